What follows belongs to an exercise in optimizing a design on an open flow for small area; a production flow would make more cautious choices. RTL that was checked went through simulation tests only; none was proved equivalent to the original. Order is by start time. A run may have started before the one above it ended, and the first run may already hold edits. The series may have gaps, and a smaller design here may also do less where the tests do not look. For runs 3, 4, 7, 8, 11, 13 to 17, 19 to 21, 27 to 29, 33, 36 and 37, only the layout was checked, not whether the RTL still works. Power is estimated from default activity; no workload was simulated.

==> run.sh <==
#!/bin/bash
# synth_recipe.tcl (not shown) runs the flow's synth.tcl, then flattens the netlist and writes it again
# the make line also repeats each setting of config.mk as NAME=value (left out here)
make -C /OpenROAD-flow-scripts/flow DESIGN_CONFIG=/design/flow/config.mk WORK_HOME=/design/flow/orfs CLKGATE_MAP_FILE= SYNTH_SCRIPT=/design/flow/synth_recipe.tcl finish
==> config.mk <==
export PLATFORM = sky130hd
export DESIGN_NAME = ALU
export DESIGN_NICKNAME = ALU
export VERILOG_FILES = /design/flow/design.v
export SDC_FILE = /design/flow/constraint.sdc
export NUM_CORES = 4
export LEC_CHECK = 0
export CAP_MARGIN = 20
export CORE_MARGIN = 2
export CORE_UTILIZATION = 40
export SLEW_MARGIN = 20
==> constraint.sdc <==
create_clock -name core_clock -period 5.0 [get_ports {clk}]
set_input_delay 1.0000 -clock core_clock [delete_from_list [all_inputs] [get_ports {clk}]]
set_output_delay 1.0000 -clock core_clock [all_outputs]
set_load 0.01 [all_outputs]
==> design.v <==
module ALU (
input             clk               ,   
input             rst_n             ,   
input             dcd_req           ,   
input      [3:0]  dcd_opcode        ,   
input      [11:0] dcd_mem_addr      ,   
input      [2:0]  dcd_src_reg_1_addr,   
input      [2:0]  dcd_src_reg_2_addr,   
input      [2:0]  dcd_dst_reg_addr  ,   
input      [15:0] dcd_const         ,   
output reg        dcd_ack           ,   
input      [31:0] data_mem_rd_data  ,   
output reg        data_mem_cen      ,   
output reg        data_mem_rw       ,   
output reg [11:0] data_mem_addr     ,   
output reg [31:0] data_mem_rw_data  ,   
input      [15:0] reg_0_rd_data     ,   
input             reg_0_ack         ,   
output reg        reg_0_req         ,   
output            reg_0_rw          ,   
output reg [2:0]  reg_0_addr        ,   
input      [15:0] reg_1_rd_data     ,   
input             reg_1_ack         ,   
output reg        reg_1_req         ,   
output reg        reg_1_rw          ,   
output reg [2:0]  reg_1_addr        ,   
output reg [15:0] reg_1_wr_data     ,   
output reg        pc_jump_req       ,   
output reg [11:0] pc_jump_addr          
);
localparam LOAD = 4'b0000;
localparam LOAD_const = 4'b0001;
localparam STORE = 4'b0010;
localparam STORE_const = 4'b0011;
localparam ADD = 4'b0100;
localparam SUBSTRACT = 4'b0101;
localparam AND = 4'b0110;
localparam OR = 4'b0111;
localparam JUMP = 4'b1000;
localparam JUMP_IF_EQ = 4'b1001;
reg dcd_req_delay;  
reg cen_delay;  
wire alu_start;  
always@(posedge clk or negedge rst_n)
if(~rst_n) dcd_req_delay <= 0; else
           dcd_req_delay <= dcd_req;
assign alu_start = dcd_req & ~dcd_req_delay;
always@(posedge clk or negedge rst_n)
if(~rst_n) cen_delay <= 0; else
           cen_delay <= data_mem_cen;
always @(posedge clk or negedge rst_n)
if(~rst_n) data_mem_cen <= 0; else
if(data_mem_cen) data_mem_cen <= 0; else
if (((dcd_opcode == LOAD) & alu_start) | ((dcd_opcode == STORE_const) & alu_start) | ((dcd_opcode == STORE) & (reg_0_req & reg_0_ack))) data_mem_cen <= 1;
always @(posedge clk or negedge rst_n)
if(~rst_n) data_mem_rw <= 0; else
if(alu_start) data_mem_rw <= (dcd_opcode == LOAD);
always @(posedge clk or negedge rst_n)
if(~rst_n) data_mem_addr <= 0; else
if(alu_start) data_mem_addr <= (dcd_mem_addr);
always @(posedge clk or negedge rst_n)
if(~rst_n) data_mem_rw_data <= 0; else
if((alu_start) & (dcd_opcode == STORE_const))       data_mem_rw_data <= dcd_const; else
if((reg_0_req & reg_0_ack) & (dcd_opcode == STORE)) data_mem_rw_data <= reg_0_rd_data;
always @(posedge clk or negedge rst_n)
if(~rst_n) reg_0_req <= 0; else
if(reg_0_ack) reg_0_req <= 0; else
if((dcd_opcode != STORE_const) & (dcd_opcode != JUMP) & (dcd_opcode != LOAD) & (dcd_opcode != LOAD_const) & alu_start) reg_0_req <= 1;
assign reg_0_rw = 1;
always @(posedge clk or negedge rst_n)
if(~rst_n) reg_0_addr <= 0; else
if(alu_start) reg_0_addr <= (dcd_src_reg_1_addr);
always @(posedge clk or negedge rst_n)
if(~rst_n) reg_1_req <= 0; else
if(((dcd_opcode == ADD) | (dcd_opcode == SUBSTRACT) | (dcd_opcode == AND) | (dcd_opcode == OR)) & (reg_1_req & reg_1_ack & reg_1_rw)) reg_1_req <= 1; else
if(reg_1_ack) reg_1_req <= 0; else
if(((dcd_opcode == LOAD_const) | (dcd_opcode == ADD) | (dcd_opcode == SUBSTRACT) | (dcd_opcode == AND) | (dcd_opcode == OR)) & (alu_start | (reg_1_req & reg_1_ack))) reg_1_req <= 1; else
if((dcd_opcode == LOAD) & cen_delay) reg_1_req <= 1; 
always @(posedge clk or negedge rst_n)
if(~rst_n) reg_1_rw <= 0; else
if ( ((dcd_opcode == ADD) | (dcd_opcode == SUBSTRACT) | (dcd_opcode == AND) | (dcd_opcode == OR)) & alu_start) reg_1_rw <= 1; else
if (alu_start & (dcd_opcode == LOAD_const)) reg_1_rw <= 0; else
if(((dcd_opcode == ADD) | (dcd_opcode == SUBSTRACT) | (dcd_opcode == AND) | (dcd_opcode == OR)) & reg_1_req & reg_1_ack) reg_1_rw <= 0; else
if((cen_delay) & (dcd_opcode == LOAD)) reg_1_rw <= 0;  
always @(posedge clk or negedge rst_n)
if(~rst_n)                                         reg_1_wr_data <= 0; else
if(reg_1_req & reg_1_ack & reg_1_rw) begin
if(dcd_opcode == ADD)                              reg_1_wr_data <= reg_0_rd_data + reg_1_rd_data; else
if(dcd_opcode == SUBSTRACT)                        reg_1_wr_data <= reg_0_rd_data - reg_1_rd_data; else 
if(dcd_opcode == AND)                              reg_1_wr_data <= reg_0_rd_data & reg_1_rd_data; else 
if(dcd_opcode == OR)                               reg_1_wr_data <= reg_0_rd_data | reg_1_rd_data; 
end
else if(alu_start & (dcd_opcode == LOAD_const))                       reg_1_wr_data <= dcd_const; else 
if((cen_delay) & (dcd_opcode == LOAD))             reg_1_wr_data <= data_mem_rd_data; 
always @(posedge clk or negedge rst_n)
if(~rst_n) reg_1_addr <= 0; else
if(((dcd_opcode == ADD) | (dcd_opcode == SUBSTRACT) | (dcd_opcode == AND) | (dcd_opcode == OR)) & (reg_1_req & reg_1_ack & reg_1_rw)) reg_1_addr <= dcd_dst_reg_addr; else
if(alu_start & ((dcd_opcode == LOAD_const) | (dcd_opcode == LOAD))) reg_1_addr <= dcd_dst_reg_addr; else
if(alu_start) reg_1_addr <= (dcd_src_reg_2_addr);
always @(posedge clk or negedge rst_n)
if(~rst_n) pc_jump_req <= 0; else
if(pc_jump_req) pc_jump_req <= 0; else  
if((alu_start) & (dcd_opcode == JUMP))        pc_jump_req <= 1; else 
if((reg_0_req & reg_0_ack) & (dcd_opcode == JUMP_IF_EQ)) pc_jump_req <= (dcd_const == reg_0_rd_data) ? 1 : 0;
always @(posedge clk or negedge rst_n)
if(~rst_n)    pc_jump_addr <= 0; else
if(alu_start) pc_jump_addr <= (dcd_mem_addr);
always @(posedge clk or negedge rst_n)
if(~rst_n)                                                                                                                       dcd_ack <= 0; else
if(dcd_ack)                                                                                                                      dcd_ack <= 0; else
if(((dcd_opcode == LOAD) | (dcd_opcode == LOAD_const)) & (reg_1_rw == 0) & (reg_1_ack))                                          dcd_ack <= 1; else
if(((dcd_opcode == STORE) | (dcd_opcode == STORE_const)) & (data_mem_cen))                                                       dcd_ack <= 1; else
if(((dcd_opcode == ADD) | (dcd_opcode == SUBSTRACT) | (dcd_opcode == AND) | (dcd_opcode == OR)) & (reg_1_rw == 0) & (reg_1_ack)) dcd_ack <= 1; else
if((dcd_opcode == JUMP) & (alu_start))                                                                                           dcd_ack <= 1; else  
if((dcd_opcode == JUMP_IF_EQ) & (reg_0_req & reg_0_ack))                                                                         dcd_ack <= 1; 
endmodule  
==> run summary, run 1 <==
* Status: finished clean
* Slew HR at roughly a third
* Worst-Margin Slew at 0.995 ns
* Max Cap Violations at 0
* Total global routing overflow at 0
* DRT Pass-1 Iters at 5
* Area leader, netlist: dfrtp_1
* Most frequent cell after synthesis: nand2_1
* Postcts setup bufs at 0
* Routed len/inst at around 20 microns
* CP required at about 5.2 ns
* Total Nets Final at 1034
* Crit-path cells: clkdlybuf4s50_1 > inv_1 > ha_1 > o21bai_1 > o211ai_1 > buf_4 > a2111oi_0 > mux2_2 > a21oi_1 > a21oi_1
* Post-CTS Hold Fix Bufs at 0
* Largest net degree at the start of global routing at 40
* Hold WC Path Type: reg2reg
* Switching share of power at 35.0%
* Top cells by area, synth: dfrtp_1 (26%), ha_1 (10%), nand2_1 (7.3%)
* Total GRT Usage at 27.2%
* Die X at 124 microns
* Worst Setup End Kind: register
* Post-synthesis cell count at 739
* Routed WL at 20900 microns
* Syn-to-layout area delta at 33.0%
* Initial Util at 41.1%
* Die ar. at around 0.015 sq mm
* Combinational power share at 40.2%
* Vias after detailed routing at 5928
* TritonCTS clock tree: yes
* Area of the core at 0.0139 sq mm
* Setup violators final at 0
* Number of buffers created by CTS at 9
* Commonest cells post-synth: nand2_1 (112), a21oi_1 (62), dfrtp_1 (59)
* Final Non-Filler Cells at 1060
* Gp weighted congestion at 0.982
* CTS clk-pin slew, worst paths at 0.06 ns
* Tmin final at 3.78 ns
* Ys flop type: dfrtp_1
* Hold_sp: dcd_ack
* Die Ht at 124 microns
* Clk root buf: clkbuf_16
* Clock buffer depth at 2
* Detail Placement HPWL at 15900 microns
* Vias in the first global route at 5672
* Clock Latency Late Sink at 0.34 ns
* Hold EP: dcd_ack
* Cells after DPL at 1044
* H-tree levels at 3
* Post-CTS sizing at 0
* Reg-to-Reg End: reg_1_wr_data[12]
* DRT iter0 DRCs at approximately 450
* Count of cell types in the netlist at approximately 70
* Power per cell area at 270 mW/mm^2
* N_diodes at 0
* Worst vdd ir at 0.000142 V
* EDFF count, synth at 0
* Critical path class: in2reg
* Most frequent CP cell: a21oi_1
* Power share of the clock group at 28.4%
* Mapped cell area at 0.00573 sq mm
* RSZ-0062 raised after global routing: false
* Final Max Tran Viols at 0
* Flop pwr share at 31.3%
* Reg2Reg Depth at 7
* Final critical-path share of the clock period at 75.6%
* CP Max Fanout at 7
* DR vias/cell at 5.59
* # rows at 43
* FF+latch count, synth at 59
* Top-level port count at 196
* Max frequency at 265 MHz
* Clock skew at 0.00920 ns
* CP peak stage delay at 0.73 ns
* R2r setup slk at 2.35 ns
* Setup TNS at 0 ns
* Mapped Avg Cell Area at 7.76 sq um
* R2r startpoint: reg_1_rw
* Async set or reset register ratio after synthesis at 100%
* DRC at 0
* Synth top area share at 25.8%
* IO Port Bufs at 162
* Startpoint Class: input port
* Critical Path Source: reg_0_rd_data[1]
* Sw power at 721 uW
* Min Hold Slack at around 0.43 ns
* DRT antenna net count at 0
* Final Hold Vio Count at 0
* First-pass GRT wire length at 31300 microns
* CTS Sinks at 59
* Layout cells sized above 1 at 5.34%
* Syn. warnings at 1
* Initial antenna violation count at 0
* LEAKAGE at 0.00340 uW
* P_int at approximately 1300 uW
* Slowest cell on the critical path: a2111oi_0
* Sequential share of the synthesized area at between 20% and 30%
* Crit path DAT at 4.01 ns
* Hold Path Cell Cnt at 1
## cell type report
class                   count  area (sq um)
multi-input cells         579          3740
clock buffers              10           229
flip-flops and latches     59          1480
clock inverters             6          41.3
fillers                  1348          6310
inverters                  49           184
well taps                 180           225
repair buffers            177          1730
## kinds of logic after synthesis
family / after synthesis / share of synthesized area, %
xor+xnor: 23 / 3.51
mux: 27 / 4.85
other cells: 2 / 0.131
fa+ha+maj: 49 / 11.0
buf+inv: 116 / 10.0
simple gates: 253 / 20.7
compound gates: 210 / 24.1
flops: 59 / 25.8
## placed cells by master, fill, tap and decap left out, types with 9 or more instances in the layout
cell / n
o21ai_0: 45
nand3_1: 13
nor3_1: 15
nand2b_1: 16
nand2_1: 112
mux2i_1: 24
conb_1: 17
clkdlybuf4s50_1: 161
nor2b_1: 11
ha_1: 47
a31oi_1: 9
clkbuf_16: 9
nor2_1: 48
buf_4: 15
inv_1: 49
a21oi_1: 62
dfrtp_1: 59
xnor2_1: 9
xor2_1: 14
## through the flow
step                      power [uW]  cell area [sq um]  utilization (%)  setup WS, ns
after floorplan                 1060               5790                -          2.06
after global placement          1460               7350             52.8         0.895
after detailed placement        1480               7350             52.8         0.820
after CTS                       2070               7620             54.7          1.18
after global routing            2170               7620             54.7          1.11
final                           2060               7620             54.7          1.22
## state kept, by name, summed over array words and instances, names as in the netlist
name              count
cen_delay             1
data_mem_cen          1
data_mem_rw           1
data_mem_rw_data     16
dcd_ack               1
dcd_req_delay         1
pc_jump_addr         12
pc_jump_req           1
reg_0_addr            3
reg_0_req             1
reg_1_addr            3
reg_1_req             1
reg_1_rw              1
reg_1_wr_data        16
## power by group through the flow
stage / combinational [uW] / clock (uW) / sequential, uW
after global routing: 899 / 615 / 658
after global placement: 815 / 0 / 649
after detailed placement: 823 / 0 / 654
after floorplan: 366 / 0 / 690
after CTS: 829 / 594 / 646
final: 829 / 586 / 645
## routing by layer
| metal | global-route usage (%) | up-vias | wire (microns) |
|---|---|---|---|
| met4 | 9.23 | 0 | 501 |
| met3 | 4.72 | 31 | 1450 |
| met1 | 35.4 | 2838 | 9000 |
| li1 | - | 2836 | - |
| met2 | 45.6 | 223 | 9900 |
| met5 | 0 | - | 0 |
## worst max path at each step
| stage | to |
|---|---|
| after floorplan | reg_1_wr_data[11] |
| after global placement | reg_1_wr_data[11] |
| after detailed placement | reg_1_wr_data[11] |
| after CTS | reg_1_wr_data[11] |
| after global routing | reg_1_wr_data[11] |
| final | reg_1_wr_data[11] |
## worst max-delay path, delay by kind of cell
family | cells | cell delay, ns
AOI/OAI and AO/OA | 5 | 1.29
buffers and inverters | 3 | 0.95
adders and majority gates | 1 | 0.35
muxes | 1 | 0.41
==> run 2, diff against run 1 <==
==> design.v (replaced) <==
module ALU (
input             clk               ,   
input             rst_n             ,   
input             dcd_req           ,   
input      [3:0]  dcd_opcode        ,   
input      [11:0] dcd_mem_addr      ,   
input      [2:0]  dcd_src_reg_1_addr,   
input      [2:0]  dcd_src_reg_2_addr,   
input      [2:0]  dcd_dst_reg_addr  ,   
input      [15:0] dcd_const         ,   
output reg        dcd_ack           ,   
input      [31:0] data_mem_rd_data  ,   
output reg        data_mem_cen      ,   
output            data_mem_rw       ,   
output     [11:0] data_mem_addr     ,   
output     [31:0] data_mem_rw_data  ,   
input      [15:0] reg_0_rd_data     ,   
input             reg_0_ack         ,   
output reg        reg_0_req         ,   
output            reg_0_rw          ,   
output reg [2:0]  reg_0_addr        ,   
input      [15:0] reg_1_rd_data     ,   
input             reg_1_ack         ,   
output reg        reg_1_req         ,   
output reg        reg_1_rw          ,   
output     [2:0]  reg_1_addr        ,   
output reg [15:0] reg_1_wr_data     ,   
output reg        pc_jump_req       ,   
output     [11:0] pc_jump_addr          
);
wire [3:0] op = dcd_opcode;
wire op_alu = op[2];                               
reg  dcd_req_delay;                                
reg  cen_delay;                                    
wire alu_start = dcd_req & ~dcd_req_delay;         
assign data_mem_addr    = dcd_mem_addr;
assign pc_jump_addr     = dcd_mem_addr;
assign data_mem_rw      = ~op[1];
assign data_mem_rw_data = {16'h0000, op[0] ? dcd_const : reg_0_rd_data};
assign reg_0_rw         = 1'b1;
assign reg_1_addr       = reg_1_rw ? dcd_src_reg_2_addr : dcd_dst_reg_addr;
wire eq = (dcd_const == reg_0_rd_data);
wire        sub = op[0] & ~op[1];
wire [15:0] a   = reg_0_rd_data;
wire [15:0] b   = reg_1_rd_data ^ {16{sub}};
wire [16:0] c;
wire [15:0] s;
assign c[0] = sub;
genvar i;
generate for (i = 0; i < 16; i = i + 1) begin : g_add
  assign s[i]   = a[i] ^ b[i] ^ c[i];
  assign c[i+1] = (a[i] & b[i]) | (a[i] & c[i]) | (b[i] & c[i]);
end endgenerate
wire [15:0] logic_res = op[0] ? (reg_0_rd_data | reg_1_rd_data) : (reg_0_rd_data & reg_1_rd_data);
wire [15:0] alu_res   = op[1] ? logic_res : s;
always @(posedge clk or negedge rst_n)
if (~rst_n) begin
  dcd_req_delay <= 1'b0;
  cen_delay     <= 1'b0;
  data_mem_cen  <= 1'b0;
  reg_0_req     <= 1'b0;
  reg_1_req     <= 1'b0;
  reg_1_rw      <= 1'b0;
  pc_jump_req   <= 1'b0;
  dcd_ack       <= 1'b0;
end else begin
  dcd_req_delay <= dcd_req;
  cen_delay     <= data_mem_cen;
  data_mem_cen  <= (alu_start & ~op[3] & ~op[2] & ~(op[1] ^ op[0]))
                 | (reg_0_ack & ~op[2] & op[1] & ~op[0]);
  reg_0_req     <= ~reg_0_ack & (reg_0_req | (alu_start & (op[2] | (op[1] & ~op[0]) | (op[3] & op[0]))));
  reg_1_req     <= reg_1_ack ? reg_1_rw
                 : (reg_1_req | (alu_start & (op[2] | (~op[3] & ~op[1] & op[0]))) | (cen_delay & ~op[1]));
  reg_1_rw      <= alu_start ? op_alu : (reg_1_rw & ~reg_1_ack);
  pc_jump_req   <= (alu_start & op[3] & ~op[0]) | (reg_0_ack & op[3] & op[0] & eq);
  dcd_ack       <= (~reg_1_rw & reg_1_ack) | (op[1] & data_mem_cen)
                 | (alu_start & op[3] & ~op[0]) | (reg_0_ack & op[3] & op[0]);
end
always @(posedge clk)
  reg_0_addr <= dcd_src_reg_1_addr;
always @(posedge clk)
  if (reg_1_rw)       reg_1_wr_data <= alu_res;
  else if (op_alu)    reg_1_wr_data <= reg_1_wr_data;
  else if (op[0])     reg_1_wr_data <= dcd_const;
  else                reg_1_wr_data <= data_mem_rd_data[15:0];
endmodule  
==> run 2 against run 1 <==
Clock power decreased by 76%. Clock skew decreased by 0.0013 ns. Die area decreased by 51%. Maximum frequency shrank 46%. Largest power group unchanged. Worst setup slack worse by 3.2 ns. Critical path depth rose by 13. Core utilization is 6.0 points higher. Combinational power shrank 56%. Global-route usage fell by 5.4 points. Via count shrank 58%. Now fails the layout checks on negative setup slack. Cell area fell by 46%.
==> run summary, run 2 <==
* Slew HR at 31.2% (-2.5 points)
* N_diodes at 0 (unchanged)
* Final Hold Vio Count at 0 (unchanged)
* Status: failed layout checks
* Synth Area in Adders at 14.0% (+3.0 points)
* Layout cells sized above 1 at 13.1% (+7.8 points)
* SO Viols: negative setup slack
* Slowest cell on the critical path: fa_2
* Vias in the first global route at 2422 (-57%)
* FF+latch count, synth at 27 (-54%)
* DRT Pass-1 Iters at 4 (-1)
* Crit path DAT at 7.12 ns (+3.11 ns)
* Power share of the clock group at 18.3% (-10 points)
* Multiplexer share of the synthesized area at 3.15% (-1.7 points)
* First-pass GRT wire length at 12800 microns (-59%)
* Tmin final at 6.98 ns (+3.20 ns)
* Setup WS post-layout at -1.98 ns (-3.20 ns)
* H-tree levels at 1 (-2)
* Top-level port count at 196 (unchanged)
* Final Non-Filler Cells at 500 (-53%)
* Sw power at 256 uW (-65%)
* Cells after DPL at 494 (-53%)
* Most frequent cells in the layout: clkdlybuf4s50_1 (120), o21ai_0 (40), xnor2_1 (30)
* Synth Area in Compound Gates at 19.8% (-4.4 points)
* IO Port Bufs at 126 (-22%)
* Max frequency at 143 MHz (-46%)
* Setup violators final at 6 (+6)
* Main combinational cell family by area after synthesis: compound AO/OA/AOI/OAI gates
* Critical path class: in2reg
* Clk root buf: clkbuf_8
* Power per cell area at 190 mW/mm^2 (-30%)
* Async set or reset register ratio after synthesis at 29.6% (-70 points)
* Top reg by flops: reg_1_wr_data
* Most frequent cell after synthesis: buf_4
* Worst vdd ir at 0.000111 V (-22%)
* DRT iter0 DRCs at 95 (-79%)
* CTS Sinks at 27 (-54%)
* Top flop regs: reg_1_wr_data x16, reg_0_addr x3
* Largest net degree at the start of global routing at 40 (unchanged)
* Initial antenna violation count at 0 (unchanged)
* Total global routing overflow at 0 (unchanged)
* Clock Latency Late Sink at 0.29 ns (-0.05 ns)
* Worst Setup End Kind: register
* Max Cap Violations at 0 (unchanged)
* Setup TNS at -7.19 ns (-7.19 ns)
* Final critical-path share of the clock period at 140% (+64 points)
* Die ar. at 0.00754 sq mm (-51%)
* Mapped Avg Cell Area at 8.85 sq um (+14%)
* Final Max Tran Viols at 0 (unchanged)
* XOR/XNOR Fraction of Synth Area at 10.2% (+6.7 points)
* Worst-Margin Slew at 1.03 ns (+0.0373 ns)
* CP required at 5.14 ns (-0.09 ns)
* Hold WC Path Type: reg2reg
* P_int at 519 uW (-61%)
* Crit path max-delay family: adder cells
* Final core occ at 60.7% (+6.0 points)
* Die X at 86.8 microns (-30%)
* RSZ-0062 raised after global routing: true
* Post-Synth Simple-Gate Area at 8.99% (-12 points)
* Post-CTS Hold Fix Bufs at 0 (unchanged)
* Gp weighted congestion at 0.773 (-21%)
* Buffers & Inverters on Critical Path at 4 (+1)
* CP Max Fanout at 3 (-4)
* Commonest non-fill, non-tap cell in the layout: clkdlybuf4s50_1
* Combinational power share at 46.8% (+6.6 points)
* Max reg flops at 16
* Vias after detailed routing at 2479 (-58%)
* Detail Placement HPWL at 6390 microns (-60%)
* EDFF count, synth at 16 (+16)
* Count of cell types in the netlist at 41 (-43%)
* Placed Area at 0.00399 sq mm (-46%)
* Crit-path cells: buf_8 > inv_8 > buf_6 > ha_4 > mux2_4 > fa_2 > fa_2 > inv_2 > fa_2 > fa_2 > fa_2 > fa_2 > fa_2 > fa_2 > fa_2 > fa_2 > fa_2 > fa_2 > fa_2 > fa_2 > xnor2_1 > or3_1 > a41oi_2
* Layout fillers at 608 (-55%)
* Routed len/inst at 16.6 microns (-16%)
* Startpoint Class: input port
* Switching share of power at 33.0% (-2.0 points)
* Die Ht at 86.8 microns (-30%)
* Initial Util at 40.8% (-0.31 points)
* Sequential share of the synthesized area at 27.0% (+1.2 points)
* Total Nets Final at 550 (-47%)
* Post-synthesis cell count at 310 (-58%)
* DRT antenna net count at 0 (unchanged)
* Routed WL at 8280 microns (-60%)
* # rows at 30 (-30%)
* Syn. warnings at 1 (unchanged)
* Synth top area share at 17.5% (-8.2 points)
* Ys flop type: edfxtp_1
* Clock buffer depth at 2 (unchanged)
* Total GRT Usage at 21.8% (-5.4 points)
* CTS clk-pin slew, worst paths at 0.12 ns (+0.06 ns)
* TritonCTS clock tree: yes
* Most frequent CP cell: fa_2
* Commonest cells post-synth: buf_4 (42), o21ai_0 (41), xnor2_1 (30)
* DRC at 0 (unchanged)
* Number of buffers created by CTS at 3 (-6)
* DR vias/cell at 4.96 (-11%)
* Area of the core at 0.00672 sq mm (-52%)
* CP peak stage delay at 0.38 ns (-0.35 ns)
* Mapped cell area at 0.00274 sq mm (-52%)
* Top cells by area, synth: edfxtp_1 (18%), buf_4 (11%), fa_1 (10%)
* Clock skew at 0.00794 ns (-0.00126 ns)
* Syn-to-layout area delta at 48.7%
* Flop pwr share at 34.9% (+3.6 points)
* LEAKAGE at 0.00158 uW (-54%)
* Area leader, netlist: edfxtp_1
* Design area at 0.00408 sq mm (-46%)
## run 2: changes by cell type in the layout (fill, tap and decap cells not counted), moves of 41 or more
cell             before  now
a21oi_1              62    6
nand2_1             112   29
ha_1                 47    3
clkdlybuf4s50_1     161  120
nor2_1               48    4
dfrtp_1              59    8
## run 2: area by class of cell
class	count	area, sq um	area share [%]
clock buffer	3	41.3	1.01
clock inverter	1	6.26	0.153
inverter	17	71.3	1.75
multi-input combinational	223	1680	41.2
sequential	27	741	18.2
tap	80	100	2.45
timing repair buffer	149	1440	35.3
## run 2: worst paths after layout
| path | to | start | slack (ns) | cells after the start |
|---|---|---|---|---|
| max in group asynchronous | dcd_req_delay | rst_n | 3.74 | 1 |
| worst max-delay path | reg_1_wr_data[15] | dcd_opcode[1] | -1.98 | 23 |
| worst max register to register | reg_1_wr_data[4] | reg_1_rw | 3.05 | 2 |
| min in group asynchronous | reg_0_req | rst_n | 0.98 | 1 |
| worst min register to register | cen_delay | data_mem_cen | 0.43 | 0 |
| worst min-delay path | cen_delay | data_mem_cen | 0.43 | 0 |
## run 2: metal layers
| layer | global-route usage [%] | vias up | part of all wire (%) |
|---|---|---|---|
| li1 | - | 1224 | - |
| met1 | 30.3 | 1157 | 44 |
| met2 | 37.1 | 81 | 50 |
| met3 | 2.00 | 17 | 4.9 |
| met4 | 4.40 | 0 | 1.3 |
| met5 | 0 | - | 0 |
## run 2: worst register-to-register path, cell delays in order (launching register included)
cell	delay, ns
dfrtp_1	0.34
buf_4	0.38
nand2b_1	0.86
## run 2: kinds of logic (layout without fill, tap and decap cells)
family	after synthesis	in the layout
muxes	8	8
buffers and inverters	75	170
AOI/OAI and AO/OA	90	90
DFF	27	27
adders and majority gates	23	23
xor gates and xnor gates	32	32
and+or+nand+nor	53	53
other	2	17
## run 2: metrics by stage
stage / total power [uW] / hold WS [ns] / worst slack [ns]
after floorplan: 476 / 0.435 / -2.30
after global placement: 630 / 0.402 / -2.69
after detailed placement: 637 / 0.409 / -2.79
after CTS: 783 / 0.436 / -1.99
after global routing: 830 / 0.464 / -2.21
final: 775 / 0.435 / -1.98
## run 2: repair_timing
| item | in CTS | in global routing |
|---|---|---|
| endpoints found under the setup margin | 8 | 7 |
| buffers inserted | 1 | 1 |
| resized for setup | 18 | 1 |
| pin swaps | 3 | 3 |
| cloned | 0 | 0 |
## run 2: power groups by stage
| stage | logic (uW) | registers, uW | clock network [uW] |
|---|---|---|---|
| global placement | 355 | 275 | 0 |
| floorplan | 191 | 285 | 0 |
| detailed placement | 361 | 276 | 0 |
| CTS | 366 | 271 | 147 |
| finish | 363 | 270 | 142 |
| global route | 402 | 272 | 155 |
==> run 3, diff against run 2 <==
--- a/design.v
+++ b/design.v
@@ -43,14 +43,7 @@
 wire        sub = op[0] & ~op[1];
 wire [15:0] a   = reg_0_rd_data;
 wire [15:0] b   = reg_1_rd_data ^ {16{sub}};
-wire [16:0] c;
-wire [15:0] s;
-assign c[0] = sub;
-genvar i;
-generate for (i = 0; i < 16; i = i + 1) begin : g_add
-  assign s[i]   = a[i] ^ b[i] ^ c[i];
-  assign c[i+1] = (a[i] & b[i]) | (a[i] & c[i]) | (b[i] & c[i]);
-end endgenerate
+wire [15:0] s = a + b + {15'd0, sub};
 wire [15:0] logic_res = op[0] ? (reg_0_rd_data | reg_1_rd_data) : (reg_0_rd_data & reg_1_rd_data);
 wire [15:0] alu_res   = op[1] ? logic_res : s;
 always @(posedge clk or negedge rst_n)
==> flow/run.sh (new file) <==
#!/bin/bash
# Standard ORFS layout, with the smallest buffer (buf_1) used for the port buffers.
set -euo pipefail
export BUFFER_PORTS_ARGS="-buffer_cell sky130_fd_sc_hd__buf_1"
bash standard.sh > standard_flow.log 2>&1
==> standard.sh (new file) <==
#!/bin/bash
# synth_recipe.tcl (not shown) runs the flow's synth.tcl, then flattens the netlist and writes it again
# the make line also repeats each setting of config.mk as NAME=value (left out here)
make -C /OpenROAD-flow-scripts/flow DESIGN_CONFIG=/design/flow/config.mk WORK_HOME=/design/flow/orfs CLKGATE_MAP_FILE= SYNTH_SCRIPT=/design/flow/synth_recipe.tcl "${@:-finish}"
removed: run.sh
==> run 3 against run 2 <==
The run now finishes clean. Largest cell class unchanged. Synthesized cell count up 24%. Via count up 20%. Final cell count up 15%. Sequential share of layout area up 2.8 points. Power down 2.6%. Area after synthesis up 17%.
==> run summary, run 3 <==
* Reg-to-Reg End: reg_1_wr_data[7]
* Crit path DAT at 3.80 ns (-3.32 ns)
* Design area at 0.00354 sq mm (-13%)
* First-pass GRT wire length at 13700 microns (+7.5%)
* Status: finished clean
* TritonCTS clock tree: yes
* Largest net degree at the start of global routing at 59 (+48%)
* Layout fillers at 789 (+30%)
* Crit-path cells: buf_1 > inv_1 > ha_1 > buf_4 > xor2_1 > ha_1 > a21oi_1 > o21ai_1 > o31ai_4 > a2bb2oi_1 > mux2i_1 > nor3_2
* Post-CTS sizing at 0 (-18)
* Final Max Tran Viols at 0 (unchanged)
* Die X at 93.5 microns (+7.7%)
* DR vias/cell at 5.18 (+4.5%)
* IO Port Bufs at 126 (unchanged)
* Max reg flops at 16 (unchanged)
* Top flop regs: reg_1_wr_data x16, reg_0_addr x3
* Area of the core at 0.00773 sq mm (+15%)
* Post-CTS Hold Fix Bufs at 0 (unchanged)
* Async set or reset register ratio after synthesis at 29.6% (unchanged)
* Worst vdd ir at 0.0000784 V (-29%)
* Slowest cell on the critical path: ha_1
* CTS clk-pin slew, worst paths at 0.11 ns (about the same)
* Setup TNS at 0 ns (+7.19 ns)
* Setup violators final at 0 (-6)
* Startpoint Class: input port
* Reg2Reg Depth at 5 (+3)
* Worst Setup End Kind: register
* CP required at 5.05 ns (-0.09 ns)
* Sequential share of the synthesized area at 23.1% (-3.9 points)
* R2r startpoint: reg_1_rw
* Power per cell area at 213 mW/mm^2 (+12%)
* Postcts setup bufs at 0 (-1)
* CP peak stage delay at 0.69 ns (+0.31 ns)
* Die Ht at 93.5 microns (+7.7%)
* Initial Util at 41.4% (+0.60 points)
* Max Cap Violations at 0 (unchanged)
* LEAKAGE at 0.00139 uW (-12%)
* Hold EP: cen_delay
* Syn. warnings at 1 (unchanged)
* Top reg by flops: reg_1_wr_data
* Initial antenna violation count at 0 (unchanged)
* Most frequent cell after synthesis: buf_4
* Most frequent CP cell: ha_1
* Total Nets Final at 606 (+10%)
* Hold WC Path Type: reg2reg
* Routed WL at 8770 microns (+5.9%)
* H-tree levels at 1 (unchanged)
* Worst-Margin Slew at 0.909 ns (-0.123 ns)
* Top cells by area, synth: edfxtp_1 (15%), buf_4 (9.9%), ha_1 (7.8%)
* R2r setup slk at 2.46 ns (-0.59 ns)
* CP Max Fanout at 14 (+11)
* DRT antenna net count at 0 (unchanged)
* Commonest non-fill, non-tap cell in the layout: buf_1
* Layout cells sized above 1 at 6.12% (-7.0 points)
* Detail Placement HPWL at 7040 microns (+10%)
* Area leader, netlist: edfxtp_1
* Final Hold Vio Count at 0 (unchanged)
* Top-level port count at 196 (unchanged)
* Clk root buf: clkbuf_8
* Final critical-path share of the clock period at 75.0% (-65 points)
* Count of cell types in the netlist at 53 (+29%)
* Routed len/inst at 15.2 microns (-8.1%)
* Tmin final at 3.75 ns (-3.23 ns)
* Ys flop type: edfxtp_1
* DRC at 0 (unchanged)
* Placed Area at 0.00349 sq mm (-12%)
* Vias in the first global route at 2793 (+15%)
* DRT Pass-1 Iters at 4 (unchanged)
* Total global routing overflow at 0 (unchanged)
* N_diodes at 0 (unchanged)
* Max frequency at 267 MHz (+86%)
* RSZ-0062 raised after global routing: false
* # rows at 32 (+6.7%)
* CTS Sinks at 27 (unchanged)
* Post-synthesis cell count at 384 (+24%)
* Clock skew at 0.00592 ns (-0.00202 ns)
* Critical path class: in2reg
* Clock buffer depth at 2 (unchanged)
* Syn-to-layout area delta at 10.6%
* Total GRT Usage at 19.8% (-2.1 points)
* Die ar. at 0.00873 sq mm (+16%)
* FF+latch count, synth at 27 (unchanged)
* Mapped Avg Cell Area at 8.33 sq um (-5.8%)
* Most frequent cells in the layout: buf_1 (125), nand2_1 (37), o21ai_0 (32)
* Slew HR at 39.4% (+8.2 points)
* Gp weighted congestion at 0.865 (+12%)
* Hold Path Cell Cnt at 0 (unchanged)
* Synth top area share at 15.0% (-2.5 points)
* Hold_sp: data_mem_cen
* Min Hold Slack at 0.443 ns (+0.00826 ns)
* Mapped cell area at 0.00320 sq mm (+17%)
* Clock Latency Late Sink at 0.28 ns (about the same)
* Commonest cells post-synth: buf_4 (42), nand2_1 (37), o21ai_0 (32)
* Vias after detailed routing at 2985 (+20%)
* Number of buffers created by CTS at 3 (unchanged)
* DRT iter0 DRCs at 96 (+1.1%)
* EDFF count, synth at 16 (unchanged)
[run 3: cell count changes after synthesis, sizes merged, moves of 13 or more]
cell   before  now
ha          5   20
xor2        2   18
fa         14    1
o21ai      49   34
a21oi       6   28
[run 3: cells by family (layout without fill, tap and decap cells)]
family / count (synthesis) / in the layout / share of synthesized area [%]
muxes: 19 / 19 / 6.49
and+or+nand+nor: 88 / 88 / 13.2
xor gates and xnor gates: 42 / 42 / 11.5
adders and majority gates: 33 / 33 / 12.2
AOI/OAI and AO/OA: 95 / 95 / 18.6
other: 2 / 17 / 0.235
DFF: 27 / 27 / 23.1
buffers and inverters: 78 / 153 / 14.7
[run 3: worst max-delay path, delay by kind of cell]
kind / cells / cell delay [ns]
fa+ha+maj: 2 / 1.02
xor+xnor: 1 / 0.15
compound gates: 4 / 0.83
buf+inv: 3 / 0.49
mux: 1 / 0.26
simple gates: 1 / 0.05
[run 3: worst max-delay path by stage]
stage,start,end,cells after the start
2_1_floorplan,dcd_opcode[1],reg_1_wr_data[13],14
3_3_place_gp,dcd_opcode[1],reg_1_wr_data[13],12
3_5_place_dp,dcd_opcode[1],reg_1_wr_data[13],12
4_1_cts,dcd_opcode[1],reg_1_wr_data[13],12
5_1_grt,dcd_opcode[1],reg_1_wr_data[13],12
6_report,dcd_opcode[1],reg_1_wr_data[13],12
[run 3: cell type report]
cell class	count	area, sq um	share of cell area (%)
Sequential cell	27	741	20.9
Inverter	19	71.3	2.02
Clock buffer	3	41.3	1.17
Tap cell	102	128	3.61
Clock inverter	1	6.26	0.177
Multi-Input combinational cell	294	2050	57.9
Timing Repair Buffer	130	504	14.3
[run 3: per-stage QoR]
stage	util [%]	power (uW)	std cells	worst slack, ns
after floorplan	-	544	399	1.28
after global placement	45.2	618	572	0.956
after detailed placement	45.2	624	572	0.956
after CTS	45.8	762	576	1.25
after global routing	45.8	809	576	0.986
final	45.8	755	576	1.25
[run 3: report_power, final]
part	switching (uW)	internal (uW)
clock	79.2	57.2
sequential	9.36	263
combinational	207	139
[run 3: layer usage]
layer  routed length (microns)  track usage (%)  up-vias
li1                          -                -     1468
met1                      3800             27.2     1374
met2                      4040             32.8      123
met3                       770             2.01       20
met4                       159             5.76        0
met5                         0                0        -
==> run 4, diff against run 3 <==
--- a/design.v
+++ b/design.v
@@ -43,7 +43,34 @@
 wire        sub = op[0] & ~op[1];
 wire [15:0] a   = reg_0_rd_data;
 wire [15:0] b   = reg_1_rd_data ^ {16{sub}};
-wire [15:0] s = a + b + {15'd0, sub};
+wire [16:0] c;           
+wire [15:0] s0;          
+wire [15:0] s;
+genvar i;
+generate for (i = 0; i < 16; i = i + 1) begin : g_add
+  wire ci = (i == 0) ? sub : (i == 6 || i == 11) ? 1'b0 : c[i];
+  assign s0[i]  = a[i] ^ b[i] ^ ci;
+  assign c[i+1] = (a[i] & b[i]) | (a[i] & ci) | (b[i] & ci);
+end endgenerate
+assign s[5:0] = s0[5:0];
+wire c6 = c[6];
+wire [4:0] t1;
+assign t1[0] = 1'b1;
+generate for (i = 1; i < 5; i = i + 1) begin : g_t1
+  assign t1[i] = t1[i-1] & s0[6+i-1];
+end endgenerate
+generate for (i = 0; i < 5; i = i + 1) begin : g_s1
+  assign s[6+i] = s0[6+i] ^ (c6 & t1[i]);
+end endgenerate
+wire c11 = c[11] | (c6 & t1[4] & s0[10]);
+wire [4:0] t2;
+assign t2[0] = 1'b1;
+generate for (i = 1; i < 5; i = i + 1) begin : g_t2
+  assign t2[i] = t2[i-1] & s0[11+i-1];
+end endgenerate
+generate for (i = 0; i < 5; i = i + 1) begin : g_s2
+  assign s[11+i] = s0[11+i] ^ (c11 & t2[i]);
+end endgenerate
 wire [15:0] logic_res = op[0] ? (reg_0_rd_data | reg_1_rd_data) : (reg_0_rd_data & reg_1_rd_data);
 wire [15:0] alu_res   = op[1] ? logic_res : s;
 always @(posedge clk or negedge rst_n)
==> run 4 against run 3 <==
Sequential share of layout area rose by 1.5 points. Area after synthesis fell by 9.3%. First-iteration DRC count fell by 17%. Register-to-register slack improved by 0.67 ns. Critical path type unchanged. Largest cell class unchanged.
==> run summary, run 4 <==
* Post-synthesis cell count at 311 (-19%)
* Final Hold Vio Count at 0 (unchanged)
* Setup TNS at 0 ns (unchanged)
* Worst Setup End Kind: register
* Mapped Avg Cell Area at 9.34 sq um (+12%)
* N_diodes at 0 (unchanged)
* Clk root buf: clkbuf_8
* FF+latch count, synth at 27 (unchanged)
* Initial Util at 40.7% (-0.73 points)
* CP required at 5.03 ns (-0.02 ns)
* Postcts setup bufs at 0 (unchanged)
* Max reg flops at 16 (unchanged)
* CTS clk-pin slew, worst paths at 0.12 ns (about the same)
* Crit path DAT at 4.77 ns (+0.97 ns)
* Routed WL at 7470 microns (-15%)
* Vias after detailed routing at 2460 (-18%)
* Initial antenna violation count at 0 (unchanged)
* Worst vdd ir at 0.0000953 V (+22%)
* Final critical-path share of the clock period at 94.7% (+20 points)
* Vias in the first global route at 2202 (-21%)
* IO Port Bufs at 126 (unchanged)
* Top reg by flops: reg_1_wr_data
* Total GRT Usage at 17.8% (-2.0 points)
* Slowest cell on the critical path: fa_1
* Most frequent cell after synthesis: buf_4
* Clock skew at 0.00855 ns (+0.00263 ns)
* Die ar. at 0.00796 sq mm (-8.9%)
* DRT antenna net count at 0 (unchanged)
* Setup violators final at 0 (unchanged)
* RSZ-0062 raised after global routing: false
* Max Cap Violations at 0 (unchanged)
* Ys flop type: edfxtp_1
* Status: finished clean
* Die Ht at 89.2 microns (-4.5%)
* Max frequency at 211 MHz (-21%)
* Area leader, netlist: edfxtp_1
* Number of buffers created by CTS at 3 (unchanged)
* Power per cell area at 216 mW/mm^2 (+1.5%)
* Detail Placement HPWL at 5810 microns (-18%)
* DRT iter0 DRCs at 80 (-17%)
* Top-level port count at 196 (unchanged)
* Commonest non-fill, non-tap cell in the layout: buf_1
* Routed len/inst at 14.7 microns (-3.5%)
* Final Max Tran Viols at 0 (unchanged)
* Async set or reset register ratio after synthesis at 29.6% (unchanged)
* Mapped cell area at 0.00290 sq mm (-9.3%)
* CP Max Fanout at 5 (-9)
* CP peak stage delay at 0.43 ns (-0.26 ns)
* Commonest cells post-synth: buf_4 (42), xnor2_1 (24), o21ai_0 (20)
* Critical Path Source: dcd_opcode[1]
* LEAKAGE at 0.00131 uW (-6.2%)
* DRT Pass-1 Iters at 4 (unchanged)
* Syn. warnings at 1 (unchanged)
* Synth top area share at 16.5% (+1.5 points)
* Critical path class: in2reg
* Post-CTS sizing at 0 (unchanged)
* Crit-path cells: clkbuf_2 > inv_4 > ha_1 > mux2_2 > fa_1 > fa_1 > inv_2 > fa_2 > fa_1 > inv_1 > fa_1 > and3_1 > and3_1 > ha_1 > nand2b_1 > ha_1 > xnor2_1 > o211ai_1 > o21ai_0
* Most frequent cells in the layout: buf_1 (124), xnor2_1 (24), o21ai_0 (20)
* Hold_sp: data_mem_cen
* Largest net degree at the start of global routing at 51 (-14%)
* Clock buffer depth at 2 (unchanged)
* DR vias/cell at 4.84 (-6.6%)
* Count of cell types in the netlist at 43 (-19%)
* First-pass GRT wire length at 10700 microns (-22%)
* Most frequent CP cell: fa_1
* CTS Sinks at 27 (unchanged)
* Sequential share of the synthesized area at 25.5% (+2.4 points)
* Post-CTS Hold Fix Bufs at 0 (unchanged)
* Total global routing overflow at 0 (unchanged)
* R2r startpoint: reg_1_rw
* Tmin final at 4.73 ns (+0.983 ns)
* DRC at 0 (unchanged)
* Layout cells sized above 1 at 8.07% (+2.0 points)
* Total Nets Final at 542 (-11%)
* Area of the core at 0.00714 sq mm (-7.6%)
* # rows at 31 (-3.1%)
* EDFF count, synth at 16 (unchanged)
* Slew HR at 35.8% (-3.6 points)
* Min Hold Slack at 0.447 ns (+0.00380 ns)
* Syn-to-layout area delta at 13.9%
* Clock Latency Late Sink at 0.29 ns (about the same)
* Die X at 89.2 microns (-4.5%)
* Top flop regs: reg_1_wr_data x16, reg_0_addr x3
* Hold WC Path Type: reg2reg
* TritonCTS clock tree: yes
* H-tree levels at 1 (unchanged)
* Top cells by area, synth: edfxtp_1 (17%), buf_4 (11%), fa_1 (8.3%)
* Worst-Margin Slew at 0.962 ns (+0.0535 ns)
* Startpoint Class: input port
* Gp weighted congestion at 0.856 (-1.0%)
-- run 4: logic make-up after synthesis --
group / count (synthesis) / synth area share (%)
compound gates: 73 / 15.6
xor+xnor: 38 / 12.0
fa+ha+maj: 30 / 15.3
buf+inv: 73 / 15.3
flops: 27 / 25.5
mux: 20 / 7.28
other cells: 2 / 0.259
simple gates: 48 / 8.66
-- run 4: metrics by stage --
step           utilization [%]  setup slack, ns  area, sq um  cells  power [uW]
2_1_floorplan                -           0.0104         2960    326         502
3_3_place_gp              45.6          -0.0713         3250    504         574
3_5_place_dp              45.6           -0.182         3250    504         580
4_1_cts                   46.3            0.122         3300    508         723
5_1_grt                   46.4           0.0329         3310    508         769
6_report                  46.4            0.267         3310    508         716
-- run 4: critical path: cells and delay by family --
family / cells / cell delay [ns]
buffers and inverters: 4 / 0.31
XOR/XNOR: 1 / 0.12
AND/OR/NAND/NOR: 3 / 0.59
multiplexers: 1 / 0.28
adder cells (fa/ha/maj): 8 / 2.23
AO/OA/AOI/OAI: 2 / 0.25
-- run 4: final timing paths --
kind	endpoint	slack [ns]	cells after the start
max	reg_1_wr_data[12]	0.27	19
min	cen_delay	0.45	0
min in group asynchronous	dcd_ack	0.60	1
max reg2reg	reg_1_wr_data[10]	3.13	1
max in group asynchronous	cen_delay	4.10	1
min reg2reg	cen_delay	0.45	0
-- run 4: cell type report --
type,count,area [sq um]
clock buffer,3,41.3
clock inverter,1,8.76
fill,755,3830
inverter,15,58.8
multi-input combinational,226,1780
sequential,27,741
tap,99,124
timing repair buffer,137,558
-- run 4: power breakdown --
part / internal [uW] / switching (uW)
Sequential: 263 / 8.82
Combinational: 131 / 171
Clock: 58.8 / 83.7
-- run 4: routing by layer --
layer / up-vias / routed length [microns] / global-route usage [%]
met5: - / 0 / 0
met4: 0 / 158 / 6.78
met3: 17 / 490 / 1.75
met2: 97 / 3580 / 30.2
met1: 1130 / 3230 / 23.4
li1: 1216 / - / -
==> run 5, diff against run 4 <==
--- a/design.v
+++ b/design.v
@@ -36,7 +36,7 @@
 assign data_mem_addr    = dcd_mem_addr;
 assign pc_jump_addr     = dcd_mem_addr;
 assign data_mem_rw      = ~op[1];
-assign data_mem_rw_data = {16'h0000, op[0] ? dcd_const : reg_0_rd_data};
+assign data_mem_rw_data = {16'h0000, reg_1_wr_data};    
 assign reg_0_rw         = 1'b1;
 assign reg_1_addr       = reg_1_rw ? dcd_src_reg_2_addr : dcd_dst_reg_addr;
 wire eq = (dcd_const == reg_0_rd_data);
@@ -71,7 +71,7 @@
 generate for (i = 0; i < 5; i = i + 1) begin : g_s2
   assign s[11+i] = s0[11+i] ^ (c11 & t2[i]);
 end endgenerate
-wire [15:0] logic_res = op[0] ? (reg_0_rd_data | reg_1_rd_data) : (reg_0_rd_data & reg_1_rd_data);
+wire [15:0] logic_res = (a & reg_1_rd_data) | ({16{op[0]}} & (a | reg_1_rd_data));    
 wire [15:0] alu_res   = op[1] ? logic_res : s;
 always @(posedge clk or negedge rst_n)
 if (~rst_n) begin
@@ -98,9 +98,15 @@
 end
 always @(posedge clk)
   reg_0_addr <= dcd_src_reg_1_addr;
+wire sel_alu  = reg_1_rw;
+wire sel_hold = op[2] & ~reg_1_rw;
+wire sel_c    = ~op[2] & op[0];
+wire sel_m    = ~op[2] & ~op[1] & ~op[0];
+wire sel_r    = ~op[2] & op[1] & ~op[0];
 always @(posedge clk)
-  if (reg_1_rw)       reg_1_wr_data <= alu_res;
-  else if (op_alu)    reg_1_wr_data <= reg_1_wr_data;
-  else if (op[0])     reg_1_wr_data <= dcd_const;
-  else                reg_1_wr_data <= data_mem_rd_data[15:0];
+  reg_1_wr_data <= ({16{sel_alu}}  & alu_res)
+                 | ({16{sel_hold}} & reg_1_wr_data)
+                 | ({16{sel_c}}    & dcd_const)
+                 | ({16{sel_m}}    & data_mem_rd_data[15:0])
+                 | ({16{sel_r}}    & reg_0_rd_data);
 endmodule  
==> run 5 against run 4 <==
Non-clock buffer count is 1 lower. Count of clock-buffer cells in the layout unchanged. Synthesized cell count increased by 4.8%. First-iteration DRC count increased by 66%. Power rose by 1.0%. Via count increased by 3.9%. Clock skew down 0.0027 ns. Wire length increased by 3.6%. Combinational power rose by 5%. Maximum frequency rose by 3.2%. Sequential power hardly changed. Register-to-register slack lost 0.32 ns. Critical path type unchanged. Critical endpoint is now reg_1_wr_data[13].
==> run summary, run 5 <==
* Top-level port count at 196 (unchanged)
* IO Port Bufs at 126 (unchanged)
* Count of cell types in the netlist at 45 (+4.7%)
* Hold WC Path Type: reg2reg
* Final Non-Filler Cells at 502 (-1.2%)
* Postcts setup bufs at 0 (unchanged)
* Ys flop type: dfxtp_1
* Setup TNS at 0 ns (unchanged)
* Detail Placement HPWL at 5980 microns (+2.9%)
* Total Nets Final at 539 (-0.55%)
* Async set or reset register ratio after synthesis at 29.6% (unchanged)
* Final Hold Vio Count at 0 (unchanged)
* Worst-Margin Slew at 0.920 ns (-0.0428 ns)
* Pre-CTS WS at 0.0366 ns (+0.218 ns)
* Startpoint Class: input port
* Die Ht at 88.0 microns (-1.4%)
* Gp weighted congestion at 0.878 (+2.5%)
* Post-CTS Hold Fix Bufs at 0 (unchanged)
* Sw power at 287 uW (+8.8%)
* TritonCTS clock tree: yes
* Routed len/inst at 15.4 microns (+4.8%)
* Syn-to-layout area delta at 9.10%
* Cells after DPL at 498 (-1.2%)
* Mapped cell area at 0.00282 sq mm (-2.9%)
* Final core occ at 45.3% (-1.1 points)
* Slew HR at 38.7% (+2.9 points)
* Worst Setup End Kind: register
* Final critical-path share of the clock period at 91.8% (-2.9 points)
* Clock skew at 0.00587 ns (-0.00267 ns)
* Number of buffers created by CTS at 3 (unchanged)
* Power share of the clock group at 19.0% (-0.9 points)
* Sequential share of the synthesized area at 20.6% (-4.9 points)
* Vias in the first global route at 2345 (+6.5%)
* CTS clk-pin slew, worst paths at 0.11 ns (about the same)
* Power per cell area at 235 mW/mm^2 (+8.7%)
* LEAKAGE at 0.00121 uW (-7.7%)
* Commonest cells post-synth: buf_4 (58), xnor2_1 (27), nand2_1 (22)
* Top flop regs: reg_1_wr_data x16, reg_0_addr x3
* Max reg flops at 16 (unchanged)
* Status: finished clean
* Clk root buf: clkbuf_8
* H-tree levels at 1 (unchanged)
* DRT iter0 DRCs at 133 (+66%)
* Combinational power share at 43.9% (+1.7 points)
* RSZ-0062 raised after global routing: false
* Total GRT Usage at 19.9% (+2.1 points)
* CTS Sinks at 27 (unchanged)
* FF+latch count, synth at 27 (unchanged)
* P_int at 437 uW (-3.5%)
* Setup WS post-layout at 0.412 ns (+0.145 ns)
* Top cells by area, synth: buf_4 (15%), dfxtp_1 (13%), fa_1 (8.5%)
* Crit path DAT at 4.75 ns (-0.02 ns)
* Max frequency at 218 MHz (+3.2%)
* Die X at 88.0 microns (-1.4%)
* Area of the core at 0.00679 sq mm (-4.8%)
* CP Max Fanout at 5 (unchanged)
* Initial Util at 41.5% (+0.80 points)
* Most frequent cell after synthesis: buf_4
* R2r setup slk at 2.81 ns (-0.32 ns)
* Syn. warnings at 1 (unchanged)
* Min Hold Slack at 0.412 ns (-0.0348 ns)
* DR vias/cell at 5.09 (+5.2%)
* Final Max Tran Viols at 0 (unchanged)
* Mapped Avg Cell Area at 8.65 sq um (-7.4%)
* Largest net degree at the start of global routing at 36 (-29%)
* Top reg by flops: reg_1_wr_data
* Most frequent cells in the layout: buf_1 (126), xnor2_1 (27), nand2_1 (22)
* Total global routing overflow at 0 (unchanged)
* CP required at 5.16 ns (+0.13 ns)
* Commonest non-fill, non-tap cell in the layout: buf_1
* First-pass GRT wire length at 11900 microns (+10%)
* Switching share of power at 39.7% (+2.8 points)
* Critical path class: in2reg
* # rows at 30 (-3.2%)
* DRT Pass-1 Iters at 8 (+4)
* Initial antenna violation count at 0 (unchanged)
* Clock buffer depth at 2 (unchanged)
* Max Cap Violations at 0 (unchanged)
* Synth top area share at 15.4% (-1.1 points)
* DRC at 0 (unchanged)
* Clock Latency Late Sink at 0.28 ns (about the same)
* Vias after detailed routing at 2557 (+3.9%)
* Post-CTS sizing at 0 (unchanged)
* N_diodes at 0 (unchanged)
* Tmin final at 4.59 ns (-0.145 ns)
* EDFF count, synth at 0 (-16)
* Area leader, netlist: buf_4
* DRT antenna net count at 0 (unchanged)
* Routed WL at 7740 microns (+3.6%)
* Die ar. at 0.00774 sq mm (-2.8%)
* Layout cells sized above 1 at 5.42% (-2.6 points)
* Setup violators final at 0 (unchanged)
* Post-synthesis cell count at 326 (+4.8%)
* Flop pwr share at 37.2% (-0.7 points)
* Worst vdd ir at 0.000128 V (+34%)
[run 5: cell count changes in the layout (fill, tap and decap cells not counted), sizes merged, moves of 10 or more]
cell    previous run  this run
mux2i             11         1
dfxtp              3        19
a222oi             0        16
nand3              4        18
edfxtp            16         0
[run 5: path summary, 6_finish.rpt]
kind,start,endpoint,cells past startpoint
min reg2reg,data_mem_cen,cen_delay,0
min in group asynchronous,rst_n,reg_1_rw,1
max in group asynchronous,rst_n,data_mem_cen,1
min,data_mem_cen,cen_delay,0
max reg2reg,reg_1_rw,reg_1_wr_data[7],4
max,dcd_opcode[1],reg_1_wr_data[13],18
[run 5: cell type report]
type                    instances  area, sq um
clock buffers                   3         41.3
flip-flops and latches         27          581
multi-input cells             218         1700
fillers                       717         3720
well taps                      96          120
inverters                      21         78.8
repair buffers                136          548
clock inverters                 1         7.51
[run 5: metal layers]
layer | up-vias | wire (microns) | GRT usage, %
met5 | - | 0 | 0
met4 | 0 | 42 | 3.36
met3 | 4 | 607 | 3.68
met2 | 105 | 3610 | 32.9
met1 | 1218 | 3470 | 27.5
li1 | 1230 | - | -
[run 5: cells by family (layout without fill, tap and decap cells)]
kind of cell,count (synthesis),count (layout),synth area share [%]
mux,5,5,1.95
other cells,2,17,0.266
xor+xnor,38,38,11.8
flops,27,27,20.6
fa+ha+maj,27,27,14.7
simple gates,66,66,12.2
buf+inv,96,161,21.2
compound gates,65,65,17.2
[run 5: power groups by stage]
stage               Clock [uW]  Sequential (uW)  Combinational (uW)
global placement             0              273                 315
global route               152              273                 356
floorplan                    0              281                 251
detailed placement           0              274                 319
CTS                        148              269                 321
finish                     137              269                 317
[run 5: through the flow]
stage	area [sq um]	total power [uW]
global placement	3020	588
floorplan	2880	532
detailed placement	3020	593
finish	3080	724
CTS	3070	738
global route	3080	781
[run 5: worst max-delay path, cell delays in order]
cell and delay, ns:
buf_1 0.08, inv_1 0.15, ha_2 0.27, mux2i_1 0.11, fa_1 0.44, fa_1 0.40, inv_1 0.08, fa_1 0.19
fa_1 0.18, inv_1 0.06, fa_1 0.44, and3b_1 0.27, and3_1 0.17, ha_1 0.13, nand2b_1 0.19, a21boi_0 0.12
o311ai_0 0.36, nand3_1 0.11
==> run 6, diff against run 5 <==
==> flow/run.sh (replaced) <==
#!/bin/bash
# Standard ORFS layout, with the smallest buffer (buf_1) used for the port buffers.
set -euo pipefail
export BUFFER_PORTS_ARGS="-buffer_cell sky130_fd_sc_hd__buf_1"
export REMOVE_ABC_BUFFERS=1
export GPL_TIMING_DRIVEN=0
bash standard.sh > standard_flow.log 2>&1
==> run 6 against run 5 <==
Sequential power hardly changed. Clock skew down 0.0018 ns. Via count down 0.39%. Count of clock-buffer cells in the layout stayed put. Area after synthesis unchanged. Synthesized cell count did not move. Global-route usage grew 0.21 points. Die area stayed put. Clock power about the same. Worst setup slack got worse by 0.11 ns. First-iteration DRC count rose by 66%. Hold slack better by 0.0057 ns. Critical path type unchanged.
==> run summary, run 6 <==
* Status: finished clean
* Cells after DPL at 489 (-1.8%)
* Switching share of power at 39.3% (-0.32 points)
* Commonest non-fill, non-tap cell in the layout: buf_1
* CP peak stage delay at 0.43 ns (about the same)
* Power share of the clock group at 18.8% (-0.2 points)
* Initial antenna violation count at 0 (unchanged)
* FF+latch count, synth at 27 (unchanged)
* Combinational power share at 43.9% (about the same)
* Mapped Avg Cell Area at 8.65 sq um (unchanged)
* # rows at 30 (unchanged)
* DRT Pass-1 Iters at 5 (-3)
* Slowest cell on the critical path: fa_1
* CTS clk-pin slew, worst paths at 0.11 ns (about the same)
* LEAKAGE at 0.00120 uW (-0.58%)
* Post-synthesis cell count at 326 (unchanged)
* Top-level port count at 196 (unchanged)
* Worst-Margin Slew at 0.970 ns (+0.0507 ns)
* Setup WS post-layout at 0.297 ns (-0.115 ns)
* Die X at 88.0 microns (unchanged)
* Syn. warnings at 1 (unchanged)
* Setup violators final at 0 (unchanged)
* Layout fillers at 720 (+0.42%)
* CTS Sinks at 27 (unchanged)
* Min Hold Slack at 0.418 ns (+0.00569 ns)
* Commonest cells post-synth: buf_4 (58), xnor2_1 (27), nand2_1 (22)
* Vias after detailed routing at 2547 (-0.39%)
* Layout cells sized above 1 at 5.97% (+0.55 points)
* CP required at 5.17 ns (about the same)
* Die ar. at 0.00774 sq mm (unchanged)
* DR vias/cell at 5.11 (+0.41%)
* Largest net degree at the start of global routing at 37 (+2.8%)
* Syn-to-layout area delta at 9.85%
* N_diodes at 0 (unchanged)
* Most frequent cells in the layout: buf_1 (124), xnor2_1 (27), nand2_1 (22)
* Worst vdd ir at 0.000112 V (-12%)
* Gp weighted congestion at 0.730 (-17%)
* Number of buffers created by CTS at 3 (unchanged)
* Total Nets Final at 535 (-0.74%)
* Reg2Reg Depth at 5 (+1)
* Die Ht at 88.0 microns (unchanged)
* Worst Setup End Kind: register
* Startpoint Class: input port
* IO Port Bufs at 126 (unchanged)
* Top cells by area, synth: buf_4 (15%), dfxtp_1 (13%), fa_1 (8.5%)
* Total GRT Usage at 20.1% (+0.21 points)
* Synth top area share at 15.4% (unchanged)
* R2r startpoint: reg_1_rw
* Most frequent cell after synthesis: buf_4
* Final Hold Vio Count at 0 (unchanged)
* Final critical-path share of the clock period at 94.1% (+2.3 points)
* Area of the core at 0.00679 sq mm (unchanged)
* Total global routing overflow at 0 (unchanged)
* Flop pwr share at 37.3% (about the same)
* Critical path class: in2reg
* Critical Path Source: dcd_opcode[1]
* DRT antenna net count at 0 (unchanged)
* Sequential share of the synthesized area at 20.6% (unchanged)
* TritonCTS clock tree: yes
* DRT iter0 DRCs at 221 (+66%)
* Area leader, netlist: buf_4
* Register area at 581 sq um (unchanged)
* Power per cell area at 233 mW/mm^2 (-0.98%)
* RSZ-0062 raised after global routing: false
* Max Cap Violations at 0 (unchanged)
* Final Max Tran Viols at 0 (unchanged)
* Mapped cell area at 0.00282 sq mm (unchanged)
* Slew HR at 35.3% (-3.4 points)
* Crit path DAT at 4.87 ns (+0.12 ns)
* Post-CTS Hold Fix Bufs at 0 (unchanged)
* Clk root buf: clkbuf_8
* CP Max Fanout at 36 (+31)
* Ys flop type: dfxtp_1
* Max frequency at 213 MHz (-2.4%)
* DRC at 0 (unchanged)
* Top reg by flops: reg_1_wr_data
* Critical Path Stages at 17 (-1)
* P_int at 438 uW (+0.24%)
* Pre-CTS WS at -0.916 ns (-0.953 ns)
* R2r setup slk at 2.85 ns (+0.04 ns)
* Vias in the first global route at 2210 (-5.8%)
* Crit-path cells: buf_12 > clkinvlp_4 > ha_4 > buf_4 > xor2_1 > ha_1 > fa_1 > fa_1 > fa_1 > inv_1 > fa_1 > inv_1 > ha_1 > nand2b_1 > ha_1 > o211ai_1 > nand3_1
* Clock Latency Late Sink at 0.28 ns (about the same)
* Top flop regs: reg_1_wr_data x16, reg_0_addr x3
* EDFF count, synth at 0 (unchanged)
* H-tree levels at 1 (unchanged)
* Most frequent CP cell: fa_1
* Max reg flops at 16 (unchanged)
* Clock skew at 0.00407 ns (-0.00180 ns)
* Routed len/inst at 16.2 microns (+5.3%)
* Sw power at 284 uW (-1.1%)
* Reg-to-Reg End: reg_1_wr_data[2]
* Buffers & Inverters on Critical Path at 5 (+1)
* Count of cell types in the netlist at 45 (unchanged)
* Detail Placement HPWL at 6060 microns (+1.4%)
* Clock buffer depth at 2 (unchanged)
* Multi-input logic area at 0.00172 sq mm (+1.4%)
* Routed WL at 8080 microns (+4.5%)
* Initial Util at 41.5% (unchanged)
* End point of the critical path: reg_1_wr_data[11]
* Hold WC Path Type: reg2reg
* Crit path max-delay family: adder cells
* First-pass GRT wire length at 11700 microns (-1.6%)
* Async set or reset register ratio after synthesis at 29.6% (unchanged)
* Final core occ at 45.6% (+0.31 points)
* Tmin final at 4.70 ns (+0.115 ns)
* Final Non-Filler Cells at 498 (-0.80%)
==> run 6: kinds of logic after synthesis <==
kind of cell / Yosys count / share of synthesized area (%)
flops: 27 / 20.6
compound gates: 65 / 17.2
other cells: 2 / 0.266
simple gates: 66 / 12.2
buf+inv: 96 / 21.2
fa+ha+maj: 27 / 14.7
mux: 5 / 1.95
xor+xnor: 38 / 11.8
==> run 6: final cells by class <==
cell class                 count  share of cell area [%]
sequential                    27                    18.7
tap                           96                    3.88
multi-input combinational    218                    55.6
clock inverter                 1                   0.242
inverter                      21                    2.67
clock buffer                   3                    1.33
timing repair buffer         132                    17.5
==> run 6: worst reg2reg max path, stage by stage, from the launching register on <==
cell and delay, ns:
dfrtp_1 0.99, nor2b_2 0.23, buf_6 0.23, a222oi_1 0.29, inv_1 0.07, a221o_1 0.25
==> run 6: worst min path at each step <==
stage | from | end | slack [ns] | cells past startpoint
after floorplan | data_mem_cen | cen_delay | 0.44 | 0
after global placement | data_mem_cen | cen_delay | 0.39 | 0
after detailed placement | data_mem_cen | cen_delay | 0.39 | 0
after CTS | data_mem_cen | cen_delay | 0.42 | 0
after global routing | data_mem_cen | cen_delay | 0.42 | 0
final | data_mem_cen | cen_delay | 0.42 | 0
==> run 6: repair_timing <==
item	CTS	global route
pin swaps	0	0
gates resized for setup	4	6
setup buffers	0	5
setup endpoints to repair	6	5
==> run 6: stage by stage <==
step / area, sq um / setup TNS, ns / power (uW)
3_3_place_gp: 2950 / -12.15 / 578
2_1_floorplan: 2360 / 0 / 460
6_report: 3100 / 0 / 721
4_1_cts: 3040 / 0 / 730
3_5_place_dp: 2970 / -5.06 / 585
5_1_grt: 3100 / 0 / 782
==> run 6: metal layers <==
metal / global-route usage, % / vias up / part of all wire [%]
met5: 5.19 / - / 0.68
met4: 3.36 / 2 / 0.63
met3: 8.29 / 6 / 12
met2: 30.9 / 136 / 45
met1: 26.4 / 1179 / 42
li1: - / 1224 / -
==> run 6: power by group through the flow <==
stage / logic, uW / registers, uW / clock network (uW)
after floorplan: 164 / 296 / 0
after global placement: 306 / 272 / 0
after detailed placement: 311 / 274 / 0
after CTS: 314 / 269 / 146
after global routing: 355 / 273 / 153
final: 317 / 269 / 136
==> run 7, diff against run 6 <==
--- a/design.v
+++ b/design.v
@@ -43,35 +43,16 @@
 wire        sub = op[0] & ~op[1];
 wire [15:0] a   = reg_0_rd_data;
 wire [15:0] b   = reg_1_rd_data ^ {16{sub}};
-wire [16:0] c;           
-wire [15:0] s0;          
-wire [15:0] s;
+wire [15:0] p   = a ^ b;                          
+wire [15:0] g   = a & b;                          
+wire [16:0] c;
+assign c[0] = sub;
 genvar i;
 generate for (i = 0; i < 16; i = i + 1) begin : g_add
-  wire ci = (i == 0) ? sub : (i == 6 || i == 11) ? 1'b0 : c[i];
-  assign s0[i]  = a[i] ^ b[i] ^ ci;
-  assign c[i+1] = (a[i] & b[i]) | (a[i] & ci) | (b[i] & ci);
+  assign c[i+1] = g[i] | (p[i] & c[i]);
 end endgenerate
-assign s[5:0] = s0[5:0];
-wire c6 = c[6];
-wire [4:0] t1;
-assign t1[0] = 1'b1;
-generate for (i = 1; i < 5; i = i + 1) begin : g_t1
-  assign t1[i] = t1[i-1] & s0[6+i-1];
-end endgenerate
-generate for (i = 0; i < 5; i = i + 1) begin : g_s1
-  assign s[6+i] = s0[6+i] ^ (c6 & t1[i]);
-end endgenerate
-wire c11 = c[11] | (c6 & t1[4] & s0[10]);
-wire [4:0] t2;
-assign t2[0] = 1'b1;
-generate for (i = 1; i < 5; i = i + 1) begin : g_t2
-  assign t2[i] = t2[i-1] & s0[11+i-1];
-end endgenerate
-generate for (i = 0; i < 5; i = i + 1) begin : g_s2
-  assign s[11+i] = s0[11+i] ^ (c11 & t2[i]);
-end endgenerate
-wire [15:0] logic_res = (a & reg_1_rd_data) | ({16{op[0]}} & (a | reg_1_rd_data));    
+wire [15:0] s = p ^ c[15:0];
+wire [15:0] logic_res = g | ({16{op[0]}} & p);
 wire [15:0] alu_res   = op[1] ? logic_res : s;
 always @(posedge clk or negedge rst_n)
 if (~rst_n) begin
==> flow/run.sh (replaced) <==
#!/bin/bash
# Standard ORFS layout, with the smallest buffer (buf_1) used for the port buffers.
set -euo pipefail
export BUFFER_PORTS_ARGS="-buffer_cell sky130_fd_sc_hd__buf_1"
bash standard.sh > standard_flow.log 2>&1
==> run 7 against run 6 <==
Non-clock buffer count grew 18. Critical path depth grew 6. Via count shrank 3.2%. Global-route usage shrank 0.76 points. Combinational power is essentially flat. Maximum frequency shrank 32%. Count of clock-buffer cells in the layout is the same. Critical path type unchanged. Power grew 0.64%. Register-to-register slack is essentially flat. The layout now fails its checks (negative setup slack). Clock skew is essentially flat. First-iteration DRC count shrank 24%. Wire length shrank 7.5%.
==> run summary, run 7 <==
* Power share of the clock group at 19.2% (+0.4 points)
* Gp weighted congestion at 0.815 (+12%)
* Design area at 0.00318 sq mm (+2.6%)
* Min Hold Slack at 0.429 ns (+0.0113 ns)
* Max Cap Violations at 0 (unchanged)
* Worst-Margin Slew at 0.859 ns (-0.111 ns)
* Post-synthesis cell count at 301 (-7.7%)
* RSZ-0062 raised after global routing: true
* Total GRT Usage at 19.3% (-0.76 points)
* First-pass GRT wire length at 11500 microns (-1.2%)
* Crit path DAT at 7.08 ns (+2.21 ns)
* Most frequent cell after synthesis: buf_4
* Power per cell area at 228 mW/mm^2 (-1.9%)
* Switching share of power at 39.0% (-0.34 points)
* Die X at 87.0 microns (-1.1%)
* Vias in the first global route at 2369 (+7.2%)
* LEAKAGE at 0.00124 uW (+3.7%)
* Area of the core at 0.00672 sq mm (-1.1%)
* P_int at 443 uW (+1.2%)
* Top flop regs: reg_1_wr_data x16, reg_0_addr x3
* Post-CTS Hold Fix Bufs at 0 (unchanged)
* Final critical-path share of the clock period at 138% (+44 points)
* Final Max Tran Viols at 0 (unchanged)
* Commonest non-fill, non-tap cell in the layout: buf_1
* Routed WL at 7480 microns (-7.5%)
* Sequential share of the synthesized area at 21.1% (+0.49 points)
* CTS clk-pin slew, worst paths at 0.11 ns (about the same)
* Setup violators final at 7 (+7)
* Layout cells sized above 1 at 14.6% (+8.6 points)
* Slew HR at 42.7% (+7.4 points)
* Startpoint Class: input port
* Critical path class: in2reg
* Vias after detailed routing at 2466 (-3.2%)
* Met3 Use GR at 3.22% (-5.1 points)
* Async set or reset register ratio after synthesis at 29.6% (unchanged)
* DRT antenna net count at 0 (unchanged)
* Mapped Avg Cell Area at 9.15 sq um (+5.8%)
* Hold WC Path Type: reg2reg
* Clk root buf: clkbuf_8
* Largest net degree at the start of global routing at 36 (-2.7%)
* Final core occ at 47.3% (+1.7 points)
* Clock buffer depth at 2 (unchanged)
* Initial Util at 41.0% (-0.50 points)
* EDFF count, synth at 0 (unchanged)
* IO Port Bufs at 126 (unchanged)
* FF+latch count, synth at 27 (unchanged)
* Status: failed layout checks
* Die ar. at 0.00756 sq mm (-2.2%)
* Total global routing overflow at 0 (unchanged)
* Synth top area share at 15.8% (+0.36 points)
* SO Viols: negative setup slack
* Area leader, netlist: buf_4
* Setup TNS at -7.98 ns (-7.98 ns)
* TritonCTS clock tree: yes
* Combinational power share at 43.8% (about the same)
* Tmin final at 6.91 ns (+2.21 ns)
* N_diodes at 0 (unchanged)
* # rows at 30 (unchanged)
* Worst Setup End Kind: register
* Number of buffers created by CTS at 3 (unchanged)
* Ys flop type: dfxtp_1
* Sw power at 283 uW (-0.22%)
* Mapped cell area at 0.00275 sq mm (-2.3%)
* Routed len/inst at 15.6 microns (-3.6%)
* Commonest cells post-synth: buf_4 (58), nand2_1 (30), dfxtp_1 (19)
* Top cells by area, synth: buf_4 (16%), dfxtp_1 (14%), fa_1 (10%)
* Setup WS post-layout at -1.91 ns (-2.21 ns)
* Max reg flops at 16 (unchanged)
* Most frequent cells in the layout: buf_1 (125), nand2_1 (30), buf_4 (23)
* CP required at 5.17 ns (about the same)
* Initial antenna violation count at 0 (unchanged)
* Total Nets Final at 541 (+1.1%)
* DRT iter0 DRCs at 167 (-24%)
* Met2 Use GR at 33.2% (+2.3 points)
* Top reg by flops: reg_1_wr_data
* M1 GR Usage at 25.7% (-0.72 points)
* CTS Sinks at 27 (unchanged)
* Clock skew at 0.00427 ns (+0.000205 ns)
* Flop pwr share at 37.0% (-0.3 points)
* DRC at 0 (unchanged)
* Worst vdd ir at 0.000100 V (-11%)
* DR vias/cell at 5.16 (+0.87%)
* Count of cell types in the netlist at 36 (-20%)
* DRT Pass-1 Iters at 6 (+1)
* Max frequency at 145 MHz (-32%)
* Final Hold Vio Count at 0 (unchanged)
* Most used routing layer in global routing: met2
* Die Ht at 87.0 microns (-1.1%)
* Top-level port count at 196 (unchanged)
* Syn-to-layout area delta at 15.4%
* Detail Placement HPWL at 5840 microns (-3.6%)
* H-tree levels at 1 (unchanged)
* CP Max Fanout at 3 (-92%)
* Syn. warnings at 1 (unchanged)
* Placed Area at 0.00310 sq mm (+4.3%)
* Clock Latency Late Sink at 0.29 ns (about the same)
## run 7: cell types whose count changed in the layout (fill, tap and decap cells not counted), moves of 8 or more
| cell | delta |
|---|---|
| buf_4 | +17 |
| fa_2 | +14 |
| fa_1 | -12 |
| inv_1 | -15 |
| o21ai_0 | -14 |
| a21oi_1 | +9 |
| nand2_1 | +8 |
| ha_1 | +9 |
| xnor2_1 | -11 |
## run 7: cell type report
class	count	area, sq um
clock inverter	1	7.51
sequential	27	581
multi-input combinational	211	1750
inverter	6	26.3
clock buffer	3	41.3
timing repair buffer	150	677
tap	80	100
fill	700	3540
## run 7: what timing repair did
item                       4_1_cts  5_1_grt
resized for setup                2        3
pin swaps                       20        9
setup buffers                    1        0
setup endpoints to repair        7        8
## run 7: cells by family after synthesis
kind of cell | synth area share, %
buffers and inverters | 19.9
multiplexers | 2.45
other | 0.273
AO/OA/AOI/OAI | 15.8
XOR/XNOR | 10.2
flip-flops | 21.1
AND/OR/NAND/NOR | 11.9
adder cells (fa/ha/maj) | 18.4
## run 7: worst max-delay path, stage by stage
cell        delay, ns
buf_8            0.08
clkinvlp_4       0.09
ha_4             0.19
mux2_4           0.28
fa_2             0.37
fa_2             0.37
fa_2             0.37
fa_2             0.37
fa_2             0.37
fa_2             0.40
fa_2             0.40
fa_2             0.35
fa_2             0.35
fa_2             0.35
fa_2             0.35
fa_2             0.35
fa_2             0.36
inv_2            0.07
fa_2             0.19
nor3_2           0.04
a221o_1          0.26
nand2_1          0.07
nand3_1          0.07
## run 7: power by group through the flow
stage                     registers (uW)  logic [uW]  clock network, uW
after floorplan                      281         241                  0
after global placement               273         313                  0
after detailed placement             274         317                  0
after CTS                            269         321                144
after global routing                 273         361                153
final                                268         318                139
## run 7: final timing paths
check | from | to | slack (ns) | depth (start not counted)
max | dcd_opcode[1] | reg_1_wr_data[15] | -1.91 | 23
min | data_mem_cen | cen_delay | 0.43 | 0
max reg2reg | reg_1_rw | reg_1_wr_data[13] | 2.86 | 4
min reg2reg | data_mem_cen | cen_delay | 0.43 | 0
max in group asynchronous | rst_n | data_mem_cen | 4.10 | 1
min in group asynchronous | rst_n | reg_1_rw | 0.60 | 1
## run 7: metal layers
layer	vias to the layer above	routed length (microns)
met5	-	0
met4	0	34
met3	7	571
met2	110	3620
met1	1159	3260
li1	1190	-
## run 7: stage by stage
step	instances	power [uW]	worst slack (ns)
after detailed placement	473	591	-2.49
after global placement	473	586	-2.40
after global routing	478	786	-2.14
final	478	726	-1.91
after floorplan	316	522	-2.45
after CTS	478	734	-2.12
==> run 8, diff against run 7 <==
--- a/design.v
+++ b/design.v
@@ -48,8 +48,9 @@
 wire [16:0] c;
 assign c[0] = sub;
 genvar i;
-generate for (i = 0; i < 16; i = i + 1) begin : g_add
+generate for (i = 0; i < 16; i = i + 2) begin : g_add
   assign c[i+1] = g[i] | (p[i] & c[i]);
+  assign c[i+2] = g[i+1] | (p[i+1] & g[i]) | (p[i+1] & p[i] & c[i]);
 end endgenerate
 wire [15:0] s = p ^ c[15:0];
 wire [15:0] logic_res = g | ({16{op[0]}} & p);
==> run 8 against run 7 <==
The run now finishes clean. Sequential share of layout area up 0.58 points. Maximum frequency rose by 71%. Hold slack barely moved. Combinational power increased by 6%. Clock skew decreased by 0.0029 ns. Critical endpoint is now reg_1_wr_data[13]. Critical path depth down 8. Power up 3.8%. Highest routed layer unchanged. Synthesized cell count up 12%. Die area is 3.1% higher. Cell area shrank 3.1%.
==> run summary, run 8 <==
* Status: finished clean
* Sequential share of the synthesized area at 20.4% (-0.67 points)
* Met3 Use GR at 3.45% (+0.23 points)
* Most frequent cells in the layout: buf_1 (126), nand2_1 (23), dfxtp_1 (19)
* Worst Setup End Kind: register
* Die X at 88.3 microns (+1.5%)
* Cells after DPL at 509 (+7.6%)
* Max Cap Violations at 0 (unchanged)
* CTS Sinks at 27 (unchanged)
* Top flop regs: reg_1_wr_data x16, reg_0_addr x3
* Mapped cell area at 0.00284 sq mm (+3.3%)
* DRT iter0 DRCs at 155 (-7.2%)
* Max reg flops at 16 (unchanged)
* Gp weighted congestion at 0.908 (+11%)
* CP Max Fanout at 12 (+9)
* M1 GR Usage at 27.9% (+2.2 points)
* CTS clk-pin slew, worst paths at 0.12 ns (about the same)
* DR vias/cell at 5.27 (+2.1%)
* Met2 Use GR at 33.8% (+0.59 points)
* Clock skew at 0.00134 ns (-0.00293 ns)
* Vias in the first global route at 2443 (+3.1%)
* Post-synthesis cell count at 336 (+12%)
* Top reg by flops: reg_1_wr_data
* RSZ-0062 raised after global routing: false
* Initial Util at 41.6% (+0.64 points)
* Worst-Margin Slew at 0.823 ns (-0.0365 ns)
* Reg2Reg Depth at 4 (unchanged)
* Total global routing overflow at 0 (unchanged)
* Max frequency at 248 MHz (+71%)
* R2r setup slk at 3.03 ns (+0.17 ns)
* Critical path class: in2reg
* Top cells by area, synth: buf_4 (15%), dfxtp_1 (13%), ha_1 (7.9%)
* Layout cells sized above 1 at 5.04% (-9.5 points)
* H-tree levels at 1 (unchanged)
* Ys flop type: dfxtp_1
* EDFF count, synth at 0 (unchanged)
* Setup TNS at 0 ns (+7.98 ns)
* TritonCTS clock tree: yes
* Reg-to-Reg End: reg_1_wr_data[11]
* Area of the core at 0.00683 sq mm (+1.7%)
* Die ar. at 0.00780 sq mm (+3.1%)
* R2r startpoint: reg_1_rw
* Final core occ at 45.1% (-2.2 points)
* IO Port Bufs at 126 (unchanged)
* Most frequent cell after synthesis: buf_4
* Crit-path cells: buf_1 > inv_2 > ha_1 > buf_4 > xor2_1 > ha_1 > a21oi_1 > and3_1 > o21ai_1 > nand2_1 > fa_1 > inv_1 > o21ai_0 > a221oi_1 > o211ai_1
* Slew HR at 45.1% (+2.4 points)
* Routed WL at 8140 microns (+8.9%)
* LEAKAGE at 0.00126 uW (+1.6%)
* Hold EP: cen_delay
* Hold Path Cell Cnt at 0 (unchanged)
* Crit path max-delay family: adder cells
* Pre-CTS WS at 0.689 ns (+3.18 ns)
* Area leader, netlist: buf_4
* DRT Pass-1 Iters at 13 (+7)
* Total GRT Usage at 20.3% (+0.95 points)
* Synth top area share at 15.0% (-0.76 points)
* First-pass GRT wire length at 12200 microns (+5.6%)
* Setup violators final at 0 (-7)
* Die Ht at 88.3 microns (+1.5%)
* Total Nets Final at 553 (+2.2%)
* FF+latch count, synth at 27 (unchanged)
* Async set or reset register ratio after synthesis at 29.6% (unchanged)
* Commonest non-fill, non-tap cell in the layout: buf_1
* Final critical-path share of the clock period at 80.6% (-58 points)
* Power per cell area at 245 mW/mm^2 (+7.1%)
* Syn. warnings at 1 (unchanged)
* Mapped Avg Cell Area at 8.46 sq um (-7.5%)
* Buffers & Inverters on Critical Path at 4 (+1)
* Critical Path Stages at 15 (-35%)
* Clock Latency Late Sink at 0.30 ns (about the same)
* Most used routing layer in global routing: met2
* N_diodes at 0 (unchanged)
* Hold WC Path Type: reg2reg
* CP required at 5.18 ns (about the same)
* Setup WS post-layout at 0.968 ns (+2.88 ns)
* Initial antenna violation count at 0 (unchanged)
* Final Max Tran Viols at 0 (unchanged)
* Tmin final at 4.03 ns (-2.88 ns)
* Vias after detailed routing at 2701 (+9.5%)
* Top-level port count at 196 (unchanged)
* Startpoint Class: input port
* Critical Path Source: dcd_opcode[1]
* CP peak stage delay at 0.62 ns (+0.22 ns)
* DRC at 0 (unchanged)
* Post-CTS sizing at 0 (-2)
* Post-CTS Hold Fix Bufs at 0 (unchanged)
* Number of buffers created by CTS at 3 (unchanged)
* Routed len/inst at 15.9 microns (+1.4%)
* Syn-to-layout area delta at 8.31%
* Most frequent CP cell: ha_1
* Postcts setup bufs at 0 (-1)
* Clock buffer depth at 2 (unchanged)
* DRT antenna net count at 0 (unchanged)
* Detail Placement HPWL at 6260 microns (+7.1%)
* Worst vdd ir at 0.0000972 V (-2.9%)
* Commonest cells post-synth: buf_4 (57), nand2_1 (23), dfxtp_1 (19)
* Hold_sp: data_mem_cen
* # rows at 30 (unchanged)
* Clk root buf: clkbuf_8
* Final Non-Filler Cells at 513 (+7.3%)
* Count of cell types in the netlist at 46 (+28%)
* Crit path DAT at 4.21 ns (-2.87 ns)
* Slowest cell on the critical path: ha_1
* Largest net degree at the start of global routing at 39 (+8.3%)
* Final Hold Vio Count at 0 (unchanged)
==> run 8: layout make-up <==
type / count / area, sq um
Inverter: 19 / 71.3
Clock inverter: 1 / 7.51
Multi-Input combinational cell: 235 / 1740
Sequential cell: 27 / 581
Timing Repair Buffer: 132 / 518
Clock buffer: 3 / 41.3
Tap cell: 96 / 120
Fill cell: 728 / 3750
==> run 8: routing by layer <==
layer | share of wire (%) | vias to the layer above
li1 | - | 1304
met5 | 0 | -
met3 | 7.8 | 13
met4 | 0.69 | 0
met2 | 47 | 131
met1 | 44 | 1253
==> run 8: logic make-up after synthesis <==
group | Yosys count | synth area share [%]
compound gates | 86 | 22.4
xor+xnor | 34 | 10.5
fa+ha+maj | 25 | 12.8
buf+inv | 89 | 20.3
flops | 27 | 20.4
mux | 5 | 1.98
other cells | 2 | 0.264
simple gates | 68 | 11.3
==> run 8: metrics by stage <==
stage,total power [uW],hold WS [ns],instance area [sq um]
after detailed placement,610,0.399,3030
final,754,0.429,3080
after global routing,808,0.465,3080
after floorplan,551,0.435,2900
after CTS,757,0.426,3080
after global placement,604,0.396,3030
==> run 8: how the worst max path moves through the flow <==
stage                             end  slack [ns]
global placement    reg_1_wr_data[13]        0.75
CTS                 reg_1_wr_data[13]        0.96
detailed placement  reg_1_wr_data[13]        0.69
finish              reg_1_wr_data[13]        0.97
global route        reg_1_wr_data[13]        0.76
floorplan           reg_1_wr_data[14]        1.28
==> run 8: worst reg2reg max path: cells and delay by family, from the launching register on <==
family | cells | cell delay (ns)
buffers and inverters | 1 | 0.31
and+or+nand+nor | 1 | 0.69
AOI/OAI and AO/OA | 2 | 0.27
DFF | 1 | 0.63
==> run 8: where the power goes <==
group | total (uW) | internal [uW] | switching (uW)
Combinational | 337 | 139 | 198
Clock | 148 | 57.2 | 90.6
Sequential | 269 | 245 | 23.3
==> run 9, diff against run 8 <==
--- a/design.v
+++ b/design.v
@@ -43,17 +43,35 @@
 wire        sub = op[0] & ~op[1];
 wire [15:0] a   = reg_0_rd_data;
 wire [15:0] b   = reg_1_rd_data ^ {16{sub}};
-wire [15:0] p   = a ^ b;                          
-wire [15:0] g   = a & b;                          
-wire [16:0] c;
-assign c[0] = sub;
+wire [16:0] c;           
+wire [15:0] s0;          
+wire [15:0] s;
 genvar i;
-generate for (i = 0; i < 16; i = i + 2) begin : g_add
-  assign c[i+1] = g[i] | (p[i] & c[i]);
-  assign c[i+2] = g[i+1] | (p[i+1] & g[i]) | (p[i+1] & p[i] & c[i]);
+generate for (i = 0; i < 16; i = i + 1) begin : g_add
+  wire ci = (i == 0) ? sub : (i == 6 || i == 11) ? 1'b0 : c[i];
+  assign s0[i]  = a[i] ^ b[i] ^ ci;
+  assign c[i+1] = (a[i] & b[i]) | (a[i] & ci) | (b[i] & ci);
 end endgenerate
-wire [15:0] s = p ^ c[15:0];
-wire [15:0] logic_res = g | ({16{op[0]}} & p);
+assign s[5:0] = s0[5:0];
+wire c6 = c[6];
+wire [4:0] t1;
+assign t1[0] = 1'b1;
+generate for (i = 1; i < 5; i = i + 1) begin : g_t1
+  assign t1[i] = t1[i-1] & s0[6+i-1];
+end endgenerate
+generate for (i = 0; i < 5; i = i + 1) begin : g_s1
+  assign s[6+i] = s0[6+i] ^ (c6 & t1[i]);
+end endgenerate
+wire c11 = c[11] | (c6 & t1[4] & s0[10]);
+wire [4:0] t2;
+assign t2[0] = 1'b1;
+generate for (i = 1; i < 5; i = i + 1) begin : g_t2
+  assign t2[i] = t2[i-1] & s0[11+i-1];
+end endgenerate
+generate for (i = 0; i < 5; i = i + 1) begin : g_s2
+  assign s[11+i] = s0[11+i] ^ (c11 & t2[i]);
+end endgenerate
+wire [15:0] logic_res = (a & reg_1_rd_data) | ({16{op[0]}} & (a | reg_1_rd_data));    
 wire [15:0] alu_res   = op[1] ? logic_res : s;
 always @(posedge clk or negedge rst_n)
 if (~rst_n) begin
--- a/config.mk
+++ b/config.mk
@@ -5,7 +5,7 @@
 export SDC_FILE = /design/flow/constraint.sdc
 export NUM_CORES = 4
 export LEC_CHECK = 0
-export CAP_MARGIN = 20
+export CAP_MARGIN = 0
 export CORE_MARGIN = 2
 export CORE_UTILIZATION = 40
-export SLEW_MARGIN = 20
+export SLEW_MARGIN = 0
==> run 9 against run 8 <==
Still clean on timing, DRC and antenna. Flip-flop and latch count stayed put. Core utilization is 0.18 points higher. Synthesized cell count is 3.0% lower. Sequential power hardly changed. Area after synthesis is 0.88% lower. Die area is 0.84% lower. Non-clock buffer count is 4 higher. Cell area is 0.16% lower. Critical path type unchanged. Critical endpoint unchanged. Highest routed layer unchanged.
==> run summary, run 9 <==
* Status: finished clean
* DRC at 0 (unchanged)
* Gp weighted congestion at 0.878 (-3.4%)
* Syn-to-layout area delta at 9.10%
* H-tree levels at 1 (unchanged)
* Top flop regs: reg_1_wr_data x16, reg_0_addr x3
* Hold WC Path Type: reg2reg
* Min Hold Slack at 0.412 ns (-0.0172 ns)
* Max Cap Violations at 0 (unchanged)
* Setup TNS at 0 ns (unchanged)
* Most frequent cell after synthesis: buf_4
* Top-level port count at 196 (unchanged)
* Area leader, netlist: buf_4
* Worst Setup End Kind: register
* Met3 Use GR at 3.68% (+0.22 points)
* Routed len/inst at 15.4 microns (-2.9%)
* First-pass GRT wire length at 11900 microns (-2.5%)
* Worst vdd ir at 0.000128 V (+32%)
* Mapped cell area at 0.00282 sq mm (-0.88%)
* EDFF count, synth at 0 (unchanged)
* Top reg by flops: reg_1_wr_data
* Syn. warnings at 1 (unchanged)
* Max reg flops at 16 (unchanged)
* Total global routing overflow at 0 (unchanged)
* Hold Path Cell Cnt at 0 (unchanged)
* DRT antenna net count at 0 (unchanged)
* Vias in the first global route at 2345 (-4.0%)
* N_diodes at 0 (unchanged)
* Reg2Reg Depth at 4 (unchanged)
* RSZ-0062 raised after global routing: false
* Slew HR at 38.7% (-6.4 points)
* CP required at 5.16 ns (-0.02 ns)
* Count of cell types in the netlist at 45 (-2.2%)
* Setup violators final at 0 (unchanged)
* Crit-path cells: buf_1 > inv_1 > ha_2 > mux2i_1 > fa_1 > fa_1 > inv_1 > fa_1 > fa_1 > inv_1 > fa_1 > and3b_1 > and3_1 > ha_1 > nand2b_1 > a21boi_0 > o311ai_0 > nand3_1
* CTS clk-pin slew, worst paths at 0.11 ns (about the same)
* Post-synthesis cell count at 326 (-3.0%)
* Most frequent cells in the layout: buf_1 (126), xnor2_1 (27), nand2_1 (22)
* Top cells by area, synth: buf_4 (15%), dfxtp_1 (13%), fa_1 (8.5%)
* P_int at 437 uW (-1.1%)
* # rows at 30 (unchanged)
* Layout cells sized above 1 at 5.42% (+0.38 points)
* CP Max Fanout at 5 (-7)
* Startpoint Class: input port
* LEAKAGE at 0.00121 uW (-4.6%)
* CP peak stage delay at 0.44 ns (-0.18 ns)
* Critical path class: in2reg
* Pre-CTS WS at 0.0366 ns (-0.652 ns)
* Crit path DAT at 4.75 ns (+0.54 ns)
* CTS Sinks at 27 (unchanged)
* Sw power at 287 uW (-8.0%)
* Initial antenna violation count at 0 (unchanged)
* Worst-Margin Slew at 0.920 ns (+0.0971 ns)
* Setup WS post-layout at 0.412 ns (-0.556 ns)
* Slowest cell on the critical path: fa_1
* M1 GR Usage at 27.5% (-0.44 points)
* Total power at 724 uW (-4.0%)
* Async set or reset register ratio after synthesis at 29.6% (unchanged)
* Clock buffer depth at 2 (unchanged)
* DRT Pass-1 Iters at 8 (-5)
* Die Ht at 88.0 microns (-0.42%)
* Detail Placement HPWL at 5980 microns (-4.5%)
* Die X at 88.0 microns (-0.42%)
* Mapped Avg Cell Area at 8.65 sq um (+2.2%)
* Most used routing layer in global routing: met2
* Sequential share of the synthesized area at 20.6% (+0.18 points)
* Power per cell area at 235 mW/mm^2 (-3.8%)
* Commonest cells post-synth: buf_4 (58), xnor2_1 (27), nand2_1 (22)
* Ys flop type: dfxtp_1
* Max frequency at 218 MHz (-12%)
* FF+latch count, synth at 27 (unchanged)
* Switching share of power at 39.7% (-1.7 points)
* IO Port Bufs at 126 (unchanged)
* Post-CTS Hold Fix Bufs at 0 (unchanged)
* Met2 Use GR at 32.9% (-0.98 points)
* Commonest non-fill, non-tap cell in the layout: buf_1
* Total GRT Usage at 19.9% (-0.40 points)
* Total Nets Final at 539 (-2.5%)
* Final Max Tran Viols at 0 (unchanged)
* Combinational power share at 43.9% (-0.8 points)
* Final Hold Vio Count at 0 (unchanged)
* Clock Latency Late Sink at 0.28 ns (-0.02 ns)
* Routed WL at 7740 microns (-5.0%)
* DRT iter0 DRCs at 133 (-14%)
* Synth top area share at 15.4% (+0.40 points)
* Area of the core at 0.00679 sq mm (-0.55%)
* Largest net degree at the start of global routing at 36 (-7.7%)
* Most frequent CP cell: fa_1
* Die ar. at 0.00774 sq mm (-0.84%)
* Power share of the clock group at 19.0% (-0.6 points)
* Tmin final at 4.59 ns (+0.556 ns)
* DR vias/cell at 5.09 (-3.3%)
* Initial Util at 41.5% (-0.14 points)
* Clk root buf: clkbuf_8
* Vias after detailed routing at 2557 (-5.3%)
* Flop pwr share at 37.2% (+1.5 points)
* Number of buffers created by CTS at 3 (unchanged)
* Clock skew at 0.00587 ns (+0.00453 ns)
* TritonCTS clock tree: yes
* Final critical-path share of the clock period at 91.8% (+11 points)
==> run 9: cell types whose count changed in the layout (fill, tap and decap cells not counted), sizes merged, moves of 5 or more <==
cell / change
nor2: -10
a21oi: -6
nand3: +7
ha: -8
a21o: -6
fa: +5
a221oi: -6
nor3: -5
xor2: -7
xnor2: +11
maj3: +5
==> run 9: stage by stage <==
| step | area [sq um] | instances | util (%) |
|---|---|---|---|
| global route | 3080 | 502 | 45.3 |
| detailed placement | 3020 | 498 | 44.5 |
| floorplan | 2880 | 341 | - |
| global placement | 3020 | 498 | 44.5 |
| CTS | 3070 | 502 | 45.2 |
| finish | 3080 | 502 | 45.3 |
==> run 9: cell families after synthesis <==
logic type / share of synthesized area [%]
muxes: 1.95
xor gates and xnor gates: 11.8
DFF: 20.6
AOI/OAI and AO/OA: 17.2
and+or+nand+nor: 12.2
adders and majority gates: 14.7
buffers and inverters: 21.2
other: 0.266
==> run 9: final timing paths <==
kind                                from                end  slack [ns]
setup / recovery           dcd_opcode[1]  reg_1_wr_data[13]        0.41
hold / removal              data_mem_cen          cen_delay        0.41
setup reg to reg                reg_1_rw   reg_1_wr_data[7]        2.81
hold reg to reg             data_mem_cen          cen_delay        0.41
max in group asynchronous          rst_n       data_mem_cen        4.09
min in group asynchronous          rst_n           reg_1_rw        0.61
==> run 9: layout make-up <==
class                   count  area [sq um]
well taps                  96           120
flip-flops and latches     27           581
clock buffers               3          41.3
inverters                  21          78.8
fillers                   717          3720
repair buffers            136           548
clock inverters             1          7.51
multi-input cells         218          1700
==> run 9: what timing repair did <==
item / 4_1_cts / 5_1_grt
endpoints found under the setup margin: 0 / 1
setup buffers: 0 / 0
gates resized for setup: 0 / 1
==> run 9: per-layer routing <==
metal	wire length, microns	up-vias
met2	3610	105
met1	3470	1218
met5	0	-
met3	607	4
li1	-	1230
met4	42	0
==> run 9: power by group through the flow <==
| stage | combinational [uW] | sequential [uW] | clock (uW) |
|---|---|---|---|
| 2_1_floorplan | 251 | 281 | 0 |
| 4_1_cts | 321 | 269 | 148 |
| 3_5_place_dp | 319 | 274 | 0 |
| 3_3_place_gp | 315 | 273 | 0 |
| 5_1_grt | 356 | 273 | 152 |
| 6_report | 317 | 269 | 137 |
==> run 9: critical path, delay by kind of cell <==
| kind | cells | cell delay, ns |
|---|---|---|
| AO/OA/AOI/OAI | 2 | 0.48 |
| adder cells (fa/ha/maj) | 7 | 2.05 |
| buffers and inverters | 4 | 0.37 |
| multiplexers | 1 | 0.11 |
| AND/OR/NAND/NOR | 4 | 0.74 |
==> run 10, diff against run 9 <==
==> flow/run.sh (replaced) <==
#!/bin/bash
# Standard ORFS layout with two changes: the smallest buffer (buf_1) for the
# port buffers, and an area-oriented ABC mapping script for synthesis.
set -euo pipefail
cp -r "$FLOW_HOME/scripts" ./orfs_scripts
cp flow/abc.script ./orfs_scripts/abc_speed.script
export SCRIPTS_DIR="$PWD/orfs_scripts"
export BUFFER_PORTS_ARGS="-buffer_cell sky130_fd_sc_hd__buf_1"
bash standard.sh > standard_flow.log 2>&1
==> flow/abc.script (new file) <==
&get -n
&st
&dch
&nf
&st
&syn2
&dch -f
&nf -R 1000
&st
&dch -f
&nf -R 1000
&put
--- a/config.mk
+++ b/config.mk
@@ -5,7 +5,7 @@
 export SDC_FILE = /design/flow/constraint.sdc
 export NUM_CORES = 4
 export LEC_CHECK = 0
-export CAP_MARGIN = 0
+export CAP_MARGIN = 20
 export CORE_MARGIN = 2
 export CORE_UTILIZATION = 40
-export SLEW_MARGIN = 0
+export SLEW_MARGIN = 20
==> run 10 against run 9 <==
Wire length is 3.0% lower. Clock skew fell by 0.0029 ns. Hold slack better by 0.015 ns. Sequential power about the same. Combinational power is 3% lower. Via count up 1.2%. Sequential share of layout area grew 0.093 points. Cell area decreased by 0.49%. Count of clock-buffer cells in the layout stayed put. Clock power is essentially flat. Synthesized cell count is 1.5% lower. Largest power group unchanged.
==> run summary, run 10 <==
* Worst Setup End Kind: register
* Clock Latency Late Sink at 0.28 ns (about the same)
* Top-level port count at 196 (unchanged)
* Layout cells sized above 1 at 5.42% (+0.0058 points)
* Max frequency at 214 MHz (-2.0%)
* Total global routing overflow at 0 (unchanged)
* Routed WL at 7500 microns (-3.0%)
* Worst vdd ir at 0.000100 V (-22%)
* P_int at 431 uW (-1.3%)
* Top reg by flops: reg_1_wr_data
* Total GRT Usage at 20.3% (+0.46 points)
* Final Hold Vio Count at 0 (unchanged)
* Total Nets Final at 557 (+3.3%)
* Number of buffers created by CTS at 3 (unchanged)
* Placed Area at 0.00301 sq mm (-0.41%)
* DRT iter0 DRCs at 145 (+9.0%)
* Crit path DAT at 4.85 ns (+0.10 ns)
* Async set or reset register ratio after synthesis at 29.6% (unchanged)
* Max Cap Violations at 0 (unchanged)
* Switching share of power at 39.5% (-0.20 points)
* Mapped cell area at 0.00269 sq mm (-4.6%)
* Routed len/inst at 15.0 microns (-2.8%)
* Max reg flops at 16 (unchanged)
* Area leader, netlist: buf_4
* CP peak stage delay at 0.45 ns (about the same)
* Power per cell area at 233 mW/mm^2 (-1.1%)
* CTS Sinks at 27 (unchanged)
* Final Non-Filler Cells at 501 (-0.20%)
* Reg-to-Reg End: reg_1_wr_data[0]
* H-tree levels at 1 (unchanged)
* Slowest cell on the critical path: fa_1
* Die ar. at 0.00739 sq mm (-4.4%)
* Design area at 0.00306 sq mm (-0.49%)
* Setup violators final at 0 (unchanged)
* Post-synthesis cell count at 321 (-1.5%)
* EDFF count, synth at 0 (unchanged)
* Top flop regs: reg_1_wr_data x16, reg_0_addr x3
* Postcts setup bufs at 0 (unchanged)
* Final Max Tran Viols at 0 (unchanged)
* Most frequent cell after synthesis: buf_4
* R2r setup slk at 2.90 ns (+0.09 ns)
* Commonest non-fill, non-tap cell in the layout: buf_1
* Syn-to-layout area delta at 13.8%
* Synth top area share at 15.9% (+0.47 points)
* IO Port Bufs at 126 (unchanged)
* Gp weighted congestion at 0.793 (-9.7%)
* Initial antenna violation count at 0 (unchanged)
* Sw power at 281 uW (-2.1%)
* Cells after DPL at 497 (-0.20%)
* Tmin final at 4.68 ns (+0.0946 ns)
* DR vias/cell at 5.17 (+1.4%)
* Detail Placement HPWL at 5790 microns (-3.0%)
* Pre-CTS WS at -0.191 ns (-0.227 ns)
* LEAKAGE at 0.00121 uW (+0.14%)
* Top cells by area, synth: buf_4 (16%), dfxtp_1 (14%), fa_1 (8.9%)
* Setup WS post-layout at 0.317 ns (-0.0946 ns)
* Die X at 86.0 microns (-2.2%)
* Commonest cells post-synth: buf_4 (57), nand2_1 (25), xor2_1 (23)
* # rows at 29 (-3.3%)
* Syn. warnings at 1 (unchanged)
* Crit-path cells: buf_1 > inv_2 > ha_1 > xnor2_1 > fa_1 > fa_1 > clkinv_1 > fa_1 > fa_1 > clkinv_1 > fa_1 > clkinv_1 > and3_1 > and3_1 > ha_1 > nand2b_1 > and4_1 > and3_1 > o311ai_1 > nand3_1
* Mapped Avg Cell Area at 8.38 sq um (-3.1%)
* Clock buffer depth at 2 (unchanged)
* Hold EP: cen_delay
* Critical path class: in2reg
* DRT antenna net count at 0 (unchanged)
* CTS clk-pin slew, worst paths at 0.11 ns (about the same)
* FF+latch count, synth at 27 (unchanged)
* DRT Pass-1 Iters at 5 (-3)
* Vias in the first global route at 2454 (+4.6%)
* N_diodes at 0 (unchanged)
* Combinational power share at 43.5% (-0.4 points)
* Slew HR at 42.2% (+3.5 points)
* Sequential share of the synthesized area at 21.6% (+1.0 points)
* Hold Path Cell Cnt at 0 (unchanged)
* R2r startpoint: reg_1_rw
* Clk root buf: clkbuf_8
* Power share of the clock group at 18.9% (about the same)
* Flop pwr share at 37.6% (+0.4 points)
* Most frequent CP cell: fa_1
* Worst-Margin Slew at 0.868 ns (-0.0520 ns)
* Reg2Reg Depth at 4 (unchanged)
* Count of cell types in the netlist at 38 (-16%)
* Hold_sp: data_mem_cen
* Final core occ at 47.7% (+2.4 points)
* Vias after detailed routing at 2588 (+1.2%)
* First-pass GRT wire length at 11900 microns (+0.70%)
* Status: finished clean
* Largest net degree at the start of global routing at 30 (-17%)
* Die Ht at 86.0 microns (-2.2%)
* RSZ-0062 raised after global routing: false
* Final critical-path share of the clock period at 93.7% (+1.9 points)
* CP Max Fanout at 5 (unchanged)
* CP required at 5.17 ns (about the same)
* Initial Util at 41.9% (+0.37 points)
* Ys flop type: dfxtp_1
* Area of the core at 0.00642 sq mm (-5.5%)
* Startpoint Class: input port
* Clock skew at 0.00292 ns (-0.00295 ns)
* Most frequent cells in the layout: buf_1 (126), nand2_1 (25), xor2_1 (23)
* TritonCTS clock tree: yes
* DRC at 0 (unchanged)
* Hold WC Path Type: reg2reg
==> run 10: changes by cell type after synthesis, moves of 4 or more <==
cell,change
xnor2_1,-17
o21ai_0,+6
nor2_1,+10
clkbuf_1,-4
maj3_1,-4
clkinv_1,+20
buf_2,-9
o211ai_1,-5
a21oi_1,+10
inv_1,-20
a221oi_1,+4
a221o_1,-5
xor2_1,+12
==> run 10: critical path: cells and delay by family <==
family          cells  cell delay, ns
fa+ha+maj           7            1.87
xor+xnor            1            0.19
buf+inv             5            0.45
simple gates        6            1.07
compound gates      1            0.28
==> run 10: power groups by stage <==
stage          clock network, uW  registers [uW]  logic (uW)
2_1_floorplan                  0             282         227
3_3_place_gp                   0             272         305
3_5_place_dp                   0             273         310
4_1_cts                      144             268         312
5_1_grt                      153             272         349
6_report                     135             268         309
==> run 10: cell families after synthesis <==
logic type	share of synthesized area [%]
adders and majority gates	14.0
other	0.279
and+or+nand+nor	12.8
buffers and inverters	18.7
xor gates and xnor gates	10.7
DFF	21.6
AOI/OAI and AO/OA	19.8
muxes	2.05
==> run 10: routing by layer <==
metal  part of all wire, %  up-vias  global-route usage (%)  routed length (microns)
met3                   6.4        5                    2.69                      483
met4                  0.57        0                    4.91                       43
met1                    44     1208                    26.3                     3270
met2                    49       98                    35.7                     3700
met5                     0        -                       0                        0
li1                      -     1277                       -                        -
==> run 10: through the flow <==
stage	hold slack [ns]	power (uW)	TNS (ns)
after CTS	0.430	724	0
after detailed placement	0.403	583	-0.412
final	0.427	712	0
after global placement	0.396	577	-0.183
after global routing	0.448	774	0
after floorplan	0.435	510	0
==> run 10: repair_timing <==
item | CTS | global route
hold buffers | 0 | 0
setup endpoints to repair | 0 | 4
resized for setup | 0 | 2
==> run 10: worst max-delay path by stage <==
stage                     slack [ns]           from                 to  cells past startpoint
final                           0.32  dcd_opcode[1]  reg_1_wr_data[15]                     20
after floorplan                 0.08  dcd_opcode[1]  reg_1_wr_data[15]                     19
after CTS                       0.07  dcd_opcode[1]  reg_1_wr_data[15]                     20
after detailed placement       -0.19  dcd_opcode[1]  reg_1_wr_data[15]                     20
after global placement         -0.13  dcd_opcode[1]  reg_1_wr_data[15]                     20
after global routing           0.006  dcd_opcode[1]  reg_1_wr_data[15]                     20
==> run 10: layout make-up <==
class / instances / area [sq um]
Multi-Input combinational cell: 232 / 1670
Inverter: 20 / 75.1
Tap cell: 77 / 96.3
Fill cell: 677 / 3360
Clock inverter: 1 / 7.51
Clock buffer: 3 / 41.3
Timing Repair Buffer: 141 / 586
Sequential cell: 27 / 581
==> run 11, diff against run 10 <==
--- a/design.v
+++ b/design.v
@@ -31,7 +31,6 @@
 wire [3:0] op = dcd_opcode;
 wire op_alu = op[2];                               
 reg  dcd_req_delay;                                
-reg  cen_delay;                                    
 wire alu_start = dcd_req & ~dcd_req_delay;         
 assign data_mem_addr    = dcd_mem_addr;
 assign pc_jump_addr     = dcd_mem_addr;
@@ -76,7 +75,6 @@
 always @(posedge clk or negedge rst_n)
 if (~rst_n) begin
   dcd_req_delay <= 1'b0;
-  cen_delay     <= 1'b0;
   data_mem_cen  <= 1'b0;
   reg_0_req     <= 1'b0;
   reg_1_req     <= 1'b0;
@@ -85,20 +83,20 @@
   dcd_ack       <= 1'b0;
 end else begin
   dcd_req_delay <= dcd_req;
-  cen_delay     <= data_mem_cen;
   data_mem_cen  <= (alu_start & ~op[3] & ~op[2] & ~(op[1] ^ op[0]))
                  | (reg_0_ack & ~op[2] & op[1] & ~op[0]);
   reg_0_req     <= ~reg_0_ack & (reg_0_req | (alu_start & (op[2] | (op[1] & ~op[0]) | (op[3] & op[0]))));
   reg_1_req     <= reg_1_ack ? reg_1_rw
-                 : (reg_1_req | (alu_start & (op[2] | (~op[3] & ~op[1] & op[0]))) | (cen_delay & ~op[1]));
-  reg_1_rw      <= alu_start ? op_alu : (reg_1_rw & ~reg_1_ack);
+                 : (reg_1_req | (alu_start & (op[2] | (~op[3] & ~op[1] & op[0]))) | (reg_1_rw & ~op[2]));
+  reg_1_rw      <= alu_start ? op_alu
+                 : op[2] ? (reg_1_rw & ~reg_1_ack) : (data_mem_cen & ~op[1]);
   pc_jump_req   <= (alu_start & op[3] & ~op[0]) | (reg_0_ack & op[3] & op[0] & eq);
   dcd_ack       <= (~reg_1_rw & reg_1_ack) | (op[1] & data_mem_cen)
                  | (alu_start & op[3] & ~op[0]) | (reg_0_ack & op[3] & op[0]);
 end
 always @(posedge clk)
   reg_0_addr <= dcd_src_reg_1_addr;
-wire sel_alu  = reg_1_rw;
+wire sel_alu  = op[2] & reg_1_rw;
 wire sel_hold = op[2] & ~reg_1_rw;
 wire sel_c    = ~op[2] & op[0];
 wire sel_m    = ~op[2] & ~op[1] & ~op[0];
==> run 11 against run 10 <==
Still clean. Die area decreased by 1.3%. Power increased by 5.5%. Sequential power decreased by 6%. First-iteration DRC count increased by 2.8%. Largest power group unchanged. Critical path type unchanged. Clock skew increased by 0.013 ns. Hold slack improved by 0.079 ns. Maximum frequency increased by 0.25%. Global-route usage increased by 0.93 points. Flip-flop and latch count decreased by 1.
==> run summary, run 11 <==
* Syn-to-layout area delta at 15.2%
* Power per cell area at 246 mW/mm^2 (+5.7%)
* Synth top area share at 16.1% (+0.22 points)
* Placed Area at 0.00297 sq mm (-1.4%)
* Most frequent CP cell: fa_1
* CTS clk-pin slew, worst paths at 0.11 ns (about the same)
* LEAKAGE at 0.00120 uW (-0.56%)
* CP required at 5.19 ns (+0.02 ns)
* Most frequent cells in the layout: buf_1 (126), xor2_1 (23), nand2_1 (21)
* Largest net degree at the start of global routing at 30 (unchanged)
* Status: finished clean
* CP Max Fanout at 4 (-1)
* Initial Util at 41.5% (-0.33 points)
* Detail Placement HPWL at 6190 microns (+6.9%)
* Post-CTS Hold Fix Bufs at 0 (unchanged)
* Clock skew at 0.0156 ns (+0.0127 ns)
* Die X at 85.4 microns (-0.65%)
* IO Port Bufs at 126 (unchanged)
* Sequential share of the synthesized area at 20.9% (-0.65 points)
* N_diodes at 0 (unchanged)
* Count of cell types in the netlist at 39 (+2.6%)
* Most used routing layer in global routing: met2
* Async set or reset register ratio after synthesis at 26.9% (-2.7 points)
* Slew HR at 42.0% (-0.12 points)
* H-tree levels at 1 (unchanged)
* EDFF count, synth at 0 (unchanged)
* DRT iter0 DRCs at 149 (+2.8%)
* Total power at 751 uW (+5.5%)
* Final critical-path share of the clock period at 93.4% (-0.23 points)
* Pre-CTS WS at -0.0548 ns (+0.136 ns)
* Vias after detailed routing at 2685 (+3.7%)
* Ys flop type: dfxtp_1
* Crit-path cells: buf_1 > ha_4 > mux2i_2 > fa_1 > fa_1 > clkinv_1 > fa_1 > fa_1 > clkinv_1 > fa_1 > clkinv_1 > and3_1 > and3_1 > ha_1 > nand2b_1 > ha_1 > xor2_1 > o22ai_1 > a222oi_1 > nand2_1
* Total Nets Final at 544 (-2.3%)
* Slowest cell on the critical path: fa_1
* Startpoint Class: input port
* Number of buffers created by CTS at 3 (unchanged)
* Postcts setup bufs at 0 (unchanged)
* Met3 Use GR at 2.92% (+0.22 points)
* Die ar. at 0.00730 sq mm (-1.3%)
* Most frequent cell after synthesis: buf_4
* Worst vdd ir at 0.000132 V (+32%)
* M1 GR Usage at 29.1% (+2.8 points)
* DRC at 0 (unchanged)
* Top cells by area, synth: buf_4 (16%), dfxtp_1 (14%), fa_1 (9.1%)
* Area of the core at 0.00639 sq mm (-0.57%)
* Mapped cell area at 0.00265 sq mm (-1.3%)
* Total GRT Usage at 21.3% (+0.93 points)
* Commonest cells post-synth: buf_4 (57), xor2_1 (23), nand2_1 (21)
* Final Hold Vio Count at 0 (unchanged)
* Clock buffer depth at 2 (unchanged)
* Die Ht at 85.4 microns (-0.65%)
* Mapped Avg Cell Area at 8.61 sq um (+2.8%)
* Max reg flops at 16 (unchanged)
* # rows at 29 (unchanged)
* Worst-Margin Slew at 0.866 ns (-0.00137 ns)
* Min Hold Slack at 0.506 ns (+0.0788 ns)
* Setup violators final at 0 (unchanged)
* Final Max Tran Viols at 0 (unchanged)
* Post-synthesis cell count at 308 (-4.0%)
* DR vias/cell at 5.50 (+6.5%)
* RSZ-0062 raised after global routing: false
* Commonest non-fill, non-tap cell in the layout: buf_1
* Critical path class: in2reg
* Initial antenna violation count at 0 (unchanged)
* CP peak stage delay at 0.43 ns (-0.02 ns)
* Vias in the first global route at 2489 (+1.4%)
* Total global routing overflow at 0 (unchanged)
* Design area at 0.00306 sq mm (-0.16%)
* Crit path DAT at 4.86 ns (about the same)
* Routed len/inst at 16.4 microns (+9.8%)
* FF+latch count, synth at 26 (-3.7%)
* DRT antenna net count at 0 (unchanged)
* CTS Sinks at 26 (-3.7%)
* Gp weighted congestion at 0.823 (+3.8%)
* Syn. warnings at 1 (unchanged)
* Max Cap Violations at 0 (unchanged)
* Clk root buf: clkbuf_8
* TritonCTS clock tree: yes
* Tmin final at 4.67 ns (-0.0117 ns)
* Post-CTS sizing at 0 (unchanged)
* Hold WC Path Type: reg2reg
* DRT Pass-1 Iters at 5 (unchanged)
* First-pass GRT wire length at 12300 microns (+3.4%)
* Top flop regs: reg_1_wr_data x16, reg_0_addr x3
* Worst Setup End Kind: register
* Top-level port count at 196 (unchanged)
* Max frequency at 214 MHz (+0.25%)
* Area leader, netlist: buf_4
* Met2 Use GR at 35.4% (-0.29 points)
* Clock Latency Late Sink at 0.29 ns (about the same)
* Top reg by flops: reg_1_wr_data
* Layout cells sized above 1 at 5.60% (+0.17 points)
* Setup WS post-layout at 0.329 ns (+0.0117 ns)
* Routed WL at 8030 microns (+7.0%)
-- run 11: cell types whose count changed in the layout (fill, tap and decap cells not counted), moves of 4 or more --
cell       delta
o22ai_1       +4
nor2_1        -4
o211ai_1      -5
a22oi_1       +9
o2bb2ai_1     +5
nand3_1       -9
o21ai_0       -5
nand2_1       -4
-- run 11: cells by family after synthesis --
logic type | share of synthesized area (%)
compound gates | 23.0
buf+inv | 19.0
simple gates | 10.2
xor+xnor | 11.2
flops | 20.9
fa+ha+maj | 13.8
mux | 1.65
other cells | 0.283
-- run 11: through the flow --
stage / std cells / TNS (ns) / utilization (%)
floorplan: 323 / 0 / -
global placement: 484 / -0.00965 / 46.5
detailed placement: 484 / -0.115 / 46.5
CTS: 488 / 0 / 47.6
global route: 488 / 0 / 47.8
finish: 488 / 0 / 47.8
-- run 11: final timing paths --
kind,from,to,slack (ns),depth (start not counted)
worst max-delay path,dcd_opcode[0],reg_1_wr_data[12],0.33,20
worst min-delay path,reg_1_wr_data[1],reg_1_wr_data[1],0.51,2
worst max register to register,reg_1_rw,reg_1_wr_data[9],3.25,4
worst min register to register,reg_1_wr_data[1],reg_1_wr_data[1],0.51,2
max in group asynchronous,rst_n,reg_0_req,4.13,1
min in group asynchronous,rst_n,data_mem_cen,0.58,1
-- run 11: cell type report --
class                      instances  area [sq um]
inverter                          20          75.1
clock buffer                       3          41.3
clock inverter                     1          30.0
multi-input combinational        220          1670
tap                               77          96.3
timing repair buffer             141           586
fill                             672          3330
sequential                        26           556
-- run 11: critical path: cells and delay by family --
family	cells	cell delay [ns]
AO/OA/AOI/OAI	2	0.38
multiplexers	1	0.09
AND/OR/NAND/NOR	4	0.61
adder cells (fa/ha/maj)	8	2.16
buffers and inverters	4	0.47
XOR/XNOR	1	0.16
-- run 11: where the power goes --
part           switching (uW)  total [uW]  leakage (uW)  internal, uW
clock                    78.9         186     0.0000357           107
combinational             183         312      0.000916           129
sequential               19.5         253      0.000250           234
total                     282         751       0.00120           470
-- run 11: layer usage --
metal / up-vias / routed length, microns
met4: 0 / 71
li1: 1262 / -
met5: - / 0
met2: 128 / 3850
met3: 7 / 651
met1: 1288 / 3450
==> run 12, diff against run 11 <==
--- a/design.v
+++ b/design.v
@@ -31,6 +31,7 @@
 wire [3:0] op = dcd_opcode;
 wire op_alu = op[2];                               
 reg  dcd_req_delay;                                
+reg  cen_delay;                                    
 wire alu_start = dcd_req & ~dcd_req_delay;         
 assign data_mem_addr    = dcd_mem_addr;
 assign pc_jump_addr     = dcd_mem_addr;
@@ -75,6 +76,7 @@
 always @(posedge clk or negedge rst_n)
 if (~rst_n) begin
   dcd_req_delay <= 1'b0;
+  cen_delay     <= 1'b0;
   data_mem_cen  <= 1'b0;
   reg_0_req     <= 1'b0;
   reg_1_req     <= 1'b0;
@@ -83,20 +85,20 @@
   dcd_ack       <= 1'b0;
 end else begin
   dcd_req_delay <= dcd_req;
+  cen_delay     <= data_mem_cen;
   data_mem_cen  <= (alu_start & ~op[3] & ~op[2] & ~(op[1] ^ op[0]))
                  | (reg_0_ack & ~op[2] & op[1] & ~op[0]);
   reg_0_req     <= ~reg_0_ack & (reg_0_req | (alu_start & (op[2] | (op[1] & ~op[0]) | (op[3] & op[0]))));
   reg_1_req     <= reg_1_ack ? reg_1_rw
-                 : (reg_1_req | (alu_start & (op[2] | (~op[3] & ~op[1] & op[0]))) | (reg_1_rw & ~op[2]));
-  reg_1_rw      <= alu_start ? op_alu
-                 : op[2] ? (reg_1_rw & ~reg_1_ack) : (data_mem_cen & ~op[1]);
+                 : (reg_1_req | (alu_start & (op[2] | (~op[3] & ~op[1] & op[0]))) | (cen_delay & ~op[1]));
+  reg_1_rw      <= alu_start ? op_alu : (reg_1_rw & ~reg_1_ack);
   pc_jump_req   <= (alu_start & op[3] & ~op[0]) | (reg_0_ack & op[3] & op[0] & eq);
   dcd_ack       <= (~reg_1_rw & reg_1_ack) | (op[1] & data_mem_cen)
                  | (alu_start & op[3] & ~op[0]) | (reg_0_ack & op[3] & op[0]);
 end
 always @(posedge clk)
   reg_0_addr <= dcd_src_reg_1_addr;
-wire sel_alu  = op[2] & reg_1_rw;
+wire sel_alu  = reg_1_rw;
 wire sel_hold = op[2] & ~reg_1_rw;
 wire sel_c    = ~op[2] & op[0];
 wire sel_m    = ~op[2] & ~op[1] & ~op[0];
==> flow/abc.script (replaced) <==
&get -n
&st
&dch
&nf
&st
&syn2
&if -g -K 6
&synch2
&nf
&st
&dch -f
&nf -R 1000
&st
&dch -f
&nf -R 1000
&put
==> run 12 against run 11 <==
Combinational power down 4%. Synthesized cell count down 1.9%. Die area down 0.50%. Global-route usage down 0.72 points. Critical path type unchanged. Largest power group unchanged.
==> run summary, run 12 <==
* Status: finished clean
* DR vias/cell at 5.27 (-4.2%)
* Top reg by flops: reg_1_wr_data
* Startpoint Class: input port
* CTS clk-pin slew, worst paths at 0.11 ns (about the same)
* Top flop regs: reg_1_wr_data x16, reg_0_addr x3
* EDFF count, synth at 0 (unchanged)
* Mapped cell area at 0.00264 sq mm (-0.52%)
* Slew HR at 29.5% (-13 points)
* Min Hold Slack at 0.453 ns (-0.0529 ns)
* Crit path DAT at 4.84 ns (-0.02 ns)
* Setup TNS at 0 ns (unchanged)
* Post-CTS Hold Fix Bufs at 0 (unchanged)
* Total power at 706 uW (-6.0%)
* Total global routing overflow at 0 (unchanged)
* R2r startpoint: reg_1_rw
* Hold_sp: data_mem_cen
* Clock skew at 0.00177 ns (-0.0138 ns)
* Slowest cell on the critical path: fa_1
* H-tree levels at 1 (unchanged)
* Worst-Margin Slew at 1.06 ns (+0.191 ns)
* Die X at 85.2 microns (-0.25%)
* Placed Area at 0.00295 sq mm (-0.63%)
* Commonest cells post-synth: buf_4 (57), clkinv_1 (24), nand2_1 (21)
* Routed len/inst at 15.7 microns (-4.3%)
* Area leader, netlist: buf_4
* N_diodes at 0 (unchanged)
* Final Max Tran Viols at 0 (unchanged)
* Worst Setup End Kind: register
* Max frequency at 214 MHz (+0.11%)
* Die Ht at 85.2 microns (-0.25%)
* CP required at 5.17 ns (-0.02 ns)
* DRT iter0 DRCs at 138 (-7.4%)
* Postcts setup bufs at 0 (unchanged)
* Most frequent cell after synthesis: buf_4
* Die ar. at 0.00726 sq mm (-0.50%)
* LEAKAGE at 0.00115 uW (-4.3%)
* DRT Pass-1 Iters at 4 (-1)
* Syn-to-layout area delta at 13.7%
* Buffers & Inverters on Critical Path at 4 (unchanged)
* Sequential share of the synthesized area at 22.0% (+1.1 points)
* Power per cell area at 235 mW/mm^2 (-4.2%)
* Vias in the first global route at 2424 (-2.6%)
* RSZ-0062 raised after global routing: false
* Design area at 0.00300 sq mm (-1.8%)
* Gp weighted congestion at 0.826 (+0.43%)
* First-pass GRT wire length at 11800 microns (-4.2%)
* Total Nets Final at 537 (-1.3%)
* Layout cells sized above 1 at 5.20% (-0.40 points)
* Synth top area share at 16.2% (+0.084 points)
* Worst vdd ir at 0.000139 V (+5.3%)
* Post-synthesis cell count at 302 (-1.9%)
* Setup violators final at 0 (unchanged)
* CTS Sinks at 27 (+3.8%)
* Critical Path Source: dcd_opcode[1]
* Initial Util at 41.6% (about the same)
* Async set or reset register ratio after synthesis at 29.6% (+2.7 points)
* Total GRT Usage at 20.5% (-0.72 points)
* DRC at 0 (unchanged)
* Initial antenna violation count at 0 (unchanged)
* Top cells by area, synth: buf_4 (16%), dfxtp_1 (14%), fa_1 (9.1%)
* # rows at 29 (unchanged)
* Final critical-path share of the clock period at 93.3% (-0.10 points)
* Clock Latency Late Sink at 0.28 ns (about the same)
* Clk root buf: clkbuf_8
* IO Port Bufs at 126 (unchanged)
* Mapped Avg Cell Area at 8.74 sq um (+1.5%)
* Most frequent CP cell: fa_1
* Max Cap Violations at 0 (unchanged)
* Detail Placement HPWL at 5970 microns (-3.6%)
* Syn. warnings at 1 (unchanged)
* Tmin final at 4.67 ns (-0.00503 ns)
* Number of buffers created by CTS at 3 (unchanged)
* Clock buffer depth at 2 (unchanged)
* Vias after detailed routing at 2536 (-5.5%)
* Top-level port count at 196 (unchanged)
* Crit-path cells: buf_1 > inv_2 > ha_1 > xnor2_1 > fa_1 > fa_1 > clkinv_1 > fa_1 > fa_1 > clkinv_1 > fa_1 > nor2b_2 > and3_1 > and2_1 > ha_1 > nand2b_1 > ha_1 > a222oi_1 > nand3_1
* Most frequent cells in the layout: buf_1 (126), clkinv_1 (23), nand2_1 (21)
* CP peak stage delay at 0.45 ns (+0.02 ns)
* CP Max Fanout at 4 (unchanged)
* Largest net degree at the start of global routing at 17 (-43%)
* Critical path class: in2reg
* Ys flop type: dfxtp_1
* Routed WL at 7570 microns (-5.6%)
* Commonest non-fill, non-tap cell in the layout: buf_1
* Crit path max-delay family: adder cells
* DRT antenna net count at 0 (unchanged)
* TritonCTS clock tree: yes
* Max reg flops at 16 (unchanged)
* Final Hold Vio Count at 0 (unchanged)
* FF+latch count, synth at 27 (+3.8%)
* Count of cell types in the netlist at 36 (-7.7%)
* Hold WC Path Type: reg2reg
* Area of the core at 0.00635 sq mm (-0.57%)
run 12: per-stage QoR:
stage	util (%)	setup WS (ns)	std cells
2_1_floorplan	-	0.00946	317
3_3_place_gp	46.5	-0.0407	477
3_5_place_dp	46.5	-0.0848	477
4_1_cts	47.2	0.195	481
5_1_grt	47.2	0.0360	481
6_report	47.2	0.334	481
run 12: worst reg2reg max path: stages, from the launching register on:
cell and delay (ns):
dfrtp_1 0.54, and2_0 0.88, o21ai_0 0.18, o21ai_0 0.20, a221oi_1 0.07, o21ai_0 0.11
run 12: layout make-up:
cell class	instances	area, sq um
fill	689	3350
multi-input combinational	209	1610
sequential	27	581
timing repair buffer	140	578
tap	77	96.3
inverter	24	90.1
clock buffer	4	45.0
run 12: where the power goes:
group / switching [uW] / internal [uW]
Clock: 79.7 / 57.4
Combinational: 175 / 126
Sequential: 22.9 / 246
Total: 277 / 429
run 12: final timing paths:
check | endpoint | slack, ns | cells past startpoint
max reg2reg | reg_1_wr_data[14] | 2.94 | 5
min reg2reg | cen_delay | 0.45 | 0
min in group asynchronous | reg_0_req | 0.61 | 1
max | reg_1_wr_data[11] | 0.33 | 19
min | cen_delay | 0.45 | 0
max in group asynchronous | reg_1_rw | 4.09 | 1
run 12: logic make-up after synthesis:
family | count (synthesis) | share of synthesized area (%)
AOI/OAI and AO/OA | 68 | 18.4
xor gates and xnor gates | 27 | 8.96
adders and majority gates | 34 | 18.4
buffers and inverters | 81 | 19.6
DFF | 27 | 22.0
muxes | 4 | 1.66
other | 2 | 0.285
and+or+nand+nor | 59 | 10.7
run 12: metal layers:
layer  vias to the layer above  share of wire (%)  track usage (%)
met3                        12                7.5             3.99
li1                       1212                  -                -
met4                         0               0.87             4.62
met1                      1201                 43             27.2
met2                       111                 49             34.7
met5                         -                  0                0
run 12: repair_timing:
action                                 CTS  global route
gates resized for setup                  0             3
endpoints found under the hold margin    0             0
setup endpoints to repair                0             2
==> run 13, diff against run 12 <==
--- a/design.v
+++ b/design.v
@@ -31,7 +31,6 @@
 wire [3:0] op = dcd_opcode;
 wire op_alu = op[2];                               
 reg  dcd_req_delay;                                
-reg  cen_delay;                                    
 wire alu_start = dcd_req & ~dcd_req_delay;         
 assign data_mem_addr    = dcd_mem_addr;
 assign pc_jump_addr     = dcd_mem_addr;
@@ -76,7 +75,6 @@
 always @(posedge clk or negedge rst_n)
 if (~rst_n) begin
   dcd_req_delay <= 1'b0;
-  cen_delay     <= 1'b0;
   data_mem_cen  <= 1'b0;
   reg_0_req     <= 1'b0;
   reg_1_req     <= 1'b0;
@@ -85,20 +83,20 @@
   dcd_ack       <= 1'b0;
 end else begin
   dcd_req_delay <= dcd_req;
-  cen_delay     <= data_mem_cen;
   data_mem_cen  <= (alu_start & ~op[3] & ~op[2] & ~(op[1] ^ op[0]))
                  | (reg_0_ack & ~op[2] & op[1] & ~op[0]);
   reg_0_req     <= ~reg_0_ack & (reg_0_req | (alu_start & (op[2] | (op[1] & ~op[0]) | (op[3] & op[0]))));
   reg_1_req     <= reg_1_ack ? reg_1_rw
-                 : (reg_1_req | (alu_start & (op[2] | (~op[3] & ~op[1] & op[0]))) | (cen_delay & ~op[1]));
-  reg_1_rw      <= alu_start ? op_alu : (reg_1_rw & ~reg_1_ack);
+                 : (reg_1_req | (alu_start & (op[2] | (~op[3] & ~op[1] & op[0]))) | (reg_1_rw & ~op[2]));
+  reg_1_rw      <= alu_start ? op_alu
+                 : op[2] ? (reg_1_rw & ~reg_1_ack) : (data_mem_cen & ~op[1]);
   pc_jump_req   <= (alu_start & op[3] & ~op[0]) | (reg_0_ack & op[3] & op[0] & eq);
   dcd_ack       <= (~reg_1_rw & reg_1_ack) | (op[1] & data_mem_cen)
                  | (alu_start & op[3] & ~op[0]) | (reg_0_ack & op[3] & op[0]);
 end
 always @(posedge clk)
   reg_0_addr <= dcd_src_reg_1_addr;
-wire sel_alu  = reg_1_rw;
+wire sel_alu  = op[2] & reg_1_rw;
 wire sel_hold = op[2] & ~reg_1_rw;
 wire sel_c    = ~op[2] & op[0];
 wire sel_m    = ~op[2] & ~op[1] & ~op[0];
==> run 13 against run 12 <==
Global-route usage increased by 0.66 points. Non-clock buffer count increased by 1. Cell area increased by 0.63%. Wire length increased by 3.3%. Maximum frequency decreased by 1.1%. Die area decreased by 0.63%. Combinational power about the same. Area after synthesis decreased by 0.66%. Largest power group unchanged.
==> run summary, run 13 <==
* Detail Placement HPWL at 6160 microns (+3.3%)
* Max reg flops at 16 (unchanged)
* Clk root buf: clkbuf_8
* Multiplexer share of the synthesized area at 1.67% (+0.011 points)
* N_diodes at 0 (unchanged)
* # rows at 29 (unchanged)
* Hold WC Path Type: reg2reg
* RSZ-0062 raised after global routing: false
* Clock buffer depth at 2 (unchanged)
* Total Nets Final at 541 (+0.74%)
* Post-Synth Simple-Gate Area at 11.9% (+1.3 points)
* Post-synthesis cell count at 305 (+0.99%)
* Slew HR at 28.4% (-1.1 points)
* DRC at 0 (unchanged)
* R2r startpoint: reg_1_rw
* Initial Util at 41.3% (-0.28 points)
* Setup violators final at 0 (unchanged)
* TritonCTS clock tree: yes
* XOR/XNOR Fraction of Synth Area at 10.0% (+1.1 points)
* Startpoint Class: input port
* Routed len/inst at 16.1 microns (+2.4%)
* Async set or reset register ratio after synthesis at 26.9% (-2.7 points)
* Most frequent cell after synthesis: buf_4
* Commonest non-fill, non-tap cell in the layout: buf_1
* Top cells by area, synth: buf_4 (16%), dfxtp_1 (15%), fa_1 (9.2%)
* Syn. warnings at 1 (unchanged)
* Hold Path Cell Cnt at 2 (+2)
* Most frequent cells in the layout: buf_1 (126), xor2_1 (23), clkinv_1 (22), nand2_1 (22), dfxtp_1 (19)
* Area of the core at 0.00635 sq mm (unchanged)
* Mapped Avg Cell Area at 8.59 sq um (-1.6%)
* First-pass GRT wire length at 12300 microns (+4.4%)
* DRT Pass-1 Iters at 5 (+1)
* EDFF count, synth at 0 (unchanged)
* Die ar. at 0.00722 sq mm (-0.63%)
* Commonest cells post-synth: buf_4 (57), xor2_1 (23), clkinv_1 (22), nand2_1 (22), dfxtp_1 (19)
* DRT iter0 DRCs at 163 (+18%)
* IO Port Bufs at 126 (unchanged)
* Vias after detailed routing at 2581 (+1.8%)
* DRT antenna net count at 0 (unchanged)
* Count of cell types in the netlist at 37 (+2.8%)
* Status: finished clean
* Reg2Reg Depth at 6 (+1)
* FF+latch count, synth at 26 (-3.7%)
* Pre-CTS WS at -0.0340 ns (+0.0508 ns)
* Routed WL at 7820 microns (+3.3%)
* H-tree levels at 1 (unchanged)
* Postcts setup bufs at 0 (unchanged)
* Setup WS post-layout at 0.284 ns (-0.0497 ns)
* Worst-Margin Slew at 1.07 ns (+0.0131 ns)
* Layout cells sized above 1 at 5.64% (+0.44 points)
* R2r setup slk at 2.81 ns (-0.13 ns)
* Die Ht at 85.0 microns (-0.32%)
* Hold EP: reg_0_req
* Clock Latency Late Sink at 0.28 ns (about the same)
* Number of buffers created by CTS at 3 (unchanged)
* Synth Area in Adders at 17.4% (-1.0 points)
* Vias in the first global route at 2504 (+3.3%)
* Top flop regs: reg_1_wr_data x16, reg_0_addr x3
* Total global routing overflow at 0 (unchanged)
* Most frequent CP cell: fa_1
* Reg-to-Reg End: reg_1_wr_data[7]
* Sequential share of the synthesized area at 21.2% (-0.81 points)
* CTS Sinks at 26 (-3.7%)
* DR vias/cell at 5.32 (+0.94%)
* Worst vdd ir at 0.000152 V (+9.5%)
* CTS clk-pin slew, worst paths at 0.10 ns (about the same)
* Synth top area share at 16.3% (+0.11 points)
* Hold_sp: reg_0_req
* Final Hold Vio Count at 0 (unchanged)
* Crit-path cells: buf_1 > clkinv_1 > ha_1 > xnor2_1 > fa_1 > fa_1 > clkinv_1 > fa_1 > fa_1 > clkinv_1 > fa_1 > nor2b_2 > and3_1 > and2_0 > ha_1 > nand2b_1 > ha_1 > xor2_1 > o22ai_1 > nand3_1 > nand3_1
* Final critical-path share of the clock period at 94.3% (+0.99 points)
* Max Cap Violations at 0 (unchanged)
* Crit path DAT at 4.88 ns (+0.04 ns)
* Area leader, netlist: buf_4
* Top-level port count at 196 (unchanged)
* Critical path class: in2reg
* Clock skew at 0.00748 ns (+0.00571 ns)
* LEAKAGE at 0.00118 uW (+2.5%)
* Worst Setup End Kind: register
* CP peak stage delay at 0.42 ns (-0.03 ns)
* Slowest cell on the critical path: fa_1
* CP Max Fanout at 3 (-1)
* Top reg by flops: reg_1_wr_data
* Initial antenna violation count at 0 (unchanged)
* CP required at 5.16 ns (about the same)
* Gp weighted congestion at 0.871 (+5.4%)
* Syn-to-layout area delta at 15.1%
* Final Max Tran Viols at 0 (unchanged)
* Total power at 736 uW (+4.2%)
* Mapped cell area at 0.00262 sq mm (-0.66%)
* Total GRT Usage at 21.2% (+0.66 points)
* Max frequency at 212 MHz (-1.1%)
* Power per cell area at 244 mW/mm^2 (+3.6%)
* Tmin final at 4.72 ns (+0.0497 ns)
* Main combinational cell family by area after synthesis: buffers and inverters
* Largest net degree at the start of global routing at 24 (+7)
* Ys flop type: dfxtp_1
* Synth Area in Compound Gates at 18.0% (-0.35 points)
* Die X at 85.0 microns (-0.32%)
[run 13: cell types whose count changed after synthesis, sizes merged, moves of 2 or more]
cell	change
maj3	-3
a222oi	+5
nor2	+6
a221oi	-2
nor2b	-2
o21ai	-2
a22oi	-9
nand4	+2
a21oi	+7
nor3	+2
clkinv	-2
xor2	+4
[run 13: kinds of logic after synthesis]
group                      count (synthesis)
buffers and inverters                     79
xor gates and xnor gates                  30
DFF                                       26
adders and majority gates                 31
AOI/OAI and AO/OA                         66
and+or+nand+nor                           67
other                                      2
muxes                                      4
[run 13: power by group]
part / switching (uW) / total, uW / internal (uW) / leakage, uW
clock: 75.7 / 183 / 107 / 0.0000357
sequential: 19.6 / 254 / 234 / 0.000250
combinational: 176 / 300 / 124 / 0.000894
[run 13: routing by layer]
| layer | vias to the layer above | part of all wire, % | track usage (%) |
|---|---|---|---|
| met2 | 117 | 50 | 36.1 |
| met5 | - | 0 | 0 |
| li1 | 1225 | - | - |
| met3 | 15 | 6.8 | 3.40 |
| met1 | 1224 | 42 | 27.8 |
| met4 | 0 | 1.8 | 5.92 |
[run 13: repair_timing]
| action | in CTS | in global routing |
|---|---|---|
| hold buffers | 0 | 0 |
| endpoints found under the setup margin | 0 | 4 |
| gates resized for setup | 0 | 3 |
[run 13: worst max path at each step]
stage / startpoint / cells past startpoint / endpoint
floorplan: dcd_opcode[1] / 19 / reg_1_wr_data[15]
global placement: dcd_opcode[1] / 20 / reg_1_wr_data[15]
detailed placement: dcd_opcode[1] / 20 / reg_1_wr_data[15]
CTS: dcd_opcode[1] / 20 / reg_1_wr_data[15]
global route: dcd_opcode[1] / 21 / reg_1_wr_data[12]
finish: dcd_opcode[1] / 21 / reg_1_wr_data[12]
[run 13: area by class of cell]
class	instances	area [sq um]
fill	658	3330
inverter	22	82.6
clock buffer	3	41.3
tap	77	96.3
multi-input combinational	215	1630
sequential	26	556
clock inverter	1	30.0
timing repair buffer	141	586
[run 13: per-stage QoR]
stage	TNS, ns	cells	utilization [%]	hold slack [ns]	cell area (sq um)
6_report	0	485	47.5	0.511	3020
5_1_grt	0	485	47.5	0.531	3020
4_1_cts	0	485	47.4	0.519	3010
3_5_place_dp	-0.0363	481	46.3	0.494	2940
3_3_place_gp	-0.0117	481	46.3	0.488	2940
2_1_floorplan	0	320	-	0.526	2680
[run 13: worst max-delay path, delay by kind of cell]
kind,cells,cell delay [ns]
buffers and inverters,4,0.43
XOR/XNOR,2,0.32
adder cells (fa/ha/maj),8,2.21
AO/OA/AOI/OAI,1,0.10
AND/OR/NAND/NOR,6,0.80
==> run 14, diff against run 13 <==
--- a/design.v
+++ b/design.v
@@ -31,6 +31,7 @@
 wire [3:0] op = dcd_opcode;
 wire op_alu = op[2];                               
 reg  dcd_req_delay;                                
+reg  cen_delay;                                    
 wire alu_start = dcd_req & ~dcd_req_delay;         
 assign data_mem_addr    = dcd_mem_addr;
 assign pc_jump_addr     = dcd_mem_addr;
@@ -71,10 +72,11 @@
   assign s[11+i] = s0[11+i] ^ (c11 & t2[i]);
 end endgenerate
 wire [15:0] logic_res = (a & reg_1_rd_data) | ({16{op[0]}} & (a | reg_1_rd_data));    
-wire [15:0] alu_res   = op[1] ? logic_res : s;
+wire [15:0] alu_res = reg_1_rd_data;
 always @(posedge clk or negedge rst_n)
 if (~rst_n) begin
   dcd_req_delay <= 1'b0;
+  cen_delay     <= 1'b0;
   data_mem_cen  <= 1'b0;
   reg_0_req     <= 1'b0;
   reg_1_req     <= 1'b0;
@@ -83,20 +85,20 @@
   dcd_ack       <= 1'b0;
 end else begin
   dcd_req_delay <= dcd_req;
+  cen_delay     <= data_mem_cen;
   data_mem_cen  <= (alu_start & ~op[3] & ~op[2] & ~(op[1] ^ op[0]))
                  | (reg_0_ack & ~op[2] & op[1] & ~op[0]);
   reg_0_req     <= ~reg_0_ack & (reg_0_req | (alu_start & (op[2] | (op[1] & ~op[0]) | (op[3] & op[0]))));
   reg_1_req     <= reg_1_ack ? reg_1_rw
-                 : (reg_1_req | (alu_start & (op[2] | (~op[3] & ~op[1] & op[0]))) | (reg_1_rw & ~op[2]));
-  reg_1_rw      <= alu_start ? op_alu
-                 : op[2] ? (reg_1_rw & ~reg_1_ack) : (data_mem_cen & ~op[1]);
+                 : (reg_1_req | (alu_start & (op[2] | (~op[3] & ~op[1] & op[0]))) | (cen_delay & ~op[1]));
+  reg_1_rw      <= alu_start ? op_alu : (reg_1_rw & ~reg_1_ack);
   pc_jump_req   <= (alu_start & op[3] & ~op[0]) | (reg_0_ack & op[3] & op[0] & eq);
   dcd_ack       <= (~reg_1_rw & reg_1_ack) | (op[1] & data_mem_cen)
                  | (alu_start & op[3] & ~op[0]) | (reg_0_ack & op[3] & op[0]);
 end
 always @(posedge clk)
   reg_0_addr <= dcd_src_reg_1_addr;
-wire sel_alu  = op[2] & reg_1_rw;
+wire sel_alu  = reg_1_rw;
 wire sel_hold = op[2] & ~reg_1_rw;
 wire sel_c    = ~op[2] & op[0];
 wire sel_m    = ~op[2] & ~op[1] & ~op[0];
==> run 14 against run 13 <==
Synthesized cell count down 33%. Non-clock buffer count fell by 12. Area after synthesis is 33% lower. First-iteration DRC count is 33% lower. Highest routed layer unchanged. Largest power group is now sequential cells. Still clean.
==> run summary, run 14 <==
* Status: finished clean
* Setup violators final at 0 (unchanged)
* DRT iter0 DRCs at 110 (-33%)
* Worst vdd ir at 0.000101 V (-34%)
* Final Max Tran Viols at 0 (unchanged)
* Startpoint Class: register
* Worst-Margin Slew at 0.840 ns (-0.230 ns)
* Placed Area at 0.00195 sq mm (-34%)
* Total global routing overflow at 0 (unchanged)
* Pre-CTS WS at 2.42 ns (+2.46 ns)
* Routed WL at 4780 microns (-39%)
* Setup TNS at 0 ns (unchanged)
* Commonest non-fill, non-tap cell in the layout: buf_1
* Tmin final at 2.69 ns (-2.02 ns)
* Mapped cell area at 0.00175 sq mm (-33%)
* Final critical-path share of the clock period at 53.8% (-40 points)
* Initial Util at 40.8% (-0.46 points)
* Gp weighted congestion at 0.766 (-12%)
* Post-synthesis cell count at 203 (-33%)
* Max Cap Violations at 0 (unchanged)
* R2r startpoint: reg_1_rw
* Max frequency at 372 MHz (+75%)
* RSZ-0062 raised after global routing: false
* EDFF count, synth at 0 (unchanged)
* Top cells by area, synth: buf_4 (24%), dfxtp_1 (22%), dfrtp_1 (11%)
* Crit-path cells: mux2_1 > buf_1
* Syn-to-layout area delta at 14.5%
* Routed len/inst at 13.8 microns (-14%)
* Post-CTS sizing at 0 (unchanged)
* Most frequent cells in the layout: buf_1 (126), a22oi_1 (26), dfxtp_1 (19)
* Crit path DAT at 1.69 ns (-3.19 ns)
* Post-CTS Hold Fix Bufs at 0 (unchanged)
* Postcts setup bufs at 0 (unchanged)
* Largest net degree at the start of global routing at 24 (unchanged)
* Die Ht at 70.2 microns (-17%)
* CP peak stage delay at 0.90 ns (+0.48 ns)
* TritonCTS clock tree: yes
* LEAKAGE at 0.000768 uW (-35%)
* Synth top area share at 24.4% (+8.1 points)
* Layout fillers at 477 (-28%)
* Setup WS post-layout at 2.31 ns (+2.02 ns)
* Syn. warnings at 1 (unchanged)
* FF+latch count, synth at 27 (+3.8%)
* Async set or reset register ratio after synthesis at 29.6% (+2.7 points)
* Hold WC Path Type: reg2reg
* Total Nets Final at 406 (-25%)
* Area leader, netlist: buf_4
* Die ar. at 0.00493 sq mm (-32%)
* Top flop regs: reg_1_wr_data x16, reg_0_addr x3
* Synth Area in Adders at 0.714% (-17 points)
* Clk root buf: clkbuf_8
* DRC at 0 (unchanged)
* End point of the critical path: reg_1_addr[1]
* IO Port Bufs at 126 (unchanged)
* Cells after DPL at 342 (-29%)
* N_diodes at 0 (unchanged)
* DR vias/cell at 5.02 (-5.7%)
* Clock Latency Late Sink at 0.27 ns (about the same)
* Min Hold Slack at 0.423 ns (-0.0881 ns)
* # rows at 24 (-17%)
* Sequential share of the synthesized area at 33.1% (+12 points)
* Vias after detailed routing at 1737 (-33%)
* Worst Setup End Kind: output port
* Area of the core at 0.00429 sq mm (-32%)
* Count of cell types in the netlist at 27 (-27%)
* Initial antenna violation count at 0 (unchanged)
* R2r setup slk at 3.06 ns (+0.25 ns)
* Die X at 70.2 microns (-17%)
* Critical Path Source: reg_1_rw
* Post-Synth Simple-Gate Area at 12.4% (+0.49 points)
* Layout cells sized above 1 at 3.06% (-2.6 points)
* XOR/XNOR Fraction of Synth Area at 4.00% (-6.0 points)
* Commonest cells post-synth: buf_4 (57), a22oi_1 (26), dfxtp_1 (19)
* Total GRT Usage at 18.7% (-2.5 points)
* Max reg flops at 16 (unchanged)
* Clock buffer depth at 2 (unchanged)
* Ys flop type: dfxtp_1
* Slew HR at 44.0% (+16 points)
* Reg2Reg Depth at 4 (-2)
* Mapped Avg Cell Area at 8.64 sq um (+0.47%)
* DRT antenna net count at 0 (unchanged)
* Synth Area in Compound Gates at 20.6% (+2.6 points)
* CTS clk-pin slew, worst paths at 0.10 ns (about the same)
* Vias in the first global route at 1539 (-39%)
* Number of buffers created by CTS at 3 (unchanged)
* Design area at 0.00201 sq mm (-33%)
* Power per cell area at 272 mW/mm^2 (+11%)
* CP required at 4.00 ns (-1.16 ns)
* CTS Sinks at 27 (+3.8%)
* First-pass GRT wire length at 7490 microns (-39%)
* Top-level port count at 196 (unchanged)
* Top reg by flops: reg_1_wr_data
* Clock skew at 0.00349 ns (-0.00399 ns)
* Slowest cell on the critical path: dfrtp_1
* Final Non-Filler Cells at 346 (-29%)
* Reg-to-Reg End: reg_1_wr_data[4]
* Critical path class: reg2out
* Detail Placement HPWL at 3760 microns (-39%)
* Multiplexer share of the synthesized area at 1.93% (+0.26 points)
* Most frequent cell after synthesis: buf_4
* H-tree levels at 1 (unchanged)
* DRT Pass-1 Iters at 4 (-1)
* CP Max Fanout at 23 (+20)
* Final Hold Vio Count at 0 (unchanged)
* Main combinational cell family by area after synthesis: buffers and inverters
run 14: area by class of cell:
cell class	count	area, sq um	area share (%)
clock inverter	1	7.51	0.374
timing repair buffer	129	495	24.7
clock buffer	3	41.3	2.06
multi-input combinational	123	776	38.7
tap	52	65.1	3.24
inverter	11	41.3	2.06
sequential	27	581	28.9
run 14: how the worst min path moves through the flow:
stage,startpoint,end,cells after the start
3_3_place_gp,data_mem_cen,cen_delay,0
2_1_floorplan,data_mem_cen,cen_delay,0
6_report,data_mem_cen,cen_delay,0
3_5_place_dp,data_mem_cen,cen_delay,0
5_1_grt,data_mem_cen,cen_delay,0
4_1_cts,data_mem_cen,cen_delay,0
run 14: cells by family after synthesis:
family,after synthesis
DFF,27
muxes,3
xor gates and xnor gates,8
buffers and inverters,68
adders and majority gates,1
other,2
and+or+nand+nor,47
AOI/OAI and AO/OA,47
run 14: report_power, final:
part,switching [uW],internal [uW]
registers,20.5,241
logic,93.9,61.3
clock network,71.3,56.5
run 14: critical path, delay by kind of cell, from the launching register on:
kind	cells	cell delay, ns
multiplexers	1	0.39
flip-flops	1	0.90
buffers and inverters	1	0.13
run 14: per-stage QoR:
stage                     utilization (%)  power (uW)
after floorplan                         -         398
after global placement               45.5         422
after detailed placement             45.5         423
after CTS                            46.6         552
after global routing                 46.7         582
final                                46.7         545
run 14: metal layers:
metal | track usage, % | part of all wire, % | vias up
met1 | 25.9 | 42 | 784
li1 | - | - | 840
met3 | 3.03 | 9.8 | 9
met4 | 5.13 | 1.2 | 0
met5 | 0 | 0 | -
met2 | 30.4 | 47 | 104
==> run 15, diff against run 14 <==
--- a/design.v
+++ b/design.v
@@ -43,36 +43,21 @@
 wire        sub = op[0] & ~op[1];
 wire [15:0] a   = reg_0_rd_data;
 wire [15:0] b   = reg_1_rd_data ^ {16{sub}};
-wire [16:0] c;           
-wire [15:0] s0;          
-wire [15:0] s;
+wire [15:0] p = a ^ b;
+wire [15:0] g = a & b;
+wire [16:0] c;
+assign c[0] = sub;
 genvar i;
-generate for (i = 0; i < 16; i = i + 1) begin : g_add
-  wire ci = (i == 0) ? sub : (i == 6 || i == 11) ? 1'b0 : c[i];
-  assign s0[i]  = a[i] ^ b[i] ^ ci;
-  assign c[i+1] = (a[i] & b[i]) | (a[i] & ci) | (b[i] & ci);
+generate for (i = 0; i < 8; i = i + 1) begin : g_rip
+  assign c[i+1] = g[i] | (p[i] & c[i]);
 end endgenerate
-assign s[5:0] = s0[5:0];
-wire c6 = c[6];
-wire [4:0] t1;
-assign t1[0] = 1'b1;
-generate for (i = 1; i < 5; i = i + 1) begin : g_t1
-  assign t1[i] = t1[i-1] & s0[6+i-1];
+generate for (i = 8; i < 16; i = i + 2) begin : g_la
+  assign c[i+1] = g[i] | (p[i] & c[i]);
+  assign c[i+2] = g[i+1] | (p[i+1] & g[i]) | (p[i+1] & p[i] & c[i]);
 end endgenerate
-generate for (i = 0; i < 5; i = i + 1) begin : g_s1
-  assign s[6+i] = s0[6+i] ^ (c6 & t1[i]);
-end endgenerate
-wire c11 = c[11] | (c6 & t1[4] & s0[10]);
-wire [4:0] t2;
-assign t2[0] = 1'b1;
-generate for (i = 1; i < 5; i = i + 1) begin : g_t2
-  assign t2[i] = t2[i-1] & s0[11+i-1];
-end endgenerate
-generate for (i = 0; i < 5; i = i + 1) begin : g_s2
-  assign s[11+i] = s0[11+i] ^ (c11 & t2[i]);
-end endgenerate
+wire [15:0] s = p ^ c[15:0];
 wire [15:0] logic_res = (a & reg_1_rd_data) | ({16{op[0]}} & (a | reg_1_rd_data));    
-wire [15:0] alu_res = reg_1_rd_data;
+wire [15:0] alu_res   = op[1] ? logic_res : s;
 always @(posedge clk or negedge rst_n)
 if (~rst_n) begin
   dcd_req_delay <= 1'b0;
==> run 15 against run 14 <==
Now fails the layout checks on negative setup slack. Core utilization grew 3.6 points. Maximum frequency shrank 54%. Synthesized cell count grew 51%. Register-to-register slack gained 0.02 ns. Clock skew grew 0.0053 ns. Area after synthesis grew 47%. Worst setup slack lost 3.2 ns. Hold slack gained 0.010 ns. Largest cell class unchanged. Largest power group is now combinational logic.
==> run summary, run 15 <==
* Sw power at 284 uW (+53%)
* Routed len/inst at 15.1 microns (+9.7%)
* Final critical-path share of the clock period at 117% (+63 points)
* Most frequent CP cell: fa_2
* Worst vdd ir at 0.000113 V (+12%)
* Top reg by flops: reg_1_wr_data
* # rows at 29 (+21%)
* Power per cell area at 229 mW/mm^2 (-16%)
* Most frequent cell after synthesis: buf_4
* Top cells by area, synth: buf_4 (17%), dfxtp_1 (15%), fa_1 (8.5%)
* Clk root buf: clkbuf_8
* Area of the core at 0.00631 sq mm (+47%)
* Layout fillers at 651 (+36%)
* XOR/XNOR Fraction of Synth Area at 9.15% (+5.2 points)
* Power share of the clock group at 18.8% (-4.7 points)
* Largest net degree at the start of global routing at 36 (+50%)
* Final core occ at 50.4% (+3.6 points)
* Final Hold Vio Count at 0 (unchanged)
* CP required at 5.19 ns (+1.19 ns)
* Synth Area in Adders at 13.4% (+13 points)
* Total global routing overflow at 0 (unchanged)
* Crit path DAT at 6.04 ns (+4.35 ns)
* CTS clk-pin slew, worst paths at 0.11 ns (about the same)
* Setup violators final at 6 (+6)
* Flop pwr share at 36.7% (-11 points)
* First-pass GRT wire length at 11800 microns (+57%)
* Max reg flops at 16 (unchanged)
* Reg-to-Reg End: reg_1_wr_data[15]
* Most frequent cells in the layout: buf_1 (125), buf_4 (25), xor2_1 (24)
* Status: failed layout checks
* Initial Util at 40.9% (+0.12 points)
* FF+latch count, synth at 27 (unchanged)
* Commonest cells post-synth: buf_4 (57), o21ai_0 (26), xor2_1 (25)
* Count of cell types in the netlist at 31 (+15%)
* Switching share of power at 38.9% (+4.9 points)
* DRT antenna net count at 0 (unchanged)
* Post-Synth Simple-Gate Area at 12.0% (-0.42 points)
* Async set or reset register ratio after synthesis at 29.6% (unchanged)
* Combinational power share at 44.5% (+16 points)
* Startpoint Class: input port
* Hold EP: cen_delay
* RSZ-0062 raised after global routing: true
* Final Max Tran Viols at 0 (unchanged)
* Vias in the first global route at 2381 (+55%)
* Multi-input logic area at 0.00169 sq mm (+120%)
* Hold_sp: data_mem_cen
* Worst Setup End Kind: register
* Initial antenna violation count at 0 (unchanged)
* Total GRT Usage at 20.3% (+1.5 points)
* Max frequency at 171 MHz (-54%)
* H-tree levels at 1 (unchanged)
* CP Max Fanout at 5 (-78%)
* Synth Area in Compound Gates at 23.6% (+2.9 points)
* P_int at 445 uW (+24%)
* Die Ht at 84.4 microns (+20%)
* TritonCTS clock tree: yes
* Post-CTS Hold Fix Bufs at 0 (unchanged)
* CP peak stage delay at 0.38 ns (-0.52 ns)
* Total Nets Final at 554 (+36%)
* Slowest cell on the critical path: fa_2
* Reg2Reg Depth at 5 (+1)
* Top-level port count at 196 (unchanged)
* Ys flop type: dfxtp_1
* Hold Path Cell Cnt at 0 (unchanged)
* LEAKAGE at 0.00127 uW (+65%)
* Crit path max-delay family: adder cells
* Placed Area at 0.00302 sq mm (+55%)
* DRT iter0 DRCs at 156 (+42%)
* DR vias/cell at 5.24 (+4.4%)
* Worst-Margin Slew at 0.904 ns (+0.0639 ns)
* Clock Latency Late Sink at 0.29 ns (+0.02 ns)
* Hold WC Path Type: reg2reg
* Total power at 729 uW (+34%)
* Layout cells sized above 1 at 12.6% (+9.5 points)
* CTS Sinks at 27 (unchanged)
* N_diodes at 0 (unchanged)
* Detail Placement HPWL at 5820 microns (+55%)
* Synth top area share at 16.6% (-7.9 points)
* Crit-path cells: clkbuf_16 > clkinv_16 > ha_4 > xor2_2 > fa_2 > fa_2 > fa_2 > fa_2 > fa_2 > fa_2 > fa_2 > a21o_1 > a21o_1 > a21o_1 > a21o_1 > a21o_1 > a21o_1 > fa_2 > xnor2_4 > a21oi_2 > a21oi_1 > o21ai_1 > o21ai_1 > a21o_1
* Routed WL at 7560 microns (+58%)
* Vias after detailed routing at 2615 (+51%)
* Gp weighted congestion at 0.822 (+7.4%)
* EDFF count, synth at 0 (unchanged)
* Area leader, netlist: buf_4
* Syn-to-layout area delta at 23.0%
* Post-synthesis cell count at 307 (+51%)
* Multiplexer share of the synthesized area at 1.31% (-0.62 points)
* Commonest non-fill, non-tap cell in the layout: buf_1
* R2r setup slk at 3.08 ns (+0.02 ns)
* Clock buffer depth at 2 (unchanged)
* R2r startpoint: reg_1_rw
* Register area at 581 sq um (unchanged)
* Critical path class: in2reg
* Top flop regs: reg_1_wr_data x16, reg_0_addr x3
* Pre-CTS WS at -1.66 ns (-4.08 ns)
* Sequential share of the synthesized area at 22.5% (-11 points)
* Setup WS post-layout at -0.843 ns (-3.15 ns)
* Design area at 0.00318 sq mm (+58%)
* Min Hold Slack at 0.433 ns (+0.0100 ns)
* SO Viols: negative setup slack
* DRC at 0 (unchanged)
* Clock skew at 0.00881 ns (+0.00532 ns)
* Main combinational cell family by area after synthesis: compound AO/OA/AOI/OAI gates
* IO Port Bufs at 126 (unchanged)
* Die ar. at 0.00712 sq mm (+45%)
* Syn. warnings at 1 (unchanged)
* Mapped Avg Cell Area at 8.42 sq um (-2.5%)
* Slew HR at 39.7% (-4.3 points)
* DRT Pass-1 Iters at 4 (unchanged)
* Buffers & Inverters on Critical Path at 2 (+1)
* Mapped cell area at 0.00258 sq mm (+47%)
* Number of buffers created by CTS at 3 (unchanged)
* Die X at 84.4 microns (+20%)
* Max Cap Violations at 0 (unchanged)
* Tmin final at 5.84 ns (+3.15 ns)
[run 15: cell type report]
| cell class | count | share of cell area [%] |
|---|---|---|
| Clock buffer | 3 | 1.30 |
| Tap cell | 77 | 3.03 |
| Timing Repair Buffer | 153 | 22.2 |
| Multi-Input combinational cell | 229 | 53.1 |
| Inverter | 9 | 1.89 |
| Sequential cell | 27 | 18.3 |
| Clock inverter | 1 | 0.236 |
[run 15: worst max path at each step]
stage	startpoint	slack, ns	cells past startpoint	end
final	dcd_opcode[1]	-0.84	24	reg_1_wr_data[15]
after global routing	dcd_opcode[1]	-1.01	24	reg_1_wr_data[15]
after CTS	dcd_opcode[1]	-0.82	24	reg_1_wr_data[15]
after detailed placement	dcd_opcode[1]	-1.66	24	reg_1_wr_data[15]
after global placement	dcd_opcode[1]	-1.56	24	reg_1_wr_data[15]
after floorplan	dcd_opcode[1]	-1.30	23	reg_1_wr_data[15]
[run 15: kinds of logic (layout without fill, tap and decap cells)]
kind of cell,Yosys count,after routing
compound gates,91,91
xor+xnor,27,27
fa+ha+maj,21,21
buf+inv,66,166
flops,27,27
mux,3,3
other cells,2,17
simple gates,70,70
[run 15: power by group through the flow]
stage	logic (uW)	registers, uW	clock network [uW]
floorplan	210	282	0
global placement	299	272	0
detailed placement	299	273	0
CTS	315	268	143
global route	359	271	151
finish	324	268	137
[run 15: per-stage QoR]
step,instances,TNS [ns]
floorplan,322,-3.98
global placement,490,-6.78
detailed placement,490,-7.19
CTS,497,-2.32
global route,499,-3.49
finish,499,-2.54
[run 15: timing repair]
item | CTS | global route
pin swaps | 26 | 12
resized for setup | 15 | 7
setup buffers | 4 | 2
endpoints found under the setup margin | 7 | 7
[run 15: layer usage]
metal / GRT usage (%) / vias up / share of wire, %
met3: 3.83 / 9 / 8.3
met4: 2.45 / 0 / 0.64
met5: 0 / - / 0
met2: 33.3 / 133 / 46
met1: 28.8 / 1204 / 45
li1: - / 1269 / -
==> run 16, diff against run 15 <==
--- a/design.v
+++ b/design.v
@@ -30,6 +30,7 @@
 );
 wire [3:0] op = dcd_opcode;
 wire op_alu = op[2];                               
+reg  sub_q;                                        
 reg  dcd_req_delay;                                
 reg  cen_delay;                                    
 wire alu_start = dcd_req & ~dcd_req_delay;         
@@ -40,22 +41,31 @@
 assign reg_0_rw         = 1'b1;
 assign reg_1_addr       = reg_1_rw ? dcd_src_reg_2_addr : dcd_dst_reg_addr;
 wire eq = (dcd_const == reg_0_rd_data);
-wire        sub = op[0] & ~op[1];
+wire        sub = sub_q;                          
 wire [15:0] a   = reg_0_rd_data;
 wire [15:0] b   = reg_1_rd_data ^ {16{sub}};
-wire [15:0] p = a ^ b;
-wire [15:0] g = a & b;
-wire [16:0] c;
-assign c[0] = sub;
+wire [16:0] c;           
+wire [15:0] s0;          
+wire [15:0] s;
 genvar i;
-generate for (i = 0; i < 8; i = i + 1) begin : g_rip
-  assign c[i+1] = g[i] | (p[i] & c[i]);
+generate for (i = 0; i < 16; i = i + 1) begin : g_add
+  wire ci = (i == 0) ? sub : (i == 8) ? 1'b0 : c[i];
+  assign s0[i]  = a[i] ^ b[i] ^ ci;
+  assign c[i+1] = (a[i] & b[i]) | (a[i] & ci) | (b[i] & ci);
 end endgenerate
-generate for (i = 8; i < 16; i = i + 2) begin : g_la
-  assign c[i+1] = g[i] | (p[i] & c[i]);
-  assign c[i+2] = g[i+1] | (p[i+1] & g[i]) | (p[i+1] & p[i] & c[i]);
-end endgenerate
-wire [15:0] s = p ^ c[15:0];
+assign s[7:0] = s0[7:0];
+wire k8 = c[8];
+wire [8:0] t1;       
+assign t1[0] = 1'b1;
+assign t1[1] = t1[0] & s0[8];
+assign t1[2] = t1[1] & s0[9];
+assign t1[3] = t1[2] & s0[10];
+assign t1[4] = t1[3] & s0[11];
+assign t1[5] = t1[4] & s0[12];
+assign t1[6] = t1[5] & s0[13];
+assign t1[7] = t1[6] & s0[14];
+assign t1[8] = t1[7] & s0[15];
+assign s[15:8] = s0[15:8] ^ ({8{k8}} & t1[7:0]);
 wire [15:0] logic_res = (a & reg_1_rd_data) | ({16{op[0]}} & (a | reg_1_rd_data));    
 wire [15:0] alu_res   = op[1] ? logic_res : s;
 always @(posedge clk or negedge rst_n)
@@ -81,8 +91,10 @@
   dcd_ack       <= (~reg_1_rw & reg_1_ack) | (op[1] & data_mem_cen)
                  | (alu_start & op[3] & ~op[0]) | (reg_0_ack & op[3] & op[0]);
 end
-always @(posedge clk)
+always @(posedge clk) begin
   reg_0_addr <= dcd_src_reg_1_addr;
+  sub_q      <= op[2] & ~op[1] & op[0];
+end
 wire sel_alu  = reg_1_rw;
 wire sel_hold = op[2] & ~reg_1_rw;
 wire sel_c    = ~op[2] & op[0];
==> run 16 against run 15 <==
The run now finishes clean. Global-route usage rose by 0.16 points. Synthesized cell count fell by 5.5%. First-iteration DRC count fell by 33%. Sequential power rose by 3%. Critical path depth fell by 7. Worst setup slack improved by 1.3 ns. Register-to-register slack got worse by 2.3 ns. Clock power rose by 35%. Highest routed layer unchanged.
==> run summary, run 16 <==
* Status: finished clean
* Postcts setup bufs at 0 (-4)
* Sw power at 267 uW (-5.9%)
* Synth top area share at 16.3% (-0.23 points)
* CP required at 5.18 ns (about the same)
* # rows at 29 (unchanged)
* Combinational power share at 38.2% (-6.3 points)
* Count of cell types in the netlist at 40 (+29%)
* Mapped cell area at 0.00262 sq mm (+1.4%)
* Power share of the clock group at 24.8% (+6.0 points)
* Ys flop type: dfxtp_1
* Worst-Margin Slew at 0.859 ns (-0.0454 ns)
* TritonCTS clock tree: yes
* Setup TNS at 0 ns (+2.54 ns)
* Crit-path cells: buf_1 > mux2i_1 > fa_1 > fa_1 > clkinv_1 > fa_1 > fa_1 > fa_1 > fa_1 > clkinv_1 > fa_1 > nor4bb_1 > buf_4 > o21ai_0 > a21oi_1 > a221oi_1 > nand2_1
* CTS Sinks at 28 (+3.7%)
* DRT antenna net count at 0 (unchanged)
* Commonest cells post-synth: buf_4 (57), clkinv_1 (21), dfxtp_1 (20), xor2_1 (20)
* Post-CTS sizing at 0 (-15)
* N_diodes at 0 (unchanged)
* Most frequent cells in the layout: buf_1 (126), clkinv_1 (21), xor2_1 (20), dfxtp_1 (20), conb_1 (17)
* Area leader, netlist: buf_4
* Top-level port count at 196 (unchanged)
* Commonest non-fill, non-tap cell in the layout: buf_1
* Final critical-path share of the clock period at 91.5% (-25 points)
* Vias after detailed routing at 2416 (-7.6%)
* DRC at 0 (unchanged)
* Syn-to-layout area delta at 12.9%
* Slowest cell on the critical path: fa_1
* Routed len/inst at 16.1 microns (+6.4%)
* Max Cap Violations at 0 (unchanged)
* Die Ht at 85.0 microns (+0.66%)
* Top cells by area, synth: buf_4 (16%), dfxtp_1 (15%), fa_1 (9.9%)
* Mapped Avg Cell Area at 9.04 sq um (+7.3%)
* Min Hold Slack at 0.422 ns (-0.0110 ns)
* Post-synthesis cell count at 290 (-5.5%)
* Top flop regs: reg_1_wr_data x16, reg_0_addr x3
* Final Non-Filler Cells at 463 (-7.2%)
* Top reg by flops: reg_1_wr_data
* First-pass GRT wire length at 11600 microns (-1.1%)
* Startpoint Class: input port
* LEAKAGE at 0.00112 uW (-11%)
* Detail Placement HPWL at 5880 microns (+1.0%)
* Flop pwr share at 36.9% (+0.2 points)
* Number of buffers created by CTS at 3 (unchanged)
* Post-CTS Hold Fix Bufs at 0 (unchanged)
* Max frequency at 219 MHz (+28%)
* Switching share of power at 35.8% (-3.1 points)
* Clock buffer depth at 2 (unchanged)
* CP peak stage delay at 0.45 ns (+0.07 ns)
* DR vias/cell at 5.22 (-0.43%)
* Async set or reset register ratio after synthesis at 28.6% (-1.1 points)
* Slew HR at 42.6% (+2.9 points)
* DRT iter0 DRCs at 104 (-33%)
* Layout cells sized above 1 at 3.63% (-8.9 points)
* IO Port Bufs at 126 (unchanged)
* Final core occ at 46.6% (-3.7 points)
* P_int at 479 uW (+7.6%)
* Most frequent cell after synthesis: buf_4
* Critical path class: in2reg
* Worst Setup End Kind: register
* Area of the core at 0.00635 sq mm (+0.57%)
* Die X at 85.0 microns (+0.66%)
* Sequential share of the synthesized area at 22.9% (+0.45 points)
* Cells after DPL at 459 (-6.3%)
* Total Nets Final at 515 (-7.0%)
* Most frequent CP cell: fa_1
* Worst vdd ir at 0.000120 V (+6.4%)
* H-tree levels at 1 (unchanged)
* Total global routing overflow at 0 (unchanged)
* Vias in the first global route at 2321 (-2.5%)
* Crit path DAT at 4.75 ns (-1.29 ns)
* Max reg flops at 16 (unchanged)
* EDFF count, synth at 0 (unchanged)
* Syn. warnings at 1 (unchanged)
* Clk root buf: clkbuf_8
* Power per cell area at 252 mW/mm^2 (+9.9%)
* Initial antenna violation count at 0 (unchanged)
* Largest net degree at the start of global routing at 18 (-50%)
* Tmin final at 4.58 ns (-1.27 ns)
* Total power at 746 uW (+2.4%)
* Hold WC Path Type: reg2reg
* Initial Util at 41.3% (+0.34 points)
* FF+latch count, synth at 28 (+3.7%)
* Total GRT Usage at 20.5% (+0.16 points)
* Final Max Tran Viols at 0 (unchanged)
* CP Max Fanout at 3 (-2)
* Clock Latency Late Sink at 0.28 ns (about the same)
* Routed WL at 7460 microns (-1.3%)
* Gp weighted congestion at 0.839 (+2.1%)
* RSZ-0062 raised after global routing: false
* Setup violators final at 0 (-6)
* CTS clk-pin slew, worst paths at 0.10 ns (about the same)
* Die ar. at 0.00722 sq mm (+1.3%)
* Clock skew at 0.00705 ns (-0.00176 ns)
* Final Hold Vio Count at 0 (unchanged)
* DRT Pass-1 Iters at 5 (+1)
==> run 16: cell types whose count changed after synthesis, sizes merged, moves of 8 or more <==
cell    change
maj3       +13
o211ai     -10
a21oi      -11
a22oi       +9
nor2       -11
o21ai      -19
clkinv     +12
nand2       -8
==> run 16: path summary, 6_finish.rpt <==
| kind | startpoint | end | slack, ns | depth (start not counted) |
|---|---|---|---|---|
| min in group asynchronous | rst_n | dcd_req_delay | 0.61 | 1 |
| worst min register to register | data_mem_cen | cen_delay | 0.42 | 0 |
| worst min-delay path | data_mem_cen | cen_delay | 0.42 | 0 |
| worst max register to register | sub_q | reg_1_wr_data[15] | 0.81 | 16 |
| max in group asynchronous | rst_n | data_mem_cen | 4.09 | 1 |
| worst max-delay path | reg_1_rd_data[0] | reg_1_wr_data[11] | 0.42 | 17 |
==> run 16: critical path: cells and delay by family <==
| family | cells | cell delay (ns) |
|---|---|---|
| buf+inv | 4 | 0.46 |
| fa+ha+maj | 7 | 2.40 |
| mux | 1 | 0.27 |
| simple gates | 2 | 0.19 |
| compound gates | 3 | 0.43 |
==> run 16: area by class of cell <==
class	count	area [sq um]
clock buffer	3	41.3
clock inverter	1	30.0
fill	686	3390
inverter	21	78.8
multi-input combinational	199	1580
sequential	28	601
tap	77	96.3
timing repair buffer	134	533
==> run 16: kinds of logic (layout without fill, tap and decap cells) <==
group | count (synthesis) | count (layout) | share of synthesized area, %
multiplexers | 4 | 4 | 1.67
buffers and inverters | 78 | 159 | 19.3
other | 2 | 17 | 0.287
AO/OA/AOI/OAI | 64 | 64 | 18.5
AND/OR/NAND/NOR | 54 | 54 | 10.3
flip-flops | 28 | 28 | 22.9
XOR/XNOR | 29 | 29 | 9.69
adder cells (fa/ha/maj) | 31 | 31 | 17.3
==> run 16: per-stage QoR <==
step	setup slack (ns)	instance area, sq um
floorplan	0.591	2680
detailed placement	0.0838	2890
CTS	0.380	2960
global placement	0.141	2890
finish	0.424	2960
global route	0.196	2960
==> run 16: metal layers <==
layer | vias to the layer above | wire length (microns) | global-route usage [%]
met1 | 1109 | 3110 | 26.1
met4 | 0 | 116 | 5.48
met3 | 11 | 698 | 5.74
met5 | - | 0 | 0
li1 | 1167 | - | -
met2 | 129 | 3530 | 33.9
==> run 16: power groups by stage <==
stage / Sequential (uW) / Clock (uW) / Combinational (uW)
6_report: 276 / 185 / 285
5_1_grt: 280 / 204 / 318
4_1_cts: 276 / 192 / 289
3_5_place_dp: 281 / 0 / 288
3_3_place_gp: 280 / 0 / 284
2_1_floorplan: 292 / 0 / 214
==> run 17, diff against run 16 <==
--- a/design.v
+++ b/design.v
@@ -49,23 +49,22 @@
 wire [15:0] s;
 genvar i;
 generate for (i = 0; i < 16; i = i + 1) begin : g_add
-  wire ci = (i == 0) ? sub : (i == 8) ? 1'b0 : c[i];
+  wire ci = (i == 0) ? sub : (i == 9) ? 1'b0 : c[i];
   assign s0[i]  = a[i] ^ b[i] ^ ci;
   assign c[i+1] = (a[i] & b[i]) | (a[i] & ci) | (b[i] & ci);
 end endgenerate
-assign s[7:0] = s0[7:0];
-wire k8 = c[8];
-wire [8:0] t1;       
+assign s[8:0] = s0[8:0];
+wire k9 = c[9];
+wire [7:0] t1;       
 assign t1[0] = 1'b1;
-assign t1[1] = t1[0] & s0[8];
-assign t1[2] = t1[1] & s0[9];
-assign t1[3] = t1[2] & s0[10];
-assign t1[4] = t1[3] & s0[11];
-assign t1[5] = t1[4] & s0[12];
-assign t1[6] = t1[5] & s0[13];
-assign t1[7] = t1[6] & s0[14];
-assign t1[8] = t1[7] & s0[15];
-assign s[15:8] = s0[15:8] ^ ({8{k8}} & t1[7:0]);
+assign t1[1] = t1[0] & s0[9];
+assign t1[2] = t1[1] & s0[10];
+assign t1[3] = t1[2] & s0[11];
+assign t1[4] = t1[3] & s0[12];
+assign t1[5] = t1[4] & s0[13];
+assign t1[6] = t1[5] & s0[14];
+assign t1[7] = t1[6] & s0[15];
+assign s[15:9] = s0[15:9] ^ ({7{k9}} & t1[6:0]);
 wire [15:0] logic_res = (a & reg_1_rd_data) | ({16{op[0]}} & (a | reg_1_rd_data));    
 wire [15:0] alu_res   = op[1] ? logic_res : s;
 always @(posedge clk or negedge rst_n)
==> run 17 against run 16 <==
Sequential power barely moved. Still clean. Register-to-register slack worse by 0.05 ns. Non-clock buffer count is 4 higher. Power up 0.32%.
==> run summary, run 17 <==
* Startpoint Class: input port
* Synth top area share at 16.4% (+0.063 points)
* Max frequency at 211 MHz (-3.5%)
* Die ar. at 0.00719 sq mm (-0.36%)
* Largest net degree at the start of global routing at 25 (+7)
* Post-CTS Hold Fix Bufs at 0 (unchanged)
* Sequential share of the synthesized area at 23.0% (+0.088 points)
* Total power at 749 uW (+0.32%)
* Syn-to-layout area delta at 14.8%
* Clock buffer depth at 2 (unchanged)
* Design area at 0.00300 sq mm (+1.2%)
* Final critical-path share of the clock period at 94.9% (+3.4 points)
* Buffers & Inverters on Critical Path at 4 (unchanged)
* H-tree levels at 1 (unchanged)
* Slowest cell on the critical path: fa_1
* Async set or reset register ratio after synthesis at 28.6% (unchanged)
* DRC at 0 (unchanged)
* Status: finished clean
* Layout fillers at 652 (-5.0%)
* Postcts setup bufs at 0 (unchanged)
* Max Cap Violations at 0 (unchanged)
* Worst-Margin Slew at 0.900 ns (+0.0416 ns)
* Pre-CTS WS at -0.239 ns (-0.323 ns)
* Crit path max-delay family: adder cells
* Initial Util at 41.4% (+0.079 points)
* Total global routing overflow at 0 (unchanged)
* Commonest cells post-synth: buf_4 (57), clkinv_1 (21), dfxtp_1 (20)
* Slew HR at 39.9% (-2.8 points)
* Top flop regs: reg_1_wr_data x16, reg_0_addr x3
* Vias in the first global route at 2466 (+6.2%)
* Gp weighted congestion at 0.831 (-1.0%)
* Top-level port count at 196 (unchanged)
* CP peak stage delay at 0.42 ns (-0.03 ns)
* CTS clk-pin slew, worst paths at 0.11 ns (about the same)
* Detail Placement HPWL at 5790 microns (-1.7%)
* First-pass GRT wire length at 11600 microns (-0.24%)
* N_diodes at 0 (unchanged)
* LEAKAGE at 0.00112 uW (-0.15%)
* Setup WS post-layout at 0.256 ns (-0.168 ns)
* Power per cell area at 250 mW/mm^2 (-0.89%)
* TritonCTS clock tree: yes
* Area of the core at 0.00631 sq mm (-0.57%)
* Mapped Avg Cell Area at 8.91 sq um (-1.4%)
* Most frequent cell after synthesis: buf_4
* Layout cells sized above 1 at 6.11% (+2.5 points)
* Post-synthesis cell count at 293 (+1.0%)
* Final core occ at 47.5% (+0.84 points)
* Final Hold Vio Count at 0 (unchanged)
* Crit-path cells: buf_1 > mux2i_2 > fa_2 > fa_1 > clkinv_1 > fa_2 > fa_2 > fa_2 > fa_1 > fa_1 > clkinv_1 > fa_2 > clkinv_1 > ha_1 > a222oi_1 > nand3_1
* DRT Pass-1 Iters at 4 (-1)
* CTS Sinks at 28 (unchanged)
* DRT antenna net count at 0 (unchanged)
* Number of buffers created by CTS at 3 (unchanged)
* Crit path DAT at 4.92 ns (+0.17 ns)
* Most frequent cells in the layout: buf_1 (126), clkinv_1 (21), dfxtp_1 (20)
* EDFF count, synth at 0 (unchanged)
* DRT iter0 DRCs at 107 (+2.9%)
* Clock skew at 0.00790 ns (+0.000845 ns)
* Total Nets Final at 522 (+1.4%)
* CP Max Fanout at 2 (-1)
* Area leader, netlist: buf_4
* Clock Latency Late Sink at 0.28 ns (about the same)
* Critical path class: in2reg
* Mapped cell area at 0.00261 sq mm (-0.38%)
* CP required at 5.17 ns (about the same)
* Worst Setup End Kind: register
* Vias after detailed routing at 2459 (+1.8%)
* Die X at 84.8 microns (-0.18%)
* Placed Area at 0.00291 sq mm (+0.69%)
* Hold WC Path Type: reg2reg
* Routed len/inst at 15.8 microns (-2.0%)
* Post-CTS sizing at 0 (unchanged)
* Setup violators final at 0 (unchanged)
* Syn. warnings at 1 (unchanged)
* Top cells by area, synth: buf_4 (16%), dfxtp_1 (15%), fa_1 (10%)
* Tmin final at 4.74 ns (+0.168 ns)
* Most frequent CP cell: fa_2
* Clk root buf: clkbuf_8
* DR vias/cell at 5.23 (+0.26%)
* Top reg by flops: reg_1_wr_data
* Min Hold Slack at 0.425 ns (+0.00344 ns)
* Commonest non-fill, non-tap cell in the layout: buf_1
* Die Ht at 84.8 microns (-0.18%)
* RSZ-0062 raised after global routing: false
* Final Max Tran Viols at 0 (unchanged)
* # rows at 29 (unchanged)
* Initial antenna violation count at 0 (unchanged)
* IO Port Bufs at 126 (unchanged)
* Ys flop type: dfxtp_1
* Routed WL at 7420 microns (-0.50%)
* Max reg flops at 16 (unchanged)
* Total GRT Usage at 20.3% (-0.15 points)
* Count of cell types in the netlist at 39 (-2.5%)
* FF+latch count, synth at 28 (unchanged)
* Worst vdd ir at 0.000115 V (-4.8%)
## run 17: cell types whose count changed after synthesis, moves of 2 or more
cell,previous run,this run
a222oi_1,11,8
maj3_1,13,10
and3_1,2,0
nand3_1,15,13
a31oi_1,1,3
o21ai_0,7,16
a21oi_1,9,12
## run 17: area by class of cell
cell class	count	area, sq um	share of cell area, %
Inverter	21	78.8	2.63
Timing Repair Buffer	138	563	18.8
Multi-Input combinational cell	202	1590	52.9
Sequential cell	28	601	20.0
Clock buffer	3	41.3	1.38
Clock inverter	1	30.0	1.00
Tap cell	77	96.3	3.22
## run 17: layer usage
layer | part of all wire [%] | vias to the layer above | track usage [%]
met5 | 0 | - | 0
met4 | 0.67 | 0 | 4.33
met3 | 5.7 | 4 | 2.16
met2 | 49 | 94 | 36.4
met1 | 44 | 1172 | 26.3
li1 | - | 1189 | -
## run 17: power by group
group,switching (uW),total (uW),internal [uW]
registers,21.5,275,253
logic,167,288,122
clock network,78.2,186,107
total,266,749,482
## run 17: cells by family (layout without fill, tap and decap cells)
family	after synthesis	count (layout)	share of synthesized area, %
other	2	17	0.288
buffers and inverters	78	163	19.4
xor gates and xnor gates	29	29	9.73
DFF	28	28	23.0
and+or+nand+nor	49	49	9.39
adders and majority gates	28	28	16.2
AOI/OAI and AO/OA	75	75	20.3
muxes	4	4	1.68
## run 17: path summary, 6_finish.rpt
check / start / endpoint / slack (ns) / cells after the start
max: reg_1_rd_data[0] / reg_1_wr_data[9] / 0.26 / 16
min: data_mem_cen / cen_delay / 0.43 / 0
max reg2reg: sub_q / reg_1_wr_data[9] / 0.76 / 15
min reg2reg: data_mem_cen / cen_delay / 0.43 / 0
max in group asynchronous: rst_n / pc_jump_req / 4.07 / 1
min in group asynchronous: rst_n / dcd_req_delay / 0.62 / 1
## run 17: worst register-to-register path: cells and delay by family (launching register included)
kind	cells	cell delay, ns
XOR/XNOR	1	0.17
flip-flops	1	0.45
AO/OA/AOI/OAI	1	0.32
buffers and inverters	3	0.23
AND/OR/NAND/NOR	1	0.10
adder cells (fa/ha/maj)	9	2.85
## run 17: through the flow
stage               std cells  setup TNS [ns]
floorplan                 308               0
global placement          465           -1.03
detailed placement        466          -0.990
CTS                       470               0
global route              470               0
finish                    470               0
==> run 18, diff against run 17 <==
--- a/design.v
+++ b/design.v
@@ -49,22 +49,24 @@
 wire [15:0] s;
 genvar i;
 generate for (i = 0; i < 16; i = i + 1) begin : g_add
-  wire ci = (i == 0) ? sub : (i == 9) ? 1'b0 : c[i];
+  wire ci = (i == 0) ? sub : (i == 7) ? 1'b0 : c[i];
   assign s0[i]  = a[i] ^ b[i] ^ ci;
   assign c[i+1] = (a[i] & b[i]) | (a[i] & ci) | (b[i] & ci);
 end endgenerate
-assign s[8:0] = s0[8:0];
-wire k9 = c[9];
-wire [7:0] t1;       
+assign s[6:0] = s0[6:0];
+wire k7 = c[7];
+wire [9:0] t1;       
 assign t1[0] = 1'b1;
-assign t1[1] = t1[0] & s0[9];
-assign t1[2] = t1[1] & s0[10];
-assign t1[3] = t1[2] & s0[11];
-assign t1[4] = t1[3] & s0[12];
-assign t1[5] = t1[4] & s0[13];
-assign t1[6] = t1[5] & s0[14];
-assign t1[7] = t1[6] & s0[15];
-assign s[15:9] = s0[15:9] ^ ({7{k9}} & t1[6:0]);
+assign t1[1] = t1[0] & s0[7];
+assign t1[2] = t1[1] & s0[8];
+assign t1[3] = t1[2] & s0[9];
+assign t1[4] = t1[3] & s0[10];
+assign t1[5] = t1[4] & s0[11];
+assign t1[6] = t1[5] & s0[12];
+assign t1[7] = t1[6] & s0[13];
+assign t1[8] = t1[7] & s0[14];
+assign t1[9] = t1[8] & s0[15];
+assign s[15:7] = s0[15:7] ^ ({9{k7}} & t1[8:0]);
 wire [15:0] logic_res = (a & reg_1_rd_data) | ({16{op[0]}} & (a | reg_1_rd_data));    
 wire [15:0] alu_res   = op[1] ? logic_res : s;
 always @(posedge clk or negedge rst_n)
==> run 18 against run 17 <==
Wire length barely moved. First-iteration DRC count rose by 39%. Final cell count did not move. Critical path type unchanged. Critical endpoint is now reg_1_wr_data[15].
==> run summary, run 18 <==
* Most frequent cells in the layout: buf_1 (126), xor2_1 (22), clkinv_1 (21)
* Hold Path Cell Cnt at 0 (unchanged)
* Top reg by flops: reg_1_wr_data
* Sequential share of the synthesized area at 22.9% (-0.099 points)
* Crit-path cells: buf_1 > xor2_1 > ha_1 > clkinv_1 > fa_1 > clkinv_1 > fa_1 > fa_1 > fa_1 > fa_1 > fa_1 > fa_1 > xor2_1 > xnor2_1 > xnor2_1 > o21ai_0
* Total GRT Usage at 19.8% (-0.51 points)
* Top flop regs: reg_1_wr_data x16, reg_0_addr x3
* Ys flop type: dfxtp_1
* Number of buffers created by CTS at 3 (unchanged)
* Synth top area share at 16.3% (-0.070 points)
* Register area at 601 sq um (unchanged)
* Commonest cells post-synth: buf_4 (57), xor2_1 (22), clkinv_1 (21)
* Die Ht at 85.0 microns (+0.21%)
* Syn-to-layout area delta at 12.3%
* Hold EP: cen_delay
* Final Hold Vio Count at 0 (unchanged)
* RSZ-0062 raised after global routing: false
* Slowest cell on the critical path: fa_1
* Setup violators final at 0 (unchanged)
* Reg-to-Reg End: reg_1_wr_data[15]
* Initial antenna violation count at 0 (unchanged)
* Layout cells sized above 1 at 3.56% (-2.5 points)
* TritonCTS clock tree: yes
* H-tree levels at 1 (unchanged)
* Count of cell types in the netlist at 37 (-5.1%)
* Slew HR at 33.4% (-6.4 points)
* Crit path max-delay family: adder cells
* Die ar. at 0.00722 sq mm (+0.41%)
* CTS Sinks at 28 (unchanged)
* Routed WL at 7430 microns (about the same)
* Top-level port count at 196 (unchanged)
* CP peak stage delay at 0.43 ns (about the same)
* CP required at 5.16 ns (about the same)
* Detail Placement HPWL at 6020 microns (+4.1%)
* Crit path DAT at 4.79 ns (-0.13 ns)
* Max reg flops at 16 (unchanged)
* CTS clk-pin slew, worst paths at 0.10 ns (about the same)
* Area leader, netlist: buf_4
* Total power at 710 uW (-5.2%)
* Hold WC Path Type: reg2reg
* Worst vdd ir at 0.000104 V (-9.7%)
* # rows at 29 (unchanged)
* DRT Pass-1 Iters at 6 (+2)
* Gp weighted congestion at 0.814 (-2.0%)
* Final Max Tran Viols at 0 (unchanged)
* Postcts setup bufs at 0 (unchanged)
* Initial Util at 41.3% (-0.059 points)
* Setup WS post-layout at 0.371 ns (+0.115 ns)
* R2r startpoint: sub_q
* Power per cell area at 241 mW/mm^2 (-3.5%)
* Critical path class: in2reg
* Hold_sp: data_mem_cen
* Async set or reset register ratio after synthesis at 28.6% (unchanged)
* Max frequency at 216 MHz (+2.5%)
* Most frequent CP cell: fa_1
* Area of the core at 0.00635 sq mm (+0.57%)
* DRT antenna net count at 0 (unchanged)
* Vias after detailed routing at 2471 (+0.49%)
* First-pass GRT wire length at 11400 microns (-1.8%)
* Final core occ at 46.4% (-1.1 points)
* Clock skew at 0.00566 ns (-0.00224 ns)
* Top cells by area, synth: buf_4 (16%), dfxtp_1 (15%), fa_1 (9.9%)
* Mapped cell area at 0.00262 sq mm (+0.43%)
* Clock buffer depth at 2 (unchanged)
* Reg2Reg Depth at 14 (-1)
* Mapped Avg Cell Area at 8.83 sq um (-0.92%)
* Syn. warnings at 1 (unchanged)
* Worst Setup End Kind: register
* Die X at 85.0 microns (+0.21%)
* Layout fillers at 666 (+2.1%)
* Tmin final at 4.63 ns (-0.115 ns)
* Min Hold Slack at 0.441 ns (+0.0158 ns)
* R2r setup slk at 0.79 ns (+0.03 ns)
* Largest net degree at the start of global routing at 18 (-28%)
* Most frequent cell after synthesis: buf_4
* EDFF count, synth at 0 (unchanged)
* Pre-CTS WS at 0.0252 ns (+0.264 ns)
* Startpoint Class: input port
* LEAKAGE at 0.00110 uW (-1.6%)
* Clock Latency Late Sink at 0.28 ns (about the same)
* Post-CTS Hold Fix Bufs at 0 (unchanged)
* Status: finished clean
* Buffers & Inverters on Critical Path at 3 (-1)
* Clk root buf: clkbuf_8
* IO Port Bufs at 126 (unchanged)
* Worst-Margin Slew at 0.998 ns (+0.0976 ns)
* Final critical-path share of the clock period at 92.6% (-2.3 points)
* Max Cap Violations at 0 (unchanged)
* N_diodes at 0 (unchanged)
* Commonest non-fill, non-tap cell in the layout: buf_1
* Routed len/inst at 15.8 microns (about the same)
* DRT iter0 DRCs at 149 (+39%)
* Post-CTS sizing at 0 (unchanged)
* Post-synthesis cell count at 297 (+1.4%)
* Total global routing overflow at 0 (unchanged)
* Vias in the first global route at 2336 (-5.3%)
* Multi-input logic area at 0.00158 sq mm (-0.32%)
* CP Max Fanout at 2 (unchanged)
* Total Nets Final at 522 (unchanged)
* Setup TNS at 0 ns (unchanged)
* DRC at 0 (unchanged)
* DR vias/cell at 5.26 (+0.49%)
* FF+latch count, synth at 28 (unchanged)
==> run 18: changes by cell type in the layout (fill, tap and decap cells not counted), moves of 3 or more <==
cell	delta
nand4_1	+3
o2bb2ai_1	-3
a22o_1	-3
xor2_1	+3
a222oi_1	+4
a21oi_1	-3
buf_4	-4
fa_2	-5
fa_1	+5
nor2_1	+3
==> run 18: area by class of cell <==
cell class	instances	area share, %
clock buffers	4	1.87
inverters	21	2.68
flip-flops and latches	28	20.4
multi-input cells	206	53.7
repair buffers	134	18.1
well taps	77	3.27
==> run 18: worst max-delay path by stage <==
stage	slack (ns)	startpoint	cells after the start	end
floorplan	0.22	reg_1_rd_data[7]	15	reg_1_wr_data[15]
detailed placement	0.03	reg_1_rd_data[7]	16	reg_1_wr_data[15]
global placement	0.06	reg_1_rd_data[7]	16	reg_1_wr_data[15]
finish	0.37	reg_1_rd_data[7]	16	reg_1_wr_data[15]
global route	0.08	reg_1_rd_data[7]	16	reg_1_wr_data[15]
CTS	0.34	reg_1_rd_data[7]	16	reg_1_wr_data[15]
==> run 18: cells by family (layout without fill, tap and decap cells) <==
logic type      Yosys count  count (layout)  synth area share, %
compound gates           72              72                 19.6
xor+xnor                 30              30                 10.0
fa+ha+maj                27              27                 15.7
buf+inv                  78             159                 19.3
flops                    28              28                 22.9
mux                       4               4                 1.67
other cells               2              17                0.286
simple gates             56              56                 10.4
==> run 18: report_power, final <==
group          internal [uW]  switching [uW]
clock network           70.6            74.5
registers                254            22.3
logic                    118             171
==> run 18: routing by layer <==
metal	vias up	global-route usage [%]	wire, microns
met5	-	0	0
met4	0	4.91	93
met3	11	2.53	624
met2	117	33.2	3530
met1	1151	27.1	3190
li1	1192	-	-
==> run 18: stage by stage <==
step                area [sq um]  instances
floorplan                   2680        312
global placement            2890        466
detailed placement          2890        466
CTS                         2950        470
global route                2950        470
finish                      2950        470
==> run 19, diff against run 18 <==
--- a/design.v
+++ b/design.v
@@ -41,9 +41,12 @@
 assign reg_0_rw         = 1'b1;
 assign reg_1_addr       = reg_1_rw ? dcd_src_reg_2_addr : dcd_dst_reg_addr;
 wire eq = (dcd_const == reg_0_rd_data);
+wire        op_inv  = ~op[1] & op[0];               
+wire        op_keep = ~(op[1] & op[0]);             
+wire        op_and  = op[1] & ~op[0];               
 wire        sub = sub_q;                          
 wire [15:0] a   = reg_0_rd_data;
-wire [15:0] b   = reg_1_rd_data ^ {16{sub}};
+wire [15:0] b   = ((reg_1_rd_data ^ {16{op_inv}}) & (~a | {16{op_keep}})) | (~a & {16{op_and}});
 wire [16:0] c;           
 wire [15:0] s0;          
 wire [15:0] s;
@@ -67,8 +70,7 @@
 assign t1[8] = t1[7] & s0[14];
 assign t1[9] = t1[8] & s0[15];
 assign s[15:7] = s0[15:7] ^ ({9{k7}} & t1[8:0]);
-wire [15:0] logic_res = (a & reg_1_rd_data) | ({16{op[0]}} & (a | reg_1_rd_data));    
-wire [15:0] alu_res   = op[1] ? logic_res : s;
+wire [15:0] alu_res   = s;
 always @(posedge clk or negedge rst_n)
 if (~rst_n) begin
   dcd_req_delay <= 1'b0;
@@ -94,7 +96,7 @@
 end
 always @(posedge clk) begin
   reg_0_addr <= dcd_src_reg_1_addr;
-  sub_q      <= op[2] & ~op[1] & op[0];
+  sub_q      <= op[2] & (op[1] ^ op[0]);
 end
 wire sel_alu  = reg_1_rw;
 wire sel_hold = op[2] & ~reg_1_rw;
==> run 19 against run 18 <==
Die area fell by 2.4%. Core utilization rose by 3.8 points. Worst setup slack worse by 0.22 ns. Sequential share of layout area down 1.3 points. Global-route usage increased by 0.95 points. Wire length shrank 0.66%. Synthesized cell count up 0.34%. Clock power increased by 32%.
==> run summary, run 19 <==
* Detail Placement HPWL at 5970 microns (-0.77%)
* Routed WL at 7380 microns (-0.66%)
* Top reg by flops: reg_1_wr_data
* Commonest cells post-synth: buf_4 (57), a21oi_1 (36), clkinv_1 (28)
* Cells after DPL at 486 (+4.3%)
* Final Non-Filler Cells at 491 (+4.5%)
* Worst vdd ir at 0.000136 V (+31%)
* TritonCTS clock tree: yes
* Die X at 83.9 microns (-1.2%)
* Hold WC Path Type: reg2reg
* Gp weighted congestion at 0.888 (+9.0%)
* FF+latch count, synth at 28 (unchanged)
* Reg-to-Reg End: reg_1_wr_data[15]
* Setup WS post-layout at 0.153 ns (-0.217 ns)
* Clock Latency Late Sink at 0.29 ns (about the same)
* Mapped Avg Cell Area at 8.58 sq um (-2.9%)
* Final Hold Vio Count at 0 (unchanged)
* Startpoint Class: input port
* R2r setup slk at 1.23 ns (+0.44 ns)
* Vias in the first global route at 2318 (-0.77%)
* DRT iter0 DRCs at 215 (+44%)
* Total global routing overflow at 0 (unchanged)
* Total GRT Usage at 20.7% (+0.95 points)
* Synth top area share at 16.7% (+0.42 points)
* DRT antenna net count at 0 (unchanged)
* Power per cell area at 263 mW/mm^2 (+9.0%)
* Worst Setup End Kind: register
* Status: finished clean
* Routed len/inst at 15.0 microns (-4.9%)
* CTS Sinks at 28 (unchanged)
* IO Port Bufs at 126 (unchanged)
* Critical Path Source: dcd_opcode[0]
* Critical path class: in2reg
* Ys flop type: dfxtp_1
* Total power at 827 uW (+16%)
* Final critical-path share of the clock period at 96.9% (+4.3 points)
* Max reg flops at 16 (unchanged)
* Worst-Margin Slew at 0.838 ns (-0.160 ns)
* Setup TNS at 0 ns (unchanged)
* H-tree levels at 1 (unchanged)
* CP Max Fanout at 4 (+2)
* Number of buffers created by CTS at 3 (unchanged)
* Async set or reset register ratio after synthesis at 28.6% (unchanged)
* Sequential share of the synthesized area at 23.5% (+0.59 points)
* Largest net degree at the start of global routing at 17 (-1)
* Hold Path Cell Cnt at 0 (unchanged)
* DR vias/cell at 5.04 (-4.1%)
* Top-level port count at 196 (unchanged)
* CP required at 5.18 ns (+0.02 ns)
* Vias after detailed routing at 2476 (+0.20%)
* Mapped cell area at 0.00256 sq mm (-2.5%)
* RSZ-0062 raised after global routing: false
* Commonest non-fill, non-tap cell in the layout: buf_1
* Pre-CTS WS at -0.443 ns (-0.468 ns)
* Initial Util at 40.7% (-0.58 points)
* Syn. warnings at 1 (unchanged)
* Die Ht at 83.9 microns (-1.2%)
* Top flop regs: reg_1_wr_data x16, reg_0_addr x3
* Initial antenna violation count at 0 (unchanged)
* Final core occ at 50.1% (+3.8 points)
* Max Cap Violations at 0 (unchanged)
* Tmin final at 4.85 ns (+0.217 ns)
* Slew HR at 43.8% (+10 points)
* Reg2Reg Depth at 17 (+3)
* Area of the core at 0.00628 sq mm (-1.1%)
* Clock buffer depth at 2 (unchanged)
* End point of the critical path: reg_1_wr_data[15]
* N_diodes at 0 (unchanged)
* Top cells by area, synth: buf_4 (17%), dfxtp_1 (16%), fa_1 (11%)
* # rows at 29 (unchanged)
* First-pass GRT wire length at 11600 microns (+1.6%)
* Syn-to-layout area delta at 23.2%
* Layout cells sized above 1 at 14.7% (+11 points)
* Clock skew at 0.00591 ns (+0.000250 ns)
* Post-synthesis cell count at 298 (+0.34%)
* EDFF count, synth at 0 (unchanged)
* DRT Pass-1 Iters at 5 (-1)
* LEAKAGE at 0.00122 uW (+11%)
* Most frequent cell after synthesis: buf_4
* Area leader, netlist: buf_4
* CTS clk-pin slew, worst paths at 0.11 ns (about the same)
* Count of cell types in the netlist at 31 (-16%)
* Setup violators final at 0 (unchanged)
* Post-CTS Hold Fix Bufs at 0 (unchanged)
* Die ar. at 0.00705 sq mm (-2.4%)
* Total Nets Final at 544 (+4.2%)
* Max frequency at 206 MHz (-4.5%)
* Final Max Tran Viols at 0 (unchanged)
* R2r startpoint: sub_q
* Clk root buf: clkbuf_8
* DRC at 0 (unchanged)
* Most frequent cells in the layout: buf_1 (124), a21oi_1 (34), buf_4 (27)
* Crit path DAT at 5.02 ns (+0.23 ns)
[run 19: cell count changes in the layout (fill, tap and decap cells not counted), moves of 4 or more]
cell,change
a21oi_1,+25
buf_4,+19
clkinv_1,+5
fa_1,-12
fa_2,+13
maj3_1,-9
nand3_1,-6
o211ai_1,+4
o21ai_0,-13
[run 19: repair_timing]
action | in CTS | in global routing
endpoints found under the setup margin | 5 | 5
pin swaps | 3 | 12
resized for setup | 4 | 7
cloned | 0 | 0
setup buffers | 0 | 1
[run 19: per-layer routing]
| metal | part of all wire [%] | vias to the layer above | GRT usage [%] |
|---|---|---|---|
| met1 | 44 | 1138 | 27.6 |
| met3 | 7.0 | 15 | 3.26 |
| li1 | - | 1216 | - |
| met5 | 0 | - | 0 |
| met2 | 48 | 107 | 34.9 |
| met4 | 1.3 | 0 | 5.72 |
[run 19: logic make-up after synthesis]
logic type      Yosys count  synth area share (%)
other cells               2                 0.294
buf+inv                  85                  20.9
simple gates             48                  8.71
xor+xnor                 29                  9.94
compound gates           84                  22.0
mux                       3                  1.32
flops                    28                  23.5
fa+ha+maj                19                  13.4
[run 19: worst min-delay path by stage]
stage / start / endpoint
2_1_floorplan: data_mem_cen / cen_delay
3_3_place_gp: data_mem_cen / cen_delay
3_5_place_dp: data_mem_cen / cen_delay
4_1_cts: data_mem_cen / cen_delay
5_1_grt: data_mem_cen / cen_delay
6_report: data_mem_cen / cen_delay
[run 19: critical path: stages]
cell and delay (ns):
clkbuf_2 0.11, buf_6 0.13, ha_4 0.18, xnor2_2 0.14
a21oi_2 0.05, a21oi_2 0.12, fa_2 0.22, clkinv_2 0.06
fa_2 0.40, fa_2 0.37, fa_2 0.35, fa_2 0.37
fa_2 0.34, clkinv_1 0.07, fa_2 0.18, clkinv_1 0.07
and3_4 0.19, and3_4 0.19, and3_4 0.19, nand3_2 0.08
xnor2_1 0.11, o211ai_1 0.09
[run 19: final cells by class]
| cell class | count | area (sq um) |
|---|---|---|
| clock buffers | 3 | 41.3 |
| fillers | 658 | 3130 |
| inverters | 28 | 111 |
| clock inverters | 1 | 30.0 |
| repair buffers | 154 | 689 |
| well taps | 77 | 96.3 |
| flip-flops and latches | 28 | 601 |
| multi-input cells | 200 | 1580 |
[run 19: report_power, final]
group          switching (uW)  internal [uW]
clock network            84.5            108
registers                24.6            257
logic                     196            157
[run 19: per-stage QoR]
stage	area, sq um	hold slack [ns]
final	3150	0.441
after global routing	3150	0.447
after CTS	3110	0.429
after detailed placement	3030	0.403
after global placement	3030	0.405
after floorplan	2670	0.435
==> run 20, diff against run 19 <==
--- a/design.v
+++ b/design.v
@@ -30,7 +30,7 @@
 );
 wire [3:0] op = dcd_opcode;
 wire op_alu = op[2];                               
-reg  sub_q;                                        
+reg  [1:0] op_q;                                   
 reg  dcd_req_delay;                                
 reg  cen_delay;                                    
 wire alu_start = dcd_req & ~dcd_req_delay;         
@@ -41,10 +41,10 @@
 assign reg_0_rw         = 1'b1;
 assign reg_1_addr       = reg_1_rw ? dcd_src_reg_2_addr : dcd_dst_reg_addr;
 wire eq = (dcd_const == reg_0_rd_data);
-wire        op_inv  = ~op[1] & op[0];               
-wire        op_keep = ~(op[1] & op[0]);             
-wire        op_and  = op[1] & ~op[0];               
-wire        sub = sub_q;                          
+wire        op_inv  = ~op_q[1] & op_q[0];               
+wire        op_keep = ~(op_q[1] & op_q[0]);             
+wire        op_and  = op_q[1] & ~op_q[0];               
+wire        sub = op_q[1] ^ op_q[0];              
 wire [15:0] a   = reg_0_rd_data;
 wire [15:0] b   = ((reg_1_rd_data ^ {16{op_inv}}) & (~a | {16{op_keep}})) | (~a & {16{op_and}});
 wire [16:0] c;           
@@ -96,7 +96,7 @@
 end
 always @(posedge clk) begin
   reg_0_addr <= dcd_src_reg_1_addr;
-  sub_q      <= op[2] & (op[1] ^ op[0]);
+  op_q       <= op[1:0];
 end
 wire sel_alu  = reg_1_rw;
 wire sel_hold = op[2] & ~reg_1_rw;
==> run 20 against run 19 <==
First-iteration DRC count is 32% lower. Die area increased by 1.8%. Combinational power decreased by 7.1%. Cell area shrank 0.64%. Clock power up 57%. Register-to-register slack worse by 0.97 ns. Via count up 1.4%. Global-route usage rose by 0.16 points. Highest routed layer unchanged. Flip-flop and latch count rose by 1. Power is 11% higher. Non-clock buffer count fell by 8. Hold slack worse by 0.014 ns. Largest cell class unchanged. Still clean on timing, DRC and antenna.
==> run summary, run 20 <==
* Slowest cell on the critical path: fa_1
* Count of cell types in the netlist at 35 (+13%)
* Final Hold Vio Count at 0 (unchanged)
* CP peak stage delay at 0.56 ns (+0.16 ns)
* Die X at 84.7 microns (+0.88%)
* Hold Path Cell Cnt at 0 (unchanged)
* Post-CTS Hold Fix Bufs at 0 (unchanged)
* Crit path max-delay family: adder cells
* Largest net degree at the start of global routing at 24 (+7)
* Clock Latency Late Sink at 0.29 ns (about the same)
* Most frequent cell after synthesis: buf_4
* Buffers & Inverters on Critical Path at 2 (-3)
* Worst Setup End Kind: register
* H-tree levels at 2 (+1)
* Most frequent CP cell: fa_1
* Die ar. at 0.00717 sq mm (+1.8%)
* DR vias/cell at 5.04 (about the same)
* Vias after detailed routing at 2511 (+1.4%)
* Number of buffers created by CTS at 5 (+2)
* Status: finished clean
* Critical Path Stages at 16 (-27%)
* Reg-to-Reg End: reg_1_wr_data[15]
* Tmin final at 4.81 ns (-0.0340 ns)
* Pre-CTS WS at -0.326 ns (+0.117 ns)
* Routed len/inst at 14.9 microns (-0.83%)
* Area of the core at 0.00631 sq mm (+0.58%)
* CTS clk-pin slew, worst paths at 0.07 ns (-0.04 ns)
* Area leader, netlist: buf_4
* Power share of the clock group at 32.8% (+9.6 points)
* Top flop regs: reg_1_wr_data x16, reg_0_addr x3, op_q x2
* Top reg by flops: reg_1_wr_data
* Switching share of power at 34.7% (-2.1 points)
* FF+latch count, synth at 29 (+3.6%)
* Synth top area share at 16.4% (-0.31 points)
* Slew HR at 41.2% (-2.6 points)
* Total power at 922 uW (+11%)
* Sequential share of the synthesized area at 23.8% (+0.34 points)
* Min Hold Slack at 0.427 ns (-0.0135 ns)
* Post-synthesis cell count at 309 (+3.7%)
* Crit-path cells: buf_1 > clkinv_1 > a21oi_1 > a21oi_1 > ha_1 > fa_1 > fa_2 > fa_2 > fa_1 > fa_1 > fa_2 > fa_1 > nand3_2 > xnor2_1 > nand2_1 > nand3_1
* Flop pwr share at 31.7% (-2.4 points)
* DRT antenna net count at 0 (unchanged)
* Syn. warnings at 1 (unchanged)
* Worst vdd ir at 0.000138 V (+1.4%)
* Mapped Avg Cell Area at 8.43 sq um (-1.8%)
* LEAKAGE at 0.00123 uW (+1.1%)
* Total global routing overflow at 0 (unchanged)
* Final critical-path share of the clock period at 96.3% (-0.68 points)
* Async set or reset register ratio after synthesis at 27.6% (-0.99 points)
* DRT iter0 DRCs at 146 (-32%)
* CP Max Fanout at 2 (-2)
* R2r setup slk at 0.26 ns (-0.97 ns)
* First-pass GRT wire length at 11900 microns (+2.9%)
* Max reg flops at 16 (unchanged)
* Final Max Tran Viols at 0 (unchanged)
* IO Port Bufs at 126 (unchanged)
* Critical path class: in2reg
* Clock skew at 0.00856 ns (+0.00265 ns)
* CTS Sinks at 29 (+3.6%)
* # rows at 29 (unchanged)
* Total GRT Usage at 20.9% (+0.16 points)
* Clock buffer depth at 2 (unchanged)
* Routed WL at 7420 microns (+0.58%)
* Worst-Margin Slew at 0.882 ns (+0.0443 ns)
* DRC at 0 (unchanged)
* Gp weighted congestion at 0.850 (-4.3%)
* CP required at 5.23 ns (+0.05 ns)
* Ys flop type: dfxtp_1
* Commonest non-fill, non-tap cell in the layout: buf_1
* Mapped cell area at 0.00260 sq mm (+1.9%)
* Power per cell area at 295 mW/mm^2 (+12%)
* Vias in the first global route at 2407 (+3.8%)
* Clk root buf: clkbuf_8
* Setup WS post-layout at 0.187 ns (+0.0340 ns)
* Max Cap Violations at 0 (unchanged)
* Hold WC Path Type: reg2reg
* Combinational power share at 35.5% (-7.2 points)
* Startpoint Class: input port
* DRT Pass-1 Iters at 5 (unchanged)
* Layout cells sized above 1 at 10.2% (-4.5 points)
* End point of the critical path: reg_1_wr_data[15]
* Commonest cells post-synth: buf_4 (57), a21oi_1 (36), clkinv_1 (29)
* Top cells by area, synth: buf_4 (16%), dfxtp_1 (16%), fa_1 (11%)
* Detail Placement HPWL at 5640 microns (-5.5%)
* Die Ht at 84.7 microns (+0.88%)
* Reg2Reg Depth at 17 (unchanged)
* Crit path DAT at 5.04 ns (+0.02 ns)
* Syn-to-layout area delta at 20.1%
* Max frequency at 208 MHz (+0.71%)
* P_int at 602 uW (+15%)
* Initial antenna violation count at 0 (unchanged)
* Sw power at 320 uW (+5.1%)
* RSZ-0062 raised after global routing: false
* Setup violators final at 0 (unchanged)
* EDFF count, synth at 0 (unchanged)
* TritonCTS clock tree: yes
* R2r startpoint: op_q[0]
* Total Nets Final at 550 (+1.1%)
* N_diodes at 0 (unchanged)
* Most frequent cells in the layout: buf_1 (126), a21oi_1 (36), clkinv_1 (29)
* Critical Path Source: reg_0_rd_data[7]
* Initial Util at 41.2% (+0.52 points)
* Top-level port count at 196 (unchanged)
[run 20: changes by cell type after synthesis, sizes merged, moves of 2 or more]
cell    change
o211ai      -3
nand3       +5
nand2      +10
o311ai      -2
[run 20: through the flow]
stage	utilization (%)	std cells	TNS, ns	area (sq um)
finish	49.5	498	0	3130
floorplan	-	324	0	2670
global route	49.5	498	0	3130
detailed placement	47.0	490	-1.41	2970
global placement	47.0	490	-1.40	2970
CTS	49.1	498	0	3100
[run 20: metal layers]
layer / up-vias / share of wire (%) / global-route usage, %
li1: 1229 / - / -
met1: 1138 / 43 / 27.2
met2: 120 / 47 / 34.5
met3: 24 / 7.2 / 3.64
met4: 0 / 2.4 / 8.23
met5: - / 0 / 0
[run 20: kinds of logic after synthesis]
kind of cell    after synthesis  share of synthesized area (%)
other cells                   2                          0.288
mux                           3                           1.30
compound gates               78                           19.9
fa+ha+maj                    20                           13.6
xor+xnor                     27                           9.08
buf+inv                      86                           20.6
simple gates                 64                           11.3
flops                        29                           23.8
[run 20: area by class of cell]
cell class / instances / area (sq um)
Clock buffer: 5 / 68.8
Clock inverter: 3 / 65.1
Fill cell: 666 / 3190
Inverter: 29 / 109
Multi-Input combinational cell: 209 / 1540
Sequential cell: 29 / 622
Tap cell: 77 / 96.3
Timing Repair Buffer: 146 / 623
[run 20: power groups by stage]
stage          combinational, uW  clock, uW  sequential [uW]
2_1_floorplan                241          0              307
3_3_place_gp                 320          0              296
3_5_place_dp                 323          0              296
4_1_cts                      325        313              292
5_1_grt                      371        322              296
6_report                     328        302              292
[run 20: how the worst min path moves through the flow]
| stage | end | slack [ns] | from |
|---|---|---|---|
| 3_3_place_gp | cen_delay | 0.39 | data_mem_cen |
| 5_1_grt | cen_delay | 0.43 | data_mem_cen |
| 6_report | cen_delay | 0.43 | data_mem_cen |
| 3_5_place_dp | cen_delay | 0.41 | data_mem_cen |
| 2_1_floorplan | cen_delay | 0.43 | data_mem_cen |
| 4_1_cts | cen_delay | 0.42 | data_mem_cen |
[run 20: timing repair]
action,in CTS,in global routing
resized for setup,1,10
setup buffers,0,0
pin swaps,0,4
endpoints found under the setup margin,1,7
gates cloned,0,0
==> run 21, diff against run 20 <==
--- a/design.v
+++ b/design.v
@@ -52,24 +52,23 @@
 wire [15:0] s;
 genvar i;
 generate for (i = 0; i < 16; i = i + 1) begin : g_add
-  wire ci = (i == 0) ? sub : (i == 7) ? 1'b0 : c[i];
+  wire ci = (i == 0) ? sub : (i == 8) ? 1'b0 : c[i];
   assign s0[i]  = a[i] ^ b[i] ^ ci;
   assign c[i+1] = (a[i] & b[i]) | (a[i] & ci) | (b[i] & ci);
 end endgenerate
-assign s[6:0] = s0[6:0];
-wire k7 = c[7];
-wire [9:0] t1;       
+assign s[7:0] = s0[7:0];
+wire k8 = c[8];
+wire [8:0] t1;       
 assign t1[0] = 1'b1;
-assign t1[1] = t1[0] & s0[7];
-assign t1[2] = t1[1] & s0[8];
-assign t1[3] = t1[2] & s0[9];
-assign t1[4] = t1[3] & s0[10];
-assign t1[5] = t1[4] & s0[11];
-assign t1[6] = t1[5] & s0[12];
-assign t1[7] = t1[6] & s0[13];
-assign t1[8] = t1[7] & s0[14];
-assign t1[9] = t1[8] & s0[15];
-assign s[15:7] = s0[15:7] ^ ({9{k7}} & t1[8:0]);
+assign t1[1] = t1[0] & s0[8];
+assign t1[2] = t1[1] & s0[9];
+assign t1[3] = t1[2] & s0[10];
+assign t1[4] = t1[3] & s0[11];
+assign t1[5] = t1[4] & s0[12];
+assign t1[6] = t1[5] & s0[13];
+assign t1[7] = t1[6] & s0[14];
+assign t1[8] = t1[7] & s0[15];
+assign s[15:8] = s0[15:8] ^ ({8{k8}} & t1[7:0]);
 wire [15:0] alu_res   = s;
 always @(posedge clk or negedge rst_n)
 if (~rst_n) begin
==> run 21 against run 20 <==
Clock power decreased by 38%. Sequential power barely moved. Flip-flop and latch count unchanged. Maximum frequency down 0.44%. Highest routed layer unchanged. Sequential share of layout area up 0.87 points.
==> run summary, run 21 <==
* Final core occ at 47.4% (-2.2 points)
* Vias in the first global route at 2336 (-2.9%)
* Worst vdd ir at 0.000155 V (+12%)
* Status: finished clean
* Commonest non-fill, non-tap cell in the layout: buf_1
* Setup violators final at 0 (unchanged)
* Most frequent cells in the layout: buf_1 (126), a21oi_1 (33), clkinv_1 (28)
* Clock skew at 0.00440 ns (-0.00417 ns)
* Layout fillers at 657 (-1.4%)
* Pre-CTS WS at -0.295 ns (+0.0311 ns)
* FF+latch count, synth at 29 (unchanged)
* Post-synthesis cell count at 305 (-1.3%)
* Top cells by area, synth: buf_4 (16%), dfxtp_1 (16%), fa_1 (11%)
* Total global routing overflow at 0 (unchanged)
* LEAKAGE at 0.00115 uW (-6.7%)
* Initial antenna violation count at 0 (unchanged)
* First-pass GRT wire length at 11000 microns (-7.4%)
* Clock Latency Late Sink at 0.28 ns (about the same)
* Top-level port count at 196 (unchanged)
* Clk root buf: clkbuf_8
* Routed WL at 6970 microns (-6.1%)
* Final critical-path share of the clock period at 96.7% (+0.43 points)
* Register area at 621 sq um (-0.20%)
* Layout cells sized above 1 at 7.43% (-2.8 points)
* Top flop regs: reg_1_wr_data x16, reg_0_addr x3, op_q x2
* Multi-input logic area at 0.00156 sq mm (+1.1%)
* Largest net degree at the start of global routing at 24 (unchanged)
* DRC at 0 (unchanged)
* N_diodes at 0 (unchanged)
* Initial Util at 41.2% (-0.079 points)
* Sequential share of the synthesized area at 23.9% (+0.046 points)
* Mapped Avg Cell Area at 8.52 sq um (+1.1%)
* Critical path class: in2reg
* Area leader, netlist: buf_4
* Synth top area share at 16.5% (+0.032 points)
* Placed Area at 0.00289 sq mm (-2.7%)
* Die ar. at 0.00716 sq mm (-0.18%)
* Die Ht at 84.6 microns (about the same)
* Final Max Tran Viols at 0 (unchanged)
* Vias after detailed routing at 2384 (-5.1%)
* IO Port Bufs at 126 (unchanged)
* H-tree levels at 2 (unchanged)
* Number of buffers created by CTS at 5 (unchanged)
* Reg2Reg Depth at 21 (+4)
* Setup TNS at 0 ns (unchanged)
* DRT Pass-1 Iters at 4 (-1)
* Setup WS post-layout at 0.166 ns (-0.0215 ns)
* Hold Path Cell Cnt at 0 (unchanged)
* # rows at 29 (unchanged)
* Routed len/inst at 14.5 microns (-2.8%)
* DRT iter0 DRCs at 111 (-24%)
* Ys flop type: dfxtp_1
* Max Cap Violations at 0 (unchanged)
* Design area at 0.00299 sq mm (-4.4%)
* Syn-to-layout area delta at 15.1%
* CTS Sinks at 29 (unchanged)
* Mapped cell area at 0.00260 sq mm (-0.19%)
* Async set or reset register ratio after synthesis at 27.6% (unchanged)
* Tmin final at 4.83 ns (+0.0215 ns)
* TritonCTS clock tree: yes
* Crit path DAT at 5.06 ns (+0.02 ns)
* Most frequent cell after synthesis: buf_4
* Cells after DPL at 473 (-3.5%)
* Max reg flops at 16 (unchanged)
* CP required at 5.23 ns (about the same)
* Gp weighted congestion at 0.905 (+6.5%)
* Final Non-Filler Cells at 481 (-3.4%)
* Clock buffer depth at 2 (unchanged)
* Top reg by flops: reg_1_wr_data
* CP Max Fanout at 6 (+4)
* Detail Placement HPWL at 5450 microns (-3.4%)
* CTS clk-pin slew, worst paths at 0.06 ns (about the same)
* Commonest cells post-synth: buf_4 (57), a21oi_1 (35), clkinv_1 (28)
* Worst Setup End Kind: register
* Total GRT Usage at 19.3% (-1.6 points)
* DRT antenna net count at 0 (unchanged)
* Power per cell area at 268 mW/mm^2 (-9.2%)
* Postcts setup bufs at 0 (unchanged)
* Total Nets Final at 533 (-3.1%)
* Max frequency at 207 MHz (-0.44%)
* EDFF count, synth at 0 (unchanged)
* Worst-Margin Slew at 0.869 ns (-0.0134 ns)
* DR vias/cell at 4.96 (-1.7%)
* Area of the core at 0.00631 sq mm (unchanged)
* Slew HR at 42.1% (+0.89 points)
* Final Hold Vio Count at 0 (unchanged)
* Startpoint Class: input port
* Count of cell types in the netlist at 32 (-8.6%)
* Die X at 84.6 microns (about the same)
* Hold WC Path Type: reg2reg
* Syn. warnings at 1 (unchanged)
* RSZ-0062 raised after global routing: false
## run 21: cell types whose count changed in the layout (fill, tap and decap cells not counted), moves of 3 or more
cell     delta
buf_4      -13
xor2_1      +5
nand2_1     -4
a21oi_1     -3
## run 21: critical path: stages
cell      delay, ns
buf_1          0.08
xor2_1         0.15
a21oi_2        0.12
a21oi_2        0.05
fa_2           0.37
fa_2           0.41
fa_2           0.35
fa_2           0.35
fa_2           0.35
fa_2           0.37
fa_2           0.34
clkinv_1       0.07
fa_2           0.23
nor2_1         0.06
and3_4         0.18
and2_4         0.17
nand4_1        0.10
xnor2_1        0.12
nand2_1        0.07
nand3_1        0.12
## run 21: final timing paths
kind | slack (ns) | from | endpoint
worst max-delay path | 0.17 | reg_1_rd_data[0] | reg_1_wr_data[15]
worst min-delay path | 0.44 | data_mem_cen | cen_delay
max in group asynchronous | 4.05 | rst_n | dcd_ack
min in group asynchronous | 0.63 | rst_n | reg_1_req
worst min register to register | 0.44 | data_mem_cen | cen_delay
worst max register to register | 0.30 | op_q[1] | reg_1_wr_data[15]
## run 21: per-stage QoR
step | hold WS (ns) | power, uW
after floorplan | 0.435 | 553
after global placement | 0.409 | 609
after detailed placement | 0.418 | 616
after CTS | 0.434 | 805
after global routing | 0.476 | 865
final | 0.440 | 800
## run 21: cell families (layout without fill, tap and decap cells)
logic type,count (synthesis),after routing,share of synthesized area (%)
xor+xnor,32,32,10.8
fa+ha+maj,20,20,13.7
other cells,2,17,0.289
simple gates,60,60,10.7
mux,3,3,1.30
compound gates,74,74,18.9
buf+inv,85,169,20.5
flops,29,29,23.9
## run 21: cell type report
type	count	share of cell area, %
flip-flops and latches	29	20.8
inverters	28	3.51
clock inverters	2	0.335
clock buffers	6	2.43
multi-input cells	206	52.2
well taps	77	3.22
repair buffers	133	17.6
## run 21: where the power goes
part | switching [uW] | internal, uW
Sequential | 27.2 | 265
Clock | 90.0 | 96.1
Combinational | 187 | 134
## run 21: what timing repair did
| item | 4_1_cts | 5_1_grt |
|---|---|---|
| setup endpoints to repair | 0 | 6 |
| gates resized for setup | 0 | 6 |
| hold buffers | 0 | 0 |
| hold endpoints to repair | 0 | 0 |
## run 21: per-layer routing
layer,GRT usage (%),up-vias,routed length (microns)
met1,23.5,1094,2810
met5,0,-,0
li1,-,1185,-
met3,3.54,11,499
met4,7.79,0,120
met2,33.6,94,3540
==> run 22, diff against run 21 <==
==> design.v: back to that of run 18 <==
--- a/config.mk
+++ b/config.mk
@@ -8,4 +8,6 @@
 export CAP_MARGIN = 20
 export CORE_MARGIN = 2
 export CORE_UTILIZATION = 40
+export CTS_CLUSTER_DIAMETER = 200
+export CTS_CLUSTER_SIZE = 30
 export SLEW_MARGIN = 20
==> run 22 against run 21 <==
Still clean. Worst setup slack gained 0.20 ns. Synthesized cell count shrank 2.6%. Core utilization shrank 0.98 points. First-iteration DRC count grew 34%. Largest power group unchanged.
==> run summary, run 22 <==
* Worst vdd ir at 0.000104 V (-33%)
* Layout cells sized above 1 at 3.56% (-3.9 points)
* Setup violators final at 0 (unchanged)
* Initial Util at 41.3% (+0.14 points)
* Setup WS post-layout at 0.371 ns (+0.205 ns)
* Tmin final at 4.63 ns (-0.205 ns)
* DRT iter0 DRCs at 149 (+34%)
* Count of cell types in the netlist at 37 (+16%)
* Worst Setup End Kind: register
* LEAKAGE at 0.00110 uW (-4.2%)
* Slew HR at 33.4% (-8.6 points)
* Die Ht at 85.0 microns (+0.43%)
* Postcts setup bufs at 0 (unchanged)
* EDFF count, synth at 0 (unchanged)
* Hold Path Cell Cnt at 0 (unchanged)
* Reg2Reg Depth at 14 (-33%)
* Commonest non-fill, non-tap cell in the layout: buf_1
* Synth top area share at 16.3% (-0.15 points)
* Hold WC Path Type: reg2reg
* Final critical-path share of the clock period at 92.6% (-4.1 points)
* Worst-Margin Slew at 0.998 ns (+0.129 ns)
* Area of the core at 0.00635 sq mm (+0.57%)
* CP Max Fanout at 2 (-4)
* Mapped cell area at 0.00262 sq mm (+0.91%)
* Die ar. at 0.00722 sq mm (+0.86%)
* TritonCTS clock tree: yes
* Pre-CTS WS at 0.0252 ns (+0.320 ns)
* DRT antenna net count at 0 (unchanged)
* Number of buffers created by CTS at 3 (-2)
* Syn-to-layout area delta at 12.3%
* Sequential share of the synthesized area at 22.9% (-0.98 points)
* Placed Area at 0.00289 sq mm (+0.17%)
* DR vias/cell at 5.26 (+6.1%)
* CTS Sinks at 28 (-3.4%)
* Total GRT Usage at 19.8% (+0.45 points)
* IO Port Bufs at 126 (unchanged)
* Setup TNS at 0 ns (unchanged)
* Vias after detailed routing at 2471 (+3.6%)
* Top reg by flops: reg_1_wr_data
* Most frequent cell after synthesis: buf_4
* Die X at 85.0 microns (+0.43%)
* Top flop regs: reg_1_wr_data x16, reg_0_addr x3
* Final Max Tran Viols at 0 (unchanged)
* Vias in the first global route at 2336 (unchanged)
* Total Nets Final at 522 (-2.1%)
* DRC at 0 (unchanged)
* Post-synthesis cell count at 297 (-2.6%)
* Clock Latency Late Sink at 0.28 ns (about the same)
* Commonest cells post-synth: buf_4 (57), xor2_1 (22), clkinv_1 (21)
* Post-CTS sizing at 0 (unchanged)
* Final Hold Vio Count at 0 (unchanged)
* Most frequent cells in the layout: buf_1 (126), xor2_1 (22), clkinv_1 (21)
* Crit path DAT at 4.79 ns (-0.27 ns)
* Gp weighted congestion at 0.814 (-10%)
* Max Cap Violations at 0 (unchanged)
* Top cells by area, synth: buf_4 (16%), dfxtp_1 (15%), fa_1 (9.9%)
* Design area at 0.00295 sq mm (-1.5%)
* Routed len/inst at 15.8 microns (+9.1%)
* Power per cell area at 241 mW/mm^2 (-9.9%)
* Max reg flops at 16 (unchanged)
* RSZ-0062 raised after global routing: false
* Startpoint Class: input port
* DRT Pass-1 Iters at 6 (+2)
* Async set or reset register ratio after synthesis at 28.6% (+0.99 points)
* R2r setup slk at 0.79 ns (+0.49 ns)
* Clk root buf: clkbuf_8
* CP required at 5.16 ns (-0.07 ns)
* FF+latch count, synth at 28 (-3.4%)
* Post-CTS Hold Fix Bufs at 0 (unchanged)
* # rows at 29 (unchanged)
* Syn. warnings at 1 (unchanged)
* N_diodes at 0 (unchanged)
* Initial antenna violation count at 0 (unchanged)
* Total global routing overflow at 0 (unchanged)
* H-tree levels at 1 (-1)
* Max frequency at 216 MHz (+4.4%)
* Clock buffer depth at 2 (unchanged)
* Top-level port count at 196 (unchanged)
* Mapped Avg Cell Area at 8.83 sq um (+3.6%)
* Status: finished clean
* CTS clk-pin slew, worst paths at 0.10 ns (+0.04 ns)
* Clock skew at 0.00566 ns (+0.00126 ns)
* Routed WL at 7430 microns (+6.6%)
* Area leader, netlist: buf_4
* Largest net degree at the start of global routing at 18 (-25%)
* Detail Placement HPWL at 6020 microns (+10%)
* First-pass GRT wire length at 11400 microns (+3.3%)
* Critical path class: in2reg
* Ys flop type: dfxtp_1
-- run 22: changes by cell type after synthesis, sizes merged, moves of 3 or more --
cell	previous run	this run
a21oi	35	9
clkinv	28	21
a221oi	3	7
nand2	22	14
o21ai	4	17
maj3	0	9
xor2	25	22
-- run 22: cell families after synthesis --
group	Yosys count	share of synthesized area [%]
DFF	28	22.9
muxes	4	1.67
xor gates and xnor gates	30	10.0
buffers and inverters	78	19.3
and+or+nand+nor	56	10.4
AOI/OAI and AO/OA	72	19.6
other	2	0.286
adders and majority gates	27	15.7
-- run 22: path summary, 6_finish.rpt --
| kind | startpoint | endpoint |
|---|---|---|
| worst min-delay path | data_mem_cen | cen_delay |
| worst min register to register | data_mem_cen | cen_delay |
| worst max register to register | sub_q | reg_1_wr_data[15] |
| min in group asynchronous | rst_n | data_mem_cen |
| max in group asynchronous | rst_n | reg_0_req |
| worst max-delay path | reg_1_rd_data[7] | reg_1_wr_data[15] |
-- run 22: final cells by class --
cell class              count  area, sq um
clock buffers               4         55.1
fillers                   666         3400
inverters                  21         78.8
multi-input cells         206         1580
flip-flops and latches     28          601
well taps                  77         96.3
repair buffers            134          533
-- run 22: power by group --
part,leakage [uW],internal [uW],switching [uW]
combinational,0.000803,118,171
clock,0.0000288,70.6,74.5
sequential,0.000271,254,22.3
total,0.00110,442,268
-- run 22: metal layers --
layer,routed length (microns),vias up,GRT usage (%)
met5,0,-,0
met4,93,0,4.91
met3,624,11,2.53
met2,3530,117,33.2
met1,3190,1151,27.1
li1,-,1192,-
-- run 22: critical path, stage by stage --
cell	delay, ns
buf_1	0.10
xor2_1	0.15
ha_1	0.19
clkinv_1	0.06
fa_1	0.16
clkinv_1	0.08
fa_1	0.41
fa_1	0.42
fa_1	0.42
fa_1	0.43
fa_1	0.42
fa_1	0.41
xor2_1	0.16
xnor2_1	0.16
xnor2_1	0.13
o21ai_0	0.08
-- run 22: metrics by stage --
stage | cells | hold slack (ns) | util [%] | total power (uW)
floorplan | 312 | 0.435 | - | 509
global placement | 466 | 0.395 | 45.5 | 567
detailed placement | 466 | 0.414 | 45.5 | 572
CTS | 470 | 0.439 | 46.4 | 724
global route | 470 | 0.450 | 46.4 | 767
finish | 470 | 0.441 | 46.4 | 710
==> run 23, diff against run 22 <==
--- a/config.mk
+++ b/config.mk
@@ -8,6 +8,5 @@
 export CAP_MARGIN = 20
 export CORE_MARGIN = 2
 export CORE_UTILIZATION = 40
-export CTS_CLUSTER_DIAMETER = 200
 export CTS_CLUSTER_SIZE = 30
 export SLEW_MARGIN = 20
==> run 23 against run 22 <==
Global-route usage stayed put. Largest cell class unchanged. Worst setup slack unchanged. Hold slack unchanged. Wire length unchanged.
==> run summary, run 23 <==
* Most frequent CP cell: fa_1
* Hold_sp: data_mem_cen
* Most frequent cells in the layout: buf_1 (126), xor2_1 (22), clkinv_1 (21)
* Startpoint Class: input port
* Area leader, netlist: buf_4
* Post-CTS sizing at 0 (unchanged)
* Multiplexer share of the synthesized area at 1.67% (unchanged)
* Number of buffers created by CTS at 3 (unchanged)
* Initial antenna violation count at 0 (unchanged)
* Final critical-path share of the clock period at 92.6% (unchanged)
* EDFF count, synth at 0 (unchanged)
* IO Port Bufs at 126 (unchanged)
* Clk root buf: clkbuf_8
* Die Ht at 85.0 microns (unchanged)
* Final Max Tran Viols at 0 (unchanged)
* TritonCTS clock tree: yes
* FF+latch count, synth at 28 (unchanged)
* Hold EP: cen_delay
* Sw power at 268 uW (unchanged)
* Total GRT Usage at 19.8% (unchanged)
* Worst vdd ir at 0.000104 V (unchanged)
* Syn. warnings at 1 (unchanged)
* Critical Path Stages at 16 (unchanged)
* Synth Area in Adders at 15.7% (unchanged)
* Synth top area share at 16.3% (unchanged)
* Ys flop type: dfxtp_1
* CTS clk-pin slew, worst paths at 0.10 ns (about the same)
* DRT antenna net count at 0 (unchanged)
* Total global routing overflow at 0 (unchanged)
* Crit-path cells: buf_1 > xor2_1 > ha_1 > clkinv_1 > fa_1 > clkinv_1 > fa_1 > fa_1 > fa_1 > fa_1 > fa_1 > fa_1 > xor2_1 > xnor2_1 > xnor2_1 > o21ai_0
* Commonest cells post-synth: buf_4 (57), xor2_1 (22), clkinv_1 (21)
* Vias in the first global route at 2336 (unchanged)
* Clock skew at 0.00566 ns (unchanged)
* Max Cap Violations at 0 (unchanged)
* H-tree levels at 1 (unchanged)
* Syn-to-layout area delta at 12.3% (unchanged)
* CP Max Fanout at 2 (unchanged)
* Power share of the clock group at 20.4% (about the same)
* Gp weighted congestion at 0.814 (unchanged)
* Setup violators final at 0 (unchanged)
* Layout cells sized above 1 at 3.56% (unchanged)
* Routed WL at 7430 microns (unchanged)
* Layout fillers at 666 (unchanged)
* Hold WC Path Type: reg2reg
* CTS Sinks at 28 (unchanged)
* CP required at 5.16 ns (about the same)
* Routed len/inst at 15.8 microns (unchanged)
* Final core occ at 46.4% (unchanged)
* Cells after DPL at 466 (unchanged)
* Die ar. at 0.00722 sq mm (unchanged)
* Most frequent cell after synthesis: buf_4
* Top cells by area, synth: buf_4 (16%), dfxtp_1 (15%), fa_1 (9.9%)
* Async set or reset register ratio after synthesis at 28.6% (unchanged)
* Area of the core at 0.00635 sq mm (unchanged)
* Commonest non-fill, non-tap cell in the layout: buf_1
* Reg-to-Reg End: reg_1_wr_data[15]
* Count of cell types in the netlist at 37 (unchanged)
* Setup TNS at 0 ns (unchanged)
* R2r startpoint: sub_q
* DR vias/cell at 5.26 (unchanged)
* Post-Synth Simple-Gate Area at 10.4% (unchanged)
* Initial Util at 41.3% (unchanged)
* Mapped cell area at 0.00262 sq mm (unchanged)
* N_diodes at 0 (unchanged)
* Critical path class: in2reg
* Status: finished clean
* Slew HR at 33.4% (unchanged)
* Post-CTS Hold Fix Bufs at 0 (unchanged)
* Crit path max-delay family: adder cells
* XOR/XNOR Fraction of Synth Area at 10.0% (unchanged)
* Top flop regs: reg_1_wr_data x16, reg_0_addr x3
* Main combinational cell family by area after synthesis: compound AO/OA/AOI/OAI gates
* Placed Area at 0.00289 sq mm (unchanged)
* Clock Latency Late Sink at 0.28 ns (about the same)
* Post-synthesis cell count at 297 (unchanged)
* Power per cell area at 241 mW/mm^2 (unchanged)
* RSZ-0062 raised after global routing: false
* P_int at 442 uW (unchanged)
* Register area at 601 sq um (unchanged)
* Postcts setup bufs at 0 (unchanged)
* LEAKAGE at 0.00110 uW (unchanged)
* Worst-Margin Slew at 0.998 ns (unchanged)
* DRT Pass-1 Iters at 6 (unchanged)
* Combinational power share at 40.7% (about the same)
* Min Hold Slack at 0.441 ns (unchanged)
* Vias after detailed routing at 2471 (unchanged)
* Worst Setup End Kind: register
* Max reg flops at 16 (unchanged)
* Buffers & Inverters on Critical Path at 3 (unchanged)
* Total Nets Final at 522 (unchanged)
* Reg2Reg Depth at 14 (unchanged)
* Top-level port count at 196 (unchanged)
* Final Non-Filler Cells at 470 (unchanged)
* Sequential share of the synthesized area at 22.9% (unchanged)
* CP peak stage delay at 0.43 ns (about the same)
* Mapped Avg Cell Area at 8.83 sq um (unchanged)
* R2r setup slk at 0.79 ns (about the same)
* Final Hold Vio Count at 0 (unchanged)
* Crit path DAT at 4.79 ns (about the same)
* Detail Placement HPWL at 6020 microns (unchanged)
* Clock buffer depth at 2 (unchanged)
* Top reg by flops: reg_1_wr_data
* Max frequency at 216 MHz (unchanged)
* Synth Area in Compound Gates at 19.6% (unchanged)
* Tmin final at 4.63 ns (unchanged)
* Hold Path Cell Cnt at 0 (unchanged)
* # rows at 29 (unchanged)
* Die X at 85.0 microns (unchanged)
* First-pass GRT wire length at 11400 microns (unchanged)
* DRC at 0 (unchanged)
* Flop pwr share at 38.9% (about the same)
* Slowest cell on the critical path: fa_1
* Design area at 0.00295 sq mm (unchanged)
* DRT iter0 DRCs at 149 (unchanged)
* Switching share of power at 37.7% (unchanged)
* Multi-input logic area at 0.00158 sq mm (unchanged)
* Largest net degree at the start of global routing at 18 (unchanged)
## run 23: cell counts in the layout (fill, tap and decap cells not counted)
No cell type changed its count.
## run 23: layout make-up
| type | instances | share of cell area, % |
|---|---|---|
| Multi-Input combinational cell | 206 | 53.7 |
| Inverter | 21 | 2.68 |
| Timing Repair Buffer | 134 | 18.1 |
| Sequential cell | 28 | 20.4 |
| Tap cell | 77 | 3.27 |
| Clock buffer | 4 | 1.87 |
## run 23: how the worst max path moves through the flow
stage                     start                 to  slack [ns]
4_1_cts        reg_1_rd_data[7]  reg_1_wr_data[15]        0.34
6_report       reg_1_rd_data[7]  reg_1_wr_data[15]        0.37
3_3_place_gp   reg_1_rd_data[7]  reg_1_wr_data[15]        0.06
2_1_floorplan  reg_1_rd_data[7]  reg_1_wr_data[15]        0.22
5_1_grt        reg_1_rd_data[7]  reg_1_wr_data[15]        0.08
3_5_place_dp   reg_1_rd_data[7]  reg_1_wr_data[15]        0.03
## run 23: power groups by stage
stage / Sequential [uW] / Clock (uW) / Combinational (uW)
6_report: 276 / 145 / 289
3_5_place_dp: 281 / 0 / 291
5_1_grt: 281 / 161 / 325
4_1_cts: 276 / 155 / 292
3_3_place_gp: 280 / 0 / 287
2_1_floorplan: 292 / 0 / 217
## run 23: metal layers
metal / up-vias / routed length, microns / GRT usage, %
li1: 1192 / - / -
met1: 1151 / 3190 / 27.1
met2: 117 / 3530 / 33.2
met3: 11 / 624 / 2.53
met4: 0 / 93 / 4.91
met5: - / 0 / 0
## run 23: cell families (layout without fill, tap and decap cells)
| group | count (synthesis) | in the layout |
|---|---|---|
| simple gates | 56 | 56 |
| fa+ha+maj | 27 | 27 |
| mux | 4 | 4 |
| compound gates | 72 | 72 |
| buf+inv | 78 | 159 |
| other cells | 2 | 17 |
| xor+xnor | 30 | 30 |
| flops | 28 | 28 |
## run 23: stage by stage
stage                     total power (uW)  setup WS (ns)
final                                  710          0.371
after global placement                 567         0.0556
after detailed placement               572         0.0252
after floorplan                        509          0.224
after global routing                   767         0.0813
after CTS                              724          0.336
==> run 24, diff against run 23 <==
--- a/flow/run.sh
+++ b/flow/run.sh
@@ -6,4 +6,6 @@
 cp flow/abc.script ./orfs_scripts/abc_speed.script
 export SCRIPTS_DIR="$PWD/orfs_scripts"
 export BUFFER_PORTS_ARGS="-buffer_cell sky130_fd_sc_hd__buf_1"
+export REMOVE_ABC_BUFFERS=1
+export GPL_TIMING_DRIVEN=0
 bash standard.sh > standard_flow.log 2>&1
--- a/config.mk
+++ b/config.mk
@@ -8,5 +8,4 @@
 export CAP_MARGIN = 20
 export CORE_MARGIN = 2
 export CORE_UTILIZATION = 40
-export CTS_CLUSTER_SIZE = 30
 export SLEW_MARGIN = 20
==> run 24 against run 23 <==
Worst setup slack lost 0.075 ns. Via count grew 1.7%. Critical endpoint unchanged. Cell area shrank 0.59%. Hold slack lost 0.024 ns. Sequential power is essentially flat. Non-clock buffer count shrank 6. Maximum frequency shrank 1.6%. Largest power group unchanged. Clock skew shrank 0.0034 ns. Largest cell class unchanged. Wire length grew 9.2%. Critical path type unchanged.
==> run summary, run 24 <==
* Layout cells sized above 1 at 3.10% (-0.46 points)
* EDFF count, synth at 0 (unchanged)
* Final critical-path share of the clock period at 94.1% (+1.5 points)
* Met3 WL at 941 microns (+51%)
* Status: finished clean
* H-tree levels at 1 (unchanged)
* Die X at 85.0 microns (unchanged)
* Post-synthesis cell count at 297 (unchanged)
* TritonCTS clock tree: yes
* Clock skew at 0.00224 ns (-0.00342 ns)
* Top-level port count at 196 (unchanged)
* Total Nets Final at 516 (-1.1%)
* Critical path class: in2reg
* Total global routing overflow at 0 (unchanged)
* N_diodes at 0 (unchanged)
* Total power at 749 uW (+5.5%)
* Final Hold Vio Count at 0 (unchanged)
* CTS clk-pin slew, worst paths at 0.11 ns (about the same)
* Max Cap Violations at 0 (unchanged)
* Clock buffer depth at 2 (unchanged)
* Vias in the first global route at 2374 (+1.6%)
* Setup TNS at 0 ns (unchanged)
* Sequential share of the synthesized area at 22.9% (unchanged)
* Clock Latency Late Sink at 0.28 ns (about the same)
* Hold_sp: data_mem_cen
* Syn. warnings at 1 (unchanged)
* DRT antenna net count at 0 (unchanged)
* CTS Sinks at 28 (unchanged)
* Worst Setup End Kind: register
* First-pass GRT wire length at 12600 microns (+11%)
* Routed len/inst at 17.5 microns (+11%)
* Routed WL at 8110 microns (+9.2%)
* Design area at 0.00293 sq mm (-0.59%)
* Area of the core at 0.00635 sq mm (unchanged)
* Crit path DAT at 4.88 ns (+0.09 ns)
* Flop pwr share at 37.2% (-1.7 points)
* Async set or reset register ratio after synthesis at 28.6% (unchanged)
* Wire length on met2 at 3600 microns (+2.2%)
* Hold EP: cen_delay
* Initial Util at 41.3% (unchanged)
* Worst-Margin Slew at 1.09 ns (+0.0885 ns)
* R2r setup slk at 0.46 ns (-0.33 ns)
* Hold WC Path Type: reg2reg
* Startpoint Class: input port
* Die ar. at 0.00722 sq mm (unchanged)
* Metal-1 WL at 3350 microns (+5.3%)
* DRT iter0 DRCs at 166 (+11%)
* DRC at 0 (unchanged)
* CP Max Fanout at 2 (unchanged)
* Commonest non-fill, non-tap cell in the layout: buf_1
* # rows at 29 (unchanged)
* Total GRT Usage at 22.6% (+2.8 points)
* Commonest cells post-synth: buf_4 (57), xor2_1 (22), clkinv_1 (21)
* Combinational power share at 37.9% (-2.8 points)
* Clk root buf: clkbuf_8
* CP required at 5.17 ns (about the same)
* P_int at 477 uW (+7.8%)
* Power per cell area at 256 mW/mm^2 (+6.1%)
* R2r startpoint: sub_q
* Die Ht at 85.0 microns (unchanged)
* Mapped cell area at 0.00262 sq mm (unchanged)
* Syn-to-layout area delta at 11.6%
* Final Max Tran Viols at 0 (unchanged)
* Detail Placement HPWL at 6300 microns (+4.6%)
* Post-CTS Hold Fix Bufs at 0 (unchanged)
* Top flop regs: reg_1_wr_data x16, reg_0_addr x3
* Switching share of power at 36.4% (-1.4 points)
* Top reg by flops: reg_1_wr_data
* Mapped Avg Cell Area at 8.83 sq um (unchanged)
* Max frequency at 213 MHz (-1.6%)
* Area leader, netlist: buf_4
* Ys flop type: dfxtp_1
* Sw power at 272 uW (+1.7%)
* RSZ-0062 raised after global routing: false
* IO Port Bufs at 126 (unchanged)
* FF+latch count, synth at 28 (unchanged)
* Number of buffers created by CTS at 3 (unchanged)
* Reg-to-Reg End: reg_1_wr_data[15]
* Initial antenna violation count at 0 (unchanged)
* Gp weighted congestion at 0.792 (-2.7%)
* DRT Pass-1 Iters at 5 (-1)
* Worst vdd ir at 0.000119 V (+15%)
* Max reg flops at 16 (unchanged)
* LEAKAGE at 0.00108 uW (-1.7%)
* Top Layer Used: met5
* Tmin final at 4.70 ns (+0.0749 ns)
* Top cells by area, synth: buf_4 (16%), dfxtp_1 (15%), fa_1 (9.9%)
* Hold Path Cell Cnt at 0 (unchanged)
* Slew HR at 27.5% (-5.9 points)
* DR vias/cell at 5.41 (+3.0%)
* Largest net degree at the start of global routing at 26 (+8)
* Synth top area share at 16.3% (unchanged)
* Count of cell types in the netlist at 37 (unchanged)
* Most frequent cell after synthesis: buf_4
* Reg2Reg Depth at 15 (+1)
* Setup violators final at 0 (unchanged)
* Most frequent cells in the layout: buf_1 (125), xor2_1 (22), clkinv_1 (21)
* Placed Area at 0.00286 sq mm (-1.2%)
* Vias after detailed routing at 2512 (+1.7%)
* Power share of the clock group at 25.0% (+4.6 points)
-- run 24: cell type report --
| cell class | count | area [sq um] |
|---|---|---|
| clock buffer | 3 | 41.3 |
| clock inverter | 1 | 30.0 |
| fill | 664 | 3420 |
| inverter | 21 | 78.8 |
| multi-input combinational | 206 | 1590 |
| sequential | 28 | 602 |
| tap | 77 | 96.3 |
| timing repair buffer | 128 | 493 |
-- run 24: cells by family after synthesis --
logic type | count (synthesis) | synth area share (%)
buf+inv | 78 | 19.3
compound gates | 72 | 19.6
simple gates | 56 | 10.4
xor+xnor | 30 | 10.0
flops | 28 | 22.9
fa+ha+maj | 27 | 15.7
mux | 4 | 1.67
other cells | 2 | 0.286
-- run 24: worst max path at each step --
stage | start | end | slack (ns) | cells past startpoint
2_1_floorplan | reg_1_rd_data[7] | reg_1_wr_data[15] | 0.22 | 15
5_1_grt | reg_1_rd_data[7] | reg_1_wr_data[15] | 0.05 | 16
6_report | reg_1_rd_data[7] | reg_1_wr_data[15] | 0.30 | 16
3_3_place_gp | reg_1_rd_data[7] | reg_1_wr_data[15] | -0.08 | 16
3_5_place_dp | reg_1_rd_data[7] | reg_1_wr_data[15] | -0.11 | 16
4_1_cts | sub_q | reg_1_wr_data[15] | 0.06 | 15
-- run 24: worst max-delay path: stages --
cell	delay, ns
buf_1	0.10
xor2_1	0.15
ha_1	0.20
clkinv_1	0.06
fa_1	0.16
clkinv_1	0.07
fa_1	0.44
fa_1	0.43
fa_1	0.43
fa_1	0.45
fa_1	0.43
fa_1	0.41
xor2_1	0.16
xnor2_1	0.18
xnor2_1	0.13
o21ai_0	0.08
-- run 24: what timing repair did --
item                                    4_1_cts  5_1_grt
buffers inserted                              0        0
endpoints found under the setup margin        0        1
resized for setup                             0        1
-- run 24: power groups by stage --
stage	Clock [uW]	Sequential (uW)	Combinational [uW]
after global placement	0	282	279
after global routing	200	282	320
after CTS	191	278	286
after floorplan	0	306	143
after detailed placement	0	283	285
final	187	278	284
-- run 24: through the flow --
| step | hold WS [ns] | utilization (%) | cells | setup slack (ns) |
|---|---|---|---|---|
| 3_3_place_gp | 0.395 | 44.4 | 458 | -0.0784 |
| 4_1_cts | 0.417 | 46.1 | 464 | 0.0649 |
| 6_report | 0.417 | 46.1 | 464 | 0.296 |
| 2_1_floorplan | 0.435 | - | 255 | 0.224 |
| 5_1_grt | 0.444 | 46.1 | 464 | 0.0520 |
| 3_5_place_dp | 0.400 | 45.0 | 460 | -0.115 |
-- run 24: routing by layer --
layer,vias up,global-route usage (%)
met1,1161,28.8
met2,156,34.4
met4,2,7.22
met3,13,8.95
li1,1180,-
met5,-,6.29
==> run 25, diff against run 24 <==
--- a/flow/run.sh
+++ b/flow/run.sh
@@ -6,6 +6,4 @@
 cp flow/abc.script ./orfs_scripts/abc_speed.script
 export SCRIPTS_DIR="$PWD/orfs_scripts"
 export BUFFER_PORTS_ARGS="-buffer_cell sky130_fd_sc_hd__buf_1"
-export REMOVE_ABC_BUFFERS=1
-export GPL_TIMING_DRIVEN=0
 bash standard.sh > standard_flow.log 2>&1
--- a/config.mk
+++ b/config.mk
@@ -7,5 +7,6 @@
 export LEC_CHECK = 0
 export CAP_MARGIN = 20
 export CORE_MARGIN = 2
-export CORE_UTILIZATION = 40
+export CORE_UTILIZATION = 65
+export PLACE_DENSITY = 0.75
 export SLEW_MARGIN = 20
==> run 25 against run 24 <==
Cell area decreased by 0.13%. Final cell count decreased by 4.7%. Synthesized cell count is the same. Critical path depth unchanged. Largest power group unchanged. Critical path type unchanged.
==> run summary, run 25 <==
* Final critical-path share of the clock period at 96.2% (+2.1 points)
* Ys flop type: dfxtp_1
* Final Max Tran Viols at 0 (unchanged)
* Die Ht at 67.5 microns (-21%)
* Routed len/inst at 16.3 microns (-6.8%)
* Power per cell area at 259 mW/mm^2 (+1.1%)
* Post-synthesis cell count at 297 (unchanged)
* DRT iter0 DRCs at 199 (+20%)
* Max frequency at 208 MHz (-2.2%)
* Startpoint Class: input port
* EDFF count, synth at 0 (unchanged)
* Gp weighted congestion at 0.852 (+7.6%)
* Top reg by flops: reg_1_wr_data
* Initial antenna violation count at 0 (unchanged)
* Post-CTS sizing at 0 (unchanged)
* Commonest cells post-synth: buf_4 (57), xor2_1 (22), clkinv_1 (21)
* DRT antenna net count at 0 (unchanged)
* Min Hold Slack at 0.423 ns (+0.00615 ns)
* CP Max Fanout at 2 (unchanged)
* Setup violators final at 0 (unchanged)
* Layout fillers at 318 (-52%)
* CTS Sinks at 28 (unchanged)
* IO Port Bufs at 126 (unchanged)
* Layout cells sized above 1 at 3.32% (+0.22 points)
* LEAKAGE at 0.00111 uW (+2.0%)
* Clock buffer depth at 2 (unchanged)
* Register area at 601 sq um (-0.21%)
* Sequential share of the synthesized area at 22.9% (unchanged)
* Syn. warnings at 1 (unchanged)
* Max reg flops at 16 (unchanged)
* Vias after detailed routing at 2551 (+1.6%)
* P_int at 480 uW (+0.68%)
* N_diodes at 0 (unchanged)
* Total global routing overflow at 0 (unchanged)
* Sw power at 276 uW (+1.5%)
* Hold WC Path Type: reg2reg
* Synth top area share at 16.3% (unchanged)
* TritonCTS clock tree: yes
* Final Hold Vio Count at 0 (unchanged)
* Area of the core at 0.00394 sq mm (-38%)
* Placed Area at 0.00285 sq mm (about the same)
* DRC at 0 (unchanged)
* Clk root buf: clkbuf_8
* Max Cap Violations at 0 (unchanged)
* Post-CTS Hold Fix Bufs at 0 (unchanged)
* Number of buffers created by CTS at 3 (unchanged)
* Total GRT Usage at 31.8% (+9.2 points)
* Count of cell types in the netlist at 37 (unchanged)
* Switching share of power at 36.5% (+0.19 points)
* Crit path DAT at 4.97 ns (+0.09 ns)
* Most frequent cells in the layout: buf_1 (126), xor2_1 (22), clkinv_1 (21)
* # rows at 23 (-21%)
* Async set or reset register ratio after synthesis at 28.6% (unchanged)
* Vias in the first global route at 2283 (-3.8%)
* Total power at 756 uW (+0.97%)
* FF+latch count, synth at 28 (unchanged)
* Critical path class: in2reg
* Mapped cell area at 0.00262 sq mm (unchanged)
* Routed WL at 7200 microns (-11%)
* Tmin final at 4.81 ns (+0.106 ns)
* Commonest non-fill, non-tap cell in the layout: buf_1
* Top flop regs: reg_1_wr_data x16, reg_0_addr x3
* CP required at 5.16 ns (about the same)
* Worst Setup End Kind: register
* Worst-Margin Slew at 1.02 ns (-0.0657 ns)
* Total Nets Final at 521 (+0.97%)
* Design area at 0.00292 sq mm (-0.13%)
* Largest net degree at the start of global routing at 26 (unchanged)
* Mapped Avg Cell Area at 8.83 sq um (unchanged)
* DRT Pass-1 Iters at 5 (unchanged)
* Postcts setup bufs at 0 (unchanged)
* Setup TNS at 0 ns (unchanged)
* Syn-to-layout area delta at 11.5%
* Most frequent cell after synthesis: buf_4
* Detail Placement HPWL at 5470 microns (-13%)
* CTS clk-pin slew, worst paths at 0.10 ns (about the same)
* H-tree levels at 1 (unchanged)
* Status: finished clean
* Power share of the clock group at 24.6% (-0.4 points)
* Die ar. at 0.00456 sq mm (-37%)
* Flop pwr share at 36.5% (-0.7 points)
* Worst vdd ir at 0.000177 V (+49%)
* Area leader, netlist: buf_4
* Combinational power share at 39.0% (+1.1 points)
* Clock Latency Late Sink at 0.28 ns (about the same)
* Clock skew at 0.00177 ns (-0.000466 ns)
* Top-level port count at 196 (unchanged)
* First-pass GRT wire length at 10800 microns (-14%)
* Top cells by area, synth: buf_4 (16%), dfxtp_1 (15%), fa_1 (9.9%)
* Initial Util at 66.5% (+25 points)
* Multi-input logic area at 0.00158 sq mm (-0.32%)
* RSZ-0062 raised after global routing: false
* DR vias/cell at 5.77 (+6.6%)
* Die X at 67.5 microns (-21%)
* Slew HR at 31.9% (+4.4 points)
==> run 25: cell counts after synthesis <==
Identical to the previous run, type by type.
==> run 25: path summary, 6_finish.rpt <==
check,startpoint,endpoint,slack (ns),cells past startpoint
max reg2reg,sub_q,reg_1_wr_data[15],0.59,14
min reg2reg,data_mem_cen,cen_delay,0.42,0
min in group asynchronous,rst_n,cen_delay,0.61,1
max,reg_1_rd_data[7],reg_1_wr_data[15],0.19,16
min,data_mem_cen,cen_delay,0.42,0
max in group asynchronous,rst_n,data_mem_cen,4.10,1
==> run 25: cell type report <==
type                    count  area share (%)
multi-input cells         206            54.1
flip-flops and latches     28            20.5
repair buffers            133            18.1
inverters                  21            2.70
well taps                  50            2.14
clock buffers               3            1.41
clock inverters             1            1.03
==> run 25: power groups by stage <==
stage | clock [uW] | sequential [uW] | combinational (uW)
after detailed placement | 0 | 280 | 290
after global routing | 194 | 279 | 328
after global placement | 0 | 279 | 283
after floorplan | 0 | 292 | 217
after CTS | 186 | 275 | 293
final | 186 | 276 | 295
==> run 25: layer usage <==
metal / part of all wire, % / GRT usage [%] / up-vias
met5: 0 / 0 / -
met2: 49 / 56.1 / 145
met4: 0.96 / 8.42 / 0
met3: 8.6 / 3.17 / 7
li1: - / - / 1190
met1: 41 / 41.2 / 1209
==> run 25: cell families (layout without fill, tap and decap cells) <==
| logic type | after synthesis | in the layout | synth area share (%) |
|---|---|---|---|
| buf+inv | 78 | 158 | 19.3 |
| compound gates | 72 | 72 | 19.6 |
| simple gates | 56 | 56 | 10.4 |
| xor+xnor | 30 | 30 | 10.0 |
| flops | 28 | 28 | 22.9 |
| fa+ha+maj | 27 | 27 | 15.7 |
| mux | 4 | 4 | 1.67 |
| other cells | 2 | 17 | 0.286 |
==> run 25: metrics by stage <==
| stage | cells | setup WS, ns | util, % |
|---|---|---|---|
| floorplan | 312 | 0.224 | - |
| global placement | 437 | 0.0600 | 72.1 |
| detailed placement | 438 | -0.0820 | 72.4 |
| CTS | 442 | 0.180 | 74.2 |
| global route | 442 | 0.0222 | 74.2 |
| finish | 442 | 0.190 | 74.2 |
==> run 25: worst max-delay path, stage by stage <==
cell and delay (ns):
buf_1 0.12, xor2_1 0.15, ha_1 0.18, clkinv_1 0.06, fa_1 0.16, clkinv_1 0.08
fa_1 0.43, fa_1 0.45, fa_1 0.44, fa_1 0.44, fa_1 0.45, fa_1 0.43
xor2_1 0.16, xnor2_1 0.19, xnor2_1 0.14, o21ai_0 0.09
==> run 26, diff against run 25 <==
--- a/flow/run.sh
+++ b/flow/run.sh
@@ -6,4 +6,7 @@
 cp flow/abc.script ./orfs_scripts/abc_speed.script
 export SCRIPTS_DIR="$PWD/orfs_scripts"
 export BUFFER_PORTS_ARGS="-buffer_cell sky130_fd_sc_hd__buf_1"
+export REMOVE_ABC_BUFFERS=1
+export GPL_TIMING_DRIVEN=0
+export CTS_ARGS="-sink_clustering_enable -repair_clock_nets -dont_use_dummy_load"
 bash standard.sh > standard_flow.log 2>&1
--- a/config.mk
+++ b/config.mk
@@ -7,6 +7,5 @@
 export LEC_CHECK = 0
 export CAP_MARGIN = 20
 export CORE_MARGIN = 2
-export CORE_UTILIZATION = 65
-export PLACE_DENSITY = 0.75
+export CORE_UTILIZATION = 40
 export SLEW_MARGIN = 20
==> run 26 against run 25 <==
Highest routed layer is now met5. Combinational power down 4%. Cell area fell by 0.90%. Critical path depth did not move.
==> run summary, run 26 <==
* Status: finished clean
* Crit path DAT at 4.87 ns (-0.10 ns)
* Final critical-path share of the clock period at 94.3% (-1.9 points)
* Routed WL at 8030 microns (+12%)
* Worst Setup End Kind: register
* Postcts setup bufs at 0 (unchanged)
* Post-synthesis cell count at 297 (unchanged)
* Design area at 0.00290 sq mm (-0.90%)
* CP Max Fanout at 2 (unchanged)
* CP required at 5.16 ns (about the same)
* Hold WC Path Type: reg2reg
* Final Hold Vio Count at 0 (unchanged)
* DR vias/cell at 5.42 (-6.1%)
* Sw power at 264 uW (-4.4%)
* EDFF count, synth at 0 (unchanged)
* CTS clk-pin slew, worst paths at 0.10 ns (about the same)
* Die X at 85.0 microns (+26%)
* Top flop regs: reg_1_wr_data x16, reg_0_addr x3
* Flop pwr share at 40.4% (+3.9 points)
* Detail Placement HPWL at 6300 microns (+15%)
* Tmin final at 4.71 ns (-0.0955 ns)
* Top cells by area, synth: buf_4 (16%), dfxtp_1 (15%), fa_1 (9.9%)
* Vias after detailed routing at 2510 (-1.6%)
* Most frequent cells in the layout: buf_1 (125), xor2_1 (22), clkinv_1 (21)
* Total GRT Usage at 22.5% (-9.3 points)
* Startpoint Class: input port
* Area of the core at 0.00635 sq mm (+61%)
* Clock buffer depth at 2 (unchanged)
* Most frequent cell after synthesis: buf_4
* Die Ht at 85.0 microns (+26%)
* Commonest cells post-synth: buf_4 (57), xor2_1 (22), clkinv_1 (21)
* DRT iter0 DRCs at 127 (-36%)
* Placed Area at 0.00286 sq mm (about the same)
* TritonCTS clock tree: yes
* Most used routing layer in global routing: met2
* Max Cap Violations at 0 (unchanged)
* Mapped cell area at 0.00262 sq mm (unchanged)
* Die ar. at 0.00722 sq mm (+58%)
* Syn-to-layout area delta at 10.5%
* Worst vdd ir at 0.000113 V (-37%)
* # rows at 29 (+26%)
* Top reg by flops: reg_1_wr_data
* P_int at 424 uW (-12%)
* Power share of the clock group at 18.4% (-6.2 points)
* Critical path class: in2reg
* RSZ-0062 raised after global routing: false
* Setup TNS at 0 ns (unchanged)
* First-pass GRT wire length at 12600 microns (+17%)
* Worst-Margin Slew at 1.09 ns (+0.0653 ns)
* Layout fillers at 668 (+110%)
* Combinational power share at 41.2% (+2.2 points)
* Clock skew at 0.00996 ns (+0.00819 ns)
* Setup violators final at 0 (unchanged)
* DRC at 0 (unchanged)
* IO Port Bufs at 126 (unchanged)
* Count of cell types in the netlist at 37 (unchanged)
* Met2 Use GR at 34.5% (-22 points)
* Largest net degree at the start of global routing at 26 (unchanged)
* Vias in the first global route at 2374 (+4.0%)
* Min Hold Slack at 0.415 ns (-0.00816 ns)
* Initial antenna violation count at 0 (unchanged)
* FF+latch count, synth at 28 (unchanged)
* Clock Latency Late Sink at 0.28 ns (about the same)
* Total global routing overflow at 0 (unchanged)
* Initial Util at 41.3% (-25 points)
* Syn. warnings at 1 (unchanged)
* CTS Sinks at 28 (unchanged)
* H-tree levels at 1 (unchanged)
* Max frequency at 212 MHz (+2.0%)
* Commonest non-fill, non-tap cell in the layout: buf_1
* Met3 Use GR at 8.95% (+5.8 points)
* Ys flop type: dfxtp_1
* Async set or reset register ratio after synthesis at 28.6% (unchanged)
* M1 GR Usage at 28.6% (-13 points)
* LEAKAGE at 0.00107 uW (-3.2%)
* Multi-input logic area at 0.00159 sq mm (+0.32%)
* DRT Pass-1 Iters at 5 (unchanged)
* Number of buffers created by CTS at 3 (unchanged)
* Total Nets Final at 516 (-0.96%)
* Sequential share of the synthesized area at 22.9% (unchanged)
* DRT antenna net count at 0 (unchanged)
* Layout cells sized above 1 at 2.85% (-0.47 points)
* N_diodes at 0 (unchanged)
* Max reg flops at 16 (unchanged)
* Mapped Avg Cell Area at 8.83 sq um (unchanged)
* Gp weighted congestion at 0.792 (-7.0%)
* Switching share of power at 38.4% (+1.9 points)
* Clk root buf: clkbuf_8
* Area leader, netlist: buf_4
* Register area at 602 sq um (+0.21%)
* Power per cell area at 237 mW/mm^2 (-8.2%)
* Slew HR at 27.6% (-4.4 points)
* Synth top area share at 16.3% (unchanged)
* Top-level port count at 196 (unchanged)
* Final Max Tran Viols at 0 (unchanged)
* Routed len/inst at 17.3 microns (+6.5%)
[run 26: cell count changes in the layout (fill, tap and decap cells not counted)]
cell / previous run / this run
buf_4: 6 / 1
nor2_1: 8 / 6
nor2_2: 0 / 2
buf_1: 126 / 125
buf_2: 0 / 1
bufinv_16: 1 / 0
dfxtp_1: 20 / 19
dfxtp_2: 0 / 1
[run 26: per-layer routing]
layer	wire [microns]	share of wire, %	up-vias
met3	1020	13	12
met1	3270	41	1156
li1	-	-	1180
met4	135	1.7	2
met2	3550	44	160
met5	59	0.73	-
[run 26: layout make-up]
class,instances,share of cell area (%)
multi-input combinational,206,54.7
sequential,28,20.8
timing repair buffer,128,17.0
tap,77,3.32
inverter,21,2.72
clock buffer,3,1.42
[run 26: worst max-delay path, cell delays in order]
cell	delay, ns
buf_1	0.10
xor2_1	0.15
ha_1	0.20
clkinv_1	0.06
fa_1	0.16
clkinv_1	0.07
fa_1	0.43
fa_1	0.43
fa_1	0.43
fa_1	0.45
fa_1	0.43
fa_1	0.41
xor2_1	0.16
xnor2_1	0.18
xnor2_1	0.13
o21ai_0	0.08
[run 26: timing repair]
item / 4_1_cts / 5_1_grt
hold buffers: 0 / 0
endpoints found under the setup margin: 0 / 1
gates resized for setup: 0 / 1
[run 26: kinds of logic after synthesis]
family	after synthesis	synth area share, %
mux	4	1.67
other cells	2	0.286
flops	28	22.9
simple gates	56	10.4
xor+xnor	30	10.0
buf+inv	78	19.3
fa+ha+maj	27	15.7
compound gates	72	19.6
[run 26: through the flow]
step	instances	power [uW]	util, %	setup slack [ns]
after global placement	458	561	44.4	-0.0784
after detailed placement	460	569	45.0	-0.115
after floorplan	255	449	-	0.224
after global routing	463	743	45.6	0.0378
final	463	688	45.6	0.285
after CTS	463	698	45.6	0.0718
[run 26: power by group through the flow]
stage | Sequential, uW | Clock (uW) | Combinational (uW)
finish | 278 | 127 | 283
global route | 282 | 141 | 320
CTS | 278 | 133 | 286
detailed placement | 283 | 0 | 285
global placement | 282 | 0 | 279
floorplan | 306 | 0 | 143
[run 26: final timing paths]
path,from,endpoint,slack [ns],cells after the start
setup / recovery,reg_1_rd_data[7],reg_1_wr_data[15],0.29,16
hold reg to reg,data_mem_cen,cen_delay,0.42,0
setup reg to reg,sub_q,reg_1_wr_data[15],0.48,15
hold / removal,data_mem_cen,cen_delay,0.42,0
min in group asynchronous,rst_n,reg_0_req,0.61,1
max in group asynchronous,rst_n,reg_1_rw,4.10,1
==> run 27, diff against run 26 <==
--- a/design.v
+++ b/design.v
@@ -30,7 +30,7 @@
 );
 wire [3:0] op = dcd_opcode;
 wire op_alu = op[2];                               
-reg  sub_q;                                        
+reg  [1:0] op_q;                                   
 reg  dcd_req_delay;                                
 reg  cen_delay;                                    
 wire alu_start = dcd_req & ~dcd_req_delay;         
@@ -41,9 +41,12 @@
 assign reg_0_rw         = 1'b1;
 assign reg_1_addr       = reg_1_rw ? dcd_src_reg_2_addr : dcd_dst_reg_addr;
 wire eq = (dcd_const == reg_0_rd_data);
-wire        sub = sub_q;                          
+wire        op_inv  = ~op_q[1] & op_q[0];               
+wire        op_keep = ~(op_q[1] & op_q[0]);             
+wire        op_and  = op_q[1] & ~op_q[0];               
+wire        sub = op_q[1] ^ op_q[0];              
 wire [15:0] a   = reg_0_rd_data;
-wire [15:0] b   = reg_1_rd_data ^ {16{sub}};
+wire [15:0] b   = ((reg_1_rd_data ^ {16{op_inv}}) & (~a | {16{op_keep}})) | (~a & {16{op_and}});
 wire [16:0] c;           
 wire [15:0] s0;          
 wire [15:0] s;
@@ -67,8 +70,7 @@
 assign t1[8] = t1[7] & s0[14];
 assign t1[9] = t1[8] & s0[15];
 assign s[15:7] = s0[15:7] ^ ({9{k7}} & t1[8:0]);
-wire [15:0] logic_res = (a & reg_1_rd_data) | ({16{op[0]}} & (a | reg_1_rd_data));    
-wire [15:0] alu_res   = op[1] ? logic_res : s;
+wire [15:0] alu_res   = s;
 always @(posedge clk or negedge rst_n)
 if (~rst_n) begin
   dcd_req_delay <= 1'b0;
@@ -94,7 +96,7 @@
 end
 always @(posedge clk) begin
   reg_0_addr <= dcd_src_reg_1_addr;
-  sub_q      <= op[2] & ~op[1] & op[0];
+  op_q       <= op[1:0];
 end
 wire sel_alu  = reg_1_rw;
 wire sel_hold = op[2] & ~reg_1_rw;
==> run 27 against run 26 <==
Area after synthesis shrank 0.72%. Worst setup slack lost 0.077 ns. First-iteration DRC count grew 20%. Core utilization grew 1.8 points. Global-route usage shrank 0.12 points. Sequential power grew 5%.
==> run summary, run 27 <==
* Clock skew at 0.00398 ns (-0.00598 ns)
* Clock Latency Late Sink at 0.28 ns (about the same)
* Hold Path Cell Cnt at 0 (unchanged)
* Most frequent cells in the layout: buf_1 (124), a21oi_1 (36), clkinv_1 (28)
* Setup TNS at 0 ns (unchanged)
* Detail Placement HPWL at 6120 microns (-2.9%)
* Count of cell types in the netlist at 35 (-5.4%)
* Wire length on met2 at 3670 microns (+3.6%)
* Die Ht at 84.7 microns (-0.34%)
* P_int at 489 uW (+15%)
* Synth top area share at 16.4% (+0.12 points)
* DR vias/cell at 5.23 (-3.5%)
* Die X at 84.7 microns (-0.34%)
* Placed Area at 0.00284 sq mm (-0.70%)
* Routed WL at 8090 microns (+0.70%)
* Max frequency at 209 MHz (-1.6%)
* Switching share of power at 38.8% (+0.37 points)
* DRT iter0 DRCs at 152 (+20%)
* Startpoint Class: input port
* Sequential share of the synthesized area at 23.8% (+0.93 points)
* Ys flop type: dfxtp_1
* Critical path class: in2reg
* Reg-to-Reg End: reg_1_wr_data[15]
* Commonest cells post-synth: buf_4 (57), a21oi_1 (36), clkinv_1 (29)
* Combinational power share at 40.7% (-0.5 points)
* Total Nets Final at 534 (+3.5%)
* Area of the core at 0.00631 sq mm (-0.57%)
* Routed len/inst at 16.9 microns (-2.7%)
* RSZ-0062 raised after global routing: false
* DRC at 0 (unchanged)
* Top Layer Used: met5
* CTS Sinks at 29 (+3.6%)
* Syn. warnings at 1 (unchanged)
* Hold_sp: data_mem_cen
* Top flop regs: reg_1_wr_data x16, reg_0_addr x3, op_q x2
* Post-CTS Hold Fix Bufs at 0 (unchanged)
* CP Max Fanout at 5 (+3)
* Min Hold Slack at 0.421 ns (+0.00622 ns)
* Final Non-Filler Cells at 479 (+3.5%)
* Commonest non-fill, non-tap cell in the layout: buf_1
* Top cells by area, synth: buf_4 (16%), dfxtp_1 (16%), fa_1 (11%)
* Async set or reset register ratio after synthesis at 27.6% (-0.99 points)
* # rows at 29 (unchanged)
* N_diodes at 0 (unchanged)
* TritonCTS clock tree: yes
* Hold EP: cen_delay
* Die ar. at 0.00717 sq mm (-0.68%)
* R2r setup slk at 0.26 ns (-0.22 ns)
* Initial Util at 41.2% (-0.060 points)
* Post-synthesis cell count at 309 (+4.0%)
* Most frequent cell after synthesis: buf_4
* Final critical-path share of the clock period at 95.8% (+1.5 points)
* LEAKAGE at 0.00113 uW (+5.6%)
* Power share of the clock group at 22.6% (+4.2 points)
* Largest net degree at the start of global routing at 24 (-7.7%)
* Status: finished clean
* First-pass GRT wire length at 12500 microns (-0.87%)
* Gp weighted congestion at 0.801 (+1.2%)
* Top-level port count at 196 (unchanged)
* CTS clk-pin slew, worst paths at 0.06 ns (-0.04 ns)
* Worst-Margin Slew at 0.888 ns (-0.198 ns)
* IO Port Bufs at 126 (unchanged)
* Power per cell area at 267 mW/mm^2 (+12%)
* Metal-1 WL at 3380 microns (+3.5%)
* Total global routing overflow at 0 (unchanged)
* Clk root buf: clkbuf_8
* H-tree levels at 2 (+1)
* Syn-to-layout area delta at 15.1%
* Met3 WL at 929 microns (-8.9%)
* DRT Pass-1 Iters at 6 (+1)
* Flop pwr share at 36.6% (-3.8 points)
* Final Max Tran Viols at 0 (unchanged)
* Setup violators final at 0 (unchanged)
* Mapped Avg Cell Area at 8.43 sq um (-4.6%)
* EDFF count, synth at 0 (unchanged)
* Cells after DPL at 472 (+2.6%)
* Worst vdd ir at 0.000140 V (+25%)
* Number of buffers created by CTS at 5 (+2)
* Tmin final at 4.79 ns (+0.0767 ns)
* Final Hold Vio Count at 0 (unchanged)
* Crit path DAT at 5.01 ns (+0.14 ns)
* Hold WC Path Type: reg2reg
* Slew HR at 40.8% (+13 points)
* Total power at 799 uW (+16%)
* Reg2Reg Depth at 18 (+3)
* DRT antenna net count at 0 (unchanged)
* Layout cells sized above 1 at 8.71% (+5.9 points)
* R2r startpoint: op_q[1]
* Vias after detailed routing at 2506 (-0.16%)
* Max reg flops at 16 (unchanged)
* Mapped cell area at 0.00260 sq mm (-0.72%)
* Clock buffer depth at 2 (unchanged)
* Total GRT Usage at 22.4% (-0.12 points)
* Sw power at 310 uW (+17%)
* Design area at 0.00300 sq mm (+3.4%)
* Area leader, netlist: buf_4
* Top reg by flops: reg_1_wr_data
* Worst Setup End Kind: register
* CP required at 5.22 ns (+0.06 ns)
* FF+latch count, synth at 29 (+3.6%)
* Max Cap Violations at 0 (unchanged)
* Initial antenna violation count at 0 (unchanged)
* Vias in the first global route at 2368 (-0.25%)
==> run 27: cell types whose count changed in the layout (fill, tap and decap cells not counted), sizes merged, moves of 8 or more <==
cell / delta
clkinv: +8
o21ai: -14
nand2: +12
maj3: -9
a21oi: +27
==> run 27: repair_timing <==
item	in CTS	in global routing
setup buffers	2	0
resized for setup	14	12
endpoints found under the hold margin	0	0
pin swaps	0	4
endpoints found under the setup margin	10	4
cloned	0	0
==> run 27: worst max-delay path, cell delays in order <==
cell,delay (ns)
buf_1,0.09
xor2_1,0.14
a21oi_1,0.11
a21oi_1,0.07
fa_2,0.39
fa_2,0.38
fa_2,0.37
fa_2,0.37
fa_2,0.36
fa_1,0.41
clkinv_1,0.09
fa_2,0.20
clkinv_1,0.08
and3_1,0.19
nand2_2,0.09
nor2_2,0.06
and3_4,0.20
nand3_2,0.09
xnor2_1,0.11
nand2_1,0.07
nand3_1,0.12
==> run 27: cell families after synthesis <==
logic type / after synthesis / synth area share (%)
buf+inv: 86 / 20.6
compound gates: 78 / 19.9
simple gates: 64 / 11.3
flops: 29 / 23.8
xor+xnor: 27 / 9.08
fa+ha+maj: 20 / 13.6
mux: 3 / 1.30
other cells: 2 / 0.288
==> run 27: layout make-up <==
cell class                      instances  area (sq um)
Clock buffer                            5          68.8
Fill cell                             706          3320
Inverter                               29           110
Multi-Input combinational cell        209          1590
Sequential cell                        29           622
Tap cell                               77          96.3
Timing Repair Buffer                  130           512
==> run 27: routing by layer <==
layer | up-vias | GRT usage (%)
met3 | 8 | 10.1
met5 | - | 4.20
met1 | 1163 | 28.9
met4 | 2 | 4.47
li1 | 1201 | -
met2 | 132 | 34.4
==> run 27: stage by stage <==
step	worst slack, ns	utilization, %
3_3_place_gp	-0.625	44.4
4_1_cts	0.00224	46.8
3_5_place_dp	-0.706	44.9
5_1_grt	0.0176	47.5
2_1_floorplan	-0.0383	-
6_report	0.208	47.5
==> run 27: worst max-delay path by stage <==
stage | end | cells after the start | startpoint
after floorplan | reg_1_wr_data[15] | 20 | reg_1_rd_data[0]
after global placement | reg_1_wr_data[15] | 21 | op_q[0]
after detailed placement | reg_1_wr_data[15] | 21 | op_q[0]
after CTS | reg_1_wr_data[15] | 18 | op_q[1]
after global routing | reg_1_wr_data[15] | 21 | reg_1_rd_data[0]
final | reg_1_wr_data[15] | 21 | reg_1_rd_data[0]
==> run 27: power by group through the flow <==
stage / logic [uW] / registers (uW) / clock network (uW)
finish: 326 / 293 / 181
global route: 368 / 298 / 196
CTS: 316 / 293 / 187
detailed placement: 310 / 297 / 0
global placement: 304 / 296 / 0
floorplan: 160 / 322 / 0
==> run 28, diff against run 27 <==
--- a/design.v
+++ b/design.v
@@ -30,7 +30,7 @@
 );
 wire [3:0] op = dcd_opcode;
 wire op_alu = op[2];                               
-reg  [1:0] op_q;                                   
+reg  sub_q;                                        
 reg  dcd_req_delay;                                
 reg  cen_delay;                                    
 wire alu_start = dcd_req & ~dcd_req_delay;         
@@ -41,12 +41,9 @@
 assign reg_0_rw         = 1'b1;
 assign reg_1_addr       = reg_1_rw ? dcd_src_reg_2_addr : dcd_dst_reg_addr;
 wire eq = (dcd_const == reg_0_rd_data);
-wire        op_inv  = ~op_q[1] & op_q[0];               
-wire        op_keep = ~(op_q[1] & op_q[0]);             
-wire        op_and  = op_q[1] & ~op_q[0];               
-wire        sub = op_q[1] ^ op_q[0];              
+wire        sub = sub_q;                          
 wire [15:0] a   = reg_0_rd_data;
-wire [15:0] b   = ((reg_1_rd_data ^ {16{op_inv}}) & (~a | {16{op_keep}})) | (~a & {16{op_and}});
+wire [15:0] b   = reg_1_rd_data ^ {16{sub}};
 wire [16:0] c;           
 wire [15:0] s0;          
 wire [15:0] s;
@@ -70,7 +67,8 @@
 assign t1[8] = t1[7] & s0[14];
 assign t1[9] = t1[8] & s0[15];
 assign s[15:7] = s0[15:7] ^ ({9{k7}} & t1[8:0]);
-wire [15:0] alu_res   = s;
+wire [15:0] logic_res = (a & reg_1_rd_data) | ({16{op[0]}} & (a | reg_1_rd_data));    
+wire [15:0] alu_res   = op[1] ? logic_res : s;
 always @(posedge clk or negedge rst_n)
 if (~rst_n) begin
   dcd_req_delay <= 1'b0;
@@ -78,7 +76,6 @@
   data_mem_cen  <= 1'b0;
   reg_0_req     <= 1'b0;
   reg_1_req     <= 1'b0;
-  reg_1_rw      <= 1'b0;
   pc_jump_req   <= 1'b0;
   dcd_ack       <= 1'b0;
 end else begin
@@ -89,14 +86,14 @@
   reg_0_req     <= ~reg_0_ack & (reg_0_req | (alu_start & (op[2] | (op[1] & ~op[0]) | (op[3] & op[0]))));
   reg_1_req     <= reg_1_ack ? reg_1_rw
                  : (reg_1_req | (alu_start & (op[2] | (~op[3] & ~op[1] & op[0]))) | (cen_delay & ~op[1]));
-  reg_1_rw      <= alu_start ? op_alu : (reg_1_rw & ~reg_1_ack);
   pc_jump_req   <= (alu_start & op[3] & ~op[0]) | (reg_0_ack & op[3] & op[0] & eq);
   dcd_ack       <= (~reg_1_rw & reg_1_ack) | (op[1] & data_mem_cen)
                  | (alu_start & op[3] & ~op[0]) | (reg_0_ack & op[3] & op[0]);
 end
 always @(posedge clk) begin
   reg_0_addr <= dcd_src_reg_1_addr;
-  op_q       <= op[1:0];
+  reg_1_rw   <= alu_start ? op_alu : (reg_1_rw & ~reg_1_ack);
+  sub_q      <= op[2] & ~op[1] & op[0];
 end
 wire sel_alu  = reg_1_rw;
 wire sel_hold = op[2] & ~reg_1_rw;
==> run 28 against run 27 <==
Combinational power down 13%. Power down 13%. Critical path depth down 5. Highest routed layer unchanged. Clock skew up 0.0037 ns. Largest power group unchanged. Non-clock buffer count down 2. Still clean on timing, DRC and antenna. Flip-flop and latch count down 1. Critical endpoint unchanged. Via count up 0.44%.
==> run summary, run 28 <==
* Crit-path cells: buf_1 > xor2_1 > ha_1 > clkinv_1 > fa_1 > clkinv_1 > fa_1 > fa_1 > fa_1 > fa_1 > fa_1 > fa_1 > xor2_1 > xnor2_1 > xnor2_1 > o21ai_0
* First-pass GRT wire length at 12300 microns (-1.3%)
* Hold_sp: data_mem_cen
* Final Hold Vio Count at 0 (unchanged)
* Critical path class: in2reg
* CTS Sinks at 28 (-3.4%)
* Commonest non-fill, non-tap cell in the layout: buf_1
* Sequential share of the synthesized area at 22.8% (-1.1 points)
* Async set or reset register ratio after synthesis at 25.0% (-2.6 points)
* # rows at 29 (unchanged)
* Cells after DPL at 460 (-2.5%)
* Worst-Margin Slew at 1.05 ns (+0.167 ns)
* Max Cap Violations at 0 (unchanged)
* IO Port Bufs at 126 (unchanged)
* Max reg flops at 16 (unchanged)
* Vias in the first global route at 2397 (+1.2%)
* Total GRT Usage at 21.8% (-0.57 points)
* FF+latch count, synth at 28 (-3.4%)
* Top reg by flops: reg_1_wr_data
* DRT iter0 DRCs at 113 (-26%)
* Buffers & Inverters on Critical Path at 3 (unchanged)
* Vias after detailed routing at 2517 (+0.44%)
* Mapped Avg Cell Area at 8.81 sq um (+4.6%)
* Crit path max-delay family: adder cells
* Final core occ at 45.6% (-1.8 points)
* DRC at 0 (unchanged)
* Routed len/inst at 17.5 microns (+3.6%)
* R2r startpoint: sub_q
* Clock buffer depth at 2 (unchanged)
* Largest net degree at the start of global routing at 26 (+8.3%)
* Power per cell area at 240 mW/mm^2 (-10%)
* Post-synthesis cell count at 297 (-3.9%)
* CP required at 5.16 ns (-0.06 ns)
* Area leader, netlist: buf_4
* CP Max Fanout at 2 (-3)
* Reg-to-Reg End: reg_1_wr_data[15]
* Setup WS post-layout at 0.255 ns (+0.0463 ns)
* H-tree levels at 1 (-1)
* Most frequent CP cell: fa_1
* Final Non-Filler Cells at 463 (-3.3%)
* Ys flop type: dfxtp_1
* Worst vdd ir at 0.000129 V (-7.8%)
* Clock Latency Late Sink at 0.28 ns (about the same)
* Die X at 84.9 microns (+0.25%)
* N_diodes at 0 (unchanged)
* Reg2Reg Depth at 15 (-3)
* Final critical-path share of the clock period at 94.9% (-0.93 points)
* Syn. warnings at 1 (unchanged)
* Setup TNS at 0 ns (unchanged)
* Top cells by area, synth: buf_4 (16%), dfxtp_1 (16%), fa_1 (9.9%)
* Final Max Tran Viols at 0 (unchanged)
* Clk root buf: clkbuf_8
* Setup violators final at 0 (unchanged)
* Die ar. at 0.00721 sq mm (+0.51%)
* R2r setup slk at 0.42 ns (+0.16 ns)
* Startpoint Class: input port
* Hold Path Cell Cnt at 0 (unchanged)
* Hold EP: cen_delay
* Detail Placement HPWL at 6310 microns (+3.1%)
* DR vias/cell at 5.44 (+3.9%)
* Layout cells sized above 1 at 2.85% (-5.9 points)
* Top-level port count at 196 (unchanged)
* Pre-CTS WS at -0.114 ns (+0.592 ns)
* Total power at 694 uW (-13%)
* Clock skew at 0.00765 ns (+0.00367 ns)
* Die Ht at 84.9 microns (+0.25%)
* Total global routing overflow at 0 (unchanged)
* Routed WL at 8100 microns (+0.11%)
* EDFF count, synth at 0 (unchanged)
* Syn-to-layout area delta at 10.7%
* Count of cell types in the netlist at 37 (+5.7%)
* Status: finished clean
* CP peak stage delay at 0.44 ns (+0.03 ns)
* Slowest cell on the critical path: fa_1
* Tmin final at 4.75 ns (-0.0463 ns)
* Initial antenna violation count at 0 (unchanged)
* Most frequent cell after synthesis: buf_4
* DRT Pass-1 Iters at 4 (-2)
* Top flop regs: reg_1_wr_data x16, reg_0_addr x3
* Area of the core at 0.00635 sq mm (+0.57%)
* Most frequent cells in the layout: buf_1 (125), xor2_1 (22), clkinv_1 (21)
* Gp weighted congestion at 0.777 (-3.1%)
* Commonest cells post-synth: buf_4 (57), xor2_1 (22), clkinv_1 (21), dfxtp_1 (21), o21ai_0 (17)
* Synth top area share at 16.3% (-0.086 points)
* Number of buffers created by CTS at 3 (-2)
* Mapped cell area at 0.00262 sq mm (+0.53%)
* Initial Util at 41.2% (about the same)
* Crit path DAT at 4.90 ns (-0.11 ns)
* Slew HR at 29.6% (-11 points)
* CTS clk-pin slew, worst paths at 0.11 ns (+0.05 ns)
* TritonCTS clock tree: yes
* Hold WC Path Type: reg2reg
* Total Nets Final at 516 (-3.4%)
* Worst Setup End Kind: register
* Max frequency at 211 MHz (+0.98%)
* LEAKAGE at 0.00107 uW (-5.7%)
* RSZ-0062 raised after global routing: false
* DRT antenna net count at 0 (unchanged)
* Postcts setup bufs at 0 (-2)
## run 28: changes by cell type in the layout (fill, tap and decap cells not counted), sizes merged, moves of 8 or more
cell / before / now
a21oi: 36 / 9
clkinv: 29 / 21
maj3: 0 / 9
nand2: 26 / 14
o21ai: 3 / 17
## run 28: metal layers
| metal | global-route usage [%] | vias up | part of all wire [%] |
|---|---|---|---|
| met3 | 9.24 | 7 | 11 |
| met2 | 34.4 | 147 | 46 |
| met4 | 5.77 | 3 | 0.57 |
| met5 | 6.29 | - | 0.75 |
| li1 | - | 1180 | - |
| met1 | 27.2 | 1180 | 41 |
## run 28: worst max-delay path by stage
stage,start,end,slack (ns),cells past startpoint
finish,reg_1_rd_data[7],reg_1_wr_data[15],0.25,16
global route,reg_1_rd_data[7],reg_1_wr_data[15],0.07,16
CTS,sub_q,reg_1_wr_data[15],0.05,15
detailed placement,reg_1_rd_data[7],reg_1_wr_data[15],-0.11,16
global placement,reg_1_rd_data[7],reg_1_wr_data[15],-0.08,16
floorplan,reg_1_rd_data[7],reg_1_wr_data[15],0.22,15
## run 28: power breakdown
| group | switching [uW] | internal (uW) | total (uW) | leakage, uW |
|---|---|---|---|---|
| combinational | 168 | 116 | 284 | 0.000777 |
| sequential | 25.1 | 254 | 279 | 0.000266 |
| clock | 76.8 | 54.3 | 131 | 0.0000216 |
## run 28: final cells by class
class	instances	area, sq um
tap	77	96.3
timing repair buffer	128	497
fill	668	3450
multi-input combinational	206	1590
clock buffer	3	41.3
inverter	21	78.8
sequential	28	597
## run 28: logic make-up (layout without fill, tap and decap cells)
logic type	count (synthesis)	in the layout	share of synthesized area (%)
multiplexers	4	4	1.67
AND/OR/NAND/NOR	56	56	10.5
other	2	17	0.287
buffers and inverters	78	152	19.4
adder cells (fa/ha/maj)	27	27	15.8
AO/OA/AOI/OAI	72	72	19.6
XOR/XNOR	30	30	10.0
flip-flops	28	28	22.8
## run 28: metrics by stage
stage / hold slack (ns) / cell area (sq um)
2_1_floorplan: 0.435 / 2250
3_3_place_gp: 0.388 / 2820
3_5_place_dp: 0.398 / 2850
4_1_cts: 0.411 / 2900
5_1_grt: 0.423 / 2900
6_report: 0.409 / 2900
## run 28: timing repair
item | CTS | global route
setup endpoints to repair | 0 | 1
hold buffers | 0 | 0
resized for setup | 0 | 1
==> run 29, diff against run 28 <==
--- a/design.v
+++ b/design.v
@@ -30,7 +30,6 @@
 );
 wire [3:0] op = dcd_opcode;
 wire op_alu = op[2];                               
-reg  sub_q;                                        
 reg  dcd_req_delay;                                
 reg  cen_delay;                                    
 wire alu_start = dcd_req & ~dcd_req_delay;         
@@ -41,7 +40,7 @@
 assign reg_0_rw         = 1'b1;
 assign reg_1_addr       = reg_1_rw ? dcd_src_reg_2_addr : dcd_dst_reg_addr;
 wire eq = (dcd_const == reg_0_rd_data);
-wire        sub = sub_q;                          
+wire        sub = op[0] & ~op[1];
 wire [15:0] a   = reg_0_rd_data;
 wire [15:0] b   = reg_1_rd_data ^ {16{sub}};
 wire [16:0] c;           
@@ -93,7 +92,6 @@
 always @(posedge clk) begin
   reg_0_addr <= dcd_src_reg_1_addr;
   reg_1_rw   <= alu_start ? op_alu : (reg_1_rw & ~reg_1_ack);
-  sub_q      <= op[2] & ~op[1] & op[0];
 end
 wire sel_alu  = reg_1_rw;
 wire sel_hold = op[2] & ~reg_1_rw;
==> run 29 against run 28 <==
Power is 1.5% higher. Worst setup slack worse by 0.050 ns. Core utilization is 0.89 points higher. Clock skew is 0.0068 ns higher. Critical path type unchanged.
==> run summary, run 29 <==
* Status: finished clean
* CTS clk-pin slew, worst paths at 0.09 ns (-0.02 ns)
* Vias after detailed routing at 2531 (+0.56%)
* Post-synthesis cell count at 302 (+1.7%)
* Commonest non-fill, non-tap cell in the layout: buf_1
* Mapped Avg Cell Area at 8.68 sq um (-1.5%)
* Top-level port count at 196 (unchanged)
* R2r setup slk at 2.91 ns (+2.49 ns)
* Worst-Margin Slew at 1.08 ns (+0.0251 ns)
* Routed len/inst at 17.1 microns (-2.1%)
* Hold Path Cell Cnt at 0 (unchanged)
* Die Ht at 85.0 microns (about the same)
* Met3 Use GR at 9.24% (unchanged)
* Clock Latency Late Sink at 0.29 ns (about the same)
* LEAKAGE at 0.00108 uW (+1.8%)
* RSZ-0062 raised after global routing: false
* Slew HR at 28.0% (-1.7 points)
* Post-CTS Hold Fix Bufs at 0 (unchanged)
* H-tree levels at 1 (unchanged)
* IO Port Bufs at 126 (unchanged)
* Crit-path cells: buf_4 > clkinv_4 > ha_4 > xor2_1 > ha_1 > clkinv_1 > fa_1 > clkinv_1 > fa_1 > fa_2 > fa_2 > fa_2 > fa_2 > fa_1 > xor2_1 > xnor2_1 > xnor2_1 > o21ai_0
* Sw power at 277 uW (+2.5%)
* DR vias/cell at 5.40 (-0.73%)
* Worst Setup End Kind: register
* R2r startpoint: reg_1_rw
* P_int at 427 uW (+0.80%)
* M1 GR Usage at 28.7% (+1.5 points)
* Reg2Reg Depth at 5 (-10)
* Layout fillers at 688 (+3.0%)
* Routed WL at 8030 microns (-0.86%)
* CP peak stage delay at 0.42 ns (-0.02 ns)
* Clk root buf: clkbuf_8
* Largest net degree at the start of global routing at 27 (+3.8%)
* Pre-CTS WS at -1.24 ns (-1.13 ns)
* Setup WS post-layout at 0.204 ns (-0.0505 ns)
* Count of cell types in the netlist at 37 (unchanged)
* EDFF count, synth at 0 (unchanged)
* Syn. warnings at 1 (unchanged)
* Gp weighted congestion at 0.820 (+5.5%)
* Worst vdd ir at 0.000108 V (-17%)
* Combinational power share at 43.2% (+2.2 points)
* Buffers & Inverters on Critical Path at 4 (+1)
* # rows at 29 (unchanged)
* Critical path class: in2reg
* Slowest cell on the critical path: fa_1
* Crit path DAT at 4.96 ns (+0.06 ns)
* Layout cells sized above 1 at 5.36% (+2.5 points)
* Ys flop type: dfxtp_1
* DRC at 0 (unchanged)
* Final critical-path share of the clock period at 95.9% (+1.0 points)
* Clock buffer depth at 2 (unchanged)
* CP required at 5.17 ns (about the same)
* DRT antenna net count at 0 (unchanged)
* Power share of the clock group at 18.9% (about the same)
* CP Max Fanout at 8 (+6)
* Vias in the first global route at 2293 (-4.3%)
* Area leader, netlist: buf_4
* Flop pwr share at 38.0% (-2.1 points)
* N_diodes at 0 (unchanged)
* Tmin final at 4.80 ns (+0.0505 ns)
* Commonest cells post-synth: buf_4 (57), nand2_1 (21), dfxtp_1 (20)
* Die X at 85.0 microns (about the same)
* Most frequent CP cell: fa_2
* Total Nets Final at 524 (+1.6%)
* Most frequent cell after synthesis: buf_4
* Max frequency at 209 MHz (-1.1%)
* Startpoint Class: input port
* Placed Area at 0.00286 sq mm (about the same)
* Top flop regs: reg_1_wr_data x16, reg_0_addr x3
* Hold_sp: data_mem_cen
* Most frequent cells in the layout: buf_1 (124), nand2_1 (21), dfxtp_1 (20)
* Sequential share of the synthesized area at 21.9% (-0.81 points)
* Clock skew at 0.0145 ns (+0.00682 ns)
* Power per cell area at 238 mW/mm^2 (-0.47%)
* Final Hold Vio Count at 0 (unchanged)
* Area of the core at 0.00635 sq mm (unchanged)
* Crit path max-delay family: adder cells
* Max Cap Violations at 0 (unchanged)
* Critical Path Stages at 18 (+2)
* Synth top area share at 16.3% (-0.031 points)
* Met2 Use GR at 31.7% (-2.6 points)
* Syn-to-layout area delta at 12.6%
* Setup violators final at 0 (unchanged)
* Initial antenna violation count at 0 (unchanged)
* Design area at 0.00295 sq mm (+1.9%)
* TritonCTS clock tree: yes
* Hold EP: cen_delay
* Die ar. at 0.00722 sq mm (+0.18%)
* Async set or reset register ratio after synthesis at 25.9% (+0.93 points)
* Initial Util at 41.3% (+0.079 points)
* Top reg by flops: reg_1_wr_data
* Switching share of power at 39.3% (+0.40 points)
* Final Max Tran Viols at 0 (unchanged)
* DRT iter0 DRCs at 165 (+46%)
* Total GRT Usage at 21.4% (-0.43 points)
* Top cells by area, synth: buf_4 (16%), dfxtp_1 (15%), fa_1 (9.9%)
* Number of buffers created by CTS at 3 (unchanged)
* Hold WC Path Type: reg2reg
* Total global routing overflow at 0 (unchanged)
* FF+latch count, synth at 27 (-3.6%)
* Most used routing layer in global routing: met2
* Reg-to-Reg End: reg_1_wr_data[12]
* First-pass GRT wire length at 12100 microns (-2.1%)
* CTS Sinks at 27 (-3.6%)
* DRT Pass-1 Iters at 5 (+1)
* Max reg flops at 16 (unchanged)
* Mapped cell area at 0.00262 sq mm (+0.19%)
* Detail Placement HPWL at 6220 microns (-1.3%)
run 29: per-stage QoR:
step           hold WS, ns  utilization, %  std cells  TNS, ns  power (uW)
6_report             0.422            46.5        469        0         704
3_5_place_dp         0.402            45.0        465    -7.14         569
2_1_floorplan        0.435               -        260   -0.766         449
3_3_place_gp         0.398            44.4        463   -12.85         564
5_1_grt              0.435            46.5        469        0         756
4_1_cts              0.422            46.2        469        0         703
run 29: cells by family after synthesis:
group	share of synthesized area, %
buffers and inverters	18.9
AOI/OAI and AO/OA	19.0
and+or+nand+nor	11.8
adders and majority gates	17.1
xor gates and xnor gates	9.68
DFF	21.9
muxes	1.29
other	0.286
run 29: timing repair:
| action | CTS | global route |
|---|---|---|
| pin swaps | 1 | 1 |
| buffers inserted | 1 | 0 |
| setup endpoints to repair | 10 | 4 |
| gates resized for setup | 9 | 6 |
run 29: layout make-up:
type                       count  area (sq um)  area share (%)
multi-input combinational    215          1660            56.1
sequential                    27           576            19.5
timing repair buffer         129           510            17.3
tap                           77          96.3            3.26
inverter                      18          72.6            2.46
clock buffer                   3          41.3            1.40
run 29: metal layers:
layer	up-vias	share of wire (%)
met1	1171	42
met5	-	0.57
met3	6	13
met2	159	44
met4	2	0.71
li1	1193	-
run 29: how the worst max path moves through the flow:
stage	from	endpoint	slack (ns)
finish	dcd_opcode[1]	reg_1_wr_data[15]	0.20
global route	dcd_opcode[1]	reg_1_wr_data[15]	0.001
CTS	dcd_opcode[1]	reg_1_wr_data[15]	0.04
detailed placement	dcd_opcode[0]	reg_1_wr_data[14]	-1.24
global placement	dcd_opcode[0]	reg_1_wr_data[15]	-1.77
floorplan	dcd_opcode[1]	reg_1_wr_data[15]	-0.41
run 29: worst reg2reg max path, cell delays in order (launching register included):
cell,delay (ns)
dfxtp_1,0.55
and2_0,0.90
o21ai_0,0.19
o21ai_0,0.21
a221oi_1,0.06
o21ai_0,0.12
run 29: power groups by stage:
stage,registers [uW],logic [uW],clock network [uW]
floorplan,296,153,0
global route,271,344,141
global placement,271,293,0
CTS,268,301,134
finish,267,304,133
detailed placement,272,297,0
==> run 30, diff against run 29 <==
--- a/design.v
+++ b/design.v
@@ -30,6 +30,7 @@
 );
 wire [3:0] op = dcd_opcode;
 wire op_alu = op[2];                               
+reg  sub_q;                                        
 reg  dcd_req_delay;                                
 reg  cen_delay;                                    
 wire alu_start = dcd_req & ~dcd_req_delay;         
@@ -40,7 +41,7 @@
 assign reg_0_rw         = 1'b1;
 assign reg_1_addr       = reg_1_rw ? dcd_src_reg_2_addr : dcd_dst_reg_addr;
 wire eq = (dcd_const == reg_0_rd_data);
-wire        sub = op[0] & ~op[1];
+wire        sub = sub_q;                          
 wire [15:0] a   = reg_0_rd_data;
 wire [15:0] b   = reg_1_rd_data ^ {16{sub}};
 wire [16:0] c;           
@@ -75,6 +76,7 @@
   data_mem_cen  <= 1'b0;
   reg_0_req     <= 1'b0;
   reg_1_req     <= 1'b0;
+  reg_1_rw      <= 1'b0;
   pc_jump_req   <= 1'b0;
   dcd_ack       <= 1'b0;
 end else begin
@@ -85,13 +87,14 @@
   reg_0_req     <= ~reg_0_ack & (reg_0_req | (alu_start & (op[2] | (op[1] & ~op[0]) | (op[3] & op[0]))));
   reg_1_req     <= reg_1_ack ? reg_1_rw
                  : (reg_1_req | (alu_start & (op[2] | (~op[3] & ~op[1] & op[0]))) | (cen_delay & ~op[1]));
+  reg_1_rw      <= alu_start ? op_alu : (reg_1_rw & ~reg_1_ack);
   pc_jump_req   <= (alu_start & op[3] & ~op[0]) | (reg_0_ack & op[3] & op[0] & eq);
   dcd_ack       <= (~reg_1_rw & reg_1_ack) | (op[1] & data_mem_cen)
                  | (alu_start & op[3] & ~op[0]) | (reg_0_ack & op[3] & op[0]);
 end
 always @(posedge clk) begin
   reg_0_addr <= dcd_src_reg_1_addr;
-  reg_1_rw   <= alu_start ? op_alu : (reg_1_rw & ~reg_1_ack);
+  sub_q      <= op[2] & ~op[1] & op[0];
 end
 wire sel_alu  = reg_1_rw;
 wire sel_hold = op[2] & ~reg_1_rw;
--- a/flow/run.sh
+++ b/flow/run.sh
@@ -1,6 +1,11 @@
 #!/bin/bash
-# Standard ORFS layout with two changes: the smallest buffer (buf_1) for the
-# port buffers, and an area-oriented ABC mapping script for synthesis.
+# Standard ORFS layout (standard.sh) with these changes:
+# - an area-oriented ABC mapping script for synthesis (flow/abc.script, used in
+#   place of ORFS's abc_speed.script in a copy of ORFS's scripts folder);
+# - the smallest buffer (buf_1) for the port buffers;
+# - the synthesis buffers are removed at floorplan, and global placement is not
+#   timing-driven;
+# - CTS inserts no dummy loads.
 set -euo pipefail
 cp -r "$FLOW_HOME/scripts" ./orfs_scripts
 cp flow/abc.script ./orfs_scripts/abc_speed.script
==> run 30 against run 29 <==
Area after synthesis did not move. Global-route usage rose by 1.1 points. Power fell by 2.3%. Flip-flop and latch count is 1 higher. Critical path type unchanged.
==> run summary, run 30 <==
* Multi-input logic area at 0.00159 sq mm (-4.2%)
* Postcts setup bufs at 0 (-1)
* Total global routing overflow at 0 (unchanged)
* Gp weighted congestion at 0.792 (-3.4%)
* Layout cells sized above 1 at 2.85% (-2.5 points)
* Max frequency at 212 MHz (+1.7%)
* Total Nets Final at 516 (-1.5%)
* Max Cap Violations at 0 (unchanged)
* RSZ-0062 raised after global routing: false
* Post-CTS Hold Fix Bufs at 0 (unchanged)
* LEAKAGE at 0.00107 uW (-1.4%)
* CP Max Fanout at 2 (-6)
* Switching share of power at 38.4% (-0.87 points)
* CP required at 5.16 ns (about the same)
* Buffers & Inverters on Critical Path at 3 (-1)
* Mapped Avg Cell Area at 8.83 sq um (+1.7%)
* EDFF count, synth at 0 (unchanged)
* Clock skew at 0.00996 ns (-0.00451 ns)
* Most frequent cells in the layout: buf_1 (125), xor2_1 (22), clkinv_1 (21)
* Synth top area share at 16.3% (unchanged)
* Hold WC Path Type: reg2reg
* Area leader, netlist: buf_4
* Worst-Margin Slew at 1.09 ns (+0.00593 ns)
* Sw power at 264 uW (-4.5%)
* IO Port Bufs at 126 (unchanged)
* Post-synthesis cell count at 297 (-1.7%)
* Die Ht at 85.0 microns (unchanged)
* Pre-CTS WS at -0.115 ns (+1.13 ns)
* FF+latch count, synth at 28 (+3.7%)
* Final Non-Filler Cells at 463 (-1.3%)
* TritonCTS clock tree: yes
* Largest net degree at the start of global routing at 26 (-3.7%)
* Vias after detailed routing at 2510 (-0.83%)
* Slowest cell on the critical path: fa_1
* Most frequent CP cell: fa_1
* Vias in the first global route at 2374 (+3.5%)
* Sequential share of the synthesized area at 22.9% (+0.95 points)
* DRT antenna net count at 0 (unchanged)
* Top cells by area, synth: buf_4 (16%), dfxtp_1 (15%), fa_1 (9.9%)
* Syn. warnings at 1 (unchanged)
* Initial Util at 41.3% (unchanged)
* Combinational power share at 41.2% (-2.0 points)
* DRT Pass-1 Iters at 5 (unchanged)
* Mapped cell area at 0.00262 sq mm (unchanged)
* DRT iter0 DRCs at 127 (-23%)
* Detail Placement HPWL at 6300 microns (+1.2%)
* Register area at 602 sq um (+4.6%)
* Commonest cells post-synth: buf_4 (57), xor2_1 (22), clkinv_1 (21)
* Die ar. at 0.00722 sq mm (unchanged)
* Crit path DAT at 4.87 ns (-0.09 ns)
* Clock Latency Late Sink at 0.28 ns (about the same)
* Final core occ at 45.6% (-0.87 points)
* Total GRT Usage at 22.5% (+1.1 points)
* Initial antenna violation count at 0 (unchanged)
* CTS Sinks at 28 (+3.7%)
* Startpoint Class: input port
* DRC at 0 (unchanged)
* Power share of the clock group at 18.4% (-0.5 points)
* # rows at 29 (unchanged)
* Top flop regs: reg_1_wr_data x16, reg_0_addr x3
* Die X at 85.0 microns (unchanged)
* Flop pwr share at 40.4% (+2.4 points)
* Max reg flops at 16 (unchanged)
* CTS clk-pin slew, worst paths at 0.10 ns (about the same)
* P_int at 424 uW (-0.92%)
* Crit-path cells: buf_1 > xor2_1 > ha_1 > clkinv_1 > fa_1 > clkinv_1 > fa_1 > fa_1 > fa_1 > fa_1 > fa_1 > fa_1 > xor2_1 > xnor2_1 > xnor2_1 > o21ai_0
* N_diodes at 0 (unchanged)
* Critical path class: in2reg
* Layout fillers at 668 (-2.9%)
* Ys flop type: dfxtp_1
* H-tree levels at 1 (unchanged)
* Routed len/inst at 17.3 microns (+1.4%)
* Worst Setup End Kind: register
* First-pass GRT wire length at 12600 microns (+4.5%)
* Commonest non-fill, non-tap cell in the layout: buf_1
* Clk root buf: clkbuf_8
* Cells after DPL at 460 (-1.1%)
* Routed WL at 8030 microns (about the same)
* CP peak stage delay at 0.45 ns (+0.03 ns)
* Setup violators final at 0 (unchanged)
* Area of the core at 0.00635 sq mm (unchanged)
* DR vias/cell at 5.42 (+0.46%)
* Top-level port count at 196 (unchanged)
* Final Max Tran Viols at 0 (unchanged)
* Crit path max-delay family: adder cells
* Final Hold Vio Count at 0 (unchanged)
* Status: finished clean
* Power per cell area at 237 mW/mm^2 (-0.46%)
* Tmin final at 4.71 ns (-0.0810 ns)
* Syn-to-layout area delta at 10.5%
* Setup WS post-layout at 0.285 ns (+0.0810 ns)
* Slew HR at 27.6% (-0.40 points)
* Worst vdd ir at 0.000113 V (+4.7%)
* Number of buffers created by CTS at 3 (unchanged)
* Async set or reset register ratio after synthesis at 28.6% (+2.6 points)
* Clock buffer depth at 2 (unchanged)
* Final critical-path share of the clock period at 94.3% (-1.6 points)
* Count of cell types in the netlist at 37 (unchanged)
* Most frequent cell after synthesis: buf_4
* Top reg by flops: reg_1_wr_data
==> run 30: cell types whose count changed in the layout (fill, tap and decap cells not counted), sizes merged, moves of 3 or more <==
cell	delta
nand2	-7
and3	-3
a22o	-3
nand4	+3
clkinv	+3
a221oi	+4
a21oi	-8
xor2	+3
==> run 30: layout make-up <==
type	count	share of cell area [%]
clock buffer	3	1.42
inverter	21	2.72
multi-input combinational	206	54.7
sequential	28	20.8
tap	77	3.32
timing repair buffer	128	17.0
==> run 30: kinds of logic (layout without fill, tap and decap cells) <==
family | Yosys count | in the layout | share of synthesized area [%]
adders and majority gates | 27 | 27 | 15.7
other | 2 | 17 | 0.286
and+or+nand+nor | 56 | 56 | 10.4
DFF | 28 | 28 | 22.9
buffers and inverters | 78 | 152 | 19.3
AOI/OAI and AO/OA | 72 | 72 | 19.6
muxes | 4 | 4 | 1.67
xor gates and xnor gates | 30 | 30 | 10.0
==> run 30: power groups by stage <==
stage	clock, uW	sequential (uW)	combinational, uW
2_1_floorplan	0	306	143
3_3_place_gp	0	282	279
3_5_place_dp	0	283	285
4_1_cts	133	278	286
5_1_grt	141	282	320
6_report	127	278	283
==> run 30: through the flow <==
step / total power (uW) / setup TNS, ns / hold slack (ns) / cell area (sq um)
after floorplan: 449 / 0 / 0.435 / 2250
after global placement: 561 / -0.0784 / 0.395 / 2820
after detailed placement: 569 / -0.115 / 0.400 / 2860
after CTS: 698 / 0 / 0.417 / 2900
after global routing: 743 / 0 / 0.444 / 2900
final: 688 / 0 / 0.415 / 2900
==> run 30: worst reg2reg max path, cell delays in order (launching register included) <==
cell,delay (ns)
dfxtp_2,0.66
xor2_1,0.14
ha_1,0.20
clkinv_1,0.06
fa_1,0.16
clkinv_1,0.07
fa_1,0.43
fa_1,0.43
fa_1,0.43
fa_1,0.45
fa_1,0.43
fa_1,0.41
xor2_1,0.16
xnor2_1,0.18
xnor2_1,0.13
o21ai_0,0.08
==> run 30: routing by layer <==
metal	track usage [%]	wire, microns
met5	6.29	59
met4	7.22	135
met3	8.95	1020
met2	34.5	3550
met1	28.6	3270
==> run 30: what timing repair did <==
| item | in CTS | in global routing |
|---|---|---|
| endpoints found under the hold margin | 0 | 0 |
| endpoints found under the setup margin | 0 | 1 |
| gates resized for setup | 0 | 1 |
==> run 30: path summary, 6_finish.rpt <==
kind / startpoint / endpoint / slack, ns / cells after the start
setup / recovery: reg_1_rd_data[7] / reg_1_wr_data[15] / 0.29 / 16
hold / removal: data_mem_cen / cen_delay / 0.42 / 0
setup reg to reg: sub_q / reg_1_wr_data[15] / 0.48 / 15
hold reg to reg: data_mem_cen / cen_delay / 0.42 / 0
max in group asynchronous: rst_n / reg_1_rw / 4.10 / 1
min in group asynchronous: rst_n / reg_0_req / 0.61 / 1
==> run 31, diff against run 30 <==
==> flow/run.sh (replaced) <==
#!/bin/bash
# Standard ORFS layout with two changes: the smallest buffer (buf_1) for the
# port buffers, and an area-oriented ABC mapping script for synthesis.
set -euo pipefail
cp -r "$FLOW_HOME/scripts" ./orfs_scripts
cp flow/abc.script ./orfs_scripts/abc_speed.script
export SCRIPTS_DIR="$PWD/orfs_scripts"
export BUFFER_PORTS_ARGS="-buffer_cell sky130_fd_sc_hd__buf_1"
export REMOVE_ABC_BUFFERS=1
export GPL_TIMING_DRIVEN=0
export CTS_ARGS="-sink_clustering_enable -repair_clock_nets -dont_use_dummy_load"
bash standard.sh > standard_flow.log 2>&1
--- a/config.mk
+++ b/config.mk
@@ -5,7 +5,7 @@
 export SDC_FILE = /design/flow/constraint.sdc
 export NUM_CORES = 4
 export LEC_CHECK = 0
-export CAP_MARGIN = 20
+export CAP_MARGIN = 0
 export CORE_MARGIN = 2
 export CORE_UTILIZATION = 40
-export SLEW_MARGIN = 20
+export SLEW_MARGIN = 0
==> run 31 against run 30 <==
Still clean on timing, DRC and antenna. Critical path type unchanged. Clock skew barely moved. Count of clock-buffer cells in the layout did not move. Area after synthesis did not move. Combinational power barely moved. Wire length rose by 1.4%. Flip-flop and latch count did not move. Final cell count rose by 0.22%. Sequential share of layout area fell by 0.080 points. Critical path depth did not move.
==> run summary, run 31 <==
* Max Cap Violations at 0 (unchanged)
* Syn. warnings at 1 (unchanged)
* DR vias/cell at 5.47 (+0.90%)
* Top cells by area, synth: buf_4 (16%), dfxtp_1 (15%), fa_1 (9.9%)
* EDFF count, synth at 0 (unchanged)
* Critical path class: in2reg
* Syn-to-layout area delta at 10.9%
* H-tree levels at 1 (unchanged)
* Largest net degree at the start of global routing at 26 (unchanged)
* Post-CTS sizing at 0 (unchanged)
* Ys flop type: dfxtp_1
* CP required at 5.16 ns (about the same)
* Combinational power share at 41.1% (about the same)
* Die X at 85.0 microns (unchanged)
* Tmin final at 4.73 ns (+0.0156 ns)
* Commonest cells post-synth: buf_4 (57), xor2_1 (22), clkinv_1 (21)
* Sw power at 271 uW (+2.5%)
* CTS Sinks at 28 (unchanged)
* Synth top area share at 16.3% (unchanged)
* Clk root buf: clkbuf_8
* Hold_sp: data_mem_cen
* Most frequent cells in the layout: buf_1 (126), xor2_1 (22), clkinv_1 (21)
* Top flop regs: reg_1_wr_data x16, reg_0_addr x3
* IO Port Bufs at 126 (unchanged)
* Commonest non-fill, non-tap cell in the layout: buf_1
* Post-CTS Hold Fix Bufs at 0 (unchanged)
* Die Ht at 85.0 microns (unchanged)
* Cells after DPL at 460 (unchanged)
* DRT antenna net count at 0 (unchanged)
* Gp weighted congestion at 0.792 (unchanged)
* R2r startpoint: sub_q
* Die ar. at 0.00722 sq mm (unchanged)
* Total global routing overflow at 0 (unchanged)
* P_int at 425 uW (+0.26%)
* Clock skew at 0.00970 ns (-0.000255 ns)
* Status: finished clean
* Most frequent cell after synthesis: buf_4
* Most frequent CP cell: fa_1
* CP Max Fanout at 2 (unchanged)
* DRT iter0 DRCs at 158 (+24%)
* Hold WC Path Type: reg2reg
* Total GRT Usage at 22.9% (+0.37 points)
* CTS clk-pin slew, worst paths at 0.11 ns (about the same)
* Clock Latency Late Sink at 0.28 ns (about the same)
* Count of cell types in the netlist at 37 (unchanged)
* TritonCTS clock tree: yes
* Final Non-Filler Cells at 464 (+0.22%)
* Max frequency at 211 MHz (-0.33%)
* Slew HR at 17.2% (-10 points)
* Crit path max-delay family: adder cells
* DRT Pass-1 Iters at 5 (unchanged)
* # rows at 29 (unchanged)
* DRC at 0 (unchanged)
* Top reg by flops: reg_1_wr_data
* Vias after detailed routing at 2538 (+1.1%)
* Area leader, netlist: buf_4
* Routed WL at 8140 microns (+1.4%)
* Mapped cell area at 0.00262 sq mm (unchanged)
* Flop pwr share at 40.0% (-0.4 points)
* Initial Util at 41.3% (unchanged)
* Top-level port count at 196 (unchanged)
* Final Hold Vio Count at 0 (unchanged)
* Buffers & Inverters on Critical Path at 3 (unchanged)
* Setup violators final at 0 (unchanged)
* CP peak stage delay at 0.45 ns (about the same)
* FF+latch count, synth at 28 (unchanged)
* Mapped Avg Cell Area at 8.83 sq um (unchanged)
* Sequential share of the synthesized area at 22.9% (unchanged)
* Design area at 0.00291 sq mm (+0.39%)
* Power per cell area at 239 mW/mm^2 (+0.73%)
* Area of the core at 0.00635 sq mm (unchanged)
* N_diodes at 0 (unchanged)
* Slowest cell on the critical path: fa_1
* Final Max Tran Viols at 0 (unchanged)
* Crit path DAT at 4.89 ns (+0.02 ns)
* Detail Placement HPWL at 6320 microns (+0.37%)
* Switching share of power at 38.9% (+0.53 points)
* Worst-Margin Slew at 1.24 ns (+0.157 ns)
* Power share of the clock group at 18.9% (+0.5 points)
* Worst vdd ir at 0.000111 V (-1.3%)
* Setup WS post-layout at 0.270 ns (-0.0156 ns)
* Pre-CTS WS at -0.121 ns (-0.00685 ns)
* Post-synthesis cell count at 297 (unchanged)
* Layout cells sized above 1 at 2.58% (-0.27 points)
* RSZ-0062 raised after global routing: false
* Startpoint Class: input port
* Async set or reset register ratio after synthesis at 28.6% (unchanged)
* Routed len/inst at 17.5 microns (+1.2%)
* Total Nets Final at 517 (+0.19%)
* Clock buffer depth at 2 (unchanged)
* Crit-path cells: buf_1 > xor2_1 > ha_1 > clkinv_1 > fa_1 > clkinv_1 > fa_1 > fa_1 > fa_1 > fa_1 > fa_1 > fa_1 > xor2_1 > xnor2_1 > xnor2_1 > o21ai_0
* Critical Path Source: reg_1_rd_data[7]
* Final critical-path share of the clock period at 94.6% (+0.31 points)
* Placed Area at 0.00285 sq mm (about the same)
* LEAKAGE at 0.00107 uW (+0.38%)
* Initial antenna violation count at 0 (unchanged)
* Worst Setup End Kind: register
* Postcts setup bufs at 0 (unchanged)
* First-pass GRT wire length at 12800 microns (+1.4%)
* Vias in the first global route at 2400 (+1.1%)
* Number of buffers created by CTS at 3 (unchanged)
* Max reg flops at 16 (unchanged)
[run 31: cell counts after synthesis]
No cell type changed its count.
[run 31: worst register-to-register path, stage by stage (launching register included)]
cell and delay, ns:
dfxtp_2 0.66, xor2_1 0.14, ha_1 0.20, clkinv_1 0.06, fa_1 0.16, clkinv_1 0.08
fa_1 0.43, fa_1 0.43, fa_1 0.43, fa_1 0.45, fa_1 0.43, fa_1 0.41
xor2_1 0.16, xnor2_1 0.18, xnor2_1 0.13, o21ai_0 0.08
[run 31: final cells by class]
cell class	count	area [sq um]
flip-flops and latches	28	602
multi-input cells	206	1580
inverters	21	78.8
clock buffers	3	41.3
repair buffers	129	507
fillers	672	3440
well taps	77	96.3
[run 31: logic make-up (layout without fill, tap and decap cells)]
group / after synthesis / count (layout) / share of synthesized area, %
AO/OA/AOI/OAI: 72 / 72 / 19.6
buffers and inverters: 78 / 153 / 19.3
XOR/XNOR: 30 / 30 / 10.0
flip-flops: 28 / 28 / 22.9
AND/OR/NAND/NOR: 56 / 56 / 10.4
multiplexers: 4 / 4 / 1.67
other: 2 / 17 / 0.286
adder cells (fa/ha/maj): 27 / 27 / 15.7
[run 31: path summary, 6_finish.rpt]
| check | slack (ns) | endpoint | cells past startpoint |
|---|---|---|---|
| setup / recovery | 0.27 | reg_1_wr_data[15] | 16 |
| hold reg to reg | 0.42 | cen_delay | 0 |
| min in group asynchronous | 0.60 | reg_0_req | 1 |
| max in group asynchronous | 4.10 | reg_1_rw | 1 |
| setup reg to reg | 0.45 | reg_1_wr_data[15] | 15 |
| hold / removal | 0.42 | cen_delay | 0 |
[run 31: power by group through the flow]
stage	registers, uW	clock network, uW	logic (uW)
after global placement	282	0	279
after floorplan	306	0	143
after CTS	278	135	287
after detailed placement	283	0	285
after global routing	282	142	321
final	278	132	286
[run 31: metrics by stage]
step / setup TNS (ns) / util [%] / hold slack, ns / power, uW
after floorplan: 0 / - / 0.435 / 449
after global placement: -0.0784 / 44.4 / 0.395 / 561
after detailed placement: -0.121 / 44.9 / 0.405 / 569
after CTS: 0 / 45.6 / 0.423 / 700
after global routing: 0 / 45.8 / 0.447 / 745
final: 0 / 45.8 / 0.423 / 696
[run 31: layer usage]
layer / GRT usage (%) / wire, microns / up-vias
li1: - / - / 1184
met1: 29.8 / 3410 / 1193
met2: 34.4 / 3630 / 153
met3: 9.24 / 978 / 6
met4: 6.78 / 62 / 2
met5: 6.29 / 59 / -
==> run 32, diff against run 31 <==
--- a/flow/run.sh
+++ b/flow/run.sh
@@ -8,5 +8,6 @@
 export BUFFER_PORTS_ARGS="-buffer_cell sky130_fd_sc_hd__buf_1"
 export REMOVE_ABC_BUFFERS=1
 export GPL_TIMING_DRIVEN=0
+export SKIP_REPAIR_TIE_FANOUT=1
 export CTS_ARGS="-sink_clustering_enable -repair_clock_nets -dont_use_dummy_load"
 bash standard.sh > standard_flow.log 2>&1
--- a/config.mk
+++ b/config.mk
@@ -5,7 +5,7 @@
 export SDC_FILE = /design/flow/constraint.sdc
 export NUM_CORES = 4
 export LEC_CHECK = 0
-export CAP_MARGIN = 0
+export CAP_MARGIN = 20
 export CORE_MARGIN = 2
 export CORE_UTILIZATION = 40
-export SLEW_MARGIN = 0
+export SLEW_MARGIN = 20
==> run 32 against run 31 <==
Sequential share of layout area rose by 0.52 points. Maximum frequency down 0.14%. Register-to-register slack about the same. Power fell by 0.40%. Area after synthesis unchanged. Non-clock buffer count is 1 lower. Sequential power about the same. Synthesized cell count did not move.
==> run summary, run 32 <==
* LEAKAGE at 0.00102 uW (-5.0%)
* DRC at 0 (unchanged)
* Worst-Margin Slew at 1.02 ns (-0.219 ns)
* Hold Path Cell Cnt at 0 (unchanged)
* Number of buffers created by CTS at 3 (unchanged)
* Final critical-path share of the clock period at 94.7% (+0.13 points)
* Worst Setup End Kind: register
* Hold WC Path Type: reg2reg
* Status: finished clean
* Syn. warnings at 1 (unchanged)
* Largest net degree at the start of global routing at 26 (unchanged)
* Layout cells sized above 1 at 2.96% (+0.38 points)
* Top reg by flops: reg_1_wr_data
* Ys flop type: dfxtp_1
* Die Ht at 85.0 microns (unchanged)
* Startpoint Class: input port
* Layout fillers at 655 (-2.5%)
* CP required at 5.16 ns (about the same)
* Vias after detailed routing at 2483 (-2.2%)
* Total power at 693 uW (-0.40%)
* Gp weighted congestion at 0.762 (-3.8%)
* Most frequent cell after synthesis: buf_4
* Die ar. at 0.00722 sq mm (unchanged)
* R2r setup slk at 0.45 ns (about the same)
* Critical path class: in2reg
* Initial Util at 41.3% (unchanged)
* Multi-input logic area at 0.00153 sq mm (-3.4%)
* Mapped Avg Cell Area at 8.83 sq um (unchanged)
* Clock skew at 0.00815 ns (-0.00155 ns)
* EDFF count, synth at 0 (unchanged)
* First-pass GRT wire length at 12400 microns (-2.8%)
* DRT Pass-1 Iters at 4 (-1)
* Async set or reset register ratio after synthesis at 28.6% (unchanged)
* Synth top area share at 16.3% (unchanged)
* RSZ-0062 raised after global routing: false
* Worst vdd ir at 0.000116 V (+4.7%)
* R2r startpoint: sub_q
* Hold_sp: data_mem_cen
* Slowest cell on the critical path: fa_1
* Mapped cell area at 0.00262 sq mm (unchanged)
* DR vias/cell at 5.54 (+1.3%)
* Min Hold Slack at 0.416 ns (-0.00671 ns)
* Sequential share of the synthesized area at 22.9% (unchanged)
* Crit path DAT at 4.90 ns (about the same)
* Total global routing overflow at 0 (unchanged)
* Clk root buf: clkbuf_8
* CTS Sinks at 28 (unchanged)
* Most frequent cells in the layout: buf_1 (125), xor2_1 (22), clkinv_1 (21)
* Register area at 602 sq um (unchanged)
* Initial antenna violation count at 0 (unchanged)
* Final Hold Vio Count at 0 (unchanged)
* Tmin final at 4.74 ns (+0.00653 ns)
* Final Max Tran Viols at 0 (unchanged)
* Cells after DPL at 445 (-3.3%)
* Count of cell types in the netlist at 37 (unchanged)
* Total GRT Usage at 22.2% (-0.74 points)
* Clock Latency Late Sink at 0.28 ns (about the same)
* Reg2Reg Depth at 15 (unchanged)
* Max frequency at 211 MHz (-0.14%)
* CP Max Fanout at 2 (unchanged)
* Buffers & Inverters on Critical Path at 3 (unchanged)
* Vias in the first global route at 2400 (unchanged)
* Final Non-Filler Cells at 448 (-3.4%)
* Top cells by area, synth: buf_4 (16%), dfxtp_1 (15%), fa_1 (9.9%)
* DRT iter0 DRCs at 132 (-16%)
* Area leader, netlist: buf_4
* Top flop regs: reg_1_wr_data x16, reg_0_addr x3
* # rows at 29 (unchanged)
* DRT antenna net count at 0 (unchanged)
* Crit-path cells: buf_1 > xor2_1 > ha_1 > clkinv_1 > fa_1 > clkinv_1 > fa_1 > fa_1 > fa_1 > fa_1 > fa_1 > fa_1 > xor2_1 > xnor2_1 > xnor2_1 > o21ai_0
* Setup violators final at 0 (unchanged)
* Post-synthesis cell count at 297 (unchanged)
* TritonCTS clock tree: yes
* Max Cap Violations at 0 (unchanged)
* Slew HR at 31.7% (+15 points)
* Commonest non-fill, non-tap cell in the layout: buf_1
* IO Port Bufs at 126 (unchanged)
* Max reg flops at 16 (unchanged)
* N_diodes at 0 (unchanged)
* Commonest cells post-synth: buf_4 (57), xor2_1 (22), clkinv_1 (21)
* CP peak stage delay at 0.44 ns (about the same)
* Detail Placement HPWL at 6190 microns (-2.0%)
* Crit path max-delay family: adder cells
* Total Nets Final at 501 (-3.1%)
* Post-CTS Hold Fix Bufs at 0 (unchanged)
* Syn-to-layout area delta at 8.21%
* H-tree levels at 1 (unchanged)
* Reg-to-Reg End: reg_1_wr_data[15]
* CTS clk-pin slew, worst paths at 0.11 ns (about the same)
* Routed WL at 7950 microns (-2.3%)
* Routed len/inst at 17.8 microns (+1.2%)
* Area of the core at 0.00635 sq mm (unchanged)
* FF+latch count, synth at 28 (unchanged)
* Top-level port count at 196 (unchanged)
* Die X at 85.0 microns (unchanged)
* Hold EP: cen_delay
* Power per cell area at 244 mW/mm^2 (+2.1%)
* Clock buffer depth at 2 (unchanged)
* Most frequent CP cell: fa_1
run 32: layer usage:
| layer | up-vias | part of all wire (%) | track usage (%) |
|---|---|---|---|
| met5 | - | 0 | 3.50 |
| met3 | 2 | 11 | 8.56 |
| met2 | 129 | 47 | 34.8 |
| met4 | 0 | 0.26 | 5.77 |
| met1 | 1187 | 42 | 28.3 |
| li1 | 1165 | - | - |
run 32: cells by family after synthesis:
group,count (synthesis),share of synthesized area (%)
and+or+nand+nor,56,10.4
buffers and inverters,78,19.3
xor gates and xnor gates,30,10.0
adders and majority gates,27,15.7
AOI/OAI and AO/OA,72,19.6
muxes,4,1.67
DFF,28,22.9
other,2,0.286
run 32: repair_timing:
action | in CTS | in global routing
resized for setup | 0 | 1
setup endpoints to repair | 0 | 1
buffers inserted | 0 | 0
run 32: layout make-up:
cell class	instances	share of cell area [%]
Clock buffer	3	1.46
Inverter	21	2.78
Timing Repair Buffer	128	17.2
Sequential cell	28	21.2
Multi-Input combinational cell	191	53.9
Tap cell	77	3.40
run 32: worst max path at each step:
stage | cells after the start | endpoint | from
6_report | 16 | reg_1_wr_data[15] | reg_1_rd_data[7]
5_1_grt | 16 | reg_1_wr_data[15] | reg_1_rd_data[7]
4_1_cts | 15 | reg_1_wr_data[15] | sub_q
3_5_place_dp | 16 | reg_1_wr_data[15] | reg_1_rd_data[7]
3_3_place_gp | 16 | reg_1_wr_data[15] | reg_1_rd_data[7]
2_1_floorplan | 15 | reg_1_wr_data[15] | reg_1_rd_data[7]
run 32: power breakdown:
group	internal, uW	switching, uW	total, uW
logic	115	168	283
clock network	54.3	76.9	131
registers	254	24.9	279
run 32: stage by stage:
stage / worst slack, ns / util, % / cell area [sq um] / TNS, ns
5_1_grt: 0.0342 / 44.7 / 2840 / 0
3_3_place_gp: -0.0796 / 43.5 / 2760 / -0.0796
3_5_place_dp: -0.120 / 44.0 / 2800 / -0.120
6_report: 0.263 / 44.7 / 2840 / 0
4_1_cts: 0.0660 / 44.7 / 2840 / 0
2_1_floorplan: 0.224 / - / 2190 / 0
==> run 33, diff against run 32 <==
--- a/design.v
+++ b/design.v
@@ -49,24 +49,23 @@
 wire [15:0] s;
 genvar i;
 generate for (i = 0; i < 16; i = i + 1) begin : g_add
-  wire ci = (i == 0) ? sub : (i == 7) ? 1'b0 : c[i];
+  wire ci = (i == 0) ? sub : (i == 8) ? 1'b0 : c[i];
   assign s0[i]  = a[i] ^ b[i] ^ ci;
   assign c[i+1] = (a[i] & b[i]) | (a[i] & ci) | (b[i] & ci);
 end endgenerate
-assign s[6:0] = s0[6:0];
-wire k7 = c[7];
-wire [9:0] t1;       
+assign s[7:0] = s0[7:0];
+wire k8 = c[8];
+wire [8:0] t1;       
 assign t1[0] = 1'b1;
-assign t1[1] = t1[0] & s0[7];
-assign t1[2] = t1[1] & s0[8];
-assign t1[3] = t1[2] & s0[9];
-assign t1[4] = t1[3] & s0[10];
-assign t1[5] = t1[4] & s0[11];
-assign t1[6] = t1[5] & s0[12];
-assign t1[7] = t1[6] & s0[13];
-assign t1[8] = t1[7] & s0[14];
-assign t1[9] = t1[8] & s0[15];
-assign s[15:7] = s0[15:7] ^ ({9{k7}} & t1[8:0]);
+assign t1[1] = t1[0] & s0[8];
+assign t1[2] = t1[1] & s0[9];
+assign t1[3] = t1[2] & s0[10];
+assign t1[4] = t1[3] & s0[11];
+assign t1[5] = t1[4] & s0[12];
+assign t1[6] = t1[5] & s0[13];
+assign t1[7] = t1[6] & s0[14];
+assign t1[8] = t1[7] & s0[15];
+assign s[15:8] = s0[15:8] ^ ({8{k8}} & t1[7:0]);
 wire [15:0] logic_res = (a & reg_1_rd_data) | ({16{op[0]}} & (a | reg_1_rd_data));    
 wire [15:0] alu_res   = op[1] ? logic_res : s;
 always @(posedge clk or negedge rst_n)
--- a/flow/run.sh
+++ b/flow/run.sh
@@ -8,6 +8,5 @@
 export BUFFER_PORTS_ARGS="-buffer_cell sky130_fd_sc_hd__buf_1"
 export REMOVE_ABC_BUFFERS=1
 export GPL_TIMING_DRIVEN=0
-export SKIP_REPAIR_TIE_FANOUT=1
 export CTS_ARGS="-sink_clustering_enable -repair_clock_nets -dont_use_dummy_load"
 bash standard.sh > standard_flow.log 2>&1
==> run 33 against run 32 <==
Sequential share of layout area shrank 0.48 points. Count of clock-buffer cells in the layout is the same. Largest power group unchanged. Critical endpoint unchanged. Still clean. Power shrank 0.51%.
==> run summary, run 33 <==
* Critical path class: in2reg
* Final Max Tran Viols at 0 (unchanged)
* R2r setup slk at 0.51 ns (+0.06 ns)
* CTS clk-pin slew, worst paths at 0.10 ns (about the same)
* Max Cap Violations at 0 (unchanged)
* Power per cell area at 237 mW/mm^2 (-2.7%)
* Placed Area at 0.00285 sq mm (+2.1%)
* DR vias/cell at 5.49 (-1.0%)
* Post-synthesis cell count at 290 (-2.4%)
* N_diodes at 0 (unchanged)
* DRT antenna net count at 0 (unchanged)
* Top flop regs: reg_1_wr_data x16, reg_0_addr x3
* Post-CTS sizing at 0 (unchanged)
* Post-CTS Hold Fix Bufs at 0 (unchanged)
* H-tree levels at 1 (unchanged)
* Layout cells sized above 1 at 3.17% (+0.20 points)
* Ys flop type: dfxtp_1
* EDFF count, synth at 0 (unchanged)
* Layout fillers at 660 (+0.76%)
* Clk root buf: clkbuf_8
* End point of the critical path: reg_1_wr_data[15]
* Detail Placement HPWL at 6180 microns (-0.15%)
* LEAKAGE at 0.00108 uW (+6.1%)
* Area leader, netlist: buf_4
* DRT iter0 DRCs at 171 (+30%)
* Clock Latency Late Sink at 0.28 ns (about the same)
* Reg-to-Reg End: reg_1_wr_data[15]
* CP Max Fanout at 5 (+3)
* FF+latch count, synth at 28 (unchanged)
* Die ar. at 0.00722 sq mm (about the same)
* Commonest non-fill, non-tap cell in the layout: buf_1
* Reg2Reg Depth at 16 (+1)
* Total GRT Usage at 21.5% (-0.61 points)
* Top-level port count at 196 (unchanged)
* Commonest cells post-synth: buf_4 (57), clkinv_1 (21), dfxtp_1 (20), xor2_1 (20)
* Design area at 0.00290 sq mm (+2.3%)
* Mapped cell area at 0.00262 sq mm (about the same)
* Final critical-path share of the clock period at 94.1% (-0.68 points)
* IO Port Bufs at 126 (unchanged)
* R2r startpoint: sub_q
* Sequential share of the synthesized area at 22.9% (about the same)
* Async set or reset register ratio after synthesis at 28.6% (unchanged)
* DRT Pass-1 Iters at 5 (+1)
* Area of the core at 0.00635 sq mm (unchanged)
* Initial Util at 41.3% (about the same)
* First-pass GRT wire length at 12000 microns (-3.7%)
* Min Hold Slack at 0.419 ns (+0.00271 ns)
* Total global routing overflow at 0 (unchanged)
* Die Ht at 85.0 microns (about the same)
* Postcts setup bufs at 0 (unchanged)
* Tmin final at 4.70 ns (-0.0340 ns)
* Total power at 689 uW (-0.51%)
* Die X at 85.0 microns (about the same)
* Status: finished clean
* Crit path DAT at 4.93 ns (+0.03 ns)
* Synth top area share at 16.3% (about the same)
* Max reg flops at 16 (unchanged)
* Worst vdd ir at 0.000132 V (+13%)
* Initial antenna violation count at 0 (unchanged)
* Vias in the first global route at 2261 (-5.8%)
* Total Nets Final at 509 (+1.6%)
* Hold WC Path Type: reg2reg
* # rows at 29 (unchanged)
* Critical Path Source: reg_0_rd_data[0]
* Syn. warnings at 1 (unchanged)
* Multi-input logic area at 0.00159 sq mm (+4.0%)
* Syn-to-layout area delta at 10.7%
* Top cells by area, synth: buf_4 (16%), dfxtp_1 (15%), fa_1 (9.9%)
* Gp weighted congestion at 0.753 (-1.1%)
* Worst Setup End Kind: register
* Max frequency at 213 MHz (+0.72%)
* Register area at 602 sq um (unchanged)
* Worst-Margin Slew at 1.12 ns (+0.0939 ns)
* Largest net degree at the start of global routing at 24 (-7.7%)
* Vias after detailed routing at 2502 (+0.77%)
* TritonCTS clock tree: yes
* Most frequent cell after synthesis: buf_4
* CP required at 5.22 ns (+0.06 ns)
* Count of cell types in the netlist at 40 (+8.1%)
* Most frequent cells in the layout: buf_1 (125), clkinv_1 (21), xor2_1 (20)
* Startpoint Class: input port
* Top reg by flops: reg_1_wr_data
* RSZ-0062 raised after global routing: false
* Number of buffers created by CTS at 3 (unchanged)
* Setup violators final at 0 (unchanged)
* Slew HR at 25.4% (-6.3 points)
* CTS Sinks at 28 (unchanged)
* Clock skew at 0.00421 ns (-0.00394 ns)
* Routed WL at 7960 microns (about the same)
* DRC at 0 (unchanged)
* Clock buffer depth at 2 (unchanged)
* Mapped Avg Cell Area at 9.04 sq um (+2.4%)
* Routed len/inst at 17.5 microns (-1.7%)
* Final Hold Vio Count at 0 (unchanged)
[run 33: power by group]
group / switching (uW) / leakage, uW / internal, uW
clock: 74.9 / 0.0000216 / 54.3
combinational: 166 / 0.000789 / 116
sequential: 24.2 / 0.000271 / 254
[run 33: how the worst min path moves through the flow]
| stage | end | startpoint | slack (ns) | cells after the start |
|---|---|---|---|---|
| 2_1_floorplan | cen_delay | data_mem_cen | 0.43 | 0 |
| 3_3_place_gp | cen_delay | data_mem_cen | 0.40 | 0 |
| 3_5_place_dp | cen_delay | data_mem_cen | 0.40 | 0 |
| 4_1_cts | cen_delay | data_mem_cen | 0.42 | 0 |
| 5_1_grt | cen_delay | data_mem_cen | 0.45 | 0 |
| 6_report | cen_delay | data_mem_cen | 0.42 | 0 |
[run 33: layout make-up]
type	instances	share of cell area, %
Inverter	21	2.72
Multi-Input combinational cell	199	54.8
Sequential cell	28	20.7
Timing Repair Buffer	128	17.0
Clock buffer	3	1.42
Tap cell	77	3.32
[run 33: logic make-up (layout without fill, tap and decap cells)]
group	after synthesis	after routing	synth area share, %
adders and majority gates	31	31	17.3
AOI/OAI and AO/OA	64	64	18.5
xor gates and xnor gates	29	29	9.69
and+or+nand+nor	54	54	10.3
muxes	4	4	1.67
buffers and inverters	78	152	19.3
DFF	28	28	22.9
other	2	17	0.287
[run 33: layer usage]
| metal | routed length, microns | track usage [%] |
|---|---|---|
| met5 | 56 | 5.59 |
| met4 | 71 | 3.46 |
| met3 | 1020 | 10.6 |
| met2 | 3590 | 33.9 |
| met1 | 3230 | 26.7 |
[run 33: per-stage QoR]
step           setup TNS (ns)  cells  setup WS [ns]  util (%)
2_1_floorplan               0    248          0.591         -
3_3_place_gp          -0.0390    451        -0.0390      44.4
3_5_place_dp           -0.200    453         -0.127      44.9
4_1_cts                     0    456        0.00534      45.6
5_1_grt                     0    456         0.0422      45.7
6_report                    0    456          0.297      45.7
[run 33: critical path, stage by stage]
cell,delay (ns)
buf_1,0.21
mux2i_1,0.15
fa_1,0.47
fa_1,0.40
clkinv_1,0.07
fa_1,0.19
fa_1,0.20
fa_1,0.21
fa_1,0.19
clkinv_1,0.08
fa_1,0.48
nor4bb_2,0.47
and3_1,0.32
nand3_1,0.12
xnor2_1,0.18
nand2_1,0.07
nand3_1,0.10
==> run 34, diff against run 33 <==
--- a/design.v
+++ b/design.v
@@ -49,23 +49,24 @@
 wire [15:0] s;
 genvar i;
 generate for (i = 0; i < 16; i = i + 1) begin : g_add
-  wire ci = (i == 0) ? sub : (i == 8) ? 1'b0 : c[i];
+  wire ci = (i == 0) ? sub : (i == 7) ? 1'b0 : c[i];
   assign s0[i]  = a[i] ^ b[i] ^ ci;
   assign c[i+1] = (a[i] & b[i]) | (a[i] & ci) | (b[i] & ci);
 end endgenerate
-assign s[7:0] = s0[7:0];
-wire k8 = c[8];
-wire [8:0] t1;       
+assign s[6:0] = s0[6:0];
+wire k7 = c[7];
+wire [9:0] t1;       
 assign t1[0] = 1'b1;
-assign t1[1] = t1[0] & s0[8];
-assign t1[2] = t1[1] & s0[9];
-assign t1[3] = t1[2] & s0[10];
-assign t1[4] = t1[3] & s0[11];
-assign t1[5] = t1[4] & s0[12];
-assign t1[6] = t1[5] & s0[13];
-assign t1[7] = t1[6] & s0[14];
-assign t1[8] = t1[7] & s0[15];
-assign s[15:8] = s0[15:8] ^ ({8{k8}} & t1[7:0]);
+assign t1[1] = t1[0] & s0[7];
+assign t1[2] = t1[1] & s0[8];
+assign t1[3] = t1[2] & s0[9];
+assign t1[4] = t1[3] & s0[10];
+assign t1[5] = t1[4] & s0[11];
+assign t1[6] = t1[5] & s0[12];
+assign t1[7] = t1[6] & s0[13];
+assign t1[8] = t1[7] & s0[14];
+assign t1[9] = t1[8] & s0[15];
+assign s[15:7] = s0[15:7] ^ ({9{k7}} & t1[8:0]);
 wire [15:0] logic_res = (a & reg_1_rd_data) | ({16{op[0]}} & (a | reg_1_rd_data));    
 wire [15:0] alu_res   = op[1] ? logic_res : s;
 always @(posedge clk or negedge rst_n)
==> flow/run.sh (replaced) <==
#!/bin/bash
# Standard ORFS layout (standard.sh) with these changes:
# - an area-oriented ABC mapping script for synthesis (flow/abc.script, used in
#   place of ORFS's abc_speed.script in a copy of ORFS's scripts folder);
# - the smallest buffer (buf_1) for the port buffers;
# - the synthesis buffers are removed at floorplan, and global placement is not
#   timing-driven;
# - the constant outputs keep synthesis's single tie cell per value (no
#   repair_tie_fanout);
# - CTS inserts no dummy loads.
set -euo pipefail
cp -r "$FLOW_HOME/scripts" ./orfs_scripts
cp flow/abc.script ./orfs_scripts/abc_speed.script
export SCRIPTS_DIR="$PWD/orfs_scripts"
export BUFFER_PORTS_ARGS="-buffer_cell sky130_fd_sc_hd__buf_1"
export REMOVE_ABC_BUFFERS=1
export GPL_TIMING_DRIVEN=0
export SKIP_REPAIR_TIE_FANOUT=1
export CTS_ARGS="-sink_clustering_enable -repair_clock_nets -dont_use_dummy_load"
bash standard.sh > standard_flow.log 2>&1
==> run 34 against run 33 <==
Final cell count down 1.8%. Combinational power about the same. Power up 0.51%. Area after synthesis about the same. Largest power group unchanged.
==> run summary, run 34 <==
* Gp weighted congestion at 0.762 (+1.2%)
* DRC at 0 (unchanged)
* N_diodes at 0 (unchanged)
* Worst vdd ir at 0.000116 V (-12%)
* # rows at 29 (unchanged)
* Placed Area at 0.00280 sq mm (-2.1%)
* Pre-CTS WS at -0.120 ns (+0.00692 ns)
* Mapped Avg Cell Area at 8.83 sq um (-2.3%)
* Largest net degree at the start of global routing at 26 (+8.3%)
* CTS Sinks at 28 (unchanged)
* Status: finished clean
* Max frequency at 211 MHz (-0.72%)
* R2r startpoint: sub_q
* Critical Path Source: reg_1_rd_data[7]
* Top-level port count at 196 (unchanged)
* Switching share of power at 38.9% (+0.42 points)
* Clk root buf: clkbuf_8
* H-tree levels at 1 (unchanged)
* Hold_sp: data_mem_cen
* CTS clk-pin slew, worst paths at 0.11 ns (about the same)
* Buffers & Inverters on Critical Path at 3 (unchanged)
* Setup WS post-layout at 0.263 ns (-0.0340 ns)
* RSZ-0062 raised after global routing: false
* Total GRT Usage at 22.2% (+0.61 points)
* Clock buffer depth at 2 (unchanged)
* Setup violators final at 0 (unchanged)
* Layout cells sized above 1 at 2.96% (-0.20 points)
* Number of buffers created by CTS at 3 (unchanged)
* TritonCTS clock tree: yes
* First-pass GRT wire length at 12400 microns (+3.9%)
* Die Ht at 85.0 microns (about the same)
* Critical path class: in2reg
* Startpoint Class: input port
* Flop pwr share at 40.2% (about the same)
* Count of cell types in the netlist at 37 (-7.5%)
* Die X at 85.0 microns (about the same)
* Crit path DAT at 4.90 ns (-0.03 ns)
* Sw power at 269 uW (+1.6%)
* LEAKAGE at 0.00102 uW (-5.7%)
* Commonest non-fill, non-tap cell in the layout: buf_1
* Total Nets Final at 501 (-1.6%)
* R2r setup slk at 0.45 ns (-0.06 ns)
* Final Hold Vio Count at 0 (unchanged)
* Max Cap Violations at 0 (unchanged)
* IO Port Bufs at 126 (unchanged)
* Crit path max-delay family: adder cells
* Worst Setup End Kind: register
* Slew HR at 31.7% (+6.3 points)
* Slowest cell on the critical path: fa_1
* Ys flop type: dfxtp_1
* Combinational power share at 40.9% (about the same)
* Total global routing overflow at 0 (unchanged)
* Most frequent CP cell: fa_1
* Initial antenna violation count at 0 (unchanged)
* Crit-path cells: buf_1 > xor2_1 > ha_1 > clkinv_1 > fa_1 > clkinv_1 > fa_1 > fa_1 > fa_1 > fa_1 > fa_1 > fa_1 > xor2_1 > xnor2_1 > xnor2_1 > o21ai_0
* Tmin final at 4.74 ns (+0.0340 ns)
* CP peak stage delay at 0.44 ns (-0.04 ns)
* Initial Util at 41.3% (about the same)
* Routed len/inst at 17.8 microns (+1.7%)
* Syn. warnings at 1 (unchanged)
* Vias after detailed routing at 2483 (-0.76%)
* Clock Latency Late Sink at 0.28 ns (about the same)
* Max reg flops at 16 (unchanged)
* DRT antenna net count at 0 (unchanged)
* Top reg by flops: reg_1_wr_data
* P_int at 423 uW (-0.17%)
* Most frequent cell after synthesis: buf_4
* Synth top area share at 16.3% (about the same)
* Post-synthesis cell count at 297 (+2.4%)
* Top flop regs: reg_1_wr_data x16, reg_0_addr x3
* CP Max Fanout at 2 (-3)
* Vias in the first global route at 2400 (+6.1%)
* CP required at 5.16 ns (-0.06 ns)
* Power share of the clock group at 18.9% (about the same)
* Most frequent cells in the layout: buf_1 (125), xor2_1 (22), clkinv_1 (21)
* Syn-to-layout area delta at 8.21%
* Mapped cell area at 0.00262 sq mm (about the same)
* Die ar. at 0.00722 sq mm (about the same)
* Top cells by area, synth: buf_4 (16%), dfxtp_1 (15%), fa_1 (9.9%)
* Routed WL at 7950 microns (about the same)
* Commonest cells post-synth: buf_4 (57), xor2_1 (22), clkinv_1 (21)
* Hold WC Path Type: reg2reg
* Power per cell area at 244 mW/mm^2 (+2.8%)
* Design area at 0.00284 sq mm (-2.2%)
* Final Max Tran Viols at 0 (unchanged)
* FF+latch count, synth at 28 (unchanged)
* Final critical-path share of the clock period at 94.7% (+0.68 points)
* Sequential share of the synthesized area at 22.9% (about the same)
* Async set or reset register ratio after synthesis at 28.6% (unchanged)
* DRT Pass-1 Iters at 4 (-1)
* EDFF count, synth at 0 (unchanged)
* Postcts setup bufs at 0 (unchanged)
* Area of the core at 0.00635 sq mm (unchanged)
* Detail Placement HPWL at 6190 microns (+0.15%)
* Area leader, netlist: buf_4
* Worst-Margin Slew at 1.02 ns (-0.0939 ns)
* Clock skew at 0.00815 ns (+0.00394 ns)
* DR vias/cell at 5.54 (+1.0%)
* DRT iter0 DRCs at 132 (-23%)
## run 34: cell count changes after synthesis, sizes merged, moves of 2 or more
| cell | before | now |
|---|---|---|
| o21ai | 7 | 17 |
| nor2b | 4 | 6 |
| nor2 | 6 | 8 |
| and2 | 1 | 3 |
| a22o | 4 | 1 |
| xor2 | 20 | 22 |
| o2bb2ai | 4 | 1 |
| nand4 | 1 | 4 |
| maj3 | 13 | 9 |
## run 34: layout make-up
| class | instances | area, sq um |
|---|---|---|
| Multi-Input combinational cell | 191 | 1530 |
| Tap cell | 77 | 96.3 |
| Fill cell | 655 | 3510 |
| Inverter | 21 | 78.8 |
| Timing Repair Buffer | 128 | 489 |
| Sequential cell | 28 | 602 |
| Clock buffer | 3 | 41.3 |
## run 34: timing repair
action,in CTS,in global routing
gates resized for setup,0,1
hold buffers,0,0
setup endpoints to repair,0,1
## run 34: logic make-up after synthesis
group / share of synthesized area [%]
compound gates: 19.6
xor+xnor: 10.0
fa+ha+maj: 15.7
buf+inv: 19.3
flops: 22.9
mux: 1.67
other cells: 0.286
simple gates: 10.4
## run 34: final timing paths
kind / depth (start not counted) / to
max in group asynchronous: 1 / reg_1_rw
min in group asynchronous: 1 / reg_0_req
hold reg to reg: 0 / cen_delay
setup / recovery: 16 / reg_1_wr_data[15]
hold / removal: 0 / cen_delay
setup reg to reg: 15 / reg_1_wr_data[15]
## run 34: power groups by stage
stage          Combinational, uW  Clock (uW)  Sequential, uW
6_report                     283         131             279
3_3_place_gp                 279           0             282
5_1_grt                      320         143             283
3_5_place_dp                 284           0             283
4_1_cts                      286         135             278
2_1_floorplan                143           0             306
## run 34: stage by stage
stage          std cells  utilization (%)  setup TNS (ns)  total power [uW]  hold slack (ns)
4_1_cts              448             44.7               0               699            0.420
3_5_place_dp         445             44.0          -0.120               567            0.395
3_3_place_gp         443             43.5         -0.0796               561            0.388
6_report             448             44.7               0               693            0.416
2_1_floorplan        240                -               0               449            0.435
5_1_grt              448             44.7               0               746            0.425
## run 34: routing by layer
| layer | track usage (%) | wire [microns] | up-vias |
|---|---|---|---|
| li1 | - | - | 1165 |
| met1 | 28.3 | 3340 | 1187 |
| met2 | 34.8 | 3720 | 129 |
| met3 | 8.56 | 874 | 2 |
| met4 | 5.77 | 21 | 0 |
| met5 | 3.50 | 0 | - |
## run 34: worst register-to-register path: stages (launching register included)
cell and delay, ns:
dfxtp_2 0.67, xor2_1 0.14, ha_1 0.20, clkinv_1 0.06
fa_1 0.16, clkinv_1 0.08, fa_1 0.43, fa_1 0.43
fa_1 0.44, fa_1 0.43, fa_1 0.43, fa_1 0.41
xor2_1 0.17, xnor2_1 0.20, xnor2_1 0.13, o21ai_0 0.08
==> run 35, diff against run 34 <==
--- a/design.v
+++ b/design.v
@@ -32,7 +32,6 @@
 wire op_alu = op[2];                               
 reg  sub_q;                                        
 reg  dcd_req_delay;                                
-reg  cen_delay;                                    
 wire alu_start = dcd_req & ~dcd_req_delay;         
 assign data_mem_addr    = dcd_mem_addr;
 assign pc_jump_addr     = dcd_mem_addr;
@@ -72,7 +71,6 @@
 always @(posedge clk or negedge rst_n)
 if (~rst_n) begin
   dcd_req_delay <= 1'b0;
-  cen_delay     <= 1'b0;
   data_mem_cen  <= 1'b0;
   reg_0_req     <= 1'b0;
   reg_1_req     <= 1'b0;
@@ -81,13 +79,13 @@
   dcd_ack       <= 1'b0;
 end else begin
   dcd_req_delay <= dcd_req;
-  cen_delay     <= data_mem_cen;
   data_mem_cen  <= (alu_start & ~op[3] & ~op[2] & ~(op[1] ^ op[0]))
                  | (reg_0_ack & ~op[2] & op[1] & ~op[0]);
   reg_0_req     <= ~reg_0_ack & (reg_0_req | (alu_start & (op[2] | (op[1] & ~op[0]) | (op[3] & op[0]))));
   reg_1_req     <= reg_1_ack ? reg_1_rw
-                 : (reg_1_req | (alu_start & (op[2] | (~op[3] & ~op[1] & op[0]))) | (cen_delay & ~op[1]));
-  reg_1_rw      <= alu_start ? op_alu : (reg_1_rw & ~reg_1_ack);
+                 : (reg_1_req | (alu_start & (op[2] | (~op[3] & ~op[1] & op[0]))) | (reg_1_rw & ~op[2]));
+  reg_1_rw      <= alu_start ? op_alu
+                 : op[2] ? (reg_1_rw & ~reg_1_ack) : (data_mem_cen & ~op[1]);
   pc_jump_req   <= (alu_start & op[3] & ~op[0]) | (reg_0_ack & op[3] & op[0] & eq);
   dcd_ack       <= (~reg_1_rw & reg_1_ack) | (op[1] & data_mem_cen)
                  | (alu_start & op[3] & ~op[0]) | (reg_0_ack & op[3] & op[0]);
@@ -96,7 +94,7 @@
   reg_0_addr <= dcd_src_reg_1_addr;
   sub_q      <= op[2] & ~op[1] & op[0];
 end
-wire sel_alu  = reg_1_rw;
+wire sel_alu  = op[2] & reg_1_rw;
 wire sel_hold = op[2] & ~reg_1_rw;
 wire sel_c    = ~op[2] & op[0];
 wire sel_m    = ~op[2] & ~op[1] & ~op[0];
==> run 35 against run 34 <==
Clock skew increased by 0.0044 ns. Cell area about the same. Critical path type unchanged. Critical endpoint unchanged. Clock power fell by 4%.
==> run summary, run 35 <==
* Ys flop type: dfxtp_1
* Startpoint Class: input port
* Postcts setup bufs at 0 (unchanged)
* Final Max Tran Viols at 0 (unchanged)
* Count of cell types in the netlist at 39 (+5.4%)
* Vias after detailed routing at 2559 (+3.1%)
* FF+latch count, synth at 27 (-3.6%)
* DR vias/cell at 5.61 (+1.3%)
* RSZ-0062 raised after global routing: false
* DRC at 0 (unchanged)
* Worst vdd ir at 0.000143 V (+23%)
* Max Cap Violations at 0 (unchanged)
* N_diodes at 0 (unchanged)
* Placed Area at 0.00279 sq mm (-0.36%)
* Top reg by flops: reg_1_wr_data
* Most frequent cell after synthesis: buf_4
* Sequential share of the synthesized area at 22.1% (-0.85 points)
* Pre-CTS WS at -0.151 ns (-0.0309 ns)
* Final core occ at 44.9% (+0.22 points)
* Die Ht at 84.8 microns (-0.23%)
* Top flop regs: reg_1_wr_data x16, reg_0_addr x3
* Post-synthesis cell count at 305 (+2.7%)
* Design area at 0.00284 sq mm (about the same)
* TritonCTS clock tree: yes
* Final Hold Vio Count at 0 (unchanged)
* Total global routing overflow at 0 (unchanged)
* Total Nets Final at 509 (+1.6%)
* Max frequency at 211 MHz (about the same)
* DRT antenna net count at 0 (unchanged)
* EDFF count, synth at 0 (unchanged)
* Die ar. at 0.00719 sq mm (-0.46%)
* Setup violators final at 0 (unchanged)
* Setup TNS at 0 ns (unchanged)
* CP required at 5.15 ns (about the same)
* CTS Sinks at 27 (-3.6%)
* Layout cells sized above 1 at 3.17% (+0.20 points)
* Area leader, netlist: buf_4
* Syn. warnings at 1 (unchanged)
* DRT Pass-1 Iters at 5 (+1)
* Vias in the first global route at 2346 (-2.3%)
* LEAKAGE at 0.00104 uW (+1.8%)
* Area of the core at 0.00631 sq mm (-0.57%)
* Detail Placement HPWL at 6540 microns (+5.6%)
* Power per cell area at 234 mW/mm^2 (-4.0%)
* Commonest non-fill, non-tap cell in the layout: buf_1
* Clock buffer depth at 2 (unchanged)
* Hold WC Path Type: reg2reg
* Routed len/inst at 18.2 microns (+2.5%)
* Initial antenna violation count at 0 (unchanged)
* Top cells by area, synth: buf_4 (16%), dfxtp_1 (15%), fa_1 (10%)
* Crit path DAT at 4.89 ns (about the same)
* Slew HR at 28.5% (-3.2 points)
* Tmin final at 4.74 ns (+0.00138 ns)
* Status: finished clean
* # rows at 29 (unchanged)
* Clk root buf: clkbuf_8
* Setup WS post-layout at 0.262 ns (-0.00138 ns)
* Commonest cells post-synth: buf_4 (57), o21ai_0 (21), dfxtp_1 (20), nand2_1 (20), xor2_1 (20)
* Final critical-path share of the clock period at 94.8% (about the same)
* Largest net degree at the start of global routing at 25 (-3.8%)
* CP Max Fanout at 3 (+1)
* Routed WL at 8300 microns (+4.4%)
* First-pass GRT wire length at 12800 microns (+3.0%)
* Most frequent cells in the layout: buf_1 (125), o21ai_0 (21), xor2_1 (20), nand2_1 (20), dfxtp_1 (19)
* DRT iter0 DRCs at 194 (+47%)
* Clock Latency Late Sink at 0.28 ns (about the same)
* Worst-Margin Slew at 1.07 ns (+0.0441 ns)
* Mapped cell area at 0.00261 sq mm (-0.48%)
* CTS clk-pin slew, worst paths at 0.10 ns (about the same)
* Synth top area share at 16.4% (+0.078 points)
* Critical path class: in2reg
* Async set or reset register ratio after synthesis at 25.9% (-2.6 points)
* Syn-to-layout area delta at 8.63%
* Die X at 84.8 microns (-0.23%)
* Max reg flops at 16 (unchanged)
* H-tree levels at 1 (unchanged)
* Gp weighted congestion at 0.814 (+6.8%)
* Initial Util at 41.3% (about the same)
* Worst Setup End Kind: register
* Total GRT Usage at 22.9% (+0.74 points)
* Number of buffers created by CTS at 3 (unchanged)
* Post-CTS Hold Fix Bufs at 0 (unchanged)
* Top-level port count at 196 (unchanged)
* IO Port Bufs at 126 (unchanged)
* Mapped Avg Cell Area at 8.56 sq um (-3.1%)
* Clock skew at 0.0125 ns (+0.00438 ns)
-- run 35: cell count changes in the layout (fill, tap and decap cells not counted), sizes merged, moves of 2 or more --
cell,delta
o31ai,+4
nor4b,+2
a211oi,-2
nor2,+8
o21ai,+4
clkinv,-3
a22oi,-6
a221oi,+3
xor2,-2
nand3,-5
nor2b,-3
nand2,+6
maj3,-5
a21oi,+9
-- run 35: final timing paths --
kind,start,end,slack (ns),cells after the start
worst max-delay path,reg_1_rd_data[7],reg_1_wr_data[15],0.26,16
worst min-delay path,reg_1_wr_data[2],reg_1_wr_data[2],0.51,2
worst max register to register,sub_q,reg_1_wr_data[15],0.41,15
worst min register to register,reg_1_wr_data[2],reg_1_wr_data[2],0.51,2
max in group asynchronous,rst_n,reg_1_req,4.17,1
min in group asynchronous,rst_n,reg_0_req,0.58,1
-- run 35: timing repair --
action                                  in CTS  in global routing
resized for setup                            1                  1
endpoints found under the hold margin        0                  0
pin swaps                                    0                  0
endpoints found under the setup margin       1                  1
-- run 35: cells by family after synthesis --
family / Yosys count / synth area share, %
compound gates: 84 / 22.1
buf+inv: 75 / 19.0
simple gates: 62 / 11.3
xor+xnor: 29 / 9.73
flops: 27 / 22.1
fa+ha+maj: 22 / 13.9
mux: 4 / 1.68
other cells: 2 / 0.288
-- run 35: worst max-delay path, cell delays in order --
cell and delay (ns):
buf_1 0.10, xor2_1 0.15, ha_1 0.20, clkinv_1 0.06
fa_1 0.17, clkinv_1 0.08, fa_1 0.42, fa_1 0.43
fa_1 0.42, fa_1 0.44, fa_1 0.44, fa_1 0.42
xor2_1 0.16, xnor2_1 0.18, xnor2_1 0.13, o21ai_0 0.08
-- run 35: area by class of cell --
class | count | area, sq um
inverters | 18 | 67.6
fillers | 664 | 3480
clock buffers | 3 | 41.3
flip-flops and latches | 27 | 577
repair buffers | 128 | 493
well taps | 77 | 96.3
multi-input cells | 203 | 1560
-- run 35: routing by layer --
layer / vias to the layer above / routed length [microns] / track usage, % / part of all wire, %
met5: - / 44 / 4.90 / 0.53
met4: 2 / 61 / 4.33 / 0.73
met3: 7 / 870 / 8.26 / 10
met2: 147 / 3810 / 36.5 / 46
met1: 1204 / 3510 / 29.7 / 42
li1: 1199 / - / - / -
-- run 35: power breakdown --
group | internal, uW | switching, uW
clock network | 54.3 | 72.1
registers | 242 | 23.1
logic | 110 | 163
-- run 35: stage by stage --
step	std cells	hold slack, ns	total power (uW)
after CTS	456	0.508	672
after global placement	451	0.480	536
final	456	0.508	664
after detailed placement	453	0.482	543
after global routing	456	0.534	716
after floorplan	248	0.526	425
==> run 36, diff against run 35 <==
--- a/design.v
+++ b/design.v
@@ -48,24 +48,23 @@
 wire [15:0] s;
 genvar i;
 generate for (i = 0; i < 16; i = i + 1) begin : g_add
-  wire ci = (i == 0) ? sub : (i == 7) ? 1'b0 : c[i];
+  wire ci = (i == 0) ? sub : (i == 8) ? 1'b0 : c[i];
   assign s0[i]  = a[i] ^ b[i] ^ ci;
   assign c[i+1] = (a[i] & b[i]) | (a[i] & ci) | (b[i] & ci);
 end endgenerate
-assign s[6:0] = s0[6:0];
-wire k7 = c[7];
-wire [9:0] t1;       
+assign s[7:0] = s0[7:0];
+wire k8 = c[8];
+wire [8:0] t1;       
 assign t1[0] = 1'b1;
-assign t1[1] = t1[0] & s0[7];
-assign t1[2] = t1[1] & s0[8];
-assign t1[3] = t1[2] & s0[9];
-assign t1[4] = t1[3] & s0[10];
-assign t1[5] = t1[4] & s0[11];
-assign t1[6] = t1[5] & s0[12];
-assign t1[7] = t1[6] & s0[13];
-assign t1[8] = t1[7] & s0[14];
-assign t1[9] = t1[8] & s0[15];
-assign s[15:7] = s0[15:7] ^ ({9{k7}} & t1[8:0]);
+assign t1[1] = t1[0] & s0[8];
+assign t1[2] = t1[1] & s0[9];
+assign t1[3] = t1[2] & s0[10];
+assign t1[4] = t1[3] & s0[11];
+assign t1[5] = t1[4] & s0[12];
+assign t1[6] = t1[5] & s0[13];
+assign t1[7] = t1[6] & s0[14];
+assign t1[8] = t1[7] & s0[15];
+assign s[15:8] = s0[15:8] ^ ({8{k8}} & t1[7:0]);
 wire [15:0] logic_res = (a & reg_1_rd_data) | ({16{op[0]}} & (a | reg_1_rd_data));    
 wire [15:0] alu_res   = op[1] ? logic_res : s;
 always @(posedge clk or negedge rst_n)
==> run 36 against run 35 <==
Flip-flop and latch count is the same. Non-clock buffer count shrank 1. Via count shrank 0.66%. Final cell count shrank 1.1%. Critical endpoint is now reg_1_wr_data[8].
==> run summary, run 36 <==
* Status: finished clean
* Detail Placement HPWL at 6280 microns (-3.9%)
* Clock skew at 0.0108 ns (-0.00174 ns)
* Crit path max-delay family: adder cells
* Clock buffer depth at 2 (unchanged)
* Sequential share of the synthesized area at 22.1% (+0.032 points)
* Async set or reset register ratio after synthesis at 25.9% (unchanged)
* Area leader, netlist: buf_4
* Syn-to-layout area delta at 8.64% (about the same)
* Top flop regs: reg_1_wr_data x16, reg_0_addr x3
* Critical path class: in2reg
* Worst Setup End Kind: register
* Sw power at 261 uW (+1.1%)
* Commonest cells post-synth: buf_4 (57), o21ai_0 (22), xor2_1 (22)
* Final Max Tran Viols at 0 (unchanged)
* EDFF count, synth at 0 (unchanged)
* Total GRT Usage at 22.5% (-0.40 points)
* RSZ-0062 raised after global routing: false
* Total Nets Final at 504 (-0.98%)
* P_int at 412 uW (+1.3%)
* Die X at 84.7 microns (about the same)
* Design area at 0.00283 sq mm (-0.13%)
* Layout fillers at 662 (-0.30%)
* First-pass GRT wire length at 12600 microns (-1.3%)
* Most used routing layer in global routing: met2
* Mapped Avg Cell Area at 8.66 sq um (+1.2%)
* CTS Sinks at 27 (unchanged)
* Routed WL at 8150 microns (-1.9%)
* Flop pwr share at 39.2% (-0.7 points)
* Syn. warnings at 1 (unchanged)
* Top-level port count at 196 (unchanged)
* Setup violators final at 0 (unchanged)
* Initial antenna violation count at 0 (unchanged)
* Worst-Margin Slew at 1.04 ns (-0.0330 ns)
* Clk root buf: clkbuf_8
* Vias in the first global route at 2426 (+3.4%)
* Most frequent CP cell: fa_1
* Initial Util at 41.3% (-0.059 points)
* Most frequent cells in the layout: buf_1 (125), xor2_1 (22), o21ai_0 (22)
* Combinational power share at 41.6% (+0.5 points)
* Top reg by flops: reg_1_wr_data
* M1 GR Usage at 28.6% (-1.2 points)
* Layout cells sized above 1 at 3.21% (+0.042 points)
* FF+latch count, synth at 27 (unchanged)
* Power share of the clock group at 19.2% (+0.2 points)
* Area of the core at 0.00631 sq mm (unchanged)
* Worst vdd ir at 0.000103 V (-28%)
* Final Hold Vio Count at 0 (unchanged)
* Slowest cell on the critical path: fa_1
* Count of cell types in the netlist at 42 (+7.7%)
* Met3 Use GR at 8.36% (+0.098 points)
* Power per cell area at 238 mW/mm^2 (+1.4%)
* Routed len/inst at 18.1 microns (-0.77%)
* DRT iter0 DRCs at 164 (-15%)
* Placed Area at 0.00277 sq mm (-0.45%)
* CTS clk-pin slew, worst paths at 0.11 ns (about the same)
* DR vias/cell at 5.64 (+0.44%)
* DRT Pass-1 Iters at 5 (unchanged)
* Synth top area share at 16.4% (+0.024 points)
* TritonCTS clock tree: yes
* Gp weighted congestion at 0.815 (about the same)
* Switching share of power at 38.8% (-0.052 points)
* Final critical-path share of the clock period at 95.0% (+0.19 points)
* Number of buffers created by CTS at 3 (unchanged)
* CP Max Fanout at 3 (unchanged)
* Multi-input logic area at 0.00157 sq mm (+0.72%)
* Ys flop type: dfxtp_1
* Met2 Use GR at 36.6% (+0.14 points)
* DRC at 0 (unchanged)
* Post-synthesis cell count at 301 (-1.3%)
* Startpoint Class: input port
* H-tree levels at 1 (unchanged)
* Clock Latency Late Sink at 0.28 ns (about the same)
* Vias after detailed routing at 2542 (-0.66%)
* Tmin final at 4.75 ns (+0.00943 ns)
* Setup WS post-layout at 0.252 ns (-0.00943 ns)
* Buffers & Inverters on Critical Path at 4 (+1)
* CP peak stage delay at 0.46 ns (+0.02 ns)
* CP required at 5.18 ns (+0.03 ns)
* DRT antenna net count at 0 (unchanged)
* Top cells by area, synth: buf_4 (16%), dfxtp_1 (15%), fa_1 (10%)
* N_diodes at 0 (unchanged)
* Largest net degree at the start of global routing at 27 (+8.0%)
* Max Cap Violations at 0 (unchanged)
* Total global routing overflow at 0 (unchanged)
* Post-CTS Hold Fix Bufs at 0 (unchanged)
* Crit path DAT at 4.92 ns (+0.03 ns)
* Postcts setup bufs at 0 (unchanged)
* Die ar. at 0.00718 sq mm (-0.13%)
* Mapped cell area at 0.00261 sq mm (-0.14%)
* Crit-path cells: buf_1 > mux2i_1 > fa_1 > fa_1 > clkinv_1 > fa_1 > fa_1 > fa_1 > fa_1 > clkinv_1 > fa_1 > clkinv_1 > ha_1 > a222oi_1 > nand2_1
* Die Ht at 84.7 microns (about the same)
* Commonest non-fill, non-tap cell in the layout: buf_1
* Slew HR at 30.7% (+2.2 points)
* Pre-CTS WS at -0.243 ns (-0.0922 ns)
* Max reg flops at 16 (unchanged)
* Hold WC Path Type: reg2reg
* Most frequent cell after synthesis: buf_4
* LEAKAGE at 0.00104 uW (+0.24%)
* Register area at 577 sq um (unchanged)
* # rows at 29 (unchanged)
* Max frequency at 211 MHz (-0.20%)
* IO Port Bufs at 126 (unchanged)
run 36: changes by cell type in the layout (fill, tap and decap cells not counted), sizes merged, moves of 2 or more:
cell    before  now
nand2       20   17
a22o         0    3
xor2        20   22
clkinv      18   16
o31ai        4    1
and2         2    0
a221oi      10   12
a222oi      12    9
run 36: timing repair:
action,4_1_cts,5_1_grt
gates cloned,0,0
setup endpoints to repair,1,2
gates resized for setup,1,3
run 36: area by class of cell:
class,instances,area share (%)
tap,77,3.40
timing repair buffer,127,17.1
multi-input combinational,201,55.5
inverter,16,2.12
clock buffer,3,1.46
sequential,27,20.4
run 36: cell families (layout without fill, tap and decap cells):
kind of cell             count (synthesis)  in the layout  share of synthesized area [%]
adder cells (fa/ha/maj)                 21             21                           13.5
AO/OA/AOI/OAI                           86             86                           22.5
XOR/XNOR                                32             32                           10.8
flip-flops                              27             27                           22.1
buffers and inverters                   73            146                           18.7
other                                    2              2                          0.288
AND/OR/NAND/NOR                         56             56                           10.5
multiplexers                             4              4                           1.68
run 36: final timing paths:
| check | from | endpoint | slack, ns | depth (start not counted) |
|---|---|---|---|---|
| worst max-delay path | reg_1_rd_data[0] | reg_1_wr_data[8] | 0.25 | 15 |
| worst min-delay path | reg_0_req | reg_0_req | 0.52 | 2 |
| worst max register to register | sub_q | reg_1_wr_data[15] | 0.50 | 15 |
| worst min register to register | reg_0_req | reg_0_req | 0.52 | 2 |
| max in group asynchronous | rst_n | data_mem_cen | 4.14 | 1 |
| min in group asynchronous | rst_n | pc_jump_req | 0.59 | 1 |
run 36: power groups by stage:
| stage | combinational [uW] | sequential [uW] | clock (uW) |
|---|---|---|---|
| final | 280 | 264 | 129 |
| after global routing | 314 | 267 | 142 |
| after CTS | 277 | 264 | 135 |
| after detailed placement | 276 | 269 | 0 |
| after global placement | 269 | 267 | 0 |
| after floorplan | 138 | 289 | 0 |
run 36: per-layer routing:
layer / vias up / routed length [microns] / part of all wire (%)
li1: 1189 / - / -
met1: 1204 / 3440 / 42
met2: 134 / 3750 / 46
met3: 13 / 848 / 10
met4: 2 / 70 / 0.86
met5: - / 44 / 0.54
run 36: through the flow:
step	power, uW	TNS (ns)	utilization [%]	hold slack, ns	cells
after detailed placement	544	-0.307	43.9	0.498	448
after global placement	536	-0.186	43.5	0.486	447
after floorplan	427	0	-	0.526	244
after global routing	723	0	44.8	0.547	451
final	673	0	44.8	0.518	451
after CTS	675	0	44.6	0.525	451
run 36: worst register-to-register path: stages (launching register included):
cell and delay (ns):
dfxtp_2 0.66, mux2i_1 0.22, fa_1 0.47, fa_1 0.42
clkinv_1 0.07, fa_1 0.20, fa_1 0.21, fa_1 0.24
fa_1 0.19, clkinv_1 0.09, fa_1 0.51, nor4bb_4 0.36
and4_2 0.34, a21oi_1 0.08, a311o_1 0.32, nand4_1 0.07
==> run 37, diff against run 36 <==
--- a/design.v
+++ b/design.v
@@ -48,23 +48,25 @@
 wire [15:0] s;
 genvar i;
 generate for (i = 0; i < 16; i = i + 1) begin : g_add
-  wire ci = (i == 0) ? sub : (i == 8) ? 1'b0 : c[i];
+  wire ci = (i == 0) ? sub : (i == 6) ? 1'b0 : c[i];
   assign s0[i]  = a[i] ^ b[i] ^ ci;
   assign c[i+1] = (a[i] & b[i]) | (a[i] & ci) | (b[i] & ci);
 end endgenerate
-assign s[7:0] = s0[7:0];
-wire k8 = c[8];
-wire [8:0] t1;       
+assign s[5:0] = s0[5:0];
+wire k6 = c[6];
+wire [10:0] t1;       
 assign t1[0] = 1'b1;
-assign t1[1] = t1[0] & s0[8];
-assign t1[2] = t1[1] & s0[9];
-assign t1[3] = t1[2] & s0[10];
-assign t1[4] = t1[3] & s0[11];
-assign t1[5] = t1[4] & s0[12];
-assign t1[6] = t1[5] & s0[13];
-assign t1[7] = t1[6] & s0[14];
-assign t1[8] = t1[7] & s0[15];
-assign s[15:8] = s0[15:8] ^ ({8{k8}} & t1[7:0]);
+assign t1[1] = t1[0] & s0[6];
+assign t1[2] = t1[1] & s0[7];
+assign t1[3] = t1[2] & s0[8];
+assign t1[4] = t1[3] & s0[9];
+assign t1[5] = t1[4] & s0[10];
+assign t1[6] = t1[5] & s0[11];
+assign t1[7] = t1[6] & s0[12];
+assign t1[8] = t1[7] & s0[13];
+assign t1[9] = t1[8] & s0[14];
+assign t1[10] = t1[9] & s0[15];
+assign s[15:6] = s0[15:6] ^ ({10{k6}} & t1[9:0]);
 wire [15:0] logic_res = (a & reg_1_rd_data) | ({16{op[0]}} & (a | reg_1_rd_data));    
 wire [15:0] alu_res   = op[1] ? logic_res : s;
 always @(posedge clk or negedge rst_n)
==> run 37 against run 36 <==
Still clean on timing, DRC and antenna. Critical path depth rose by 3. Clock power barely moved. Area after synthesis rose by 0.91%. Highest routed layer unchanged. Cell area rose by 1.4%. First-iteration DRC count rose by 11%. Die area rose by 0.86%. Worst setup slack improved by 0.025 ns. Sequential power barely moved. Largest power group unchanged. Non-clock buffer count rose by 2.
==> run summary, run 37 <==
* Final Non-Filler Cells at 461 (+2.2%)
* DRT antenna net count at 0 (unchanged)
* Startpoint Class: input port
* DR vias/cell at 5.71 (+1.4%)
* Initial Util at 41.4% (+0.14 points)
* Die X at 85.1 microns (+0.43%)
* Clock skew at 0.0309 ns (+0.0201 ns)
* Most frequent cell after synthesis: buf_4
* Setup WS post-layout at 0.277 ns (+0.0251 ns)
* Worst Setup End Kind: register
* Max frequency at 212 MHz (+0.53%)
* Hold WC Path Type: reg2reg
* First-pass GRT wire length at 13000 microns (+3.1%)
* CTS clk-pin slew, worst paths at 0.12 ns (about the same)
* Initial antenna violation count at 0 (unchanged)
* Mapped Avg Cell Area at 8.51 sq um (-1.7%)
* Mapped cell area at 0.00263 sq mm (+0.91%)
* R2r setup slk at 0.47 ns (-0.03 ns)
* Crit path DAT at 4.96 ns (+0.04 ns)
* Vias in the first global route at 2505 (+3.3%)
* Count of cell types in the netlist at 41 (-2.4%)
* # rows at 29 (unchanged)
* Top cells by area, synth: buf_4 (16%), dfxtp_1 (15%), fa_1 (9.9%)
* Tmin final at 4.72 ns (-0.0251 ns)
* Clock Latency Late Sink at 0.29 ns (about the same)
* Total power at 671 uW (-0.27%)
* CP Max Fanout at 2 (-1)
* Cells after DPL at 458 (+2.2%)
* Top flop regs: reg_1_wr_data x16, reg_0_addr x3
* Setup violators final at 0 (unchanged)
* Top-level port count at 196 (unchanged)
* FF+latch count, synth at 27 (unchanged)
* N_diodes at 0 (unchanged)
* IO Port Bufs at 126 (unchanged)
* Power per cell area at 234 mW/mm^2 (-1.6%)
* Top reg by flops: reg_1_wr_data
* LEAKAGE at 0.00105 uW (+1.3%)
* CTS Sinks at 27 (unchanged)
* Max Cap Violations at 0 (unchanged)
* Max reg flops at 16 (unchanged)
* Final critical-path share of the clock period at 94.5% (-0.50 points)
* Post-synthesis cell count at 309 (+2.7%)
* Ys flop type: dfxtp_1
* Pre-CTS WS at -0.586 ns (-0.343 ns)
* Final Max Tran Viols at 0 (unchanged)
* EDFF count, synth at 0 (unchanged)
* Vias after detailed routing at 2634 (+3.6%)
* Most frequent cells in the layout: buf_1 (125), nor2_1 (20), clkinv_1 (19), nand2_1 (19), dfxtp_1 (19)
* Crit-path cells: buf_1 > xor2_1 > ha_1 > clkinv_1 > fa_1 > clkinv_1 > fa_2 > fa_2 > fa_2 > fa_2 > fa_2 > fa_2 > fa_2 > xor2_1 > xnor2_1 > xnor2_1 > nand2_1 > nand4_1
* Sequential share of the synthesized area at 21.9% (-0.20 points)
* DRC at 0 (unchanged)
* Total global routing overflow at 0 (unchanged)
* Total GRT Usage at 22.9% (+0.40 points)
* Largest net degree at the start of global routing at 25 (-7.4%)
* H-tree levels at 1 (unchanged)
* Commonest non-fill, non-tap cell in the layout: buf_1
* Postcts setup bufs at 0 (unchanged)
* Gp weighted congestion at 0.803 (-1.4%)
* Die ar. at 0.00724 sq mm (+0.86%)
* Total Nets Final at 514 (+2.0%)
* Worst vdd ir at 0.000120 V (+16%)
* Min Hold Slack at 0.510 ns (-0.00791 ns)
* Synth top area share at 16.3% (-0.15 points)
* TritonCTS clock tree: yes
* DRT Pass-1 Iters at 5 (unchanged)
* CP required at 5.24 ns (+0.06 ns)
* RSZ-0062 raised after global routing: false
* Clk root buf: clkbuf_8
* Area of the core at 0.00635 sq mm (+0.57%)
* DRT iter0 DRCs at 182 (+11%)
* Slowest cell on the critical path: fa_2
* Routed len/inst at 18.3 microns (+1.5%)
* Final Hold Vio Count at 0 (unchanged)
* Buffers & Inverters on Critical Path at 3 (-1)
* Number of buffers created by CTS at 3 (unchanged)
* Die Ht at 85.1 microns (+0.43%)
* CP peak stage delay at 0.37 ns (-0.09 ns)
* Most frequent CP cell: fa_2
* Syn-to-layout area delta at 9.13%
* Detail Placement HPWL at 6620 microns (+5.3%)
* Area leader, netlist: buf_4
* Async set or reset register ratio after synthesis at 25.9% (unchanged)
* Commonest cells post-synth: buf_4 (57), nor2_1 (21), dfxtp_1 (20)
* Layout cells sized above 1 at 4.95% (+1.7 points)
* Layout fillers at 666 (+0.60%)
* Slew HR at 43.2% (+12 points)
* Syn. warnings at 1 (unchanged)
* Crit path max-delay family: adder cells
* Routed WL at 8450 microns (+3.8%)
* Clock buffer depth at 2 (unchanged)
* Status: finished clean
* Worst-Margin Slew at 0.849 ns (-0.187 ns)
* Critical path class: in2reg
-- run 37: where the power goes --
| part | switching, uW | internal (uW) |
|---|---|---|
| logic | 164 | 113 |
| clock network | 75.5 | 54.3 |
| registers | 21.8 | 242 |
-- run 37: stage by stage --
step / util (%) / TNS (ns) / instance area [sq um]
4_1_cts: 45.1 / 0 / 2860
6_report: 45.2 / 0 / 2870
3_3_place_gp: 43.6 / -1.06 / 2770
2_1_floorplan: - / -0.240 / 2200
3_5_place_dp: 44.2 / -1.11 / 2810
5_1_grt: 45.2 / 0 / 2870
-- run 37: timing repair --
action                     in CTS  in global routing
gates resized for setup         6                  2
setup endpoints to repair       2                  1
pin swaps                       1                  7
gates cloned                    0                  0
hold buffers                    0                  0
-- run 37: worst paths after layout --
check / startpoint / to / depth (start not counted)
max in group asynchronous: rst_n / data_mem_cen / 1
min in group asynchronous: rst_n / dcd_ack / 1
hold / removal: reg_0_req / reg_0_req / 2
hold reg to reg: reg_0_req / reg_0_req / 2
setup reg to reg: sub_q / reg_1_wr_data[15] / 17
setup / recovery: reg_1_rd_data[6] / reg_1_wr_data[15] / 18
-- run 37: cell type report --
type | count | area, sq um | area share (%)
inverters | 19 | 71.3 | 2.48
multi-input cells | 206 | 1590 | 55.3
repair buffers | 129 | 497 | 17.3
well taps | 77 | 96.3 | 3.36
clock buffers | 3 | 41.3 | 1.44
flip-flops and latches | 27 | 577 | 20.1
-- run 37: cell families after synthesis --
kind of cell / after synthesis / synth area share [%]
flops: 27 / 21.9
compound gates: 75 / 20.4
simple gates: 75 / 13.7
fa+ha+maj: 21 / 13.4
xor+xnor: 29 / 9.66
other cells: 2 / 0.286
mux: 4 / 1.67
buf+inv: 76 / 19.0
-- run 37: per-layer routing --
metal / vias to the layer above / wire length (microns) / track usage [%]
li1: 1212 / - / -
met1: 1243 / 3420 / 29.1
met2: 169 / 3790 / 36.1
met3: 8 / 1110 / 8.95
met4: 2 / 87 / 5.48
met5: - / 42 / 6.29
-- run 37: worst reg2reg max path, cell delays in order (launching register included) --
cell and delay [ns]:
dfxtp_2 0.66, xor2_1 0.14, ha_1 0.20, clkinv_1 0.06, fa_1 0.16, clkinv_1 0.07
fa_2 0.34, fa_2 0.35, fa_2 0.37, fa_2 0.37, fa_2 0.37, fa_2 0.35
fa_2 0.36, xor2_1 0.16, xnor2_1 0.19, xnor2_1 0.14, nand2_1 0.07, nand4_1 0.14
==> run 38, diff against run 37 <==
--- a/design.v
+++ b/design.v
@@ -48,25 +48,24 @@
 wire [15:0] s;
 genvar i;
 generate for (i = 0; i < 16; i = i + 1) begin : g_add
-  wire ci = (i == 0) ? sub : (i == 6) ? 1'b0 : c[i];
+  wire ci = (i == 0) ? sub : (i == 7) ? 1'b0 : c[i];
   assign s0[i]  = a[i] ^ b[i] ^ ci;
   assign c[i+1] = (a[i] & b[i]) | (a[i] & ci) | (b[i] & ci);
 end endgenerate
-assign s[5:0] = s0[5:0];
-wire k6 = c[6];
-wire [10:0] t1;       
+assign s[6:0] = s0[6:0];
+wire k7 = c[7];
+wire [9:0] t1;       
 assign t1[0] = 1'b1;
-assign t1[1] = t1[0] & s0[6];
-assign t1[2] = t1[1] & s0[7];
-assign t1[3] = t1[2] & s0[8];
-assign t1[4] = t1[3] & s0[9];
-assign t1[5] = t1[4] & s0[10];
-assign t1[6] = t1[5] & s0[11];
-assign t1[7] = t1[6] & s0[12];
-assign t1[8] = t1[7] & s0[13];
-assign t1[9] = t1[8] & s0[14];
-assign t1[10] = t1[9] & s0[15];
-assign s[15:6] = s0[15:6] ^ ({10{k6}} & t1[9:0]);
+assign t1[1] = t1[0] & s0[7];
+assign t1[2] = t1[1] & s0[8];
+assign t1[3] = t1[2] & s0[9];
+assign t1[4] = t1[3] & s0[10];
+assign t1[5] = t1[4] & s0[11];
+assign t1[6] = t1[5] & s0[12];
+assign t1[7] = t1[6] & s0[13];
+assign t1[8] = t1[7] & s0[14];
+assign t1[9] = t1[8] & s0[15];
+assign s[15:7] = s0[15:7] ^ ({9{k7}} & t1[8:0]);
 wire [15:0] logic_res = (a & reg_1_rd_data) | ({16{op[0]}} & (a | reg_1_rd_data));    
 wire [15:0] alu_res   = op[1] ? logic_res : s;
 always @(posedge clk or negedge rst_n)
--- a/config.mk
+++ b/config.mk
@@ -8,4 +8,5 @@
 export CAP_MARGIN = 20
 export CORE_MARGIN = 2
 export CORE_UTILIZATION = 40
+export PLACE_DENSITY = 0.8
 export SLEW_MARGIN = 20
==> run 38 against run 37 <==
Still clean on timing, DRC and antenna. Critical path depth shrank 2. Area after synthesis shrank 0.76%. Clock skew shrank 0.013 ns. Worst setup slack lost 0.065 ns. Non-clock buffer count shrank 1. Clock power grew 3%.
==> run summary, run 38 <==
* Final Hold Vio Count at 0 (unchanged)
* Power share of the clock group at 19.8% (+0.5 points)
* Vias in the first global route at 2555 (+2.0%)
* Sequential share of the synthesized area at 22.1% (+0.17 points)
* Met3 WL at 1150 microns (+2.9%)
* Most frequent cells in the layout: buf_1 (125), o21ai_0 (21), xor2_1 (20), nand2_1 (20), dfxtp_1 (19)
* EDFF count, synth at 0 (unchanged)
* Commonest cells post-synth: buf_4 (57), o21ai_0 (21), dfxtp_1 (20), nand2_1 (20), xor2_1 (20)
* Count of cell types in the netlist at 39 (-4.9%)
* FF+latch count, synth at 27 (unchanged)
* Critical path class: in2reg
* Post-synthesis cell count at 305 (-1.3%)
* Die ar. at 0.00719 sq mm (-0.73%)
* Commonest non-fill, non-tap cell in the layout: buf_1
* Clk root buf: clkbuf_8
* Layout cells sized above 1 at 3.69% (-1.3 points)
* Routed WL at 8270 microns (-2.2%)
* Post-CTS Hold Fix Bufs at 0 (unchanged)
* DR vias/cell at 5.75 (+0.56%)
* Ys flop type: dfxtp_1
* Crit-path cells: buf_1 > xor2_1 > ha_1 > clkinv_1 > fa_1 > clkinv_1 > fa_1 > fa_1 > fa_1 > fa_2 > fa_1 > fa_1 > xor2_1 > xnor2_1 > xnor2_1 > o21ai_0
* Total GRT Usage at 22.8% (-0.053 points)
* Final critical-path share of the clock period at 95.8% (+1.3 points)
* Setup violators final at 0 (unchanged)
* TritonCTS clock tree: yes
* Status: finished clean
* CP required at 5.15 ns (-0.09 ns)
* CP Max Fanout at 3 (+1)
* Gp weighted congestion at 0.872 (+8.6%)
* Slowest cell on the critical path: fa_1
* Worst-Margin Slew at 0.893 ns (+0.0448 ns)
* Top flop regs: reg_1_wr_data x16, reg_0_addr x3
* Critical Path Source: reg_1_rd_data[7]
* Number of buffers created by CTS at 3 (unchanged)
* Worst Setup End Kind: register
* Hold Path Cell Cnt at 2 (unchanged)
* Top Layer Used: met5
* Die X at 84.8 microns (-0.36%)
* Synth top area share at 16.4% (+0.12 points)
* Reg2Reg Depth at 15 (-2)
* Die Ht at 84.8 microns (-0.36%)
* Max Cap Violations at 0 (unchanged)
* H-tree levels at 1 (unchanged)
* Clock buffer depth at 2 (unchanged)
* Setup WS post-layout at 0.212 ns (-0.0655 ns)
* Clock Latency Late Sink at 0.29 ns (about the same)
* CP peak stage delay at 0.45 ns (+0.08 ns)
* Slew HR at 40.2% (-3.0 points)
* R2r setup slk at 0.37 ns (-0.10 ns)
* Top cells by area, synth: buf_4 (16%), dfxtp_1 (15%), fa_1 (10%)
* Crit path max-delay family: adder cells
* Detail Placement HPWL at 6440 microns (-2.7%)
* IO Port Bufs at 126 (unchanged)
* LEAKAGE at 0.00104 uW (-1.6%)
* DRT Pass-1 Iters at 7 (+2)
* Combinational power share at 41.0% (-0.3 points)
* Syn-to-layout area delta at 8.96%
* Max frequency at 209 MHz (-1.4%)
* Sw power at 267 uW (+2.1%)
* First-pass GRT wire length at 12800 microns (-1.4%)
* Area leader, netlist: buf_4
* DRT iter0 DRCs at 199 (+9.3%)
* N_diodes at 0 (unchanged)
* Most frequent CP cell: fa_1
* Metal-1 WL at 3280 microns (-3.9%)
* Buffers & Inverters on Critical Path at 3 (unchanged)
* R2r startpoint: sub_q
* Hold EP: reg_1_wr_data[2]
* Clock skew at 0.0181 ns (-0.0127 ns)
* Tmin final at 4.79 ns (+0.0655 ns)
* Switching share of power at 39.6% (+0.63 points)
* Hold WC Path Type: reg2reg
* Crit path DAT at 4.94 ns (-0.02 ns)
* Routed len/inst at 18.1 microns (-1.1%)
* Top-level port count at 196 (unchanged)
* Vias after detailed routing at 2620 (-0.53%)
* DRT antenna net count at 0 (unchanged)
* RSZ-0062 raised after global routing: false
* Initial antenna violation count at 0 (unchanged)
* Hold_sp: reg_1_wr_data[2]
* DRC at 0 (unchanged)
* Pre-CTS WS at -0.180 ns (+0.406 ns)
* # rows at 29 (unchanged)
* Total power at 674 uW (+0.51%)
* Layout fillers at 660 (-0.90%)
* Max reg flops at 16 (unchanged)
* Async set or reset register ratio after synthesis at 25.9% (unchanged)
* Total Nets Final at 509 (-0.97%)
* Wire length on met2 at 3710 microns (-2.1%)
* Syn. warnings at 1 (unchanged)
* Final Max Tran Viols at 0 (unchanged)
* CTS clk-pin slew, worst paths at 0.12 ns (about the same)
* Flop pwr share at 39.2% (-0.2 points)
* Power per cell area at 237 mW/mm^2 (+1.4%)
* Largest net degree at the start of global routing at 25 (unchanged)
* Total global routing overflow at 0 (unchanged)
* Area of the core at 0.00631 sq mm (-0.57%)
* Setup TNS at 0 ns (unchanged)
* P_int at 408 uW (-0.52%)
* Most frequent cell after synthesis: buf_4
* Mapped Avg Cell Area at 8.56 sq um (+0.54%)
* Reg-to-Reg End: reg_1_wr_data[15]
* CTS Sinks at 27 (unchanged)
* Mapped cell area at 0.00261 sq mm (-0.76%)
* Top reg by flops: reg_1_wr_data
* Initial Util at 41.3% (-0.079 points)
* Startpoint Class: input port
* Worst vdd ir at 0.000100 V (-17%)
[run 38: changes by cell type after synthesis, moves of 4 or more]
cell     before  now
and3_1        5    1
nor2_1       21   16
o21ai_0      12   21
o31ai_1       0    4
[run 38: area by class of cell]
class | instances | area (sq um) | share of cell area, %
multi-input combinational | 203 | 1570 | 55.0
tap | 77 | 96.3 | 3.39
sequential | 27 | 577 | 20.3
inverter | 18 | 67.6 | 2.38
clock buffer | 3 | 41.3 | 1.45
timing repair buffer | 128 | 497 | 17.5
[run 38: power by group through the flow]
stage | Sequential, uW | Clock, uW | Combinational (uW)
final | 264 | 134 | 276
after global routing | 268 | 142 | 311
after CTS | 264 | 134 | 274
after detailed placement | 269 | 0 | 273
after global placement | 268 | 0 | 263
after floorplan | 289 | 0 | 136
[run 38: kinds of logic after synthesis]
logic type / after synthesis / share of synthesized area, %
AO/OA/AOI/OAI: 84 / 22.1
flip-flops: 27 / 22.1
multiplexers: 4 / 1.68
XOR/XNOR: 29 / 9.73
other: 2 / 0.288
buffers and inverters: 75 / 19.0
adder cells (fa/ha/maj): 22 / 13.9
AND/OR/NAND/NOR: 62 / 11.3
[run 38: how the worst max path moves through the flow]
stage | endpoint | slack (ns) | cells past startpoint
after floorplan | reg_1_wr_data[15] | 0.23 | 15
after global placement | reg_1_wr_data[15] | -0.05 | 16
after detailed placement | reg_1_wr_data[15] | -0.18 | 16
after CTS | reg_1_wr_data[15] | 0.17 | 16
after global routing | reg_1_wr_data[15] | 0.02 | 16
final | reg_1_wr_data[15] | 0.21 | 16
[run 38: layer usage]
layer  up-vias  GRT usage [%]
li1       1196              -
met1      1215           28.4
met2       193           35.5
met3        14           10.0
met4         2           6.93
met5         -           4.20
[run 38: tightest hold or removal path, cell delays in order, from the launching register on]
cell,delay (ns)
dfxtp_1,0.37
a222oi_1,0.07
nand2_1,0.06
[run 38: what timing repair did]
| action | 4_1_cts | 5_1_grt |
|---|---|---|
| resized for setup | 1 | 2 |
| pin swaps | 0 | 1 |
| endpoints found under the setup margin | 1 | 1 |
| buffers inserted | 0 | 0 |
| hold endpoints to repair | 0 | 0 |
[run 38: stage by stage]
step	area, sq um	utilization (%)	hold slack (ns)	std cells
floorplan	2180	-	0.526	248
global placement	2750	43.6	0.486	451
detailed placement	2790	44.2	0.496	453
CTS	2830	44.8	0.523	456
global route	2840	45.0	0.555	456
finish	2840	45.0	0.520	456
==> run 39, diff against run 38 <==
--- a/config.mk
+++ b/config.mk
@@ -7,6 +7,5 @@
 export LEC_CHECK = 0
 export CAP_MARGIN = 20
 export CORE_MARGIN = 2
-export CORE_UTILIZATION = 40
-export PLACE_DENSITY = 0.8
+export CORE_UTILIZATION = 55
 export SLEW_MARGIN = 20
==> run 39 against run 38 <==
Area after synthesis unchanged. Global-route usage increased by 7.1 points. Register-to-register slack improved by 0.12 ns. Flip-flop and latch count unchanged. Via count decreased by 1.9%. Sequential share of layout area increased by 0.32 points. Critical path type unchanged. Highest routed layer unchanged.
==> run summary, run 39 <==
* Top-level port count at 196 (unchanged)
* Worst-Margin Slew at 1.08 ns (+0.187 ns)
* Mapped Avg Cell Area at 8.56 sq um (unchanged)
* Vias in the first global route at 2356 (-7.8%)
* Setup TNS at 0 ns (unchanged)
* Syn-to-layout area delta at 7.29%
* DRT Pass-1 Iters at 5 (-2)
* Critical path class: in2reg
* FF+latch count, synth at 27 (unchanged)
* EDFF count, synth at 0 (unchanged)
* Clock Latency Late Sink at 0.28 ns (about the same)
* Vias after detailed routing at 2569 (-1.9%)
* Setup violators final at 0 (unchanged)
* Layout cells sized above 1 at 2.90% (-0.79 points)
* RSZ-0062 raised after global routing: false
* TritonCTS clock tree: yes
* Routed WL at 7860 microns (-4.9%)
* Syn. warnings at 1 (unchanged)
* DRT iter0 DRCs at 130 (-35%)
* Number of buffers created by CTS at 3 (unchanged)
* Initial Util at 56.0% (+15 points)
* Final Hold Vio Count at 0 (unchanged)
* Clock buffer depth at 2 (unchanged)
* Area leader, netlist: buf_4
* # rows at 25 (-14%)
* CP required at 5.16 ns (about the same)
* Worst vdd ir at 0.000112 V (+11%)
* CTS clk-pin slew, worst paths at 0.10 ns (-0.02 ns)
* Largest net degree at the start of global routing at 25 (unchanged)
* Commonest non-fill, non-tap cell in the layout: buf_1
* Layout fillers at 473 (-28%)
* Die X at 72.9 microns (-14%)
* Post-synthesis cell count at 305 (unchanged)
* Slew HR at 27.7% (-12 points)
* H-tree levels at 1 (unchanged)
* DRC at 0 (unchanged)
* Detail Placement HPWL at 6110 microns (-5.2%)
* Mapped cell area at 0.00261 sq mm (unchanged)
* Postcts setup bufs at 0 (unchanged)
* Clock skew at 0.00331 ns (-0.0148 ns)
* Total GRT Usage at 29.9% (+7.1 points)
* Ys flop type: dfxtp_1
* Gp weighted congestion at 0.818 (-6.2%)
* Max reg flops at 16 (unchanged)
* Commonest cells post-synth: buf_4 (57), o21ai_0 (21), dfxtp_1 (20), nand2_1 (20), xor2_1 (20)
* Count of cell types in the netlist at 39 (unchanged)
* DR vias/cell at 5.93 (+3.3%)
* Synth top area share at 16.4% (unchanged)
* Max Cap Violations at 0 (unchanged)
* Routed len/inst at 18.2 microns (+0.10%)
* Max frequency at 212 MHz (+1.5%)
* LEAKAGE at 0.00104 uW (about the same)
* Crit path DAT at 4.87 ns (-0.07 ns)
* Top reg by flops: reg_1_wr_data
* N_diodes at 0 (unchanged)
* Total global routing overflow at 0 (unchanged)
* CTS Sinks at 27 (unchanged)
* Worst Setup End Kind: register
* Final critical-path share of the clock period at 94.3% (-1.4 points)
* Most frequent cell after synthesis: buf_4
* Die Ht at 72.9 microns (-14%)
* Startpoint Class: input port
* Async set or reset register ratio after synthesis at 25.9% (unchanged)
* Initial antenna violation count at 0 (unchanged)
* Sequential share of the synthesized area at 22.1% (unchanged)
* Die ar. at 0.00531 sq mm (-26%)
* Clk root buf: clkbuf_8
* Hold WC Path Type: reg2reg
* DRT antenna net count at 0 (unchanged)
* Final Max Tran Viols at 0 (unchanged)
* CP Max Fanout at 3 (unchanged)
* Final core occ at 60.1% (+15 points)
* Most frequent cells in the layout: buf_1 (125), o21ai_0 (21), xor2_1 (20), nand2_1 (20), dfxtp_1 (19)
* IO Port Bufs at 126 (unchanged)
* Top cells by area, synth: buf_4 (16%), dfxtp_1 (15%), fa_1 (10%)
* Total Nets Final at 509 (unchanged)
* Power per cell area at 237 mW/mm^2 (+0.17%)
* First-pass GRT wire length at 11900 microns (-7.0%)
* Area of the core at 0.00466 sq mm (-26%)
* Status: finished clean
* Tmin final at 4.72 ns (-0.0722 ns)
* Top flop regs: reg_1_wr_data x16, reg_0_addr x3
## run 39: cell count changes in the layout (fill, tap and decap cells not counted)
cell | before | now
buf_4 | 0 | 1
buf_6 | 2 | 1
fa_1 | 12 | 13
fa_2 | 1 | 0
nor2_1 | 14 | 15
nor2_2 | 2 | 1
nor4b_1 | 1 | 2
nor4b_2 | 1 | 0
## run 39: worst paths after layout
check	from	to	slack (ns)	depth (start not counted)
worst min register to register	reg_0_req	reg_0_req	0.51	2
worst max register to register	sub_q	reg_1_wr_data[15]	0.49	15
worst max-delay path	reg_1_rd_data[7]	reg_1_wr_data[15]	0.28	16
min in group asynchronous	rst_n	dcd_req_delay	0.60	1
max in group asynchronous	rst_n	data_mem_cen	4.12	1
worst min-delay path	reg_0_req	reg_0_req	0.51	2
## run 39: worst max-delay path: stages
cell      delay (ns)
buf_1           0.12
xor2_1          0.15
ha_1            0.20
clkinv_1        0.06
fa_1            0.16
clkinv_1        0.08
fa_1            0.41
fa_1            0.43
fa_1            0.42
fa_1            0.44
fa_1            0.43
fa_1            0.41
xor2_1          0.16
xnor2_1         0.19
xnor2_1         0.13
o21ai_0         0.08
## run 39: per-layer routing
layer	vias to the layer above	part of all wire (%)	global-route usage [%]
met5	-	0.56	7.07
met4	2	1.5	8.02
met3	14	13	11.3
met2	163	43	44.7
met1	1184	42	40.0
li1	1206	-	-
## run 39: layout make-up
type | instances | area, sq um | share of cell area (%)
multi-input combinational | 203 | 1550 | 55.5
sequential | 27 | 577 | 20.6
timing repair buffer | 128 | 493 | 17.6
inverter | 18 | 67.6 | 2.41
tap | 54 | 67.6 | 2.41
clock buffer | 3 | 41.3 | 1.47
## run 39: stage by stage
stage | cells | worst slack, ns | power (uW) | hold WS (ns) | instance area, sq um
after floorplan | 248 | 0.228 | 425 | 0.526 | 2180
after global placement | 428 | -0.0669 | 536 | 0.481 | 2720
after detailed placement | 430 | -0.0999 | 542 | 0.492 | 2760
after CTS | 433 | 0.0883 | 670 | 0.516 | 2800
after global routing | 433 | 0.00615 | 717 | 0.547 | 2800
final | 433 | 0.284 | 665 | 0.511 | 2800
## run 39: kinds of logic after synthesis
logic type | count (synthesis) | share of synthesized area [%]
mux | 4 | 1.68
flops | 27 | 22.1
simple gates | 62 | 11.3
compound gates | 84 | 22.1
fa+ha+maj | 22 | 13.9
other cells | 2 | 0.288
xor+xnor | 29 | 9.73
buf+inv | 75 | 19.0
## run 39: report_power, final
group          leakage [uW]  internal, uW  switching, uW  total, uW
combinational      0.000758           109            163        272
sequential         0.000258           242           23.0        265
clock             0.0000216          54.3           73.1        127
## run 39: what timing repair did
item	4_1_cts	5_1_grt
gates resized for setup	0	1
endpoints found under the setup margin	0	2
hold buffers	0	0
==> run 40, diff against run 39 <==
--- a/config.mk
+++ b/config.mk
@@ -7,5 +7,5 @@
 export LEC_CHECK = 0
 export CAP_MARGIN = 20
 export CORE_MARGIN = 2
-export CORE_UTILIZATION = 55
+export CORE_UTILIZATION = 65
 export SLEW_MARGIN = 20
==> run 40 against run 39 <==
Non-clock buffer count unchanged. Global-route usage is 4.8 points higher. Core utilization rose by 11 points. Synthesized cell count stayed put. First-iteration DRC count is 77% higher. Count of clock-buffer cells in the layout unchanged.
==> run summary, run 40 <==
* Status: finished clean
* DRT Pass-1 Iters at 5 (unchanged)
* Buffers & Inverters on Critical Path at 3 (unchanged)
* Crit-path cells: buf_1 > xor2_1 > ha_1 > clkinv_1 > fa_1 > clkinv_1 > fa_1 > fa_1 > fa_2 > fa_1 > fa_1 > fa_1 > xor2_1 > xnor2_1 > xnor2_1 > o21ai_0
* Max reg flops at 16 (unchanged)
* Most frequent cells in the layout: buf_1 (125), o21ai_0 (21), xor2_1 (20), nand2_1 (20), dfxtp_1 (19)
* Routed len/inst at 18.3 microns (+0.62%)
* Final critical-path share of the clock period at 95.0% (+0.67 points)
* Worst-Margin Slew at 0.836 ns (-0.244 ns)
* Die ar. at 0.00454 sq mm (-15%)
* Area of the core at 0.00394 sq mm (-15%)
* Sequential share of the synthesized area at 22.1% (unchanged)
* Layout fillers at 340 (-28%)
* CTS Sinks at 27 (unchanged)
* R2r startpoint: sub_q
* Power per cell area at 239 mW/mm^2 (+0.60%)
* Clock skew at 0.0148 ns (+0.0115 ns)
* Vias in the first global route at 2380 (+1.0%)
* Gp weighted congestion at 0.863 (+5.4%)
* Vias after detailed routing at 2655 (+3.3%)
* Clock buffer depth at 2 (unchanged)
* Top flop regs: reg_1_wr_data x16, reg_0_addr x3
* Hold EP: reg_0_req
* Ys flop type: dfxtp_1
* Startpoint Class: input port
* CTS clk-pin slew, worst paths at 0.11 ns (about the same)
* Die Ht at 67.4 microns (-7.6%)
* TritonCTS clock tree: yes
* Slowest cell on the critical path: fa_1
* DRT antenna net count at 0 (unchanged)
* Cells after DPL at 426 (-0.93%)
* Met3 Use GR at 13.8% (+2.5 points)
* Die X at 67.4 microns (-7.6%)
* Tmin final at 4.75 ns (+0.0334 ns)
* Min Hold Slack at 0.510 ns (-0.00111 ns)
* CP required at 5.15 ns (about the same)
* DRT iter0 DRCs at 230 (+77%)
* Async set or reset register ratio after synthesis at 25.9% (unchanged)
* Clock Latency Late Sink at 0.28 ns (about the same)
* Count of cell types in the netlist at 39 (unchanged)
* Top reg by flops: reg_1_wr_data
* Layout cells sized above 1 at 3.43% (+0.53 points)
* Syn-to-layout area delta at 7.29% (unchanged)
* Total Nets Final at 509 (unchanged)
* Commonest cells post-synth: buf_4 (57), o21ai_0 (21), dfxtp_1 (20), nand2_1 (20), xor2_1 (20)
* Slew HR at 44.2% (+17 points)
* Synth top area share at 16.4% (unchanged)
* IO Port Bufs at 126 (unchanged)
* First-pass GRT wire length at 11600 microns (-3.2%)
* Syn. warnings at 1 (unchanged)
* M1 GR Usage at 41.7% (+1.8 points)
* Setup TNS at 0 ns (unchanged)
* Setup violators final at 0 (unchanged)
* DRC at 0 (unchanged)
* Initial Util at 66.2% (+10 points)
* Top cells by area, synth: buf_4 (16%), dfxtp_1 (15%), fa_1 (10%)
* Crit path DAT at 4.90 ns (+0.03 ns)
* Mapped cell area at 0.00261 sq mm (unchanged)
* CP Max Fanout at 3 (unchanged)
* Met2 Use GR at 55.8% (+11 points)
* Crit path max-delay family: adder cells
* Top-level port count at 196 (unchanged)
* Routed WL at 7840 microns (-0.31%)
* Total global routing overflow at 0 (unchanged)
* LEAKAGE at 0.00104 uW (-0.11%)
* H-tree levels at 1 (unchanged)
* Reg-to-Reg End: reg_1_wr_data[15]
* Clk root buf: clkbuf_8
* Worst vdd ir at 0.000129 V (+15%)
* R2r setup slk at 0.43 ns (-0.06 ns)
* CP peak stage delay at 0.45 ns (about the same)
* Mapped Avg Cell Area at 8.56 sq um (unchanged)
* Total GRT Usage at 34.7% (+4.8 points)
* Max frequency at 211 MHz (-0.70%)
* Max Cap Violations at 0 (unchanged)
* EDFF count, synth at 0 (unchanged)
* Hold_sp: reg_0_req
* RSZ-0062 raised after global routing: false
* Critical path class: in2reg
* # rows at 23 (-8.0%)
* Area leader, netlist: buf_4
* Most used routing layer in global routing: met2
* Reg2Reg Depth at 15 (unchanged)
* Final Non-Filler Cells at 429 (-0.92%)
* Final Max Tran Viols at 0 (unchanged)
* Worst Setup End Kind: register
* Hold WC Path Type: reg2reg
* N_diodes at 0 (unchanged)
* Most frequent cell after synthesis: buf_4
* Post-synthesis cell count at 305 (unchanged)
* Most frequent CP cell: fa_1
* FF+latch count, synth at 27 (unchanged)
* Initial antenna violation count at 0 (unchanged)
* DR vias/cell at 6.19 (+4.3%)
* Final Hold Vio Count at 0 (unchanged)
* Largest net degree at the start of global routing at 25 (unchanged)
* Commonest non-fill, non-tap cell in the layout: buf_1
* Number of buffers created by CTS at 3 (unchanged)
* Detail Placement HPWL at 6050 microns (-0.94%)
* Hold Path Cell Cnt at 2 (unchanged)
run 40: cell counts after synthesis:
Identical to the previous run, type by type.
run 40: routing by layer:
layer | share of wire [%] | vias up
met2 | 46 | 216
li1 | - | 1204
met5 | 0 | -
met1 | 37 | 1223
met4 | 2.0 | 0
met3 | 14 | 12
run 40: cell families after synthesis:
logic type               Yosys count  synth area share (%)
buffers and inverters             75                  19.0
AND/OR/NAND/NOR                   62                  11.3
XOR/XNOR                          29                  9.73
flip-flops                        27                  22.1
other                              2                 0.288
multiplexers                       4                  1.68
AO/OA/AOI/OAI                     84                  22.1
adder cells (fa/ha/maj)           22                  13.9
run 40: final cells by class:
type                       count  area (sq um)  area share, %
multi-input combinational    203          1560           55.7
inverter                      18          67.6           2.41
timing repair buffer         128           493           17.6
clock buffer                   3          41.3           1.47
sequential                    27           577           20.6
tap                           50          62.6           2.23
run 40: how the worst max path moves through the flow:
| stage | startpoint | end | cells after the start |
|---|---|---|---|
| global placement | reg_1_rd_data[7] | reg_1_wr_data[15] | 16 |
| CTS | sub_q | reg_1_wr_data[15] | 15 |
| finish | reg_1_rd_data[7] | reg_1_wr_data[15] | 16 |
| detailed placement | reg_1_rd_data[7] | reg_1_wr_data[15] | 16 |
| floorplan | reg_1_rd_data[7] | reg_1_wr_data[15] | 15 |
| global route | reg_1_rd_data[7] | reg_1_wr_data[15] | 16 |
run 40: timing repair:
item,CTS,global route
resized for setup,0,2
hold buffers,0,0
setup buffers,0,0
endpoints found under the setup margin,0,2
run 40: metrics by stage:
| stage | power, uW | util (%) | setup slack [ns] | instance area, sq um |
|---|---|---|---|---|
| 6_report | 669 | 71.0 | 0.251 | 2800 |
| 5_1_grt | 710 | 71.0 | 0.0156 | 2800 |
| 4_1_cts | 668 | 70.8 | 0.0347 | 2790 |
| 3_5_place_dp | 541 | 69.8 | -0.147 | 2750 |
| 3_3_place_gp | 533 | 68.9 | -0.0557 | 2720 |
| 2_1_floorplan | 425 | - | 0.228 | 2180 |
run 40: worst register-to-register path, stage by stage, from the launching register on:
cell,delay (ns)
dfxtp_2,0.67
xor2_1,0.15
ha_1,0.21
clkinv_1,0.06
fa_1,0.16
clkinv_1,0.08
fa_1,0.42
fa_1,0.45
fa_2,0.39
fa_1,0.43
fa_1,0.44
fa_1,0.41
xor2_1,0.16
xnor2_1,0.20
xnor2_1,0.13
o21ai_0,0.08
run 40: report_power, final:
| group | switching, uW | internal [uW] | leakage, uW |
|---|---|---|---|
| registers | 21.8 | 242 | 0.000258 |
| logic | 167 | 110 | 0.000756 |
| clock network | 73.8 | 54.3 | 0.0000216 |

==> afterwards: timing with drivers on the ports <==
How much do the figures lean on ideal ports? The routed layouts below were timed once more, with nothing changed but the port constraints. Step 1: set_driving_cell puts a clkbuf_16 on clk and a buf_2 on each other input, an assumption about the parent block. Step 2, shift: input delay + t, output delay - t, t = (earliest + latest rising clock arrival at the registers) / 2. This alone moves slack from input paths to output paths. a / b / c = ideal ports / drivers / drivers and shift; a / b = the first two.
run | t, ns | slack for setup (ns) | worst setup path at the end | worst slew at a driven data input, ns
run 1 | 0.380 | 1.221 / 1.234 / 0.854 | input to register | 0.07
run 2 | 0.311 | -1.980 / -1.998 / -2.310 | input to register | 0.12
run 3 | 0.307 | 1.250 / 1.259 / 0.952 | input to register | 0.13
run 4 | 0.311 | 0.267 / 0.273 / -0.038 | input to register | 0.14
run 5 | 0.303 | 0.412 / 0.415 / 0.112 | input to register | 0.11
run 6 | 0.307 | 0.297 / 0.257 / -0.050 | input to register | 0.18
run 7 | 0.314 | -1.911 / -1.936 / -2.250 | input to register | 0.12
run 8 | 0.321 | 0.968 / 0.972 / 0.652 | input to register | 0.12
run 9 | 0.303 | 0.412 / 0.415 / 0.112 | input to register | 0.11
run 10 | 0.306 | 0.317 / 0.320 / 0.014 | input to register | 0.11
run 11 | 0.313 | 0.329 / 0.325 / 0.012 | input to register | 0.12
run 12 | 0.309 | 0.334 / 0.341 / 0.032 | input to register | 0.11
run 13 | 0.301 | 0.284 / 0.281 / -0.020 | input to register | 0.11
run 14 | 0.295 | 2.308 / 2.283 / 2.393 | input to register | 0.12
run 15 | 0.308 | -0.843 / -0.870 / -1.178 | input to register | 0.11
run 16 | 0.308 | 0.424 / 0.429 / 0.120 | input to register | 0.11
run 17 | 0.307 | 0.256 / 0.257 / -0.050 | input to register | 0.11
run 18 | 0.300 | 0.371 / 0.377 / 0.077 | input to register | 0.12
run 19 | 0.320 | 0.153 / 0.159 / -0.161 | input to register | 0.11
run 20 | 0.315 | 0.187 / 0.188 / -0.127 | input to register | 0.12
run 21 | 0.305 | 0.166 / 0.163 / -0.142 | input to register | 0.11
run 22 | 0.300 | 0.371 / 0.377 / 0.077 | input to register | 0.12
run 23 | 0.300 | 0.371 / 0.377 / 0.077 | input to register | 0.12
run 24 | 0.311 | 0.296 / 0.307 / -0.004 | input to register | 0.19
run 25 | 0.309 | 0.190 / 0.197 / -0.112 | input to register | 0.11
run 26 | 0.304 | 0.285 / 0.296 / -0.008 | input to register | 0.19
run 27 | 0.303 | 0.208 / 0.210 / -0.093 | input to register | 0.18
run 28 | 0.307 | 0.255 / 0.263 / -0.044 | input to register | 0.18
run 29 | 0.311 | 0.204 / 0.205 / -0.107 | input to register | 0.18
run 30 | 0.304 | 0.285 / 0.296 / -0.008 | input to register | 0.19
run 31 | 0.309 | 0.270 / 0.280 / -0.029 | input to register | 0.19
run 32 | 0.303 | 0.263 / 0.271 / -0.032 | input to register | 0.18
run 33 | 0.308 | 0.297 / 0.304 / -0.005 | input to register | 0.19
run 34 | 0.303 | 0.263 / 0.271 / -0.032 | input to register | 0.18
run 35 | 0.303 | 0.262 / 0.252 / -0.052 | input to register | 0.18
run 36 | 0.307 | 0.252 / 0.255 / -0.052 | input to register | 0.18
run 37 | 0.303 | 0.277 / 0.287 / -0.017 | input to register | 0.18
run 38 | 0.307 | 0.212 / 0.199 / -0.108 | input to register | 0.17
run 39 | 0.305 | 0.284 / 0.286 / -0.020 | input to register | 0.17
run 40 | 0.304 | 0.251 / 0.256 / -0.048 | input to register | 0.16
With both steps, setup timing fails in 24 of these runs, where it was met with ideal ports. For run 1, which loses most, drivers alone change the setup slack by +0.013 ns; drivers and shift together by -0.367 ns.
